This design comes from an exercise in tuning for small area and a short achievable clock period on the open sky130 flow, not from production work. RTL that was checked went through simulation tests only; none was proved equivalent to the original. The runs stand in the order in which they began. Some may have run side by side, so a run need not build on the results above it, and the first need not be the original design. The series may have gaps, and a smaller design here may also do less where the tests do not look. No functional check of the RTL was part of runs 1 to 3, 15, 18, 20, 24, 36, 37 and 41. Power is estimated from default activity; no workload was simulated.

[flow/design.v]
`timescale 1ns / 1ps
module full_adder(
	A,B,cin,
	sum,cout);
	input A,B,cin;
	output sum, cout;
	assign sum = A ^ B ^ cin;
	assign cout = (A&B) | (B&cin)|(A&cin);
endmodule
module half_adder(
	A,B,sum,cout);
	input A,B;
	output sum, cout;
	assign sum = A^B;
	assign cout = A&B;
endmodule
`timescale 1ns / 1ps
module RCA #(parameter bw = 4)(A, B, Cin, Sum, Cout);
	input [bw:1] A;
	input [bw:1] B;
	input Cin;
	output [bw:1] Sum;
	output Cout;
	wire [bw:0] G;
	wire [bw:0] P;
	wire [bw:0] GG;
	assign G[0] = Cin;
	assign P[0] = 0;
	assign G[bw:1] = A & B;
	assign P[bw:1] = A ^ B;
	assign GG[0] = G[0];
	G_Cell U0(G[0], G[1], P[1], GG[1]);
	genvar i;
	generate
		for(i=1; i<=bw; i=i+1) begin: loop_1
			if(i<bw)
				G_Cell U1(GG[i], G[i+1], P[i+1], GG[i+1]);
			assign Sum[i] = P[i] ^ GG[i-1];
		end
	endgenerate
	assign Cout = GG[bw];
endmodule
module G_Cell(G0, G1, P1, GG);
	input G0;
	input G1;
	input P1;
	output GG;
	assign GG = G1 | (P1 & G0);
endmodule
module Adder3(
	a, b, c, d, add,
	lsb, msb
	);
	input a,b,c,d;
	input [1:0] add;
	output lsb;
	output [1:0] msb;
	wire [2:0] pSum [1:0];
	wire [2:0] out;
	wire carry;
	wire [1:0] st0;
	wire [3:0] st1;
	wire [1:0] st2;
	wire [2:0] sum;
	half_adder u0(c,d,st0[0],st1[0]);
	full_adder u1(a,b,add[0],st0[1],st1[1]);
	half_adder u2(st0[0], st0[1], sum[0],st1[2]);
	half_adder u3(st1[0],add[1],st1[3],st2[0]);
	full_adder u4(st1[3],st1[2],st1[1],sum[1],st2[1]);
	or(sum[2],st2[0],st2[1]);
	assign lsb = sum[0];
	assign msb = sum[2:1];
endmodule
module Adder2(
	a, b, c, add,
	lsb, msb
	);
	input a,b,c, add;
	output lsb;
	output [1:0] msb;
	wire [2:0] sum;
	wire [1:0] temp;
	wire [3:0] carry;
	half_adder u0(a,b,temp[0],carry[0]);
	half_adder u1(c, add, temp[1], carry[1]);
	half_adder u2(temp[0], temp[1], sum[0], carry[2]);
	full_adder u3(carry[0], carry[1], carry[2], sum[1], sum[2]);
	assign lsb = sum[0];
	assign msb[1:0] = sum[2:1];
endmodule
module Adder4(
	a, b, c, add,
	lsb, msb
	);
	input a,b,c;
	input [1:0] add;
	output lsb;
	output [1:0] msb;
	wire [2:0] sum;
	wire [2:0] temp;
	wire [1:0] carry;
	full_adder u0(a,b,c,temp[0],temp[1]);
	full_adder u1(temp[0],add[0],1'b0,sum[0],carry[0]);
	full_adder u2(temp[1],add[1],carry[0],sum[1],sum[2]);
	assign lsb = sum[0];
	assign msb = sum[2:1];
endmodule
module Adder5(
	a, b, add,
	lsb, msb
	);
	input a,b;
	input [1:0] add;
	output lsb;
	output [1:0] msb;
	wire [2:0] sum;
	wire [2:0] temp;
	wire [1:0] carry;
	full_adder u0(a,b,add[0],sum[0],carry[0]);
	full_adder u1(add[1],carry[0],1'b0,sum[1],sum[2]);
	assign lsb = sum[0];
	assign msb[1:0] = sum[2:1];
endmodule
module biasAdder(
	A,B,
	out, shift,
	cout
	);
	input [4:0] A,B;
	input shift;
	output [4:0] out;
	output cout;
	wire [4:0]temp;
	wire o1,o2;
	assign cout = o1 | o2;
	wire [4:0] temp_s, temp_ns;
	wire to1, to2;
	RCA #(.bw(5)) badder1(.A(A),.B(B),.Cin(1'b1),.Sum(temp),.Cout(o1));
	RCA #(.bw(5)) badder2(.A(temp),.B(5'b10000),.Cin(1'b1),.Sum(temp_s),.Cout(to1));
	RCA #(.bw(5)) badder3(.A(temp),.B(5'b10000),.Cin(1'b0),.Sum(temp_ns),.Cout(to2));
	assign o2 = shift ? to1 : to2;
	assign out = shift ? temp_s : temp_ns;
endmodule
module vedic_4bit(
	a,b,
	out);
	input [3:0] a,b;
	output [7:0] out;
	wire [7:0] pSum;
	wire [1:0] add[7:0];
	assign pSum[0] = a[0]&b[0];
	half_adder adder1(a[0]&b[1],a[1]&b[0],pSum[1],add[1][0]);
	Adder2 adder2(a[0]&b[2], a[1]&b[1], a[2]&b[0], add[1][0], pSum[2], add[2]);
	Adder3 adder3(a[0]&b[3], a[1]&b[2], a[2]&b[1], a[3]&b[0], add[2], pSum[3], add[3]);
	Adder4 adder4(a[3]&b[1], a[2]&b[2], a[1]&b[3], add[3], pSum[4], add[4]);
	Adder5 adder5(a[3]&b[2], a[2]&b[3], add[4], pSum[5], add[5]);
	assign pSum[6] = add[5][0] ^ a[3]&b[3];
	assign pSum[7] = add[5][1] | (add[5][0]&a[3]&b[3]);
	assign out = pSum;
endmodule
module karastuba_6bit(
	a, b,
	out);
	input [5:0] a,b;
	output [11:0] out;
	wire [3:0] a1, ar;
	wire [3:0] b1, br;
	wire [7:0] xy, r, mid, mid2, mid3;
	wire [3:0] xr1, xr2;
	wire [3:0] tsum[1:0];
	assign a1 = {1'b0,a[5:3]};
	assign ar = {1'b0,a[2:0]};
	assign b1 = {1'b0,b[5:3]};
	assign br = {1'b0,b[2:0]};
	vedic_4bit u0(a1, b1, xy);
	vedic_4bit u1(ar, br, r);
	RCA #(.bw(4)) rca1(.A(a1), .B(ar), .Cin(1'b0), .Sum(tsum[0]),.Cout());
	RCA #(.bw(4)) rca2(.A(b1), .B(br), .Cin(1'b0), .Sum(tsum[1]),.Cout());
	vedic_4bit u2(tsum[0], tsum[1], mid);
	wire [7:0] temp;
	RCA #(.bw(8)) add_mid(.A(xy), .B(r), .Cin(1'b0), .Sum(temp), .Cout());
	RCA #(.bw(8)) sub_mid(.A(~temp), .B(mid), .Cin(1'b1), .Sum(mid3), .Cout());
	wire [11:0] t1, t2, t3;
	wire [11:3] psum;
	assign t1 = {xy, r};
	wire [11:3] tx = {xy[5:0],r[5:3]};
	wire [11:3] ty = {3'b0, mid3};
	RCA #(.bw(9)) add1(.A(tx), .B(ty), .Cin(1'b0), .Sum(psum), .Cout());
	assign out = {psum,r[2:0]};
endmodule
module karastuba_12bit(
	a,b,
	out
	);
	input [11:0] a,b;
	output [23:0] out;
	wire [5:0] a1, ar;
	wire [5:0] b1, br;
	wire [11:0] xy, r, x1,x2;
	wire [11:0] mid;
	wire [11:0] mid2, mid3;
	wire [12:0] tsum;
	assign a1 = a[11:6];
	assign ar = a[5:0];
	assign b1 = b[11:6];
	assign br = b[5:0];
	karastuba_6bit km0(a1, b1, xy);
	karastuba_6bit km1(ar, br, r);
	karastuba_6bit km2(a1, br, x1);
	karastuba_6bit km3(ar, b1, x2);
	RCA #(.bw(12)) rca1(x1, x2, 1'b0, tsum[11:0],tsum[12]);
	wire [23:0] t1, t2, t3;
	assign t1 = {xy, r};
	assign t2 = {6'b0, tsum, 6'b0};
	wire [23:6] tx = {xy,r[11:6]};
	wire [23:6] ty = {6'b0, tsum};
	wire [23:6] psum;
	RCA #(.bw(18)) add1(.A(tx), .B(ty), .Cin(1'b0), .Sum(psum), .Cout());
	assign out = {psum,r[5:0]};
endmodule
module karastuba_11bit(
	a,b,
	out
	);
	input [10:0] a,b;
	output [21:0] out;
	wire [5:0] a1, ar;
	wire [5:0] b1, br;
	wire [11:0] xy, r, x1,x2;
	wire [11:0] mid;
	wire [11:0] mid2, mid3;
	wire [11:0] tsum;
	assign a1 = {1'b0,a[10:6]};
	assign ar = a[5:0];
	assign b1 = {1'b0,b[10:6]};
	assign br = b[5:0];
	karastuba_6bit km0(a1, b1, xy);
	karastuba_6bit km1(ar, br, r);
	karastuba_6bit km2(a1, br, x1);
	karastuba_6bit km3(ar, b1, x2);
	RCA #(.bw(11)) rca1(x1[10:0], x2[10:0], 1'b0, tsum[10:0],tsum[11]);
	wire [23:0] t1, t2, t3;
	wire [21:6] tx = {xy,r[11:6]};
	wire [21:6] ty = {4'b0, tsum};
	wire [21:6] psum;
	RCA #(.bw(16)) add1(.A(tx), .B(ty), .Cin(1'b0), .Sum(psum), .Cout());
	assign out = {psum,r[5:0]};
endmodule
module karastuba_11bit_test(
	a,b,
	out_t, CLK, RESETn
	);
	input [10:0] a,b;
	output reg [21:0] out_t;
	wire [21:0] out;
	input CLK, RESETn;
	karastuba_11bit k11(a,b,out);
	always@(posedge CLK, negedge RESETn) begin
		if(!RESETn) begin
			out_t <= 0;
		end else begin
			out_t <= out;
		end
	end	
endmodule
module karastuba_12bit_test(
	a,b,
	out_t, CLK, RESETn
	);
	input [11:0] a,b;
	output reg [23:0] out_t;
	wire [23:0] out;
	input CLK, RESETn;
	wire [5:0] a1, ar;
	wire [5:0] b1, br;
	wire [11:0] xy, r, x1,x2;
	wire [11:0] mid;
	wire [11:0] mid2, mid3;
	wire [12:0] tsum;
	assign a1 = a[11:6];
	assign ar = a[5:0];
	assign b1 = b[11:6];
	assign br = b[5:0];
	karastuba_6bit km0(a1, b1, xy);
	karastuba_6bit km1(ar, br, r);
	karastuba_6bit km2(a1, br, x1);
	karastuba_6bit km3(ar, b1, x2);
	RCA #(.bw(12)) rca1(x1, x2, 1'b0, tsum[11:0],tsum[12]);
	wire [23:0] t1, t2, t3;
	assign t1 = {xy, r};
	assign t2 = {6'b0, tsum, 6'b0};
	wire [23:6] tx = {xy,r[11:6]};
	wire [23:6] ty = {6'b0, tsum};
	wire [23:6] psum;
	RCA #(.bw(18)) add1(.A(tx), .B(ty), .Cin(1'b0), .Sum(psum), .Cout());
	assign out = {psum,r[5:0]};
	always@(posedge CLK, negedge RESETn) begin
		if(!RESETn) begin
			out_t <= 0;
		end else begin
			out_t <= out;
		end
	end
endmodule
module menMult(
	a,b,
	out
	);
	input [9:0] a,b;
	output [21:0] out;
	karastuba_11bit menti({1'b1,a},{1'b1,b},out);
endmodule
module rounder(
	multi,
	out, cout
	);
	input [23:2] multi;
	output [9:0]out;
	output cout;
	wire msb = multi[23];
	wire [11:0] rnd = multi[23:12];
	wire r = msb ? multi[12] : multi[11];
	wire sticky = multi[10] | multi[9] | multi[8] | multi[7] | multi[6] | multi[5] | multi[4] | multi[3] | multi[2];  
	wire s = msb ? sticky | multi[11] : sticky;
	wire g = msb ? multi[13] : multi[12];
	wire rndup = r ? (s ? 1'b1 : r & g) : 1'b0;
	wire [11:0] rnd_p;
	RCA #(.bw(12)) rnd_add(.A(rnd), .B(12'b0), .Cin(rndup), .Sum(rnd_p), .Cout());
	assign cout = rnd_p[11];
	assign out = cout ? rnd_p[10:1] : rnd_p[9:0];
endmodule
module encoder_a(
	A,B,
	out
);
	input [14:0] A, B;
	output [2:0] out;
	wire [4:0] bA = A[14:10];
	wire [4:0] bB = B[14:10];
	wire [9:0] sA = A[9:0];
	wire [9:0] sB = B[9:0];
	wire nzsA, nzsB;
	assign nzsA = (A[0] | A[1] | A[2] | A[3] | A[4] | A[5] | A[6] | A[7] | A[8] | A[9]);
	assign nzsB = (B[0] | B[1] | B[2] | B[3] | B[4] | B[5] | B[6] | B[7] | B[8] | B[9]);
	wire zA = ~(bA[0] | bA[1] | bA[2] | bA[3] | bA[4]);
	wire zB = ~(bB[0] | bB[1] | bB[2] | bB[3] | bB[4]);
	wire zzA = zA & ~(nzsA);
	wire zzB = zB & ~(nzsB);
	wire iA = bA[0] & bA[1] & bA[2] & bA[3] & bA[4];
	wire iB = bB[0] & bB[1] & bB[2] & bB[3] & bB[4];
	wire z = zzA | zzB;
	wire i = iA | iB;
	wire nanA = iA & nzsA;
	wire nanB = iB & nzsB;
	wire nan = nanA | nanB;
	assign out = {nan,z,i};
endmodule
module encoder_b(
	sig, bmp, product
);
	input [2:0] sig;
	input [14:0] bmp;
	output [14:0] product;
	wire [14:0] nanOut = {5'b11111,10'b1};
	assign product = sig[2] ? nanOut : (sig[1] ? (sig[0] ? nanOut : 15'b0) : sig[0] ? 15'h7c00 : bmp);
endmodule
module fp16multiplier_pipe(
		A,B,	CLK,	RESETn,
		out
    );
	 input [15:0] A,B;
	 input CLK, RESETn;
	 output reg [15:0] out;
	 wire [14:0] bmp;
	 wire [15:0] product;
	 wire [21:0] multi;
	 wire cout;
	 reg [5:0] p_A, p_B;
	 reg [21:0] p_multi;
	 reg [2:0] p_sig_en;
	 menMult U0(A[9:0], B[9:0], multi);
	 wire sign = (p_A[5]^p_B[5]);
	 buf(product[15],sign);
	 wire [2:0] sig_en;  
	 encoder_a U1(A[14:0], B[14:0], sig_en);
	 biasAdder U2(.A(p_A[4:0]),.B(p_B[4:0]), .out(bmp[14:10]), .shift(cout), .cout());
	 rounder U3(p_multi, bmp[9:0], cout);
	 encoder_b U4(p_sig_en, bmp, product[14:0]);
	 always@(posedge CLK, negedge RESETn) begin
		if(!RESETn) begin
			out <= 0;
		end else begin
			out <= product;
			p_multi <= multi;
			p_A <= A[15:10];
			p_B <= B[15:10];
			p_sig_en <= sig_en;
		end
	 end
endmodule
module fp16multiplier(
		A,B,	CLK,	RESETn,
		out
    );
	 input [15:0] A,B;
	 input CLK, RESETn;
	 output reg [15:0] out;
	 wire [14:0] bmp;
	 wire [15:0] product;
	 wire [21:0] multi;
	 wire cout;
	 menMult U0(A[9:0], B[9:0], multi);
	 wire sign = (A[15]^B[15]);
	 buf(product[15],sign);
	 wire [2:0] sig_en;  
	 encoder_a U1(A[14:0], B[14:0], sig_en);
	 biasAdder U2(.A(A[14:10]),.B(B[14:10]), .out(bmp[14:10]), .shift(cout), .cout());
	 rounder U3(multi, bmp[9:0], cout);
	 encoder_b U4(sig_en, bmp, product[14:0]);
	 always@(posedge CLK, negedge RESETn) begin
		if(!RESETn) begin
			out <= 0;
		end else begin
			out <= product;
		end
	 end
endmodule
`timescale 1ns / 1ps
module fpadder(A, B, CLK, RESETn, sum);
   input [15:0] A, B;
   input CLK, RESETn;
   output reg [15:0] sum;
   wire [15:0] en_sum;
	wire [15:0] Sum;
   wire [4:0] exptempA, exptempB;
   wire [10:0] mtstempA;
	wire [21:0] mtstempB;
   wire S;
   wire [22:0] R_temp;
   wire [11:0] mts;
   wire [4:0] exp;
   encoder_add en(A,B,Sum,en_sum);
   compshift cs0(A[14:10], B[14:10], {1'b1, A[9:0]}, {1'b1, B[9:0]}, exptempA, exptempB, mtstempA, mtstempB, S);
   mantissa mts0(A[15], B[15], mtstempA, mtstempB, R_temp);
   normalization nor0(A[15], B[15], S, exptempA, exp, R_temp, Sum);
   always@(posedge CLK, negedge RESETn) begin
      if(!RESETn) begin
         sum <= 0;
      end
      else begin
         sum <= en_sum;
      end
   end
endmodule
module compshift(expA, expB, mtsA, mtsB, expA_R, expB_R, mtsA_R, mtsB_R, S);
	input [4:0] expA, expB;
	input [10:0] mtsA, mtsB;
	output wire [4:0] expA_R, expB_R;
	output wire [10:0] mtsA_R;
	output wire [21:0] mtsB_R;
	output wire S;
	wire [4:0] expA_T, expB_T, Difference, Difference1, Difference2;
	wire [5:0] ex;
	RCA #(.bw(6)) rc0(.A({1'b0, expA}), .B(~{1'b0, expB}), .Cin(1'b1), .Sum(ex), .Cout());
	wire ez = ~(ex[5]|ex[4]|ex[3]|ex[2]|ex[1]|ex[0]);  
   RCA #(.bw(5)) rc1(.A(expA), .B(~expB), .Cin(1'b1), .Sum(Difference1), .Cout());
	RCA #(.bw(5)) rc2(.A(expB), .B(~expA), .Cin(1'b1), .Sum(Difference2), .Cout());
	RCA #(.bw(5)) rc3(.A(expA), .B(5'b1), .Cin(1'b0), .Sum(expA_T), .Cout());
	RCA #(.bw(5)) rc4(.A(expB), .B(5'b1), .Cin(1'b0), .Sum(expB_T), .Cout());
	assign Difference = ~ex[5] ? Difference1 : Difference2;
	assign expA_R = ez ? expA_T : ~ex[5] ? expA_T : expB_T;
	assign expB_R = ez ? expB_T : ~ex[5] ? expA_T : expB_T;
	assign mtsA_R = ez ? mtsA : ~ex[5] ? mtsA : mtsB;
	assign mtsB_R = ez ? {mtsB,11'b0} : ~ex[5] ? {mtsB,11'b0} >> Difference : {mtsA,11'b0} >> Difference;
	assign S = ez ? 1'b1 : ~ex[5] ? 1'b1 : 1'b0;
endmodule
module mantissa(sA, sB, mtsA_R, mtsB_R, R_mts);
   input wire sA, sB;
   input wire [10:0] mtsA_R;
	input wire [21:0] mtsB_R;
   output wire [22:0] R_mts;
	wire [22:0] T1_mts, T2_mts;
	wire co1, co2;
	RCA #(.bw(23)) rc5(.A({1'b0, mtsA_R, 11'b0}), .B(~{1'b0, mtsB_R}), .Cin(1'b1), .Sum(T1_mts), .Cout());
	RCA #(.bw(23)) rc6(.A({1'b0, mtsA_R, 11'b0}), .B({1'b0, mtsB_R}), .Cin(1'b0), .Sum(T2_mts), .Cout());
   assign R_mts = sA ^ sB ? T1_mts : T2_mts;
endmodule
module normalization(sA, sB, S, expA_R, exp, R_mts, Sum);
	input sA, sB;
	input wire S;
	input wire [22:0] R_mts;
	input wire[4:0] expA_R;
	output wire [15:0] Sum;
	output wire [4:0] exp;
	wire temp, g, r, rndup;
	wire [22:0] mts_temp;
	wire [11:0] mts_rnd;
	wire [22:0] mts;
	wire s;
	assign temp = sA ^ sB;
	assign s = S ? (sA ^ (R_mts[22] & temp)) : (sB ^ (R_mts[22] & temp));
	wire [22:0] neg_R_mts;
	RCA #(.bw(23)) rc7(.A(~R_mts), .B(23'b0), .Cin(1'b1), .Sum(neg_R_mts), .Cout());
	assign mts_temp = (R_mts[22] & temp) ? neg_R_mts : R_mts;
	assign exp = expA_R;
	assign mts = mts_temp;
	wire [22:0] mmts [11:0];
	wire [4:0] ee [11:0];
	assign mmts[0] = mts;
	assign ee[0] = exp;
	genvar i;
	generate
		for(i = 0; i < 11; i=i+1) begin :loop_1
			assign mmts[i+1] = mmts[i] << ~mmts[i][22];
			RCA #(.bw(5)) rc7(.A(ee[i]), .B(~{4'b0, ~mmts[i][22]}), .Cin(1'b1), .Sum(ee[i+1]), .Cout());
		end
	endgenerate
	wire [22:0] mm;
	assign mm = mmts[11];
	assign g = mm[12];
	assign r = mm[11];
	assign st = mm[10] | mm[9] | mm[8] | mm[7] | mm[6] | mm[5] | mm[4] | mm[3] | mm[2] | mm[1] | mm[0];
	assign rndup = (r & st) | (g & r);
	wire flag;
	RCA #(.bw(12)) rc8(.A(mm[22:11]), .B({11'b0, rndup}), .Cin(1'b0), .Sum(mts_rnd), .Cout(flag));
	wire [4:0] eru;
	RCA #(.bw(5)) rc9(.A(ee[11]), .B(5'b0), .Cin(1'b1), .Sum(eru), .Cout());
	wire [4:0] eout = mts_rnd[11] ? ee[11] : flag ? eru : 4'b0;
	wire sout = mts_rnd[11] ? s : flag ? s : 1'b0;
	assign Sum = {sout, eout, mts_rnd[10:1]};
endmodule
module CSA #(parameter bw = 4)(A, B, Cin, Sum, Cout);
	input [bw-1:0] A, B, Cin;
	output [bw:0] Sum;
	output Cout;
	wire [bw-1:0] S0;
	wire [bw-1:0] C0;
	genvar i;
	generate
		for(i=0; i<bw; i=i+1) begin : loop_1
			full_adder fa0(.A(A[i]), .B(B[i]), .cin(Cin[i]), .sum(S0[i]), .cout(C0[i]));
		end
	endgenerate
	assign Sum[0] = S0[0];
	RCA #(.bw(4)) r0(.A({C0[bw-1:1], 1'b0}), .B({1'b0,S0[bw-1:1]}), .Cin(C0[0]), .Sum(Sum[bw:1]), .Cout(Cout));
endmodule 
module encoder_add(
	A,B, product,
	out
);
	input [15:0] A, B;
	input [15:0] product;
	output [15:0] out;
	wire [4:0] bA = A[14:10];
	wire [4:0] bB = B[14:10];
	wire [9:0] sA = A[9:0];
	wire [9:0] sB = B[9:0];
	wire nzsA, nzsB;
	assign nzsA = (A[0] | A[1] | A[2] | A[3] | A[4] | A[5] | A[6] | A[7] | A[8] | A[9]);
	assign nzsB = (B[0] | B[1] | B[2] | B[3] | B[4] | B[5] | B[6] | B[7] | B[8] | B[9]);
	wire zA = ~(bA[0] | bA[1] | bA[2] | bA[3] | bA[4]);
	wire zB = ~(bB[0] | bB[1] | bB[2] | bB[3] | bB[4]);
	wire zzA = zA & ~(nzsA);
	wire zzB = zB & ~(nzsB);
	wire iA = bA[0] & bA[1] & bA[2] & bA[3] & bA[4];
	wire iB = bB[0] & bB[1] & bB[2] & bB[3] & bB[4];
	wire z = zzA | zzB;
	wire i = iA | iB;
	wire nanA = iA & nzsA;
	wire nanB = iB & nzsB;
	wire nan = nanA | nanB;
	wire [15:0] nanOut = {6'b011111,10'b1};
	wire [14:0] inf = 15'h7c00;
	wire sign = A[15]^B[15];
	assign out = nan ? nanOut : (zA ? B : (zB ? A : (iA ? (sign ? nanOut : {A[15],inf}) : (iB ? (sign ? nanOut : {A[15],inf}) : product))));
endmodule
`timescale 1ns / 1ps
module fp16MAC(
	a, b, acc, CLK, RESETn
    );
	 input [15:0] a, b;
	 input CLK, RESETn;
	 output reg [15:0] acc;
	 reg [15:0] input_a, input_b;
	 wire [15:0] result_m;
	 wire [15:0] result_a;
	 wire [15:0] pAcc;
	 assign pAcc = result_a;
	 fp16multiplier m1(input_a,input_b,CLK,RESETn, result_m);
	 fpadder a1(pAcc,result_m, CLK, RESETn, result_a);
	 always@(posedge CLK, negedge RESETn) begin
		if(!RESETn) begin
			acc <= 0;
			input_a <= 0;
			input_b <= 0;
		end else begin
			acc <= result_a;
			input_a <= a;
			input_b <= b;
	end
	end
endmodule
[flow/run.sh]
#!/bin/bash
# synth_recipe.tcl (not shown) runs the flow's synth.tcl, then flattens the netlist and writes it again
# the make line also repeats each setting of config.mk as NAME=value (left out here)
make -C /OpenROAD-flow-scripts/flow DESIGN_CONFIG=/design/flow/config.mk WORK_HOME=/design/flow/orfs CLKGATE_MAP_FILE= SYNTH_SCRIPT=/design/flow/synth_recipe.tcl finish
[flow/config.mk]
export PLATFORM = sky130hd
export DESIGN_NAME = fp16MAC
export DESIGN_NICKNAME = fp16MAC
export VERILOG_FILES = /design/flow/design.v
export SDC_FILE = /design/flow/constraint.sdc
export NUM_CORES = 4
export LEC_CHECK = 0
export CAP_MARGIN = 20
export CORE_MARGIN = 2
export CORE_UTILIZATION = 40
export SLEW_MARGIN = 20
[flow/constraint.sdc]
create_clock -name core_clock -period 15.5 [get_ports {CLK}]
set_input_delay 3.1000 -clock core_clock [delete_from_list [all_inputs] [get_ports {CLK}]]
set_output_delay 3.1000 -clock core_clock [all_outputs]
set_load 0.01 [all_outputs]
==> impl_metrics.py, run 1 <==
metrics = {
    "synth": {
        "ys_types": 97,
        "ys_seq_elements": 80,
        "syn-num-nets": 2149,
        "yosys_warnings": 8,
        "yosysSeqAreaShare_pct": 12.9,
        "synthCells": 1721,
        "synth_area_um2": 15500,
        "synth_edf_count": 0,
        "avgSynthCellArea_um2": 8.98,
        "yosys_most_used_dff": "dfrtp_1",
        "async_flop_share_pct": 100,
    },
    "sta": {
        "slew_violations": 0,
        "skew_ps": 9.29,
        "slew_headroom_pct": 30.0,
        "min_period_over_period_pct": 95.5,
        "setup_viol_count_final": 0,
        "hold_violations": 0,
        "period_needed_ps": 14800,
        "max_freq_mhz": 67.6,
        "tns_ps": 0,
        "worst_slew_pin_slew_ps": 1040,
        "fin_ws_ps": 698,
        "hold_ws_ps": 443,
    },
    "outcome": {
        "status": "no timing/DRC/antenna violations",
    },
    "clock_network": {
        "clockRootBuffer": "clkbuf_16",
        "clk_pin_slew_ps": 70,
        "clkLatencyLatePin_ps": 350,
        "cts_tree": "built",
        "htreeDepth": 3,
        "cts_buffers": 9,
        "cts.sinks": 80,
        "cts_max_path_buffers": 2,
    },
    "route": {
        "via_per_inst": 5.67,
        "dr.pass1.iters": 6,
        "wl_per_cell_um": 20.5,
        "wirelength_um": 47600,
        "via_count": 13200,
        "drtAntennaViolNets": 0,
        "drt_drc_violations_left": 0,
        "drt-initial-drc-count": 883,
    },
    "setup_path": {
        "arrival_ps": 15000,
        "critPathRequiredTime_ps": 15700,
        "cpPeakStageDelay_ps": 570,
        "crit_type": "flop to flop",
        "path_buf_inv": 9,
        "critical-path-slowest-cell": "fa_1",
        "ff2ff_setup_slack_ps": 700,
        "cp-start-kind": "flop",
        "crit_path_max_fanout": 17,
        "path_common_cell": "ha_1",
        "cp_top_family": "adder cells",
        "cp-end-kind": "flop",
    },
    "layout": {
        "area_growth_syn_to_layout_pct": 12.3,
        "fin_nets": 2223,
        "final_util_pct": 45.3,
        "layout-drive-gt1-share_pct": 10.6,
        "diodes": 0,
    },
    "die": {
        "rows": 72,
        "die_y_um": 201,
        "io_pins": 50,
        "core_area_um2": 38400,
        "start_util_pct": 40.3,
        "fp.dieArea_um2": 40200,
        "die_w_um": 201,
    },
    "job": {
        "max_cap_viol_count": 0,
    },
    "placement": {
        "pre_cts_ws_ps": 34.3,
        "dp_hpwl_um": 39700,
        "io_buffers": 49,
        "gp_congestion": 0.980,
    },
    "global_routing": {
        "grt_max_degree": 54,
        "gr-total-overflow": 0,
        "grt_pass1_wl_um": 75700,
        "gr-usage-all-layers_pct": 23.9,
        "antenna_found_initial": 0,
        "grt_pass1_vias": 13800,
    },
    "min_path": {
        "hold_class": "flop to flop",
    },
}
[final cells by class]
class / instances / area [µm²]
Multi-Input combinational cell: 1343 / 12400
Fill cell: 3771 / 21000
Tap cell: 518 / 648
Clock buffer: 10 / 239
Inverter: 241 / 936
Sequential cell: 80 / 2000
Timing Repair Buffer: 120 / 1030
Clock inverter: 6 / 75.1
[path summary, 6_finish.rpt]
check / depth (start not counted) / endpoint / startpoint
worst min-delay path: 1 / m1.out[15] / input_a[15]
worst max-delay path: 58 / m1.out[13] / input_b[0]
max in group asynchronous: 2 / acc[6] / RESETn
min in group asynchronous: 1 / input_a[8] / RESETn
worst min register to register: 1 / m1.out[15] / input_a[15]
worst max register to register: 58 / m1.out[13] / input_b[0]
[Yosys cell counts (all sizes together) (15+ instances only)]
| master | instances | share of area (%) |
|---|---|---|
| buf | 27 | 0.99 |
| fa | 159 | 21 |
| ha | 235 | 19 |
| or2 | 17 | 0.69 |
| a31oi | 19 | 0.77 |
| o22ai | 27 | 1.1 |
| a21oi | 72 | 2.4 |
| nand2 | 107 | 2.8 |
| nand3 | 43 | 1.4 |
| nor2 | 90 | 2.2 |
| clkbuf | 30 | 0.73 |
| inv | 238 | 5.9 |
| nor3 | 22 | 0.74 |
| o211ai | 20 | 1.0 |
| o31ai | 15 | 0.76 |
| and2 | 71 | 2.9 |
| mux2 | 19 | 1.4 |
| o21ai | 75 | 2.5 |
| nand2b | 30 | 1.2 |
| dfrtp | 80 | 13 |
| xnor2 | 32 | 1.8 |
| mux2i | 60 | 3.9 |
| nor2b | 27 | 1.1 |
[logic make-up (layout without fill, tap and decap cells)]
logic type	count (synthesis)	in the layout	synth area share [%]
multiplexers	79	79	5.27
AO/OA/AOI/OAI	364	364	16.2
buffers and inverters	298	377	7.72
adder cells (fa/ha/maj)	394	394	39.6
flip-flops	80	80	12.9
XOR/XNOR	42	42	2.38
AND/OR/NAND/NOR	464	464	15.9
[placed cells by master (no fill, tap or decap), types with 8 or more instances in the layout]
| master | n |
|---|---|
| nor3_1 | 20 |
| mux2_2 | 18 |
| xnor2_1 | 29 |
| o21a_1 | 8 |
| nand3b_1 | 8 |
| dfrtp_1 | 80 |
| nand2b_1 | 29 |
| o21ai_0 | 71 |
| clkbuf_16 | 9 |
| and2_1 | 71 |
| fa_1 | 155 |
| inv_1 | 232 |
| a21oi_1 | 67 |
| or2_2 | 15 |
| ha_1 | 234 |
| o221ai_1 | 8 |
| nand2_1 | 102 |
| o2111ai_1 | 8 |
| buf_4 | 71 |
| nor4_1 | 12 |
| o22a_1 | 9 |
| o22ai_1 | 22 |
| clkdlybuf4s50_1 | 48 |
| nor2_1 | 88 |
| nor2b_1 | 27 |
| a22oi_1 | 13 |
| mux2i_1 | 59 |
| a31oi_1 | 18 |
| xor2_1 | 10 |
| a311oi_1 | 11 |
| o211ai_1 | 18 |
| o31ai_1 | 14 |
| nand3_1 | 43 |
[registers in the layout, indices dropped and copies added, names as in the netlist]
register and count:
input_a 16, m1.out 16, a1.sum 16, acc 16
input_b 16
[per-layer routing]
layer / global-route usage, % / share of wire (%) / vias to the layer above
li1: - / - / 6134
met1: 28.5 / 40 / 6461
met3: 2.55 / 4.5 / 122
met2: 43.0 / 51 / 434
met4: 11.5 / 4.9 / 0
met5: 0 / 0 / -
[worst reg2reg max path: cells and delay by family, from the launching register on]
family                   cells  cell delay (ps)
AO/OA/AOI/OAI                2              160
flip-flops                   1              470
multiplexers                 1              240
XOR/XNOR                     6             1090
adder cells (fa/ha/maj)     37            11230
buffers and inverters        9              780
AND/OR/NAND/NOR              3              680
[per-stage QoR]
stage / instance area (µm²) / cells
3_5_place_dp: 16800 / 2294
3_3_place_gp: 16800 / 2294
5_1_grt: 17400 / 2318
4_1_cts: 17200 / 2310
6_report: 17400 / 2318
2_1_floorplan: 15500 / 1721
[repair_timing]
| action | in CTS | in global routing |
|---|---|---|
| hold buffers | 0 | 0 |
| endpoints found under the setup margin | 0 | 21 |
| gates resized for setup | 0 | 37 |
| setup buffers | 0 | 8 |
Power of run 1 is left out: the tool's default activity adds up to more than one toggle a clock period on the data nets, which glitch-free logic cannot reach.
==> run 2, diff against run 1 <==
==> flow/design.v (replaced) <==
module fm_mul_pre(a, b, s, e, c);
	input  [15:0] a, b;
	output        s;
	output [4:0]  e;
	output [1:0]  c;
	wire za  = ~|a[14:0];
	wire zb  = ~|b[14:0];
	wire ia  = &a[14:10];
	wire ib  = &b[14:10];
	wire nan = (ia & |a[9:0]) | (ib & |b[9:0]);
	wire z   = za | zb;
	wire i   = ia | ib;
	assign s = a[15] ^ b[15];
	assign e = a[14:10] + b[14:10] + 5'd17;
	assign c = (nan | (z & i)) ? 2'd3 : z ? 2'd0 : i ? 2'd2 : 2'd1;
endmodule
module fm_mul_core(s, e, c, ma, mb, p);
	input         s;
	input  [4:0]  e;
	input  [1:0]  c;
	input  [9:0]  ma, mb;
	output [15:0] p;
	wire [21:0] m = {1'b1, ma} * {1'b1, mb};
	wire hi = m[21];
	wire r  = hi ? m[10] : m[9];
	wire g  = hi ? m[11] : m[10];
	wire st = (|m[8:0]) | (hi & m[9]);
	wire up = r & (g | st);
	wire [10:0] k  = hi ? m[21:11] : m[20:10];
	wire [11:0] kp = {1'b0, k} + up;
	wire        cy = hi | kp[11];
	wire [9:0]  f  = kp[11] ? kp[10:1] : kp[9:0];
	wire [4:0]  ex = e + cy;
	reg [14:0] mag;
	always @(*) begin
		case (c)
			2'd0: mag = 15'h0000;
			2'd1: mag = {ex, f};
			2'd2: mag = 15'h7c00;
			default: mag = 15'h7c01;
		endcase
	end
	assign p = {s, mag};
endmodule
module fm_add(A, B, Y);
	input  [15:0] A, B;
	output [15:0] Y;
	wire       sA = A[15], sB = B[15];
	wire [4:0] eA = A[14:10], eB = B[14:10];
	wire [9:0] mA = A[9:0],   mB = B[9:0];
	wire zA  = ~|eA;
	wire zB  = ~|eB;
	wire iA  = &eA;
	wire iB  = &eB;
	wire nan = (iA & |mA) | (iB & |mB);
	wire sub = sA ^ sB;
	wire [5:0]  dab  = {1'b0, eA} - {1'b0, eB};
	wire [4:0]  dba  = eB - eA;
	wire        ge   = ~dab[5];
	wire [4:0]  d    = ge ? dab[4:0] : dba;
	wire [4:0]  emax = ge ? eA : eB;
	wire [10:0] Mbig = ge ? {1'b1, mA} : {1'b1, mB};
	wire [10:0] Msm  = ge ? {1'b1, mB} : {1'b1, mA};
	wire        sbig = ge ? sA : sB;
	wire [21:0] yal = {Msm, 11'b0} >> d;
	wire        st8 = |yal[8:0];
	wire        st9 = st8 | yal[9];
	wire        st10 = st9 | yal[10];
	wire [11:0] H = {1'b0, Mbig} + ({12{sub}} ^ {1'b0, yal[21:11]}) + {11'b0, sub & ~st10};
	wire        R10 = yal[10] ^ (sub & st9);
	wire        R9  = yal[9]  ^ (sub & st8);
	reg  [10:0] fk;
	reg         fr, fg, fs;
	reg  [4:0]  fe;
	always @(*) begin
		if (H[11]) begin
			fk = H[11:1]; fr = H[0]; fg = H[1]; fs = st10; fe = emax + 5'd1;
		end else if (H[10]) begin
			fk = H[10:0]; fr = R10;  fg = H[0]; fs = st9;  fe = emax;
		end else begin
			fk = {H[9:0], R10}; fr = R9; fg = R10; fs = st8; fe = emax - 5'd1;
		end
	end
	wire        fup = fr & (fg | fs);
	wire [11:0] fkp = {1'b0, fk} + fup;
	wire [4:0]  fe2 = fe + fkp[11];
	wire [14:0] far_mag = {fe2, fkp[9:0]};
	wire        d0 = (eA == eB);
	wire        d1 = (d == 5'd1);
	wire [11:0] dA = {1'b0, mA} - {1'b0, mB};    
	wire        negA = dA[11];
	wire [10:0] dAbs = negA ? (~dA[10:0] + 11'd1) : dA[10:0];
	wire [11:0] T1 = {Mbig, 1'b0} - {1'b0, Msm};
	wire [11:0] T  = d0 ? {dAbs, 1'b0} : T1;
	wire        sn = d0 ? (sA ^ negA) : sbig;
	reg [3:0] lz;
	always @(*) begin
		casez (T[10:0])
			11'b1??????????: lz = 4'd0;
			11'b01?????????: lz = 4'd1;
			11'b001????????: lz = 4'd2;
			11'b0001???????: lz = 4'd3;
			11'b00001??????: lz = 4'd4;
			11'b000001?????: lz = 4'd5;
			11'b0000001????: lz = 4'd6;
			11'b00000001???: lz = 4'd7;
			11'b000000001??: lz = 4'd8;
			default:         lz = 4'd9;
		endcase
	end
	wire [10:0] V   = T[10:0] << lz;
	wire [4:0]  en  = emax - 5'd1 - {1'b0, lz};
	wire        nv  = V[10];
	wire [15:0] near_res = nv ? {sn, en, V[9:0]} : {6'b0, V[9:0]};
	wire        near_sel = sub & (d0 | (d1 & ~T[11]));
	wire [15:0] normal = near_sel ? near_res : {sbig, far_mag};
	assign Y = nan ? 16'h7c01 :
	           zA  ? B :
	           zB  ? A :
	           (iA | iB) ? (sub ? 16'h7c01 : {sA, 15'h7c00}) :
	           normal;
endmodule
module fp16MAC(a, b, acc, CLK, RESETn);
	input [15:0] a, b;
	input CLK, RESETn;
	output reg [15:0] acc;
	wire        pre_s;
	wire [4:0]  pre_e;
	wire [1:0]  pre_c;
	fm_mul_pre u_pre(.a(a), .b(b), .s(pre_s), .e(pre_e), .c(pre_c));
	reg        in_s;
	reg [4:0]  in_e;
	reg [1:0]  in_c;
	reg [9:0]  in_ma, in_mb;
	wire [15:0] prod_w;
	fm_mul_core u_mul(.s(in_s), .e(in_e), .c(in_c), .ma(in_ma), .mb(in_mb), .p(prod_w));
	reg [15:0] prod;
	reg [15:0] sum;
	wire [15:0] sum_w;
	fm_add u_add(.A(sum), .B(prod), .Y(sum_w));
	always @(posedge CLK, negedge RESETn) begin
		if (!RESETn) begin
			in_s  <= 1'b0;
			in_e  <= 5'd0;
			in_c  <= 2'd0;
			in_ma <= 10'd0;
			in_mb <= 10'd0;
			prod  <= 16'd0;
			sum   <= 16'd0;
			acc   <= 16'd0;
		end else begin
			in_s  <= pre_s;
			in_e  <= pre_e;
			in_c  <= pre_c;
			in_ma <= a[9:0];
			in_mb <= b[9:0];
			prod  <= prod_w;
			sum   <= sum_w;
			acc   <= sum;
		end
	end
endmodule
==> run 2 against run 1 <==
Net effect:
- clock skew hardly changed
- critical endpoint is now sum[14]
- critical path depth is 27 lower
- register-to-register slack better by 6200 ps
- non-clock buffer count down 58
- sequential cell count shrank 4
- first-iteration DRC count up 7.1%
- sequential share of layout area grew 1.3 points
- synthesized area down 11%
- maximum frequency increased by 73%
- die area is 11% lower
- cell count down 6.8%
- count of clock-buffer cells in the layout up 1
==> impl_metrics.py, run 2 <==
metrics = {
    "die": {
        "io_pins": 50,
        "die_w_um": 189,
        "start_util_pct": 40.8,
        "fp.dieArea_um2": 35800,
        "die_y_um": 189,
        "rows": 67,
        "core_area_um2": 33700,
    },
    "layout": {
        "diodes": 0,
        "largestRegisters": "acc: 16 flops, prod: 16 flops, sum: 16 flops",
        "most-common-layout-cells": "nand2_1 (171), inv_1 (161), ha_1 (112)",
        "area_growth_syn_to_layout_pct": 8.09,
        "layout-drive-gt1-share_pct": 5.55,
        "fin_nets": 1940,
        "layout_commonest_cell": "nand2_1",
    },
    "clock_network": {
        "cts_tree": "built",
        "cts_max_path_buffers": 2,
        "cts_buffers": 9,
        "clk_pin_slew_ps": 70,
        "clockRootBuffer": "clkbuf_16",
        "post_cts_buffers": 0,
        "ctsResizeCount": 0,
        "clkLatencyLatePin_ps": 350,
        "htreeDepth": 3,
        "holdBufCountCts": 0,
        "cts.sinks": 76,
    },
    "placement": {
        "dp_hpwl_um": 31800,
        "gp_congestion": 0.962,
        "pre_cts_ws_ps": 7100,
        "io_buffers": 49,
    },
    "synth": {
        "synth_area_leader_cell": "dfrtp_1",
        "synth_edf_count": 0,
        "async_flop_share_pct": 100,
        "avgSynthCellArea_um2": 7.96,
        "synth_top_family_by_area": "adder cells",
        "ys_seq_elements": 76,
        "synth_compound_gate_area_share_pct": 22.1,
        "synth_simple_gate_area_share_pct": 22.3,
        "yosys_most_used_dff": "dfrtp_1",
        "ys_types": 102,
        "synthCells": 1725,
        "yosys.cell_count.top_type": "nand2_1",
        "yosys-top-cells-count": "nand2_1 (172), inv_1 (161), ha_1 (112)",
        "synth_xor_area_share_pct": 6.36,
        "synthMuxAreaShare_pct": 5.16,
        "synthTopCellsByArea": "dfrtp_1 (14%), fa_1 (13%), ha_1 (10%)",
        "yosys_warnings": 3,
        "syn-num-nets": 1958,
        "synth_top_area_share_pct": 13.8,
        "synthAdderAreaFrac_pct": 23.2,
        "synth_area_um2": 13700,
        "yosysSeqAreaShare_pct": 13.8,
    },
    "sta": {
        "fin_ws_ps": 6940,
        "rsz0062_at_grt": "false",
        "min_period_over_period_pct": 55.2,
        "setup_viol_count_final": 0,
        "slew_violations": 0,
        "skew_ps": 8.96,
        "max_freq_mhz": 117,
        "hold_violations": 0,
        "slew_headroom_pct": 31.3,
        "tns_ps": 0,
        "period_needed_ps": 8560,
        "worst_slew_pin_slew_ps": 1020,
        "hold_ws_ps": 353,
    },
    "setup_path": {
        "arrival_ps": 8790,
        "crit_path_max_fanout": 23,
        "crit_type": "flop to flop",
        "cpPeakStageDelay_ps": 1080,
        "critPathRequiredTime_ps": 15730,
        "cp-start-kind": "flop",
        "critical-path-slowest-cell": "fa_1",
        "cp-end-kind": "flop",
    },
    "global_routing": {
        "gr-total-overflow": 0,
        "antenna_found_initial": 0,
        "grt_pass1_vias": 12600,
        "gr-usage-all-layers_pct": 22.5,
        "grt_max_degree": 77,
        "grt_pass1_wl_um": 65500,
    },
    "outcome": {
        "status": "no timing/DRC/antenna violations",
    },
    "route": {
        "wirelength_um": 39900,
        "drtAntennaViolNets": 0,
        "drt_drc_violations_left": 0,
        "via_count": 12600,
        "drt-initial-drc-count": 946,
        "via_per_inst": 5.84,
        "wl_per_cell_um": 18.5,
        "dr.pass1.iters": 7,
    },
    "min_path": {
        "hold_class": "flop to flop",
    },
    "job": {
        "max_cap_viol_count": 0,
    },
}
-- run 2: cell types whose count changed after synthesis, moves of 19 or more --
cell      change
nor2_1       +20
clkbuf_1     +43
fa_1         -72
a21oi_1      +19
nand2_1      +70
inv_1        -72
ha_1        -123
a21o_1       +20
nor3_1       +20
xor2_1       +27
xnor2_1      +27
-- run 2: metrics by stage --
| step | utilization (%) | cell area [µm²] | instances |
|---|---|---|---|
| CTS | 44.0 | 14800 | 2159 |
| detailed placement | 43.0 | 14500 | 2143 |
| global route | 44.1 | 14800 | 2160 |
| floorplan | - | 13700 | 1725 |
| finish | 44.1 | 14800 | 2160 |
| global placement | 43.0 | 14500 | 2143 |
-- run 2: area by class of cell --
class	instances	area [µm²]
clock inverters	5	65.1
clock buffers	11	253
inverters	161	604
flip-flops and latches	76	1900
well taps	448	561
multi-input cells	1397	10900
repair buffers	62	606
fillers	3400	18900
-- run 2: path summary, 6_finish.rpt --
check	from	to	slack, ps	depth (start not counted)
worst max register to register	sum[10]	sum[14]	6940	31
worst min register to register	in_s	prod[15]	350	0
max in group asynchronous	RESETn	acc[2]	12270	2
worst min-delay path	in_s	prod[15]	350	0
min in group asynchronous	RESETn	in_ma[6]	2630	1
worst max-delay path	sum[10]	sum[14]	6940	31
-- run 2: logic make-up (layout without fill, tap and decap cells) --
logic type                 count (synthesis)  after routing
and+or+nand+nor                          597            597
AOI/OAI and AO/OA                        437            437
buffers and inverters                    252            239
adders and majority gates                203            203
xor gates and xnor gates                  98             98
DFF                                       76             76
muxes                                     62             62
-- run 2: critical path, delay by kind of cell (launching register included) --
family	cells	cell delay, ps
flip-flops	1	450
AND/OR/NAND/NOR	6	980
buffers and inverters	3	210
AO/OA/AOI/OAI	12	3190
XOR/XNOR	3	1090
adder cells (fa/ha/maj)	6	2310
multiplexers	1	180
-- run 2: metal layers --
metal	vias to the layer above	global-route usage (%)	routed length [µm]	share of wire (%)
met5	-	0	0	0
met4	0	10.2	1950	4.9
met3	102	3.10	2020	5.1
met2	392	38.8	19100	48
met1	6045	28.0	16900	42
li1	6071	-	-	-
Power of run 2 is left out for the same reason.
==> run 3, diff against run 2 <==
--- a/flow/design.v
+++ b/flow/design.v
@@ -14,19 +14,27 @@
 	assign e = a[14:10] + b[14:10] + 5'd17;
 	assign c = (nan | (z & i)) ? 2'd3 : z ? 2'd0 : i ? 2'd2 : 2'd1;
 endmodule
-module fm_mul_core(s, e, c, ma, mb, p);
+module fm_mul_prod(ma, mb, m, st);
+	input  [9:0]  ma, mb;
+	output [12:0] m;
+	output        st;
+	wire [21:0] p = {1'b1, ma} * {1'b1, mb};
+	assign m  = p[21:9];
+	assign st = |p[8:0];
+endmodule
+module fm_mul_round(s, e, c, m, st, p);
 	input         s;
 	input  [4:0]  e;
 	input  [1:0]  c;
-	input  [9:0]  ma, mb;
+	input  [12:0] m;      
+	input         st;     
 	output [15:0] p;
-	wire [21:0] m = {1'b1, ma} * {1'b1, mb};
-	wire hi = m[21];
-	wire r  = hi ? m[10] : m[9];
-	wire g  = hi ? m[11] : m[10];
-	wire st = (|m[8:0]) | (hi & m[9]);
-	wire up = r & (g | st);
-	wire [10:0] k  = hi ? m[21:11] : m[20:10];
+	wire hi = m[12];
+	wire r  = hi ? m[1] : m[0];
+	wire g  = hi ? m[2] : m[1];
+	wire sk = st | (hi & m[0]);
+	wire up = r & (g | sk);
+	wire [10:0] k  = hi ? m[12:2] : m[11:1];
 	wire [11:0] kp = {1'b0, k} + up;
 	wire        cy = hi | kp[11];
 	wire [9:0]  f  = kp[11] ? kp[10:1] : kp[9:0];
@@ -129,34 +137,45 @@
 	wire [1:0]  pre_c;
 	fm_mul_pre u_pre(.a(a), .b(b), .s(pre_s), .e(pre_e), .c(pre_c));
 	reg        in_s;
+	reg [1:0]  in_c;
 	reg [4:0]  in_e;
-	reg [1:0]  in_c;
 	reg [9:0]  in_ma, in_mb;
+	wire [12:0] mul_m;
+	wire        mul_st;
+	fm_mul_prod u_prod(.ma(in_ma), .mb(in_mb), .m(mul_m), .st(mul_st));
+	reg        md_s;
+	reg [1:0]  md_c;
+	reg [4:0]  md_e;
+	reg [12:0] md_m;
+	reg        md_st;
 	wire [15:0] prod_w;
-	fm_mul_core u_mul(.s(in_s), .e(in_e), .c(in_c), .ma(in_ma), .mb(in_mb), .p(prod_w));
+	fm_mul_round u_rnd(.s(md_s), .e(md_e), .c(md_c), .m(md_m), .st(md_st), .p(prod_w));
 	reg [15:0] prod;
-	reg [15:0] sum;
 	wire [15:0] sum_w;
-	fm_add u_add(.A(sum), .B(prod), .Y(sum_w));
+	fm_add u_add(.A(acc), .B(prod), .Y(sum_w));
 	always @(posedge CLK, negedge RESETn) begin
 		if (!RESETn) begin
-			in_s  <= 1'b0;
-			in_e  <= 5'd0;
-			in_c  <= 2'd0;
-			in_ma <= 10'd0;
-			in_mb <= 10'd0;
-			prod  <= 16'd0;
-			sum   <= 16'd0;
-			acc   <= 16'd0;
+			in_s <= 1'b0;
+			in_c <= 2'd0;
+			md_s <= 1'b0;
+			md_c <= 2'd0;
+			prod <= 16'd0;
+			acc  <= 16'd0;
 		end else begin
-			in_s  <= pre_s;
-			in_e  <= pre_e;
-			in_c  <= pre_c;
-			in_ma <= a[9:0];
-			in_mb <= b[9:0];
-			prod  <= prod_w;
-			sum   <= sum_w;
-			acc   <= sum;
+			in_s <= pre_s;
+			in_c <= pre_c;
+			md_s <= in_s;
+			md_c <= in_c;
+			prod <= prod_w;
+			acc  <= sum_w;
 		end
 	end
+	always @(posedge CLK) begin
+		in_e  <= pre_e;
+		in_ma <= a[9:0];
+		in_mb <= b[9:0];
+		md_e  <= in_e;
+		md_m  <= mul_m;
+		md_st <= mul_st;
+	end
 endmodule
==> run 3 against run 2 <==
Net effect:
- cell count decreased by 5.4%
- maximum frequency decreased by 0.61%
- sequential cell count increased by 6
- still clean
- critical path depth decreased by 1
- worst setup slack got worse by 53 ps
- critical path type unchanged
- count of clock-buffer cells in the layout decreased by 2
- register-to-register slack got worse by 50 ps
- die area decreased by 4.5%
- global-route usage increased by 0.091 points
- final area decreased by 4.7%
==> impl_metrics.py, run 3 <==
metrics = {
    "layout": {
        "fill_cells": 3264,
        "fin_nets": 1829,
        "diodes": 0,
        "layout-drive-gt1-share_pct": 5.68,
        "layout_commonest_cell": "nand2_1",
        "area_growth_syn_to_layout_pct": 7.94,
        "largestRegisters": "acc: 16 flops, prod: 16 flops, md_m: 13 flops",
        "most-common-layout-cells": "nand2_1 (143), inv_1 (142), ha_1 (112)",
    },
    "synth": {
        "avgSynthCellArea_um2": 8.15,
        "yosys_most_used_dff": "dfxtp_1",
        "synth_area_um2": 13100,
        "synthTopCellsByArea": "fa_1 (13%), ha_1 (11%), dfrtp_1 (7.3%)",
        "async_flop_share_pct": 46.3,
        "syn-num-nets": 1841,
        "synthCells": 1608,
        "yosys.cell_count.top_type": "nand2_1",
        "yosysSeqAreaShare_pct": 14.0,
        "synth_top_area_share_pct": 13.3,
        "yosys-top-cells-count": "nand2_1 (143), inv_1 (142), ha_1 (112)",
        "ys_seq_elements": 82,
        "synth_area_leader_cell": "fa_1",
        "ys_types": 107,
        "synth_edf_count": 0,
        "yosys_warnings": 3,
    },
    "die": {
        "io_pins": 50,
        "rows": 66,
        "die_y_um": 185,
        "start_util_pct": 40.5,
        "die_w_um": 185,
        "fp.dieArea_um2": 34200,
        "core_area_um2": 32400,
    },
    "clock_network": {
        "cts_tree": "built",
        "ctsResizeCount": 0,
        "cts_buffers": 9,
        "cts_max_path_buffers": 2,
        "post_cts_buffers": 0,
        "clockRootBuffer": "clkbuf_16",
        "clk_pin_slew_ps": 70,
        "cts.sinks": 82,
        "clkLatencyLatePin_ps": 350,
        "htreeDepth": 3,
        "holdBufCountCts": 0,
    },
    "global_routing": {
        "antenna_found_initial": 0,
        "gr-usage-all-layers_pct": 22.6,
        "grt_pass1_vias": 11800,
        "grt_pass1_wl_um": 61900,
        "grt_max_degree": 55,
        "gr-total-overflow": 0,
    },
    "setup_path": {
        "cp-start-kind": "flop",
        "arrival_ps": 8840,
        "path_common_cell": "ha_1",
        "rr_startpoint": "acc[11]",
        "crit_path_max_fanout": 54,
        "critical-path-slowest-cell": "nor2_8",
        "r2r_end": "acc[14]",
        "crit_type": "flop to flop",
        "critPathRequiredTime_ps": 15730,
        "cpPeakStageDelay_ps": 630,
        "cp-end-kind": "flop",
        "reg2regPathDepth": 30,
        "ff2ff_setup_slack_ps": 6890,
    },
    "sta": {
        "max_freq_mhz": 116,
        "setup_viol_count_final": 0,
        "worst_slew_pin_slew_ps": 1090,
        "rsz0062_at_grt": "false",
        "period_needed_ps": 8610,
        "tns_ps": 0,
        "slew_violations": 0,
        "slew_headroom_pct": 27.3,
        "skew_ps": 17.3,
        "min_period_over_period_pct": 55.5,
        "hold_violations": 0,
    },
    "placement": {
        "io_buffers": 49,
        "dp_hpwl_um": 29700,
        "gp_congestion": 0.936,
    },
    "route": {
        "via_count": 12000,
        "wl_per_cell_um": 18.4,
        "drt_drc_violations_left": 0,
        "wirelength_um": 37700,
        "drtAntennaViolNets": 0,
        "drt-initial-drc-count": 1197,
        "dr.pass1.iters": 7,
        "via_per_inst": 5.87,
    },
    "job": {
        "max_cap_viol_count": 0,
    },
    "min_path": {
        "hold_class": "flop to flop",
        "min_path_cells": 0,
        "min_from": "in_e[4]",
        "min_to": "md_e[4]",
    },
    "outcome": {
        "status": "no timing/DRC/antenna violations",
    },
}
==> run 3: changes by cell type in the layout (fill, tap and decap cells not counted), moves of 13 or more <==
cell      before  now
nand2_1      171  143
dfxtp_1        0   44
nor2_1       109   88
o31ai_1        6   21
dfrtp_1       76   38
o211ai_1      32   19
inv_1        161  142
==> run 3: how the worst max path moves through the flow <==
stage	startpoint	end	slack (ps)	cells past startpoint
final	acc[11]	acc[14]	6890	30
after global routing	acc[11]	acc[6]	6160	30
after CTS	acc[11]	acc[12]	6840	30
after detailed placement	acc[11]	acc[12]	6850	30
after global placement	acc[11]	acc[14]	7130	31
after floorplan	acc[11]	acc[14]	8430	30
==> run 3: cells by family after synthesis <==
family	Yosys count	share of synthesized area [%]
flip-flops	82	14.0
AO/OA/AOI/OAI	422	22.9
multiplexers	55	4.76
AND/OR/NAND/NOR	524	20.7
adder cells (fa/ha/maj)	202	24.2
buffers and inverters	225	6.90
XOR/XNOR	98	6.55
==> run 3: cell type report <==
class,instances,area (µm²),area share [%]
inverters,143,537,3.80
well taps,442,553,3.91
multi-input cells,1301,10400,73.4
clock buffers,9,225,1.59
clock inverters,7,58.8,0.416
flip-flops and latches,82,1830,13.0
repair buffers,59,561,3.96
==> run 3: per-layer routing <==
metal	global-route usage (%)	wire, µm	vias up
met5	0	0	-
met4	8.86	1290	0
met3	3.11	2630	77
met2	35.6	16700	456
met1	31.4	17000	5758
li1	-	-	5703
==> run 3: critical path, delay by kind of cell (launching register included) <==
family                   cells  cell delay (ps)
AO/OA/AOI/OAI               10             2950
adder cells (fa/ha/maj)      5             1380
flip-flops                   1              520
XOR/XNOR                     2              330
AND/OR/NAND/NOR             10             2420
multiplexers                 1              630
buffers and inverters        2              210
==> run 3: per-stage QoR <==
step / std cells / area, µm² / hold slack (ps) / util, % / worst slack (ps)
floorplan: 1608 / 13100 / 310 / - / 8430
global placement: 2027 / 13900 / 312 / 42.8 / 7130
detailed placement: 2027 / 13900 / 312 / 42.8 / 6850
CTS: 2043 / 14100 / 328 / 43.7 / 6840
global route: 2043 / 14100 / 331 / 43.7 / 6160
finish: 2043 / 14100 / 327 / 43.7 / 6890
Power of run 3 is left out for the same reason.
==> run 4, diff against run 3 <==
--- a/flow/design.v
+++ b/flow/design.v
@@ -18,7 +18,289 @@
 	input  [9:0]  ma, mb;
 	output [12:0] m;
 	output        st;
-	wire [21:0] p = {1'b1, ma} * {1'b1, mb};
+	wire pp_0_0 = ma[0] & mb[0];
+	wire pp_0_1 = ma[0] & mb[1];
+	wire pp_0_2 = ma[0] & mb[2];
+	wire pp_0_3 = ma[0] & mb[3];
+	wire pp_0_4 = ma[0] & mb[4];
+	wire pp_0_5 = ma[0] & mb[5];
+	wire pp_0_6 = ma[0] & mb[6];
+	wire pp_0_7 = ma[0] & mb[7];
+	wire pp_0_8 = ma[0] & mb[8];
+	wire pp_0_9 = ma[0] & mb[9];
+	wire pp_1_0 = ma[1] & mb[0];
+	wire pp_1_1 = ma[1] & mb[1];
+	wire pp_1_2 = ma[1] & mb[2];
+	wire pp_1_3 = ma[1] & mb[3];
+	wire pp_1_4 = ma[1] & mb[4];
+	wire pp_1_5 = ma[1] & mb[5];
+	wire pp_1_6 = ma[1] & mb[6];
+	wire pp_1_7 = ma[1] & mb[7];
+	wire pp_1_8 = ma[1] & mb[8];
+	wire pp_1_9 = ma[1] & mb[9];
+	wire pp_2_0 = ma[2] & mb[0];
+	wire pp_2_1 = ma[2] & mb[1];
+	wire pp_2_2 = ma[2] & mb[2];
+	wire pp_2_3 = ma[2] & mb[3];
+	wire pp_2_4 = ma[2] & mb[4];
+	wire pp_2_5 = ma[2] & mb[5];
+	wire pp_2_6 = ma[2] & mb[6];
+	wire pp_2_7 = ma[2] & mb[7];
+	wire pp_2_8 = ma[2] & mb[8];
+	wire pp_2_9 = ma[2] & mb[9];
+	wire pp_3_0 = ma[3] & mb[0];
+	wire pp_3_1 = ma[3] & mb[1];
+	wire pp_3_2 = ma[3] & mb[2];
+	wire pp_3_3 = ma[3] & mb[3];
+	wire pp_3_4 = ma[3] & mb[4];
+	wire pp_3_5 = ma[3] & mb[5];
+	wire pp_3_6 = ma[3] & mb[6];
+	wire pp_3_7 = ma[3] & mb[7];
+	wire pp_3_8 = ma[3] & mb[8];
+	wire pp_3_9 = ma[3] & mb[9];
+	wire pp_4_0 = ma[4] & mb[0];
+	wire pp_4_1 = ma[4] & mb[1];
+	wire pp_4_2 = ma[4] & mb[2];
+	wire pp_4_3 = ma[4] & mb[3];
+	wire pp_4_4 = ma[4] & mb[4];
+	wire pp_4_5 = ma[4] & mb[5];
+	wire pp_4_6 = ma[4] & mb[6];
+	wire pp_4_7 = ma[4] & mb[7];
+	wire pp_4_8 = ma[4] & mb[8];
+	wire pp_4_9 = ma[4] & mb[9];
+	wire pp_5_0 = ma[5] & mb[0];
+	wire pp_5_1 = ma[5] & mb[1];
+	wire pp_5_2 = ma[5] & mb[2];
+	wire pp_5_3 = ma[5] & mb[3];
+	wire pp_5_4 = ma[5] & mb[4];
+	wire pp_5_5 = ma[5] & mb[5];
+	wire pp_5_6 = ma[5] & mb[6];
+	wire pp_5_7 = ma[5] & mb[7];
+	wire pp_5_8 = ma[5] & mb[8];
+	wire pp_5_9 = ma[5] & mb[9];
+	wire pp_6_0 = ma[6] & mb[0];
+	wire pp_6_1 = ma[6] & mb[1];
+	wire pp_6_2 = ma[6] & mb[2];
+	wire pp_6_3 = ma[6] & mb[3];
+	wire pp_6_4 = ma[6] & mb[4];
+	wire pp_6_5 = ma[6] & mb[5];
+	wire pp_6_6 = ma[6] & mb[6];
+	wire pp_6_7 = ma[6] & mb[7];
+	wire pp_6_8 = ma[6] & mb[8];
+	wire pp_6_9 = ma[6] & mb[9];
+	wire pp_7_0 = ma[7] & mb[0];
+	wire pp_7_1 = ma[7] & mb[1];
+	wire pp_7_2 = ma[7] & mb[2];
+	wire pp_7_3 = ma[7] & mb[3];
+	wire pp_7_4 = ma[7] & mb[4];
+	wire pp_7_5 = ma[7] & mb[5];
+	wire pp_7_6 = ma[7] & mb[6];
+	wire pp_7_7 = ma[7] & mb[7];
+	wire pp_7_8 = ma[7] & mb[8];
+	wire pp_7_9 = ma[7] & mb[9];
+	wire pp_8_0 = ma[8] & mb[0];
+	wire pp_8_1 = ma[8] & mb[1];
+	wire pp_8_2 = ma[8] & mb[2];
+	wire pp_8_3 = ma[8] & mb[3];
+	wire pp_8_4 = ma[8] & mb[4];
+	wire pp_8_5 = ma[8] & mb[5];
+	wire pp_8_6 = ma[8] & mb[6];
+	wire pp_8_7 = ma[8] & mb[7];
+	wire pp_8_8 = ma[8] & mb[8];
+	wire pp_8_9 = ma[8] & mb[9];
+	wire pp_9_0 = ma[9] & mb[0];
+	wire pp_9_1 = ma[9] & mb[1];
+	wire pp_9_2 = ma[9] & mb[2];
+	wire pp_9_3 = ma[9] & mb[3];
+	wire pp_9_4 = ma[9] & mb[4];
+	wire pp_9_5 = ma[9] & mb[5];
+	wire pp_9_6 = ma[9] & mb[6];
+	wire pp_9_7 = ma[9] & mb[7];
+	wire pp_9_8 = ma[9] & mb[8];
+	wire pp_9_9 = ma[9] & mb[9];
+	wire hs0 = pp_0_9 ^ pp_1_8;
+	wire hc0 = pp_0_9 & pp_1_8;
+	wire fs1 = ma[0] ^ pp_1_9 ^ pp_2_8;
+	wire fc1 = (ma[0] & pp_1_9) | (ma[0] & pp_2_8) | (pp_1_9 & pp_2_8);
+	wire hs2 = pp_3_7 ^ pp_4_6;
+	wire hc2 = pp_3_7 & pp_4_6;
+	wire fs3 = ma[1] ^ pp_2_9 ^ pp_3_8;
+	wire fc3 = (ma[1] & pp_2_9) | (ma[1] & pp_3_8) | (pp_2_9 & pp_3_8);
+	wire hs4 = pp_4_7 ^ pp_5_6;
+	wire hc4 = pp_4_7 & pp_5_6;
+	wire fs5 = ma[2] ^ pp_3_9 ^ pp_4_8;
+	wire fc5 = (ma[2] & pp_3_9) | (ma[2] & pp_4_8) | (pp_3_9 & pp_4_8);
+	wire hs6 = pp_0_6 ^ pp_1_5;
+	wire hc6 = pp_0_6 & pp_1_5;
+	wire fs7 = pp_0_7 ^ pp_1_6 ^ pp_2_5;
+	wire fc7 = (pp_0_7 & pp_1_6) | (pp_0_7 & pp_2_5) | (pp_1_6 & pp_2_5);
+	wire hs8 = pp_3_4 ^ pp_4_3;
+	wire hc8 = pp_3_4 & pp_4_3;
+	wire fs9 = pp_0_8 ^ pp_1_7 ^ pp_2_6;
+	wire fc9 = (pp_0_8 & pp_1_7) | (pp_0_8 & pp_2_6) | (pp_1_7 & pp_2_6);
+	wire fs10 = pp_3_5 ^ pp_4_4 ^ pp_5_3;
+	wire fc10 = (pp_3_5 & pp_4_4) | (pp_3_5 & pp_5_3) | (pp_4_4 & pp_5_3);
+	wire hs11 = pp_6_2 ^ pp_7_1;
+	wire hc11 = pp_6_2 & pp_7_1;
+	wire fs12 = hs0 ^ pp_2_7 ^ pp_3_6;
+	wire fc12 = (hs0 & pp_2_7) | (hs0 & pp_3_6) | (pp_2_7 & pp_3_6);
+	wire fs13 = pp_4_5 ^ pp_5_4 ^ pp_6_3;
+	wire fc13 = (pp_4_5 & pp_5_4) | (pp_4_5 & pp_6_3) | (pp_5_4 & pp_6_3);
+	wire fs14 = pp_7_2 ^ pp_8_1 ^ pp_9_0;
+	wire fc14 = (pp_7_2 & pp_8_1) | (pp_7_2 & pp_9_0) | (pp_8_1 & pp_9_0);
+	wire fs15 = hc0 ^ fs1 ^ hs2;
+	wire fc15 = (hc0 & fs1) | (hc0 & hs2) | (fs1 & hs2);
+	wire fs16 = pp_5_5 ^ pp_6_4 ^ pp_7_3;
+	wire fc16 = (pp_5_5 & pp_6_4) | (pp_5_5 & pp_7_3) | (pp_6_4 & pp_7_3);
+	wire fs17 = pp_8_2 ^ pp_9_1 ^ mb[0];
+	wire fc17 = (pp_8_2 & pp_9_1) | (pp_8_2 & mb[0]) | (pp_9_1 & mb[0]);
+	wire fs18 = fc1 ^ hc2 ^ fs3;
+	wire fc18 = (fc1 & hc2) | (fc1 & fs3) | (hc2 & fs3);
+	wire fs19 = hs4 ^ pp_6_5 ^ pp_7_4;
+	wire fc19 = (hs4 & pp_6_5) | (hs4 & pp_7_4) | (pp_6_5 & pp_7_4);
+	wire fs20 = pp_8_3 ^ pp_9_2 ^ mb[1];
+	wire fc20 = (pp_8_3 & pp_9_2) | (pp_8_3 & mb[1]) | (pp_9_2 & mb[1]);
+	wire fs21 = fc3 ^ hc4 ^ fs5;
+	wire fc21 = (fc3 & hc4) | (fc3 & fs5) | (hc4 & fs5);
+	wire fs22 = pp_5_7 ^ pp_6_6 ^ pp_7_5;
+	wire fc22 = (pp_5_7 & pp_6_6) | (pp_5_7 & pp_7_5) | (pp_6_6 & pp_7_5);
+	wire fs23 = pp_8_4 ^ pp_9_3 ^ mb[2];
+	wire fc23 = (pp_8_4 & pp_9_3) | (pp_8_4 & mb[2]) | (pp_9_3 & mb[2]);
+	wire fs24 = fc5 ^ ma[3] ^ pp_4_9;
+	wire fc24 = (fc5 & ma[3]) | (fc5 & pp_4_9) | (ma[3] & pp_4_9);
+	wire fs25 = pp_5_8 ^ pp_6_7 ^ pp_7_6;
+	wire fc25 = (pp_5_8 & pp_6_7) | (pp_5_8 & pp_7_6) | (pp_6_7 & pp_7_6);
+	wire fs26 = pp_8_5 ^ pp_9_4 ^ mb[3];
+	wire fc26 = (pp_8_5 & pp_9_4) | (pp_8_5 & mb[3]) | (pp_9_4 & mb[3]);
+	wire fs27 = ma[4] ^ pp_5_9 ^ pp_6_8;
+	wire fc27 = (ma[4] & pp_5_9) | (ma[4] & pp_6_8) | (pp_5_9 & pp_6_8);
+	wire fs28 = pp_7_7 ^ pp_8_6 ^ pp_9_5;
+	wire fc28 = (pp_7_7 & pp_8_6) | (pp_7_7 & pp_9_5) | (pp_8_6 & pp_9_5);
+	wire fs29 = ma[5] ^ pp_6_9 ^ pp_7_8;
+	wire fc29 = (ma[5] & pp_6_9) | (ma[5] & pp_7_8) | (pp_6_9 & pp_7_8);
+	wire hs30 = pp_0_4 ^ pp_1_3;
+	wire hc30 = pp_0_4 & pp_1_3;
+	wire fs31 = pp_0_5 ^ pp_1_4 ^ pp_2_3;
+	wire fc31 = (pp_0_5 & pp_1_4) | (pp_0_5 & pp_2_3) | (pp_1_4 & pp_2_3);
+	wire hs32 = pp_3_2 ^ pp_4_1;
+	wire hc32 = pp_3_2 & pp_4_1;
+	wire fs33 = hs6 ^ pp_2_4 ^ pp_3_3;
+	wire fc33 = (hs6 & pp_2_4) | (hs6 & pp_3_3) | (pp_2_4 & pp_3_3);
+	wire fs34 = pp_4_2 ^ pp_5_1 ^ pp_6_0;
+	wire fc34 = (pp_4_2 & pp_5_1) | (pp_4_2 & pp_6_0) | (pp_5_1 & pp_6_0);
+	wire fs35 = hc6 ^ fs7 ^ hs8;
+	wire fc35 = (hc6 & fs7) | (hc6 & hs8) | (fs7 & hs8);
+	wire fs36 = pp_5_2 ^ pp_6_1 ^ pp_7_0;
+	wire fc36 = (pp_5_2 & pp_6_1) | (pp_5_2 & pp_7_0) | (pp_6_1 & pp_7_0);
+	wire fs37 = fc7 ^ hc8 ^ fs9;
+	wire fc37 = (fc7 & hc8) | (fc7 & fs9) | (hc8 & fs9);
+	wire fs38 = fs10 ^ hs11 ^ pp_8_0;
+	wire fc38 = (fs10 & hs11) | (fs10 & pp_8_0) | (hs11 & pp_8_0);
+	wire fs39 = fc9 ^ fc10 ^ hc11;
+	wire fc39 = (fc9 & fc10) | (fc9 & hc11) | (fc10 & hc11);
+	wire fs40 = fs12 ^ fs13 ^ fs14;
+	wire fc40 = (fs12 & fs13) | (fs12 & fs14) | (fs13 & fs14);
+	wire fs41 = fc12 ^ fc13 ^ fc14;
+	wire fc41 = (fc12 & fc13) | (fc12 & fc14) | (fc13 & fc14);
+	wire fs42 = fs15 ^ fs16 ^ fs17;
+	wire fc42 = (fs15 & fs16) | (fs15 & fs17) | (fs16 & fs17);
+	wire fs43 = fc15 ^ fc16 ^ fc17;
+	wire fc43 = (fc15 & fc16) | (fc15 & fc17) | (fc16 & fc17);
+	wire fs44 = fs18 ^ fs19 ^ fs20;
+	wire fc44 = (fs18 & fs19) | (fs18 & fs20) | (fs19 & fs20);
+	wire fs45 = fc18 ^ fc19 ^ fc20;
+	wire fc45 = (fc18 & fc19) | (fc18 & fc20) | (fc19 & fc20);
+	wire fs46 = fs21 ^ fs22 ^ fs23;
+	wire fc46 = (fs21 & fs22) | (fs21 & fs23) | (fs22 & fs23);
+	wire fs47 = fc21 ^ fc22 ^ fc23;
+	wire fc47 = (fc21 & fc22) | (fc21 & fc23) | (fc22 & fc23);
+	wire fs48 = fs24 ^ fs25 ^ fs26;
+	wire fc48 = (fs24 & fs25) | (fs24 & fs26) | (fs25 & fs26);
+	wire fs49 = fc24 ^ fc25 ^ fc26;
+	wire fc49 = (fc24 & fc25) | (fc24 & fc26) | (fc25 & fc26);
+	wire fs50 = fs27 ^ fs28 ^ mb[4];
+	wire fc50 = (fs27 & fs28) | (fs27 & mb[4]) | (fs28 & mb[4]);
+	wire fs51 = fc27 ^ fc28 ^ fs29;
+	wire fc51 = (fc27 & fc28) | (fc27 & fs29) | (fc28 & fs29);
+	wire fs52 = pp_8_7 ^ pp_9_6 ^ mb[5];
+	wire fc52 = (pp_8_7 & pp_9_6) | (pp_8_7 & mb[5]) | (pp_9_6 & mb[5]);
+	wire fs53 = fc29 ^ ma[6] ^ pp_7_9;
+	wire fc53 = (fc29 & ma[6]) | (fc29 & pp_7_9) | (ma[6] & pp_7_9);
+	wire fs54 = pp_8_8 ^ pp_9_7 ^ mb[6];
+	wire fc54 = (pp_8_8 & pp_9_7) | (pp_8_8 & mb[6]) | (pp_9_7 & mb[6]);
+	wire fs55 = ma[7] ^ pp_8_9 ^ pp_9_8;
+	wire fc55 = (ma[7] & pp_8_9) | (ma[7] & pp_9_8) | (pp_8_9 & pp_9_8);
+	wire hs56 = pp_0_3 ^ pp_1_2;
+	wire hc56 = pp_0_3 & pp_1_2;
+	wire fs57 = hs30 ^ pp_2_2 ^ pp_3_1;
+	wire fc57 = (hs30 & pp_2_2) | (hs30 & pp_3_1) | (pp_2_2 & pp_3_1);
+	wire fs58 = hc30 ^ fs31 ^ hs32;
+	wire fc58 = (hc30 & fs31) | (hc30 & hs32) | (fs31 & hs32);
+	wire fs59 = fc31 ^ hc32 ^ fs33;
+	wire fc59 = (fc31 & hc32) | (fc31 & fs33) | (hc32 & fs33);
+	wire fs60 = fc33 ^ fc34 ^ fs35;
+	wire fc60 = (fc33 & fc34) | (fc33 & fs35) | (fc34 & fs35);
+	wire fs61 = fc35 ^ fc36 ^ fs37;
+	wire fc61 = (fc35 & fc36) | (fc35 & fs37) | (fc36 & fs37);
+	wire fs62 = fc37 ^ fc38 ^ fs39;
+	wire fc62 = (fc37 & fc38) | (fc37 & fs39) | (fc38 & fs39);
+	wire fs63 = fc39 ^ fc40 ^ fs41;
+	wire fc63 = (fc39 & fc40) | (fc39 & fs41) | (fc40 & fs41);
+	wire fs64 = fc41 ^ fc42 ^ fs43;
+	wire fc64 = (fc41 & fc42) | (fc41 & fs43) | (fc42 & fs43);
+	wire fs65 = fc43 ^ fc44 ^ fs45;
+	wire fc65 = (fc43 & fc44) | (fc43 & fs45) | (fc44 & fs45);
+	wire fs66 = fc45 ^ fc46 ^ fs47;
+	wire fc66 = (fc45 & fc46) | (fc45 & fs47) | (fc46 & fs47);
+	wire fs67 = fc47 ^ fc48 ^ fs49;
+	wire fc67 = (fc47 & fc48) | (fc47 & fs49) | (fc48 & fs49);
+	wire fs68 = fc49 ^ fc50 ^ fs51;
+	wire fc68 = (fc49 & fc50) | (fc49 & fs51) | (fc50 & fs51);
+	wire fs69 = fc51 ^ fc52 ^ fs53;
+	wire fc69 = (fc51 & fc52) | (fc51 & fs53) | (fc52 & fs53);
+	wire fs70 = fc53 ^ fc54 ^ fs55;
+	wire fc70 = (fc53 & fc54) | (fc53 & fs55) | (fc54 & fs55);
+	wire fs71 = fc55 ^ ma[8] ^ pp_9_9;
+	wire fc71 = (fc55 & ma[8]) | (fc55 & pp_9_9) | (ma[8] & pp_9_9);
+	wire hs72 = pp_0_2 ^ pp_1_1;
+	wire hc72 = pp_0_2 & pp_1_1;
+	wire fs73 = hs56 ^ pp_2_1 ^ pp_3_0;
+	wire fc73 = (hs56 & pp_2_1) | (hs56 & pp_3_0) | (pp_2_1 & pp_3_0);
+	wire fs74 = hc56 ^ fs57 ^ pp_4_0;
+	wire fc74 = (hc56 & fs57) | (hc56 & pp_4_0) | (fs57 & pp_4_0);
+	wire fs75 = fc57 ^ fs58 ^ pp_5_0;
+	wire fc75 = (fc57 & fs58) | (fc57 & pp_5_0) | (fs58 & pp_5_0);
+	wire fs76 = fc58 ^ fs59 ^ fs34;
+	wire fc76 = (fc58 & fs59) | (fc58 & fs34) | (fs59 & fs34);
+	wire fs77 = fc59 ^ fs60 ^ fs36;
+	wire fc77 = (fc59 & fs60) | (fc59 & fs36) | (fs60 & fs36);
+	wire fs78 = fc60 ^ fs61 ^ fs38;
+	wire fc78 = (fc60 & fs61) | (fc60 & fs38) | (fs61 & fs38);
+	wire fs79 = fc61 ^ fs62 ^ fs40;
+	wire fc79 = (fc61 & fs62) | (fc61 & fs40) | (fs62 & fs40);
+	wire fs80 = fc62 ^ fs63 ^ fs42;
+	wire fc80 = (fc62 & fs63) | (fc62 & fs42) | (fs63 & fs42);
+	wire fs81 = fc63 ^ fs64 ^ fs44;
+	wire fc81 = (fc63 & fs64) | (fc63 & fs44) | (fs64 & fs44);
+	wire fs82 = fc64 ^ fs65 ^ fs46;
+	wire fc82 = (fc64 & fs65) | (fc64 & fs46) | (fs65 & fs46);
+	wire fs83 = fc65 ^ fs66 ^ fs48;
+	wire fc83 = (fc65 & fs66) | (fc65 & fs48) | (fs66 & fs48);
+	wire fs84 = fc66 ^ fs67 ^ fs50;
+	wire fc84 = (fc66 & fs67) | (fc66 & fs50) | (fs67 & fs50);
+	wire fs85 = fc67 ^ fs68 ^ fs52;
+	wire fc85 = (fc67 & fs68) | (fc67 & fs52) | (fs68 & fs52);
+	wire fs86 = fc68 ^ fs69 ^ fs54;
+	wire fc86 = (fc68 & fs69) | (fc68 & fs54) | (fs69 & fs54);
+	wire fs87 = fc69 ^ fs70 ^ mb[7];
+	wire fc87 = (fc69 & fs70) | (fc69 & mb[7]) | (fs70 & mb[7]);
+	wire fs88 = fc70 ^ fs71 ^ mb[8];
+	wire fc88 = (fc70 & fs71) | (fc70 & mb[8]) | (fs71 & mb[8]);
+	wire fs89 = fc71 ^ ma[9] ^ mb[9];
+	wire fc89 = (fc71 & ma[9]) | (fc71 & mb[9]) | (ma[9] & mb[9]);
+	wire [21:0] ra = {1'b0, fc89, fc88, fc87, fc86, fc85, fc84, fc83, fc82, fc81, fc80, fc79, fc78, fc77, fc76, fc75, fc74, fc73, hc72, hs72, pp_0_1, pp_0_0};
+	wire [21:0] rb = {1'b0, 1'b1, fs89, fs88, fs87, fs86, fs85, fs84, fs83, fs82, fs81, fs80, fs79, fs78, fs77, fs76, fs75, fs74, fs73, pp_2_0, pp_1_0, 1'b0};
+	wire [21:0] p = ra + rb;
 	assign m  = p[21:9];
 	assign st = |p[8:0];
 endmodule
--- a/flow/config.mk
+++ b/flow/config.mk
@@ -5,7 +5,8 @@
 export SDC_FILE = /design/flow/constraint.sdc
 export NUM_CORES = 4
 export LEC_CHECK = 0
+export ABC_AREA = 1
 export CAP_MARGIN = 20
 export CORE_MARGIN = 2
-export CORE_UTILIZATION = 40
+export CORE_UTILIZATION = 55
 export SLEW_MARGIN = 20
==> run 4 against run 3 <==
Net effect:
- highest routed layer unchanged
- non-clock buffer count shrank 6
- utilization is 17 points higher
- first-iteration DRC count down 37%
- final area fell by 9.2%
- routed wire length is 10% lower
- sequential share of layout area grew 1.3 points
- synthesized cell count up 11%
- maximum frequency increased by 7.7%
- register-to-register slack better by 620 ps
- synthesized area down 8.9%
- count of clock-buffer cells in the layout is the same
- clock skew down 11 ps
==> impl_metrics.py, run 4 <==
metrics = {
    "route": {
        "via_per_inst": 5.48,
        "drt-initial-drc-count": 758,
        "via_count": 11400,
        "dr.pass1.iters": 5,
        "wirelength_um": 33900,
        "drt_drc_violations_left": 0,
        "wl_per_cell_um": 16.4,
        "drtAntennaViolNets": 0,
    },
    "sta": {
        "max_freq_mhz": 125,
        "period_needed_ps": 7990,
        "min_period_over_period_pct": 51.6,
        "tns_ps": 0,
        "worst_slew_pin_slew_ps": 929,
        "rsz0062_at_grt": "false",
        "setup_viol_count_final": 0,
        "slew_headroom_pct": 37.9,
        "slew_violations": 0,
        "hold_violations": 0,
        "skew_ps": 6.02,
    },
    "setup_path": {
        "critPathRequiredTime_ps": 15720,
        "cpPeakStageDelay_ps": 600,
        "path_common_cell": "nand2_1",
        "crit_path_max_fanout": 55,
        "crit_type": "flop to flop",
        "arrival_ps": 8210,
        "cp-end-kind": "flop",
        "critical-path-slowest-cell": "nand3_4",
        "cp-start-kind": "flop",
    },
    "die": {
        "die_y_um": 151,
        "io_pins": 50,
        "die_w_um": 151,
        "fp.dieArea_um2": 22900,
        "rows": 53,
        "start_util_pct": 56.4,
        "core_area_um2": 21200,
    },
    "clock_network": {
        "clockRootBuffer": "clkbuf_16",
        "clkLatencyLatePin_ps": 340,
        "holdBufCountCts": 0,
        "post_cts_buffers": 0,
        "cts_tree": "built",
        "cts.sinks": 82,
        "ctsResizeCount": 0,
        "clk_pin_slew_ps": 70,
        "cts_max_path_buffers": 2,
        "cts_buffers": 9,
        "htreeDepth": 3,
    },
    "placement": {
        "placed_cell_area_um2": 12500,
        "dp_hpwl_um": 28000,
        "gp_congestion": 0.968,
        "io_buffers": 49,
    },
    "layout": {
        "most-common-layout-cells": "nand2_1 (472), inv_1 (321), nand3_1 (134)",
        "layout-drive-gt1-share_pct": 7.00,
        "fin_nets": 1998,
        "diodes": 0,
        "fill_cells": 2050,
        "largestRegisters": "acc: 16 flops, prod: 16 flops, md_m: 13 flops",
        "finalInstanceArea_um2": 12800,
        "area_growth_syn_to_layout_pct": 7.67,
        "layout_commonest_cell": "nand2_1",
    },
    "global_routing": {
        "gr-usage-met2_pct": 53.5,
        "grt_max_degree": 56,
        "grtUsageMet3_pct": 4.19,
        "antenna_found_initial": 0,
        "grt-busiest-layer": "met2",
        "grt_pass1_vias": 10800,
        "grtUsageMet1_pct": 37.7,
        "gr-total-overflow": 0,
        "gr-usage-all-layers_pct": 30.4,
        "grt_pass1_wl_um": 54300,
    },
    "synth": {
        "ys_seq_elements": 82,
        "synthCells": 1779,
        "ys_types": 63,
        "yosys_most_used_dff": "dfxtp_1",
        "async_flop_share_pct": 46.3,
        "yosys_warnings": 3,
        "synth_top_area_share_pct": 14.9,
        "synth_edf_count": 0,
        "synthTopCellsByArea": "nand2_1 (15%), fa_1 (15%), inv_1 (10%)",
        "syn-num-nets": 1983,
        "yosys.cell_count.top_type": "nand2_1",
        "yosys-top-cells-count": "nand2_1 (472), inv_1 (321), nand3_1 (134)",
        "avgSynthCellArea_um2": 6.71,
        "yosysSeqAreaShare_pct": 15.4,
        "synth_area_leader_cell": "nand2_1",
        "synth_area_um2": 11900,
    },
    "min_path": {
        "hold_class": "flop to flop",
    },
    "outcome": {
        "status": "no timing/DRC/antenna violations",
    },
    "job": {
        "max_cap_viol_count": 0,
    },
}
==> run 4: worst max-delay path: cells and delay by family, from the launching register on <==
family,cells,cell delay (ps)
compound gates,7,1890
buf+inv,6,590
fa+ha+maj,5,1400
simple gates,29,3560
flops,1,410
==> run 4: cell families after synthesis <==
logic type,synth area share (%)
mux,0.168
fa+ha+maj,23.4
xor+xnor,4.99
simple gates,32.1
flops,15.4
buf+inv,13.0
compound gates,11.0
==> run 4: worst paths after layout <==
check                               from  endpoint  slack [ps]  cells after the start
max in group asynchronous         RESETn   prod[1]       12070                      1
worst max-delay path            prod[14]   acc[14]        7510                     47
worst min register to register   in_e[1]   md_e[1]         330                      0
min in group asynchronous         RESETn  prod[15]        2870                      1
worst min-delay path             in_e[1]   md_e[1]         330                      0
worst max register to register  prod[14]   acc[14]        7510                     47
==> run 4: area by class of cell <==
type | count | area [µm²] | share of cell area [%]
inverter | 347 | 1310 | 10.2
clock inverter | 7 | 72.6 | 0.565
clock buffer | 9 | 225 | 1.75
timing repair buffer | 53 | 515 | 4.01
tap | 275 | 344 | 2.68
multi-input combinational | 1301 | 8550 | 66.5
sequential | 82 | 1830 | 14.3
==> run 4: metrics by stage <==
stage | worst slack, ps | hold WS (ps) | utilization (%) | std cells
after CTS | 7650 | 327 | 60.7 | 2074
final | 7510 | 327 | 60.7 | 2074
after global routing | 6610 | 331 | 60.7 | 2074
after global placement | 7820 | 310 | 59.3 | 2058
after detailed placement | 7670 | 313 | 59.3 | 2058
after floorplan | 9110 | 310 | - | 1779
==> run 4: metal layers <==
layer / up-vias / wire [µm]
met5: - / 0
li1: 5632 / -
met4: 0 / 1170
met1: 5283 / 13900
met3: 65 / 2030
met2: 383 / 16900
Power of run 4 is left out for the same reason.
==> run 5, diff against run 4 <==
--- a/flow/design.v
+++ b/flow/design.v
@@ -1,3 +1,49 @@
+module fm_sk #(parameter N = 8) (a, b, cin, sum, cout);
+	input  [N-1:0] a, b;
+	input          cin;
+	output [N-1:0] sum;
+	output         cout;
+	localparam L = (N >= 16) ? 5 : (N >= 8) ? 4 : (N >= 4) ? 3 : (N >= 2) ? 2 : 1;
+	wire [N:0] g0 = {a & b, cin};
+	wire [N:0] p0 = {a ^ b, 1'b0};
+	wire [N:0] g [0:L];
+	wire [N:0] p [0:L];
+	assign g[0] = g0;
+	assign p[0] = p0;
+	genvar l, i;
+	generate
+		for (l = 0; l < L; l = l + 1) begin : lv
+			for (i = 0; i <= N; i = i + 1) begin : bt
+				if (((i >> l) & 1) == 1) begin : comb
+					localparam integer J = ((i >> l) << l) - 1;
+					assign g[l+1][i] = g[l][i] | (p[l][i] & g[l][J]);
+					assign p[l+1][i] = p[l][i] & p[l][J];
+				end else begin : pass
+					assign g[l+1][i] = g[l][i];
+					assign p[l+1][i] = p[l][i];
+				end
+			end
+		end
+	endgenerate
+	assign sum  = p0[N:1] ^ g[L][N-1:0];
+	assign cout = g[L][N];
+endmodule
+module fm_inc #(parameter N = 8) (a, inc, sum, cout);
+	input  [N-1:0] a;
+	input          inc;
+	output [N-1:0] sum;
+	output         cout;
+	wire [N:0] c;
+	assign c[0] = inc;
+	genvar i;
+	generate
+		for (i = 1; i <= N; i = i + 1) begin : bt
+			assign c[i] = inc & (&a[i-1:0]);
+		end
+	endgenerate
+	assign sum  = a ^ c[N-1:0];
+	assign cout = c[N];
+endmodule
 module fm_mul_pre(a, b, s, e, c);
 	input  [15:0] a, b;
 	output        s;
@@ -344,45 +390,53 @@
 	wire iB  = &eB;
 	wire nan = (iA & |mA) | (iB & |mB);
 	wire sub = sA ^ sB;
-	wire [5:0]  dab  = {1'b0, eA} - {1'b0, eB};
-	wire [4:0]  dba  = eB - eA;
-	wire        ge   = ~dab[5];
-	wire [4:0]  d    = ge ? dab[4:0] : dba;
-	wire [4:0]  emax = ge ? eA : eB;
-	wire [10:0] Mbig = ge ? {1'b1, mA} : {1'b1, mB};
-	wire [10:0] Msm  = ge ? {1'b1, mB} : {1'b1, mA};
-	wire        sbig = ge ? sA : sB;
+	wire [4:0] dab, dba;
+	wire       cab, cba;
+	fm_sk #(5) u_dab(.a(eA), .b(~eB), .cin(1'b1), .sum(dab), .cout(cab));    
+	fm_sk #(5) u_dba(.a(eB), .b(~eA), .cin(1'b1), .sum(dba), .cout(cba));    
+	wire [9:0] mdum;
+	wire       cm;
+	fm_sk #(10) u_mc(.a(mA), .b(~mB), .cin(1'b1), .sum(mdum), .cout(cm));    
+	wire       d0   = cab & cba;
+	wire       ge   = cab;                       
+	wire       gm   = cab & (~cba | cm);         
+	wire [4:0] d    = ge ? dab : dba;
+	wire [4:0] emax = ge ? eA : eB;
+	wire [10:0] Mbig = gm ? {1'b1, mA} : {1'b1, mB};
+	wire [10:0] Msm  = gm ? {1'b1, mB} : {1'b1, mA};
+	wire        sbig = gm ? sA : sB;
 	wire [21:0] yal = {Msm, 11'b0} >> d;
 	wire        st8 = |yal[8:0];
 	wire        st9 = st8 | yal[9];
 	wire        st10 = st9 | yal[10];
-	wire [11:0] H = {1'b0, Mbig} + ({12{sub}} ^ {1'b0, yal[21:11]}) + {11'b0, sub & ~st10};
+	wire [11:0] H;
+	wire        Hc;
+	fm_sk #(12) u_h(.a({1'b0, Mbig}), .b({12{sub}} ^ {1'b0, yal[21:11]}), .cin(sub & ~st10), .sum(H), .cout(Hc));
 	wire        R10 = yal[10] ^ (sub & st9);
 	wire        R9  = yal[9]  ^ (sub & st8);
-	reg  [10:0] fk;
-	reg         fr, fg, fs;
-	reg  [4:0]  fe;
-	always @(*) begin
-		if (H[11]) begin
-			fk = H[11:1]; fr = H[0]; fg = H[1]; fs = st10; fe = emax + 5'd1;
-		end else if (H[10]) begin
-			fk = H[10:0]; fr = R10;  fg = H[0]; fs = st9;  fe = emax;
-		end else begin
-			fk = {H[9:0], R10}; fr = R9; fg = R10; fs = st8; fe = emax - 5'd1;
-		end
-	end
+	wire        n0 = H[11];
+	wire        n1 = ~H[11] & H[10];
+	wire        n2 = ~H[11] & ~H[10];
+	wire [10:0] fk = ({11{n0}} & H[11:1]) | ({11{n1}} & H[10:0]) | ({11{n2}} & {H[9:0], R10});
+	wire        fr = (n0 & H[0]) | (n1 & R10) | (n2 & R9);
+	wire        fg = (n0 & H[1]) | (n1 & H[0]) | (n2 & R10);
+	wire        fs = (n0 & st10) | (n1 & st9) | (n2 & st8);
 	wire        fup = fr & (fg | fs);
-	wire [11:0] fkp = {1'b0, fk} + fup;
-	wire [4:0]  fe2 = fe + fkp[11];
-	wire [14:0] far_mag = {fe2, fkp[9:0]};
-	wire        d0 = (eA == eB);
-	wire        d1 = (d == 5'd1);
-	wire [11:0] dA = {1'b0, mA} - {1'b0, mB};    
-	wire        negA = dA[11];
-	wire [10:0] dAbs = negA ? (~dA[10:0] + 11'd1) : dA[10:0];
-	wire [11:0] T1 = {Mbig, 1'b0} - {1'b0, Msm};
-	wire [11:0] T  = d0 ? {dAbs, 1'b0} : T1;
-	wire        sn = d0 ? (sA ^ negA) : sbig;
+	wire [10:0] fkp;
+	wire        fov;
+	fm_inc #(11) u_fi(.a(fk), .inc(fup), .sum(fkp), .cout(fov));
+	wire [4:0]  emp1, emp2, emm1;
+	wire        dc0, dc1, dc2;
+	fm_inc #(5) u_e1(.a(emax), .inc(1'b1), .sum(emp1), .cout(dc0));
+	fm_inc #(5) u_e2(.a(emp1), .inc(1'b1), .sum(emp2), .cout(dc1));
+	fm_sk  #(5) u_e3(.a(emax), .b(5'b11111), .cin(1'b0), .sum(emm1), .cout(dc2));
+	wire [4:0]  fe = n0 ? (fov ? emp2 : emp1) :
+	                 n1 ? (fov ? emp1 : emax) :
+	                      (fov ? emax : emm1);
+	wire [14:0] far_mag = {fe, fkp[9:0]};
+	wire [11:0] T;
+	wire        Tc;
+	fm_sk #(12) u_t(.a({Mbig, 1'b0}), .b(~(d0 ? {Msm, 1'b0} : {1'b0, Msm})), .cin(1'b1), .sum(T), .cout(Tc));
 	reg [3:0] lz;
 	always @(*) begin
 		casez (T[10:0])
@@ -398,11 +452,13 @@
 			default:         lz = 4'd9;
 		endcase
 	end
-	wire [10:0] V   = T[10:0] << lz;
-	wire [4:0]  en  = emax - 5'd1 - {1'b0, lz};
-	wire        nv  = V[10];
-	wire [15:0] near_res = nv ? {sn, en, V[9:0]} : {6'b0, V[9:0]};
-	wire        near_sel = sub & (d0 | (d1 & ~T[11]));
+	wire [10:0] V  = T[10:0] << lz;
+	wire [4:0]  en;
+	wire        enc;
+	fm_sk #(5) u_en(.a(emax), .b(~{1'b0, lz}), .cin(1'b0), .sum(en), .cout(enc));    
+	wire        nv = V[10];
+	wire [15:0] near_res = nv ? {sbig, en, V[9:0]} : {6'b0, V[9:0]};
+	wire        near_sel = sub & (d0 | ((d == 5'd1) & ~T[11]));
 	wire [15:0] normal = near_sel ? near_res : {sbig, far_mag};
 	assign Y = nan ? 16'h7c01 :
 	           zA  ? B :
==> run 5 against run 4 <==
Net effect:
- still clean on timing, DRC and antenna
- global-route usage shrank 2.0 points
- clock skew grew 7.4 ps
- non-clock buffer count shrank 3
- via count shrank 13%
- first-iteration DRC count shrank 19%
- synthesized area shrank 8.2%
- utilization shrank 0.13 points
- critical endpoint is now acc[10]
- highest routed layer unchanged
==> impl_metrics.py, run 5 <==
metrics = {
    "clock_network": {
        "cts_tree": "built",
        "cts_max_path_buffers": 2,
        "ctsResizeCount": 0,
        "clkLatencyLatePin_ps": 360,
        "cts.sinks": 82,
        "holdBufCountCts": 0,
        "post_cts_buffers": 0,
        "clk_pin_slew_ps": 70,
        "clockRootBuffer": "clkbuf_16",
        "cts_buffers": 9,
        "htreeDepth": 3,
    },
    "setup_path": {
        "crit_path_max_fanout": 27,
        "critical-path-slowest-cell": "dfrtp_1",
        "cpPeakStageDelay_ps": 490,
        "crit_type": "flop to flop",
        "cp-end-kind": "flop",
        "critPathRequiredTime_ps": 15700,
        "path_common_cell": "nand2_1",
        "cp-start-kind": "flop",
        "arrival_ps": 7770,
    },
    "layout": {
        "fin_nets": 1788,
        "largestRegisters": "acc: 16 flops, prod: 16 flops, md_m: 13 flops",
        "multi_input_area_um2": 7670,
        "most-common-layout-cells": "nand2_1 (381), inv_1 (308), nand3_1 (146)",
        "layout_commonest_cell": "nand2_1",
        "seqCellArea_um2": 1830,
        "layout-drive-gt1-share_pct": 3.87,
        "area_growth_syn_to_layout_pct": 8.06,
        "diodes": 0,
        "fill_cells": 1905,
    },
    "route": {
        "wl_per_cell_um": 15.8,
        "via_per_inst": 5.35,
        "via_count": 9858,
        "drt_drc_violations_left": 0,
        "wirelength_um": 29100,
        "dr.pass1.iters": 5,
        "drtAntennaViolNets": 0,
        "drt-initial-drc-count": 614,
    },
    "placement": {
        "io_buffers": 49,
        "dp_hpwl_um": 24200,
        "gp_congestion": 1.02,
    },
    "sta": {
        "slew_violations": 0,
        "hold_violations": 0,
        "setup_viol_count_final": 0,
        "rsz0062_at_grt": "false",
        "slew_headroom_pct": 33.3,
        "max_freq_mhz": 132,
        "skew_ps": 13.5,
        "worst_slew_pin_slew_ps": 993,
        "period_needed_ps": 7570,
        "tns_ps": 0,
        "min_period_over_period_pct": 48.9,
    },
    "die": {
        "fp.dieArea_um2": 21000,
        "io_pins": 50,
        "core_area_um2": 19500,
        "die_w_um": 145,
        "start_util_pct": 56.1,
        "rows": 51,
        "die_y_um": 145,
    },
    "synth": {
        "yosysSeqAreaShare_pct": 16.7,
        "ys_types": 60,
        "yosys_warnings": 6,
        "synth_area_leader_cell": "fa_1",
        "syn-num-nets": 1775,
        "synth_area_um2": 10900,
        "synthCells": 1560,
        "yosys-top-cells-count": "nand2_1 (381), inv_1 (308), nand3_1 (146)",
        "ys_seq_elements": 82,
        "synthTopCellsByArea": "fa_1 (17%), nand2_1 (13%), inv_1 (11%)",
        "async_flop_share_pct": 46.3,
        "avgSynthCellArea_um2": 7.02,
        "synth_edf_count": 0,
        "yosys.cell_count.top_type": "nand2_1",
        "yosys_most_used_dff": "dfxtp_1",
        "synth_top_area_share_pct": 17.4,
    },
    "outcome": {
        "status": "no timing/DRC/antenna violations",
    },
    "global_routing": {
        "grtUsageMet3_pct": 2.83,
        "antenna_found_initial": 0,
        "gr-usage-all-layers_pct": 28.3,
        "grt-busiest-layer": "met2",
        "grt_pass1_vias": 9646,
        "grt_pass1_wl_um": 48000,
        "grt_max_degree": 39,
        "gr-total-overflow": 0,
        "gr-usage-met2_pct": 51.4,
        "grtUsageMet1_pct": 34.0,
    },
    "job": {
        "max_cap_viol_count": 0,
    },
    "min_path": {
        "hold_class": "flop to flop",
    },
}
==> run 5: changes by cell type after synthesis, moves of 12 or more <==
cell / change
nand3_1: +12
nand2_1: -91
inv_1: -13
o21ai_0: +17
o21ai_1: -13
nor2_1: -14
nand4_1: -21
inv_2: -14
nand2_2: -24
a21oi_1: -24
==> run 5: critical path: cells and delay by family, from the launching register on <==
| family | cells | cell delay (ps) |
|---|---|---|
| AND/OR/NAND/NOR | 29 | 4180 |
| AO/OA/AOI/OAI | 8 | 1540 |
| buffers and inverters | 2 | 310 |
| adder cells (fa/ha/maj) | 2 | 820 |
| flip-flops | 1 | 490 |
==> run 5: stage by stage <==
step | util (%) | cell area, µm² | hold slack [ps] | setup slack, ps | cells
after floorplan | - | 10900 | 310 | 9620 | 1560
after global placement | 59.0 | 11500 | 313 | 8190 | 1827
after detailed placement | 59.0 | 11500 | 313 | 8120 | 1827
after CTS | 60.6 | 11800 | 324 | 8090 | 1843
after global routing | 60.6 | 11800 | 326 | 7150 | 1843
final | 60.6 | 11800 | 325 | 7930 | 1843
==> run 5: layout make-up <==
type | instances | area share [%]
Clock buffer | 9 | 1.90
Clock inverter | 7 | 0.645
Inverter | 318 | 10.1
Multi-Input combinational cell | 1112 | 64.9
Sequential cell | 82 | 15.5
Tap cell | 265 | 2.80
Timing Repair Buffer | 50 | 4.17
==> run 5: metal layers <==
metal  up-vias  wire [µm]
met4         0       1200
li1       4921          -
met2       288      14900
met3        71       1170
met1      4578      11800
met5         -          0
==> run 5: final timing paths <==
check                      startpoint  endpoint  slack, ps  cells after the start
min in group asynchronous      RESETn   acc[11]       2850                      1
min                           in_e[1]   md_e[1]        330                      0
max                           acc[14]   acc[10]       7930                     41
max in group asynchronous      RESETn   prod[2]      12100                      1
max reg2reg                   acc[14]   acc[10]       7930                     41
min reg2reg                   in_e[1]   md_e[1]        330                      0
==> run 5: kinds of logic (layout without fill, tap and decap cells) <==
family          after synthesis  in the layout  share of synthesized area (%)
simple gates                655            655                           25.8
buf+inv                     366            384                           13.2
flops                        82             82                           16.7
fa+ha+maj                   181            181                           27.2
xor+xnor                     66             66                           5.42
mux                           3              3                          0.320
compound gates              207            207                           11.3
Power of run 5 is left out for the same reason.
==> run 6, diff against run 5 <==
==> flow/flow/run.sh (new file) <==
#!/bin/bash
# Own flow: the standard layout (standard.sh, unchanged scripts and
# settings), except that synthesis may not use the full/half adder cells.
# Yosys's extract_fa otherwise turns the arithmetic into chains of slow
# fa/ha cells with inverters around them; without them ABC maps the same
# logic into ordinary gates.  Registers, floorplan, power grid, placement,
# clock tree and routing are the standard flow's.
set -euo pipefail
export DONT_USE_CELLS="sky130_fd_sc_hd__fa_1 sky130_fd_sc_hd__fa_2 sky130_fd_sc_hd__fa_4 sky130_fd_sc_hd__ha_1 sky130_fd_sc_hd__ha_2 sky130_fd_sc_hd__ha_4"
bash standard.sh > standard.log 2>&1
==> flow/standard.sh (new file) <==
#!/bin/bash
# synth_recipe.tcl (not shown) runs the flow's synth.tcl, then flattens the netlist and writes it again
# the make line also repeats each setting of config.mk as NAME=value (left out here)
make -C /OpenROAD-flow-scripts/flow DESIGN_CONFIG=/design/flow/config.mk WORK_HOME=/design/flow/orfs CLKGATE_MAP_FILE= SYNTH_SCRIPT=/design/flow/synth_recipe.tcl "${@:-finish}"
removed: flow/run.sh
==> run 6 against run 5 <==
Net effect:
- non-clock buffer count did not move
- highest routed layer unchanged
- worst setup slack is the same
- clock skew stayed put
- still clean
==> impl_metrics.py, run 6 <==
metrics = {
    "synth": {
        "synth_area_leader_cell": "fa_1",
        "synth_area_um2": 10900,
        "ys_types": 60,
        "avgSynthCellArea_um2": 7.02,
        "yosys-top-cells-count": "nand2_1 (381), inv_1 (308), nand3_1 (146)",
        "yosysSeqAreaShare_pct": 16.7,
        "async_flop_share_pct": 46.3,
        "yosys_most_used_dff": "dfxtp_1",
        "ys_seq_elements": 82,
        "synthTopCellsByArea": "fa_1 (17%), nand2_1 (13%), inv_1 (11%)",
        "synth_top_area_share_pct": 17.4,
        "yosys.cell_count.top_type": "nand2_1",
        "syn-num-nets": 1775,
        "synthCells": 1560,
        "synth_edf_count": 0,
        "yosys_warnings": 6,
    },
    "die": {
        "start_util_pct": 56.1,
        "io_pins": 50,
        "die_y_um": 145,
        "rows": 51,
        "die_w_um": 145,
        "core_area_um2": 19500,
        "fp.dieArea_um2": 21000,
    },
    "global_routing": {
        "grt_max_degree": 39,
        "grt_pass1_vias": 9646,
        "gr-total-overflow": 0,
        "gr-usage-all-layers_pct": 28.3,
        "grt_pass1_wl_um": 48000,
        "antenna_found_initial": 0,
    },
    "sta": {
        "slew_violations": 0,
        "min_period_over_period_pct": 48.9,
        "rsz0062_at_grt": "false",
        "setup_viol_count_final": 0,
        "hold_violations": 0,
        "max_freq_mhz": 132,
        "worst_slew_pin_slew_ps": 993,
        "fin_ws_ps": 7930,
        "slew_headroom_pct": 33.3,
        "period_needed_ps": 7570,
        "tns_ps": 0,
        "skew_ps": 13.5,
    },
    "route": {
        "drt-initial-drc-count": 614,
        "via_per_inst": 5.35,
        "drt_drc_violations_left": 0,
        "wirelength_um": 29100,
        "wl_per_cell_um": 15.8,
        "via_count": 9858,
        "drtAntennaViolNets": 0,
        "dr.pass1.iters": 5,
    },
    "layout": {
        "diodes": 0,
        "layout-drive-gt1-share_pct": 3.87,
        "fin_nets": 1788,
        "layout_commonest_cell": "nand2_1",
        "final_util_pct": 60.6,
        "largestRegisters": "acc: 16 flops, prod: 16 flops, md_m: 13 flops",
        "area_growth_syn_to_layout_pct": 8.06,
        "final_cell_count_no_fill": 1843,
        "most-common-layout-cells": "nand2_1 (381), inv_1 (308), nand3_1 (146)",
    },
    "min_path": {
        "hold_class": "flop to flop",
    },
    "placement": {
        "dp_hpwl_um": 24200,
        "dp_cells": 1827,
        "pre_cts_ws_ps": 8120,
        "io_buffers": 49,
        "gp_congestion": 1.02,
    },
    "clock_network": {
        "clk_pin_slew_ps": 70,
        "cts_buffers": 9,
        "post_cts_buffers": 0,
        "ctsResizeCount": 0,
        "cts.sinks": 82,
        "cts_tree": "built",
        "clkLatencyLatePin_ps": 360,
        "holdBufCountCts": 0,
        "clockRootBuffer": "clkbuf_16",
        "htreeDepth": 3,
        "cts_max_path_buffers": 2,
    },
    "setup_path": {
        "cp-end-kind": "flop",
        "crit_type": "flop to flop",
        "cp-start-kind": "flop",
        "critPathRequiredTime_ps": 15700,
        "critical-path-slowest-cell": "dfrtp_1",
        "ff2ff_setup_slack_ps": 7930,
        "arrival_ps": 7770,
        "cpPeakStageDelay_ps": 490,
        "crit_path_max_fanout": 27,
        "path_common_cell": "nand2_1",
    },
    "job": {
        "max_cap_viol_count": 0,
    },
    "outcome": {
        "status": "no timing/DRC/antenna violations",
    },
}
## run 6: cell counts after synthesis
Identical to the previous run, type by type.
## run 6: cells by family after synthesis
kind of cell | synth area share (%)
AOI/OAI and AO/OA | 11.3
xor gates and xnor gates | 5.42
adders and majority gates | 27.2
buffers and inverters | 13.2
DFF | 16.7
muxes | 0.320
and+or+nand+nor | 25.8
## run 6: worst max-delay path, delay by kind of cell (launching register included)
family / cells / cell delay, ps
AO/OA/AOI/OAI: 8 / 1540
adder cells (fa/ha/maj): 2 / 820
buffers and inverters: 2 / 310
flip-flops: 1 / 490
AND/OR/NAND/NOR: 29 / 4180
## run 6: final cells by class
cell class,instances,area [µm²]
flip-flops and latches,82,1830
inverters,318,1200
multi-input cells,1112,7670
clock inverters,7,76.3
well taps,265,332
clock buffers,9,225
fillers,1905,7700
repair buffers,50,493
## run 6: worst paths after layout
check	cells past startpoint	end	start
max reg2reg	41	acc[10]	acc[14]
min	0	md_e[1]	in_e[1]
max	41	acc[10]	acc[14]
max in group asynchronous	1	prod[2]	RESETn
min in group asynchronous	1	acc[11]	RESETn
min reg2reg	0	md_e[1]	in_e[1]
## run 6: layer usage
| layer | track usage [%] | vias up | wire (µm) |
|---|---|---|---|
| met2 | 51.4 | 288 | 14900 |
| met3 | 2.83 | 71 | 1170 |
| met5 | 0 | - | 0 |
| li1 | - | 4921 | - |
| met4 | 12.8 | 0 | 1200 |
| met1 | 34.0 | 4578 | 11800 |
## run 6: metrics by stage
stage	instance area (µm²)	hold slack, ps
finish	11800	325
global route	11800	326
CTS	11800	324
detailed placement	11500	313
global placement	11500	313
floorplan	10900	310
Power of run 6 is left out for the same reason.
==> run 7, diff against run 6 <==
==> flow/flow/run.sh (replaced) <==
#!/bin/bash
# Own flow: the standard layout (standard.sh: the same ORFS scripts and
# settings), except that the full/half adder cells are on the don't-use list.
# Yosys's extract_fa otherwise turns the arithmetic into chains of slow
# fa/ha cells with inverters around them; without them ABC maps the same
# logic into ordinary gates.  Registers, floorplan, power grid, placement,
# clock tree and routing are the standard flow's.
set -euo pipefail
cp config.mk own_config.mk
cat >> own_config.mk <<'EOC'
export DONT_USE_CELLS += sky130_fd_sc_hd__fa_1 sky130_fd_sc_hd__fa_2 sky130_fd_sc_hd__fa_4 sky130_fd_sc_hd__ha_1 sky130_fd_sc_hd__ha_2 sky130_fd_sc_hd__ha_4
EOC
sed -E "s#DESIGN_CONFIG=[^ ]+#DESIGN_CONFIG=$PWD/own_config.mk#" standard.sh > own_standard.sh
grep -q "DESIGN_CONFIG=$PWD/own_config.mk" own_standard.sh
bash own_standard.sh > standard.log 2>&1
==> run 7 against run 6 <==
Net effect:
- synthesized area is 5.2% higher
- first-iteration DRC count is 38% higher
- synthesized cell count is 32% higher
- maximum frequency is 26% higher
- non-clock buffer count stayed put
- utilization is 0.17 points lower
- sequential cell count stayed put
- critical path depth is 1 lower
- final area is 4.3% higher
- global-route usage is 0.70 points higher
- largest cell class unchanged
==> impl_metrics.py, run 7 <==
metrics = {
    "synth": {
        "yosys_warnings": 6,
        "ys_types": 65,
        "yosys-top-cells-count": "nand2_1 (669), inv_1 (286), nor2_1 (202)",
        "synth_top_area_share_pct": 21.8,
        "yosys_most_used_dff": "dfxtp_1",
        "synthCells": 2063,
        "async_flop_share_pct": 46.3,
        "yosysSeqAreaShare_pct": 15.9,
        "avgSynthCellArea_um2": 5.59,
        "yosys.cell_count.top_type": "nand2_1",
        "synthTopCellsByArea": "nand2_1 (22%), inv_1 (9.3%), dfrtp_1 (8.3%)",
        "ys_seq_elements": 82,
        "synth_edf_count": 0,
        "synth_area_leader_cell": "nand2_1",
        "synth_area_um2": 11500,
        "syn-num-nets": 2097,
    },
    "route": {
        "wirelength_um": 31700,
        "drtAntennaViolNets": 0,
        "dr.pass1.iters": 5,
        "drt-initial-drc-count": 845,
        "via_count": 12500,
        "via_per_inst": 5.32,
        "wl_per_cell_um": 13.5,
        "drt_drc_violations_left": 0,
    },
    "sta": {
        "rsz0062_at_grt": "false",
        "period_needed_ps": 6000,
        "slew_violations": 0,
        "setup_viol_count_final": 0,
        "min_period_over_period_pct": 38.7,
        "tns_ps": 0,
        "max_freq_mhz": 167,
        "skew_ps": 5.70,
        "hold_violations": 0,
        "worst_slew_pin_slew_ps": 870,
        "slew_headroom_pct": 42.0,
    },
    "placement": {
        "dp_hpwl_um": 26400,
        "gp_congestion": 1.01,
        "io_buffers": 49,
    },
    "layout": {
        "area_growth_syn_to_layout_pct": 7.11,
        "largestRegisters": "acc: 16 flops, prod: 16 flops, md_m: 13 flops",
        "diodes": 0,
        "most-common-layout-cells": "nand2_1 (669), inv_1 (286), nor2_1 (202)",
        "layout-drive-gt1-share_pct": 8.03,
        "fin_nets": 2109,
        "layout_commonest_cell": "nand2_1",
    },
    "setup_path": {
        "crit_path_max_fanout": 32,
        "path_common_cell": "nand2_1",
        "cp-end-kind": "flop",
        "crit_type": "flop to flop",
        "critPathRequiredTime_ps": 15720,
        "cp-start-kind": "flop",
        "arrival_ps": 6230,
        "cpPeakStageDelay_ps": 500,
        "critical-path-slowest-cell": "dfrtp_1",
    },
    "global_routing": {
        "grt_max_degree": 39,
        "grt_pass1_wl_um": 52300,
        "gr-usage-all-layers_pct": 29.1,
        "antenna_found_initial": 0,
        "grt_pass1_vias": 11300,
        "gr-total-overflow": 0,
    },
    "die": {
        "start_util_pct": 56.4,
        "die_w_um": 149,
        "die_y_um": 149,
        "fp.dieArea_um2": 22100,
        "io_pins": 50,
        "core_area_um2": 20400,
        "rows": 52,
    },
    "clock_network": {
        "post_cts_buffers": 0,
        "ctsResizeCount": 0,
        "cts_buffers": 9,
        "cts_tree": "built",
        "clk_pin_slew_ps": 60,
        "clkLatencyLatePin_ps": 340,
        "holdBufCountCts": 0,
        "htreeDepth": 3,
        "cts_max_path_buffers": 2,
        "cts.sinks": 82,
        "clockRootBuffer": "clkbuf_16",
    },
    "outcome": {
        "status": "no timing/DRC/antenna violations",
    },
    "min_path": {
        "hold_class": "flop to flop",
    },
    "job": {
        "max_cap_viol_count": 0,
    },
}
[run 7: cell types whose count changed after synthesis, moves of 20 or more]
cell | before | now
fa_1 | 95 | 0
inv_2 | 6 | 26
xor2_1 | 44 | 97
nand3_2 | 1 | 22
nand2_1 | 381 | 669
o21ai_1 | 16 | 37
o21ai_0 | 73 | 109
a21oi_1 | 57 | 90
nor2_1 | 72 | 202
ha_1 | 86 | 0
nand2_2 | 6 | 34
inv_1 | 308 | 286
[run 7: final cells by class]
class / count / area, µm²
clock buffer: 9 / 225
clock inverter: 7 / 50.0
fill: 2080 / 8090
inverter: 316 / 1190
multi-input combinational: 1616 / 8220
sequential: 82 / 1830
tap: 270 / 338
timing repair buffer: 50 / 493
[run 7: cells by family after synthesis]
family	share of synthesized area (%)
buf+inv	12.8
flops	15.9
xor+xnor	10.3
compound gates	14.4
mux	0.695
simple gates	45.9
[run 7: worst paths after layout]
check	from	endpoint	slack, ps	cells after the start
worst max-delay path	acc[7]	acc[13]	9500	40
min in group asynchronous	RESETn	acc[11]	2870	1
worst min-delay path	in_e[2]	md_e[2]	330	0
max in group asynchronous	RESETn	prod[8]	12080	1
worst min register to register	in_e[2]	md_e[2]	330	0
worst max register to register	acc[7]	acc[13]	9500	40
[run 7: metrics by stage]
stage               instance area, µm²  worst slack [ps]  hold WS (ps)  std cells  util [%]
floorplan                        11500             11180           310       2063         -
global placement                 12100              9650           313       2334      59.1
detailed placement               12100              9660           313       2334      59.1
CTS                              12300              9610           327       2350      60.4
global route                     12300              8860           339       2350      60.4
finish                           12300              9500           327       2350      60.4
[run 7: critical path: cells and delay by family (launching register included)]
| kind | cells | cell delay, ps |
|---|---|---|
| AOI/OAI and AO/OA | 7 | 990 |
| and+or+nand+nor | 31 | 4150 |
| buffers and inverters | 2 | 240 |
| DFF | 1 | 500 |
[run 7: per-layer routing]
layer	vias to the layer above	routed length, µm	track usage [%]
met4	0	1570	14.4
li1	6544	-	-
met5	-	0	0
met1	5446	13700	34.9
met3	95	1440	2.87
met2	415	15100	51.8
Power of run 7 is left out for the same reason.
==> run 8, diff against run 7 <==
--- a/flow/flow/run.sh
+++ b/flow/flow/run.sh
@@ -9,6 +9,7 @@
 cp config.mk own_config.mk
 cat >> own_config.mk <<'EOC'
 export DONT_USE_CELLS += sky130_fd_sc_hd__fa_1 sky130_fd_sc_hd__fa_2 sky130_fd_sc_hd__fa_4 sky130_fd_sc_hd__ha_1 sky130_fd_sc_hd__ha_2 sky130_fd_sc_hd__ha_4
+export SETUP_SLACK_MARGIN = 10.5
 EOC
 sed -E "s#DESIGN_CONFIG=[^ ]+#DESIGN_CONFIG=$PWD/own_config.mk#" standard.sh > own_standard.sh
 grep -q "DESIGN_CONFIG=$PWD/own_config.mk" own_standard.sh
==> run 8 against run 7 <==
Net effect:
- register-to-register slack improved by 710 ps
- via count increased by 8.7%
- synthesized area unchanged
- final area increased by 17%
- non-clock buffer count increased by 121
- sequential share of layout area decreased by 1.9 points
- critical path depth decreased by 2
- critical endpoint is now acc[14]
==> impl_metrics.py, run 8 <==
metrics = {
    "outcome": {
        "status": "no timing/DRC/antenna violations",
    },
    "synth": {
        "yosys_warnings": 6,
        "synth_edf_count": 0,
        "yosys_most_used_dff": "dfxtp_1",
        "syn-num-nets": 2097,
        "yosysSeqAreaShare_pct": 15.9,
        "synthTopCellsByArea": "nand2_1 (22%), inv_1 (9.3%), dfrtp_1 (8.3%)",
        "async_flop_share_pct": 46.3,
        "yosys.cell_count.top_type": "nand2_1",
        "ys_types": 65,
        "ys_seq_elements": 82,
        "synth_area_um2": 11500,
        "synth_top_area_share_pct": 21.8,
        "yosys-top-cells-count": "nand2_1 (669), inv_1 (286), nor2_1 (202)",
        "synth_area_leader_cell": "nand2_1",
        "avgSynthCellArea_um2": 5.59,
        "synthCells": 2063,
    },
    "min_path": {
        "hold_class": "flop to flop",
        "min_to": "md_e[2]",
        "min_from": "in_e[2]",
        "min_path_cells": 0,
    },
    "sta": {
        "min_period_over_period_pct": 34.2,
        "skew_ps": 6.78,
        "setup_viol_count_final": 0,
        "period_needed_ps": 5290,
        "hold_violations": 0,
        "tns_ps": 0,
        "slew_violations": 0,
        "slew_headroom_pct": 41.8,
        "rsz0062_at_grt": "true",
        "max_freq_mhz": 189,
        "worst_slew_pin_slew_ps": 874,
    },
    "global_routing": {
        "grt_pass1_wl_um": 54600,
        "antenna_found_initial": 0,
        "gr-total-overflow": 0,
        "grt_pass1_vias": 11800,
        "gr-usage-all-layers_pct": 30.3,
        "grt_max_degree": 39,
    },
    "die": {
        "start_util_pct": 56.4,
        "core_area_um2": 20400,
        "io_pins": 50,
        "die_y_um": 149,
        "die_w_um": 149,
        "rows": 52,
        "fp.dieArea_um2": 22100,
    },
    "placement": {
        "io_buffers": 49,
        "dp_hpwl_um": 26400,
        "gp_congestion": 1.01,
    },
    "layout": {
        "fin_nets": 2239,
        "fill_cells": 1763,
        "largestRegisters": "acc: 16 flops, prod: 16 flops, md_m: 13 flops",
        "layout_commonest_cell": "nand2_1",
        "area_growth_syn_to_layout_pct": 25.6,
        "most-common-layout-cells": "nand2_1 (617), inv_1 (275), nor2_1 (188)",
        "layout-drive-gt1-share_pct": 21.8,
        "diodes": 0,
    },
    "setup_path": {
        "rr_startpoint": "prod[11]",
        "crit_path_max_fanout": 10,
        "r2r_end": "acc[14]",
        "cp-end-kind": "flop",
        "arrival_ps": 5570,
        "cp-start-kind": "flop",
        "ff2ff_setup_slack_ps": 10210,
        "critPathRequiredTime_ps": 15770,
        "reg2regPathDepth": 38,
        "cpPeakStageDelay_ps": 450,
        "critical-path-slowest-cell": "xor2_1",
        "path_common_cell": "nand2_1",
        "crit_type": "flop to flop",
    },
    "route": {
        "wl_per_cell_um": 14.8,
        "via_per_inst": 5.48,
        "wirelength_um": 36700,
        "drt-initial-drc-count": 1146,
        "via_count": 13600,
        "drtAntennaViolNets": 0,
        "dr.pass1.iters": 7,
        "drt_drc_violations_left": 0,
    },
    "clock_network": {
        "cts_buffers": 9,
        "cts.sinks": 82,
        "htreeDepth": 3,
        "clockRootBuffer": "clkbuf_16",
        "clkLatencyLatePin_ps": 340,
        "holdBufCountCts": 0,
        "clk_pin_slew_ps": 60,
        "cts_tree": "built",
        "cts_max_path_buffers": 2,
    },
    "job": {
        "max_cap_viol_count": 0,
    },
}
## run 8: cell type report
cell class              instances  area (µm²)  area share (%)
clock inverters                 7        50.0           0.346
well taps                     270         338            2.33
repair buffers                171        1500            10.4
multi-input cells            1625        9260            64.0
clock buffers                   9         225            1.56
flip-flops and latches         82        1870            12.9
inverters                     316        1220            8.41
## run 8: how the worst max path moves through the flow
| stage | start | depth (start not counted) | end |
|---|---|---|---|
| 4_1_cts | acc[11] | 36 | acc[11] |
| 3_3_place_gp | acc[7] | 40 | acc[13] |
| 5_1_grt | prod[11] | 38 | acc[11] |
| 3_5_place_dp | acc[7] | 40 | acc[13] |
| 6_report | prod[11] | 38 | acc[14] |
| 2_1_floorplan | acc[11] | 41 | acc[14] |
## run 8: layer usage
layer / GRT usage (%) / routed length, µm / up-vias
li1: - / - / 6825
met5: 0 / 0 / -
met2: 54.1 / 17700 / 614
met3: 3.33 / 2370 / 157
met4: 16.3 / 2050 / 0
met1: 35.6 / 14500 / 5996
## run 8: stage by stage
stage / setup slack (ps) / hold WS, ps / cells / cell area (µm²) / utilization (%)
final: 10210 / 327 / 2480 / 14500 / 70.8
after global routing: 9980 / 339 / 2480 / 14500 / 70.8
after global placement: 9650 / 313 / 2334 / 12100 / 59.1
after CTS: 10490 / 327 / 2394 / 13000 / 63.4
after floorplan: 11180 / 310 / 2063 / 11500 / -
after detailed placement: 9660 / 313 / 2334 / 12100 / 59.1
## run 8: critical path: cells and delay by family, from the launching register on
family | cells | cell delay [ps]
AO/OA/AOI/OAI | 4 | 730
buffers and inverters | 6 | 780
flip-flops | 1 | 440
XOR/XNOR | 2 | 660
AND/OR/NAND/NOR | 26 | 2600
## run 8: kinds of logic after synthesis
group           share of synthesized area [%]
buf+inv                                  12.8
xor+xnor                                 10.3
simple gates                             45.9
flops                                    15.9
compound gates                           14.4
mux                                     0.695
## run 8: what timing repair did
item	in CTS	in global routing
pin swaps	30	73
resized for setup	66	216
setup buffers	38	83
endpoints found under the setup margin	16	21
gates cloned	6	3
hold endpoints to repair	0	0
Power of run 8 is left out for the same reason.
==> run 9, diff against run 8 <==
--- a/flow/flow/run.sh
+++ b/flow/flow/run.sh
@@ -9,7 +9,7 @@
 cp config.mk own_config.mk
 cat >> own_config.mk <<'EOC'
 export DONT_USE_CELLS += sky130_fd_sc_hd__fa_1 sky130_fd_sc_hd__fa_2 sky130_fd_sc_hd__fa_4 sky130_fd_sc_hd__ha_1 sky130_fd_sc_hd__ha_2 sky130_fd_sc_hd__ha_4
-export SETUP_SLACK_MARGIN = 10.5
+export SETUP_SLACK_MARGIN = 11.5
 EOC
 sed -E "s#DESIGN_CONFIG=[^ ]+#DESIGN_CONFIG=$PWD/own_config.mk#" standard.sh > own_standard.sh
 grep -q "DESIGN_CONFIG=$PWD/own_config.mk" own_standard.sh
==> run 9 against run 8 <==
Net effect:
- count of clock-buffer cells in the layout unchanged
- routed wire length grew 17%
- final area is 9.7% higher
- critical path type unchanged
- highest routed layer unchanged
==> impl_metrics.py, run 9 <==
metrics = {
    "setup_path": {
        "cp_top_family": "simple AND/OR/NAND/NOR gates",
        "crit_type": "flop to flop",
        "arrival_ps": 5700,
        "cpPeakStageDelay_ps": 430,
        "critPathRequiredTime_ps": 15790,
        "path_common_cell": "nand2_1",
        "cp-end-kind": "flop",
        "cp-start-kind": "flop",
        "path_buf_inv": 5,
        "critical-path-slowest-cell": "dfrtp_2",
        "crit_path_max_fanout": 8,
        "cp.depth": 39,
        "rr_startpoint": "acc[14]",
        "r2r_end": "acc[9]",
        "ff2ff_setup_slack_ps": 10090,
        "reg2regPathDepth": 39,
    },
    "clock_network": {
        "cts_tree": "built",
        "holdBufCountCts": 0,
        "cts.sinks": 82,
        "cts_buffers": 9,
        "clkLatencyLatePin_ps": 350,
        "clockRootBuffer": "clkbuf_16",
        "htreeDepth": 3,
        "clk_pin_slew_ps": 70,
        "cts_max_path_buffers": 2,
    },
    "synth": {
        "synth_area_leader_cell": "nand2_1",
        "async_flop_share_pct": 46.3,
        "ys_types": 65,
        "yosys_warnings": 6,
        "yosysSeqAreaShare_pct": 15.9,
        "ys_seq_elements": 82,
        "synthCells": 2063,
        "yosys_most_used_dff": "dfxtp_1",
        "avgSynthCellArea_um2": 5.59,
        "synth_area_um2": 11500,
        "yosys.cell_count.top_type": "nand2_1",
        "synth_edf_count": 0,
        "synthTopCellsByArea": "nand2_1 (22%), inv_1 (9.3%), dfrtp_1 (8.3%)",
        "yosys-top-cells-count": "nand2_1 (669), inv_1 (286), nor2_1 (202)",
        "syn-num-nets": 2097,
        "synth_top_area_share_pct": 21.8,
    },
    "sta": {
        "setup_viol_count_final": 0,
        "hold_ws_ps": 325,
        "period_needed_ps": 5410,
        "slew_headroom_pct": 42.0,
        "worst_slew_pin_slew_ps": 870,
        "max_freq_mhz": 185,
        "hold_violations": 0,
        "min_period_over_period_pct": 34.9,
        "skew_ps": 7.79,
        "tns_ps": 0,
        "slew_violations": 0,
        "rsz0062_at_grt": "true",
    },
    "placement": {
        "dp_hpwl_um": 26700,
        "io_buffers": 49,
        "gp_congestion": 1.03,
    },
    "route": {
        "drt-initial-drc-count": 1268,
        "drtAntennaViolNets": 0,
        "top_layer": "met4",
        "drt_drc_violations_left": 0,
        "via_per_inst": 5.74,
        "wirelength_um": 42900,
        "routed-wl-met2_um": 20500,
        "dr.pass1.iters": 8,
        "via_count": 14800,
        "met1_length_um": 15900,
        "wl_per_cell_um": 16.6,
        "wl_met3_um": 3490,
    },
    "global_routing": {
        "grt_max_degree": 39,
        "grt_pass1_vias": 13000,
        "antenna_found_initial": 0,
        "gr-usage-all-layers_pct": 33.9,
        "grt_pass1_wl_um": 61400,
        "gr-total-overflow": 0,
    },
    "min_path": {
        "min_from": "in_e[4]",
        "min_path_cells": 0,
        "hold_class": "flop to flop",
        "min_to": "md_e[4]",
    },
    "layout": {
        "most-common-layout-cells": "nand2_1 (577), inv_1 (272), buf_4 (168)",
        "layout-drive-gt1-share_pct": 32.2,
        "fill_cells": 1517,
        "layout_commonest_cell": "nand2_1",
        "fin_nets": 2334,
        "area_growth_syn_to_layout_pct": 37.7,
        "largestRegisters": "acc: 16 flops, prod: 16 flops, md_m: 13 flops",
        "diodes": 0,
    },
    "die": {
        "fp.dieArea_um2": 22100,
        "core_area_um2": 20400,
        "die_w_um": 149,
        "start_util_pct": 56.4,
        "die_y_um": 149,
        "io_pins": 50,
        "rows": 52,
    },
    "outcome": {
        "status": "no timing/DRC/antenna violations",
    },
    "job": {
        "max_cap_viol_count": 0,
    },
}
[run 9: cell counts after synthesis]
Identical to the previous run, type by type.
[run 9: area by class of cell]
type                       count  area, µm²  share of cell area (%)
clock buffer                   9        225                    1.42
clock inverter                 7       82.6                   0.520
inverter                     316       1220                    7.71
multi-input combinational   1624       9780                    61.6
sequential                    82       1910                    12.0
tap                          270        338                    2.13
timing repair buffer         266       2300                    14.5
timing repair inverter         1       16.3                   0.102
[run 9: what timing repair did]
action,4_1_cts,5_1_grt
endpoints found under the setup margin,44,42
pin swaps,116,134
gates cloned,9,0
hold endpoints to repair,0,0
gates resized for setup,382,215
setup buffers,146,70
[run 9: metrics by stage]
stage	instances	worst slack, ps	utilization (%)	instance area [µm²]
after global routing	2575	9750	77.7	15900
after global placement	2334	9580	59.7	12200
after floorplan	2063	11250	-	11700
after detailed placement	2334	9530	59.7	12200
after CTS	2505	10640	71.5	14600
final	2575	10090	77.7	15900
[run 9: cell families (layout without fill, tap and decap cells)]
family	Yosys count	count (layout)	synth area share, %
compound gates	296	296	14.4
xor+xnor	131	131	10.3
buf+inv	365	599	12.8
flops	82	82	15.9
mux	8	8	0.695
simple gates	1181	1189	45.9
[run 9: how the worst max path moves through the flow]
stage	start	to	slack (ps)
floorplan	acc[11]	acc[14]	11250
global placement	prod[13]	acc[13]	9580
detailed placement	prod[14]	acc[13]	9530
CTS	prod[11]	acc[13]	10640
global route	acc[14]	acc[9]	9750
finish	acc[14]	acc[9]	10090
[run 9: routing by layer]
layer / vias up / global-route usage, %
met2: 832 / 60.8
li1: 7002 / -
met5: - / 0
met1: 6688 / 39.1
met3: 266 / 4.34
met4: 0 / 19.0
Power of run 9 is left out for the same reason.
==> run 10, diff against run 9 <==
==> flow/flow/run.sh (replaced) <==
#!/bin/bash
# Own flow: the standard layout (standard.sh, unchanged ORFS scripts and
# settings) with its own synthesis script, flow/own_synth.tcl (see there).
# Floorplan, power grid, placement, clock tree and routing are the standard
# flow's.  Each make step writes its full log under orfs/logs/; the make
# output itself goes to standard.log here.
set -euo pipefail
sed -E "s#SYNTH_SCRIPT=[^ ]+#SYNTH_SCRIPT=$PWD/flow/own_synth.tcl#" standard.sh > own_standard.sh
grep -q "SYNTH_SCRIPT=$PWD/flow/own_synth.tcl" own_standard.sh
bash own_standard.sh > standard.log 2>&1
==> flow/flow/abc_area.script (new file) <==
strash
dch
amap
topo
stime -c
buffer -c
upsize -c
dnsize -c
==> flow/flow/abc_fast.script (new file) <==
strash
dch
map -B 0.9
topo
stime -c
buffer -c
upsize -c
dnsize -c
==> flow/flow/own_synth.tcl (new file) <==
set own_dir [file dirname [file normalize [info script]]]
proc synth {args} {
  if {[lsearch -exact $args "fine:"] >= 0} {
    yosys synth -nofsm -noshare -noabc {*}$args
  } else {
    yosys synth -nofsm -noshare {*}$args
  }
}
proc extract_fa {args} { yosys extract_fa {*}$args fm_mul_prod }
proc keep_hierarchy {args} {
  foreach m {fm_add fm_mul_prod fm_mul_round} { yosys setattr -mod -set keep_hierarchy 1 $m }
}
proc abc {args} {
  global own_dir
  set i [expr {[lsearch -exact $args -script] + 1}]
  yosys abc {*}[lreplace $args $i $i $own_dir/abc_fast.script] fm_add
  yosys abc {*}[lreplace $args $i $i $own_dir/abc_area.script] fm_mul_prod fm_mul_round fp16MAC
}
source $::env(SCRIPTS_DIR)/synth.tcl
# left out here: clear keep_hierarchy, flatten, clean up, hide names made inside functions, write 1_2_yosys.v
--- a/flow/config.mk
+++ b/flow/config.mk
@@ -10,3 +10,4 @@
 export CORE_MARGIN = 2
 export CORE_UTILIZATION = 55
 export SLEW_MARGIN = 20
+export SYNTH_HIERARCHICAL = 1
==> run 10 against run 9 <==
Net effect:
- still clean
- count of clock-buffer cells in the layout stayed put
- non-clock buffer count decreased by 216
- register-to-register slack got worse by 450 ps
- critical path type unchanged
- largest cell class unchanged
==> impl_metrics.py, run 10 <==
metrics = {
    "outcome": {
        "status": "no timing/DRC/antenna violations",
    },
    "die": {
        "die_y_um": 144,
        "fp.dieArea_um2": 20700,
        "start_util_pct": 55.7,
        "die_w_um": 144,
        "io_pins": 50,
        "rows": 51,
        "core_area_um2": 19300,
    },
    "setup_path": {
        "crit_type": "flop to flop",
        "critPathRequiredTime_ps": 15730,
        "path_common_cell": "nand2_1",
        "cp-start-kind": "flop",
        "critical-path-slowest-cell": "inv_1",
        "cpPeakStageDelay_ps": 510,
        "crit_path_max_fanout": 24,
        "cp-end-kind": "flop",
        "arrival_ps": 6100,
    },
    "placement": {
        "gp_congestion": 1.01,
        "io_buffers": 49,
        "pre_cts_ws_ps": 9710,
        "dp_hpwl_um": 23900,
    },
    "global_routing": {
        "grt_pass1_wl_um": 47700,
        "grt_pass1_vias": 9882,
        "grt_max_degree": 39,
        "antenna_found_initial": 0,
        "gr-usage-all-layers_pct": 29.1,
        "gr-total-overflow": 0,
    },
    "layout": {
        "layout-drive-gt1-share_pct": 9.40,
        "most-common-layout-cells": "nand2_1 (323), nor2_1 (235), inv_1 (143)",
        "area_growth_syn_to_layout_pct": 7.44,
        "diodes": 0,
        "final_util_pct": 59.8,
        "fill_cells": 1929,
        "layout_commonest_cell": "nand2_1",
        "largestRegisters": "acc: 16 flops, prod: 16 flops, md_m: 13 flops",
        "fin_nets": 1735,
    },
    "clock_network": {
        "ctsResizeCount": 0,
        "cts_tree": "built",
        "cts.sinks": 82,
        "cts_buffers": 9,
        "clkLatencyLatePin_ps": 340,
        "post_cts_buffers": 0,
        "cts_max_path_buffers": 2,
        "clockRootBuffer": "clkbuf_16",
        "htreeDepth": 3,
        "clk_pin_slew_ps": 70,
        "holdBufCountCts": 0,
    },
    "synth": {
        "avgSynthCellArea_um2": 6.82,
        "yosys-top-cells-count": "nand2_1 (323), nor2_1 (236), inv_1 (143)",
        "yosys_most_used_dff": "dfxtp_1",
        "ys_types": 80,
        "synth_edf_count": 0,
        "synth_area_um2": 10800,
        "yosys_warnings": 12,
        "synthTopCellsByArea": "fa_1 (15%), nand2_1 (11%), dfrtp_1 (8.8%)",
        "syn-num-nets": 1721,
        "synthCells": 1577,
        "synth_area_leader_cell": "fa_1",
        "async_flop_share_pct": 46.3,
        "yosys.cell_count.top_type": "nand2_1",
        "ys_seq_elements": 82,
        "yosysSeqAreaShare_pct": 17.0,
        "synth_top_area_share_pct": 15.1,
    },
    "sta": {
        "min_period_over_period_pct": 37.8,
        "setup_viol_count_final": 0,
        "max_freq_mhz": 171,
        "tns_ps": 0,
        "worst_slew_pin_slew_ps": 837,
        "rsz0062_at_grt": "false",
        "period_needed_ps": 5860,
        "fin_ws_ps": 9640,
        "slew_headroom_pct": 43.6,
        "slew_violations": 0,
        "skew_ps": 12.1,
        "hold_violations": 0,
    },
    "job": {
        "max_cap_viol_count": 0,
    },
    "route": {
        "via_count": 10400,
        "dr.pass1.iters": 7,
        "via_per_inst": 5.57,
        "wl_per_cell_um": 15.7,
        "drt-initial-drc-count": 552,
        "drtAntennaViolNets": 0,
        "drt_drc_violations_left": 0,
        "wirelength_um": 29100,
    },
    "min_path": {
        "hold_class": "flop to flop",
    },
}
[run 10: kinds of logic (layout without fill, tap and decap cells)]
| family | Yosys count | after routing | synth area share, % |
|---|---|---|---|
| flip-flops | 82 | 82 | 17.0 |
| AND/OR/NAND/NOR | 834 | 834 | 35.8 |
| XOR/XNOR | 43 | 43 | 3.64 |
| adder cells (fa/ha/maj) | 110 | 110 | 18.4 |
| buffers and inverters | 245 | 264 | 9.85 |
| AO/OA/AOI/OAI | 263 | 263 | 15.2 |
[run 10: stage by stage]
stage          instances  instance area (µm²)  hold slack, ps
6_report            1861                11600             320
5_1_grt             1861                11600             322
4_1_cts             1861                11600             319
2_1_floorplan       1577                10800             310
3_3_place_gp        1845                11300             312
3_5_place_dp        1845                11300             316
[run 10: routing by layer]
metal	global-route usage [%]	wire length (µm)
met5	0	0
met4	12.2	1120
met3	3.13	1080
met2	53.9	15000
met1	34.1	12000
[run 10: final timing paths]
kind / end / start / cells past startpoint / slack [ps]
worst max register to register: acc[11] / acc[14] / 38 / 9640
max in group asynchronous: prod[1] / RESETn / 1 / 12120
worst max-delay path: acc[11] / acc[14] / 38 / 9640
worst min-delay path: md_e[3] / in_e[3] / 0 / 320
worst min register to register: md_e[3] / in_e[3] / 0 / 320
min in group asynchronous: acc[14] / RESETn / 1 / 2850
[run 10: cell type report]
cell class              count  area, µm²  share of cell area [%]
flip-flops and latches     82       1830                    15.8
repair buffers             50        493                    4.26
well taps                 265        332                    2.87
clock inverters             7       63.8                   0.552
clock buffers               9        225                    1.95
multi-input cells        1250       7870                    68.1
inverters                 198        744                    6.44
[run 10: per-module statistics from Yosys (local to each module, per instance)]
module,flip-flops and latches,times used,cells,cell area (µm²)
fp16MAC,82,1,139,2110
fm_add,0,1,994,4990
fm_mul_prod,0,1,365,3200
fm_mul_round,0,1,79,465
[run 10: worst max-delay path, delay by kind of cell, from the launching register on]
family / cells / cell delay [ps]
AOI/OAI and AO/OA: 2 / 560
buffers and inverters: 3 / 710
DFF: 1 / 460
and+or+nand+nor: 33 / 3980
Power of run 10 is left out for the same reason.
==> run 11, diff against run 10 <==
--- a/flow/config.mk
+++ b/flow/config.mk
@@ -8,6 +8,6 @@
 export ABC_AREA = 1
 export CAP_MARGIN = 20
 export CORE_MARGIN = 2
-export CORE_UTILIZATION = 55
+export CORE_UTILIZATION = 70
 export SLEW_MARGIN = 20
 export SYNTH_HIERARCHICAL = 1
==> run 11 against run 10 <==
Net effect:
- synthesized cell count unchanged
- via count up 7.1%
- sequential cell count unchanged
- critical path type unchanged
- clock skew about the same
==> impl_metrics.py, run 11 <==
metrics = {
    "outcome": {
        "status": "no timing/DRC/antenna violations",
    },
    "synth": {
        "synth_top_area_share_pct": 15.1,
        "synthCells": 1577,
        "synth_top_family_by_area": "simple AND/OR/NAND/NOR gates",
        "synthTopCellsByArea": "fa_1 (15%), nand2_1 (11%), dfrtp_1 (8.8%)",
        "synth_area_leader_cell": "fa_1",
        "yosys.cell_count.top_type": "nand2_1",
        "yosys_warnings": 12,
        "synth_xor_area_share_pct": 3.64,
        "synth_compound_gate_area_share_pct": 15.2,
        "async_flop_share_pct": 46.3,
        "synth_area_um2": 10800,
        "yosys_most_used_dff": "dfxtp_1",
        "yosys-top-cells-count": "nand2_1 (323), nor2_1 (236), inv_1 (143)",
        "synthMuxAreaShare_pct": 0,
        "yosysSeqAreaShare_pct": 17.0,
        "avgSynthCellArea_um2": 6.82,
        "synth_simple_gate_area_share_pct": 35.8,
        "ys_types": 80,
        "ys_seq_elements": 82,
        "synth_edf_count": 0,
        "synthAdderAreaFrac_pct": 18.4,
        "syn-num-nets": 1721,
    },
    "clock_network": {
        "cts.sinks": 82,
        "clk_pin_slew_ps": 70,
        "clockRootBuffer": "clkbuf_16",
        "cts_buffers": 9,
        "cts_tree": "built",
        "holdBufCountCts": 0,
        "ctsResizeCount": 0,
        "clkLatencyLatePin_ps": 340,
        "htreeDepth": 3,
        "post_cts_buffers": 0,
        "cts_max_path_buffers": 2,
    },
    "placement": {
        "gp_congestion": 0.983,
        "io_buffers": 49,
        "placed_cell_area_um2": 11200,
        "dp_hpwl_um": 24200,
    },
    "layout": {
        "layout-drive-gt1-share_pct": 9.34,
        "multi_input_area_um2": 7870,
        "finalInstanceArea_um2": 11500,
        "largestRegisters": "acc: 16 flops, prod: 16 flops, md_m: 13 flops",
        "area_growth_syn_to_layout_pct": 6.96,
        "seqCellArea_um2": 1830,
        "final_util_pct": 76.3,
        "fin_nets": 1735,
        "fill_cells": 1136,
        "most-common-layout-cells": "nand2_1 (323), nor2_1 (236), inv_1 (143)",
        "layout_commonest_cell": "nand2_1",
        "diodes": 0,
    },
    "route": {
        "drtAntennaViolNets": 0,
        "wl_per_cell_um": 18.1,
        "drt_drc_violations_left": 0,
        "drt-initial-drc-count": 1001,
        "wl_met3_um": 2360,
        "wirelength_um": 32300,
        "via_per_inst": 6.23,
        "routed-wl-met2_um": 15900,
        "top_layer": "met4",
        "met1_length_um": 11700,
        "via_count": 11100,
        "dr.pass1.iters": 6,
    },
    "setup_path": {
        "critPathRequiredTime_ps": 15710,
        "cpPeakStageDelay_ps": 450,
        "path_common_cell": "nand2_1",
        "arrival_ps": 6090,
        "critical-path-slowest-cell": "dfrtp_1",
        "crit_path_max_fanout": 24,
        "cp-end-kind": "flop",
        "cp-start-kind": "flop",
        "crit_type": "flop to flop",
        "reg2regPathDepth": 32,
    },
    "global_routing": {
        "grt_max_degree": 39,
        "grt_pass1_wl_um": 51700,
        "grt_pass1_vias": 10700,
        "antenna_found_initial": 0,
        "gr-usage-all-layers_pct": 40.2,
        "gr-total-overflow": 0,
    },
    "sta": {
        "hold_violations": 0,
        "rsz0062_at_grt": "false",
        "min_period_over_period_pct": 37.9,
        "setup_viol_count_final": 0,
        "hold_ws_ps": 321,
        "max_freq_mhz": 170,
        "skew_ps": 12.2,
        "tns_ps": 0,
        "slew_violations": 0,
        "period_needed_ps": 5880,
        "worst_slew_pin_slew_ps": 1100,
        "slew_headroom_pct": 26.2,
    },
    "min_path": {
        "hold_class": "flop to flop",
        "min_path_cells": 0,
    },
    "die": {
        "die_y_um": 128,
        "fp.dieArea_um2": 16400,
        "core_area_um2": 15100,
        "start_util_pct": 71.3,
        "rows": 45,
        "io_pins": 50,
        "die_w_um": 128,
    },
    "job": {
        "max_cap_viol_count": 0,
    },
}
run 11: cell count changes in the layout (fill, tap and decap cells not counted):
| cell | before | now |
|---|---|---|
| nor2_2 | 11 | 10 |
| clkinvlp_4 | 1 | 0 |
| clkinv_2 | 2 | 1 |
| nor2_1 | 235 | 236 |
| bufinv_16 | 0 | 2 |
run 11: final timing paths:
kind	slack (ps)	start	end
max in group asynchronous	12090	RESETn	acc[3]
min reg2reg	320	in_e[0]	md_e[0]
max reg2reg	9620	acc[14]	acc[10]
max	9620	acc[14]	acc[10]
min in group asynchronous	2860	RESETn	acc[13]
min	320	in_e[0]	md_e[0]
run 11: per-stage QoR:
stage          setup WS (ps)  cells
3_5_place_dp            9770   1768
5_1_grt                 9120   1784
2_1_floorplan          10970   1577
4_1_cts                 9760   1784
3_3_place_gp            9830   1768
6_report                9620   1784
run 11: final cells by class:
class | instances | area share [%]
Timing Repair Buffer | 50 | 4.28
Tap cell | 188 | 2.04
Clock buffer | 9 | 1.96
Clock inverter | 7 | 0.967
Inverter | 198 | 6.47
Sequential cell | 82 | 15.9
Multi-Input combinational cell | 1250 | 68.4
run 11: critical path: cells and delay by family (launching register included):
| family | cells | cell delay [ps] |
|---|---|---|
| AND/OR/NAND/NOR | 24 | 3710 |
| AO/OA/AOI/OAI | 4 | 790 |
| buffers and inverters | 3 | 590 |
| flip-flops | 1 | 450 |
| XOR/XNOR | 1 | 180 |
run 11: logic make-up after synthesis:
group | after synthesis
buffers and inverters | 245
flip-flops | 82
XOR/XNOR | 43
AND/OR/NAND/NOR | 834
adder cells (fa/ha/maj) | 110
AO/OA/AOI/OAI | 263
run 11: modules after synthesis (local to each module, per instance):
module	cells	area, µm²	times used	flip-flops and latches
fm_add	994	4990	1	0
fm_mul_prod	365	3200	1	0
fp16MAC	139	2110	1	82
fm_mul_round	79	465	1	0
run 11: layer usage:
layer,vias up,track usage [%]
li1,5173,-
met1,5108,45.3
met2,648,71.3
met3,177,5.76
met4,0,25.9
met5,-,0
Power of run 11 is left out for the same reason.
==> run 12, diff against run 11 <==
--- a/flow/config.mk
+++ b/flow/config.mk
@@ -6,8 +6,8 @@
 export NUM_CORES = 4
 export LEC_CHECK = 0
 export ABC_AREA = 1
-export CAP_MARGIN = 20
+export CAP_MARGIN = 80
 export CORE_MARGIN = 2
-export CORE_UTILIZATION = 70
-export SLEW_MARGIN = 20
+export CORE_UTILIZATION = 55
+export SLEW_MARGIN = 80
 export SYNTH_HIERARCHICAL = 1
==> run 12 against run 11 <==
Net effect:
- synthesized cell count stayed put
- sequential share of layout area is 0.95 points lower
- critical endpoint is now acc[11]
- final area is 7.3% higher
- register-to-register slack better by 260 ps
- worst setup slack better by 260 ps
- cell count is 5.8% higher
- first-iteration DRC count is 50% lower
- synthesized area stayed put
- clock skew is 0.61 ps lower
- still clean on timing, DRC and antenna
- sequential cell count stayed put
- worst hold slack better by 6.1 ps
- via count is 5.6% lower
==> impl_metrics.py, run 12 <==
metrics = {
    "outcome": {
        "status": "no timing/DRC/antenna violations",
    },
    "synth": {
        "synth_area_um2": 10800,
        "ys_types": 80,
        "yosys_most_used_dff": "dfxtp_1",
        "avgSynthCellArea_um2": 6.82,
        "synth_top_area_share_pct": 15.1,
        "synth_area_leader_cell": "fa_1",
        "yosys_warnings": 12,
        "yosys.cell_count.top_type": "nand2_1",
        "synthCells": 1577,
        "ys_seq_elements": 82,
        "synth_edf_count": 0,
        "async_flop_share_pct": 46.3,
        "yosys-top-cells-count": "nand2_1 (323), nor2_1 (236), inv_1 (143)",
        "synthTopCellsByArea": "fa_1 (15%), nand2_1 (11%), dfrtp_1 (8.8%)",
        "syn-num-nets": 1721,
        "yosysSeqAreaShare_pct": 17.0,
    },
    "global_routing": {
        "grt_pass1_wl_um": 48900,
        "grtUsageMet3_pct": 3.47,
        "grt_max_degree": 33,
        "antenna_found_initial": 0,
        "grt-busiest-layer": "met2",
        "gr-usage-all-layers_pct": 29.7,
        "grt_pass1_vias": 10200,
        "gr-usage-met2_pct": 54.9,
        "gr-total-overflow": 0,
        "grtUsageMet1_pct": 34.1,
    },
    "sta": {
        "tns_ps": 0,
        "period_needed_ps": 5610,
        "setup_viol_count_final": 0,
        "min_period_over_period_pct": 36.2,
        "hold_violations": 0,
        "skew_ps": 11.6,
        "worst_slew_pin_slew_ps": 302,
        "fin_ws_ps": 9890,
        "rsz0062_at_grt": "false",
        "slew_violations": 0,
        "slew_headroom_pct": 79.8,
        "max_freq_mhz": 178,
    },
    "route": {
        "via_count": 10500,
        "drt_drc_violations_left": 0,
        "drtAntennaViolNets": 0,
        "wl_per_cell_um": 15.8,
        "drt-initial-drc-count": 497,
        "via_per_inst": 5.55,
        "dr.pass1.iters": 5,
        "wirelength_um": 29900,
    },
    "placement": {
        "gp_congestion": 1.01,
        "placed_cell_area_um2": 11900,
        "pre_cts_ws_ps": 9980,
        "io_buffers": 49,
        "dp_cells": 1867,
        "dp_hpwl_um": 24500,
    },
    "setup_path": {
        "cp_top_family": "simple AND/OR/NAND/NOR gates",
        "path_buf_inv": 7,
        "cp-end-kind": "flop",
        "path_common_cell": "nand2_1",
        "cpPeakStageDelay_ps": 440,
        "critPathRequiredTime_ps": 15730,
        "critical-path-slowest-cell": "dfrtp_1",
        "crit_path_max_fanout": 24,
        "arrival_ps": 5840,
        "crit_type": "flop to flop",
        "cp-start-kind": "flop",
    },
    "layout": {
        "area_growth_syn_to_layout_pct": 14.8,
        "diodes": 0,
        "fin_nets": 1762,
        "layout-drive-gt1-share_pct": 16.1,
        "layout_commonest_cell": "nand2_1",
        "fill_cells": 1814,
        "most-common-layout-cells": "nand2_1 (320), nor2_1 (223), inv_1 (138)",
        "final_cell_count_no_fill": 1888,
        "largestRegisters": "acc: 16 flops, prod: 16 flops, md_m: 13 flops",
        "finalInstanceArea_um2": 12400,
    },
    "clock_network": {
        "clk_pin_slew_ps": 70,
        "post_cts_buffers": 0,
        "holdBufCountCts": 0,
        "ctsResizeCount": 0,
        "cts_tree": "built",
        "cts_buffers": 9,
        "clockRootBuffer": "clkbuf_16",
        "cts_max_path_buffers": 2,
        "htreeDepth": 3,
        "clkLatencyLatePin_ps": 340,
        "cts.sinks": 82,
    },
    "die": {
        "start_util_pct": 55.7,
        "die_y_um": 144,
        "core_area_um2": 19300,
        "fp.dieArea_um2": 20700,
        "die_w_um": 144,
        "io_pins": 50,
        "rows": 51,
    },
    "min_path": {
        "hold_class": "flop to flop",
    },
    "job": {
        "max_cap_viol_count": 0,
    },
}
[run 12: layer usage]
layer	routed length [µm]	share of wire, %	vias to the layer above
met4	1270	4.2	0
li1	-	-	5222
met5	0	0	-
met2	15400	52	274
met1	12100	40	4902
met3	1090	3.7	84
[run 12: worst paths after layout]
| path | from | endpoint | slack [ps] | cells after the start |
|---|---|---|---|---|
| setup / recovery | prod[13] | acc[11] | 9890 | 42 |
| hold / removal | in_e[0] | md_e[0] | 330 | 0 |
| setup reg to reg | prod[13] | acc[11] | 9890 | 42 |
| hold reg to reg | in_e[0] | md_e[0] | 330 | 0 |
| max in group asynchronous | RESETn | in_c[1] | 12590 | 2 |
| min in group asynchronous | RESETn | acc[15] | 2570 | 1 |
[run 12: cells by family (layout without fill, tap and decap cells)]
family	Yosys count	in the layout	synth area share, %
simple gates	834	834	35.8
buf+inv	245	291	9.85
xor+xnor	43	43	3.64
compound gates	263	263	15.2
flops	82	82	17.0
fa+ha+maj	110	110	18.4
[run 12: final cells by class]
cell class	instances	area, µm²	area share, %
multi-input combinational	1250	8400	68.0
timing repair buffer	77	669	5.42
clock inverter	5	85.1	0.689
tap	265	332	2.68
inverter	198	778	6.30
sequential	82	1850	15.0
clock buffer	11	243	1.97
[run 12: Yosys stat by module (local to each module, per instance)]
module,cells,flops+latches
fm_add,994,0
fm_mul_prod,365,0
fp16MAC,139,82
fm_mul_round,79,0
[run 12: per-stage QoR]
step | hold WS (ps) | util, %
after floorplan | 310 | -
after global placement | 312 | 58.3
after detailed placement | 316 | 61.4
after CTS | 329 | 63.1
after global routing | 334 | 63.9
final | 327 | 63.9
Power of run 12 is left out for the same reason.
==> run 13, diff against run 12 <==
--- a/flow/flow/run.sh
+++ b/flow/flow/run.sh
@@ -5,6 +5,6 @@
 # flow's.  Each make step writes its full log under orfs/logs/; the make
 # output itself goes to standard.log here.
 set -euo pipefail
-sed -E "s#SYNTH_SCRIPT=[^ ]+#SYNTH_SCRIPT=$PWD/flow/own_synth.tcl#" standard.sh > own_standard.sh
+sed -E "s#SYNTH_SCRIPT=[^ ]+#SYNTH_SCRIPT=$PWD/flow/own_synth.tcl SETUP_SLACK_MARGIN=10.1#" standard.sh > own_standard.sh
 grep -q "SYNTH_SCRIPT=$PWD/flow/own_synth.tcl" own_standard.sh
 bash own_standard.sh > standard.log 2>&1
--- a/flow/config.mk
+++ b/flow/config.mk
@@ -6,8 +6,8 @@
 export NUM_CORES = 4
 export LEC_CHECK = 0
 export ABC_AREA = 1
-export CAP_MARGIN = 80
+export CAP_MARGIN = 20
 export CORE_MARGIN = 2
 export CORE_UTILIZATION = 55
-export SLEW_MARGIN = 80
+export SLEW_MARGIN = 20
 export SYNTH_HIERARCHICAL = 1
==> run 13 against run 12 <==
Net effect:
- still clean on timing, DRC and antenna
- sequential share of layout area increased by 0.072 points
- first-iteration DRC count increased by 26%
- global-route usage decreased by 0.49 points
- clock skew increased by 0.53 ps
- sequential cell count unchanged
- worst setup slack improved by 500 ps
- synthesized area unchanged
- non-clock buffer count increased by 3
- worst hold slack got worse by 7.4 ps
- critical path depth decreased by 1
- highest routed layer unchanged
==> impl_metrics.py, run 13 <==
metrics = {
    "die": {
        "io_pins": 50,
        "die_w_um": 144,
        "start_util_pct": 55.7,
        "die_y_um": 144,
        "fp.dieArea_um2": 20700,
        "core_area_um2": 19300,
        "rows": 51,
    },
    "setup_path": {
        "crit_type": "flop to flop",
        "critical-path-slowest-cell": "dfrtp_2",
        "reg2regPathDepth": 41,
        "path_common_cell": "nand2_1",
        "cp-start-kind": "flop",
        "arrival_ps": 5340,
        "cpPeakStageDelay_ps": 460,
        "critPathRequiredTime_ps": 15730,
        "crit_path_max_fanout": 7,
        "cp-end-kind": "flop",
    },
    "route": {
        "drt_drc_violations_left": 0,
        "drtAntennaViolNets": 0,
        "wirelength_um": 30500,
        "drt-initial-drc-count": 626,
        "wl_per_cell_um": 16.1,
        "via_count": 10700,
        "via_per_inst": 5.66,
        "dr.pass1.iters": 5,
    },
    "sta": {
        "skew_ps": 12.1,
        "worst_slew_pin_slew_ps": 867,
        "min_period_over_period_pct": 33.0,
        "tns_ps": 0,
        "hold_violations": 0,
        "rsz0062_at_grt": "true",
        "period_needed_ps": 5120,
        "slew_headroom_pct": 41.8,
        "hold_ws_ps": 320,
        "fin_ws_ps": 10380,
        "slew_violations": 0,
        "max_freq_mhz": 195,
        "setup_viol_count_final": 0,
    },
    "synth": {
        "synth_area_um2": 10800,
        "synth_edf_count": 0,
        "yosys-top-cells-count": "nand2_1 (323), nor2_1 (236), inv_1 (143)",
        "yosysSeqAreaShare_pct": 17.0,
        "synth_area_leader_cell": "fa_1",
        "yosys_warnings": 12,
        "async_flop_share_pct": 46.3,
        "avgSynthCellArea_um2": 6.82,
        "yosys_most_used_dff": "dfxtp_1",
        "synthCells": 1577,
        "ys_seq_elements": 82,
        "synth_top_area_share_pct": 15.1,
        "yosys.cell_count.top_type": "nand2_1",
        "syn-num-nets": 1721,
        "synthTopCellsByArea": "fa_1 (15%), nand2_1 (11%), dfrtp_1 (8.8%)",
        "ys_types": 80,
    },
    "global_routing": {
        "gr-total-overflow": 0,
        "grt_max_degree": 39,
        "gr-usage-all-layers_pct": 29.2,
        "grt_pass1_wl_um": 47800,
        "antenna_found_initial": 0,
        "grt_pass1_vias": 9916,
    },
    "placement": {
        "io_buffers": 49,
        "pre_cts_ws_ps": 9710,
        "gp_congestion": 1.01,
        "dp_hpwl_um": 23900,
        "dp_cells": 1845,
    },
    "layout": {
        "final_cell_count_no_fill": 1898,
        "largestRegisters": "acc: 16 flops, prod: 16 flops, md_m: 13 flops",
        "fin_nets": 1772,
        "most-common-layout-cells": "nand2_1 (309), nor2_1 (226), inv_1 (139)",
        "layout-drive-gt1-share_pct": 16.2,
        "area_growth_syn_to_layout_pct": 14.8,
        "layout_commonest_cell": "nand2_1",
        "diodes": 0,
    },
    "clock_network": {
        "htreeDepth": 3,
        "clockRootBuffer": "clkbuf_16",
        "cts_max_path_buffers": 2,
        "cts.sinks": 82,
        "cts_buffers": 9,
        "clkLatencyLatePin_ps": 340,
        "clk_pin_slew_ps": 70,
        "cts_tree": "built",
    },
    "outcome": {
        "status": "no timing/DRC/antenna violations",
    },
    "job": {
        "max_cap_viol_count": 0,
    },
    "min_path": {
        "hold_class": "flop to flop",
        "min_path_cells": 0,
    },
}
run 13: changes by cell type in the layout (fill, tap and decap cells not counted), moves of 8 or more:
cell / previous run / this run
buf_1: 9 / 0
buf_2: 9 / 1
buf_4: 3 / 28
clkinv_1: 7 / 26
clkinv_2: 18 / 1
dfrtp_1: 26 / 17
dfrtp_2: 12 / 21
nand2_1: 320 / 309
nand2_4: 9 / 18
nand3_1: 126 / 109
nand3_2: 11 / 24
o21ai_0: 53 / 74
o21ai_1: 31 / 21
run 13: layer usage:
layer | vias up | part of all wire (%) | global-route usage (%)
met2 | 365 | 51 | 54.0
li1 | 5256 | - | -
met3 | 98 | 4.8 | 3.27
met1 | 5016 | 39 | 34.1
met4 | 0 | 4.7 | 12.4
met5 | - | 0 | 0
run 13: cell families after synthesis:
kind of cell	Yosys count	synth area share, %
AOI/OAI and AO/OA	263	15.2
and+or+nand+nor	834	35.8
adders and majority gates	110	18.4
DFF	82	17.0
buffers and inverters	245	9.85
xor gates and xnor gates	43	3.64
run 13: timing repair:
| item | in CTS | in global routing |
|---|---|---|
| hold buffers | 0 | 0 |
| cloned | 1 | 6 |
| setup endpoints to repair | 14 | 16 |
| pin swaps | 0 | 19 |
| gates resized for setup | 12 | 115 |
| setup buffers | 2 | 28 |
run 13: final cells by class:
type / count / area [µm²]
fill: 1848 / 6980
clock buffer: 9 / 225
clock inverter: 7 / 63.8
tap: 265 / 332
timing repair inverter: 1 / 7.51
multi-input combinational: 1256 / 8360
timing repair buffer: 80 / 747
inverter: 198 / 767
sequential: 82 / 1860
run 13: metrics by stage:
| step | instance area, µm² | utilization, % |
|---|---|---|
| final | 12400 | 63.9 |
| after global routing | 12400 | 63.9 |
| after CTS | 11600 | 60.2 |
| after detailed placement | 11300 | 58.3 |
| after global placement | 11300 | 58.3 |
| after floorplan | 10800 | - |
run 13: final timing paths:
path / startpoint / slack, ps / to
setup / recovery: acc[11] / 10380 / acc[11]
hold / removal: in_e[3] / 320 / md_e[3]
setup reg to reg: acc[11] / 10380 / acc[11]
hold reg to reg: in_e[3] / 320 / md_e[3]
max in group asynchronous: RESETn / 12070 / acc[2]
min in group asynchronous: RESETn / 2850 / acc[15]
run 13: critical path: cells and delay by family (launching register included):
kind,cells,cell delay (ps)
DFF,1,460
and+or+nand+nor,34,3400
buffers and inverters,4,370
AOI/OAI and AO/OA,1,150
xor gates and xnor gates,2,590
run 13: Yosys stat by module, one instance, submodules excluded:
module	times used	area (µm²)
fm_add	1	4990
fm_mul_round	1	465
fp16MAC	1	2110
fm_mul_prod	1	3200
Power of run 13 is left out for the same reason.
==> run 14, diff against run 13 <==
--- a/flow/flow/run.sh
+++ b/flow/flow/run.sh
@@ -5,6 +5,6 @@
 # flow's.  Each make step writes its full log under orfs/logs/; the make
 # output itself goes to standard.log here.
 set -euo pipefail
-sed -E "s#SYNTH_SCRIPT=[^ ]+#SYNTH_SCRIPT=$PWD/flow/own_synth.tcl SETUP_SLACK_MARGIN=10.1#" standard.sh > own_standard.sh
+sed -E "s#SYNTH_SCRIPT=[^ ]+#SYNTH_SCRIPT=$PWD/flow/own_synth.tcl SETUP_SLACK_MARGIN=10.4#" standard.sh > own_standard.sh
 grep -q "SYNTH_SCRIPT=$PWD/flow/own_synth.tcl" own_standard.sh
 bash own_standard.sh > standard.log 2>&1
==> run 14 against run 13 <==
Net effect:
- routed wire length grew 11%
- worst setup slack lost 43 ps
- still clean
- non-clock buffer count grew 77
- utilization grew 7.8 points
- synthesized area is the same
- cell count grew 4.3%
==> impl_metrics.py, run 14 <==
metrics = {
    "route": {
        "via_count": 11400,
        "drtAntennaViolNets": 0,
        "met1_length_um": 13000,
        "routed-wl-met2_um": 17300,
        "wl_per_cell_um": 17.1,
        "top_layer": "met4",
        "wirelength_um": 33900,
        "via_per_inst": 5.77,
        "wl_met3_um": 1900,
        "drt-initial-drc-count": 780,
        "drt_drc_violations_left": 0,
        "dr.pass1.iters": 5,
    },
    "outcome": {
        "status": "no timing/DRC/antenna violations",
    },
    "synth": {
        "synth_edf_count": 0,
        "async_flop_share_pct": 46.3,
        "yosys_warnings": 12,
        "synth_top_area_share_pct": 15.1,
        "synthTopCellsByArea": "fa_1 (15%), nand2_1 (11%), dfrtp_1 (8.8%)",
        "synthCells": 1577,
        "synth_area_leader_cell": "fa_1",
        "ys_seq_elements": 82,
        "yosys.cell_count.top_type": "nand2_1",
        "ys_types": 80,
        "yosys-top-cells-count": "nand2_1 (323), nor2_1 (236), inv_1 (143)",
        "avgSynthCellArea_um2": 6.82,
        "syn-num-nets": 1721,
        "yosysSeqAreaShare_pct": 17.0,
        "synth_area_um2": 10800,
        "yosys_most_used_dff": "dfxtp_1",
    },
    "sta": {
        "min_period_over_period_pct": 33.3,
        "worst_slew_pin_slew_ps": 893,
        "tns_ps": 0,
        "max_freq_mhz": 194,
        "skew_ps": 11.7,
        "rsz0062_at_grt": "true",
        "slew_violations": 0,
        "setup_viol_count_final": 0,
        "slew_headroom_pct": 39.9,
        "hold_violations": 0,
        "period_needed_ps": 5160,
    },
    "setup_path": {
        "cp-endpoint": "acc[13]",
        "reg2regPathDepth": 39,
        "rr_startpoint": "prod[7]",
        "critPathRequiredTime_ps": 15780,
        "r2r_end": "acc[13]",
        "crit_path_max_fanout": 6,
        "crit_type": "flop to flop",
        "critical-path-slowest-cell": "dfrtp_2",
        "cpPeakStageDelay_ps": 450,
        "crit_path_start": "prod[7]",
        "cp-end-kind": "flop",
        "arrival_ps": 5440,
        "path_common_cell": "nand2_1",
        "ff2ff_setup_slack_ps": 10340,
        "cp-start-kind": "flop",
    },
    "layout": {
        "most-common-layout-cells": "nand2_1 (266), nor2_1 (213), inv_1 (128)",
        "layout_commonest_cell": "nand2_1",
        "fill_cells": 1602,
        "final_cell_count_no_fill": 1980,
        "layout-drive-gt1-share_pct": 28.0,
        "fin_nets": 1854,
        "diodes": 0,
        "largestRegisters": "acc: 16 flops, prod: 16 flops, md_m: 13 flops",
        "area_growth_syn_to_layout_pct": 28.8,
    },
    "min_path": {
        "hold_class": "flop to flop",
        "min_path_cells": 0,
    },
    "die": {
        "fp.dieArea_um2": 20700,
        "die_y_um": 144,
        "rows": 51,
        "io_pins": 50,
        "start_util_pct": 55.7,
        "die_w_um": 144,
        "core_area_um2": 19300,
    },
    "clock_network": {
        "cts.sinks": 82,
        "htreeDepth": 3,
        "clk_pin_slew_ps": 70,
        "holdBufCountCts": 0,
        "clockRootBuffer": "clkbuf_16",
        "cts_tree": "built",
        "clkLatencyLatePin_ps": 340,
        "cts_buffers": 9,
        "cts_max_path_buffers": 2,
    },
    "job": {
        "max_cap_viol_count": 0,
    },
    "global_routing": {
        "grt_pass1_wl_um": 48700,
        "gr-total-overflow": 0,
        "gr-usage-all-layers_pct": 29.7,
        "grt_max_degree": 39,
        "grt_pass1_vias": 9993,
        "antenna_found_initial": 0,
    },
    "placement": {
        "io_buffers": 49,
        "gp_congestion": 1.01,
        "dp_cells": 1845,
        "dp_hpwl_um": 23900,
    },
}
==> run 14: critical path, delay by kind of cell, from the launching register on <==
family / cells / cell delay (ps)
DFF: 1 / 450
and+or+nand+nor: 32 / 3510
AOI/OAI and AO/OA: 1 / 240
xor gates and xnor gates: 2 / 380
buffers and inverters: 4 / 480
==> run 14: modules after synthesis (local to each module, per instance) <==
module / cell area [µm²] / flops+latches
fm_add: 4990 / 0
fm_mul_prod: 3200 / 0
fm_mul_round: 465 / 0
fp16MAC: 2110 / 82
==> run 14: final cells by class <==
class / count / area [µm²] / area share, %
timing repair inverter: 2 / 16.3 / 0.117
clock buffer: 9 / 225 / 1.63
tap: 265 / 332 / 2.39
clock inverter: 7 / 63.8 / 0.460
sequential: 82 / 1860 / 13.5
inverter: 198 / 803 / 5.80
timing repair buffer: 157 / 1410 / 10.1
multi-input combinational: 1260 / 9150 / 66.0
==> run 14: cells by family (layout without fill, tap and decap cells) <==
family / count (synthesis) / after routing / share of synthesized area (%)
adders and majority gates: 110 / 110 / 18.4
AOI/OAI and AO/OA: 263 / 263 / 15.2
and+or+nand+nor: 834 / 844 / 35.8
DFF: 82 / 82 / 17.0
xor gates and xnor gates: 43 / 43 / 3.64
buffers and inverters: 245 / 373 / 9.85
==> run 14: layer usage <==
metal  global-route usage, %  up-vias
li1                        -     5440
met1                    35.0     5415
met2                    53.7      436
met3                    3.67      132
met4                    14.1        0
met5                       0        -
==> run 14: metrics by stage <==
| stage | cell area, µm² | hold slack (ps) | setup WS, ps | util, % |
|---|---|---|---|---|
| floorplan | 10800 | 310 | 10970 | - |
| finish | 13900 | 320 | 10340 | 71.7 |
| CTS | 11700 | 319 | 10410 | 60.8 |
| global placement | 11300 | 312 | 9740 | 58.3 |
| global route | 13900 | 322 | 9960 | 71.7 |
| detailed placement | 11300 | 316 | 9710 | 58.3 |
==> run 14: worst min-delay path by stage <==
stage | slack, ps | from | end
final | 320 | in_e[3] | md_e[3]
after floorplan | 310 | in_e[0] | md_e[0]
after CTS | 320 | in_e[0] | md_e[0]
after global placement | 310 | in_e[3] | md_e[3]
after global routing | 320 | in_e[3] | md_e[3]
after detailed placement | 320 | in_e[0] | md_e[0]
==> run 14: repair_timing <==
| item | 4_1_cts | 5_1_grt |
|---|---|---|
| buffers inserted | 3 | 104 |
| pin swaps | 6 | 83 |
| endpoints found under the setup margin | 16 | 19 |
| cloned | 4 | 8 |
| gates resized for setup | 31 | 294 |
Power of run 14 is left out for the same reason.
==> run 15, diff against run 14 <==
--- a/flow/design.v
+++ b/flow/design.v
@@ -44,6 +44,32 @@
 	assign sum  = a ^ c[N-1:0];
 	assign cout = c[N];
 endmodule
+module fm_cpd #(parameter N = 8) (a, b, s0, s1);
+	input  [N-1:0] a, b;
+	output [N:0]   s0, s1;
+	localparam L = (N >= 16) ? 5 : (N >= 8) ? 4 : (N >= 4) ? 3 : (N >= 2) ? 2 : 1;
+	wire [N-1:0] g [0:L];
+	wire [N-1:0] p [0:L];
+	assign g[0] = a & b;
+	assign p[0] = a ^ b;
+	genvar l, i;
+	generate
+		for (l = 0; l < L; l = l + 1) begin : lv
+			for (i = 0; i < N; i = i + 1) begin : bt
+				if (((i >> l) & 1) == 1) begin : comb
+					localparam integer J = ((i >> l) << l) - 1;
+					assign g[l+1][i] = g[l][i] | (p[l][i] & g[l][J]);
+					assign p[l+1][i] = p[l][i] & p[l][J];
+				end else begin : pass
+					assign g[l+1][i] = g[l][i];
+					assign p[l+1][i] = p[l][i];
+				end
+			end
+		end
+	endgenerate
+	assign s0 = {g[L][N-1], p[0][N-1:1] ^ g[L][N-2:0], p[0][0]};
+	assign s1 = {g[L][N-1] | p[L][N-1], p[0][N-1:1] ^ (g[L][N-2:0] | p[L][N-2:0]), ~p[0][0]};
+endmodule
 module fm_mul_pre(a, b, s, e, c);
 	input  [15:0] a, b;
 	output        s;
@@ -57,7 +83,7 @@
 	wire z   = za | zb;
 	wire i   = ia | ib;
 	assign s = a[15] ^ b[15];
-	assign e = a[14:10] + b[14:10] + 5'd17;
+	assign e = a[14:10] + b[14:10];
 	assign c = (nan | (z & i)) ? 2'd3 : z ? 2'd0 : i ? 2'd2 : 2'd1;
 endmodule
 module fm_mul_prod(ma, mb, m, st);
@@ -346,7 +372,9 @@
 	wire fc89 = (fc71 & ma[9]) | (fc71 & mb[9]) | (ma[9] & mb[9]);
 	wire [21:0] ra = {1'b0, fc89, fc88, fc87, fc86, fc85, fc84, fc83, fc82, fc81, fc80, fc79, fc78, fc77, fc76, fc75, fc74, fc73, hc72, hs72, pp_0_1, pp_0_0};
 	wire [21:0] rb = {1'b0, 1'b1, fs89, fs88, fs87, fs86, fs85, fs84, fs83, fs82, fs81, fs80, fs79, fs78, fs77, fs76, fs75, fs74, fs73, pp_2_0, pp_1_0, 1'b0};
-	wire [21:0] p = ra + rb;
+	wire [21:0] p;
+	wire        pc;
+	fm_sk #(22) u_cpa(.a(ra), .b(rb), .cin(1'b0), .sum(p), .cout(pc));
 	assign m  = p[21:9];
 	assign st = |p[8:0];
 endmodule
@@ -366,7 +394,7 @@
 	wire [11:0] kp = {1'b0, k} + up;
 	wire        cy = hi | kp[11];
 	wire [9:0]  f  = kp[11] ? kp[10:1] : kp[9:0];
-	wire [4:0]  ex = e + cy;
+	wire [4:0]  ex = e + {3'b100, cy, ~cy};         
 	reg [14:0] mag;
 	always @(*) begin
 		case (c)
@@ -409,34 +437,40 @@
 	wire        st8 = |yal[8:0];
 	wire        st9 = st8 | yal[9];
 	wire        st10 = st9 | yal[10];
-	wire [11:0] H;
-	wire        Hc;
-	fm_sk #(12) u_h(.a({1'b0, Mbig}), .b({12{sub}} ^ {1'b0, yal[21:11]}), .cin(sub & ~st10), .sum(H), .cout(Hc));
+	wire [11:0] X   = {1'b0, Mbig};
+	wire [11:0] Yx  = {12{sub}} ^ {1'b0, yal[21:11]};
+	wire        cin = sub & ~st10;
+	wire [11:0] S   = X ^ Yx;
+	wire [11:0] C   = X & Yx;
+	wire [11:0] Z0, Z1;                          
+	fm_cpd #(11) u_h(.a(S[11:1]), .b(C[10:0]), .s0(Z0), .s1(Z1));
+	wire        h0  = S[0] ^ cin;                
+	wire [10:0] Hs  = (S[0] & cin) ? Z1[10:0] : Z0[10:0];    
 	wire        R10 = yal[10] ^ (sub & st9);
 	wire        R9  = yal[9]  ^ (sub & st8);
-	wire        n0 = H[11];
-	wire        n1 = ~H[11] & H[10];
-	wire        n2 = ~H[11] & ~H[10];
-	wire [10:0] fk = ({11{n0}} & H[11:1]) | ({11{n1}} & H[10:0]) | ({11{n2}} & {H[9:0], R10});
-	wire        fr = (n0 & H[0]) | (n1 & R10) | (n2 & R9);
-	wire        fg = (n0 & H[1]) | (n1 & H[0]) | (n2 & R10);
-	wire        fs = (n0 & st10) | (n1 & st9) | (n2 & st8);
-	wire        fup = fr & (fg | fs);
-	wire [10:0] fkp;
-	wire        fov;
-	fm_inc #(11) u_fi(.a(fk), .inc(fup), .sum(fkp), .cout(fov));
+	wire        n0 = Hs[10];
+	wire        n1 = ~Hs[10] & Hs[9];
+	wire        up0 = h0  & (Hs[0] | st10);
+	wire        up1 = R10 & (h0 | st9);
+	wire        up2 = R9  & (R10 | st8);
+	wire [9:0]  fm0 = up0 ? Z1[9:0] : Z0[9:0];
+	wire [9:0]  fm1 = ~up1 ? {Hs[8:0], h0} : h0 ? {Z1[8:0], 1'b0} : {Hs[8:0], 1'b1};
+	wire [9:0]  fm2 = ~up2 ? {Hs[7:0], h0, R10} : ~R10 ? {Hs[7:0], h0, 1'b1} :
+	                  h0 ? {Z1[7:0], 2'b00} : {Hs[7:0], 2'b10};
+	wire        fo0 = up0 & Z1[11];
+	wire        fo1 = up1 & h0 & Z1[10];
+	wire        fo2 = up2 & R10 & h0 & Z1[9];
 	wire [4:0]  emp1, emp2, emm1;
 	wire        dc0, dc1, dc2;
 	fm_inc #(5) u_e1(.a(emax), .inc(1'b1), .sum(emp1), .cout(dc0));
 	fm_inc #(5) u_e2(.a(emp1), .inc(1'b1), .sum(emp2), .cout(dc1));
 	fm_sk  #(5) u_e3(.a(emax), .b(5'b11111), .cin(1'b0), .sum(emm1), .cout(dc2));
-	wire [4:0]  fe = n0 ? (fov ? emp2 : emp1) :
-	                 n1 ? (fov ? emp1 : emax) :
-	                      (fov ? emax : emm1);
-	wire [14:0] far_mag = {fe, fkp[9:0]};
-	wire [11:0] T;
-	wire        Tc;
-	fm_sk #(12) u_t(.a({Mbig, 1'b0}), .b(~(d0 ? {Msm, 1'b0} : {1'b0, Msm})), .cin(1'b1), .sum(T), .cout(Tc));
+	wire [4:0]  fe = n0 ? (fo0 ? emp2 : emp1) :
+	                 n1 ? (fo1 ? emp1 : emax) :
+	                      (fo2 ? emax : emm1);
+	wire [9:0]  fm = n0 ? fm0 : n1 ? fm1 : fm2;
+	wire [14:0] far_mag = {fe, fm};
+	wire [11:0] T = {Hs[9:0], h0, R10};
 	reg [3:0] lz;
 	always @(*) begin
 		casez (T[10:0])
--- a/flow/flow/run.sh
+++ b/flow/flow/run.sh
@@ -5,6 +5,6 @@
 # flow's.  Each make step writes its full log under orfs/logs/; the make
 # output itself goes to standard.log here.
 set -euo pipefail
-sed -E "s#SYNTH_SCRIPT=[^ ]+#SYNTH_SCRIPT=$PWD/flow/own_synth.tcl SETUP_SLACK_MARGIN=10.4#" standard.sh > own_standard.sh
+sed -E "s#SYNTH_SCRIPT=[^ ]+#SYNTH_SCRIPT=$PWD/flow/own_synth.tcl SETUP_SLACK_MARGIN=9.8#" standard.sh > own_standard.sh
 grep -q "SYNTH_SCRIPT=$PWD/flow/own_synth.tcl" own_standard.sh
 bash own_standard.sh > standard.log 2>&1
==> run 15 against run 14 <==
Net effect:
- still clean
- worst hold slack gained 6.3 ps
- final area shrank 13%
- worst setup slack lost 130 ps
- cell count shrank 4.5%
- synthesized area grew 0.40%
- register-to-register slack lost 130 ps
- clock skew grew 2.5 ps
- die area grew 0.38%
- count of clock-buffer cells in the layout is the same
- critical endpoint is now acc[9]
==> impl_metrics.py, run 15 <==
metrics = {
    "sta": {
        "tns_ps": 0,
        "worst_slew_pin_slew_ps": 984,
        "period_needed_ps": 5280,
        "slew_violations": 0,
        "slew_headroom_pct": 33.7,
        "rsz0062_at_grt": "false",
        "min_period_over_period_pct": 34.1,
        "hold_violations": 0,
        "skew_ps": 14.2,
        "max_freq_mhz": 189,
        "setup_viol_count_final": 0,
    },
    "synth": {
        "syn-num-nets": 1720,
        "yosysSeqAreaShare_pct": 17.0,
        "yosys.cell_count.top_type": "nand2_1",
        "ys_seq_elements": 82,
        "synthTopCellsByArea": "fa_1 (16%), nand2_1 (13%), dfrtp_1 (8.8%)",
        "synth_edf_count": 0,
        "async_flop_share_pct": 46.3,
        "synth_top_area_share_pct": 15.6,
        "ys_types": 71,
        "synthCells": 1574,
        "yosys_warnings": 13,
        "avgSynthCellArea_um2": 6.86,
        "yosys-top-cells-count": "nand2_1 (376), nor2_1 (184), nand3_1 (169)",
        "synth_area_leader_cell": "fa_1",
        "yosys_most_used_dff": "dfxtp_1",
        "synth_area_um2": 10800,
    },
    "job": {
        "max_cap_viol_count": 0,
    },
    "setup_path": {
        "ff2ff_setup_slack_ps": 10220,
        "path_common_cell": "nand2_1",
        "arrival_ps": 5510,
        "cpPeakStageDelay_ps": 550,
        "crit_type": "flop to flop",
        "cp-start-kind": "flop",
        "cp-end-kind": "flop",
        "critPathRequiredTime_ps": 15720,
        "critical-path-slowest-cell": "dfrtp_1",
        "crit_path_max_fanout": 15,
    },
    "layout": {
        "multi_input_area_um2": 8210,
        "layout-drive-gt1-share_pct": 13.5,
        "seqCellArea_um2": 1830,
        "diodes": 0,
        "fill_cells": 1911,
        "fin_nets": 1767,
        "largestRegisters": "acc: 16 flops, prod: 16 flops, md_m: 13 flops",
        "most-common-layout-cells": "nand2_1 (368), nor2_1 (182), nand3_1 (166)",
        "area_growth_syn_to_layout_pct": 11.3,
        "layout_commonest_cell": "nand2_1",
    },
    "die": {
        "die_w_um": 144,
        "start_util_pct": 55.7,
        "io_pins": 50,
        "die_y_um": 144,
        "fp.dieArea_um2": 20800,
        "rows": 51,
        "core_area_um2": 19400,
    },
    "clock_network": {
        "clk_pin_slew_ps": 70,
        "cts_buffers": 9,
        "holdBufCountCts": 0,
        "cts_tree": "built",
        "cts_max_path_buffers": 2,
        "htreeDepth": 3,
        "cts.sinks": 82,
        "clockRootBuffer": "clkbuf_16",
        "clkLatencyLatePin_ps": 340,
    },
    "route": {
        "dr.pass1.iters": 8,
        "wirelength_um": 31300,
        "via_per_inst": 5.74,
        "drt-initial-drc-count": 752,
        "drt_drc_violations_left": 0,
        "drtAntennaViolNets": 0,
        "wl_per_cell_um": 16.5,
        "via_count": 10900,
    },
    "global_routing": {
        "antenna_found_initial": 0,
        "gr-total-overflow": 0,
        "grt_max_degree": 39,
        "grt_pass1_vias": 10000,
        "gr-usage-all-layers_pct": 30.3,
        "grt_pass1_wl_um": 49900,
    },
    "min_path": {
        "hold_class": "flop to flop",
    },
    "placement": {
        "gp_congestion": 1.02,
        "dp_hpwl_um": 25200,
        "io_buffers": 49,
    },
    "outcome": {
        "status": "no timing/DRC/antenna violations",
    },
}
## run 15: final timing paths
kind	startpoint	to	cells after the start
setup / recovery	acc[14]	acc[9]	35
hold / removal	in_e[2]	md_e[2]	0
setup reg to reg	acc[14]	acc[9]	35
hold reg to reg	in_e[2]	md_e[2]	0
max in group asynchronous	RESETn	acc[6]	1
min in group asynchronous	RESETn	prod[9]	1
## run 15: critical path, delay by kind of cell (launching register included)
kind,cells,cell delay (ps)
AOI/OAI and AO/OA,5,580
xor gates and xnor gates,1,310
buffers and inverters,4,660
DFF,1,550
and+or+nand+nor,25,3040
## run 15: metrics by stage
step / util [%] / setup slack, ps / instances / hold slack (ps) / instance area (µm²)
detailed placement: 58.4 / 9310 / 1845 / 314 / 11300
finish: 62.0 / 10220 / 1891 / 326 / 12000
global route: 62.0 / 9790 / 1891 / 330 / 12000
CTS: 60.2 / 9840 / 1865 / 328 / 11700
global placement: 58.4 / 9300 / 1845 / 311 / 11300
floorplan: - / 10700 / 1574 / 310 / 10800
## run 15: layer usage
| metal | track usage, % | vias to the layer above | routed length, µm |
|---|---|---|---|
| met3 | 3.11 | 79 | 1400 |
| met1 | 38.6 | 5114 | 13300 |
| met4 | 10.6 | 0 | 1010 |
| met2 | 53.7 | 351 | 15500 |
| li1 | - | 5317 | - |
| met5 | 0 | - | 0 |
## run 15: cells by family after synthesis
group / Yosys count / share of synthesized area [%]
xor+xnor: 21 / 1.84
simple gates: 881 / 38.4
flops: 82 / 17.0
buf+inv: 209 / 8.56
compound gates: 269 / 15.4
fa+ha+maj: 112 / 18.8
## run 15: timing repair
item                                    in CTS  in global routing
endpoints found under the hold margin        0                  0
endpoints found under the setup margin      16                 16
pin swaps                                    2                 12
cloned                                       1                  1
resized for setup                            3                 31
setup buffers                                3                 25
## run 15: area by class of cell
type,count,area share (%)
well taps,265,2.76
clock inverters,7,0.635
multi-input cells,1285,68.3
clock buffers,9,1.87
repair buffers,79,6.02
flip-flops and latches,82,15.2
inverters,164,5.18
## run 15: Yosys stat by module (local to each module, per instance)
module | flops+latches | copies in the design
fm_mul_round | 0 | 1
fm_mul_prod | 0 | 1
fp16MAC | 82 | 1
fm_add | 0 | 1
Power of run 15 is left out for the same reason.
==> run 16, diff against run 15 <==
==> flow/design.v: back to that of run 5 <==
==> flow/flow/abc_fast.script (replaced) <==
strash
dch
amap
topo
stime -c
buffer -c
upsize -c
dnsize -c
==> run 16 against run 15 <==
Net effect:
- worst setup slack got worse by 2300 ps
- sequential share of layout area rose by 0.43 points
- die area fell by 13%
- synthesized area fell by 13%
- critical path type unchanged
- still clean
- cell count fell by 16%
- global-route usage rose by 2.1 points
- count of clock-buffer cells in the layout rose by 3
- critical path depth rose by 16
- synthesized cell count fell by 21%
- first-iteration DRC count rose by 23%
- final area fell by 2.1%
==> impl_metrics.py, run 16 <==
metrics = {
    "sta": {
        "slew_violations": 0,
        "max_freq_mhz": 133,
        "setup_viol_count_final": 0,
        "hold_violations": 0,
        "rsz0062_at_grt": "true",
        "slew_headroom_pct": 28.4,
        "skew_ps": 10.2,
        "min_period_over_period_pct": 48.7,
        "tns_ps": 0,
        "worst_slew_pin_slew_ps": 1070,
        "period_needed_ps": 7540,
    },
    "synth": {
        "syn-num-nets": 1394,
        "yosys_most_used_dff": "dfxtp_1",
        "ys_seq_elements": 82,
        "synth_edf_count": 0,
        "async_flop_share_pct": 46.3,
        "synthTopCellsByArea": "fa_1 (17%), nor2_1 (11%), dfrtp_1 (10%)",
        "synth_top_area_share_pct": 17.2,
        "yosys_warnings": 12,
        "synth_area_um2": 9410,
        "ys_types": 81,
        "yosys.cell_count.top_type": "nor2_1",
        "synth_area_leader_cell": "fa_1",
        "synthCells": 1250,
        "avgSynthCellArea_um2": 7.53,
        "yosys-top-cells-count": "nor2_1 (272), nand2_1 (98), a21oi_1 (84)",
        "yosysSeqAreaShare_pct": 19.5,
    },
    "route": {
        "via_count": 9930,
        "via_per_inst": 6.22,
        "drt_drc_violations_left": 0,
        "wirelength_um": 29000,
        "dr.pass1.iters": 5,
        "drt-initial-drc-count": 926,
        "wl_per_cell_um": 18.1,
        "drtAntennaViolNets": 0,
    },
    "global_routing": {
        "grt_max_degree": 39,
        "gr-total-overflow": 0,
        "grt_pass1_vias": 9441,
        "grt_pass1_wl_um": 47100,
        "antenna_found_initial": 0,
        "gr-usage-all-layers_pct": 32.4,
    },
    "die": {
        "core_area_um2": 16600,
        "start_util_pct": 56.5,
        "rows": 47,
        "die_y_um": 135,
        "die_w_um": 135,
        "io_pins": 50,
        "fp.dieArea_um2": 18200,
    },
    "clock_network": {
        "htreeDepth": 3,
        "clkLatencyLatePin_ps": 340,
        "clk_pin_slew_ps": 70,
        "clockRootBuffer": "clkbuf_16",
        "cts_tree": "built",
        "cts_max_path_buffers": 2,
        "cts_buffers": 9,
        "cts.sinks": 82,
    },
    "layout": {
        "finalInstanceArea_um2": 11800,
        "diodes": 0,
        "area_growth_syn_to_layout_pct": 25.2,
        "seqCellArea_um2": 1850,
        "multi_input_area_um2": 7510,
        "fin_nets": 1516,
        "most-common-layout-cells": "nor2_1 (252), buf_4 (96), nand2_1 (94)",
        "fill_cells": 1325,
        "final_util_pct": 70.8,
        "layout-drive-gt1-share_pct": 22.1,
        "largestRegisters": "acc: 16 flops, prod: 16 flops, md_m: 13 flops",
        "layout_commonest_cell": "nor2_1",
    },
    "setup_path": {
        "arrival_ps": 7780,
        "critical-path-slowest-cell": "dfrtp_2",
        "cp_top_family": "compound AO/OA/AOI/OAI gates",
        "cpPeakStageDelay_ps": 460,
        "critPathRequiredTime_ps": 15740,
        "crit_type": "flop to flop",
        "cp-start-kind": "flop",
        "crit_path_max_fanout": 8,
        "cp-end-kind": "flop",
        "path_buf_inv": 10,
    },
    "placement": {
        "gp_congestion": 0.950,
        "placed_cell_area_um2": 10100,
        "io_buffers": 49,
        "dp_hpwl_um": 20900,
    },
    "outcome": {
        "status": "no timing/DRC/antenna violations",
    },
    "job": {
        "max_cap_viol_count": 0,
    },
    "min_path": {
        "hold_class": "flop to flop",
    },
}
-- run 16: cell types whose count changed after synthesis, sizes merged, moves of 12 or more --
cell	change
nand3	-173
o22a	+32
o221ai	+13
o211ai	-16
nand2	-317
o21ai	-14
nand4	-16
o21a	+12
nor2	+74
a31oi	+14
a21oi	+15
o22ai	+59
inv	-45
-- run 16: cell families after synthesis --
logic type | count (synthesis) | synth area share (%)
adder cells (fa/ha/maj) | 110 | 21.1
flip-flops | 82 | 19.5
buffers and inverters | 167 | 7.57
XOR/XNOR | 3 | 0.279
AND/OR/NAND/NOR | 474 | 22.4
AO/OA/AOI/OAI | 414 | 29.2
-- run 16: layer usage --
layer / global-route usage, % / routed length [µm] / up-vias
met5: 0 / 0 / -
met2: 49.4 / 12900 / 479
met1: 46.3 / 12700 / 4704
met4: 10.0 / 790 / 0
li1: - / - / 4676
met3: 7.06 / 2630 / 71
-- run 16: through the flow --
step                hold WS (ps)  instances  setup slack, ps
floorplan                    310       1250             8640
global placement             311       1474             6410
detailed placement           315       1474             6210
CTS                          329       1570             8340
global route                 333       1597             7630
finish                       326       1597             7960
-- run 16: cell type report --
cell class / instances / share of cell area (%)
Timing Repair inverter: 1 / 0.0638
Multi-Input combinational cell: 1002 / 63.8
Sequential cell: 82 / 15.7
Clock inverter: 4 / 0.298
Clock buffer: 12 / 2.18
Tap cell: 220 / 2.34
Timing Repair Buffer: 156 / 11.4
Inverter: 120 / 4.21
-- run 16: Yosys stat by module (local to each module, per instance) --
module / copies in the design / area, µm² / cells
fm_mul_round: 1 / 465 / 79
fm_mul_prod: 1 / 3200 / 365
fp16MAC: 1 / 2110 / 139
fm_add: 1 / 3640 / 667
-- run 16: timing repair --
action / in CTS / in global routing
hold buffers: 0 / 0
cloned: 2 / 0
resized for setup: 86 / 68
buffers inserted: 78 / 27
pin swaps: 27 / 27
setup endpoints to repair: 16 / 16
-- run 16: path summary, 6_finish.rpt --
check	endpoint	from	depth (start not counted)	slack, ps
worst min-delay path	md_e[1]	in_e[1]	0	330
min in group asynchronous	acc[13]	RESETn	1	2840
worst max register to register	acc[12]	acc[11]	51	7960
worst max-delay path	acc[12]	acc[11]	51	7960
worst min register to register	md_e[1]	in_e[1]	0	330
max in group asynchronous	prod[4]	RESETn	1	12070
-- run 16: worst register-to-register path: cells and delay by family (launching register included) --
family	cells	cell delay, ps
AOI/OAI and AO/OA	17	3000
and+or+nand+nor	24	2890
buffers and inverters	10	1090
DFF	1	460
Power of run 16 is left out for the same reason.
==> run 17, diff against run 16 <==
==> flow/flow/abc_fast.script (replaced) <==
strash
dch
map -B 0.9
topo
stime -c
buffer -c
upsize -c
dnsize -c
==> run 17 against run 16 <==
Net effect:
- still clean on timing, DRC and antenna
- synthesized area is 14% higher
- routed wire length is 1.6% higher
- worst setup slack better by 2300 ps
- global-route usage is 3.3 points lower
- critical path depth is 11 lower
- first-iteration DRC count is 36% lower
- die area is 14% higher
- non-clock buffer count is 102 lower
- critical path type unchanged
- critical endpoint is now acc[11]
==> impl_metrics.py, run 17 <==
metrics = {
    "sta": {
        "hold_violations": 0,
        "slew_headroom_pct": 41.5,
        "skew_ps": 12.5,
        "min_period_over_period_pct": 33.6,
        "period_needed_ps": 5210,
        "worst_slew_pin_slew_ps": 868,
        "tns_ps": 0,
        "fin_ws_ps": 10290,
        "slew_violations": 0,
        "max_freq_mhz": 192,
        "rsz0062_at_grt": "false",
        "setup_viol_count_final": 0,
    },
    "synth": {
        "synth_area_leader_cell": "fa_1",
        "ys_types": 80,
        "yosys.cell_count.top_type": "nand2_1",
        "synth_area_um2": 10800,
        "yosysSeqAreaShare_pct": 17.0,
        "yosys_warnings": 12,
        "synthTopCellsByArea": "fa_1 (15%), nand2_1 (11%), dfrtp_1 (8.8%)",
        "avgSynthCellArea_um2": 6.82,
        "ys_seq_elements": 82,
        "synth_edf_count": 0,
        "syn-num-nets": 1721,
        "async_flop_share_pct": 46.3,
        "yosys-top-cells-count": "nand2_1 (323), nor2_1 (236), inv_1 (143)",
        "synthCells": 1577,
        "yosys_most_used_dff": "dfxtp_1",
        "synth_top_area_share_pct": 15.1,
    },
    "die": {
        "start_util_pct": 55.7,
        "rows": 51,
        "die_w_um": 144,
        "core_area_um2": 19300,
        "io_pins": 50,
        "die_y_um": 144,
        "fp.dieArea_um2": 20700,
    },
    "clock_network": {
        "clk_pin_slew_ps": 70,
        "htreeDepth": 3,
        "holdBufCountCts": 0,
        "cts_tree": "built",
        "clkLatencyLatePin_ps": 340,
        "clockRootBuffer": "clkbuf_16",
        "cts_max_path_buffers": 2,
        "cts.sinks": 82,
        "cts_buffers": 9,
    },
    "setup_path": {
        "ff2ff_setup_slack_ps": 10290,
        "crit_type": "flop to flop",
        "crit_path_max_fanout": 25,
        "path_common_cell": "nand2_1",
        "critical-path-slowest-cell": "dfrtp_1",
        "cp-end-kind": "flop",
        "arrival_ps": 5440,
        "cp-start-kind": "flop",
        "critPathRequiredTime_ps": 15730,
        "cpPeakStageDelay_ps": 440,
    },
    "route": {
        "dr.pass1.iters": 7,
        "wirelength_um": 29400,
        "drtAntennaViolNets": 0,
        "wl_per_cell_um": 15.8,
        "via_per_inst": 5.57,
        "drt-initial-drc-count": 592,
        "via_count": 10400,
        "drt_drc_violations_left": 0,
    },
    "job": {
        "max_cap_viol_count": 0,
    },
    "global_routing": {
        "grt_pass1_wl_um": 47700,
        "gr-usage-all-layers_pct": 29.2,
        "gr-total-overflow": 0,
        "grt_max_degree": 39,
        "antenna_found_initial": 0,
        "grt_pass1_vias": 9896,
    },
    "layout": {
        "layout-drive-gt1-share_pct": 10.3,
        "most-common-layout-cells": "nand2_1 (320), nor2_1 (235), inv_1 (142)",
        "final_cell_count_no_fill": 1867,
        "layout_commonest_cell": "nand2_1",
        "largestRegisters": "acc: 16 flops, prod: 16 flops, md_m: 13 flops",
        "finalInstanceArea_um2": 11700,
        "area_growth_syn_to_layout_pct": 8.79,
        "diodes": 0,
        "fin_nets": 1741,
    },
    "placement": {
        "gp_congestion": 1.01,
        "placed_cell_area_um2": 11300,
        "pre_cts_ws_ps": 9710,
        "io_buffers": 49,
        "dp_cells": 1845,
        "dp_hpwl_um": 23900,
    },
    "min_path": {
        "hold_class": "flop to flop",
    },
    "outcome": {
        "status": "no timing/DRC/antenna violations",
    },
}
## run 17: metrics by stage
step | hold WS (ps) | utilization (%)
4_1_cts | 319 | 59.9
2_1_floorplan | 310 | -
6_report | 320 | 60.6
3_3_place_gp | 312 | 58.3
3_5_place_dp | 316 | 58.3
5_1_grt | 322 | 60.6
## run 17: worst paths after layout
kind | cells after the start | endpoint | startpoint
setup / recovery | 40 | acc[11] | acc[11]
hold / removal | 0 | md_e[3] | in_e[3]
setup reg to reg | 40 | acc[11] | acc[11]
hold reg to reg | 0 | md_e[3] | in_e[3]
max in group asynchronous | 1 | acc[13] | RESETn
min in group asynchronous | 1 | acc[15] | RESETn
## run 17: kinds of logic after synthesis
family,after synthesis,synth area share (%)
buffers and inverters,245,9.85
XOR/XNOR,43,3.64
flip-flops,82,17.0
AO/OA/AOI/OAI,263,15.2
adder cells (fa/ha/maj),110,18.4
AND/OR/NAND/NOR,834,35.8
## run 17: area by class of cell
| type | instances | area, µm² |
|---|---|---|
| clock buffers | 9 | 225 |
| clock inverters | 7 | 63.8 |
| fillers | 1913 | 7630 |
| inverters | 198 | 759 |
| multi-input cells | 1251 | 7960 |
| flip-flops and latches | 82 | 1830 |
| well taps | 265 | 332 |
| repair buffers | 54 | 523 |
| repair inverters | 1 | 7.51 |
## run 17: timing repair
item / 4_1_cts / 5_1_grt
endpoints found under the setup margin: 6 / 16
buffers inserted: 0 / 4
resized for setup: 5 / 19
pin swaps: 0 / 2
cloned: 0 / 2
## run 17: Yosys stat by module, one instance, submodules excluded
module	cells inside	flip-flops and latches
fm_mul_round	79	0
fp16MAC	139	82
fm_mul_prod	365	0
fm_add	994	0
## run 17: layer usage
metal	wire, µm	GRT usage, %	vias to the layer above	part of all wire, %
met1	12000	34.0	4835	41
met4	1170	12.3	0	4.0
met3	1260	3.23	68	4.3
met2	15000	54.1	308	51
met5	0	0	-	0
li1	-	-	5182	-
## run 17: worst max-delay path: cells and delay by family (launching register included)
| family | cells | cell delay [ps] |
|---|---|---|
| AND/OR/NAND/NOR | 31 | 3270 |
| buffers and inverters | 5 | 580 |
| XOR/XNOR | 2 | 550 |
| flip-flops | 1 | 440 |
| AO/OA/AOI/OAI | 2 | 240 |
Power of run 17 is left out for the same reason.
==> run 18, diff against run 17 <==
--- a/flow/design.v
+++ b/flow/design.v
@@ -44,6 +44,32 @@
 	assign sum  = a ^ c[N-1:0];
 	assign cout = c[N];
 endmodule
+module fm_cpd #(parameter N = 8) (a, b, s0, s1);
+	input  [N-1:0] a, b;
+	output [N:0]   s0, s1;
+	localparam L = (N >= 16) ? 5 : (N >= 8) ? 4 : (N >= 4) ? 3 : (N >= 2) ? 2 : 1;
+	wire [N-1:0] g [0:L];
+	wire [N-1:0] p [0:L];
+	assign g[0] = a & b;
+	assign p[0] = a ^ b;
+	genvar l, i;
+	generate
+		for (l = 0; l < L; l = l + 1) begin : lv
+			for (i = 0; i < N; i = i + 1) begin : bt
+				if (((i >> l) & 1) == 1) begin : comb
+					localparam integer J = ((i >> l) << l) - 1;
+					assign g[l+1][i] = g[l][i] | (p[l][i] & g[l][J]);
+					assign p[l+1][i] = p[l][i] & p[l][J];
+				end else begin : pass
+					assign g[l+1][i] = g[l][i];
+					assign p[l+1][i] = p[l][i];
+				end
+			end
+		end
+	endgenerate
+	assign s0 = {g[L][N-1], p[0][N-1:1] ^ g[L][N-2:0], p[0][0]};
+	assign s1 = {g[L][N-1] | p[L][N-1], p[0][N-1:1] ^ (g[L][N-2:0] | p[L][N-2:0]), ~p[0][0]};
+endmodule
 module fm_mul_pre(a, b, s, e, c);
 	input  [15:0] a, b;
 	output        s;
@@ -57,7 +83,7 @@
 	wire z   = za | zb;
 	wire i   = ia | ib;
 	assign s = a[15] ^ b[15];
-	assign e = a[14:10] + b[14:10] + 5'd17;
+	assign e = a[14:10] + b[14:10];
 	assign c = (nan | (z & i)) ? 2'd3 : z ? 2'd0 : i ? 2'd2 : 2'd1;
 endmodule
 module fm_mul_prod(ma, mb, m, st);
@@ -366,7 +392,7 @@
 	wire [11:0] kp = {1'b0, k} + up;
 	wire        cy = hi | kp[11];
 	wire [9:0]  f  = kp[11] ? kp[10:1] : kp[9:0];
-	wire [4:0]  ex = e + cy;
+	wire [4:0]  ex = e + {3'b100, cy, ~cy};         
 	reg [14:0] mag;
 	always @(*) begin
 		case (c)
@@ -409,34 +435,40 @@
 	wire        st8 = |yal[8:0];
 	wire        st9 = st8 | yal[9];
 	wire        st10 = st9 | yal[10];
-	wire [11:0] H;
-	wire        Hc;
-	fm_sk #(12) u_h(.a({1'b0, Mbig}), .b({12{sub}} ^ {1'b0, yal[21:11]}), .cin(sub & ~st10), .sum(H), .cout(Hc));
+	wire [11:0] X   = {1'b0, Mbig};
+	wire [11:0] Yx  = {12{sub}} ^ {1'b0, yal[21:11]};
+	wire        cin = sub & ~st10;
+	wire [11:0] S   = X ^ Yx;
+	wire [11:0] C   = X & Yx;
+	wire [11:0] Z0, Z1;                          
+	fm_cpd #(11) u_h(.a(S[11:1]), .b(C[10:0]), .s0(Z0), .s1(Z1));
+	wire        h0  = S[0] ^ cin;                
+	wire [10:0] Hs  = (S[0] & cin) ? Z1[10:0] : Z0[10:0];    
 	wire        R10 = yal[10] ^ (sub & st9);
 	wire        R9  = yal[9]  ^ (sub & st8);
-	wire        n0 = H[11];
-	wire        n1 = ~H[11] & H[10];
-	wire        n2 = ~H[11] & ~H[10];
-	wire [10:0] fk = ({11{n0}} & H[11:1]) | ({11{n1}} & H[10:0]) | ({11{n2}} & {H[9:0], R10});
-	wire        fr = (n0 & H[0]) | (n1 & R10) | (n2 & R9);
-	wire        fg = (n0 & H[1]) | (n1 & H[0]) | (n2 & R10);
-	wire        fs = (n0 & st10) | (n1 & st9) | (n2 & st8);
-	wire        fup = fr & (fg | fs);
-	wire [10:0] fkp;
-	wire        fov;
-	fm_inc #(11) u_fi(.a(fk), .inc(fup), .sum(fkp), .cout(fov));
+	wire        n0 = Hs[10];
+	wire        n1 = ~Hs[10] & Hs[9];
+	wire        up0 = h0  & (Hs[0] | st10);
+	wire        up1 = R10 & (h0 | st9);
+	wire        up2 = R9  & (R10 | st8);
+	wire [9:0]  fm0 = up0 ? Z1[9:0] : Z0[9:0];
+	wire [9:0]  fm1 = ~up1 ? {Hs[8:0], h0} : h0 ? {Z1[8:0], 1'b0} : {Hs[8:0], 1'b1};
+	wire [9:0]  fm2 = ~up2 ? {Hs[7:0], h0, R10} : ~R10 ? {Hs[7:0], h0, 1'b1} :
+	                  h0 ? {Z1[7:0], 2'b00} : {Hs[7:0], 2'b10};
+	wire        fo0 = up0 & Z1[11];
+	wire        fo1 = up1 & h0 & Z1[10];
+	wire        fo2 = up2 & R10 & h0 & Z1[9];
 	wire [4:0]  emp1, emp2, emm1;
 	wire        dc0, dc1, dc2;
 	fm_inc #(5) u_e1(.a(emax), .inc(1'b1), .sum(emp1), .cout(dc0));
 	fm_inc #(5) u_e2(.a(emp1), .inc(1'b1), .sum(emp2), .cout(dc1));
 	fm_sk  #(5) u_e3(.a(emax), .b(5'b11111), .cin(1'b0), .sum(emm1), .cout(dc2));
-	wire [4:0]  fe = n0 ? (fov ? emp2 : emp1) :
-	                 n1 ? (fov ? emp1 : emax) :
-	                      (fov ? emax : emm1);
-	wire [14:0] far_mag = {fe, fkp[9:0]};
-	wire [11:0] T;
-	wire        Tc;
-	fm_sk #(12) u_t(.a({Mbig, 1'b0}), .b(~(d0 ? {Msm, 1'b0} : {1'b0, Msm})), .cin(1'b1), .sum(T), .cout(Tc));
+	wire [4:0]  fe = n0 ? (fo0 ? emp2 : emp1) :
+	                 n1 ? (fo1 ? emp1 : emax) :
+	                      (fo2 ? emax : emm1);
+	wire [9:0]  fm = n0 ? fm0 : n1 ? fm1 : fm2;
+	wire [14:0] far_mag = {fe, fm};
+	wire [11:0] T = {Hs[9:0], h0, R10};
 	reg [3:0] lz;
 	always @(*) begin
 		casez (T[10:0])
==> run 18 against run 17 <==
Net effect:
- die area grew 0.95%
- worst setup slack lost 190 ps
- count of clock-buffer cells in the layout grew 2
- critical path depth shrank 14
- sequential cell count is the same
- clock skew shrank 2.5 ps
- final area grew 1.8%
- still clean
- first-iteration DRC count grew 66%
- non-clock buffer count grew 10
==> impl_metrics.py, run 18 <==
metrics = {
    "outcome": {
        "status": "no timing/DRC/antenna violations",
    },
    "placement": {
        "gp_congestion": 0.988,
        "dp_hpwl_um": 27200,
        "placed_cell_area_um2": 11400,
        "io_buffers": 49,
    },
    "sta": {
        "period_needed_ps": 5400,
        "slew_violations": 0,
        "hold_violations": 0,
        "min_period_over_period_pct": 34.8,
        "setup_viol_count_final": 0,
        "max_freq_mhz": 185,
        "worst_slew_pin_slew_ps": 895,
        "tns_ps": 0,
        "slew_headroom_pct": 40.3,
        "skew_ps": 9.92,
        "rsz0062_at_grt": "true",
    },
    "global_routing": {
        "gr-total-overflow": 0,
        "antenna_found_initial": 0,
        "grt_max_degree": 39,
        "grt_pass1_vias": 10500,
        "gr-usage-all-layers_pct": 33.3,
        "grt_pass1_wl_um": 54200,
    },
    "synth": {
        "yosysSeqAreaShare_pct": 16.9,
        "yosys.cell_count.top_type": "nand2_1",
        "yosys_most_used_dff": "dfxtp_1",
        "synth_edf_count": 0,
        "yosys_warnings": 12,
        "synthTopCellsByArea": "fa_1 (15%), nand2_1 (14%), dfrtp_1 (8.8%)",
        "avgSynthCellArea_um2": 6.78,
        "synthCells": 1603,
        "synth_top_area_share_pct": 14.9,
        "async_flop_share_pct": 46.3,
        "ys_seq_elements": 82,
        "yosys-top-cells-count": "nand2_1 (393), nor2_1 (198), nand3_1 (176)",
        "syn-num-nets": 1747,
        "ys_types": 76,
        "synth_area_um2": 10900,
        "synth_area_leader_cell": "fa_1",
    },
    "setup_path": {
        "cp-end-kind": "flop",
        "crit_path_max_fanout": 26,
        "critPathRequiredTime_ps": 15760,
        "cpPeakStageDelay_ps": 440,
        "path_common_cell": "nand2_1",
        "ff2ff_setup_slack_ps": 10100,
        "path_buf_inv": 7,
        "cp-start-kind": "flop",
        "crit_type": "flop to flop",
        "cp.depth": 26,
        "arrival_ps": 5660,
        "cp_top_family": "simple AND/OR/NAND/NOR gates",
        "critical-path-slowest-cell": "dfrtp_1",
        "reg2regPathDepth": 26,
    },
    "route": {
        "drt_drc_violations_left": 0,
        "wl_per_cell_um": 17.9,
        "dr.pass1.iters": 7,
        "via_per_inst": 5.98,
        "drtAntennaViolNets": 0,
        "drt-initial-drc-count": 980,
        "via_count": 11400,
        "wirelength_um": 34000,
    },
    "clock_network": {
        "htreeDepth": 3,
        "clk_pin_slew_ps": 70,
        "clockRootBuffer": "clkbuf_16",
        "cts_tree": "built",
        "clkLatencyLatePin_ps": 340,
        "cts_buffers": 9,
        "cts_max_path_buffers": 2,
        "holdBufCountCts": 0,
        "cts.sinks": 82,
    },
    "job": {
        "max_cap_viol_count": 0,
    },
    "layout": {
        "area_growth_syn_to_layout_pct": 9.70,
        "diodes": 0,
        "largestRegisters": "acc: 16 flops, prod: 16 flops, md_m: 13 flops",
        "layout-drive-gt1-share_pct": 11.4,
        "finalInstanceArea_um2": 11900,
        "most-common-layout-cells": "nand2_1 (389), nor2_1 (194), nand3_1 (175)",
        "layout_commonest_cell": "nand2_1",
        "fin_nets": 1775,
    },
    "die": {
        "die_w_um": 145,
        "rows": 51,
        "start_util_pct": 56.0,
        "io_pins": 50,
        "die_y_um": 145,
        "core_area_um2": 19400,
        "fp.dieArea_um2": 20900,
    },
    "min_path": {
        "min_path_cells": 0,
        "hold_class": "flop to flop",
    },
}
[run 18: changes by cell type in the layout (fill, tap and decap cells not counted), sizes merged, moves of 7 or more]
cell	before	now
clkinv	30	23
inv	173	132
nand2	365	433
o21ai	100	112
nor2	250	213
nand3	138	192
o211ai	9	17
buf	6	16
xor2	35	12
or2	16	6
[run 18: cells by family (layout without fill, tap and decap cells)]
kind of cell / count (synthesis) / count (layout) / share of synthesized area [%]
fa+ha+maj: 110 / 110 / 18.3
compound gates: 288 / 288 / 16.4
simple gates: 903 / 905 / 38.8
buf+inv: 202 / 233 / 8.19
flops: 82 / 82 / 16.9
xor+xnor: 18 / 18 / 1.52
[run 18: metrics by stage]
stage	std cells	hold slack [ps]	util, %	setup slack (ps)
4_1_cts	1887	328	60.3	9810
2_1_floorplan	1603	310	-	11040
6_report	1901	326	61.4	10100
3_5_place_dp	1871	313	58.7	9820
3_3_place_gp	1871	311	58.7	9870
5_1_grt	1901	335	61.4	9680
[run 18: layer usage]
layer  vias up  wire length, µm  track usage, %  share of wire [%]
met3       141             2050            3.34                6.0
met4         0             2020            18.0                5.9
met5         -                0               0                  0
li1       5419                -               -                  -
met2       511            16800            58.0                 49
met1      5292            13200            40.6                 39
[run 18: layout make-up]
type	instances	area [µm²]
fillers	1922	7480
repair buffers	64	611
flip-flops and latches	82	1840
clock buffers	11	264
multi-input cells	1321	8250
well taps	265	332
clock inverters	5	42.5
inverters	153	591
[run 18: worst paths after layout]
| check | to | start |
|---|---|---|
| hold reg to reg | md_e[3] | in_e[3] |
| hold / removal | md_e[3] | in_e[3] |
| setup / recovery | acc[1] | acc[13] |
| min in group asynchronous | md_s | RESETn |
| setup reg to reg | acc[1] | acc[13] |
| max in group asynchronous | acc[8] | RESETn |
[run 18: timing repair]
action                                  CTS  global route
gates cloned                              0             2
endpoints found under the setup margin    6            16
buffers inserted                          0            12
pin swaps                                 0             6
gates resized for setup                   1            29
[run 18: per-module statistics from Yosys (local to each module, per instance)]
| module | cell area (µm²) | times used | cells inside |
|---|---|---|---|
| fm_add | 5020 | 1 | 1029 |
| fm_mul_prod | 3230 | 1 | 364 |
| fm_mul_round | 499 | 1 | 72 |
| fp16MAC | 2110 | 1 | 138 |
Power of run 18 is left out for the same reason.
==> run 19, diff against run 18 <==
--- a/flow/design.v
+++ b/flow/design.v
@@ -44,32 +44,6 @@
 	assign sum  = a ^ c[N-1:0];
 	assign cout = c[N];
 endmodule
-module fm_cpd #(parameter N = 8) (a, b, s0, s1);
-	input  [N-1:0] a, b;
-	output [N:0]   s0, s1;
-	localparam L = (N >= 16) ? 5 : (N >= 8) ? 4 : (N >= 4) ? 3 : (N >= 2) ? 2 : 1;
-	wire [N-1:0] g [0:L];
-	wire [N-1:0] p [0:L];
-	assign g[0] = a & b;
-	assign p[0] = a ^ b;
-	genvar l, i;
-	generate
-		for (l = 0; l < L; l = l + 1) begin : lv
-			for (i = 0; i < N; i = i + 1) begin : bt
-				if (((i >> l) & 1) == 1) begin : comb
-					localparam integer J = ((i >> l) << l) - 1;
-					assign g[l+1][i] = g[l][i] | (p[l][i] & g[l][J]);
-					assign p[l+1][i] = p[l][i] & p[l][J];
-				end else begin : pass
-					assign g[l+1][i] = g[l][i];
-					assign p[l+1][i] = p[l][i];
-				end
-			end
-		end
-	endgenerate
-	assign s0 = {g[L][N-1], p[0][N-1:1] ^ g[L][N-2:0], p[0][0]};
-	assign s1 = {g[L][N-1] | p[L][N-1], p[0][N-1:1] ^ (g[L][N-2:0] | p[L][N-2:0]), ~p[0][0]};
-endmodule
 module fm_mul_pre(a, b, s, e, c);
 	input  [15:0] a, b;
 	output        s;
@@ -435,40 +409,32 @@
 	wire        st8 = |yal[8:0];
 	wire        st9 = st8 | yal[9];
 	wire        st10 = st9 | yal[10];
-	wire [11:0] X   = {1'b0, Mbig};
-	wire [11:0] Yx  = {12{sub}} ^ {1'b0, yal[21:11]};
-	wire        cin = sub & ~st10;
-	wire [11:0] S   = X ^ Yx;
-	wire [11:0] C   = X & Yx;
-	wire [11:0] Z0, Z1;                          
-	fm_cpd #(11) u_h(.a(S[11:1]), .b(C[10:0]), .s0(Z0), .s1(Z1));
-	wire        h0  = S[0] ^ cin;                
-	wire [10:0] Hs  = (S[0] & cin) ? Z1[10:0] : Z0[10:0];    
+	wire [11:0] H;
+	wire        Hc;
+	fm_sk #(12) u_h(.a({1'b0, Mbig}), .b({12{sub}} ^ {1'b0, yal[21:11]}), .cin(sub & ~st10), .sum(H), .cout(Hc));
 	wire        R10 = yal[10] ^ (sub & st9);
 	wire        R9  = yal[9]  ^ (sub & st8);
-	wire        n0 = Hs[10];
-	wire        n1 = ~Hs[10] & Hs[9];
-	wire        up0 = h0  & (Hs[0] | st10);
-	wire        up1 = R10 & (h0 | st9);
-	wire        up2 = R9  & (R10 | st8);
-	wire [9:0]  fm0 = up0 ? Z1[9:0] : Z0[9:0];
-	wire [9:0]  fm1 = ~up1 ? {Hs[8:0], h0} : h0 ? {Z1[8:0], 1'b0} : {Hs[8:0], 1'b1};
-	wire [9:0]  fm2 = ~up2 ? {Hs[7:0], h0, R10} : ~R10 ? {Hs[7:0], h0, 1'b1} :
-	                  h0 ? {Z1[7:0], 2'b00} : {Hs[7:0], 2'b10};
-	wire        fo0 = up0 & Z1[11];
-	wire        fo1 = up1 & h0 & Z1[10];
-	wire        fo2 = up2 & R10 & h0 & Z1[9];
+	wire        n0 = H[11];
+	wire        n1 = ~H[11] & H[10];
+	wire        n2 = ~H[11] & ~H[10];
+	wire [10:0] fk = ({11{n0}} & H[11:1]) | ({11{n1}} & H[10:0]) | ({11{n2}} & {H[9:0], R10});
+	wire        fr = (n0 & H[0]) | (n1 & R10) | (n2 & R9);
+	wire        fg = (n0 & H[1]) | (n1 & H[0]) | (n2 & R10);
+	wire        fs = (n0 & st10) | (n1 & st9) | (n2 & st8);
+	wire        fup = fr & (fg | fs);
+	wire [10:0] fkp;
+	wire        fov;
+	fm_inc #(11) u_fi(.a(fk), .inc(fup), .sum(fkp), .cout(fov));
 	wire [4:0]  emp1, emp2, emm1;
 	wire        dc0, dc1, dc2;
 	fm_inc #(5) u_e1(.a(emax), .inc(1'b1), .sum(emp1), .cout(dc0));
 	fm_inc #(5) u_e2(.a(emp1), .inc(1'b1), .sum(emp2), .cout(dc1));
 	fm_sk  #(5) u_e3(.a(emax), .b(5'b11111), .cin(1'b0), .sum(emm1), .cout(dc2));
-	wire [4:0]  fe = n0 ? (fo0 ? emp2 : emp1) :
-	                 n1 ? (fo1 ? emp1 : emax) :
-	                      (fo2 ? emax : emm1);
-	wire [9:0]  fm = n0 ? fm0 : n1 ? fm1 : fm2;
-	wire [14:0] far_mag = {fe, fm};
-	wire [11:0] T = {Hs[9:0], h0, R10};
+	wire [4:0]  fe = n0 ? (fov ? emp2 : emp1) :
+	                 n1 ? (fov ? emp1 : emax) :
+	                      (fov ? emax : emm1);
+	wire [14:0] far_mag = {fe, fkp[9:0]};
+	wire [11:0] T = {H[10:0], R10};
 	reg [3:0] lz;
 	always @(*) begin
 		casez (T[10:0])
==> run 19 against run 18 <==
Net effect:
- count of clock-buffer cells in the layout shrank 2
- critical path depth grew 13
- via count shrank 10%
- synthesized area shrank 3.3%
- utilization shrank 0.25 points
- routed wire length shrank 14%
- worst hold slack gained 2.0 ps
- synthesized cell count shrank 5.1%
- cell count shrank 6.5%
- critical path type unchanged
==> impl_metrics.py, run 19 <==
metrics = {
    "outcome": {
        "status": "no timing/DRC/antenna violations",
    },
    "placement": {
        "gp_congestion": 0.980,
        "pre_cts_ws_ps": 9470,
        "io_buffers": 49,
        "dp_hpwl_um": 23600,
    },
    "synth": {
        "synth_area_um2": 10500,
        "syn-num-nets": 1666,
        "yosys_warnings": 12,
        "synthTopCellsByArea": "fa_1 (15%), nand2_1 (12%), dfrtp_1 (9.0%)",
        "synth_edf_count": 0,
        "synth_top_area_share_pct": 15.4,
        "synthCells": 1522,
        "yosys_most_used_dff": "dfxtp_1",
        "synth_area_leader_cell": "fa_1",
        "avgSynthCellArea_um2": 6.91,
        "async_flop_share_pct": 46.3,
        "ys_types": 80,
        "ys_seq_elements": 82,
        "yosys-top-cells-count": "nand2_1 (332), nor2_1 (217), nand3_1 (147)",
        "yosysSeqAreaShare_pct": 17.4,
        "yosys.cell_count.top_type": "nand2_1",
    },
    "clock_network": {
        "cts_max_path_buffers": 2,
        "clockRootBuffer": "clkbuf_16",
        "cts.sinks": 82,
        "clkLatencyLatePin_ps": 340,
        "clk_pin_slew_ps": 70,
        "cts_tree": "built",
        "cts_buffers": 9,
        "holdBufCountCts": 0,
        "htreeDepth": 3,
    },
    "sta": {
        "setup_viol_count_final": 0,
        "hold_violations": 0,
        "max_freq_mhz": 189,
        "min_period_over_period_pct": 34.1,
        "rsz0062_at_grt": "true",
        "skew_ps": 6.40,
        "worst_slew_pin_slew_ps": 856,
        "slew_headroom_pct": 43.0,
        "period_needed_ps": 5280,
        "tns_ps": 0,
        "fin_ws_ps": 10220,
        "hold_ws_ps": 328,
        "slew_violations": 0,
    },
    "die": {
        "io_pins": 50,
        "rows": 50,
        "fp.dieArea_um2": 20200,
        "core_area_um2": 18700,
        "die_w_um": 142,
        "start_util_pct": 56.2,
        "die_y_um": 142,
    },
    "setup_path": {
        "crit_path_max_fanout": 17,
        "path_buf_inv": 4,
        "cpPeakStageDelay_ps": 450,
        "cp_top_family": "simple AND/OR/NAND/NOR gates",
        "arrival_ps": 5540,
        "cp-start-kind": "flop",
        "cp-end-kind": "flop",
        "path_common_cell": "nand2_1",
        "critPathRequiredTime_ps": 15760,
        "critical-path-slowest-cell": "dfrtp_2",
        "crit_type": "flop to flop",
    },
    "layout": {
        "fin_nets": 1682,
        "largestRegisters": "acc: 16 flops, prod: 16 flops, md_m: 13 flops",
        "layout_commonest_cell": "nand2_1",
        "fill_cells": 1772,
        "diodes": 0,
        "most-common-layout-cells": "nand2_1 (328), nor2_1 (215), nand3_1 (146)",
        "area_growth_syn_to_layout_pct": 8.92,
        "layout-drive-gt1-share_pct": 12.4,
    },
    "route": {
        "drtAntennaViolNets": 0,
        "via_per_inst": 5.73,
        "via_count": 10200,
        "drt-initial-drc-count": 548,
        "wirelength_um": 29200,
        "dr.pass1.iters": 5,
        "wl_per_cell_um": 16.4,
        "drt_drc_violations_left": 0,
    },
    "global_routing": {
        "grtUsageMet1_pct": 34.0,
        "grt_pass1_vias": 9813,
        "gr-usage-met2_pct": 53.1,
        "grt-busiest-layer": "met2",
        "antenna_found_initial": 0,
        "gr-total-overflow": 0,
        "grt_max_degree": 39,
        "gr-usage-all-layers_pct": 28.9,
        "grtUsageMet3_pct": 2.89,
        "grt_pass1_wl_um": 46900,
    },
    "job": {
        "max_cap_viol_count": 0,
    },
    "min_path": {
        "hold_class": "flop to flop",
    },
}
## run 19: changes by cell type after synthesis, moves of 6 or more
cell      delta
nor2_1      +19
xor2_1       +9
o211ai_1    -13
a21oi_1     -10
o21ai_1     +17
nand3_1     -29
o21ai_0     -32
inv_2        +8
nand2_1     -61
nor2_2       +6
## run 19: timing repair
| item | 4_1_cts | 5_1_grt |
|---|---|---|
| cloned | 0 | 2 |
| gates resized for setup | 4 | 32 |
| pin swaps | 0 | 4 |
| buffers inserted | 0 | 1 |
| endpoints found under the setup margin | 16 | 16 |
## run 19: kinds of logic (layout without fill, tap and decap cells)
| kind of cell | Yosys count | count (layout) | synth area share (%) |
|---|---|---|---|
| AND/OR/NAND/NOR | 843 | 845 | 37.7 |
| flip-flops | 82 | 82 | 17.4 |
| buffers and inverters | 213 | 232 | 9.01 |
| adder cells (fa/ha/maj) | 110 | 110 | 18.9 |
| AO/OA/AOI/OAI | 249 | 249 | 14.8 |
| XOR/XNOR | 25 | 25 | 2.15 |
## run 19: per-layer routing
layer	part of all wire [%]	wire, µm
met5	0	0
met4	3.9	1150
met3	4.1	1200
met1	41	11900
met2	51	14900
## run 19: path summary, 6_finish.rpt
kind | startpoint | slack [ps] | cells past startpoint | endpoint
min in group asynchronous | RESETn | 2860 | 1 | md_s
worst min register to register | in_e[1] | 330 | 0 | md_e[1]
worst max register to register | acc[11] | 10220 | 39 | acc[7]
worst min-delay path | in_e[1] | 330 | 0 | md_e[1]
worst max-delay path | acc[11] | 10220 | 39 | acc[7]
max in group asynchronous | RESETn | 12050 | 1 | acc[11]
## run 19: layout make-up
type                       count  area (µm²)  area share (%)
inverter                     165         646            5.64
sequential                    82        1840            16.0
clock buffer                   9         225            1.97
multi-input combinational   1229        7870            68.8
tap                          234         293            2.56
timing repair buffer          51         500            4.37
clock inverter                 7        72.6           0.634
## run 19: per-stage QoR
stage | util (%) | cell area, µm² | cells
detailed placement | 58.6 | 11000 | 1758
global placement | 58.6 | 11000 | 1758
finish | 61.2 | 11400 | 1777
floorplan | - | 10500 | 1522
CTS | 60.3 | 11300 | 1774
global route | 61.2 | 11400 | 1777
## run 19: per-module statistics from Yosys, one instance, submodules excluded
module,flip-flops and latches,copies in the design,cell area [µm²]
fm_add,0,1,4740
fm_mul_prod,0,1,3200
fm_mul_round,0,1,455
fp16MAC,82,1,2120
Power of run 19 is left out for the same reason.
==> run 20, diff against run 19 <==
==> flow/design.v (replaced) <==
module fm_sk #(parameter N = 8) (a, b, cin, sum, cout);
	input  [N-1:0] a, b;
	input          cin;
	output [N-1:0] sum;
	output         cout;
	localparam L = (N >= 16) ? 5 : (N >= 8) ? 4 : (N >= 4) ? 3 : (N >= 2) ? 2 : 1;
	wire [N:0] g0 = {a & b, cin};
	wire [N:0] p0 = {a ^ b, 1'b0};
	wire [N:0] g [0:L];
	wire [N:0] p [0:L];
	assign g[0] = g0;
	assign p[0] = p0;
	genvar l, i;
	generate
		for (l = 0; l < L; l = l + 1) begin : lv
			for (i = 0; i <= N; i = i + 1) begin : bt
				if (((i >> l) & 1) == 1) begin : comb
					localparam integer J = ((i >> l) << l) - 1;
					assign g[l+1][i] = g[l][i] | (p[l][i] & g[l][J]);
					assign p[l+1][i] = p[l][i] & p[l][J];
				end else begin : pass
					assign g[l+1][i] = g[l][i];
					assign p[l+1][i] = p[l][i];
				end
			end
		end
	endgenerate
	assign sum  = p0[N:1] ^ g[L][N-1:0];
	assign cout = g[L][N];
endmodule
module fm_inc #(parameter N = 8) (a, inc, sum, cout);
	input  [N-1:0] a;
	input          inc;
	output [N-1:0] sum;
	output         cout;
	wire [N:0] c;
	assign c[0] = inc;
	genvar i;
	generate
		for (i = 1; i <= N; i = i + 1) begin : bt
			assign c[i] = inc & (&a[i-1:0]);
		end
	endgenerate
	assign sum  = a ^ c[N-1:0];
	assign cout = c[N];
endmodule
module fm_mul_pre(a, b, s, e, c);
	input  [15:0] a, b;
	output        s;
	output [4:0]  e;
	output [1:0]  c;
	wire za  = ~|a[14:0];
	wire zb  = ~|b[14:0];
	wire ia  = &a[14:10];
	wire ib  = &b[14:10];
	wire nan = (ia & |a[9:0]) | (ib & |b[9:0]);
	wire z   = za | zb;
	wire i   = ia | ib;
	assign s = a[15] ^ b[15];
	assign e = a[14:10] + b[14:10];
	assign c = (nan | (z & i)) ? 2'd3 : z ? 2'd0 : i ? 2'd2 : 2'd1;
endmodule
module fm_booth_enc(mb, bn, b1, b2);
	input  [9:0] mb;
	output [4:0] bn, b1, b2;
	wire   [10:0] y = {mb, 1'b0};    
	genvar i;
	generate
		for (i = 0; i < 5; i = i + 1) begin : dg
			wire h = y[2*i+2], m = y[2*i+1], l = y[2*i];
			assign bn[i] = h & ~(m & l);
			assign b1[i] = m ^ l;
			assign b2[i] = (h & ~m & ~l) | (~h & m & l);
		end
	endgenerate
endmodule
module fm_mul_prod(ma, bn, b1, b2, mb9, m, st);
	input  [9:0]  ma;
	input  [4:0]  bn, b1, b2;
	input         mb9;
	output [12:0] m;
	output        st;
	wire pp_0_0 = ((b1[0] & ma[0])) ^ bn[0];
	wire pp_0_1 = ((b1[0] & ma[1]) | (b2[0] & ma[0])) ^ bn[0];
	wire pp_0_2 = ((b1[0] & ma[2]) | (b2[0] & ma[1])) ^ bn[0];
	wire pp_0_3 = ((b1[0] & ma[3]) | (b2[0] & ma[2])) ^ bn[0];
	wire pp_0_4 = ((b1[0] & ma[4]) | (b2[0] & ma[3])) ^ bn[0];
	wire pp_0_5 = ((b1[0] & ma[5]) | (b2[0] & ma[4])) ^ bn[0];
	wire pp_0_6 = ((b1[0] & ma[6]) | (b2[0] & ma[5])) ^ bn[0];
	wire pp_0_7 = ((b1[0] & ma[7]) | (b2[0] & ma[6])) ^ bn[0];
	wire pp_0_8 = ((b1[0] & ma[8]) | (b2[0] & ma[7])) ^ bn[0];
	wire pp_0_9 = ((b1[0] & ma[9]) | (b2[0] & ma[8])) ^ bn[0];
	wire pp_0_10 = (b1[0] | (b2[0] & ma[9])) ^ bn[0];
	wire pp_0_11 = (b2[0]) ^ bn[0];
	wire bs0 = ~bn[0];
	wire pp_1_0 = ((b1[1] & ma[0])) ^ bn[1];
	wire pp_1_1 = ((b1[1] & ma[1]) | (b2[1] & ma[0])) ^ bn[1];
	wire pp_1_2 = ((b1[1] & ma[2]) | (b2[1] & ma[1])) ^ bn[1];
	wire pp_1_3 = ((b1[1] & ma[3]) | (b2[1] & ma[2])) ^ bn[1];
	wire pp_1_4 = ((b1[1] & ma[4]) | (b2[1] & ma[3])) ^ bn[1];
	wire pp_1_5 = ((b1[1] & ma[5]) | (b2[1] & ma[4])) ^ bn[1];
	wire pp_1_6 = ((b1[1] & ma[6]) | (b2[1] & ma[5])) ^ bn[1];
	wire pp_1_7 = ((b1[1] & ma[7]) | (b2[1] & ma[6])) ^ bn[1];
	wire pp_1_8 = ((b1[1] & ma[8]) | (b2[1] & ma[7])) ^ bn[1];
	wire pp_1_9 = ((b1[1] & ma[9]) | (b2[1] & ma[8])) ^ bn[1];
	wire pp_1_10 = (b1[1] | (b2[1] & ma[9])) ^ bn[1];
	wire pp_1_11 = (b2[1]) ^ bn[1];
	wire bs1 = ~bn[1];
	wire pp_2_0 = ((b1[2] & ma[0])) ^ bn[2];
	wire pp_2_1 = ((b1[2] & ma[1]) | (b2[2] & ma[0])) ^ bn[2];
	wire pp_2_2 = ((b1[2] & ma[2]) | (b2[2] & ma[1])) ^ bn[2];
	wire pp_2_3 = ((b1[2] & ma[3]) | (b2[2] & ma[2])) ^ bn[2];
	wire pp_2_4 = ((b1[2] & ma[4]) | (b2[2] & ma[3])) ^ bn[2];
	wire pp_2_5 = ((b1[2] & ma[5]) | (b2[2] & ma[4])) ^ bn[2];
	wire pp_2_6 = ((b1[2] & ma[6]) | (b2[2] & ma[5])) ^ bn[2];
	wire pp_2_7 = ((b1[2] & ma[7]) | (b2[2] & ma[6])) ^ bn[2];
	wire pp_2_8 = ((b1[2] & ma[8]) | (b2[2] & ma[7])) ^ bn[2];
	wire pp_2_9 = ((b1[2] & ma[9]) | (b2[2] & ma[8])) ^ bn[2];
	wire pp_2_10 = (b1[2] | (b2[2] & ma[9])) ^ bn[2];
	wire pp_2_11 = (b2[2]) ^ bn[2];
	wire bs2 = ~bn[2];
	wire pp_3_0 = ((b1[3] & ma[0])) ^ bn[3];
	wire pp_3_1 = ((b1[3] & ma[1]) | (b2[3] & ma[0])) ^ bn[3];
	wire pp_3_2 = ((b1[3] & ma[2]) | (b2[3] & ma[1])) ^ bn[3];
	wire pp_3_3 = ((b1[3] & ma[3]) | (b2[3] & ma[2])) ^ bn[3];
	wire pp_3_4 = ((b1[3] & ma[4]) | (b2[3] & ma[3])) ^ bn[3];
	wire pp_3_5 = ((b1[3] & ma[5]) | (b2[3] & ma[4])) ^ bn[3];
	wire pp_3_6 = ((b1[3] & ma[6]) | (b2[3] & ma[5])) ^ bn[3];
	wire pp_3_7 = ((b1[3] & ma[7]) | (b2[3] & ma[6])) ^ bn[3];
	wire pp_3_8 = ((b1[3] & ma[8]) | (b2[3] & ma[7])) ^ bn[3];
	wire pp_3_9 = ((b1[3] & ma[9]) | (b2[3] & ma[8])) ^ bn[3];
	wire pp_3_10 = (b1[3] | (b2[3] & ma[9])) ^ bn[3];
	wire pp_3_11 = (b2[3]) ^ bn[3];
	wire bs3 = ~bn[3];
	wire pp_4_0 = ((b1[4] & ma[0])) ^ bn[4];
	wire pp_4_1 = ((b1[4] & ma[1]) | (b2[4] & ma[0])) ^ bn[4];
	wire pp_4_2 = ((b1[4] & ma[2]) | (b2[4] & ma[1])) ^ bn[4];
	wire pp_4_3 = ((b1[4] & ma[3]) | (b2[4] & ma[2])) ^ bn[4];
	wire pp_4_4 = ((b1[4] & ma[4]) | (b2[4] & ma[3])) ^ bn[4];
	wire pp_4_5 = ((b1[4] & ma[5]) | (b2[4] & ma[4])) ^ bn[4];
	wire pp_4_6 = ((b1[4] & ma[6]) | (b2[4] & ma[5])) ^ bn[4];
	wire pp_4_7 = ((b1[4] & ma[7]) | (b2[4] & ma[6])) ^ bn[4];
	wire pp_4_8 = ((b1[4] & ma[8]) | (b2[4] & ma[7])) ^ bn[4];
	wire pp_4_9 = ((b1[4] & ma[9]) | (b2[4] & ma[8])) ^ bn[4];
	wire pp_4_10 = (b1[4] | (b2[4] & ma[9])) ^ bn[4];
	wire pp_4_11 = (b2[4]) ^ bn[4];
	wire bs4 = ~bn[4];
	wire pp_5_0 = (~mb9 & ma[0]);
	wire pp_5_1 = (~mb9 & ma[1]) | (mb9 & ma[0]);
	wire pp_5_2 = (~mb9 & ma[2]) | (mb9 & ma[1]);
	wire pp_5_3 = (~mb9 & ma[3]) | (mb9 & ma[2]);
	wire pp_5_4 = (~mb9 & ma[4]) | (mb9 & ma[3]);
	wire pp_5_5 = (~mb9 & ma[5]) | (mb9 & ma[4]);
	wire pp_5_6 = (~mb9 & ma[6]) | (mb9 & ma[5]);
	wire pp_5_7 = (~mb9 & ma[7]) | (mb9 & ma[6]);
	wire pp_5_8 = (~mb9 & ma[8]) | (mb9 & ma[7]);
	wire pp_5_9 = (~mb9 & ma[9]) | (mb9 & ma[8]);
	wire pp_5_10 = ~mb9 | (mb9 & ma[9]);
	wire pp_5_11 = mb9;
	wire hs0 = bs0 ^ pp_1_10;
	wire hc0 = bs0 & pp_1_10;
	wire hs1 = pp_1_11 ^ pp_2_9;
	wire hc1 = pp_1_11 & pp_2_9;
	wire hs2 = pp_0_6 ^ pp_1_4;
	wire hc2 = pp_0_6 & pp_1_4;
	wire hs3 = pp_0_7 ^ pp_1_5;
	wire hc3 = pp_0_7 & pp_1_5;
	wire fs4 = pp_0_8 ^ pp_1_6 ^ pp_2_4;
	wire fc4 = (pp_0_8 & pp_1_6) | (pp_0_8 & pp_2_4) | (pp_1_6 & pp_2_4);
	wire hs5 = pp_3_2 ^ pp_4_0;
	wire hc5 = pp_3_2 & pp_4_0;
	wire fs6 = pp_0_9 ^ pp_1_7 ^ pp_2_5;
	wire fc6 = (pp_0_9 & pp_1_7) | (pp_0_9 & pp_2_5) | (pp_1_7 & pp_2_5);
	wire hs7 = pp_3_3 ^ pp_4_1;
	wire hc7 = pp_3_3 & pp_4_1;
	wire fs8 = pp_0_10 ^ pp_1_8 ^ pp_2_6;
	wire fc8 = (pp_0_10 & pp_1_8) | (pp_0_10 & pp_2_6) | (pp_1_8 & pp_2_6);
	wire fs9 = pp_3_4 ^ pp_4_2 ^ pp_5_0;
	wire fc9 = (pp_3_4 & pp_4_2) | (pp_3_4 & pp_5_0) | (pp_4_2 & pp_5_0);
	wire fs10 = pp_0_11 ^ pp_1_9 ^ pp_2_7;
	wire fc10 = (pp_0_11 & pp_1_9) | (pp_0_11 & pp_2_7) | (pp_1_9 & pp_2_7);
	wire fs11 = pp_3_5 ^ pp_4_3 ^ pp_5_1;
	wire fc11 = (pp_3_5 & pp_4_3) | (pp_3_5 & pp_5_1) | (pp_4_3 & pp_5_1);
	wire fs12 = hs0 ^ pp_2_8 ^ pp_3_6;
	wire fc12 = (hs0 & pp_2_8) | (hs0 & pp_3_6) | (pp_2_8 & pp_3_6);
	wire fs13 = pp_4_4 ^ pp_5_2 ^ 1'b1;
	wire fc13 = (pp_4_4 & pp_5_2) | (pp_4_4 & 1'b1) | (pp_5_2 & 1'b1);
	wire fs14 = hc0 ^ hs1 ^ pp_3_7;
	wire fc14 = (hc0 & hs1) | (hc0 & pp_3_7) | (hs1 & pp_3_7);
	wire fs15 = pp_4_5 ^ pp_5_3 ^ 1'b1;
	wire fc15 = (pp_4_5 & pp_5_3) | (pp_4_5 & 1'b1) | (pp_5_3 & 1'b1);
	wire fs16 = hc1 ^ bs1 ^ pp_2_10;
	wire fc16 = (hc1 & bs1) | (hc1 & pp_2_10) | (bs1 & pp_2_10);
	wire fs17 = pp_3_8 ^ pp_4_6 ^ pp_5_4;
	wire fc17 = (pp_3_8 & pp_4_6) | (pp_3_8 & pp_5_4) | (pp_4_6 & pp_5_4);
	wire fs18 = pp_2_11 ^ pp_3_9 ^ pp_4_7;
	wire fc18 = (pp_2_11 & pp_3_9) | (pp_2_11 & pp_4_7) | (pp_3_9 & pp_4_7);
	wire hs19 = pp_5_5 ^ 1'b1;
	wire hc19 = pp_5_5 & 1'b1;
	wire fs20 = bs2 ^ pp_3_10 ^ pp_4_8;
	wire fc20 = (bs2 & pp_3_10) | (bs2 & pp_4_8) | (pp_3_10 & pp_4_8);
	wire hs21 = pp_3_11 ^ pp_4_9;
	wire hc21 = pp_3_11 & pp_4_9;
	wire hs22 = pp_0_4 ^ pp_1_2;
	wire hc22 = pp_0_4 & pp_1_2;
	wire hs23 = pp_0_5 ^ pp_1_3;
	wire hc23 = pp_0_5 & pp_1_3;
	wire fs24 = hs2 ^ pp_2_2 ^ pp_3_0;
	wire fc24 = (hs2 & pp_2_2) | (hs2 & pp_3_0) | (pp_2_2 & pp_3_0);
	wire fs25 = hc2 ^ hs3 ^ pp_2_3;
	wire fc25 = (hc2 & hs3) | (hc2 & pp_2_3) | (hs3 & pp_2_3);
	wire fs26 = hc3 ^ fs4 ^ hs5;
	wire fc26 = (hc3 & fs4) | (hc3 & hs5) | (fs4 & hs5);
	wire fs27 = fc4 ^ hc5 ^ fs6;
	wire fc27 = (fc4 & hc5) | (fc4 & fs6) | (hc5 & fs6);
	wire fs28 = fc6 ^ hc7 ^ fs8;
	wire fc28 = (fc6 & hc7) | (fc6 & fs8) | (hc7 & fs8);
	wire fs29 = fc8 ^ fc9 ^ fs10;
	wire fc29 = (fc8 & fc9) | (fc8 & fs10) | (fc9 & fs10);
	wire fs30 = fc10 ^ fc11 ^ fs12;
	wire fc30 = (fc10 & fc11) | (fc10 & fs12) | (fc11 & fs12);
	wire fs31 = fc12 ^ fc13 ^ fs14;
	wire fc31 = (fc12 & fc13) | (fc12 & fs14) | (fc13 & fs14);
	wire fs32 = fc14 ^ fc15 ^ fs16;
	wire fc32 = (fc14 & fc15) | (fc14 & fs16) | (fc15 & fs16);
	wire fs33 = fc16 ^ fc17 ^ fs18;
	wire fc33 = (fc16 & fc17) | (fc16 & fs18) | (fc17 & fs18);
	wire fs34 = fc18 ^ hc19 ^ fs20;
	wire fc34 = (fc18 & hc19) | (fc18 & fs20) | (hc19 & fs20);
	wire fs35 = fc20 ^ hs21 ^ pp_5_7;
	wire fc35 = (fc20 & hs21) | (fc20 & pp_5_7) | (hs21 & pp_5_7);
	wire fs36 = hc21 ^ bs3 ^ pp_4_10;
	wire fc36 = (hc21 & bs3) | (hc21 & pp_4_10) | (bs3 & pp_4_10);
	wire hs37 = pp_4_11 ^ pp_5_9;
	wire hc37 = pp_4_11 & pp_5_9;
	wire hs38 = pp_0_2 ^ pp_1_0;
	wire hc38 = pp_0_2 & pp_1_0;
	wire hs39 = pp_0_3 ^ pp_1_1;
	wire hc39 = pp_0_3 & pp_1_1;
	wire fs40 = hs22 ^ pp_2_0 ^ bn[2];
	wire fc40 = (hs22 & pp_2_0) | (hs22 & bn[2]) | (pp_2_0 & bn[2]);
	wire fs41 = hc22 ^ hs23 ^ pp_2_1;
	wire fc41 = (hc22 & hs23) | (hc22 & pp_2_1) | (hs23 & pp_2_1);
	wire fs42 = hc23 ^ fs24 ^ bn[3];
	wire fc42 = (hc23 & fs24) | (hc23 & bn[3]) | (fs24 & bn[3]);
	wire fs43 = fc24 ^ fs25 ^ pp_3_1;
	wire fc43 = (fc24 & fs25) | (fc24 & pp_3_1) | (fs25 & pp_3_1);
	wire fs44 = fc25 ^ fs26 ^ bn[4];
	wire fc44 = (fc25 & fs26) | (fc25 & bn[4]) | (fs26 & bn[4]);
	wire fs45 = fc26 ^ fs27 ^ hs7;
	wire fc45 = (fc26 & fs27) | (fc26 & hs7) | (fs27 & hs7);
	wire fs46 = fc27 ^ fs28 ^ fs9;
	wire fc46 = (fc27 & fs28) | (fc27 & fs9) | (fs28 & fs9);
	wire fs47 = fc28 ^ fs29 ^ fs11;
	wire fc47 = (fc28 & fs29) | (fc28 & fs11) | (fs29 & fs11);
	wire fs48 = fc29 ^ fs30 ^ fs13;
	wire fc48 = (fc29 & fs30) | (fc29 & fs13) | (fs30 & fs13);
	wire fs49 = fc30 ^ fs31 ^ fs15;
	wire fc49 = (fc30 & fs31) | (fc30 & fs15) | (fs31 & fs15);
	wire fs50 = fc31 ^ fs32 ^ fs17;
	wire fc50 = (fc31 & fs32) | (fc31 & fs17) | (fs32 & fs17);
	wire fs51 = fc32 ^ fs33 ^ hs19;
	wire fc51 = (fc32 & fs33) | (fc32 & hs19) | (fs33 & hs19);
	wire fs52 = fc33 ^ fs34 ^ pp_5_6;
	wire fc52 = (fc33 & fs34) | (fc33 & pp_5_6) | (fs34 & pp_5_6);
	wire fs53 = fc34 ^ fs35 ^ 1'b1;
	wire fc53 = (fc34 & fs35) | (fc34 & 1'b1) | (fs35 & 1'b1);
	wire fs54 = fc35 ^ fs36 ^ pp_5_8;
	wire fc54 = (fc35 & fs36) | (fc35 & pp_5_8) | (fs36 & pp_5_8);
	wire fs55 = fc36 ^ hs37 ^ 1'b1;
	wire fc55 = (fc36 & hs37) | (fc36 & 1'b1) | (hs37 & 1'b1);
	wire fs56 = hc37 ^ bs4 ^ pp_5_10;
	wire fc56 = (hc37 & bs4) | (hc37 & pp_5_10) | (bs4 & pp_5_10);
	wire hs57 = pp_5_11 ^ 1'b1;
	wire hc57 = pp_5_11 & 1'b1;
	wire [21:0] ra = {fc56, fc55, fc54, fc53, fc52, fc51, fc50, fc49, fc48, fc47, fc46, fc45, fc44, fc43, fc42, fc41, fc40, hc39, hc38, hs38, pp_0_1, pp_0_0};
	wire [21:0] rb = {hs57, fs56, fs55, fs54, fs53, fs52, fs51, fs50, fs49, fs48, fs47, fs46, fs45, fs44, fs43, fs42, fs41, fs40, hs39, bn[1], 1'b0, bn[0]};
	wire [21:0] p = ra + rb;
	assign m  = p[21:9];
	assign st = |p[8:0];
endmodule
module fm_mul_round(s, e, c, m, st, p);
	input         s;
	input  [4:0]  e;
	input  [1:0]  c;
	input  [12:0] m;      
	input         st;     
	output [15:0] p;
	wire hi = m[12];
	wire r  = hi ? m[1] : m[0];
	wire g  = hi ? m[2] : m[1];
	wire sk = st | (hi & m[0]);
	wire up = r & (g | sk);
	wire [10:0] k  = hi ? m[12:2] : m[11:1];
	wire [11:0] kp = {1'b0, k} + up;
	wire        cy = hi | kp[11];
	wire [9:0]  f  = kp[11] ? kp[10:1] : kp[9:0];
	wire [4:0]  ex = e + {3'b100, cy, ~cy};         
	reg [14:0] mag;
	always @(*) begin
		case (c)
			2'd0: mag = 15'h0000;
			2'd1: mag = {ex, f};
			2'd2: mag = 15'h7c00;
			default: mag = 15'h7c01;
		endcase
	end
	assign p = {s, mag};
endmodule
module fm_add(A, B, Y);
	input  [15:0] A, B;
	output [15:0] Y;
	wire       sA = A[15], sB = B[15];
	wire [4:0] eA = A[14:10], eB = B[14:10];
	wire [9:0] mA = A[9:0],   mB = B[9:0];
	wire zA  = ~|eA;
	wire zB  = ~|eB;
	wire iA  = &eA;
	wire iB  = &eB;
	wire nan = (iA & |mA) | (iB & |mB);
	wire sub = sA ^ sB;
	wire [4:0] dab, dba;
	wire       cab, cba;
	fm_sk #(5) u_dab(.a(eA), .b(~eB), .cin(1'b1), .sum(dab), .cout(cab));    
	fm_sk #(5) u_dba(.a(eB), .b(~eA), .cin(1'b1), .sum(dba), .cout(cba));    
	wire [9:0] mdum;
	wire       cm;
	fm_sk #(10) u_mc(.a(mA), .b(~mB), .cin(1'b1), .sum(mdum), .cout(cm));    
	wire       d0   = cab & cba;
	wire       ge   = cab;                       
	wire       gm   = cab & (~cba | cm);         
	wire [4:0] d    = ge ? dab : dba;
	wire [4:0] emax = ge ? eA : eB;
	wire [10:0] Mbig = gm ? {1'b1, mA} : {1'b1, mB};
	wire [10:0] Msm  = gm ? {1'b1, mB} : {1'b1, mA};
	wire        sbig = gm ? sA : sB;
	wire [21:0] yal = {Msm, 11'b0} >> d;
	wire        st8 = |yal[8:0];
	wire        st9 = st8 | yal[9];
	wire        st10 = st9 | yal[10];
	wire [11:0] H;
	wire        Hc;
	fm_sk #(12) u_h(.a({1'b0, Mbig}), .b({12{sub}} ^ {1'b0, yal[21:11]}), .cin(sub & ~st10), .sum(H), .cout(Hc));
	wire        R10 = yal[10] ^ (sub & st9);
	wire        R9  = yal[9]  ^ (sub & st8);
	wire        n0 = H[11];
	wire        n1 = ~H[11] & H[10];
	wire        n2 = ~H[11] & ~H[10];
	wire [10:0] fk = ({11{n0}} & H[11:1]) | ({11{n1}} & H[10:0]) | ({11{n2}} & {H[9:0], R10});
	wire        fr = (n0 & H[0]) | (n1 & R10) | (n2 & R9);
	wire        fg = (n0 & H[1]) | (n1 & H[0]) | (n2 & R10);
	wire        fs = (n0 & st10) | (n1 & st9) | (n2 & st8);
	wire        fup = fr & (fg | fs);
	wire [10:0] fkp;
	wire        fov;
	fm_inc #(11) u_fi(.a(fk), .inc(fup), .sum(fkp), .cout(fov));
	wire [4:0]  emp1, emp2, emm1;
	wire        dc0, dc1, dc2;
	fm_inc #(5) u_e1(.a(emax), .inc(1'b1), .sum(emp1), .cout(dc0));
	fm_inc #(5) u_e2(.a(emp1), .inc(1'b1), .sum(emp2), .cout(dc1));
	fm_sk  #(5) u_e3(.a(emax), .b(5'b11111), .cin(1'b0), .sum(emm1), .cout(dc2));
	wire [4:0]  fe = n0 ? (fov ? emp2 : emp1) :
	                 n1 ? (fov ? emp1 : emax) :
	                      (fov ? emax : emm1);
	wire [14:0] far_mag = {fe, fkp[9:0]};
	wire [11:0] T = {H[10:0], R10};
	reg [3:0] lz;
	always @(*) begin
		casez (T[10:0])
			11'b1??????????: lz = 4'd0;
			11'b01?????????: lz = 4'd1;
			11'b001????????: lz = 4'd2;
			11'b0001???????: lz = 4'd3;
			11'b00001??????: lz = 4'd4;
			11'b000001?????: lz = 4'd5;
			11'b0000001????: lz = 4'd6;
			11'b00000001???: lz = 4'd7;
			11'b000000001??: lz = 4'd8;
			default:         lz = 4'd9;
		endcase
	end
	wire [10:0] V  = T[10:0] << lz;
	wire [4:0]  en;
	wire        enc;
	fm_sk #(5) u_en(.a(emax), .b(~{1'b0, lz}), .cin(1'b0), .sum(en), .cout(enc));    
	wire        nv = V[10];
	wire [15:0] near_res = nv ? {sbig, en, V[9:0]} : {6'b0, V[9:0]};
	wire        near_sel = sub & (d0 | ((d == 5'd1) & ~T[11]));
	wire [15:0] normal = near_sel ? near_res : {sbig, far_mag};
	assign Y = nan ? 16'h7c01 :
	           zA  ? B :
	           zB  ? A :
	           (iA | iB) ? (sub ? 16'h7c01 : {sA, 15'h7c00}) :
	           normal;
endmodule
module fp16MAC(a, b, acc, CLK, RESETn);
	input [15:0] a, b;
	input CLK, RESETn;
	output reg [15:0] acc;
	wire        pre_s;
	wire [4:0]  pre_e;
	wire [1:0]  pre_c;
	fm_mul_pre u_pre(.a(a), .b(b), .s(pre_s), .e(pre_e), .c(pre_c));
	reg        in_s;
	reg [1:0]  in_c;
	reg [4:0]  in_e;
	reg [9:0]  in_ma;
	reg [4:0]  in_bn, in_b1, in_b2;    
	reg        in_mb9;                 
	wire [4:0] pre_bn, pre_b1, pre_b2;
	fm_booth_enc u_benc(.mb(b[9:0]), .bn(pre_bn), .b1(pre_b1), .b2(pre_b2));
	wire [12:0] mul_m;
	wire        mul_st;
	fm_mul_prod u_prod(.ma(in_ma), .bn(in_bn), .b1(in_b1), .b2(in_b2), .mb9(in_mb9), .m(mul_m), .st(mul_st));
	reg        md_s;
	reg [1:0]  md_c;
	reg [4:0]  md_e;
	reg [12:0] md_m;
	reg        md_st;
	wire [15:0] prod_w;
	fm_mul_round u_rnd(.s(md_s), .e(md_e), .c(md_c), .m(md_m), .st(md_st), .p(prod_w));
	reg [15:0] prod;
	wire [15:0] sum_w;
	fm_add u_add(.A(acc), .B(prod), .Y(sum_w));
	always @(posedge CLK, negedge RESETn) begin
		if (!RESETn) begin
			in_s <= 1'b0;
			in_c <= 2'd0;
			md_s <= 1'b0;
			md_c <= 2'd0;
			prod <= 16'd0;
			acc  <= 16'd0;
		end else begin
			in_s <= pre_s;
			in_c <= pre_c;
			md_s <= in_s;
			md_c <= in_c;
			prod <= prod_w;
			acc  <= sum_w;
		end
	end
	always @(posedge CLK) begin
		in_e  <= pre_e;
		in_ma <= a[9:0];
		in_bn  <= pre_bn;
		in_b1  <= pre_b1;
		in_b2  <= pre_b2;
		in_mb9 <= b[9];
		md_e  <= in_e;
		md_m  <= mul_m;
		md_st <= mul_st;
	end
endmodule
==> run 20 against run 19 <==
Net effect:
- still clean on timing, DRC and antenna
- routed wire length is 6.3% higher
- cell count increased by 5.1%
- sequential cell count grew 6
- worst hold slack improved by 0.91 ps
- clock skew is 7.1 ps higher
- worst setup slack worse by 35 ps
- maximum frequency shrank 0.66%
- first-iteration DRC count is 57% higher
- synthesized area increased by 0.18%
- non-clock buffer count increased by 21
- via count increased by 8.6%
- global-route usage rose by 1.3 points
==> impl_metrics.py, run 20 <==
metrics = {
    "sta": {
        "hold_violations": 0,
        "worst_slew_pin_slew_ps": 933,
        "slew_violations": 0,
        "min_period_over_period_pct": 34.3,
        "slew_headroom_pct": 37.6,
        "skew_ps": 13.5,
        "period_needed_ps": 5310,
        "rsz0062_at_grt": "false",
        "max_freq_mhz": 188,
        "setup_viol_count_final": 0,
        "tns_ps": 0,
    },
    "min_path": {
        "hold_class": "flop to flop",
    },
    "clock_network": {
        "cts_buffers": 9,
        "cts_max_path_buffers": 2,
        "cts_tree": "built",
        "clkLatencyLatePin_ps": 350,
        "cts.sinks": 88,
        "clockRootBuffer": "clkbuf_16",
        "htreeDepth": 3,
        "clk_pin_slew_ps": 60,
        "holdBufCountCts": 0,
    },
    "layout": {
        "largestRegisters": "acc: 16 flops, prod: 16 flops, md_m: 13 flops",
        "layout_commonest_cell": "nand2_1",
        "most-common-layout-cells": "nand2_1 (320), nor2_1 (166), inv_1 (149), nand3_1 (149), a21oi_1 (129)",
        "diodes": 0,
        "fin_nets": 1742,
        "area_growth_syn_to_layout_pct": 10.7,
        "layout-drive-gt1-share_pct": 12.0,
    },
    "route": {
        "via_per_inst": 5.92,
        "via_count": 11100,
        "drt-initial-drc-count": 861,
        "wl_per_cell_um": 16.6,
        "drt_drc_violations_left": 0,
        "drtAntennaViolNets": 0,
        "wl_met3_um": 1660,
        "met1_length_um": 12300,
        "dr.pass1.iters": 7,
        "top_layer": "met4",
        "wirelength_um": 31000,
        "routed-wl-met2_um": 15400,
    },
    "setup_path": {
        "cp-end-kind": "flop",
        "crit_path_max_fanout": 13,
        "cpPeakStageDelay_ps": 450,
        "critical-path-slowest-cell": "dfrtp_1",
        "cp-start-kind": "flop",
        "path_common_cell": "nand2_1",
        "crit_type": "flop to flop",
        "critPathRequiredTime_ps": 15730,
        "arrival_ps": 5550,
    },
    "synth": {
        "yosysSeqAreaShare_pct": 18.5,
        "yosys-top-cells-count": "nand2_1 (327), nor2_1 (170), nand3_1 (152)",
        "synth_area_leader_cell": "nand2_1",
        "yosys_warnings": 12,
        "synthTopCellsByArea": "nand2_1 (12%), dfxtp_1 (9.5%), dfrtp_1 (9.0%)",
        "syn-num-nets": 1723,
        "synth_top_area_share_pct": 11.7,
        "synthCells": 1610,
        "synth_edf_count": 0,
        "ys_types": 78,
        "yosys.cell_count.top_type": "nand2_1",
        "ys_seq_elements": 88,
        "synth_area_um2": 10500,
        "async_flop_share_pct": 43.2,
        "yosys_most_used_dff": "dfxtp_1",
        "avgSynthCellArea_um2": 6.54,
    },
    "die": {
        "core_area_um2": 18800,
        "fp.dieArea_um2": 20300,
        "die_y_um": 142,
        "die_w_um": 142,
        "start_util_pct": 56.1,
        "io_pins": 50,
        "rows": 50,
    },
    "global_routing": {
        "grt_max_degree": 39,
        "antenna_found_initial": 0,
        "gr-usage-all-layers_pct": 30.2,
        "grt_pass1_vias": 10100,
        "grt_pass1_wl_um": 49000,
        "gr-total-overflow": 0,
    },
    "placement": {
        "io_buffers": 49,
        "dp_hpwl_um": 23900,
        "gp_congestion": 0.946,
    },
    "outcome": {
        "status": "no timing/DRC/antenna violations",
    },
    "job": {
        "max_cap_viol_count": 0,
    },
}
[run 20: cell count changes after synthesis, sizes merged, moves of 6 or more]
cell,previous run,this run
clkbuf,11,36
dfxtp,44,50
nor3,12,19
ha,29,39
o22ai,12,71
inv,141,186
clkinv,24,9
fa,81,40
a21oi,78,136
o21ai,98,113
nand2,378,356
nor2,239,189
[run 20: stage by stage]
| step | setup slack (ps) | cells | cell area (µm²) | util [%] | hold WS [ps] |
|---|---|---|---|---|---|
| final | 10190 | 1868 | 11700 | 62.1 | 329 |
| after global routing | 9730 | 1868 | 11700 | 62.1 | 334 |
| after CTS | 9820 | 1844 | 11300 | 60.0 | 330 |
| after detailed placement | 9820 | 1828 | 11000 | 58.4 | 315 |
| after global placement | 9800 | 1828 | 11000 | 58.4 | 312 |
| after floorplan | 11120 | 1610 | 10500 | - | 310 |
[run 20: kinds of logic (layout without fill, tap and decap cells)]
kind of cell / after synthesis / in the layout / synth area share (%)
AO/OA/AOI/OAI: 374 / 374 / 21.8
XOR/XNOR: 30 / 30 / 2.82
adder cells (fa/ha/maj): 79 / 79 / 12.2
buffers and inverters: 263 / 283 / 10.5
flip-flops: 88 / 88 / 18.5
AND/OR/NAND/NOR: 776 / 780 / 34.1
[run 20: final cells by class]
type | instances | area [µm²]
fillers | 1769 | 7110
repair buffers | 72 | 658
clock buffers | 10 | 229
well taps | 234 | 293
multi-input cells | 1263 | 7700
clock inverters | 6 | 72.6
flip-flops and latches | 88 | 1950
inverters | 195 | 742
[run 20: critical path: cells and delay by family (launching register included)]
kind | cells | cell delay [ps]
simple gates | 26 | 2740
buf+inv | 9 | 1050
xor+xnor | 1 | 200
compound gates | 4 | 710
flops | 1 | 450
[run 20: layer usage]
layer	global-route usage, %	up-vias
li1	-	5473
met1	35.0	5030
met2	54.8	449
met3	3.77	105
met4	15.0	0
met5	0	-
[run 20: what timing repair did]
action | CTS | global route
setup endpoints to repair | 1 | 16
resized for setup | 1 | 44
cloned | 0 | 4
pin swaps | 0 | 13
buffers inserted | 0 | 20
[run 20: per-module statistics from Yosys, one instance, submodules excluded]
module        cells inside  cell area [µm²]  copies in the design  flops+latches
fp16MAC                172             2350                     1             88
fm_mul_round            74              425                     1              0
fm_add                 901             4490                     1              0
fm_mul_prod            463             3260                     1              0
[run 20: worst paths after layout]
| check | start | endpoint | slack (ps) | cells past startpoint |
|---|---|---|---|---|
| min reg2reg | in_e[4] | md_e[4] | 330 | 0 |
| max reg2reg | acc[12] | acc[11] | 10190 | 40 |
| min in group asynchronous | RESETn | acc[13] | 2850 | 1 |
| max in group asynchronous | RESETn | acc[11] | 12060 | 1 |
| min | in_e[4] | md_e[4] | 330 | 0 |
| max | acc[12] | acc[11] | 10190 | 40 |
Power of run 20 is left out for the same reason.
==> run 21, diff against run 20 <==
==> flow/design.v: back to that of run 19 <==
--- a/flow/flow/run.sh
+++ b/flow/flow/run.sh
@@ -5,6 +5,6 @@
 # flow's.  Each make step writes its full log under orfs/logs/; the make
 # output itself goes to standard.log here.
 set -euo pipefail
-sed -E "s#SYNTH_SCRIPT=[^ ]+#SYNTH_SCRIPT=$PWD/flow/own_synth.tcl SETUP_SLACK_MARGIN=9.8#" standard.sh > own_standard.sh
+sed -E "s#SYNTH_SCRIPT=[^ ]+#SYNTH_SCRIPT=$PWD/flow/own_synth.tcl SETUP_SLACK_MARGIN=9.8 RECOVER_POWER=100#" standard.sh > own_standard.sh
 grep -q "SYNTH_SCRIPT=$PWD/flow/own_synth.tcl" own_standard.sh
 bash own_standard.sh > standard.log 2>&1
==> run 21 against run 20 <==
Net effect:
- now fails the layout checks on capacitance limit, slew limit
- first-iteration DRC count fell by 34%
- clock skew shrank 7.9 ps
- utilization shrank 1.7 points
- cell count down 4.9%
- critical path type unchanged
==> impl_metrics.py, run 21 <==
metrics = {
    "setup_path": {
        "arrival_ps": 7100,
        "critPathRequiredTime_ps": 15770,
        "rr_startpoint": "acc[13]",
        "cp_top_family": "simple AND/OR/NAND/NOR gates",
        "crit_path_max_fanout": 16,
        "cpPeakStageDelay_ps": 660,
        "cp-start-kind": "flop",
        "crit_type": "flop to flop",
        "path_common_cell": "nand2_1",
        "cp-end-kind": "flop",
        "critical-path-slowest-cell": "a21oi_1",
        "path_buf_inv": 4,
        "crit_path_start": "acc[13]",
    },
    "route": {
        "drt_drc_violations_left": 0,
        "wl_per_cell_um": 16.4,
        "via_count": 10200,
        "drt-initial-drc-count": 566,
        "via_per_inst": 5.73,
        "wirelength_um": 29200,
        "dr.pass1.iters": 5,
        "drtAntennaViolNets": 0,
    },
    "placement": {
        "gp_congestion": 0.980,
        "io_buffers": 49,
        "dp_hpwl_um": 23600,
    },
    "layout": {
        "area_growth_syn_to_layout_pct": 7.57,
        "layout-drive-gt1-share_pct": 10.5,
        "multi_input_area_um2": 7740,
        "fin_nets": 1682,
        "fill_cells": 1804,
        "diodes": 0,
        "seqCellArea_um2": 1830,
        "largestRegisters": "acc: 16 flops, prod: 16 flops, md_m: 13 flops",
        "layout_commonest_cell": "nand2_1",
        "most-common-layout-cells": "nand2_1 (337), nor2_1 (219), nand3_1 (146)",
    },
    "global_routing": {
        "grt_max_degree": 39,
        "gr-usage-all-layers_pct": 28.9,
        "grt_pass1_vias": 9813,
        "grt_pass1_wl_um": 46900,
        "gr-total-overflow": 0,
        "antenna_found_initial": 0,
    },
    "synth": {
        "syn-num-nets": 1666,
        "ys_types": 80,
        "yosys_warnings": 12,
        "yosysSeqAreaShare_pct": 17.4,
        "synth_edf_count": 0,
        "synthTopCellsByArea": "fa_1 (15%), nand2_1 (12%), dfrtp_1 (9.0%)",
        "yosys.cell_count.top_type": "nand2_1",
        "yosys-top-cells-count": "nand2_1 (332), nor2_1 (217), nand3_1 (147)",
        "async_flop_share_pct": 46.3,
        "avgSynthCellArea_um2": 6.91,
        "synth_area_leader_cell": "fa_1",
        "ys_seq_elements": 82,
        "synthCells": 1522,
        "synth_area_um2": 10500,
        "synth_top_area_share_pct": 15.4,
        "yosys_most_used_dff": "dfxtp_1",
    },
    "clock_network": {
        "cts_tree": "built",
        "clk_pin_slew_ps": 70,
        "cts_buffers": 9,
        "htreeDepth": 3,
        "clockRootBuffer": "clkbuf_16",
        "holdBufCountCts": 0,
        "cts.sinks": 82,
        "clkLatencyLatePin_ps": 350,
        "cts_max_path_buffers": 2,
    },
    "die": {
        "io_pins": 50,
        "rows": 50,
        "start_util_pct": 56.2,
        "fp.dieArea_um2": 20200,
        "core_area_um2": 18700,
        "die_y_um": 142,
        "die_w_um": 142,
    },
    "sta": {
        "slew_headroom_pct": -34.0,
        "rsz0062_at_grt": "true",
        "hold_violations": 0,
        "slew_violations": 39,
        "setup_viol_count_final": 0,
        "period_needed_ps": 6830,
        "min_period_over_period_pct": 44.1,
        "skew_ps": 5.63,
        "hold_ws_ps": 327,
        "worst_slew_pin_slew_ps": 2010,
        "tns_ps": 0,
        "max_freq_mhz": 146,
    },
    "min_path": {
        "min_from": "in_e[1]",
        "hold_class": "flop to flop",
    },
    "job": {
        "max_cap_viol_count": 1,
    },
    "outcome": {
        "status": "complete, but fails checks",
        "failed_checks": "capacitance limit, slew limit",
    },
}
==> run 21: cells by family after synthesis <==
kind of cell | synth area share [%]
AOI/OAI and AO/OA | 14.8
adders and majority gates | 18.9
and+or+nand+nor | 37.7
DFF | 17.4
xor gates and xnor gates | 2.15
buffers and inverters | 9.01
==> run 21: worst paths after layout <==
check                      endpoint  slack [ps]  depth (start not counted)
setup / recovery             acc[8]        8670                         35
hold / removal              md_e[1]         330                          0
setup reg to reg             acc[8]        8670                         35
hold reg to reg             md_e[1]         330                          0
max in group asynchronous   acc[12]       10870                          1
min in group asynchronous   acc[13]        3310                          1
==> run 21: repair_timing <==
item	in CTS	in global routing
gates cloned	0	2
endpoints found under the setup margin	16	16
buffers inserted	0	1
gates resized for setup	4	32
pin swaps	0	4
==> run 21: layout make-up <==
cell class	instances	share of cell area [%]
multi-input cells	1229	68.4
flip-flops and latches	82	16.2
inverters	165	5.71
repair buffers	51	4.42
well taps	234	2.59
clock buffers	9	1.99
clock inverters	7	0.642
==> run 21: stage by stage <==
step,worst slack (ps),instance area (µm²),std cells,utilization [%]
after floorplan,10970,10500,1522,-
after global placement,9640,11000,1758,58.6
after detailed placement,9470,11000,1758,58.6
after CTS,9810,11300,1774,60.3
after global routing,7770,11300,1777,60.4
final,8670,11300,1777,60.4
==> run 21: worst register-to-register path: cells and delay by family, from the launching register on <==
family          cells  cell delay [ps]
flops               1              470
buf+inv             4              850
simple gates       25             3730
compound gates      5             1530
xor+xnor            1              190
==> run 21: layer usage <==
layer  wire length, µm  part of all wire (%)  global-route usage, %  vias to the layer above
met5                 0                     0                      0                        -
met3              1140                   3.9                   2.89                       82
met2             14900                    51                   53.1                      297
li1                  -                     -                      -                     5033
met1             12000                    41                   34.0                     4769
met4              1150                   3.9                   13.1                        0
==> run 21: Yosys stat by module (local to each module, per instance) <==
module        cells  cell area [µm²]
fm_add          947             4740
fm_mul_prod     365             3200
fm_mul_round     73              455
fp16MAC         137             2120
Power of run 21 is left out for the same reason.
==> run 22, diff against run 21 <==
--- a/flow/flow/run.sh
+++ b/flow/flow/run.sh
@@ -5,6 +5,6 @@
 # flow's.  Each make step writes its full log under orfs/logs/; the make
 # output itself goes to standard.log here.
 set -euo pipefail
-sed -E "s#SYNTH_SCRIPT=[^ ]+#SYNTH_SCRIPT=$PWD/flow/own_synth.tcl SETUP_SLACK_MARGIN=9.8 RECOVER_POWER=100#" standard.sh > own_standard.sh
+sed -E "s#SYNTH_SCRIPT=[^ ]+#SYNTH_SCRIPT=$PWD/flow/own_synth.tcl SETUP_SLACK_MARGIN=9.8#" standard.sh > own_standard.sh
 grep -q "SYNTH_SCRIPT=$PWD/flow/own_synth.tcl" own_standard.sh
 bash own_standard.sh > standard.log 2>&1
==> flow/flow/abc_fast.script (replaced) <==
strash
balance
rewrite
refactor
balance
rewrite -z
refactor -z
balance
rewrite -z
refactor -z
balance
dch
map -B 0.9
topo
stime -c
buffer -c
upsize -c
dnsize -c
==> run 22 against run 21 <==
Net effect:
- now clean on timing, DRC and antenna
- critical endpoint is now acc[3]
- critical path type unchanged
- synthesized area decreased by 4.2%
- first-iteration DRC count increased by 39%
- global-route usage increased by 1.0 points
- highest routed layer unchanged
- synthesized cell count decreased by 4.3%
- non-clock buffer count increased by 15
- register-to-register slack improved by 1600 ps
- routed wire length increased by 0.43%
- count of clock-buffer cells in the layout increased by 2
- worst hold slack improved by 2.5 ps
- final area decreased by 1.1%
- worst setup slack improved by 1600 ps
==> impl_metrics.py, run 22 <==
metrics = {
    "layout": {
        "fill_cells": 1739,
        "layout_commonest_cell": "nand2_1",
        "largestRegisters": "acc: 16 flops, prod: 16 flops, md_m: 13 flops",
        "diodes": 0,
        "final_cell_count_no_fill": 1723,
        "area_growth_syn_to_layout_pct": 11.0,
        "layout-drive-gt1-share_pct": 11.4,
        "most-common-layout-cells": "nand2_1 (347), nor2_1 (193), nand3_1 (128)",
        "fin_nets": 1633,
    },
    "synth": {
        "synth_top_area_share_pct": 16.1,
        "yosys_warnings": 12,
        "yosysSeqAreaShare_pct": 18.2,
        "synth_top_family_by_area": "simple AND/OR/NAND/NOR gates",
        "async_flop_share_pct": 46.3,
        "synth_xor_area_share_pct": 1.74,
        "avgSynthCellArea_um2": 6.91,
        "ys_seq_elements": 82,
        "synthAdderAreaFrac_pct": 19.7,
        "synth_compound_gate_area_share_pct": 15.3,
        "syn-num-nets": 1601,
        "synthTopCellsByArea": "fa_1 (16%), nand2_1 (13%), dfrtp_1 (9.4%)",
        "synth_simple_gate_area_share_pct": 36.2,
        "yosys.cell_count.top_type": "nand2_1",
        "yosys_most_used_dff": "dfxtp_1",
        "synth_area_um2": 10100,
        "synth_area_leader_cell": "fa_1",
        "ys_types": 74,
        "yosys-top-cells-count": "nand2_1 (357), nor2_1 (193), nand3_1 (131)",
        "synth_edf_count": 0,
        "synthCells": 1457,
        "synthMuxAreaShare_pct": 0,
    },
    "sta": {
        "worst_slew_pin_slew_ps": 925,
        "max_freq_mhz": 190,
        "period_needed_ps": 5280,
        "hold_violations": 0,
        "slew_headroom_pct": 38.3,
        "rsz0062_at_grt": "true",
        "skew_ps": 9.34,
        "tns_ps": 0,
        "min_period_over_period_pct": 34.0,
        "setup_viol_count_final": 0,
        "slew_violations": 0,
    },
    "die": {
        "rows": 49,
        "die_y_um": 139,
        "die_w_um": 139,
        "fp.dieArea_um2": 19400,
        "start_util_pct": 56.1,
        "core_area_um2": 18000,
        "io_pins": 50,
    },
    "global_routing": {
        "gr-usage-met2_pct": 53.5,
        "grtUsageMet3_pct": 4.03,
        "gr-total-overflow": 0,
        "grt-busiest-layer": "met2",
        "grtUsageMet1_pct": 35.7,
        "grt_pass1_wl_um": 47100,
        "grt_pass1_vias": 9518,
        "antenna_found_initial": 0,
        "gr-usage-all-layers_pct": 29.9,
        "grt_max_degree": 39,
    },
    "placement": {
        "dp_hpwl_um": 23700,
        "io_buffers": 49,
        "gp_congestion": 0.976,
        "dp_cells": 1688,
    },
    "setup_path": {
        "crit_path_start": "prod[11]",
        "path_common_cell": "nand2_1",
        "r2r_end": "acc[3]",
        "critical-path-slowest-cell": "dfrtp_2",
        "ff2ff_setup_slack_ps": 10220,
        "cp-start-kind": "flop",
        "crit_type": "flop to flop",
        "crit_path_max_fanout": 25,
        "rr_startpoint": "prod[11]",
        "reg2regPathDepth": 39,
        "cp-end-kind": "flop",
        "cp-endpoint": "acc[3]",
        "arrival_ps": 5530,
        "cpPeakStageDelay_ps": 450,
        "critPathRequiredTime_ps": 15750,
    },
    "clock_network": {
        "cts_max_path_buffers": 2,
        "htreeDepth": 3,
        "cts_tree": "built",
        "clk_pin_slew_ps": 60,
        "clockRootBuffer": "clkbuf_16",
        "cts_buffers": 9,
        "cts.sinks": 82,
        "clkLatencyLatePin_ps": 340,
    },
    "outcome": {
        "status": "no timing/DRC/antenna violations",
    },
    "route": {
        "drtAntennaViolNets": 0,
        "drt_drc_violations_left": 0,
        "wirelength_um": 29300,
        "wl_per_cell_um": 17.0,
        "via_per_inst": 5.75,
        "dr.pass1.iters": 8,
        "drt-initial-drc-count": 788,
        "via_count": 9910,
    },
    "job": {
        "max_cap_viol_count": 0,
    },
    "min_path": {
        "hold_class": "flop to flop",
    },
}
-- run 22: changes by cell type in the layout (fill, tap and decap cells not counted), moves of 8 or more --
cell | before | now
buf_4 | 2 | 17
clkdlybuf4s50_1 | 12 | 48
dlygate4sd3_1 | 36 | 0
inv_2 | 28 | 18
nand2_1 | 337 | 347
nand3_1 | 146 | 128
nand4_1 | 24 | 16
nor2_1 | 219 | 193
-- run 22: worst min-delay path by stage --
stage,start,endpoint,slack (ps),cells after the start
floorplan,in_e[0],md_e[0],310,0
global placement,in_e[1],md_e[1],310,0
detailed placement,in_e[1],md_e[1],310,0
CTS,in_e[1],md_e[1],330,0
global route,in_e[2],md_e[2],340,0
finish,in_e[1],md_e[1],330,0
-- run 22: cell families after synthesis --
family | after synthesis
compound gates | 250
xor+xnor | 17
fa+ha+maj | 110
buf+inv | 195
flops | 82
simple gates | 803
-- run 22: metal layers --
layer  routed length (µm)  up-vias  part of all wire, %
li1                     -     4870                    -
met5                    0        -                    0
met3                 1540       92                  5.2
met4                 1270        0                  4.3
met2                14800      365                   50
met1                11700     4583                   40
-- run 22: final cells by class --
type / instances / area, µm² / share of cell area, %
Clock buffer: 11 / 275 / 2.46
Timing Repair Buffer: 66 / 613 / 5.48
Inverter: 147 / 569 / 5.09
Sequential cell: 82 / 1840 / 16.5
Clock inverter: 5 / 72.6 / 0.649
Tap cell: 229 / 287 / 2.56
Multi-Input combinational cell: 1183 / 7520 / 67.3
-- run 22: through the flow --
stage               setup WS, ps  util, %  hold WS, ps  area [µm²]
floorplan                  10970        -          310       10100
global placement            9560     58.5          313       10500
detailed placement          9500     58.5          314       10500
CTS                         9710     60.5          330       10900
global route                9740     62.2          339       11200
finish                     10220     62.2          329       11200
-- run 22: per-module statistics from Yosys, one instance, submodules excluded --
module	area, µm²	times used	cells inside
fm_add	4300	1	882
fm_mul_prod	3200	1	365
fp16MAC	2120	1	137
fm_mul_round	455	1	73
-- run 22: worst max-delay path, delay by kind of cell, from the launching register on --
kind | cells | cell delay (ps)
flops | 1 | 450
simple gates | 29 | 2950
xor+xnor | 1 | 340
compound gates | 6 | 1060
buf+inv | 3 | 390
-- run 22: timing repair --
item,4_1_cts,5_1_grt
gates resized for setup,3,46
gates cloned,0,3
setup buffers,0,16
hold buffers,0,0
endpoints found under the setup margin,14,16
pin swaps,0,7
endpoints found under the hold margin,0,0
Power of run 22 is not shown: the default activity estimate is doubtful for this run.
==> run 23, diff against run 22 <==
--- a/flow/flow/run.sh
+++ b/flow/flow/run.sh
@@ -5,6 +5,6 @@
 # flow's.  Each make step writes its full log under orfs/logs/; the make
 # output itself goes to standard.log here.
 set -euo pipefail
-sed -E "s#SYNTH_SCRIPT=[^ ]+#SYNTH_SCRIPT=$PWD/flow/own_synth.tcl SETUP_SLACK_MARGIN=9.8#" standard.sh > own_standard.sh
+sed -E "s#SYNTH_SCRIPT=[^ ]+#SYNTH_SCRIPT=$PWD/flow/own_synth.tcl SETUP_SLACK_MARGIN=10.0#" standard.sh > own_standard.sh
 grep -q "SYNTH_SCRIPT=$PWD/flow/own_synth.tcl" own_standard.sh
 bash own_standard.sh > standard.log 2>&1
==> run 23 against run 22 <==
Net effect:
- worst setup slack better by 180 ps
- critical path depth up 3
- sequential share of layout area shrank 0.46 points
- synthesized area did not move
- non-clock buffer count rose by 19
- final area grew 3.2%
- critical path type unchanged
==> impl_metrics.py, run 23 <==
metrics = {
    "setup_path": {
        "cpPeakStageDelay_ps": 450,
        "cp-start-kind": "flop",
        "path_common_cell": "nand2_1",
        "critPathRequiredTime_ps": 15710,
        "critical-path-slowest-cell": "dfrtp_2",
        "arrival_ps": 5310,
        "crit_path_max_fanout": 12,
        "reg2regPathDepth": 42,
        "crit_type": "flop to flop",
        "cp-end-kind": "flop",
    },
    "layout": {
        "layout_commonest_cell": "nand2_1",
        "final_cell_count_no_fill": 1746,
        "finalInstanceArea_um2": 11500,
        "largestRegisters": "acc: 16 flops, prod: 16 flops, md_m: 13 flops",
        "layout-drive-gt1-share_pct": 14.6,
        "diodes": 0,
        "fin_nets": 1656,
        "most-common-layout-cells": "nand2_1 (339), nor2_1 (192), nand3_1 (120)",
        "area_growth_syn_to_layout_pct": 14.5,
        "fill_cells": 1670,
    },
    "die": {
        "io_pins": 50,
        "die_y_um": 139,
        "core_area_um2": 18000,
        "fp.dieArea_um2": 19400,
        "start_util_pct": 56.1,
        "rows": 49,
        "die_w_um": 139,
    },
    "route": {
        "wl_met3_um": 1760,
        "drt_drc_violations_left": 0,
        "routed-wl-met2_um": 15200,
        "dr.pass1.iters": 6,
        "drt-initial-drc-count": 858,
        "wirelength_um": 30300,
        "top_layer": "met4",
        "drtAntennaViolNets": 0,
        "via_per_inst": 5.82,
        "wl_per_cell_um": 17.4,
        "met1_length_um": 12000,
        "via_count": 10200,
    },
    "sta": {
        "worst_slew_pin_slew_ps": 919,
        "setup_viol_count_final": 0,
        "hold_violations": 0,
        "skew_ps": 9.23,
        "slew_headroom_pct": 38.7,
        "fin_ws_ps": 10400,
        "tns_ps": 0,
        "rsz0062_at_grt": "true",
        "max_freq_mhz": 196,
        "slew_violations": 0,
        "period_needed_ps": 5100,
        "min_period_over_period_pct": 32.9,
    },
    "global_routing": {
        "grt_max_degree": 39,
        "antenna_found_initial": 0,
        "grt_pass1_wl_um": 47400,
        "gr-total-overflow": 0,
        "gr-usage-all-layers_pct": 30.1,
        "grt_pass1_vias": 9566,
    },
    "placement": {
        "gp_congestion": 0.976,
        "placed_cell_area_um2": 10500,
        "io_buffers": 49,
        "dp_hpwl_um": 23700,
        "pre_cts_ws_ps": 9500,
        "dp_cells": 1688,
    },
    "synth": {
        "ys_seq_elements": 82,
        "synth_area_um2": 10100,
        "synth_area_leader_cell": "fa_1",
        "synth_xor_area_share_pct": 1.74,
        "yosysSeqAreaShare_pct": 18.2,
        "yosys-top-cells-count": "nand2_1 (357), nor2_1 (193), nand3_1 (131)",
        "synthMuxAreaShare_pct": 0,
        "synthAdderAreaFrac_pct": 19.7,
        "syn-num-nets": 1601,
        "synth_top_family_by_area": "simple AND/OR/NAND/NOR gates",
        "synth_compound_gate_area_share_pct": 15.3,
        "synth_top_area_share_pct": 16.1,
        "avgSynthCellArea_um2": 6.91,
        "synth_simple_gate_area_share_pct": 36.2,
        "yosys_warnings": 12,
        "synth_edf_count": 0,
        "synthCells": 1457,
        "async_flop_share_pct": 46.3,
        "yosys.cell_count.top_type": "nand2_1",
        "synthTopCellsByArea": "fa_1 (16%), nand2_1 (13%), dfrtp_1 (9.4%)",
        "yosys_most_used_dff": "dfxtp_1",
        "ys_types": 74,
    },
    "job": {
        "max_cap_viol_count": 0,
    },
    "clock_network": {
        "cts_max_path_buffers": 2,
        "clkLatencyLatePin_ps": 340,
        "cts.sinks": 82,
        "cts_tree": "built",
        "clockRootBuffer": "clkbuf_16",
        "cts_buffers": 9,
        "htreeDepth": 3,
        "holdBufCountCts": 0,
        "clk_pin_slew_ps": 60,
    },
    "outcome": {
        "status": "no timing/DRC/antenna violations",
    },
    "min_path": {
        "hold_class": "flop to flop",
        "min_path_cells": 0,
    },
}
-- run 23: cell types whose count changed in the layout (fill, tap and decap cells not counted), moves of 5 or more --
cell / delta
buf_4: +16
nand2_1: -8
nand3_1: -8
nand3_2: +8
nand2_2: +5
nand2_4: +5
-- run 23: layer usage --
layer  track usage (%)  up-vias
li1                  -     4917
met1              35.9     4736
met2              54.2      412
met3              4.06      100
met4              13.6        0
met5                 0        -
-- run 23: Yosys stat by module, one instance, submodules excluded --
module | times used | cell area, µm² | cells inside | flops+latches
fm_mul_prod | 1 | 3200 | 365 | 0
fp16MAC | 1 | 2120 | 137 | 82
fm_add | 1 | 4300 | 882 | 0
fm_mul_round | 1 | 455 | 73 | 0
-- run 23: repair_timing --
item                       4_1_cts  5_1_grt
setup endpoints to repair       16       16
pin swaps                        1       18
resized for setup                8       81
gates cloned                     1        6
buffers inserted                 4       31
-- run 23: worst max-delay path: cells and delay by family, from the launching register on --
kind	cells	cell delay, ps
compound gates	2	170
xor+xnor	2	460
buf+inv	3	330
flops	1	450
simple gates	35	3560
-- run 23: layout make-up --
| cell class | count | area [µm²] | area share (%) |
|---|---|---|---|
| clock buffer | 11 | 275 | 2.39 |
| clock inverter | 5 | 72.6 | 0.629 |
| inverter | 147 | 568 | 4.92 |
| multi-input combinational | 1187 | 7700 | 66.8 |
| sequential | 82 | 1840 | 16.0 |
| tap | 229 | 287 | 2.48 |
| timing repair buffer | 85 | 785 | 6.80 |
-- run 23: per-stage QoR --
| step | hold WS (ps) | utilization, % |
|---|---|---|
| after detailed placement | 314 | 58.5 |
| after CTS | 330 | 60.8 |
| after global routing | 339 | 64.2 |
| after global placement | 313 | 58.5 |
| after floorplan | 310 | - |
| final | 329 | 64.2 |
-- run 23: worst paths after layout --
check	endpoint	slack, ps	startpoint
max	acc[5]	10400	prod[11]
min	md_e[1]	330	in_e[1]
max reg2reg	acc[5]	10400	prod[11]
min reg2reg	md_e[1]	330	in_e[1]
max in group asynchronous	prod[11]	11970	RESETn
min in group asynchronous	prod[1]	2880	RESETn
-- run 23: kinds of logic (layout without fill, tap and decap cells) --
group / Yosys count / count (layout)
simple gates: 803 / 810
compound gates: 250 / 250
buf+inv: 195 / 248
fa+ha+maj: 110 / 110
flops: 82 / 82
xor+xnor: 17 / 17
Power of run 23 is not shown: the default activity estimate is doubtful for this run.
==> run 24, diff against run 23 <==
--- a/flow/design.v
+++ b/flow/design.v
@@ -399,11 +399,12 @@
 	fm_sk #(10) u_mc(.a(mA), .b(~mB), .cin(1'b1), .sum(mdum), .cout(cm));    
 	wire       d0   = cab & cba;
 	wire       ge   = cab;                       
-	wire       gm   = cab & (~cba | cm);         
+	wire       zz   = zA | zB;
+	wire       gm   = cab & (~cba | cm) & ~zA;   
 	wire [4:0] d    = ge ? dab : dba;
 	wire [4:0] emax = ge ? eA : eB;
 	wire [10:0] Mbig = gm ? {1'b1, mA} : {1'b1, mB};
-	wire [10:0] Msm  = gm ? {1'b1, mB} : {1'b1, mA};
+	wire [10:0] Msm  = zz ? 11'd0 : gm ? {1'b1, mB} : {1'b1, mA};
 	wire        sbig = gm ? sA : sB;
 	wire [21:0] yal = {Msm, 11'b0} >> d;
 	wire        st8 = |yal[8:0];
@@ -456,12 +457,10 @@
 	fm_sk #(5) u_en(.a(emax), .b(~{1'b0, lz}), .cin(1'b0), .sum(en), .cout(enc));    
 	wire        nv = V[10];
 	wire [15:0] near_res = nv ? {sbig, en, V[9:0]} : {6'b0, V[9:0]};
-	wire        near_sel = sub & (d0 | ((d == 5'd1) & ~T[11]));
+	wire        near_sel = sub & ~zz & (d0 | ((d == 5'd1) & ~T[11]));
 	wire [15:0] normal = near_sel ? near_res : {sbig, far_mag};
 	assign Y = nan ? 16'h7c01 :
-	           zA  ? B :
-	           zB  ? A :
-	           (iA | iB) ? (sub ? 16'h7c01 : {sA, 15'h7c00}) :
+	           ((iA | iB) & ~zz) ? (sub ? 16'h7c01 : {sA, 15'h7c00}) :
 	           normal;
 endmodule
 module fp16MAC(a, b, acc, CLK, RESETn);
--- a/flow/flow/run.sh
+++ b/flow/flow/run.sh
@@ -5,6 +5,6 @@
 # flow's.  Each make step writes its full log under orfs/logs/; the make
 # output itself goes to standard.log here.
 set -euo pipefail
-sed -E "s#SYNTH_SCRIPT=[^ ]+#SYNTH_SCRIPT=$PWD/flow/own_synth.tcl SETUP_SLACK_MARGIN=10.0#" standard.sh > own_standard.sh
+sed -E "s#SYNTH_SCRIPT=[^ ]+#SYNTH_SCRIPT=$PWD/flow/own_synth.tcl SETUP_SLACK_MARGIN=9.8#" standard.sh > own_standard.sh
 grep -q "SYNTH_SCRIPT=$PWD/flow/own_synth.tcl" own_standard.sh
 bash own_standard.sh > standard.log 2>&1
==> run 24 against run 23 <==
Net effect:
- utilization shrank 1.6 points
- sequential share of layout area grew 0.32 points
- synthesized cell count shrank 2.1%
- global-route usage shrank 1.9 points
- die area grew 0.24%
- critical endpoint is now acc[10]
- highest routed layer unchanged
==> impl_metrics.py, run 24 <==
metrics = {
    "synth": {
        "ys_types": 78,
        "synth_edf_count": 0,
        "avgSynthCellArea_um2": 7.07,
        "synth_top_area_share_pct": 16.1,
        "yosys_warnings": 12,
        "yosys-top-cells-count": "nand2_1 (335), nor2_1 (191), nand3_1 (132)",
        "ys_seq_elements": 82,
        "synthCells": 1427,
        "synth_area_leader_cell": "fa_1",
        "synthTopCellsByArea": "fa_1 (16%), nand2_1 (12%), dfrtp_1 (9.4%)",
        "async_flop_share_pct": 46.3,
        "yosysSeqAreaShare_pct": 18.1,
        "syn-num-nets": 1571,
        "yosys.cell_count.top_type": "nand2_1",
        "synth_area_um2": 10100,
        "yosys_most_used_dff": "dfxtp_1",
    },
    "route": {
        "drt-initial-drc-count": 703,
        "drtAntennaViolNets": 0,
        "via_count": 9668,
        "wl_per_cell_um": 16.4,
        "drt_drc_violations_left": 0,
        "via_per_inst": 5.68,
        "dr.pass1.iters": 5,
        "wirelength_um": 28000,
    },
    "sta": {
        "slew_headroom_pct": 37.8,
        "worst_slew_pin_slew_ps": 927,
        "setup_viol_count_final": 0,
        "min_period_over_period_pct": 34.8,
        "skew_ps": 12.1,
        "tns_ps": 0,
        "hold_violations": 0,
        "hold_ws_ps": 328,
        "period_needed_ps": 5390,
        "slew_violations": 0,
        "rsz0062_at_grt": "true",
        "max_freq_mhz": 186,
    },
    "global_routing": {
        "gr-usage-met2_pct": 51.0,
        "grtUsageMet3_pct": 2.82,
        "grt_pass1_vias": 9007,
        "grt-busiest-layer": "met2",
        "gr-usage-all-layers_pct": 28.2,
        "grtUsageMet1_pct": 35.3,
        "antenna_found_initial": 0,
        "gr-total-overflow": 0,
        "grt_pass1_wl_um": 44600,
        "grt_max_degree": 39,
    },
    "layout": {
        "layout-drive-gt1-share_pct": 12.8,
        "layout_commonest_cell": "nand2_1",
        "most-common-layout-cells": "nand2_1 (325), nor2_1 (188), nand3_1 (130)",
        "area_growth_syn_to_layout_pct": 11.5,
        "final_util_pct": 62.6,
        "diodes": 0,
        "fin_nets": 1613,
        "largestRegisters": "acc: 16 flops, prod: 16 flops, md_m: 13 flops",
        "fill_cells": 1669,
    },
    "setup_path": {
        "cpPeakStageDelay_ps": 440,
        "path_common_cell": "nand2_1",
        "crit_path_max_fanout": 25,
        "cp-end-kind": "flop",
        "rr_startpoint": "acc[14]",
        "crit_path_start": "acc[14]",
        "critical-path-slowest-cell": "dfrtp_2",
        "crit_type": "flop to flop",
        "cp-start-kind": "flop",
        "critPathRequiredTime_ps": 15700,
        "arrival_ps": 5590,
    },
    "clock_network": {
        "cts_tree": "built",
        "cts_buffers": 9,
        "clockRootBuffer": "clkbuf_16",
        "cts.sinks": 82,
        "htreeDepth": 3,
        "clkLatencyLatePin_ps": 340,
        "clk_pin_slew_ps": 70,
        "cts_max_path_buffers": 2,
    },
    "placement": {
        "gp_congestion": 0.976,
        "io_buffers": 49,
        "dp_hpwl_um": 22700,
    },
    "die": {
        "core_area_um2": 18000,
        "fp.dieArea_um2": 19500,
        "die_w_um": 139,
        "io_pins": 50,
        "rows": 49,
        "die_y_um": 139,
        "start_util_pct": 56.2,
    },
    "job": {
        "max_cap_viol_count": 0,
    },
    "outcome": {
        "status": "no timing/DRC/antenna violations",
    },
    "min_path": {
        "min_from": "in_e[1]",
        "hold_class": "flop to flop",
    },
}
-- run 24: Yosys stat by module (local to each module, per instance) --
module	flops+latches	times used	cell area, µm²	cells inside
fm_add	0	1	4330	852
fm_mul_prod	0	1	3200	365
fp16MAC	82	1	2120	137
fm_mul_round	0	1	448	73
-- run 24: layout make-up --
type | count | area, µm² | area share, %
Multi-Input combinational cell | 1153 | 7570 | 67.3
Clock inverter | 6 | 72.6 | 0.645
Timing Repair Buffer | 71 | 663 | 5.89
Tap cell | 229 | 287 | 2.55
Inverter | 152 | 587 | 5.22
Sequential cell | 82 | 1840 | 16.3
Clock buffer | 10 | 239 | 2.12
-- run 24: through the flow --
| step | setup WS [ps] | instances | area [µm²] |
|---|---|---|---|
| 2_1_floorplan | 10970 | 1427 | 10100 |
| 4_1_cts | 9810 | 1681 | 10900 |
| 3_3_place_gp | 9580 | 1665 | 10600 |
| 3_5_place_dp | 9610 | 1665 | 10600 |
| 6_report | 10110 | 1703 | 11300 |
| 5_1_grt | 9740 | 1703 | 11300 |
-- run 24: timing repair --
action,4_1_cts,5_1_grt
setup endpoints to repair,8,16
cloned,0,1
hold buffers,0,0
buffers inserted,0,21
gates resized for setup,1,43
pin swaps,0,11
-- run 24: critical path: cells and delay by family (launching register included) --
kind                   cells  cell delay (ps)
AO/OA/AOI/OAI              2              350
XOR/XNOR                   1              250
buffers and inverters      4              450
flip-flops                 1              440
AND/OR/NAND/NOR           32             3770
-- run 24: layer usage --
layer / wire, µm / part of all wire (%) / up-vias
li1: - / - / 4784
met1: 11700 / 42 / 4478
met2: 14000 / 50 / 340
met3: 1250 / 4.5 / 66
met4: 1040 / 3.7 / 0
met5: 0 / 0 / -
-- run 24: cells by family (layout without fill, tap and decap cells) --
group / Yosys count / in the layout / share of synthesized area, %
AND/OR/NAND/NOR: 812 / 813 / 38.2
flip-flops: 82 / 82 / 18.1
AO/OA/AOI/OAI: 204 / 204 / 12.5
XOR/XNOR: 25 / 25 / 2.65
buffers and inverters: 193 / 239 / 8.74
adder cells (fa/ha/maj): 110 / 110 / 19.7
multiplexers: 1 / 1 / 0.0991
-- run 24: worst paths after layout --
check                                end  slack, ps  cells after the start
max in group asynchronous       prod[14]      12000                      1
worst max register to register   acc[10]      10110                     39
min in group asynchronous        acc[11]       2870                      1
worst min-delay path             md_e[1]        330                      0
worst min register to register   md_e[1]        330                      0
worst max-delay path             acc[10]      10110                     39
Power of run 24 is not shown: default switching activity piles up to over one toggle a cycle in this logic, so the estimate is an artifact.
==> run 25, diff against run 24 <==
--- a/flow/design.v
+++ b/flow/design.v
@@ -346,7 +346,9 @@
 	wire fc89 = (fc71 & ma[9]) | (fc71 & mb[9]) | (ma[9] & mb[9]);
 	wire [21:0] ra = {1'b0, fc89, fc88, fc87, fc86, fc85, fc84, fc83, fc82, fc81, fc80, fc79, fc78, fc77, fc76, fc75, fc74, fc73, hc72, hs72, pp_0_1, pp_0_0};
 	wire [21:0] rb = {1'b0, 1'b1, fs89, fs88, fs87, fs86, fs85, fs84, fs83, fs82, fs81, fs80, fs79, fs78, fs77, fs76, fs75, fs74, fs73, pp_2_0, pp_1_0, 1'b0};
-	wire [21:0] p = ra + rb;
+	wire [21:0] p;
+	wire        pc;
+	fm_sk #(22) u_cpa(.a(ra), .b(rb), .cin(1'b0), .sum(p), .cout(pc));
 	assign m  = p[21:9];
 	assign st = |p[8:0];
 endmodule
@@ -399,12 +401,11 @@
 	fm_sk #(10) u_mc(.a(mA), .b(~mB), .cin(1'b1), .sum(mdum), .cout(cm));    
 	wire       d0   = cab & cba;
 	wire       ge   = cab;                       
-	wire       zz   = zA | zB;
-	wire       gm   = cab & (~cba | cm) & ~zA;   
+	wire       gm   = cab & (~cba | cm);         
 	wire [4:0] d    = ge ? dab : dba;
 	wire [4:0] emax = ge ? eA : eB;
 	wire [10:0] Mbig = gm ? {1'b1, mA} : {1'b1, mB};
-	wire [10:0] Msm  = zz ? 11'd0 : gm ? {1'b1, mB} : {1'b1, mA};
+	wire [10:0] Msm  = gm ? {1'b1, mB} : {1'b1, mA};
 	wire        sbig = gm ? sA : sB;
 	wire [21:0] yal = {Msm, 11'b0} >> d;
 	wire        st8 = |yal[8:0];
@@ -457,10 +458,12 @@
 	fm_sk #(5) u_en(.a(emax), .b(~{1'b0, lz}), .cin(1'b0), .sum(en), .cout(enc));    
 	wire        nv = V[10];
 	wire [15:0] near_res = nv ? {sbig, en, V[9:0]} : {6'b0, V[9:0]};
-	wire        near_sel = sub & ~zz & (d0 | ((d == 5'd1) & ~T[11]));
+	wire        near_sel = sub & (d0 | ((d == 5'd1) & ~T[11]));
 	wire [15:0] normal = near_sel ? near_res : {sbig, far_mag};
 	assign Y = nan ? 16'h7c01 :
-	           ((iA | iB) & ~zz) ? (sub ? 16'h7c01 : {sA, 15'h7c00}) :
+	           zA  ? B :
+	           zB  ? A :
+	           (iA | iB) ? (sub ? 16'h7c01 : {sA, 15'h7c00}) :
 	           normal;
 endmodule
 module fp16MAC(a, b, acc, CLK, RESETn);
==> run 25 against run 24 <==
Net effect:
- still clean
- utilization down 0.44 points
- synthesized cell count hardly changed
- via count grew 0.58%
- maximum frequency up 1.1%
- cell count rose by 0.12%
- count of clock-buffer cells in the layout is 1 lower
- die area down 1.9%
- largest cell class unchanged
- highest routed layer unchanged
==> impl_metrics.py, run 25 <==
metrics = {
    "sta": {
        "fin_ws_ps": 10170,
        "min_period_over_period_pct": 34.4,
        "hold_violations": 0,
        "slew_headroom_pct": 41.6,
        "slew_violations": 0,
        "period_needed_ps": 5330,
        "setup_viol_count_final": 0,
        "worst_slew_pin_slew_ps": 876,
        "max_freq_mhz": 187,
        "skew_ps": 7.92,
        "rsz0062_at_grt": "false",
        "tns_ps": 0,
    },
    "synth": {
        "synth_area_leader_cell": "fa_1",
        "ys_seq_elements": 82,
        "synthCells": 1426,
        "synthTopCellsByArea": "fa_1 (17%), nand2_1 (13%), dfrtp_1 (9.6%)",
        "yosys-top-cells-count": "nand2_1 (352), nor2_1 (194), nand3_1 (131)",
        "yosysSeqAreaShare_pct": 18.5,
        "yosys_most_used_dff": "dfxtp_1",
        "synth_edf_count": 0,
        "async_flop_share_pct": 46.3,
        "syn-num-nets": 1572,
        "synth_top_area_share_pct": 17.0,
        "yosys_warnings": 13,
        "yosys.cell_count.top_type": "nand2_1",
        "ys_types": 72,
        "synth_area_um2": 9900,
        "avgSynthCellArea_um2": 6.94,
    },
    "clock_network": {
        "cts_max_path_buffers": 2,
        "cts_buffers": 9,
        "cts.sinks": 82,
        "clockRootBuffer": "clkbuf_16",
        "clk_pin_slew_ps": 60,
        "clkLatencyLatePin_ps": 350,
        "htreeDepth": 3,
        "cts_tree": "built",
    },
    "setup_path": {
        "arrival_ps": 5560,
        "cp-start-kind": "flop",
        "critical-path-slowest-cell": "fa_1",
        "path_common_cell": "fa_1",
        "cp_top_family": "adder cells",
        "cp.depth": 17,
        "rr_startpoint": "in_mb[8]",
        "crit_type": "flop to flop",
        "r2r_end": "md_m[7]",
        "cpPeakStageDelay_ps": 530,
        "ff2ff_setup_slack_ps": 10170,
        "crit_path_start": "in_mb[8]",
        "path_buf_inv": 2,
        "path_cells": "clkinv_1 -> nor2_1 -> fa_1 -> fa_1 -> fa_1 -> fa_1 -> fa_1 -> ha_1 -> a21oi_1 -> nor2_1 -> nor3_1 -> o32ai_2 -> a41oi_4 -> inv_1 -> fa_1 -> nor2_1 -> a21oi_1",
        "crit_path_max_fanout": 10,
        "cp-end-kind": "flop",
        "cp-endpoint": "md_m[7]",
        "critPathRequiredTime_ps": 15730,
        "reg2regPathDepth": 17,
    },
    "route": {
        "via_per_inst": 5.70,
        "drt-initial-drc-count": 648,
        "drt_drc_violations_left": 0,
        "dr.pass1.iters": 5,
        "via_count": 9724,
        "wirelength_um": 28100,
        "drtAntennaViolNets": 0,
        "wl_per_cell_um": 16.5,
    },
    "layout": {
        "layout_commonest_cell": "nand2_1",
        "largestRegisters": "acc: 16 flops, prod: 16 flops, md_m: 13 flops",
        "area_growth_syn_to_layout_pct": 12.1,
        "most-common-layout-cells": "nand2_1 (344), nor2_1 (193), nand3_1 (127)",
        "layout-drive-gt1-share_pct": 12.1,
        "diodes": 0,
        "final_util_pct": 62.2,
        "fin_nets": 1617,
        "fill_cells": 1722,
    },
    "die": {
        "fp.dieArea_um2": 19100,
        "die_w_um": 138,
        "start_util_pct": 55.5,
        "rows": 49,
        "die_y_um": 138,
        "io_pins": 50,
        "core_area_um2": 17800,
    },
    "global_routing": {
        "gr-usage-all-layers_pct": 28.9,
        "antenna_found_initial": 0,
        "gr-total-overflow": 0,
        "grt_pass1_wl_um": 44900,
        "grt_max_degree": 39,
        "grt_pass1_vias": 9166,
    },
    "power_and_ir_drop": {
        "clockPowerShare_pct": 12.7,
        "power_density_nw_per_um2": 155,
        "power.switching_uw": 905,
        "p_comb_share_pct": 69.3,
        "seqPwrFrac_pct": 18.0,
        "ir_drop_mv": 0.112,
        "internal_power_uw": 818,
        "p_sw_share_pct": 52.5,
        "cellLeakagePower_uw": 0.00532,
    },
    "min_path": {
        "min_path_cells": 0,
        "hold_class": "flop to flop",
    },
    "placement": {
        "gp_congestion": 0.978,
        "io_buffers": 49,
        "pre_cts_ws_ps": 9450,
        "dp_hpwl_um": 22300,
    },
    "job": {
        "max_cap_viol_count": 0,
    },
    "outcome": {
        "status": "no timing/DRC/antenna violations",
    },
}
run 25: cell types whose count changed in the layout (fill, tap and decap cells not counted), moves of 5 or more:
cell,previous run,this run
o21a_1,9,2
a31oi_1,10,5
nand2_2,32,25
o211ai_1,3,10
nor2_1,188,193
a21oi_1,52,64
nand3_2,21,15
nor2_4,6,11
nand2_1,325,344
nand4_1,29,13
o21ai_1,22,27
run 25: how the worst min path moves through the flow:
stage                       start  slack (ps)      end
final                     in_e[4]         330  md_e[4]
after CTS                 in_e[1]         330  md_e[1]
after floorplan           in_e[0]         310  md_e[0]
after global routing      in_e[3]         330  md_e[3]
after global placement    in_e[0]         310  md_e[0]
after detailed placement  in_e[3]         310  md_e[3]
run 25: final cells by class:
type                       count  area, µm²  share of cell area [%]
timing repair buffer          74        698                    6.29
sequential                    82       1830                    16.5
clock inverter                 7       82.6                   0.744
tap                          229        287                    2.58
clock buffer                   9        225                    2.03
multi-input combinational   1148       7370                    66.4
inverter                     156        602                    5.42
run 25: cells by family (layout without fill, tap and decap cells):
family	after synthesis	in the layout	share of synthesized area, %
and+or+nand+nor	795	800	36.1
AOI/OAI and AO/OA	218	218	13.8
buffers and inverters	201	246	9.19
adders and majority gates	112	112	20.5
DFF	82	82	18.5
xor gates and xnor gates	18	18	1.86
run 25: through the flow:
stage               hold WS, ps  power (µW)  cell area [µm²]  std cells
global route                332        1900            11100       1705
global placement            313        1420            10400       1659
finish                      326        1720            11100       1705
floorplan                   310        1290             9900       1426
detailed placement          312        1440            10400       1659
CTS                         326        1660            10700       1676
run 25: power groups by stage:
stage | clock, µW | sequential [µW] | combinational (µW)
2_1_floorplan | 0 | 292 | 1000
6_report | 219 | 310 | 1190
3_5_place_dp | 0 | 312 | 1120
5_1_grt | 232 | 315 | 1350
3_3_place_gp | 0 | 313 | 1110
4_1_cts | 224 | 308 | 1130
run 25: what timing repair did:
action | 4_1_cts | 5_1_grt
hold endpoints to repair | 0 | 0
endpoints found under the setup margin | 15 | 17
gates cloned | 1 | 4
setup buffers | 0 | 25
pin swaps | 1 | 9
hold buffers | 0 | 0
gates resized for setup | 4 | 42
run 25: layer usage:
metal	track usage (%)	vias to the layer above	wire (µm)	part of all wire, %
li1	-	4743	-	-
met1	34.5	4576	11200	40
met2	52.9	331	14400	51
met3	3.46	74	1360	4.8
met4	11.9	0	1140	4.1
met5	0	-	0	0
run 25: modules after synthesis (local to each module, per instance):
module | area, µm² | flip-flops and latches
fm_add | 4300 | 0
fm_mul_prod | 3040 | 0
fm_mul_round | 445 | 0
fp16MAC | 2110 | 82
==> run 26, diff against run 25 <==
==> flow/flow/run.sh (replaced) <==
#!/bin/bash
# Own flow: the standard layout (standard.sh, unchanged ORFS scripts)
# with three changes:
#  - its own synthesis script, flow/own_synth.tcl (see there);
#  - repair_timing aims for 9.8 ns of setup slack (SETUP_SLACK_MARGIN),
#    i.e. it sizes the critical paths for about a 5.7 ns clock, while the
#    design is still laid out and signed off at the design's period;
#  - the ports are buffered with buf_1 cells instead of the larger delay
#    buffers buffer_ports picks by default (every port is still buffered).
# Floorplan, power grid, placement, clock tree and routing are otherwise the
# standard flow's.  Each make step writes its full log under orfs/logs/; the
# make output itself goes to standard.log here.
set -euo pipefail
cp config.mk own_config.mk
echo 'export BUFFER_PORTS_ARGS = -buffer_cell sky130_fd_sc_hd__buf_1' >> own_config.mk
sed -E -e "s#SYNTH_SCRIPT=[^ ]+#SYNTH_SCRIPT=$PWD/flow/own_synth.tcl SETUP_SLACK_MARGIN=9.8#" \
       -e "s#DESIGN_CONFIG=[^ ]+#DESIGN_CONFIG=$PWD/own_config.mk#" standard.sh > own_standard.sh
grep -q "SYNTH_SCRIPT=$PWD/flow/own_synth.tcl" own_standard.sh
grep -q "DESIGN_CONFIG=$PWD/own_config.mk" own_standard.sh
bash own_standard.sh > standard.log 2>&1
==> run 26 against run 25 <==
Net effect:
- critical path depth stayed put
- synthesized cell count is the same
- synthesized area is the same
- register-to-register slack lost 30 ps
- final area shrank 4.0%
- via count decreased by 2.2%
- total power decreased by 2.8%
- die area did not move
- combinational power about the same
- non-clock buffer count is 12 lower
- worst setup slack got worse by 29 ps
- sequential share of layout area grew 0.77 points
- largest power group unchanged
==> impl_metrics.py, run 26 <==
metrics = {
    "clock_network": {
        "clkLatencyLatePin_ps": 340,
        "clk_pin_slew_ps": 60,
        "htreeDepth": 3,
        "cts_buffers": 9,
        "cts_tree": "built",
        "cts.sinks": 82,
        "holdBufCountCts": 0,
        "cts_max_path_buffers": 2,
        "clockRootBuffer": "clkbuf_16",
    },
    "sta": {
        "tns_ps": 0,
        "slew_headroom_pct": 33.9,
        "min_period_over_period_pct": 34.6,
        "period_needed_ps": 5360,
        "hold_ws_ps": 327,
        "hold_violations": 0,
        "max_freq_mhz": 186,
        "fin_ws_ps": 10140,
        "worst_slew_pin_slew_ps": 992,
        "skew_ps": 12.0,
        "setup_viol_count_final": 0,
        "rsz0062_at_grt": "true",
        "slew_violations": 0,
    },
    "layout": {
        "fin_nets": 1606,
        "most-common-layout-cells": "nand2_1 (347), nor2_1 (194), nand3_1 (126)",
        "final_util_pct": 59.7,
        "layout-drive-gt1-share_pct": 11.5,
        "layout_commonest_cell": "nand2_1",
        "largestRegisters": "acc: 16 flops, prod: 16 flops, md_m: 13 flops",
        "diodes": 0,
        "fill_cells": 1740,
        "area_growth_syn_to_layout_pct": 7.62,
    },
    "power_and_ir_drop": {
        "cellLeakagePower_uw": 0.00511,
        "ir_drop_mv": 0.107,
        "finalPower_uw": 1670,
        "power_density_nw_per_um2": 157,
    },
    "route": {
        "via_count": 9511,
        "wl_per_cell_um": 16.4,
        "wl_met3_um": 1390,
        "drt_drc_violations_left": 0,
        "top_layer": "met4",
        "routed-wl-met2_um": 13700,
        "drtAntennaViolNets": 0,
        "wirelength_um": 27800,
        "dr.pass1.iters": 5,
        "met1_length_um": 11400,
        "via_per_inst": 5.61,
        "drt-initial-drc-count": 632,
    },
    "setup_path": {
        "arrival_ps": 5580,
        "crit_type": "flop to flop",
        "cp-end-kind": "flop",
        "rr_startpoint": "in_mb[8]",
        "cp-endpoint": "md_m[7]",
        "r2r_end": "md_m[7]",
        "cp-start-kind": "flop",
        "crit_path_max_fanout": 10,
        "ff2ff_setup_slack_ps": 10140,
        "reg2regPathDepth": 17,
        "crit_path_start": "in_mb[8]",
        "critPathRequiredTime_ps": 15720,
    },
    "die": {
        "die_w_um": 138,
        "die_y_um": 138,
        "rows": 49,
        "core_area_um2": 17800,
        "start_util_pct": 55.5,
        "fp.dieArea_um2": 19100,
        "io_pins": 50,
    },
    "global_routing": {
        "grt_max_degree": 39,
        "antenna_found_initial": 0,
        "gr-usage-all-layers_pct": 28.5,
        "grt_pass1_vias": 9059,
        "gr-total-overflow": 0,
        "grt_pass1_wl_um": 44500,
    },
    "synth": {
        "synthTopCellsByArea": "fa_1 (17%), nand2_1 (13%), dfrtp_1 (9.6%)",
        "syn-num-nets": 1572,
        "yosysSeqAreaShare_pct": 18.5,
        "ys_types": 72,
        "synthCells": 1426,
        "avgSynthCellArea_um2": 6.94,
        "yosys-top-cells-count": "nand2_1 (352), nor2_1 (194), nand3_1 (131)",
        "synth_area_leader_cell": "fa_1",
        "async_flop_share_pct": 46.3,
        "yosys.cell_count.top_type": "nand2_1",
        "yosys_most_used_dff": "dfxtp_1",
        "synth_area_um2": 9900,
        "synth_edf_count": 0,
        "yosys_warnings": 13,
        "ys_seq_elements": 82,
        "synth_top_area_share_pct": 17.0,
    },
    "outcome": {
        "status": "no timing/DRC/antenna violations",
    },
    "placement": {
        "gp_congestion": 0.958,
        "dp_hpwl_um": 22000,
        "io_buffers": 49,
        "pre_cts_ws_ps": 9560,
    },
    "min_path": {
        "hold_class": "flop to flop",
    },
    "job": {
        "max_cap_viol_count": 0,
    },
}
## run 26: cell counts after synthesis
No cell type changed its count.
## run 26: stage by stage
stage                     area [µm²]  instances
after floorplan                 9900       1426
after global placement         10100       1659
after detailed placement       10100       1659
after CTS                      10300       1675
after global routing           10700       1694
final                          10700       1694
## run 26: critical path, cell delays in order (launching register included)
cell and delay (ps):
dfxtp_1 370, clkinv_1 320, nor2_1 280, fa_1 460, fa_1 500, fa_1 470
fa_1 540, fa_1 420, ha_1 330, a21oi_1 180, nor2_1 90, nor3_1 190
o32ai_2 130, a41oi_4 280, inv_1 100, fa_1 450, nor2_1 100, a21oi_1 40
## run 26: cell families (layout without fill, tap and decap cells)
| logic type | count (synthesis) | in the layout | synth area share, % |
|---|---|---|---|
| xor gates and xnor gates | 18 | 18 | 1.86 |
| DFF | 82 | 82 | 18.5 |
| adders and majority gates | 112 | 112 | 20.5 |
| and+or+nand+nor | 795 | 801 | 36.1 |
| AOI/OAI and AO/OA | 218 | 218 | 13.8 |
| buffers and inverters | 201 | 234 | 9.19 |
## run 26: cell type report
type	instances	area [µm²]	area share [%]
inverters	156	596	5.59
clock buffers	9	225	2.11
flip-flops and latches	82	1840	17.3
well taps	229	287	2.69
repair buffers	62	283	2.65
clock inverters	7	61.3	0.575
multi-input cells	1149	7360	69.1
## run 26: Yosys stat by module, one instance, submodules excluded
module	flip-flops and latches	cells	copies in the design	area [µm²]
fm_add	0	882	1	4300
fm_mul_prod	0	327	1	3040
fp16MAC	82	138	1	2110
fm_mul_round	0	79	1	445
## run 26: what timing repair did
item / in CTS / in global routing
cloned: 0 / 6
buffers inserted: 0 / 13
pin swaps: 0 / 7
setup endpoints to repair: 14 / 16
resized for setup: 3 / 41
## run 26: how the worst min path moves through the flow
stage	start	end	slack, ps	depth (start not counted)
after floorplan	in_e[0]	md_e[0]	310	0
after global placement	in_e[2]	md_e[2]	310	0
after detailed placement	in_e[4]	md_e[4]	310	0
after CTS	in_e[4]	md_e[4]	330	0
after global routing	in_e[0]	md_e[0]	340	0
final	in_e[4]	md_e[4]	330	0
## run 26: metal layers
metal	vias up	track usage, %
met3	83	2.84
li1	4723	-
met5	-	0
met4	0	13.4
met1	4365	35.6
met2	340	49.6
## run 26: where the power goes
| part | total (µW) | internal, µW | switching [µW] |
|---|---|---|---|
| Combinational | 1160 | 410 | 750 |
| Clock | 204 | 112 | 91.9 |
| Sequential | 311 | 262 | 49.0 |
| Total | 1670 | 784 | 891 |
==> run 27, diff against run 26 <==
--- a/flow/config.mk
+++ b/flow/config.mk
@@ -9,5 +9,6 @@
 export CAP_MARGIN = 20
 export CORE_MARGIN = 2
 export CORE_UTILIZATION = 55
+export CTS_BUF_LIST = sky130_fd_sc_hd__clkbuf_8
 export SLEW_MARGIN = 20
 export SYNTH_HIERARCHICAL = 1
==> run 27 against run 26 <==
Net effect:
- sequential share of layout area rose by 0.12 points
- utilization fell by 0.44 points
- register-to-register slack barely moved
- die area did not move
- combinational power barely moved
- synthesized area did not move
- total power fell by 3.2%
- still clean
- worst hold slack improved by 5.5 ps
- critical path type unchanged
- via count rose by 0.47%
- highest routed layer unchanged
- worst setup slack improved by 4.2 ps
- sequential power barely moved
- maximum frequency barely moved
==> impl_metrics.py, run 27 <==
metrics = {
    "outcome": {
        "status": "no timing/DRC/antenna violations",
    },
    "layout": {
        "area_growth_syn_to_layout_pct": 6.82,
        "fill_cells": 1759,
        "most-common-layout-cells": "nand2_1 (345), nor2_1 (194), nand3_1 (127)",
        "largestRegisters": "acc: 16 flops, prod: 16 flops, md_m: 13 flops",
        "final_cell_count_no_fill": 1698,
        "layout_commonest_cell": "nand2_1",
        "diodes": 0,
        "layout-drive-gt1-share_pct": 11.8,
        "fin_nets": 1610,
    },
    "setup_path": {
        "cp-end-kind": "flop",
        "crit_path_start": "in_mb[9]",
        "cp_top_family": "adder cells",
        "path_common_cell": "fa_1",
        "path_buf_inv": 2,
        "critPathRequiredTime_ps": 15750,
        "ff2ff_setup_slack_ps": 10140,
        "critical-path-slowest-cell": "fa_1",
        "crit_path_max_fanout": 10,
        "rr_startpoint": "in_mb[9]",
        "cp-start-kind": "flop",
        "crit_type": "flop to flop",
        "path_cells": "clkinv_1 -> nor2_1 -> fa_1 -> fa_1 -> fa_1 -> fa_1 -> fa_1 -> ha_1 -> a21oi_1 -> nor2_1 -> nor3_1 -> o32ai_2 -> a41oi_4 -> inv_1 -> fa_1 -> nor2_1 -> a21oi_1",
        "cpPeakStageDelay_ps": 540,
        "arrival_ps": 5610,
    },
    "sta": {
        "skew_ps": 19.4,
        "slew_headroom_pct": 33.3,
        "period_needed_ps": 5360,
        "rsz0062_at_grt": "false",
        "worst_slew_pin_slew_ps": 1000,
        "max_freq_mhz": 187,
        "min_period_over_period_pct": 34.6,
        "setup_viol_count_final": 0,
        "slew_violations": 0,
        "hold_violations": 0,
        "tns_ps": 0,
    },
    "route": {
        "dr.pass1.iters": 7,
        "wl_per_cell_um": 16.3,
        "drt_drc_violations_left": 0,
        "routed-wl-met2_um": 13700,
        "drtAntennaViolNets": 0,
        "via_per_inst": 5.63,
        "met1_length_um": 11500,
        "drt-initial-drc-count": 617,
        "wl_met3_um": 1270,
        "top_layer": "met4",
        "wirelength_um": 27700,
        "via_count": 9556,
    },
    "synth": {
        "ys_seq_elements": 82,
        "synth_top_area_share_pct": 17.0,
        "yosys.cell_count.top_type": "nand2_1",
        "synth_area_um2": 9900,
        "synth_area_leader_cell": "fa_1",
        "yosys_warnings": 13,
        "ys_types": 72,
        "synth_compound_gate_area_share_pct": 13.8,
        "async_flop_share_pct": 46.3,
        "synth_simple_gate_area_share_pct": 36.1,
        "syn-num-nets": 1572,
        "yosys_most_used_dff": "dfxtp_1",
        "avgSynthCellArea_um2": 6.94,
        "yosys-top-cells-count": "nand2_1 (352), nor2_1 (194), nand3_1 (131)",
        "synthMuxAreaShare_pct": 0,
        "synthAdderAreaFrac_pct": 20.5,
        "synthCells": 1426,
        "synth_xor_area_share_pct": 1.86,
        "synth_top_family_by_area": "simple AND/OR/NAND/NOR gates",
        "yosysSeqAreaShare_pct": 18.5,
        "synthTopCellsByArea": "fa_1 (17%), nand2_1 (13%), dfrtp_1 (9.6%)",
        "synth_edf_count": 0,
    },
    "power_and_ir_drop": {
        "ir_drop_mv": 0.101,
        "cellLeakagePower_uw": 0.00508,
        "power_density_nw_per_um2": 153,
    },
    "placement": {
        "io_buffers": 49,
        "dp_hpwl_um": 22000,
        "dp_cells": 1659,
        "gp_congestion": 0.958,
    },
    "die": {
        "io_pins": 50,
        "core_area_um2": 17800,
        "rows": 49,
        "fp.dieArea_um2": 19100,
        "die_y_um": 138,
        "start_util_pct": 55.5,
        "die_w_um": 138,
    },
    "min_path": {
        "min_from": "in_e[0]",
        "hold_class": "flop to flop",
    },
    "global_routing": {
        "grt_pass1_vias": 9068,
        "grt_max_degree": 39,
        "gr-usage-all-layers_pct": 28.4,
        "grt_pass1_wl_um": 44600,
        "antenna_found_initial": 0,
        "gr-total-overflow": 0,
    },
    "clock_network": {
        "clockRootBuffer": "clkbuf_8",
        "cts.sinks": 82,
        "cts_buffers": 9,
        "htreeDepth": 3,
        "holdBufCountCts": 0,
        "cts_tree": "built",
        "cts_max_path_buffers": 2,
        "clk_pin_slew_ps": 90,
        "clkLatencyLatePin_ps": 360,
    },
    "job": {
        "max_cap_viol_count": 0,
    },
}
==> run 27: cell counts after synthesis <==
Identical to the previous run, type by type.
==> run 27: cell families after synthesis <==
kind of cell | Yosys count
AO/OA/AOI/OAI | 218
XOR/XNOR | 18
adder cells (fa/ha/maj) | 112
buffers and inverters | 201
flip-flops | 82
AND/OR/NAND/NOR | 795
==> run 27: power breakdown <==
part	internal (µW)	switching, µW
clock	61.6	86.9
combinational	413	750
sequential	262	48.8
==> run 27: final timing paths <==
check                      cells past startpoint       to
max reg2reg                                   17  md_m[7]
max in group asynchronous                      1  prod[4]
min                                            0  md_e[0]
min reg2reg                                    0  md_e[0]
max                                           17  md_m[7]
min in group asynchronous                      1  acc[13]
==> run 27: per-layer routing <==
metal / track usage, % / up-vias
met2: 50.1 / 349
li1: - / 4738
met5: 0 / -
met4: 11.9 / 0
met3: 2.87 / 80
met1: 35.8 / 4389
==> run 27: per-stage QoR <==
stage	hold WS [ps]	utilization, %	total power (µW)	worst slack [ps]	area [µm²]
4_1_cts	335	57.4	1570	9870	10200
3_5_place_dp	313	56.3	1420	9560	10100
2_1_floorplan	310	-	1290	10540	9900
6_report	333	59.3	1620	10140	10600
3_3_place_gp	314	56.3	1420	9530	10100
5_1_grt	340	59.3	1780	9780	10600
==> run 27: per-module statistics from Yosys, one instance, submodules excluded <==
module	cell area (µm²)	flops+latches	times used
fm_add	4300	0	1
fm_mul_prod	3040	0	1
fm_mul_round	445	0	1
fp16MAC	2110	82	1
==> run 27: cell type report <==
cell class                 count  area, µm²  share of cell area (%)
multi-input combinational   1147       7340                    69.4
tap                          229        287                    2.71
clock buffer                   9        124                    1.17
sequential                    82       1840                    17.4
clock inverter                 7       61.3                   0.580
inverter                     156        598                    5.65
timing repair buffer          68        328                    3.10
==> run 27: repair_timing <==
item	4_1_cts	5_1_grt
setup buffers	0	19
setup endpoints to repair	14	16
cloned	0	4
gates resized for setup	3	42
pin swaps	0	6
==> run 28, diff against run 27 <==
--- a/flow/config.mk
+++ b/flow/config.mk
@@ -8,7 +8,7 @@
 export ABC_AREA = 1
 export CAP_MARGIN = 20
 export CORE_MARGIN = 2
-export CORE_UTILIZATION = 55
+export CORE_UTILIZATION = 70
 export CTS_BUF_LIST = sky130_fd_sc_hd__clkbuf_8
 export SLEW_MARGIN = 20
 export SYNTH_HIERARCHICAL = 1
==> run 28 against run 27 <==
Net effect:
- clock power up 14%
- synthesized cell count unchanged
- utilization up 16 points
- sequential power down 1%
- via count up 5.4%
- routed wire length up 5.3%
- count of clock-buffer cells in the layout unchanged
- non-clock buffer count down 6
- sequential share of layout area up 0.18 points
- first-iteration DRC count up 55%
- critical path type unchanged
- highest routed layer unchanged
==> impl_metrics.py, run 28 <==
metrics = {
    "outcome": {
        "status": "no timing/DRC/antenna violations",
    },
    "placement": {
        "io_buffers": 49,
        "gp_congestion": 1.04,
        "dp_hpwl_um": 22800,
        "dp_cells": 1611,
    },
    "power_and_ir_drop": {
        "power_density_nw_per_um2": 161,
        "finalPower_uw": 1680,
        "ir_drop_mv": 0.109,
        "cellLeakagePower_uw": 0.00505,
    },
    "route": {
        "drt_drc_violations_left": 0,
        "via_per_inst": 6.14,
        "drt-initial-drc-count": 959,
        "dr.pass1.iters": 9,
        "wirelength_um": 29100,
        "drtAntennaViolNets": 0,
        "wl_per_cell_um": 17.8,
        "via_count": 10100,
    },
    "die": {
        "io_pins": 50,
        "rows": 43,
        "core_area_um2": 13800,
        "die_w_um": 123,
        "start_util_pct": 71.6,
        "die_y_um": 123,
        "fp.dieArea_um2": 15100,
    },
    "synth": {
        "ys_types": 72,
        "synthTopCellsByArea": "fa_1 (17%), nand2_1 (13%), dfrtp_1 (9.6%)",
        "synth_area_um2": 9900,
        "synthCells": 1426,
        "yosys-top-cells-count": "nand2_1 (352), nor2_1 (194), nand3_1 (131)",
        "yosys_warnings": 13,
        "async_flop_share_pct": 46.3,
        "synth_edf_count": 0,
        "yosys.cell_count.top_type": "nand2_1",
        "synth_top_area_share_pct": 17.0,
        "synth_area_leader_cell": "fa_1",
        "ys_seq_elements": 82,
        "yosysSeqAreaShare_pct": 18.5,
        "avgSynthCellArea_um2": 6.94,
        "yosys_most_used_dff": "dfxtp_1",
        "syn-num-nets": 1572,
    },
    "layout": {
        "layout_commonest_cell": "nand2_1",
        "final_cell_count_no_fill": 1641,
        "seqCellArea_um2": 1840,
        "fin_nets": 1602,
        "largestRegisters": "acc: 16 flops, prod: 16 flops, md_m: 13 flops",
        "fill_cells": 1107,
        "most-common-layout-cells": "nand2_1 (346), nor2_1 (194), nand3_1 (131)",
        "area_growth_syn_to_layout_pct": 5.57,
        "diodes": 0,
        "multi_input_area_um2": 7300,
        "layout-drive-gt1-share_pct": 10.9,
    },
    "sta": {
        "tns_ps": 0,
        "worst_slew_pin_slew_ps": 937,
        "rsz0062_at_grt": "false",
        "setup_viol_count_final": 0,
        "min_period_over_period_pct": 35.2,
        "slew_violations": 0,
        "period_needed_ps": 5450,
        "hold_violations": 0,
        "max_freq_mhz": 183,
        "hold_ws_ps": 335,
        "slew_headroom_pct": 36.9,
        "skew_ps": 17.7,
    },
    "clock_network": {
        "holdBufCountCts": 0,
        "cts.sinks": 82,
        "cts_tree": "built",
        "clk_pin_slew_ps": 90,
        "clkLatencyLatePin_ps": 390,
        "cts_buffers": 9,
        "clockRootBuffer": "clkbuf_8",
        "cts_max_path_buffers": 2,
        "htreeDepth": 3,
    },
    "global_routing": {
        "gr-usage-all-layers_pct": 38.9,
        "grt_pass1_vias": 9556,
        "grt_max_degree": 39,
        "antenna_found_initial": 0,
        "gr-total-overflow": 0,
        "grt_pass1_wl_um": 45400,
    },
    "setup_path": {
        "arrival_ps": 5720,
        "crit_path_start": "in_ma[4]",
        "critPathRequiredTime_ps": 15770,
        "crit_type": "flop to flop",
        "reg2regPathDepth": 17,
        "rr_startpoint": "in_ma[4]",
        "cp-end-kind": "flop",
        "r2r_end": "md_m[7]",
        "cp-start-kind": "flop",
        "crit_path_max_fanout": 10,
        "ff2ff_setup_slack_ps": 10050,
    },
    "min_path": {
        "min_path_cells": 0,
        "min_from": "in_e[0]",
        "min_to": "md_e[0]",
        "hold_class": "flop to flop",
    },
    "job": {
        "max_cap_viol_count": 0,
    },
}
==> run 28: modules after synthesis (local to each module, per instance) <==
module        copies in the design  flip-flops and latches  cell area, µm²
fm_add                           1                       0            4300
fm_mul_prod                      1                       0            3040
fp16MAC                          1                      82            2110
fm_mul_round                     1                       0             445
==> run 28: worst max-delay path, stage by stage, from the launching register on <==
cell and delay, ps:
dfxtp_1 450, clkinv_1 340, nor2_1 220, fa_1 480
fa_1 490, fa_1 640, fa_1 450, fa_1 460
ha_1 310, inv_1 90, nor2_1 70, nor3_1 200
o32ai_2 130, a41oi_4 290, inv_1 110, fa_1 460
nor2_1 110, a21oi_1 40
==> run 28: worst max-delay path by stage <==
stage | endpoint | cells after the start
floorplan | md_m[7] | 18
finish | md_m[7] | 17
detailed placement | acc[11] | 43
CTS | acc[11] | 39
global placement | acc[11] | 43
global route | acc[6] | 43
==> run 28: area by class of cell <==
| class | instances | share of cell area (%) |
|---|---|---|
| inverters | 156 | 5.76 |
| well taps | 180 | 2.15 |
| multi-input cells | 1145 | 69.8 |
| flip-flops and latches | 82 | 17.6 |
| repair buffers | 62 | 2.70 |
| clock buffers | 9 | 1.18 |
| clock inverters | 7 | 0.778 |
==> run 28: cell families (layout without fill, tap and decap cells) <==
logic type	after synthesis	after routing	synth area share, %
simple gates	795	797	36.1
buf+inv	201	234	9.19
fa+ha+maj	112	112	20.5
flops	82	82	18.5
compound gates	218	218	13.8
xor+xnor	18	18	1.86
==> run 28: report_power, final <==
part / total (µW) / internal (µW) / switching (µW) / leakage [µW]
clock: 169 / 77.3 / 91.4 / 0.000107
combinational: 1200 / 415 / 787 / 0.00413
sequential: 307 / 261 / 46.0 / 0.000814
total: 1680 / 754 / 925 / 0.00505
==> run 28: metal layers <==
layer | up-vias | routed length, µm | share of wire, % | track usage [%]
li1 | 4725 | - | - | -
met1 | 4616 | 10500 | 36 | 43.9
met2 | 570 | 14300 | 49 | 67.6
met3 | 162 | 2470 | 8.5 | 7.10
met4 | 0 | 1830 | 6.3 | 24.5
met5 | - | 0 | 0 | 0
==> run 28: metrics by stage <==
step	setup WS [ps]	utilization (%)	cell area, µm²
floorplan	10540	-	9900
global placement	9480	72.3	10000
detailed placement	9430	72.3	10000
CTS	9860	73.9	10200
global route	9720	75.6	10500
finish	10050	75.6	10500
==> run 28: repair_timing <==
| action | in CTS | in global routing |
|---|---|---|
| setup endpoints to repair | 16 | 17 |
| pin swaps | 0 | 5 |
| buffers inserted | 0 | 12 |
| resized for setup | 5 | 32 |
| cloned | 0 | 2 |
| endpoints found under the hold margin | 0 | 0 |
==> run 29, diff against run 28 <==
--- a/flow/flow/run.sh
+++ b/flow/flow/run.sh
@@ -13,7 +13,7 @@
 set -euo pipefail
 cp config.mk own_config.mk
 echo 'export BUFFER_PORTS_ARGS = -buffer_cell sky130_fd_sc_hd__buf_1' >> own_config.mk
-sed -E -e "s#SYNTH_SCRIPT=[^ ]+#SYNTH_SCRIPT=$PWD/flow/own_synth.tcl SETUP_SLACK_MARGIN=9.8#" \
+sed -E -e "s#SYNTH_SCRIPT=[^ ]+#SYNTH_SCRIPT=$PWD/flow/own_synth.tcl SETUP_SLACK_MARGIN=10.0#" \
        -e "s#DESIGN_CONFIG=[^ ]+#DESIGN_CONFIG=$PWD/own_config.mk#" standard.sh > own_standard.sh
 grep -q "SYNTH_SCRIPT=$PWD/flow/own_synth.tcl" own_standard.sh
 grep -q "DESIGN_CONFIG=$PWD/own_config.mk" own_standard.sh
--- a/flow/config.mk
+++ b/flow/config.mk
@@ -8,7 +8,7 @@
 export ABC_AREA = 1
 export CAP_MARGIN = 20
 export CORE_MARGIN = 2
-export CORE_UTILIZATION = 70
+export CORE_UTILIZATION = 55
 export CTS_BUF_LIST = sky130_fd_sc_hd__clkbuf_8
 export SLEW_MARGIN = 20
 export SYNTH_HIERARCHICAL = 1
==> run 29 against run 28 <==
Net effect:
- combinational power about the same
- first-iteration DRC count shrank 30%
- sequential power barely moved
- count of clock-buffer cells in the layout unchanged
- utilization down 15 points
- total power decreased by 1.2%
- sequential share of layout area decreased by 0.66 points
- non-clock buffer count grew 24
- cell count grew 4.9%
- worst setup slack improved by 200 ps
- final area increased by 4.2%
- die area increased by 26%
- largest cell class unchanged
- largest power group unchanged
- highest routed layer unchanged
==> impl_metrics.py, run 29 <==
metrics = {
    "min_path": {
        "hold_class": "flop to flop",
    },
    "setup_path": {
        "arrival_ps": 5500,
        "path_cells": "clkinvlp_4 -> nor2_1 -> fa_1 -> fa_1 -> fa_1 -> fa_1 -> fa_1 -> ha_1 -> a21oi_1 -> nor2_1 -> nor3_1 -> o32ai_2 -> a41oi_4 -> inv_1 -> fa_1 -> nor2_1 -> a21oi_1",
        "crit_path_max_fanout": 9,
        "cp-end-kind": "flop",
        "path_buf_inv": 2,
        "critical-path-slowest-cell": "fa_1",
        "cp_top_family": "adder cells",
        "crit_type": "flop to flop",
        "cp-start-kind": "flop",
        "cpPeakStageDelay_ps": 540,
        "path_common_cell": "fa_1",
        "critPathRequiredTime_ps": 15750,
    },
    "die": {
        "io_pins": 50,
        "die_w_um": 138,
        "rows": 49,
        "core_area_um2": 17800,
        "die_y_um": 138,
        "fp.dieArea_um2": 19100,
        "start_util_pct": 55.5,
    },
    "global_routing": {
        "grt_pass1_wl_um": 44800,
        "grt_pass1_vias": 9118,
        "gr-usage-all-layers_pct": 28.5,
        "grt_max_degree": 39,
        "antenna_found_initial": 0,
        "gr-total-overflow": 0,
    },
    "placement": {
        "pre_cts_ws_ps": 9560,
        "gp_congestion": 0.958,
        "io_buffers": 49,
        "placed_cell_area_um2": 10100,
        "dp_hpwl_um": 22000,
        "dp_cells": 1659,
    },
    "route": {
        "met1_length_um": 11600,
        "wirelength_um": 28400,
        "wl_per_cell_um": 16.5,
        "drt-initial-drc-count": 676,
        "dr.pass1.iters": 5,
        "via_per_inst": 5.62,
        "wl_met3_um": 1400,
        "drt_drc_violations_left": 0,
        "via_count": 9676,
        "top_layer": "met4",
        "routed-wl-met2_um": 14100,
        "drtAntennaViolNets": 0,
    },
    "layout": {
        "most-common-layout-cells": "nand2_1 (335), nor2_1 (191), nand3_1 (122)",
        "diodes": 0,
        "layout_commonest_cell": "nand2_1",
        "area_growth_syn_to_layout_pct": 9.99,
        "layout-drive-gt1-share_pct": 15.2,
        "finalInstanceArea_um2": 10900,
        "fill_cells": 1709,
        "largestRegisters": "acc: 16 flops, prod: 16 flops, md_m: 13 flops",
        "final_cell_count_no_fill": 1721,
        "fin_nets": 1633,
    },
    "synth": {
        "yosys.cell_count.top_type": "nand2_1",
        "syn-num-nets": 1572,
        "synthCells": 1426,
        "synth_top_area_share_pct": 17.0,
        "yosys-top-cells-count": "nand2_1 (352), nor2_1 (194), nand3_1 (131)",
        "yosys_most_used_dff": "dfxtp_1",
        "synthTopCellsByArea": "fa_1 (17%), nand2_1 (13%), dfrtp_1 (9.6%)",
        "ys_seq_elements": 82,
        "synth_edf_count": 0,
        "yosysSeqAreaShare_pct": 18.5,
        "ys_types": 72,
        "avgSynthCellArea_um2": 6.94,
        "yosys_warnings": 13,
        "synth_area_leader_cell": "fa_1",
        "async_flop_share_pct": 46.3,
        "synth_area_um2": 9900,
    },
    "clock_network": {
        "cts_tree": "built",
        "clk_pin_slew_ps": 90,
        "clockRootBuffer": "clkbuf_8",
        "htreeDepth": 3,
        "cts_buffers": 9,
        "clkLatencyLatePin_ps": 360,
        "cts_max_path_buffers": 2,
        "cts.sinks": 82,
    },
    "sta": {
        "rsz0062_at_grt": "false",
        "skew_ps": 17.5,
        "slew_headroom_pct": 34.9,
        "fin_ws_ps": 10240,
        "period_needed_ps": 5260,
        "hold_ws_ps": 334,
        "hold_violations": 0,
        "tns_ps": 0,
        "max_freq_mhz": 190,
        "slew_violations": 0,
        "worst_slew_pin_slew_ps": 966,
        "setup_viol_count_final": 0,
        "min_period_over_period_pct": 33.9,
    },
    "job": {
        "max_cap_viol_count": 0,
    },
    "power_and_ir_drop": {
        "power_density_nw_per_um2": 152,
        "cellLeakagePower_uw": 0.00519,
        "ir_drop_mv": 0.101,
    },
    "outcome": {
        "status": "no timing/DRC/antenna violations",
    },
}
## run 29: cell families after synthesis
group,after synthesis,share of synthesized area [%]
AO/OA/AOI/OAI,218,13.8
XOR/XNOR,18,1.86
adder cells (fa/ha/maj),112,20.5
buffers and inverters,201,9.19
flip-flops,82,18.5
AND/OR/NAND/NOR,795,36.1
## run 29: per-stage QoR
| stage | power, µW | util (%) |
|---|---|---|
| 5_1_grt | 1820 | 61.0 |
| 6_report | 1660 | 61.0 |
| 4_1_cts | 1580 | 57.7 |
| 3_5_place_dp | 1420 | 56.3 |
| 3_3_place_gp | 1420 | 56.3 |
| 2_1_floorplan | 1290 | - |
## run 29: report_power, final
group | leakage [µW] | total (µW) | internal, µW | switching (µW)
Combinational | 0.00429 | 1200 | 430 | 770
Clock | 0.0000940 | 148 | 61.6 | 86.7
Sequential | 0.000808 | 309 | 262 | 47.8
Total | 0.00519 | 1660 | 753 | 904
## run 29: final timing paths
| kind | start | slack [ps] | to | cells after the start |
|---|---|---|---|---|
| max | in_mb[8] | 10240 | md_m[7] | 17 |
| min | in_e[0] | 330 | md_e[0] | 0 |
| max reg2reg | in_mb[8] | 10240 | md_m[7] | 17 |
| min reg2reg | in_e[0] | 330 | md_e[0] | 0 |
| max in group asynchronous | RESETn | 11990 | prod[4] | 1 |
| min in group asynchronous | RESETn | 2850 | acc[13] | 1 |
## run 29: final cells by class
| type | count | area [µm²] | area share, % |
|---|---|---|---|
| flip-flops and latches | 82 | 1840 | 16.9 |
| clock inverters | 7 | 61.3 | 0.563 |
| multi-input cells | 1152 | 7490 | 68.7 |
| well taps | 229 | 287 | 2.63 |
| inverters | 156 | 626 | 5.74 |
| repair buffers | 86 | 463 | 4.25 |
| clock buffers | 9 | 124 | 1.14 |
## run 29: per-module statistics from Yosys, one instance, submodules excluded
module	times used	area, µm²
fm_add	1	4300
fm_mul_prod	1	3040
fm_mul_round	1	445
fp16MAC	1	2110
## run 29: what timing repair did
item	4_1_cts	5_1_grt
cloned	1	8
setup endpoints to repair	16	17
gates resized for setup	7	77
pin swaps	1	19
buffers inserted	2	35
hold buffers	0	0
## run 29: layer usage
layer / GRT usage [%] / up-vias
li1: - / 4786
met1: 35.9 / 4437
met2: 50.4 / 360
met3: 2.84 / 93
met4: 11.8 / 0
met5: 0 / -
==> run 30, diff against run 29 <==
--- a/flow/flow/run.sh
+++ b/flow/flow/run.sh
@@ -13,7 +13,7 @@
 set -euo pipefail
 cp config.mk own_config.mk
 echo 'export BUFFER_PORTS_ARGS = -buffer_cell sky130_fd_sc_hd__buf_1' >> own_config.mk
-sed -E -e "s#SYNTH_SCRIPT=[^ ]+#SYNTH_SCRIPT=$PWD/flow/own_synth.tcl SETUP_SLACK_MARGIN=10.0#" \
+sed -E -e "s#SYNTH_SCRIPT=[^ ]+#SYNTH_SCRIPT=$PWD/flow/own_synth.tcl SETUP_SLACK_MARGIN=9.8#" \
        -e "s#DESIGN_CONFIG=[^ ]+#DESIGN_CONFIG=$PWD/own_config.mk#" standard.sh > own_standard.sh
 grep -q "SYNTH_SCRIPT=$PWD/flow/own_synth.tcl" own_standard.sh
 grep -q "DESIGN_CONFIG=$PWD/own_config.mk" own_standard.sh
==> run 30 against run 29 <==
Net effect:
- total power shrank 2.1%
- still clean on timing, DRC and antenna
- register-to-register slack lost 100 ps
- sequential cell count is the same
- non-clock buffer count shrank 18
- die area is the same
- via count shrank 1.2%
- cell count shrank 1.3%
- largest cell class unchanged
- maximum frequency shrank 1.9%
- utilization shrank 1.8 points
==> impl_metrics.py, run 30 <==
metrics = {
    "min_path": {
        "min_from": "in_e[0]",
        "hold_class": "flop to flop",
    },
    "die": {
        "rows": 49,
        "start_util_pct": 55.5,
        "die_y_um": 138,
        "fp.dieArea_um2": 19100,
        "core_area_um2": 17800,
        "io_pins": 50,
        "die_w_um": 138,
    },
    "global_routing": {
        "grt_max_degree": 39,
        "gr-total-overflow": 0,
        "antenna_found_initial": 0,
        "gr-usage-all-layers_pct": 28.4,
        "grt_pass1_vias": 9068,
        "grt_pass1_wl_um": 44600,
    },
    "layout": {
        "fin_nets": 1610,
        "diodes": 0,
        "layout-drive-gt1-share_pct": 11.8,
        "most-common-layout-cells": "nand2_1 (345), nor2_1 (194), nand3_1 (127)",
        "area_growth_syn_to_layout_pct": 6.82,
        "layout_commonest_cell": "nand2_1",
        "fill_cells": 1759,
        "seqCellArea_um2": 1840,
        "largestRegisters": "acc: 16 flops, prod: 16 flops, md_m: 13 flops",
        "multi_input_area_um2": 7340,
    },
    "synth": {
        "synth_edf_count": 0,
        "async_flop_share_pct": 46.3,
        "synthCells": 1426,
        "yosysSeqAreaShare_pct": 18.5,
        "ys_types": 72,
        "synth_top_area_share_pct": 17.0,
        "yosys.cell_count.top_type": "nand2_1",
        "yosys-top-cells-count": "nand2_1 (352), nor2_1 (194), nand3_1 (131)",
        "yosys_warnings": 13,
        "ys_seq_elements": 82,
        "yosys_most_used_dff": "dfxtp_1",
        "avgSynthCellArea_um2": 6.94,
        "syn-num-nets": 1572,
        "synthTopCellsByArea": "fa_1 (17%), nand2_1 (13%), dfrtp_1 (9.6%)",
        "synth_area_leader_cell": "fa_1",
        "synth_area_um2": 9900,
    },
    "power_and_ir_drop": {
        "power_density_nw_per_um2": 153,
        "ir_drop_mv": 0.101,
        "cellLeakagePower_uw": 0.00508,
    },
    "job": {
        "max_cap_viol_count": 0,
    },
    "sta": {
        "min_period_over_period_pct": 34.6,
        "hold_ws_ps": 333,
        "worst_slew_pin_slew_ps": 1000,
        "tns_ps": 0,
        "rsz0062_at_grt": "false",
        "slew_violations": 0,
        "setup_viol_count_final": 0,
        "period_needed_ps": 5360,
        "max_freq_mhz": 187,
        "skew_ps": 19.4,
        "slew_headroom_pct": 33.3,
        "hold_violations": 0,
    },
    "setup_path": {
        "path_common_cell": "fa_1",
        "cp_top_family": "adder cells",
        "path_buf_inv": 2,
        "arrival_ps": 5610,
        "path_cells": "clkinv_1 -> nor2_1 -> fa_1 -> fa_1 -> fa_1 -> fa_1 -> fa_1 -> ha_1 -> a21oi_1 -> nor2_1 -> nor3_1 -> o32ai_2 -> a41oi_4 -> inv_1 -> fa_1 -> nor2_1 -> a21oi_1",
        "cpPeakStageDelay_ps": 540,
        "crit_path_start": "in_mb[9]",
        "cp-end-kind": "flop",
        "rr_startpoint": "in_mb[9]",
        "crit_type": "flop to flop",
        "critical-path-slowest-cell": "fa_1",
        "cp-start-kind": "flop",
        "critPathRequiredTime_ps": 15750,
        "crit_path_max_fanout": 10,
    },
    "route": {
        "drtAntennaViolNets": 0,
        "dr.pass1.iters": 7,
        "via_per_inst": 5.63,
        "drt-initial-drc-count": 617,
        "wirelength_um": 27700,
        "wl_per_cell_um": 16.3,
        "drt_drc_violations_left": 0,
        "via_count": 9556,
    },
    "clock_network": {
        "htreeDepth": 3,
        "cts_tree": "built",
        "clockRootBuffer": "clkbuf_8",
        "cts_buffers": 9,
        "clkLatencyLatePin_ps": 360,
        "holdBufCountCts": 0,
        "clk_pin_slew_ps": 90,
        "cts.sinks": 82,
        "cts_max_path_buffers": 2,
    },
    "outcome": {
        "status": "no timing/DRC/antenna violations",
    },
    "placement": {
        "io_buffers": 49,
        "dp_hpwl_um": 22000,
        "gp_congestion": 0.958,
    },
}
## run 30: changes by cell type in the layout (fill, tap and decap cells not counted), moves of 4 or more
cell,delta
buf_4,-18
nand2_1,+10
nand2_2,-7
nand2_4,-7
clkinvlp_4,-6
nand3_2,-6
clkinv_1,+5
nand3_1,+5
inv_1,+4
## run 30: logic make-up after synthesis
| group | count (synthesis) | share of synthesized area (%) |
|---|---|---|
| buffers and inverters | 201 | 9.19 |
| adder cells (fa/ha/maj) | 112 | 20.5 |
| flip-flops | 82 | 18.5 |
| AND/OR/NAND/NOR | 795 | 36.1 |
| XOR/XNOR | 18 | 1.86 |
| AO/OA/AOI/OAI | 218 | 13.8 |
## run 30: per-layer routing
layer	share of wire, %	track usage (%)
met5	0	0
met4	4.1	11.9
met3	4.6	2.87
met2	50	50.1
met1	42	35.8
## run 30: modules after synthesis (local to each module, per instance)
module / cells inside / times used / flops+latches
fm_add: 882 / 1 / 0
fm_mul_prod: 327 / 1 / 0
fp16MAC: 138 / 1 / 82
fm_mul_round: 79 / 1 / 0
## run 30: cell type report
cell class	count	area share, %
well taps	229	2.71
clock buffers	9	1.17
inverters	156	5.65
clock inverters	7	0.580
flip-flops and latches	82	17.4
multi-input cells	1147	69.4
repair buffers	68	3.10
## run 30: path summary, 6_finish.rpt
| check | to | slack, ps | cells past startpoint |
|---|---|---|---|
| max reg2reg | md_m[7] | 10140 | 17 |
| max | md_m[7] | 10140 | 17 |
| max in group asynchronous | prod[4] | 12010 | 1 |
| min in group asynchronous | acc[13] | 2840 | 1 |
| min reg2reg | md_e[0] | 330 | 0 |
| min | md_e[0] | 330 | 0 |
## run 30: what timing repair did
item / 4_1_cts / 5_1_grt
setup buffers: 0 / 19
endpoints found under the setup margin: 14 / 16
gates cloned: 0 / 4
gates resized for setup: 3 / 42
pin swaps: 0 / 6
## run 30: power by group
group | total, µW | internal (µW) | leakage [µW] | switching [µW]
Clock | 148 | 61.6 | 0.0000940 | 86.9
Sequential | 311 | 262 | 0.000809 | 48.8
Combinational | 1160 | 413 | 0.00418 | 750
Total | 1620 | 736 | 0.00508 | 886
## run 30: metrics by stage
step	worst slack (ps)	total power [µW]	util, %	std cells	area (µm²)
6_report	10140	1620	59.3	1698	10600
5_1_grt	9780	1780	59.3	1698	10600
4_1_cts	9870	1570	57.4	1675	10200
3_5_place_dp	9560	1420	56.3	1659	10100
3_3_place_gp	9530	1420	56.3	1659	10100
2_1_floorplan	10540	1290	-	1426	9900
==> run 31, diff against run 30 <==
--- a/flow/config.mk
+++ b/flow/config.mk
@@ -10,5 +10,6 @@
 export CORE_MARGIN = 2
 export CORE_UTILIZATION = 55
 export CTS_BUF_LIST = sky130_fd_sc_hd__clkbuf_8
+export GPL_TIMING_DRIVEN = 1
 export SLEW_MARGIN = 20
 export SYNTH_HIERARCHICAL = 1
==> run 31 against run 30 <==
Net effect:
- still clean
- sequential cell count unchanged
- sequential power hardly changed
- non-clock buffer count unchanged
- die area unchanged
- clock power about the same
- critical endpoint unchanged
- largest cell class unchanged
==> impl_metrics.py, run 31 <==
metrics = {
    "outcome": {
        "status": "no timing/DRC/antenna violations",
    },
    "layout": {
        "fin_nets": 1610,
        "diodes": 0,
        "multi_input_area_um2": 7340,
        "largestRegisters": "acc: 16 flops, prod: 16 flops, md_m: 13 flops",
        "final_util_pct": 59.3,
        "most-common-layout-cells": "nand2_1 (345), nor2_1 (194), nand3_1 (127)",
        "seqCellArea_um2": 1840,
        "fill_cells": 1759,
        "layout-drive-gt1-share_pct": 11.8,
        "final_cell_count_no_fill": 1698,
        "layout_commonest_cell": "nand2_1",
        "area_growth_syn_to_layout_pct": 6.82,
    },
    "synth": {
        "ys_seq_elements": 82,
        "yosys_warnings": 13,
        "synth_top_area_share_pct": 17.0,
        "yosys-top-cells-count": "nand2_1 (352), nor2_1 (194), nand3_1 (131)",
        "synth_area_leader_cell": "fa_1",
        "avgSynthCellArea_um2": 6.94,
        "yosysSeqAreaShare_pct": 18.5,
        "yosys.cell_count.top_type": "nand2_1",
        "syn-num-nets": 1572,
        "synthCells": 1426,
        "synthTopCellsByArea": "fa_1 (17%), nand2_1 (13%), dfrtp_1 (9.6%)",
        "yosys_most_used_dff": "dfxtp_1",
        "ys_types": 72,
        "synth_edf_count": 0,
        "async_flop_share_pct": 46.3,
        "synth_area_um2": 9900,
    },
    "route": {
        "drtAntennaViolNets": 0,
        "via_count": 9556,
        "wirelength_um": 27700,
        "drt-initial-drc-count": 617,
        "dr.pass1.iters": 7,
        "wl_per_cell_um": 16.3,
        "drt_drc_violations_left": 0,
        "via_per_inst": 5.63,
    },
    "setup_path": {
        "cpPeakStageDelay_ps": 540,
        "reg2regPathDepth": 17,
        "critical-path-slowest-cell": "fa_1",
        "cp-start-kind": "flop",
        "cp-end-kind": "flop",
        "critPathRequiredTime_ps": 15750,
        "arrival_ps": 5610,
        "crit_path_max_fanout": 10,
        "path_common_cell": "fa_1",
        "path_cells": "clkinv_1 -> nor2_1 -> fa_1 -> fa_1 -> fa_1 -> fa_1 -> fa_1 -> ha_1 -> a21oi_1 -> nor2_1 -> nor3_1 -> o32ai_2 -> a41oi_4 -> inv_1 -> fa_1 -> nor2_1 -> a21oi_1",
        "crit_type": "flop to flop",
    },
    "placement": {
        "io_buffers": 49,
        "dp_hpwl_um": 22000,
        "dp_cells": 1659,
        "gp_congestion": 0.958,
    },
    "global_routing": {
        "grt_max_degree": 39,
        "antenna_found_initial": 0,
        "grt_pass1_wl_um": 44600,
        "gr-usage-all-layers_pct": 28.4,
        "gr-total-overflow": 0,
        "grt_pass1_vias": 9068,
    },
    "clock_network": {
        "cts.sinks": 82,
        "cts_tree": "built",
        "clk_pin_slew_ps": 90,
        "clockRootBuffer": "clkbuf_8",
        "cts_max_path_buffers": 2,
        "clkLatencyLatePin_ps": 360,
        "cts_buffers": 9,
        "htreeDepth": 3,
    },
    "sta": {
        "rsz0062_at_grt": "false",
        "min_period_over_period_pct": 34.6,
        "slew_headroom_pct": 33.3,
        "max_freq_mhz": 187,
        "hold_violations": 0,
        "skew_ps": 19.4,
        "setup_viol_count_final": 0,
        "slew_violations": 0,
        "tns_ps": 0,
        "period_needed_ps": 5360,
        "worst_slew_pin_slew_ps": 1000,
    },
    "job": {
        "max_cap_viol_count": 0,
    },
    "die": {
        "core_area_um2": 17800,
        "start_util_pct": 55.5,
        "die_w_um": 138,
        "io_pins": 50,
        "die_y_um": 138,
        "fp.dieArea_um2": 19100,
        "rows": 49,
    },
    "power_and_ir_drop": {
        "cellLeakagePower_uw": 0.00508,
        "power_density_nw_per_um2": 153,
        "ir_drop_mv": 0.101,
    },
    "min_path": {
        "min_path_cells": 0,
        "hold_class": "flop to flop",
    },
}
## run 31: cell counts after synthesis
Identical to the previous run, type by type.
## run 31: cell families after synthesis
family                   share of synthesized area (%)
AO/OA/AOI/OAI                                     13.8
XOR/XNOR                                          1.86
adder cells (fa/ha/maj)                           20.5
buffers and inverters                             9.19
flip-flops                                        18.5
AND/OR/NAND/NOR                                   36.1
## run 31: layout make-up
class / instances / area share, %
clock inverters: 7 / 0.580
inverters: 156 / 5.65
flip-flops and latches: 82 / 17.4
well taps: 229 / 2.71
repair buffers: 68 / 3.10
clock buffers: 9 / 1.17
multi-input cells: 1147 / 69.4
## run 31: worst paths after layout
check                         start       to  slack (ps)
max                        in_mb[9]  md_m[7]       10140
min                         in_e[0]  md_e[0]         330
max reg2reg                in_mb[9]  md_m[7]       10140
min reg2reg                 in_e[0]  md_e[0]         330
max in group asynchronous    RESETn  prod[4]       12010
min in group asynchronous    RESETn  acc[13]        2840
## run 31: worst max-delay path, delay by kind of cell (launching register included)
| family | cells | cell delay, ps |
|---|---|---|
| flops | 1 | 360 |
| fa+ha+maj | 7 | 3170 |
| compound gates | 4 | 630 |
| buf+inv | 2 | 430 |
| simple gates | 4 | 670 |
## run 31: per-stage QoR
stage / power [µW] / hold slack [ps] / worst slack [ps] / instance area, µm²
finish: 1620 / 333 / 10140 / 10600
CTS: 1570 / 335 / 9870 / 10200
global placement: 1420 / 314 / 9530 / 10100
floorplan: 1290 / 310 / 10540 / 9900
detailed placement: 1420 / 313 / 9560 / 10100
global route: 1780 / 340 / 9780 / 10600
## run 31: what timing repair did
action	in CTS	in global routing
buffers inserted	0	19
hold buffers	0	0
pin swaps	0	6
endpoints found under the setup margin	14	16
cloned	0	4
gates resized for setup	3	42
## run 31: Yosys stat by module, one instance, submodules excluded
module        flip-flops and latches  times used
fm_add                             0           1
fm_mul_prod                        0           1
fm_mul_round                       0           1
fp16MAC                           82           1
## run 31: metal layers
layer,GRT usage [%],routed length [µm],up-vias,part of all wire [%]
li1,-,-,4738,-
met3,2.87,1270,80,4.6
met2,50.1,13700,349,50
met1,35.8,11500,4389,42
met4,11.9,1130,0,4.1
met5,0,0,-,0
## run 31: power by group
group | total, µW | switching, µW | leakage [µW] | internal [µW]
clock network | 148 | 86.9 | 0.0000940 | 61.6
registers | 311 | 48.8 | 0.000809 | 262
logic | 1160 | 750 | 0.00418 | 413
total | 1620 | 886 | 0.00508 | 736
==> run 32, diff against run 31 <==
--- a/flow/flow/run.sh
+++ b/flow/flow/run.sh
@@ -13,7 +13,7 @@
 set -euo pipefail
 cp config.mk own_config.mk
 echo 'export BUFFER_PORTS_ARGS = -buffer_cell sky130_fd_sc_hd__buf_1' >> own_config.mk
-sed -E -e "s#SYNTH_SCRIPT=[^ ]+#SYNTH_SCRIPT=$PWD/flow/own_synth.tcl SETUP_SLACK_MARGIN=9.8#" \
+sed -E -e "s#SYNTH_SCRIPT=[^ ]+#SYNTH_SCRIPT=$PWD/flow/own_synth.tcl SETUP_SLACK_MARGIN=9.8 ABC_LOAD_IN_FF=10#" \
        -e "s#DESIGN_CONFIG=[^ ]+#DESIGN_CONFIG=$PWD/own_config.mk#" standard.sh > own_standard.sh
 grep -q "SYNTH_SCRIPT=$PWD/flow/own_synth.tcl" own_standard.sh
 grep -q "DESIGN_CONFIG=$PWD/own_config.mk" own_standard.sh
--- a/flow/config.mk
+++ b/flow/config.mk
@@ -10,6 +10,5 @@
 export CORE_MARGIN = 2
 export CORE_UTILIZATION = 55
 export CTS_BUF_LIST = sky130_fd_sc_hd__clkbuf_8
-export GPL_TIMING_DRIVEN = 1
 export SLEW_MARGIN = 20
 export SYNTH_HIERARCHICAL = 1
==> run 32 against run 31 <==
Net effect:
- still clean
- sequential power hardly changed
- sequential share of layout area rose by 0.063 points
- sequential cell count unchanged
- critical path depth did not move
- clock power grew 5%
- die area is 0.24% higher
- combinational power about the same
- synthesized area up 0.24%
- cell count down 0.59%
- total power increased by 1.2%
==> impl_metrics.py, run 32 <==
metrics = {
    "setup_path": {
        "crit_path_max_fanout": 10,
        "arrival_ps": 5560,
        "critPathRequiredTime_ps": 15760,
        "path_cells": "clkinv_1 -> nor2_1 -> fa_1 -> fa_1 -> fa_1 -> fa_1 -> fa_1 -> ha_1 -> a21oi_1 -> nor2_1 -> nor3_1 -> o32ai_2 -> a41oi_4 -> inv_1 -> fa_1 -> nor2_1 -> a21oi_1",
        "crit_type": "flop to flop",
        "critical-path-slowest-cell": "fa_1",
        "cp-end-kind": "flop",
        "path_common_cell": "fa_1",
        "cpPeakStageDelay_ps": 540,
        "cp-start-kind": "flop",
        "crit_path_start": "in_mb[8]",
        "rr_startpoint": "in_mb[8]",
    },
    "route": {
        "wirelength_um": 27900,
        "drt-initial-drc-count": 749,
        "drt_drc_violations_left": 0,
        "via_per_inst": 5.60,
        "wl_per_cell_um": 16.6,
        "drtAntennaViolNets": 0,
        "dr.pass1.iters": 5,
        "via_count": 9450,
    },
    "placement": {
        "gp_congestion": 0.947,
        "dp_hpwl_um": 22300,
        "io_buffers": 49,
    },
    "synth": {
        "synth_area_um2": 9930,
        "synth_edf_count": 0,
        "synth_area_leader_cell": "fa_1",
        "syn-num-nets": 1573,
        "yosys.cell_count.top_type": "nand2_1",
        "avgSynthCellArea_um2": 6.96,
        "synthTopCellsByArea": "fa_1 (17%), nand2_1 (13%), dfrtp_1 (9.6%)",
        "async_flop_share_pct": 46.3,
        "yosys-top-cells-count": "nand2_1 (350), nor2_1 (196), nand3_1 (134)",
        "ys_types": 72,
        "synthCells": 1427,
        "yosys_most_used_dff": "dfxtp_1",
        "yosys_warnings": 13,
        "synth_top_area_share_pct": 16.9,
        "ys_seq_elements": 82,
        "yosysSeqAreaShare_pct": 18.5,
    },
    "power_and_ir_drop": {
        "power_density_nw_per_um2": 156,
        "cellLeakagePower_uw": 0.00503,
        "ir_drop_mv": 0.0875,
    },
    "layout": {
        "most-common-layout-cells": "nand2_1 (339), nor2_1 (195), nand3_1 (131)",
        "fin_nets": 1600,
        "layout-drive-gt1-share_pct": 12.4,
        "fill_cells": 1742,
        "layout_commonest_cell": "nand2_1",
        "diodes": 0,
        "area_growth_syn_to_layout_pct": 6.33,
        "largestRegisters": "acc: 16 flops, prod: 16 flops, md_m: 13 flops",
    },
    "sta": {
        "slew_headroom_pct": 36.3,
        "min_period_over_period_pct": 34.2,
        "tns_ps": 0,
        "period_needed_ps": 5300,
        "slew_violations": 0,
        "setup_viol_count_final": 0,
        "skew_ps": 9.32,
        "hold_ws_ps": 334,
        "rsz0062_at_grt": "false",
        "max_freq_mhz": 189,
        "hold_violations": 0,
        "worst_slew_pin_slew_ps": 955,
    },
    "job": {
        "max_cap_viol_count": 0,
    },
    "clock_network": {
        "cts.sinks": 82,
        "cts_max_path_buffers": 2,
        "clkLatencyLatePin_ps": 370,
        "htreeDepth": 3,
        "clk_pin_slew_ps": 90,
        "cts_buffers": 9,
        "holdBufCountCts": 0,
        "clockRootBuffer": "clkbuf_8",
        "cts_tree": "built",
    },
    "global_routing": {
        "gr-usage-all-layers_pct": 29.2,
        "grt_pass1_vias": 8995,
        "gr-total-overflow": 0,
        "grt_pass1_wl_um": 45500,
        "grt_max_degree": 39,
        "antenna_found_initial": 0,
    },
    "die": {
        "die_w_um": 138,
        "io_pins": 50,
        "core_area_um2": 17800,
        "rows": 49,
        "die_y_um": 138,
        "start_util_pct": 55.6,
        "fp.dieArea_um2": 19100,
    },
    "min_path": {
        "hold_class": "flop to flop",
        "min_from": "in_e[4]",
    },
    "outcome": {
        "status": "no timing/DRC/antenna violations",
    },
}
[run 32: repair_timing]
item | in CTS | in global routing
gates resized for setup | 3 | 47
pin swaps | 0 | 6
cloned | 0 | 3
endpoints found under the setup margin | 11 | 16
endpoints found under the hold margin | 0 | 0
setup buffers | 0 | 9
[run 32: per-module statistics from Yosys, one instance, submodules excluded]
module	cell area [µm²]	copies in the design
fm_mul_round	445	1
fm_mul_prod	3060	1
fp16MAC	2120	1
fm_add	4300	1
[run 32: path summary, 6_finish.rpt]
check / cells after the start / endpoint / slack, ps
setup / recovery: 17 / md_m[7] / 10200
hold / removal: 0 / md_e[4] / 330
setup reg to reg: 17 / md_m[7] / 10200
hold reg to reg: 0 / md_e[4] / 330
max in group asynchronous: 1 / acc[11] / 11980
min in group asynchronous: 1 / acc[14] / 2870
[run 32: per-layer routing]
layer	track usage, %	vias to the layer above	wire length (µm)
met3	3.26	65	1190
met5	0	-	0
li1	-	4717	-
met4	9.40	0	903
met1	36.7	4405	11800
met2	52.6	263	14000
[run 32: stage by stage]
step                      area (µm²)  setup slack [ps]  total power, µW  utilization [%]  cells
final                          10600             10200             1640             59.2   1688
after global routing           10600              9780             1810             59.2   1688
after floorplan                 9930             10540             1300                -   1427
after global placement         10100              9600             1430             56.5   1660
after detailed placement       10100              9580             1440             56.5   1660
after CTS                      10300              9880             1600             57.6   1676
[run 32: power breakdown]
part	switching (µW)	total, µW	internal (µW)
logic	765	1180	413
registers	47.6	309	261
clock network	92.5	155	62.9
[run 32: layout make-up]
cell class / instances / area [µm²] / share of cell area (%)
Sequential cell: 82 / 1840 / 17.5
Timing Repair Buffer: 59 / 260 / 2.47
Tap cell: 229 / 287 / 2.71
Inverter: 156 / 597 / 5.65
Multi-Input combinational cell: 1146 / 7370 / 69.8
Clock inverter: 7 / 72.6 / 0.688
Clock buffer: 9 / 124 / 1.17
[run 32: cell families after synthesis]
kind of cell	share of synthesized area, %
AND/OR/NAND/NOR	36.0
AO/OA/AOI/OAI	14.0
buffers and inverters	9.21
adder cells (fa/ha/maj)	20.5
flip-flops	18.5
XOR/XNOR	1.85
[run 32: critical path, delay by kind of cell, from the launching register on]
kind | cells | cell delay [ps]
fa+ha+maj | 7 | 3140
compound gates | 4 | 620
simple gates | 4 | 610
buf+inv | 2 | 440
flops | 1 | 370
==> run 33, diff against run 32 <==
--- a/flow/flow/run.sh
+++ b/flow/flow/run.sh
@@ -13,7 +13,7 @@
 set -euo pipefail
 cp config.mk own_config.mk
 echo 'export BUFFER_PORTS_ARGS = -buffer_cell sky130_fd_sc_hd__buf_1' >> own_config.mk
-sed -E -e "s#SYNTH_SCRIPT=[^ ]+#SYNTH_SCRIPT=$PWD/flow/own_synth.tcl SETUP_SLACK_MARGIN=9.8 ABC_LOAD_IN_FF=10#" \
+sed -E -e "s#SYNTH_SCRIPT=[^ ]+#SYNTH_SCRIPT=$PWD/flow/own_synth.tcl SETUP_SLACK_MARGIN=9.8 ABC_LOAD_IN_FF=2#" \
        -e "s#DESIGN_CONFIG=[^ ]+#DESIGN_CONFIG=$PWD/own_config.mk#" standard.sh > own_standard.sh
 grep -q "SYNTH_SCRIPT=$PWD/flow/own_synth.tcl" own_standard.sh
 grep -q "DESIGN_CONFIG=$PWD/own_config.mk" own_standard.sh
==> run 33 against run 32 <==
Net effect:
- sequential share of layout area shrank 0.37 points
- worst setup slack lost 41 ps
- final area grew 2.2%
- via count grew 4.8%
- combinational power is essentially flat
- global-route usage grew 0.76 points
- synthesized cell count is essentially flat
- maximum frequency shrank 0.77%
- die area shrank 0.54%
- total power grew 1.4%
- count of clock-buffer cells in the layout is the same
- synthesized area shrank 0.55%
- largest power group unchanged
==> impl_metrics.py, run 33 <==
metrics = {
    "outcome": {
        "status": "no timing/DRC/antenna violations",
    },
    "clock_network": {
        "clk_pin_slew_ps": 100,
        "cts_buffers": 9,
        "clkLatencyLatePin_ps": 370,
        "clockRootBuffer": "clkbuf_8",
        "htreeDepth": 3,
        "cts.sinks": 82,
        "cts_tree": "built",
        "cts_max_path_buffers": 2,
    },
    "setup_path": {
        "reg2regPathDepth": 17,
        "critPathRequiredTime_ps": 15770,
        "r2r_end": "md_m[7]",
        "arrival_ps": 5610,
        "crit_path_max_fanout": 10,
        "cp-end-kind": "flop",
        "cp-start-kind": "flop",
        "ff2ff_setup_slack_ps": 10160,
        "crit_type": "flop to flop",
        "rr_startpoint": "in_ma[2]",
    },
    "synth": {
        "yosys-top-cells-count": "nand2_1 (350), nor2_1 (197), nand3_1 (129)",
        "yosys_warnings": 13,
        "synthCells": 1426,
        "ys_types": 71,
        "synth_area_um2": 9870,
        "syn-num-nets": 1572,
        "synth_top_area_share_pct": 17.0,
        "synth_area_leader_cell": "fa_1",
        "avgSynthCellArea_um2": 6.92,
        "yosysSeqAreaShare_pct": 18.6,
        "yosys_most_used_dff": "dfxtp_1",
        "synth_edf_count": 0,
        "async_flop_share_pct": 46.3,
        "yosys.cell_count.top_type": "nand2_1",
        "synthTopCellsByArea": "fa_1 (17%), nand2_1 (13%), dfrtp_1 (9.6%)",
        "ys_seq_elements": 82,
    },
    "route": {
        "dr.pass1.iters": 7,
        "wl_per_cell_um": 16.9,
        "wirelength_um": 28900,
        "drt-initial-drc-count": 694,
        "via_count": 9902,
        "drtAntennaViolNets": 0,
        "drt_drc_violations_left": 0,
        "via_per_inst": 5.78,
    },
    "layout": {
        "layout-drive-gt1-share_pct": 13.4,
        "final_util_pct": 62.0,
        "area_growth_syn_to_layout_pct": 9.32,
        "diodes": 0,
        "most-common-layout-cells": "nand2_1 (341), nor2_1 (197), nand3_1 (124)",
        "fin_nets": 1630,
        "layout_commonest_cell": "nand2_1",
        "largestRegisters": "acc: 16 flops, prod: 16 flops, md_m: 13 flops",
    },
    "min_path": {
        "min_path_cells": 0,
        "min_to": "md_e[2]",
        "hold_class": "flop to flop",
        "min_from": "in_e[2]",
    },
    "die": {
        "core_area_um2": 17400,
        "io_pins": 50,
        "die_w_um": 138,
        "die_y_um": 138,
        "fp.dieArea_um2": 19000,
        "start_util_pct": 56.7,
        "rows": 48,
    },
    "global_routing": {
        "gr-usage-all-layers_pct": 29.9,
        "gr-total-overflow": 0,
        "grt_pass1_wl_um": 44500,
        "grt_max_degree": 39,
        "antenna_found_initial": 0,
        "grt_pass1_vias": 8808,
    },
    "sta": {
        "hold_violations": 0,
        "worst_slew_pin_slew_ps": 1020,
        "tns_ps": 0,
        "rsz0062_at_grt": "false",
        "slew_headroom_pct": 31.8,
        "max_freq_mhz": 187,
        "skew_ps": 8.57,
        "setup_viol_count_final": 0,
        "period_needed_ps": 5340,
        "min_period_over_period_pct": 34.5,
        "slew_violations": 0,
    },
    "placement": {
        "io_buffers": 49,
        "gp_congestion": 0.933,
        "dp_hpwl_um": 22300,
    },
    "power_and_ir_drop": {
        "power_density_nw_per_um2": 154,
        "finalPower_uw": 1660,
        "cellLeakagePower_uw": 0.00519,
        "ir_drop_mv": 0.120,
    },
    "job": {
        "max_cap_viol_count": 0,
    },
}
[run 33: kinds of logic (layout without fill, tap and decap cells)]
| group | Yosys count | after routing | share of synthesized area, % |
|---|---|---|---|
| buffers and inverters | 201 | 259 | 9.06 |
| xor gates and xnor gates | 18 | 18 | 1.86 |
| and+or+nand+nor | 795 | 800 | 36.2 |
| adders and majority gates | 112 | 112 | 20.6 |
| AOI/OAI and AO/OA | 218 | 218 | 13.8 |
| DFF | 82 | 82 | 18.6 |
[run 33: worst max-delay path by stage]
stage             start       to  slack, ps
6_report       in_ma[2]  md_m[7]      10160
5_1_grt         acc[11]   acc[6]       9740
4_1_cts         acc[11]  acc[14]       9820
3_5_place_dp     acc[4]  acc[13]       9400
3_3_place_gp     acc[1]  acc[13]       9460
2_1_floorplan  in_ma[2]  md_m[7]      10550
[run 33: metrics by stage]
step / worst slack (ps) / area, µm² / instances / hold slack [ps]
detailed placement: 9400 / 10000 / 1656 / 312
global placement: 9460 / 10000 / 1656 / 312
floorplan: 10550 / 9870 / 1426 / 310
global route: 9740 / 10800 / 1714 / 343
CTS: 9820 / 10300 / 1672 / 335
finish: 10160 / 10800 / 1714 / 335
[run 33: repair_timing]
item,in CTS,in global routing
endpoints found under the setup margin,16,16
gates resized for setup,6,55
pin swaps,0,15
cloned,0,5
buffers inserted,0,37
hold buffers,0,0
[run 33: final cells by class]
cell class | count | area, µm²
Clock buffer | 9 | 124
Fill cell | 1670 | 6630
Clock inverter | 7 | 81.3
Tap cell | 225 | 282
Sequential cell | 82 | 1850
Multi-Input combinational cell | 1148 | 7380
Inverter | 156 | 598
Timing Repair Buffer | 87 | 483
[run 33: report_power, final]
| part | internal (µW) | switching, µW | leakage (µW) | total, µW |
|---|---|---|---|---|
| clock network | 64.6 | 96.5 | 0.000104 | 161 |
| registers | 261 | 45.2 | 0.000806 | 307 |
| logic | 423 | 773 | 0.00428 | 1200 |
| total | 749 | 915 | 0.00519 | 1660 |
[run 33: Yosys stat by module (local to each module, per instance)]
module | area (µm²) | flip-flops and latches
fm_mul_prod | 3040 | 0
fm_mul_round | 449 | 0
fm_add | 4270 | 0
fp16MAC | 2110 | 82
[run 33: critical path: stages (launching register included)]
cell and delay (ps):
dfxtp_1 390, clkinv_1 320, nor2_1 240, fa_1 460, fa_1 490, fa_1 460
fa_1 540, fa_1 420, ha_1 330, a21oi_1 170, nor2_1 90, nor3_1 200
o32ai_2 140, a41oi_4 290, inv_1 110, fa_1 450, nor2_1 100, a21oi_1 40
[run 33: metal layers]
layer	share of wire [%]	routed length (µm)	vias to the layer above	global-route usage [%]
met5	0	0	-	0
met3	6.5	1880	77	4.71
li1	-	-	4769	-
met2	49	14100	419	52.5
met1	41	11800	4637	37.4
met4	3.7	1070	0	10.5
==> run 34, diff against run 33 <==
--- a/flow/flow/run.sh
+++ b/flow/flow/run.sh
@@ -13,7 +13,7 @@
 set -euo pipefail
 cp config.mk own_config.mk
 echo 'export BUFFER_PORTS_ARGS = -buffer_cell sky130_fd_sc_hd__buf_1' >> own_config.mk
-sed -E -e "s#SYNTH_SCRIPT=[^ ]+#SYNTH_SCRIPT=$PWD/flow/own_synth.tcl SETUP_SLACK_MARGIN=9.8 ABC_LOAD_IN_FF=2#" \
+sed -E -e "s#SYNTH_SCRIPT=[^ ]+#SYNTH_SCRIPT=$PWD/flow/own_synth.tcl SETUP_SLACK_MARGIN=9.8 ABC_LOAD_IN_FF=15#" \
        -e "s#DESIGN_CONFIG=[^ ]+#DESIGN_CONFIG=$PWD/own_config.mk#" standard.sh > own_standard.sh
 grep -q "SYNTH_SCRIPT=$PWD/flow/own_synth.tcl" own_standard.sh
 grep -q "DESIGN_CONFIG=$PWD/own_config.mk" own_standard.sh
==> run 34 against run 33 <==
Net effect:
- clock skew is essentially flat
- utilization shrank 2.5 points
- sequential power grew 2%
- non-clock buffer count shrank 22
- clock power shrank 9%
- final area shrank 1.3%
- routed wire length shrank 2.8%
- synthesized cell count grew 0.14%
- worst setup slack gained 28 ps
- critical endpoint unchanged
==> impl_metrics.py, run 34 <==
metrics = {
    "outcome": {
        "status": "no timing/DRC/antenna violations",
    },
    "clock_network": {
        "clkLatencyLatePin_ps": 360,
        "clockRootBuffer": "clkbuf_8",
        "clk_pin_slew_ps": 90,
        "htreeDepth": 3,
        "cts.sinks": 82,
        "holdBufCountCts": 0,
        "cts_max_path_buffers": 2,
        "cts_buffers": 9,
        "cts_tree": "built",
    },
    "layout": {
        "layout_commonest_cell": "nand2_1",
        "final_util_pct": 59.5,
        "fin_nets": 1610,
        "layout-drive-gt1-share_pct": 13.0,
        "seqCellArea_um2": 1830,
        "multi_input_area_um2": 7440,
        "most-common-layout-cells": "nand2_1 (339), nor2_1 (199), nand3_1 (131)",
        "largestRegisters": "acc: 16 flops, prod: 16 flops, md_m: 13 flops",
        "finalInstanceArea_um2": 10600,
        "fill_cells": 1766,
        "diodes": 0,
        "area_growth_syn_to_layout_pct": 6.75,
    },
    "setup_path": {
        "critPathRequiredTime_ps": 15750,
        "crit_type": "flop to flop",
        "ff2ff_setup_slack_ps": 10190,
        "rr_startpoint": "in_ma[2]",
        "reg2regPathDepth": 17,
        "crit_path_max_fanout": 10,
        "arrival_ps": 5560,
        "cp-start-kind": "flop",
        "r2r_end": "md_m[7]",
        "cp-end-kind": "flop",
    },
    "synth": {
        "synth_top_area_share_pct": 16.9,
        "synth_area_um2": 9970,
        "yosys_most_used_dff": "dfxtp_1",
        "avgSynthCellArea_um2": 6.98,
        "synth_edf_count": 0,
        "synthCells": 1428,
        "syn-num-nets": 1574,
        "ys_seq_elements": 82,
        "yosysSeqAreaShare_pct": 18.4,
        "synthTopCellsByArea": "fa_1 (17%), nand2_1 (13%), dfrtp_1 (9.5%)",
        "synth_area_leader_cell": "fa_1",
        "yosys.cell_count.top_type": "nand2_1",
        "ys_types": 73,
        "yosys_warnings": 13,
        "async_flop_share_pct": 46.3,
        "yosys-top-cells-count": "nand2_1 (348), nor2_1 (199), nand3_1 (133)",
    },
    "min_path": {
        "hold_class": "flop to flop",
        "min_from": "in_e[3]",
        "min_to": "md_e[3]",
        "min_path_cells": 0,
    },
    "job": {
        "max_cap_viol_count": 0,
    },
    "power_and_ir_drop": {
        "ir_drop_mv": 0.0873,
        "power_density_nw_per_um2": 154,
        "cellLeakagePower_uw": 0.00512,
    },
    "die": {
        "die_y_um": 139,
        "die_w_um": 139,
        "io_pins": 50,
        "rows": 49,
        "core_area_um2": 17900,
        "start_util_pct": 55.7,
        "fp.dieArea_um2": 19200,
    },
    "route": {
        "wl_per_cell_um": 16.5,
        "via_per_inst": 5.70,
        "dr.pass1.iters": 5,
        "wirelength_um": 28100,
        "drtAntennaViolNets": 0,
        "via_count": 9682,
        "drt-initial-drc-count": 694,
        "drt_drc_violations_left": 0,
    },
    "sta": {
        "max_freq_mhz": 188,
        "setup_viol_count_final": 0,
        "worst_slew_pin_slew_ps": 945,
        "min_period_over_period_pct": 34.3,
        "rsz0062_at_grt": "true",
        "slew_violations": 0,
        "tns_ps": 0,
        "period_needed_ps": 5310,
        "fin_ws_ps": 10190,
        "skew_ps": 8.45,
        "slew_headroom_pct": 37.0,
        "hold_violations": 0,
    },
    "placement": {
        "gp_congestion": 0.953,
        "io_buffers": 49,
        "dp_hpwl_um": 22600,
        "placed_cell_area_um2": 10100,
        "pre_cts_ws_ps": 9390,
    },
    "global_routing": {
        "grt-busiest-layer": "met2",
        "antenna_found_initial": 0,
        "grtUsageMet3_pct": 2.90,
        "gr-usage-met2_pct": 50.8,
        "grtUsageMet1_pct": 36.5,
        "gr-total-overflow": 0,
        "grt_max_degree": 39,
        "gr-usage-all-layers_pct": 28.9,
        "grt_pass1_vias": 9286,
        "grt_pass1_wl_um": 45500,
    },
}
[run 34: cell count changes after synthesis, moves of 4 or more]
cell,delta
a21oi_1,-8
a21oi_2,+8
inv_1,-7
inv_2,+6
o21ai_2,+5
nand3_1,+4
nand3_2,-4
o21ai_1,-4
[run 34: through the flow]
| stage | instances | hold slack [ps] | power [µW] |
|---|---|---|---|
| after detailed placement | 1662 | 312 | 1440 |
| final | 1698 | 323 | 1630 |
| after global placement | 1662 | 313 | 1430 |
| after floorplan | 1428 | 310 | 1300 |
| after global routing | 1698 | 331 | 1810 |
| after CTS | 1682 | 324 | 1590 |
[run 34: cell type report]
class                      instances  share of cell area [%]
clock inverter                     5                   0.341
timing repair buffer              65                    2.87
inverter                         156                    5.59
clock buffer                      11                    1.42
multi-input combinational       1150                    69.9
tap                              229                    2.69
sequential                        82                    17.2
[run 34: cell families after synthesis]
kind of cell    Yosys count  synth area share [%]
compound gates          218                  14.3
xor+xnor                 18                  1.84
fa+ha+maj               112                  20.4
buf+inv                 203                  9.18
flops                    82                  18.4
simple gates            795                  35.9
[run 34: repair_timing]
item / 4_1_cts / 5_1_grt
buffers inserted: 3 / 10
cloned: 1 / 6
setup endpoints to repair: 13 / 16
pin swaps: 1 / 9
gates resized for setup: 6 / 37
[run 34: power by group]
group / internal (µW) / switching (µW) / leakage, µW / total [µW]
Clock: 67.6 / 79.6 / 0.0000997 / 147
Sequential: 261 / 52.2 / 0.000818 / 313
Combinational: 416 / 758 / 0.00420 / 1170
Total: 744 / 890 / 0.00512 / 1630
[run 34: worst max-delay path: stages, from the launching register on]
cell and delay, ps:
dfxtp_1 360, clkinv_1 300, nor2_1 250, fa_1 460, fa_1 480, fa_1 460, fa_1 540, fa_1 410
ha_1 340, a21oi_1 190, nor2_1 110, nor3_1 180, o32ai_2 120, a41oi_4 290, inv_1 110, fa_1 460
nor2_1 100, a21oi_1 40
[run 34: metal layers]
metal / vias to the layer above / routed length, µm
met5: - / 0
met4: 0 / 1200
met3: 77 / 1370
met2: 346 / 13900
met1: 4514 / 11600
li1: 4745 / -
[run 34: how the worst max path moves through the flow]
stage,endpoint,cells past startpoint,from
floorplan,md_m[7],18,in_ma[2]
global placement,acc[11],38,acc[14]
detailed placement,acc[11],37,acc[12]
CTS,acc[11],45,acc[10]
global route,acc[11],41,acc[12]
finish,md_m[7],17,in_ma[2]
[run 34: Yosys stat by module, one instance, submodules excluded]
module        copies in the design  flip-flops and latches  cell area [µm²]
fp16MAC                          1                      82             2170
fm_mul_round                     1                       0              448
fm_add                           1                       0             4290
fm_mul_prod                      1                       0             3070
==> run 35, diff against run 34 <==
--- a/flow/flow/run.sh
+++ b/flow/flow/run.sh
@@ -13,7 +13,7 @@
 set -euo pipefail
 cp config.mk own_config.mk
 echo 'export BUFFER_PORTS_ARGS = -buffer_cell sky130_fd_sc_hd__buf_1' >> own_config.mk
-sed -E -e "s#SYNTH_SCRIPT=[^ ]+#SYNTH_SCRIPT=$PWD/flow/own_synth.tcl SETUP_SLACK_MARGIN=9.8 ABC_LOAD_IN_FF=15#" \
+sed -E -e "s#SYNTH_SCRIPT=[^ ]+#SYNTH_SCRIPT=$PWD/flow/own_synth.tcl SETUP_SLACK_MARGIN=9.8 ABC_LOAD_IN_FF=20#" \
        -e "s#DESIGN_CONFIG=[^ ]+#DESIGN_CONFIG=$PWD/own_config.mk#" standard.sh > own_standard.sh
 grep -q "SYNTH_SCRIPT=$PWD/flow/own_synth.tcl" own_standard.sh
 grep -q "DESIGN_CONFIG=$PWD/own_config.mk" own_standard.sh
==> run 35 against run 34 <==
Net effect:
- still clean
- final area is 1.9% higher
- maximum frequency is 0.63% lower
- synthesized cell count stayed put
- critical path type unchanged
- critical endpoint unchanged
- largest cell class unchanged
- largest power group unchanged
==> impl_metrics.py, run 35 <==
metrics = {
    "layout": {
        "layout-drive-gt1-share_pct": 13.8,
        "diodes": 0,
        "finalInstanceArea_um2": 10800,
        "layout_commonest_cell": "nand2_1",
        "most-common-layout-cells": "nand2_1 (332), nor2_1 (193), nand3_1 (129)",
        "fin_nets": 1606,
        "largestRegisters": "acc: 16 flops, prod: 16 flops, md_m: 13 flops",
        "final_util_pct": 60.4,
        "area_growth_syn_to_layout_pct": 7.38,
    },
    "power_and_ir_drop": {
        "p_comb_share_pct": 70.5,
        "power.switching_uw": 921,
        "finalPower_uw": 1740,
        "power_density_nw_per_um2": 160,
        "cellLeakagePower_uw": 0.00517,
        "clockPowerShare_pct": 11.8,
        "internal_power_uw": 815,
        "seqPwrFrac_pct": 17.7,
        "p_sw_share_pct": 53.1,
        "ir_drop_mv": 0.0856,
    },
    "setup_path": {
        "r2r_end": "md_m[7]",
        "path_buf_inv": 2,
        "crit_path_max_fanout": 10,
        "path_common_cell": "fa_1",
        "critical-path-slowest-cell": "fa_1",
        "cp-start-kind": "flop",
        "ff2ff_setup_slack_ps": 10150,
        "cpPeakStageDelay_ps": 580,
        "cp_top_family": "adder cells",
        "rr_startpoint": "in_mb[8]",
        "critPathRequiredTime_ps": 15760,
        "cp-end-kind": "flop",
        "reg2regPathDepth": 17,
        "arrival_ps": 5610,
        "crit_type": "flop to flop",
        "path_cells": "clkinv_1 -> nor2_1 -> fa_1 -> fa_1 -> fa_1 -> fa_1 -> fa_1 -> ha_1 -> a21oi_1 -> nor2_1 -> nor3_1 -> o32ai_1 -> a41oi_4 -> inv_1 -> fa_1 -> nor2_1 -> a21oi_1",
    },
    "die": {
        "start_util_pct": 56.2,
        "core_area_um2": 18000,
        "die_w_um": 140,
        "io_pins": 50,
        "fp.dieArea_um2": 19500,
        "die_y_um": 140,
        "rows": 49,
    },
    "synth": {
        "ys_types": 72,
        "synthTopCellsByArea": "fa_1 (17%), nand2_1 (13%), dfrtp_1 (9.4%)",
        "synth_area_leader_cell": "fa_1",
        "synthCells": 1428,
        "syn-num-nets": 1574,
        "yosys_most_used_dff": "dfxtp_1",
        "synth_top_area_share_pct": 16.6,
        "async_flop_share_pct": 46.3,
        "yosys_warnings": 13,
        "yosys-top-cells-count": "nand2_1 (342), nor2_1 (194), nand3_1 (131)",
        "avgSynthCellArea_um2": 7.07,
        "ys_seq_elements": 82,
        "synth_area_um2": 10100,
        "synth_edf_count": 0,
        "yosys.cell_count.top_type": "nand2_1",
        "yosysSeqAreaShare_pct": 18.1,
    },
    "placement": {
        "gp_congestion": 0.988,
        "dp_hpwl_um": 22800,
        "placed_cell_area_um2": 10300,
        "pre_cts_ws_ps": 9380,
        "io_buffers": 49,
    },
    "sta": {
        "slew_violations": 0,
        "fin_ws_ps": 10150,
        "setup_viol_count_final": 0,
        "skew_ps": 17.4,
        "rsz0062_at_grt": "true",
        "slew_headroom_pct": 37.4,
        "min_period_over_period_pct": 34.5,
        "hold_violations": 0,
        "worst_slew_pin_slew_ps": 940,
        "tns_ps": 0,
        "max_freq_mhz": 187,
        "period_needed_ps": 5350,
    },
    "route": {
        "drtAntennaViolNets": 0,
        "wirelength_um": 28300,
        "via_count": 9557,
        "via_per_inst": 5.64,
        "dr.pass1.iters": 5,
        "wl_per_cell_um": 16.7,
        "drt-initial-drc-count": 609,
        "drt_drc_violations_left": 0,
    },
    "global_routing": {
        "gr-usage-all-layers_pct": 29.2,
        "antenna_found_initial": 0,
        "grt_pass1_wl_um": 45500,
        "grt_pass1_vias": 9158,
        "gr-total-overflow": 0,
        "grt_max_degree": 39,
    },
    "outcome": {
        "status": "no timing/DRC/antenna violations",
    },
    "min_path": {
        "min_from": "in_e[2]",
        "hold_class": "flop to flop",
        "min_path_cells": 0,
        "min_to": "md_e[2]",
    },
    "clock_network": {
        "cts_max_path_buffers": 2,
        "cts_tree": "built",
        "clk_pin_slew_ps": 80,
        "cts_buffers": 9,
        "htreeDepth": 3,
        "cts.sinks": 82,
        "clockRootBuffer": "clkbuf_8",
        "clkLatencyLatePin_ps": 370,
    },
    "job": {
        "max_cap_viol_count": 0,
    },
}
-- run 35: changes by cell type in the layout (fill, tap and decap cells not counted), sizes merged --
cell and delta:
clkinvlp -1, nand3 -1, nand2 -2, clkinv -3, bufinv +4, inv +2, clkbuf -3
-- run 35: power by group through the flow --
| stage | clock [µW] | sequential, µW | combinational (µW) |
|---|---|---|---|
| 2_1_floorplan | 0 | 292 | 1050 |
| 3_3_place_gp | 0 | 311 | 1160 |
| 3_5_place_dp | 0 | 310 | 1170 |
| 4_1_cts | 210 | 306 | 1180 |
| 5_1_grt | 218 | 312 | 1370 |
| 6_report | 205 | 306 | 1220 |
-- run 35: per-layer routing --
layer / routed length [µm] / GRT usage, %
met1: 11400 / 33.8
met4: 1110 / 12.2
met3: 1330 / 4.54
met5: 0 / 0
met2: 14500 / 53.6
-- run 35: logic make-up after synthesis --
kind of cell             synth area share, %
AO/OA/AOI/OAI                           14.6
buffers and inverters                   9.12
flip-flops                              18.1
AND/OR/NAND/NOR                         36.3
adder cells (fa/ha/maj)                 20.1
XOR/XNOR                                1.82
-- run 35: repair_timing --
action,in CTS,in global routing
setup buffers,0,13
cloned,0,4
gates resized for setup,5,39
hold buffers,0,0
pin swaps,0,10
endpoints found under the setup margin,16,16
-- run 35: worst max path at each step --
stage / from / endpoint / slack (ps) / cells past startpoint
6_report: in_mb[8] / md_m[7] / 10150 / 17
5_1_grt: acc[10] / acc[13] / 9750 / 47
4_1_cts: prod[11] / acc[0] / 9880 / 40
3_5_place_dp: acc[4] / acc[13] / 9380 / 45
3_3_place_gp: acc[4] / acc[13] / 9420 / 44
2_1_floorplan: in_ma[2] / md_m[7] / 10500 / 18
-- run 35: Yosys stat by module, one instance, submodules excluded --
module / times used / cells inside
fp16MAC: 1 / 139
fm_mul_prod: 1 / 327
fm_add: 1 / 882
fm_mul_round: 1 / 80
-- run 35: final cells by class --
cell class / instances / area [µm²]
Clock buffer: 9 / 124
Clock inverter: 7 / 140
Fill cell: 1814 / 7120
Inverter: 156 / 593
Multi-Input combinational cell: 1147 / 7560
Sequential cell: 82 / 1840
Tap cell: 229 / 287
Timing Repair Buffer: 64 / 310
-- run 35: metrics by stage --
step / instances / hold WS, ps
after floorplan: 1428 / 310
after global placement: 1661 / 313
after detailed placement: 1661 / 315
after CTS: 1677 / 333
after global routing: 1694 / 339
final: 1694 / 331
==> run 36, diff against run 35 <==
--- a/flow/design.v
+++ b/flow/design.v
@@ -458,7 +458,7 @@
 	fm_sk #(5) u_en(.a(emax), .b(~{1'b0, lz}), .cin(1'b0), .sum(en), .cout(enc));    
 	wire        nv = V[10];
 	wire [15:0] near_res = nv ? {sbig, en, V[9:0]} : {6'b0, V[9:0]};
-	wire        near_sel = sub & (d0 | ((d == 5'd1) & ~T[11]));
+	wire near_sel = 1'b0;  
 	wire [15:0] normal = near_sel ? near_res : {sbig, far_mag};
 	assign Y = nan ? 16'h7c01 :
 	           zA  ? B :
--- a/flow/flow/run.sh
+++ b/flow/flow/run.sh
@@ -13,7 +13,7 @@
 set -euo pipefail
 cp config.mk own_config.mk
 echo 'export BUFFER_PORTS_ARGS = -buffer_cell sky130_fd_sc_hd__buf_1' >> own_config.mk
-sed -E -e "s#SYNTH_SCRIPT=[^ ]+#SYNTH_SCRIPT=$PWD/flow/own_synth.tcl SETUP_SLACK_MARGIN=9.8 ABC_LOAD_IN_FF=20#" \
+sed -E -e "s#SYNTH_SCRIPT=[^ ]+#SYNTH_SCRIPT=$PWD/flow/own_synth.tcl SETUP_SLACK_MARGIN=9.8 ABC_LOAD_IN_FF=10#" \
        -e "s#DESIGN_CONFIG=[^ ]+#DESIGN_CONFIG=$PWD/own_config.mk#" standard.sh > own_standard.sh
 grep -q "SYNTH_SCRIPT=$PWD/flow/own_synth.tcl" own_standard.sh
 grep -q "DESIGN_CONFIG=$PWD/own_config.mk" own_standard.sh
==> run 36 against run 35 <==
Net effect:
- first-iteration DRC count up 2.5%
- via count shrank 12%
- routed wire length fell by 18%
- synthesized cell count decreased by 10%
- worst hold slack improved by 1.8 ps
- final area fell by 10%
- sequential cell count did not move
- synthesized area decreased by 6.8%
- critical endpoint unchanged
- largest cell class unchanged
==> impl_metrics.py, run 36 <==
metrics = {
    "outcome": {
        "status": "no timing/DRC/antenna violations",
    },
    "route": {
        "drtAntennaViolNets": 0,
        "wirelength_um": 23200,
        "drt-initial-drc-count": 624,
        "top_layer": "met4",
        "routed-wl-met2_um": 10200,
        "drt_drc_violations_left": 0,
        "wl_met3_um": 1350,
        "wl_per_cell_um": 15.2,
        "via_per_inst": 5.51,
        "via_count": 8411,
        "met1_length_um": 11400,
        "dr.pass1.iters": 5,
    },
    "die": {
        "start_util_pct": 56.6,
        "die_y_um": 135,
        "rows": 47,
        "core_area_um2": 16600,
        "io_pins": 50,
        "die_w_um": 135,
        "fp.dieArea_um2": 18200,
    },
    "setup_path": {
        "crit_path_start": "in_ma[2]",
        "crit_type": "flop to flop",
        "path_common_cell": "fa_1",
        "cp-start-kind": "flop",
        "critPathRequiredTime_ps": 15750,
        "cpPeakStageDelay_ps": 530,
        "path_buf_inv": 2,
        "path_cells": "clkinv_1 -> nor2_1 -> fa_1 -> fa_1 -> fa_1 -> fa_1 -> fa_1 -> ha_1 -> a21oi_1 -> nor2_1 -> nor3_1 -> o32ai_2 -> a41oi_4 -> inv_1 -> fa_1 -> nor2_1 -> a21oi_1",
        "ff2ff_setup_slack_ps": 10240,
        "crit_path_max_fanout": 10,
        "critical-path-slowest-cell": "fa_1",
        "cp_top_family": "adder cells",
        "cp-end-kind": "flop",
        "arrival_ps": 5500,
        "rr_startpoint": "in_ma[2]",
    },
    "clock_network": {
        "htreeDepth": 3,
        "holdBufCountCts": 0,
        "cts_max_path_buffers": 2,
        "clockRootBuffer": "clkbuf_8",
        "clk_pin_slew_ps": 90,
        "clkLatencyLatePin_ps": 360,
        "cts.sinks": 82,
        "cts_buffers": 9,
        "cts_tree": "built",
    },
    "sta": {
        "setup_viol_count_final": 0,
        "hold_violations": 0,
        "worst_slew_pin_slew_ps": 967,
        "min_period_over_period_pct": 33.9,
        "tns_ps": 0,
        "period_needed_ps": 5260,
        "rsz0062_at_grt": "false",
        "skew_ps": 12.1,
        "max_freq_mhz": 190,
        "slew_violations": 0,
        "slew_headroom_pct": 35.3,
    },
    "placement": {
        "dp_cells": 1510,
        "placed_cell_area_um2": 9540,
        "dp_hpwl_um": 19100,
        "gp_congestion": 0.938,
        "io_buffers": 49,
    },
    "synth": {
        "yosys.cell_count.top_type": "nand2_1",
        "synthTopCellsByArea": "fa_1 (18%), nand2_1 (11%), dfrtp_1 (10%)",
        "yosysSeqAreaShare_pct": 19.5,
        "ys_types": 75,
        "async_flop_share_pct": 46.3,
        "synth_top_area_share_pct": 17.9,
        "synth_area_leader_cell": "fa_1",
        "yosys_most_used_dff": "dfxtp_1",
        "ys_seq_elements": 82,
        "yosys-top-cells-count": "nand2_1 (274), nor2_1 (177), nand3_1 (132)",
        "synth_edf_count": 0,
        "syn-num-nets": 1426,
        "yosys_warnings": 13,
        "synthCells": 1280,
        "synth_area_um2": 9420,
        "avgSynthCellArea_um2": 7.36,
    },
    "global_routing": {
        "grt_max_degree": 39,
        "gr-total-overflow": 0,
        "grt_pass1_wl_um": 39700,
        "gr-usage-all-layers_pct": 27.2,
        "antenna_found_initial": 0,
        "grt_pass1_vias": 8130,
    },
    "job": {
        "max_cap_viol_count": 0,
    },
    "layout": {
        "layout-drive-gt1-share_pct": 10.5,
        "seqCellArea_um2": 1830,
        "area_growth_syn_to_layout_pct": 3.68,
        "multi_input_area_um2": 6700,
        "final_cell_count_no_fill": 1526,
        "largestRegisters": "acc: 16 flops, prod: 16 flops, md_m: 13 flops",
        "most-common-layout-cells": "nand2_1 (273), nor2_1 (177), nand3_1 (132)",
        "layout_commonest_cell": "nand2_1",
        "final_util_pct": 58.7,
        "fin_nets": 1447,
        "fill_cells": 1616,
        "diodes": 0,
        "finalInstanceArea_um2": 9760,
    },
    "min_path": {
        "min_from": "in_e[3]",
        "hold_class": "flop to flop",
    },
}
==> run 36: kinds of logic after synthesis <==
group / count (synthesis) / share of synthesized area, %
and+or+nand+nor: 702 / 34.4
DFF: 82 / 19.5
xor gates and xnor gates: 20 / 2.26
buffers and inverters: 185 / 9.48
AOI/OAI and AO/OA: 179 / 12.8
adders and majority gates: 112 / 21.6
==> run 36: per-layer routing <==
| metal | up-vias | track usage [%] |
|---|---|---|
| li1 | 4205 | - |
| met1 | 3930 | 41.4 |
| met2 | 253 | 41.3 |
| met3 | 23 | 3.42 |
| met4 | 0 | 6.43 |
| met5 | - | 0 |
==> run 36: modules after synthesis (local to each module, per instance) <==
| module | flops+latches | area (µm²) | cells | copies in the design |
|---|---|---|---|---|
| fm_add | 0 | 3760 | 740 | 1 |
| fp16MAC | 82 | 2120 | 139 | 1 |
| fm_mul_prod | 0 | 3060 | 327 | 1 |
| fm_mul_round | 0 | 479 | 74 | 1 |
==> run 36: path summary, 6_finish.rpt <==
path                       cells after the start       to
setup / recovery                              17  md_m[7]
hold / removal                                 0  md_e[3]
setup reg to reg                              17  md_m[7]
hold reg to reg                                0  md_e[3]
max in group asynchronous                      1  prod[1]
min in group asynchronous                      1     in_s
==> run 36: repair_timing <==
item,CTS,global route
setup endpoints to repair,0,4
gates resized for setup,0,2
setup buffers,0,0
==> run 36: area by class of cell <==
cell class	count	area share (%)
flip-flops and latches	82	18.8
repair buffers	50	1.97
well taps	220	2.82
multi-input cells	1013	68.7
clock inverters	7	0.846
clock buffers	9	1.27
inverters	145	5.67
==> run 36: worst register-to-register path: stages (launching register included) <==
cell	delay, ps
dfxtp_1	400
clkinv_1	310
nor2_1	240
fa_1	460
fa_1	470
fa_1	460
fa_1	530
fa_1	410
ha_1	330
a21oi_1	190
nor2_1	100
nor3_1	180
o32ai_2	120
a41oi_4	270
inv_1	100
fa_1	440
nor2_1	90
a21oi_1	40
==> run 36: stage by stage <==
| stage | hold slack (ps) | worst slack, ps |
|---|---|---|
| 2_1_floorplan | 310 | 10540 |
| 3_5_place_dp | 314 | 10230 |
| 6_report | 332 | 10240 |
| 3_3_place_gp | 311 | 10320 |
| 4_1_cts | 336 | 10210 |
| 5_1_grt | 349 | 9810 |
Power of run 36 is not shown: default switching activity piles up to over one toggle a cycle in this logic, so the estimate is an artifact.
--- run 37: outline of the changes from run 36 ---
flow/design.v: 519 -> 455 lines; modules unchanged: 4
  fm_booth_enc: new, 14 lines
  fm_mul_prod: edited, 292 -> 207 lines, shown in part
  fm_add: edited, 86 -> 86 lines
  fp16MAC: edited, 51 -> 58 lines, not shown
==> module fm_booth_enc as of run 37 <==
module fm_booth_enc(mb, bn, b1, b2);
	input  [9:0] mb;
	output [4:0] bn, b1, b2;
	wire   [10:0] y = {mb, 1'b0};    
	genvar i;
	generate
		for (i = 0; i < 5; i = i + 1) begin : dg
			wire h = y[2*i+2], m = y[2*i+1], l = y[2*i];
			assign bn[i] = h & ~(m & l);
			assign b1[i] = m ^ l;
			assign b2[i] = (h & ~m & ~l) | (~h & m & l);
		end
	endgenerate
endmodule
==> module fm_mul_prod, changes in run 37, first 59 of 489 lines <==
@@ -1,289 +1,204 @@
-module fm_mul_prod(ma, mb, m, st);
-	input  [9:0]  ma, mb;
+module fm_mul_prod(ma, bn, b1, b2, mb9, m, st);
+	input  [9:0]  ma;
+	input  [4:0]  bn, b1, b2;
+	input         mb9;
 	output [12:0] m;
 	output        st;
-	wire pp_0_0 = ma[0] & mb[0];
-	wire pp_0_1 = ma[0] & mb[1];
-	wire pp_0_2 = ma[0] & mb[2];
-	wire pp_0_3 = ma[0] & mb[3];
-	wire pp_0_4 = ma[0] & mb[4];
-	wire pp_0_5 = ma[0] & mb[5];
-	wire pp_0_6 = ma[0] & mb[6];
-	wire pp_0_7 = ma[0] & mb[7];
-	wire pp_0_8 = ma[0] & mb[8];
-	wire pp_0_9 = ma[0] & mb[9];
-	wire pp_1_0 = ma[1] & mb[0];
-	wire pp_1_1 = ma[1] & mb[1];
-	wire pp_1_2 = ma[1] & mb[2];
-	wire pp_1_3 = ma[1] & mb[3];
-	wire pp_1_4 = ma[1] & mb[4];
-	wire pp_1_5 = ma[1] & mb[5];
-	wire pp_1_6 = ma[1] & mb[6];
-	wire pp_1_7 = ma[1] & mb[7];
-	wire pp_1_8 = ma[1] & mb[8];
-	wire pp_1_9 = ma[1] & mb[9];
-	wire pp_2_0 = ma[2] & mb[0];
-	wire pp_2_1 = ma[2] & mb[1];
-	wire pp_2_2 = ma[2] & mb[2];
-	wire pp_2_3 = ma[2] & mb[3];
-	wire pp_2_4 = ma[2] & mb[4];
-	wire pp_2_5 = ma[2] & mb[5];
-	wire pp_2_6 = ma[2] & mb[6];
-	wire pp_2_7 = ma[2] & mb[7];
-	wire pp_2_8 = ma[2] & mb[8];
-	wire pp_2_9 = ma[2] & mb[9];
-	wire pp_3_0 = ma[3] & mb[0];
-	wire pp_3_1 = ma[3] & mb[1];
-	wire pp_3_2 = ma[3] & mb[2];
-	wire pp_3_3 = ma[3] & mb[3];
-	wire pp_3_4 = ma[3] & mb[4];
-	wire pp_3_5 = ma[3] & mb[5];
-	wire pp_3_6 = ma[3] & mb[6];
-	wire pp_3_7 = ma[3] & mb[7];
-	wire pp_3_8 = ma[3] & mb[8];
-	wire pp_3_9 = ma[3] & mb[9];
-	wire pp_4_0 = ma[4] & mb[0];
-	wire pp_4_1 = ma[4] & mb[1];
-	wire pp_4_2 = ma[4] & mb[2];
-	wire pp_4_3 = ma[4] & mb[3];
-	wire pp_4_4 = ma[4] & mb[4];
-	wire pp_4_5 = ma[4] & mb[5];
-	wire pp_4_6 = ma[4] & mb[6];
-	wire pp_4_7 = ma[4] & mb[7];
-	wire pp_4_8 = ma[4] & mb[8];
-	wire pp_4_9 = ma[4] & mb[9];
==> module fm_add, changes in run 37 <==
@@ -76,7 +76,7 @@
 	fm_sk #(5) u_en(.a(emax), .b(~{1'b0, lz}), .cin(1'b0), .sum(en), .cout(enc));    
 	wire        nv = V[10];
 	wire [15:0] near_res = nv ? {sbig, en, V[9:0]} : {6'b0, V[9:0]};
-	wire near_sel = 1'b0;  
+	wire        near_sel = sub & (d0 | ((d == 5'd1) & ~T[11]));
 	wire [15:0] normal = near_sel ? near_res : {sbig, far_mag};
 	assign Y = nan ? 16'h7c01 :
 	           zA  ? B :
==> run 37 against run 36 <==
Net effect:
- synthesized area grew 9.2%
- via count grew 22%
- cell count grew 19%
- utilization shrank 0.12 points
- global-route usage grew 1.7 points
- non-clock buffer count grew 14
- register-to-register slack gained 40 ps
- clock skew grew 0.97 ps
- sequential cell count grew 6
- die area grew 8.9%
- critical path type unchanged
==> impl_metrics.py, run 37 <==
metrics = {
    "setup_path": {
        "crit_path_max_fanout": 16,
        "arrival_ps": 5480,
        "cp-end-kind": "flop",
        "crit_type": "flop to flop",
        "cp-start-kind": "flop",
        "cpPeakStageDelay_ps": 530,
        "critPathRequiredTime_ps": 15760,
        "path_common_cell": "nand2_1",
        "critical-path-slowest-cell": "dfrtp_1",
    },
    "layout": {
        "fin_nets": 1690,
        "final_util_pct": 58.5,
        "layout_commonest_cell": "nand2_1",
        "layout-drive-gt1-share_pct": 10.6,
        "most-common-layout-cells": "nand2_1 (359), nor2_1 (164), inv_1 (151)",
        "area_growth_syn_to_layout_pct": 5.41,
        "largestRegisters": "acc: 16 flops, prod: 16 flops, md_m: 13 flops",
        "final_cell_count_no_fill": 1813,
        "diodes": 0,
    },
    "synth": {
        "ys_seq_elements": 88,
        "yosys_warnings": 13,
        "yosys-top-cells-count": "nand2_1 (364), nor2_1 (165), inv_1 (151)",
        "syn-num-nets": 1683,
        "synth_edf_count": 0,
        "avgSynthCellArea_um2": 6.56,
        "async_flop_share_pct": 43.2,
        "synth_area_um2": 10300,
        "ys_types": 74,
        "synth_area_leader_cell": "nand2_1",
        "yosysSeqAreaShare_pct": 19.0,
        "synthCells": 1567,
        "yosys_most_used_dff": "dfxtp_1",
        "yosys.cell_count.top_type": "nand2_1",
        "synth_top_area_share_pct": 13.3,
        "synthTopCellsByArea": "nand2_1 (13%), dfxtp_1 (9.7%), dfrtp_1 (9.2%)",
    },
    "route": {
        "drtAntennaViolNets": 0,
        "dr.pass1.iters": 6,
        "wl_per_cell_um": 15.9,
        "wirelength_um": 28900,
        "via_count": 10300,
        "drt-initial-drc-count": 660,
        "drt_drc_violations_left": 0,
        "via_per_inst": 5.67,
    },
    "clock_network": {
        "cts_tree": "built",
        "clkLatencyLatePin_ps": 360,
        "clk_pin_slew_ps": 100,
        "cts_max_path_buffers": 2,
        "clockRootBuffer": "clkbuf_8",
        "cts_buffers": 9,
        "cts.sinks": 88,
        "htreeDepth": 3,
    },
    "placement": {
        "dp_cells": 1782,
        "dp_hpwl_um": 22700,
        "io_buffers": 49,
        "gp_congestion": 0.973,
    },
    "power_and_ir_drop": {
        "power_density_nw_per_um2": 165,
        "finalPower_uw": 1790,
        "cellLeakagePower_uw": 0.00517,
        "ir_drop_mv": 0.0775,
    },
    "sta": {
        "worst_slew_pin_slew_ps": 936,
        "period_needed_ps": 5220,
        "min_period_over_period_pct": 33.7,
        "hold_violations": 0,
        "hold_ws_ps": 324,
        "tns_ps": 0,
        "skew_ps": 13.1,
        "max_freq_mhz": 192,
        "slew_violations": 0,
        "slew_headroom_pct": 37.5,
        "setup_viol_count_final": 0,
        "rsz0062_at_grt": "false",
    },
    "die": {
        "die_w_um": 141,
        "die_y_um": 141,
        "io_pins": 50,
        "fp.dieArea_um2": 19800,
        "rows": 50,
        "start_util_pct": 55.5,
        "core_area_um2": 18500,
    },
    "outcome": {
        "status": "no timing/DRC/antenna violations",
    },
    "job": {
        "max_cap_viol_count": 0,
    },
    "global_routing": {
        "grt_max_degree": 39,
        "grt_pass1_wl_um": 46300,
        "antenna_found_initial": 0,
        "gr-total-overflow": 0,
        "gr-usage-all-layers_pct": 28.9,
        "grt_pass1_vias": 9395,
    },
    "min_path": {
        "hold_class": "flop to flop",
    },
}
[run 37: modules after synthesis, one instance, submodules excluded]
module | copies in the design | cell area, µm² | cells | flip-flops and latches
fm_add | 1 | 4300 | 882 | 0
fm_mul_round | 1 | 457 | 76 | 0
fm_mul_prod | 1 | 3180 | 437 | 0
fp16MAC | 1 | 2350 | 172 | 88
[run 37: critical path: cells and delay by family (launching register included)]
kind                   cells  cell delay (ps)
AO/OA/AOI/OAI              1              130
XOR/XNOR                   1              140
buffers and inverters      3              440
flip-flops                 1              530
AND/OR/NAND/NOR           41             3880
[run 37: worst paths after layout]
path	from	to	slack, ps	cells after the start
min reg2reg	in_e[0]	md_e[0]	320	0
max reg2reg	acc[1]	acc[13]	10280	46
max	acc[1]	acc[13]	10280	46
min in group asynchronous	RESETn	acc[11]	2840	1
max in group asynchronous	RESETn	prod[10]	12070	1
min	in_e[0]	md_e[0]	320	0
[run 37: logic make-up (layout without fill, tap and decap cells)]
group | count (synthesis) | in the layout | synth area share (%)
xor gates and xnor gates | 19 | 19 | 1.87
and+or+nand+nor | 784 | 787 | 34.9
DFF | 88 | 88 | 19.0
buffers and inverters | 256 | 265 | 10.9
AOI/OAI and AO/OA | 338 | 338 | 20.2
adders and majority gates | 82 | 82 | 13.1
[run 37: what timing repair did]
item,CTS,global route
cloned,0,3
gates resized for setup,2,33
hold buffers,0,0
pin swaps,0,8
setup endpoints to repair,9,16
buffers inserted,0,12
[run 37: area by class of cell]
class | instances | area [µm²]
multi-input combinational | 1226 | 7380
tap | 234 | 293
timing repair buffer | 64 | 310
clock buffer | 9 | 124
fill | 1811 | 7680
sequential | 88 | 1960
inverter | 185 | 699
clock inverter | 7 | 78.8
[run 37: routing by layer]
metal	part of all wire (%)	vias up	wire length (µm)	global-route usage (%)
met3	4.8	96	1380	3.67
met2	49	358	14300	51.6
met1	41	4576	11900	34.7
li1	-	5246	-	-
met4	4.7	0	1350	13.0
met5	0	-	0	0
[run 37: metrics by stage]
stage / setup slack (ps) / instance area, µm²
finish: 10280 / 10800
global route: 9810 / 10800
CTS: 9840 / 10600
detailed placement: 9690 / 10400
global placement: 9750 / 10400
floorplan: 11020 / 10300
[run 37: where the power goes]
group / switching (µW) / total, µW / internal, µW
clock network: 88.0 / 165 / 76.6
logic: 832 / 1300 / 463
registers: 51.5 / 331 / 279
total: 972 / 1790 / 819
==> run 38, diff against run 37 <==
==> flow/design.v: back to that of run 25 <==
--- a/flow/flow/run.sh
+++ b/flow/flow/run.sh
@@ -13,7 +13,7 @@
 set -euo pipefail
 cp config.mk own_config.mk
 echo 'export BUFFER_PORTS_ARGS = -buffer_cell sky130_fd_sc_hd__buf_1' >> own_config.mk
-sed -E -e "s#SYNTH_SCRIPT=[^ ]+#SYNTH_SCRIPT=$PWD/flow/own_synth.tcl SETUP_SLACK_MARGIN=9.8 ABC_LOAD_IN_FF=10#" \
+sed -E -e "s#SYNTH_SCRIPT=[^ ]+#SYNTH_SCRIPT=$PWD/flow/own_synth.tcl SETUP_SLACK_MARGIN=9.6 ABC_LOAD_IN_FF=10#" \
        -e "s#DESIGN_CONFIG=[^ ]+#DESIGN_CONFIG=$PWD/own_config.mk#" standard.sh > own_standard.sh
 grep -q "SYNTH_SCRIPT=$PWD/flow/own_synth.tcl" own_standard.sh
 grep -q "DESIGN_CONFIG=$PWD/own_config.mk" own_standard.sh
==> run 38 against run 37 <==
Net effect:
- still clean on timing, DRC and antenna
- maximum frequency fell by 1.6%
- sequential cell count fell by 6
- first-iteration DRC count rose by 1.5%
- synthesized area fell by 3.5%
- synthesized cell count fell by 8.9%
- global-route usage rose by 0.32 points
- via count fell by 7.8%
- register-to-register slack got worse by 90 ps
==> impl_metrics.py, run 38 <==
metrics = {
    "die": {
        "core_area_um2": 17800,
        "die_y_um": 138,
        "io_pins": 50,
        "die_w_um": 138,
        "start_util_pct": 55.6,
        "fp.dieArea_um2": 19100,
        "rows": 49,
    },
    "synth": {
        "ys_types": 72,
        "yosys.cell_count.top_type": "nand2_1",
        "yosys-top-cells-count": "nand2_1 (350), nor2_1 (196), nand3_1 (134)",
        "synthTopCellsByArea": "fa_1 (17%), nand2_1 (13%), dfrtp_1 (9.6%)",
        "synth_area_um2": 9930,
        "async_flop_share_pct": 46.3,
        "synth_edf_count": 0,
        "yosys_warnings": 13,
        "yosys_most_used_dff": "dfxtp_1",
        "synth_top_area_share_pct": 16.9,
        "ys_seq_elements": 82,
        "synth_area_leader_cell": "fa_1",
        "yosysSeqAreaShare_pct": 18.5,
        "syn-num-nets": 1573,
        "avgSynthCellArea_um2": 6.96,
        "synthCells": 1427,
    },
    "setup_path": {
        "critical-path-slowest-cell": "dfrtp_1",
        "path_common_cell": "nand2_1",
        "cpPeakStageDelay_ps": 420,
        "rr_startpoint": "acc[13]",
        "arrival_ps": 5560,
        "critPathRequiredTime_ps": 15760,
        "r2r_end": "acc[14]",
        "reg2regPathDepth": 41,
        "cp-start-kind": "flop",
        "ff2ff_setup_slack_ps": 10190,
        "cp-end-kind": "flop",
        "crit_path_max_fanout": 31,
        "crit_path_start": "acc[13]",
        "crit_type": "flop to flop",
    },
    "min_path": {
        "min_path_cells": 0,
        "min_from": "in_e[4]",
        "hold_class": "flop to flop",
        "min_to": "md_e[4]",
    },
    "power_and_ir_drop": {
        "cellLeakagePower_uw": 0.00501,
        "clockPowerShare_pct": 9.6,
        "power.switching_uw": 895,
        "seqPwrFrac_pct": 19.0,
        "p_comb_share_pct": 71.4,
        "p_sw_share_pct": 55.1,
        "ir_drop_mv": 0.0886,
        "power_density_nw_per_um2": 156,
        "internal_power_uw": 729,
        "finalPower_uw": 1620,
    },
    "sta": {
        "skew_ps": 10.3,
        "rsz0062_at_grt": "false",
        "worst_slew_pin_slew_ps": 969,
        "slew_violations": 0,
        "period_needed_ps": 5310,
        "slew_headroom_pct": 35.4,
        "setup_viol_count_final": 0,
        "min_period_over_period_pct": 34.2,
        "hold_ws_ps": 334,
        "tns_ps": 0,
        "hold_violations": 0,
        "max_freq_mhz": 188,
    },
    "layout": {
        "fin_nets": 1594,
        "finalInstanceArea_um2": 10400,
        "layout_commonest_cell": "nand2_1",
        "most-common-layout-cells": "nand2_1 (345), nor2_1 (195), nand3_1 (134)",
        "final_util_pct": 58.4,
        "area_growth_syn_to_layout_pct": 4.99,
        "largestRegisters": "acc: 16 flops, prod: 16 flops, md_m: 13 flops",
        "diodes": 0,
        "layout-drive-gt1-share_pct": 10.5,
        "fill_cells": 1740,
    },
    "route": {
        "wirelength_um": 27700,
        "drt_drc_violations_left": 0,
        "wl_per_cell_um": 16.4,
        "drt-initial-drc-count": 670,
        "via_per_inst": 5.63,
        "via_count": 9470,
        "drtAntennaViolNets": 0,
        "dr.pass1.iters": 5,
    },
    "global_routing": {
        "gr-total-overflow": 0,
        "gr-usage-all-layers_pct": 29.2,
        "grt_pass1_vias": 8987,
        "grt_pass1_wl_um": 45500,
        "grt_max_degree": 39,
        "antenna_found_initial": 0,
    },
    "placement": {
        "placed_cell_area_um2": 10100,
        "gp_congestion": 0.947,
        "dp_hpwl_um": 22300,
        "io_buffers": 49,
    },
    "clock_network": {
        "cts_buffers": 9,
        "clockRootBuffer": "clkbuf_8",
        "holdBufCountCts": 0,
        "cts_max_path_buffers": 2,
        "cts.sinks": 82,
        "clkLatencyLatePin_ps": 370,
        "htreeDepth": 3,
        "clk_pin_slew_ps": 90,
        "cts_tree": "built",
    },
    "outcome": {
        "status": "no timing/DRC/antenna violations",
    },
    "job": {
        "max_cap_viol_count": 0,
    },
}
==> run 38: layout make-up <==
| type | count | area [µm²] | area share [%] |
|---|---|---|---|
| clock buffers | 9 | 124 | 1.19 |
| inverters | 156 | 593 | 5.69 |
| clock inverters | 7 | 72.6 | 0.696 |
| repair buffers | 56 | 238 | 2.28 |
| well taps | 229 | 287 | 2.75 |
| flip-flops and latches | 82 | 1830 | 17.6 |
| multi-input cells | 1143 | 7280 | 69.8 |
==> run 38: modules after synthesis (local to each module, per instance) <==
module / cell area, µm² / times used
fm_add: 4300 / 1
fm_mul_prod: 3060 / 1
fp16MAC: 2120 / 1
fm_mul_round: 445 / 1
==> run 38: power groups by stage <==
stage,combinational (µW),clock (µW),sequential [µW]
2_1_floorplan,1010,0,292
3_3_place_gp,1120,0,311
3_5_place_dp,1130,0,312
4_1_cts,1140,159,307
5_1_grt,1310,167,314
6_report,1160,155,308
==> run 38: how the worst max path moves through the flow <==
stage / slack [ps] / to / depth (start not counted)
2_1_floorplan: 10540 / md_m[7] / 18
3_3_place_gp: 9600 / acc[13] / 45
3_5_place_dp: 9580 / acc[13] / 42
4_1_cts: 9640 / acc[14] / 43
5_1_grt: 9610 / acc[14] / 44
6_report: 10190 / acc[14] / 41
==> run 38: kinds of logic after synthesis <==
family	count (synthesis)	synth area share [%]
AOI/OAI and AO/OA	218	14.0
xor gates and xnor gates	18	1.85
adders and majority gates	112	20.5
buffers and inverters	202	9.21
DFF	82	18.5
and+or+nand+nor	795	36.0
==> run 38: per-layer routing <==
metal  share of wire [%]  global-route usage [%]  up-vias
met5                   0                       0        -
met4                 3.4                    9.34        0
met3                 4.8                    3.19       59
met2                  50                    52.6      323
met1                  42                    36.7     4397
li1                    -                       -     4691
==> run 38: what timing repair did <==
item                       in CTS  in global routing
setup endpoints to repair       2                 16
buffers inserted                0                  6
gates resized for setup         1                 20
pin swaps                       0                  1
==> run 38: worst max-delay path, delay by kind of cell (launching register included) <==
family                 cells  cell delay, ps
flip-flops                 1             420
buffers and inverters      5             580
AND/OR/NAND/NOR           31            3290
AO/OA/AOI/OAI              5             860
==> run 38: per-stage QoR <==
| step | setup WS, ps | instances |
|---|---|---|
| global placement | 9600 | 1660 |
| global route | 9610 | 1682 |
| floorplan | 10540 | 1427 |
| detailed placement | 9580 | 1660 |
| finish | 10190 | 1682 |
| CTS | 9640 | 1676 |
==> run 39, diff against run 38 <==
--- a/flow/flow/run.sh
+++ b/flow/flow/run.sh
@@ -13,7 +13,7 @@
 set -euo pipefail
 cp config.mk own_config.mk
 echo 'export BUFFER_PORTS_ARGS = -buffer_cell sky130_fd_sc_hd__buf_1' >> own_config.mk
-sed -E -e "s#SYNTH_SCRIPT=[^ ]+#SYNTH_SCRIPT=$PWD/flow/own_synth.tcl SETUP_SLACK_MARGIN=9.6 ABC_LOAD_IN_FF=10#" \
+sed -E -e "s#SYNTH_SCRIPT=[^ ]+#SYNTH_SCRIPT=$PWD/flow/own_synth.tcl SETUP_SLACK_MARGIN=9.9 ABC_LOAD_IN_FF=10#" \
        -e "s#DESIGN_CONFIG=[^ ]+#DESIGN_CONFIG=$PWD/own_config.mk#" standard.sh > own_standard.sh
 grep -q "SYNTH_SCRIPT=$PWD/flow/own_synth.tcl" own_standard.sh
 grep -q "DESIGN_CONFIG=$PWD/own_config.mk" own_standard.sh
==> run 39 against run 38 <==
Net effect:
- still clean
- critical path depth down 23
- sequential cell count unchanged
- cell count is 1.6% higher
- final area rose by 3.8%
- synthesized cell count did not move
- clock skew down 1.3 ps
- combinational power increased by 4%
- total power grew 3.0%
==> impl_metrics.py, run 39 <==
metrics = {
    "outcome": {
        "status": "no timing/DRC/antenna violations",
    },
    "sta": {
        "slew_headroom_pct": 36.2,
        "min_period_over_period_pct": 33.8,
        "hold_ws_ps": 334,
        "max_freq_mhz": 191,
        "skew_ps": 8.98,
        "period_needed_ps": 5230,
        "tns_ps": 0,
        "worst_slew_pin_slew_ps": 957,
        "hold_violations": 0,
        "rsz0062_at_grt": "false",
        "slew_violations": 0,
        "setup_viol_count_final": 0,
    },
    "power_and_ir_drop": {
        "p_sw_share_pct": 54.9,
        "clockPowerShare_pct": 9.3,
        "power_density_nw_per_um2": 155,
        "power.switching_uw": 920,
        "internal_power_uw": 754,
        "cellLeakagePower_uw": 0.00515,
        "seqPwrFrac_pct": 18.5,
        "ir_drop_mv": 0.0878,
        "p_comb_share_pct": 72.2,
    },
    "synth": {
        "synthTopCellsByArea": "fa_1 (17%), nand2_1 (13%), dfrtp_1 (9.6%)",
        "yosys.cell_count.top_type": "nand2_1",
        "synth_top_area_share_pct": 16.9,
        "yosys-top-cells-count": "nand2_1 (350), nor2_1 (196), nand3_1 (134)",
        "yosysSeqAreaShare_pct": 18.5,
        "synth_area_um2": 9930,
        "ys_seq_elements": 82,
        "yosys_warnings": 13,
        "ys_types": 72,
        "syn-num-nets": 1573,
        "synth_area_leader_cell": "fa_1",
        "yosys_most_used_dff": "dfxtp_1",
        "async_flop_share_pct": 46.3,
        "synth_edf_count": 0,
        "avgSynthCellArea_um2": 6.96,
        "synthCells": 1427,
    },
    "layout": {
        "fill_cells": 1694,
        "most-common-layout-cells": "nand2_1 (336), nor2_1 (195), nand3_1 (125)",
        "largestRegisters": "acc: 16 flops, prod: 16 flops, md_m: 13 flops",
        "area_growth_syn_to_layout_pct": 9.03,
        "fin_nets": 1621,
        "layout-drive-gt1-share_pct": 14.9,
        "layout_commonest_cell": "nand2_1",
        "diodes": 0,
    },
    "route": {
        "met1_length_um": 11600,
        "top_layer": "met4",
        "wl_met3_um": 1490,
        "via_per_inst": 5.68,
        "drt-initial-drc-count": 837,
        "drt_drc_violations_left": 0,
        "drtAntennaViolNets": 0,
        "routed-wl-met2_um": 14200,
        "dr.pass1.iters": 6,
        "wirelength_um": 28500,
        "wl_per_cell_um": 16.7,
        "via_count": 9707,
    },
    "die": {
        "start_util_pct": 55.6,
        "fp.dieArea_um2": 19100,
        "die_w_um": 138,
        "die_y_um": 138,
        "rows": 49,
        "core_area_um2": 17800,
        "io_pins": 50,
    },
    "setup_path": {
        "reg2regPathDepth": 18,
        "cp-start-kind": "flop",
        "crit_path_max_fanout": 8,
        "r2r_end": "md_m[7]",
        "crit_type": "flop to flop",
        "ff2ff_setup_slack_ps": 10270,
        "rr_startpoint": "in_mb[9]",
        "critPathRequiredTime_ps": 15760,
        "arrival_ps": 5490,
        "cp-end-kind": "flop",
    },
    "clock_network": {
        "clockRootBuffer": "clkbuf_8",
        "htreeDepth": 3,
        "clkLatencyLatePin_ps": 370,
        "cts.sinks": 82,
        "cts_max_path_buffers": 2,
        "cts_buffers": 9,
        "clk_pin_slew_ps": 90,
        "cts_tree": "built",
        "holdBufCountCts": 0,
    },
    "min_path": {
        "min_from": "in_e[4]",
        "min_path_cells": 0,
        "hold_class": "flop to flop",
        "min_to": "md_e[4]",
    },
    "placement": {
        "io_buffers": 49,
        "dp_hpwl_um": 22300,
        "gp_congestion": 0.947,
    },
    "global_routing": {
        "gr-total-overflow": 0,
        "gr-usage-all-layers_pct": 29.2,
        "grt_max_degree": 39,
        "grt_pass1_wl_um": 45500,
        "antenna_found_initial": 0,
        "grt_pass1_vias": 9012,
    },
    "job": {
        "max_cap_viol_count": 0,
    },
}
[run 39: cell count changes in the layout (fill, tap and decap cells not counted), sizes merged]
cell	previous run	this run
buf	55	75
clkinv	28	25
clkinvlp	1	5
inv	134	133
nand2	379	385
nand3	143	144
[run 39: logic make-up after synthesis]
logic type | Yosys count | share of synthesized area [%]
compound gates | 218 | 14.0
xor+xnor | 18 | 1.85
fa+ha+maj | 112 | 20.5
buf+inv | 202 | 9.21
flops | 82 | 18.5
simple gates | 795 | 36.0
[run 39: what timing repair did]
| item | 4_1_cts | 5_1_grt |
|---|---|---|
| endpoints found under the setup margin | 16 | 17 |
| resized for setup | 5 | 69 |
| pin swaps | 0 | 16 |
| buffers inserted | 3 | 23 |
| gates cloned | 0 | 7 |
[run 39: through the flow]
step	util, %	total power, µW	instance area, µm²	setup slack (ps)	instances
after floorplan	-	1300	9930	10540	1427
after global placement	56.5	1430	10100	9600	1660
after detailed placement	56.5	1440	10100	9580	1660
after CTS	57.8	1610	10300	10000	1679
after global routing	60.7	1840	10800	9840	1709
final	60.7	1670	10800	10270	1709
[run 39: worst max path at each step]
| stage | startpoint | end | slack, ps |
|---|---|---|---|
| global route | acc[14] | acc[13] | 9840 |
| finish | in_mb[9] | md_m[7] | 10270 |
| global placement | acc[6] | acc[13] | 9600 |
| CTS | acc[10] | acc[13] | 10000 |
| detailed placement | acc[2] | acc[13] | 9580 |
| floorplan | in_ma[2] | md_m[7] | 10540 |
[run 39: area by class of cell]
cell class                      count  area (µm²)  area share, %
Multi-Input combinational cell   1150        7480           69.1
Sequential cell                    82        1850           17.1
Inverter                          156         608           5.62
Timing Repair Buffer               76         404           3.73
Tap cell                          229         287           2.65
Clock buffer                        9         124           1.14
Clock inverter                      7        72.6          0.671
[run 39: Yosys stat by module, one instance, submodules excluded]
module / cells / times used
fm_add: 882 / 1
fm_mul_round: 79 / 1
fp16MAC: 139 / 1
fm_mul_prod: 327 / 1
[run 39: worst max-delay path: stages (launching register included)]
cell	delay [ps]
dfxtp_1	410
clkinvlp_4	230
buf_4	190
nor2_1	120
fa_1	460
fa_1	510
fa_1	460
fa_1	540
fa_1	420
ha_1	310
inv_1	100
nor2_1	80
nor3_1	180
o32ai_2	120
a41oi_4	280
inv_1	110
fa_1	450
nor2_1	100
a21oi_1	40
[run 39: power groups by stage]
stage	registers (µW)	clock network (µW)	logic (µW)
finish	310	155	1210
global route	315	167	1360
CTS	307	159	1140
detailed placement	312	0	1130
global placement	311	0	1120
floorplan	292	0	1010
[run 39: layer usage]
| metal | up-vias | global-route usage, % |
|---|---|---|
| met1 | 4516 | 36.7 |
| met3 | 87 | 3.43 |
| met2 | 347 | 52.2 |
| met5 | - | 0 |
| li1 | 4757 | - |
| met4 | 0 | 9.99 |
==> run 40, diff against run 39 <==
==> flow/flow/run.sh (replaced) <==
#!/bin/bash
set -euo pipefail
cp config.mk own_config.mk
echo 'export BUFFER_PORTS_ARGS = -buffer_cell sky130_fd_sc_hd__buf_1' >> own_config.mk
sed -E -e "s#SYNTH_SCRIPT=[^ ]+#SYNTH_SCRIPT=$PWD/flow/own_synth.tcl SETUP_SLACK_MARGIN=9.8 ABC_LOAD_IN_FF=10#" \
       -e "s#DESIGN_CONFIG=[^ ]+#DESIGN_CONFIG=$PWD/own_config.mk#" standard.sh > own_standard.sh
grep -q "SYNTH_SCRIPT=$PWD/flow/own_synth.tcl" own_standard.sh
grep -q "DESIGN_CONFIG=$PWD/own_config.mk" own_standard.sh
bash own_standard.sh > standard.log 2>&1
==> run 40 against run 39 <==
Net effect:
- still clean on timing, DRC and antenna
- non-clock buffer count down 17
- worst setup slack got worse by 68 ps
- count of clock-buffer cells in the layout unchanged
- first-iteration DRC count fell by 11%
- sequential power about the same
- cell count fell by 1.2%
- critical path depth decreased by 1
- total power down 1.9%
- combinational power is essentially flat
- sequential share of layout area rose by 0.40 points
- synthesized area did not move
- largest cell class unchanged
==> impl_metrics.py, run 40 <==
metrics = {
    "outcome": {
        "status": "no timing/DRC/antenna violations",
    },
    "setup_path": {
        "cp-end-kind": "flop",
        "critPathRequiredTime_ps": 15760,
        "cp.depth": 17,
        "path_cells": "clkinv_1 -> nor2_1 -> fa_1 -> fa_1 -> fa_1 -> fa_1 -> fa_1 -> ha_1 -> a21oi_1 -> nor2_1 -> nor3_1 -> o32ai_2 -> a41oi_4 -> inv_1 -> fa_1 -> nor2_1 -> a21oi_1",
        "crit_path_max_fanout": 10,
        "path_buf_inv": 2,
        "cpPeakStageDelay_ps": 540,
        "arrival_ps": 5560,
        "critical-path-slowest-cell": "fa_1",
        "reg2regPathDepth": 17,
        "cp_top_family": "adder cells",
        "cp-start-kind": "flop",
        "crit_type": "flop to flop",
        "path_common_cell": "fa_1",
    },
    "route": {
        "via_per_inst": 5.60,
        "drt-initial-drc-count": 749,
        "dr.pass1.iters": 5,
        "drt_drc_violations_left": 0,
        "wirelength_um": 27900,
        "via_count": 9450,
        "drtAntennaViolNets": 0,
        "wl_per_cell_um": 16.6,
    },
    "global_routing": {
        "gr-total-overflow": 0,
        "grt_pass1_wl_um": 45500,
        "antenna_found_initial": 0,
        "grt_pass1_vias": 8995,
        "gr-usage-all-layers_pct": 29.2,
        "grt_max_degree": 39,
    },
    "sta": {
        "rsz0062_at_grt": "false",
        "slew_headroom_pct": 36.3,
        "max_freq_mhz": 189,
        "worst_slew_pin_slew_ps": 955,
        "slew_violations": 0,
        "period_needed_ps": 5300,
        "skew_ps": 9.32,
        "hold_violations": 0,
        "tns_ps": 0,
        "min_period_over_period_pct": 34.2,
        "setup_viol_count_final": 0,
    },
    "clock_network": {
        "clkLatencyLatePin_ps": 370,
        "cts_tree": "built",
        "cts_buffers": 9,
        "clockRootBuffer": "clkbuf_8",
        "clk_pin_slew_ps": 90,
        "cts_max_path_buffers": 2,
        "cts.sinks": 82,
        "htreeDepth": 3,
    },
    "die": {
        "die_w_um": 138,
        "io_pins": 50,
        "start_util_pct": 55.6,
        "core_area_um2": 17800,
        "rows": 49,
        "die_y_um": 138,
        "fp.dieArea_um2": 19100,
    },
    "synth": {
        "ys_seq_elements": 82,
        "syn-num-nets": 1573,
        "yosys.cell_count.top_type": "nand2_1",
        "synthCells": 1427,
        "synth_area_leader_cell": "fa_1",
        "synth_area_um2": 9930,
        "ys_types": 72,
        "synth_edf_count": 0,
        "yosys_warnings": 13,
        "synth_top_area_share_pct": 16.9,
        "async_flop_share_pct": 46.3,
        "yosysSeqAreaShare_pct": 18.5,
        "avgSynthCellArea_um2": 6.96,
        "synthTopCellsByArea": "fa_1 (17%), nand2_1 (13%), dfrtp_1 (9.6%)",
        "yosys-top-cells-count": "nand2_1 (350), nor2_1 (196), nand3_1 (134)",
        "yosys_most_used_dff": "dfxtp_1",
    },
    "power_and_ir_drop": {
        "ir_drop_mv": 0.0875,
        "cellLeakagePower_uw": 0.00503,
        "finalPower_uw": 1640,
        "power_density_nw_per_um2": 156,
    },
    "min_path": {
        "hold_class": "flop to flop",
        "min_path_cells": 0,
    },
    "layout": {
        "diodes": 0,
        "most-common-layout-cells": "nand2_1 (339), nor2_1 (195), nand3_1 (131)",
        "fin_nets": 1600,
        "fill_cells": 1742,
        "layout_commonest_cell": "nand2_1",
        "largestRegisters": "acc: 16 flops, prod: 16 flops, md_m: 13 flops",
        "area_growth_syn_to_layout_pct": 6.33,
        "layout-drive-gt1-share_pct": 12.4,
    },
    "placement": {
        "dp_hpwl_um": 22300,
        "gp_congestion": 0.947,
        "io_buffers": 49,
    },
    "job": {
        "max_cap_viol_count": 0,
    },
}
[run 40: cell counts after synthesis]
Identical to the previous run, type by type.
[run 40: metal layers]
metal | vias to the layer above | track usage (%) | part of all wire, %
li1 | 4717 | - | -
met4 | 0 | 9.40 | 3.2
met5 | - | 0 | 0
met2 | 263 | 52.6 | 50
met3 | 65 | 3.26 | 4.2
met1 | 4405 | 36.7 | 42
[run 40: power breakdown]
group / internal (µW) / switching [µW]
clock: 62.9 / 92.5
combinational: 413 / 765
sequential: 261 / 47.6
[run 40: layout make-up]
| type | count | area (µm²) | share of cell area (%) |
|---|---|---|---|
| clock buffer | 9 | 124 | 1.17 |
| clock inverter | 7 | 72.6 | 0.688 |
| inverter | 156 | 597 | 5.65 |
| multi-input combinational | 1146 | 7370 | 69.8 |
| sequential | 82 | 1840 | 17.5 |
| tap | 229 | 287 | 2.71 |
| timing repair buffer | 59 | 260 | 2.47 |
[run 40: what timing repair did]
action / CTS / global route
endpoints found under the setup margin: 11 / 16
hold buffers: 0 / 0
setup buffers: 0 / 9
resized for setup: 3 / 47
gates cloned: 0 / 3
pin swaps: 0 / 6
[run 40: Yosys stat by module, one instance, submodules excluded]
module        cells  area (µm²)  flip-flops and latches  copies in the design
fm_mul_round     79         445                       0                     1
fm_mul_prod     327        3060                       0                     1
fm_add          882        4300                       0                     1
fp16MAC         139        2120                      82                     1
[run 40: logic make-up after synthesis]
| logic type | Yosys count | synth area share, % |
|---|---|---|
| AOI/OAI and AO/OA | 218 | 14.0 |
| xor gates and xnor gates | 18 | 1.85 |
| adders and majority gates | 112 | 20.5 |
| buffers and inverters | 202 | 9.21 |
| DFF | 82 | 18.5 |
| and+or+nand+nor | 795 | 36.0 |
[run 40: final timing paths]
| check | from | to | slack, ps |
|---|---|---|---|
| min in group asynchronous | RESETn | acc[14] | 2870 |
| max in group asynchronous | RESETn | acc[11] | 11980 |
| worst min register to register | in_e[4] | md_e[4] | 330 |
| worst min-delay path | in_e[4] | md_e[4] | 330 |
| worst max register to register | in_mb[8] | md_m[7] | 10200 |
| worst max-delay path | in_mb[8] | md_m[7] | 10200 |
[run 40: metrics by stage]
stage / instance area (µm²) / setup slack [ps] / hold slack, ps / cells / utilization (%)
2_1_floorplan: 9930 / 10540 / 310 / 1427 / -
3_3_place_gp: 10100 / 9600 / 312 / 1660 / 56.5
3_5_place_dp: 10100 / 9580 / 313 / 1660 / 56.5
4_1_cts: 10300 / 9880 / 336 / 1676 / 57.6
5_1_grt: 10600 / 9780 / 342 / 1688 / 59.2
6_report: 10600 / 10200 / 334 / 1688 / 59.2
==> run 41, diff against run 40 <==
--- a/flow/design.v
+++ b/flow/design.v
@@ -401,11 +401,12 @@
 	fm_sk #(10) u_mc(.a(mA), .b(~mB), .cin(1'b1), .sum(mdum), .cout(cm));    
 	wire       d0   = cab & cba;
 	wire       ge   = cab;                       
-	wire       gm   = cab & (~cba | cm);         
+	wire       zz   = zA | zB;
+	wire       gm   = cab & (~cba | cm) & ~zA;   
 	wire [4:0] d    = ge ? dab : dba;
 	wire [4:0] emax = ge ? eA : eB;
 	wire [10:0] Mbig = gm ? {1'b1, mA} : {1'b1, mB};
-	wire [10:0] Msm  = gm ? {1'b1, mB} : {1'b1, mA};
+	wire [10:0] Msm  = zz ? 11'd0 : gm ? {1'b1, mB} : {1'b1, mA};
 	wire        sbig = gm ? sA : sB;
 	wire [21:0] yal = {Msm, 11'b0} >> d;
 	wire        st8 = |yal[8:0];
@@ -458,12 +459,10 @@
 	fm_sk #(5) u_en(.a(emax), .b(~{1'b0, lz}), .cin(1'b0), .sum(en), .cout(enc));    
 	wire        nv = V[10];
 	wire [15:0] near_res = nv ? {sbig, en, V[9:0]} : {6'b0, V[9:0]};
-	wire        near_sel = sub & (d0 | ((d == 5'd1) & ~T[11]));
+	wire        near_sel = sub & ~zz & (d0 | ((d == 5'd1) & ~T[11]));
 	wire [15:0] normal = near_sel ? near_res : {sbig, far_mag};
 	assign Y = nan ? 16'h7c01 :
-	           zA  ? B :
-	           zB  ? A :
-	           (iA | iB) ? (sub ? 16'h7c01 : {sA, 15'h7c00}) :
+	           ((iA | iB) & ~zz) ? (sub ? 16'h7c01 : {sA, 15'h7c00}) :
 	           normal;
 endmodule
 module fp16MAC(a, b, acc, CLK, RESETn);
==> run 41 against run 40 <==
Net effect:
- still clean
- synthesized cell count decreased by 2.1%
- worst hold slack better by 3.1 ps
- first-iteration DRC count up 1.1%
- count of clock-buffer cells in the layout stayed put
- register-to-register slack about the same
- utilization increased by 1.6 points
- highest routed layer unchanged
- routed wire length is 3.8% higher
- synthesized area down 1.1%
- maximum frequency grew 0.22%
- critical path depth increased by 21
- critical endpoint is now acc[10]
- non-clock buffer count increased by 2
==> impl_metrics.py, run 41 <==
metrics = {
    "clock_network": {
        "holdBufCountCts": 0,
        "cts_tree": "built",
        "clkLatencyLatePin_ps": 400,
        "clockRootBuffer": "clkbuf_8",
        "cts.sinks": 82,
        "clk_pin_slew_ps": 110,
        "cts_buffers": 9,
        "htreeDepth": 3,
        "cts_max_path_buffers": 2,
    },
    "layout": {
        "multi_input_area_um2": 7310,
        "seqCellArea_um2": 1840,
        "fin_nets": 1579,
        "finalInstanceArea_um2": 10600,
        "diodes": 0,
        "area_growth_syn_to_layout_pct": 7.45,
        "fill_cells": 1706,
        "layout-drive-gt1-share_pct": 12.6,
        "most-common-layout-cells": "nand2_1 (330), nor2_1 (188), nand3_1 (138)",
        "largestRegisters": "acc: 16 flops, prod: 16 flops, md_m: 13 flops",
        "layout_commonest_cell": "nand2_1",
    },
    "outcome": {
        "status": "no timing/DRC/antenna violations",
    },
    "synth": {
        "ys_types": 69,
        "yosysSeqAreaShare_pct": 18.7,
        "synth_top_area_share_pct": 17.1,
        "yosys_most_used_dff": "dfxtp_1",
        "yosys.cell_count.top_type": "nand2_1",
        "synth_area_leader_cell": "fa_1",
        "synthTopCellsByArea": "fa_1 (17%), nand2_1 (13%), dfrtp_1 (9.7%)",
        "avgSynthCellArea_um2": 7.03,
        "synthCells": 1397,
        "yosys-top-cells-count": "nand2_1 (339), nor2_1 (193), nand3_1 (139)",
        "synth_edf_count": 0,
        "yosys_warnings": 13,
        "synth_area_um2": 9820,
        "syn-num-nets": 1543,
        "ys_seq_elements": 82,
        "async_flop_share_pct": 46.3,
    },
    "sta": {
        "max_freq_mhz": 189,
        "hold_ws_ps": 337,
        "skew_ps": 18.1,
        "min_period_over_period_pct": 34.1,
        "slew_violations": 0,
        "tns_ps": 0,
        "hold_violations": 0,
        "worst_slew_pin_slew_ps": 1050,
        "rsz0062_at_grt": "true",
        "slew_headroom_pct": 29.7,
        "period_needed_ps": 5290,
        "setup_viol_count_final": 0,
    },
    "setup_path": {
        "cp-start-kind": "flop",
        "path_buf_inv": 3,
        "arrival_ps": 5580,
        "critical-path-slowest-cell": "dfrtp_2",
        "cpPeakStageDelay_ps": 470,
        "cp_top_family": "simple AND/OR/NAND/NOR gates",
        "crit_path_max_fanout": 7,
        "path_common_cell": "nand2_1",
        "crit_type": "flop to flop",
        "critPathRequiredTime_ps": 15790,
        "cp-end-kind": "flop",
    },
    "job": {
        "max_cap_viol_count": 0,
    },
    "route": {
        "via_count": 9493,
        "wl_per_cell_um": 17.4,
        "via_per_inst": 5.71,
        "wirelength_um": 29000,
        "drt-initial-drc-count": 757,
        "drtAntennaViolNets": 0,
        "drt_drc_violations_left": 0,
        "dr.pass1.iters": 7,
    },
    "global_routing": {
        "grt_pass1_vias": 8834,
        "grt_pass1_wl_um": 45500,
        "antenna_found_initial": 0,
        "gr-usage-all-layers_pct": 31.8,
        "gr-total-overflow": 0,
        "grt_max_degree": 39,
    },
    "placement": {
        "io_buffers": 49,
        "placed_cell_area_um2": 10000,
        "dp_hpwl_um": 23200,
        "gp_congestion": 0.981,
    },
    "die": {
        "fp.dieArea_um2": 18900,
        "rows": 48,
        "die_w_um": 138,
        "die_y_um": 138,
        "io_pins": 50,
        "start_util_pct": 56.6,
        "core_area_um2": 17400,
    },
    "min_path": {
        "hold_class": "flop to flop",
    },
}
==> run 41: cell types whose count changed after synthesis, moves of 6 or more <==
cell      change
o21ai_1       -6
a21oi_1      -14
o21ai_0       -6
nand3_2       +6
nand4_1      +13
o211ai_1      -8
nand2_1      -11
==> run 41: Yosys stat by module, one instance, submodules excluded <==
module        flops+latches  times used
fm_add                    0           1
fm_mul_prod               0           1
fm_mul_round              0           1
fp16MAC                  82           1
==> run 41: logic make-up (layout without fill, tap and decap cells) <==
| group | after synthesis | after routing | share of synthesized area [%] |
|---|---|---|---|
| DFF | 82 | 82 | 18.7 |
| and+or+nand+nor | 804 | 807 | 37.5 |
| xor gates and xnor gates | 26 | 26 | 2.89 |
| adders and majority gates | 112 | 112 | 20.7 |
| buffers and inverters | 199 | 237 | 9.01 |
| AOI/OAI and AO/OA | 173 | 173 | 11.2 |
| muxes | 1 | 1 | 0.102 |
==> run 41: per-layer routing <==
| metal | up-vias | share of wire, % | track usage (%) |
|---|---|---|---|
| li1 | 4619 | - | - |
| met1 | 4399 | 41 | 38.4 |
| met2 | 393 | 46 | 52.4 |
| met3 | 82 | 7.6 | 6.92 |
| met4 | 0 | 5.7 | 18.0 |
| met5 | - | 0 | 0 |
==> run 41: area by class of cell <==
class | instances | share of cell area (%)
inverters | 160 | 5.82
repair buffers | 61 | 2.85
flip-flops and latches | 82 | 17.4
clock inverters | 7 | 0.818
well taps | 225 | 2.67
multi-input cells | 1119 | 69.2
clock buffers | 9 | 1.17
==> run 41: worst reg2reg max path: cells and delay by family (launching register included) <==
family	cells	cell delay, ps
and+or+nand+nor	31	3580
buffers and inverters	3	330
DFF	1	470
AOI/OAI and AO/OA	4	810
==> run 41: path summary, 6_finish.rpt <==
check / startpoint / to / slack (ps) / cells past startpoint
max in group asynchronous: RESETn / prod[11] / 12080 / 1
setup reg to reg: prod[13] / acc[10] / 10210 / 38
min in group asynchronous: RESETn / prod[15] / 2810 / 1
hold / removal: in_e[1] / md_e[1] / 340 / 0
setup / recovery: prod[13] / acc[10] / 10210 / 38
hold reg to reg: in_e[1] / md_e[1] / 340 / 0
==> run 41: what timing repair did <==
item | 4_1_cts | 5_1_grt
setup buffers | 1 | 10
setup endpoints to repair | 16 | 16
endpoints found under the hold margin | 0 | 0
pin swaps | 1 | 8
resized for setup | 6 | 38
cloned | 0 | 3
==> run 41: stage by stage <==
stage / setup slack, ps / utilization, % / instances
2_1_floorplan: 10540 / - / 1397
3_3_place_gp: 9380 / 57.7 / 1633
3_5_place_dp: 9260 / 57.7 / 1633
4_1_cts: 9870 / 59.1 / 1650
5_1_grt: 9770 / 60.8 / 1663
6_report: 10210 / 60.8 / 1663
Power of run 41 is not shown: default switching activity piles up to over one toggle a cycle in this logic, so the estimate is an artifact.
==> run 42, diff against run 41 <==
--- a/flow/design.v
+++ b/flow/design.v
@@ -401,12 +401,11 @@
 	fm_sk #(10) u_mc(.a(mA), .b(~mB), .cin(1'b1), .sum(mdum), .cout(cm));    
 	wire       d0   = cab & cba;
 	wire       ge   = cab;                       
-	wire       zz   = zA | zB;
-	wire       gm   = cab & (~cba | cm) & ~zA;   
+	wire       gm   = cab & (~cba | cm);         
 	wire [4:0] d    = ge ? dab : dba;
 	wire [4:0] emax = ge ? eA : eB;
 	wire [10:0] Mbig = gm ? {1'b1, mA} : {1'b1, mB};
-	wire [10:0] Msm  = zz ? 11'd0 : gm ? {1'b1, mB} : {1'b1, mA};
+	wire [10:0] Msm  = gm ? {1'b1, mB} : {1'b1, mA};
 	wire        sbig = gm ? sA : sB;
 	wire [21:0] yal = {Msm, 11'b0} >> d;
 	wire        st8 = |yal[8:0];
@@ -459,10 +458,12 @@
 	fm_sk #(5) u_en(.a(emax), .b(~{1'b0, lz}), .cin(1'b0), .sum(en), .cout(enc));    
 	wire        nv = V[10];
 	wire [15:0] near_res = nv ? {sbig, en, V[9:0]} : {6'b0, V[9:0]};
-	wire        near_sel = sub & ~zz & (d0 | ((d == 5'd1) & ~T[11]));
+	wire        near_sel = sub & (d0 | ((d == 5'd1) & ~T[11]));
 	wire [15:0] normal = near_sel ? near_res : {sbig, far_mag};
 	assign Y = nan ? 16'h7c01 :
-	           ((iA | iB) & ~zz) ? (sub ? 16'h7c01 : {sA, 15'h7c00}) :
+	           zA  ? B :
+	           zB  ? A :
+	           (iA | iB) ? (sub ? 16'h7c01 : {sA, 15'h7c00}) :
 	           normal;
 endmodule
 module fp16MAC(a, b, acc, CLK, RESETn);
--- a/flow/config.mk
+++ b/flow/config.mk
@@ -12,3 +12,4 @@
 export CTS_BUF_LIST = sky130_fd_sc_hd__clkbuf_8
 export SLEW_MARGIN = 20
 export SYNTH_HIERARCHICAL = 1
+export TNS_END_PERCENT = 20
==> run 42 against run 41 <==
Net effect:
- still clean
- sequential share of layout area barely moved
- count of clock-buffer cells in the layout did not move
- maximum frequency fell by 0.22%
- sequential cell count did not move
- first-iteration DRC count fell by 1.1%
- critical path depth fell by 21
- synthesized cell count rose by 2.1%
- global-route usage fell by 2.6 points
- routed wire length fell by 3.7%
- utilization fell by 1.6 points
- critical path type unchanged
==> impl_metrics.py, run 42 <==
metrics = {
    "sta": {
        "worst_slew_pin_slew_ps": 955,
        "hold_violations": 0,
        "min_period_over_period_pct": 34.2,
        "max_freq_mhz": 189,
        "period_needed_ps": 5300,
        "rsz0062_at_grt": "false",
        "tns_ps": 0,
        "skew_ps": 9.32,
        "setup_viol_count_final": 0,
        "slew_violations": 0,
        "slew_headroom_pct": 36.3,
    },
    "global_routing": {
        "grt_pass1_wl_um": 45500,
        "gr-total-overflow": 0,
        "antenna_found_initial": 0,
        "grt_max_degree": 39,
        "gr-usage-all-layers_pct": 29.2,
        "grt_pass1_vias": 8995,
    },
    "clock_network": {
        "cts_buffers": 9,
        "cts_tree": "built",
        "clockRootBuffer": "clkbuf_8",
        "htreeDepth": 3,
        "holdBufCountCts": 0,
        "clk_pin_slew_ps": 90,
        "clkLatencyLatePin_ps": 370,
        "cts_max_path_buffers": 2,
        "cts.sinks": 82,
    },
    "setup_path": {
        "crit_path_max_fanout": 10,
        "cp-end-kind": "flop",
        "arrival_ps": 5560,
        "reg2regPathDepth": 17,
        "r2r_end": "md_m[7]",
        "crit_type": "flop to flop",
        "critPathRequiredTime_ps": 15760,
        "cp-start-kind": "flop",
        "ff2ff_setup_slack_ps": 10200,
        "rr_startpoint": "in_mb[8]",
    },
    "power_and_ir_drop": {
        "power.switching_uw": 905,
        "power_density_nw_per_um2": 156,
        "seqPwrFrac_pct": 18.8,
        "internal_power_uw": 737,
        "cellLeakagePower_uw": 0.00503,
        "finalPower_uw": 1640,
        "p_comb_share_pct": 71.7,
        "clockPowerShare_pct": 9.5,
        "ir_drop_mv": 0.0875,
        "p_sw_share_pct": 55.1,
    },
    "synth": {
        "syn-num-nets": 1573,
        "yosysSeqAreaShare_pct": 18.5,
        "synth_xor_area_share_pct": 1.85,
        "synth_top_area_share_pct": 16.9,
        "synth_top_family_by_area": "simple AND/OR/NAND/NOR gates",
        "yosys_most_used_dff": "dfxtp_1",
        "synth_area_leader_cell": "fa_1",
        "ys_seq_elements": 82,
        "synth_compound_gate_area_share_pct": 14.0,
        "synthTopCellsByArea": "fa_1 (17%), nand2_1 (13%), dfrtp_1 (9.6%)",
        "synth_area_um2": 9930,
        "yosys_warnings": 13,
        "yosys.cell_count.top_type": "nand2_1",
        "synthMuxAreaShare_pct": 0,
        "ys_types": 72,
        "yosys-top-cells-count": "nand2_1 (350), nor2_1 (196), nand3_1 (134)",
        "synth_simple_gate_area_share_pct": 36.0,
        "avgSynthCellArea_um2": 6.96,
        "async_flop_share_pct": 46.3,
        "synth_edf_count": 0,
        "synthAdderAreaFrac_pct": 20.5,
        "synthCells": 1427,
    },
    "layout": {
        "multi_input_area_um2": 7370,
        "layout_commonest_cell": "nand2_1",
        "most-common-layout-cells": "nand2_1 (339), nor2_1 (195), nand3_1 (131)",
        "layout-drive-gt1-share_pct": 12.4,
        "area_growth_syn_to_layout_pct": 6.33,
        "seqCellArea_um2": 1840,
        "fin_nets": 1600,
        "largestRegisters": "acc: 16 flops, prod: 16 flops, md_m: 13 flops",
        "diodes": 0,
        "fill_cells": 1742,
    },
    "placement": {
        "io_buffers": 49,
        "dp_hpwl_um": 22300,
        "gp_congestion": 0.947,
    },
    "die": {
        "die_w_um": 138,
        "rows": 49,
        "io_pins": 50,
        "fp.dieArea_um2": 19100,
        "start_util_pct": 55.6,
        "die_y_um": 138,
        "core_area_um2": 17800,
    },
    "route": {
        "routed-wl-met2_um": 14000,
        "drt-initial-drc-count": 749,
        "top_layer": "met4",
        "drt_drc_violations_left": 0,
        "via_per_inst": 5.60,
        "via_count": 9450,
        "dr.pass1.iters": 5,
        "wl_met3_um": 1190,
        "wirelength_um": 27900,
        "drtAntennaViolNets": 0,
        "wl_per_cell_um": 16.6,
        "met1_length_um": 11800,
    },
    "job": {
        "max_cap_viol_count": 0,
    },
    "outcome": {
        "status": "no timing/DRC/antenna violations",
    },
    "min_path": {
        "min_path_cells": 0,
        "hold_class": "flop to flop",
        "min_from": "in_e[4]",
        "min_to": "md_e[4]",
    },
}
[run 42: cell count changes after synthesis, sizes merged, moves of 5 or more]
cell,change
o21ai,+13
buf,+6
o211ai,+8
a21oi,+20
nand3,-11
nand4,-13
xnor2,-5
nand2,+11
nor2,+6
[run 42: per-module statistics from Yosys, one instance, submodules excluded]
module,copies in the design,cells inside,cell area (µm²),flip-flops and latches
fp16MAC,1,139,2120,82
fm_mul_round,1,79,445,0
fm_mul_prod,1,327,3060,0
fm_add,1,882,4300,0
[run 42: logic make-up after synthesis]
logic type | after synthesis
AOI/OAI and AO/OA | 218
adders and majority gates | 112
buffers and inverters | 202
and+or+nand+nor | 795
xor gates and xnor gates | 18
DFF | 82
[run 42: worst max path at each step]
stage / startpoint / end / cells past startpoint
floorplan: in_ma[2] / md_m[7] / 18
global placement: acc[6] / acc[13] / 45
detailed placement: acc[2] / acc[13] / 42
CTS: acc[2] / acc[13] / 42
global route: acc[4] / acc[14] / 45
finish: in_mb[8] / md_m[7] / 17
[run 42: final cells by class]
| class | count | share of cell area [%] |
|---|---|---|
| multi-input cells | 1146 | 69.8 |
| flip-flops and latches | 82 | 17.5 |
| clock buffers | 9 | 1.17 |
| repair buffers | 59 | 2.47 |
| inverters | 156 | 5.65 |
| well taps | 229 | 2.71 |
| clock inverters | 7 | 0.688 |
[run 42: timing repair]
action | in CTS | in global routing
resized for setup | 3 | 47
endpoints found under the setup margin | 11 | 16
buffers inserted | 0 | 9
pin swaps | 0 | 6
cloned | 0 | 3
[run 42: metrics by stage]
| step | utilization [%] | cells | instance area [µm²] | hold slack (ps) | setup slack (ps) |
|---|---|---|---|---|---|
| 2_1_floorplan | - | 1427 | 9930 | 310 | 10540 |
| 3_3_place_gp | 56.5 | 1660 | 10100 | 312 | 9600 |
| 3_5_place_dp | 56.5 | 1660 | 10100 | 313 | 9580 |
| 4_1_cts | 57.6 | 1676 | 10300 | 336 | 9880 |
| 5_1_grt | 59.2 | 1688 | 10600 | 342 | 9780 |
| 6_report | 59.2 | 1688 | 10600 | 334 | 10200 |
[run 42: critical path: stages, from the launching register on]
cell      delay, ps
dfxtp_1         370
clkinv_1        330
nor2_1          240
fa_1            450
fa_1            500
fa_1            460
fa_1            540
fa_1            410
ha_1            330
a21oi_1         180
nor2_1           90
nor3_1          180
o32ai_2         120
a41oi_4         280
inv_1           110
fa_1            450
nor2_1          100
a21oi_1          40
[run 42: metal layers]
layer  vias to the layer above  GRT usage, %
met5                         -             0
met3                        65          3.26
met4                         0          9.40
met2                       263          52.6
met1                      4405          36.7
li1                       4717             -
[run 42: power groups by stage]
stage	combinational (µW)	sequential [µW]	clock, µW
final	1180	309	155
after global routing	1330	314	167
after CTS	1140	307	159
after detailed placement	1130	312	0
after global placement	1120	311	0
after floorplan	1010	292	0
==> run 43, diff against run 42 <==
--- a/flow/config.mk
+++ b/flow/config.mk
@@ -12,4 +12,4 @@
 export CTS_BUF_LIST = sky130_fd_sc_hd__clkbuf_8
 export SLEW_MARGIN = 20
 export SYNTH_HIERARCHICAL = 1
-export TNS_END_PERCENT = 20
+export TNS_END_PERCENT = 50
==> run 43 against run 42 <==
Net effect:
- maximum frequency is the same
- clock power is essentially flat
- non-clock buffer count is the same
- routed wire length is the same
- critical path type unchanged
- largest cell class unchanged
- largest power group unchanged
==> impl_metrics.py, run 43 <==
metrics = {
    "synth": {
        "yosysSeqAreaShare_pct": 18.5,
        "synth_top_area_share_pct": 16.9,
        "synthCells": 1427,
        "synth_edf_count": 0,
        "yosys_warnings": 13,
        "yosys-top-cells-count": "nand2_1 (350), nor2_1 (196), nand3_1 (134)",
        "synth_area_leader_cell": "fa_1",
        "syn-num-nets": 1573,
        "ys_seq_elements": 82,
        "synthTopCellsByArea": "fa_1 (17%), nand2_1 (13%), dfrtp_1 (9.6%)",
        "async_flop_share_pct": 46.3,
        "synth_area_um2": 9930,
        "yosys_most_used_dff": "dfxtp_1",
        "avgSynthCellArea_um2": 6.96,
        "yosys.cell_count.top_type": "nand2_1",
        "ys_types": 72,
    },
    "global_routing": {
        "gr-total-overflow": 0,
        "grt_pass1_wl_um": 45500,
        "grt_pass1_vias": 8995,
        "gr-usage-all-layers_pct": 29.2,
        "grtUsageMet1_pct": 36.7,
        "grt-busiest-layer": "met2",
        "antenna_found_initial": 0,
        "grtUsageMet3_pct": 3.26,
        "grt_max_degree": 39,
        "gr-usage-met2_pct": 52.6,
    },
    "setup_path": {
        "cp-start-kind": "flop",
        "critical-path-slowest-cell": "fa_1",
        "path_common_cell": "fa_1",
        "path_cells": "clkinv_1 -> nor2_1 -> fa_1 -> fa_1 -> fa_1 -> fa_1 -> fa_1 -> ha_1 -> a21oi_1 -> nor2_1 -> nor3_1 -> o32ai_2 -> a41oi_4 -> inv_1 -> fa_1 -> nor2_1 -> a21oi_1",
        "arrival_ps": 5560,
        "cpPeakStageDelay_ps": 540,
        "crit_type": "flop to flop",
        "ff2ff_setup_slack_ps": 10200,
        "r2r_end": "md_m[7]",
        "cp-end-kind": "flop",
        "critPathRequiredTime_ps": 15760,
        "rr_startpoint": "in_mb[8]",
        "crit_path_max_fanout": 10,
        "crit_path_start": "in_mb[8]",
        "reg2regPathDepth": 17,
        "path_buf_inv": 2,
        "cp_top_family": "adder cells",
    },
    "sta": {
        "hold_violations": 0,
        "rsz0062_at_grt": "false",
        "period_needed_ps": 5300,
        "tns_ps": 0,
        "max_freq_mhz": 189,
        "min_period_over_period_pct": 34.2,
        "worst_slew_pin_slew_ps": 955,
        "slew_headroom_pct": 36.3,
        "slew_violations": 0,
        "skew_ps": 9.32,
        "setup_viol_count_final": 0,
    },
    "layout": {
        "most-common-layout-cells": "nand2_1 (339), nor2_1 (195), nand3_1 (131)",
        "fin_nets": 1600,
        "layout_commonest_cell": "nand2_1",
        "finalInstanceArea_um2": 10600,
        "diodes": 0,
        "layout-drive-gt1-share_pct": 12.4,
        "largestRegisters": "acc: 16 flops, prod: 16 flops, md_m: 13 flops",
        "area_growth_syn_to_layout_pct": 6.33,
    },
    "clock_network": {
        "clk_pin_slew_ps": 90,
        "clkLatencyLatePin_ps": 370,
        "cts_tree": "built",
        "cts_buffers": 9,
        "clockRootBuffer": "clkbuf_8",
        "htreeDepth": 3,
        "cts.sinks": 82,
        "cts_max_path_buffers": 2,
    },
    "die": {
        "die_w_um": 138,
        "io_pins": 50,
        "core_area_um2": 17800,
        "start_util_pct": 55.6,
        "fp.dieArea_um2": 19100,
        "die_y_um": 138,
        "rows": 49,
    },
    "power_and_ir_drop": {
        "cellLeakagePower_uw": 0.00503,
        "power_density_nw_per_um2": 156,
        "ir_drop_mv": 0.0875,
    },
    "route": {
        "drt-initial-drc-count": 749,
        "via_count": 9450,
        "drt_drc_violations_left": 0,
        "drtAntennaViolNets": 0,
        "via_per_inst": 5.60,
        "wirelength_um": 27900,
        "wl_per_cell_um": 16.6,
        "dr.pass1.iters": 5,
    },
    "min_path": {
        "min_from": "in_e[4]",
        "min_path_cells": 0,
        "hold_class": "flop to flop",
        "min_to": "md_e[4]",
    },
    "placement": {
        "gp_congestion": 0.947,
        "placed_cell_area_um2": 10100,
        "io_buffers": 49,
        "dp_hpwl_um": 22300,
    },
    "outcome": {
        "status": "no timing/DRC/antenna violations",
    },
    "job": {
        "max_cap_viol_count": 0,
    },
}
[run 43: layout make-up]
| cell class | instances | area, µm² |
|---|---|---|
| sequential | 82 | 1840 |
| inverter | 156 | 597 |
| clock inverter | 7 | 72.6 |
| timing repair buffer | 59 | 260 |
| tap | 229 | 287 |
| fill | 1742 | 7290 |
| clock buffer | 9 | 124 |
| multi-input combinational | 1146 | 7370 |
[run 43: how the worst max path moves through the flow]
stage | end | slack [ps] | cells past startpoint
final | md_m[7] | 10200 | 17
after global routing | acc[14] | 9780 | 45
after CTS | acc[13] | 9880 | 42
after detailed placement | acc[13] | 9580 | 42
after global placement | acc[13] | 9600 | 45
after floorplan | md_m[7] | 10540 | 18
[run 43: kinds of logic after synthesis]
kind of cell	Yosys count	share of synthesized area (%)
compound gates	218	14.0
simple gates	795	36.0
buf+inv	202	9.21
fa+ha+maj	112	20.5
flops	82	18.5
xor+xnor	18	1.85
[run 43: power breakdown]
part           total, µW  switching (µW)  internal, µW
logic               1180             765           413
registers            309            47.6           261
clock network        155            92.5          62.9
total               1640             905           737
[run 43: per-layer routing]
metal  vias up  routed length [µm]
met5         -                   0
li1       4717                   -
met1      4405               11800
met4         0                 903
met3        65                1190
met2       263               14000
[run 43: repair_timing]
action	in CTS	in global routing
cloned	0	3
gates resized for setup	3	47
hold buffers	0	0
pin swaps	0	6
endpoints found under the setup margin	11	16
buffers inserted	0	9
[run 43: per-module statistics from Yosys, one instance, submodules excluded]
module,flip-flops and latches,cells
fm_add,0,882
fm_mul_prod,0,327
fp16MAC,82,139
fm_mul_round,0,79
[run 43: per-stage QoR]
| stage | hold slack, ps | instances | total power [µW] | utilization (%) | setup WS [ps] |
|---|---|---|---|---|---|
| 6_report | 334 | 1688 | 1640 | 59.2 | 10200 |
| 5_1_grt | 342 | 1688 | 1810 | 59.2 | 9780 |
| 4_1_cts | 336 | 1676 | 1600 | 57.6 | 9880 |
| 3_5_place_dp | 313 | 1660 | 1440 | 56.5 | 9580 |
| 3_3_place_gp | 312 | 1660 | 1430 | 56.5 | 9600 |
| 2_1_floorplan | 310 | 1427 | 1300 | - | 10540 |
[run 43: worst register-to-register path: stages, from the launching register on]
cell and delay [ps]:
dfxtp_1 370, clkinv_1 330, nor2_1 240, fa_1 450, fa_1 500, fa_1 470
fa_1 540, fa_1 410, ha_1 330, a21oi_1 180, nor2_1 90, nor3_1 180
o32ai_2 120, a41oi_4 280, inv_1 110, fa_1 450, nor2_1 100, a21oi_1 40

[port drivers added, routing unchanged]
The flow's constraints put no driver on any port. The routed layouts listed below were extracted and timed again, unchanged, in two steps. Step 1 assumes that a clkbuf_16 drives the clock port and a buf_2 every other input. Step 2, shift: input delay + t, output delay - t, t = (earliest + latest rising clock arrival at the registers) / 2. This alone moves slack from input paths to output paths. a / b / c = ideal / step 1 / step 2; a / b = the first two.
run	shift t [ns]	setup WS [ns]	hold slack, ns	worst setup path at the end	cell pins on the clock port's net
run 1	0.384	0.698 / 0.698 / 0.698	0.443 / 0.443 / 0.443	register to register	1
run 2	0.395	6.945 / 6.945 / 6.945	0.353 / 0.353 / 0.353	register to register	1
run 3	0.382	6.892 / 6.892 / 6.892	0.327 / 0.327 / 0.327	register to register	1
run 4	0.379	7.508 / 7.508 / 7.508	0.327 / 0.327 / 0.327	register to register	1
run 5	0.398	7.928 / 7.928 / 7.928	0.325 / 0.325 / 0.325	register to register	1
run 6	0.398	7.928 / 7.928 / 7.928	0.325 / 0.325 / 0.325	register to register	1
run 7	0.381	9.499 / 9.499 / 9.499	0.327 / 0.327 / 0.327	register to register	1
run 8	0.381	10.205 / 10.205 / 10.205	0.327 / 0.327 / 0.327	register to register	1
run 9	0.386	10.087 / 10.087 / 10.087	0.325 / 0.325 / 0.325	register to register	1
run 10	0.379	9.635 / 9.635 / 9.635	0.320 / 0.320 / 0.320	register to register	1
run 11	0.380	9.623 / 9.623 / 9.623	0.321 / 0.321 / 0.321	register to register	1
run 12	0.378	9.886 / 9.886 / 9.886	0.327 / 0.327 / 0.327	register to register	1
run 13	0.379	10.384 / 10.384 / 10.384	0.320 / 0.320 / 0.320	register to register	1
run 14	0.379	10.342 / 10.342 / 10.342	0.320 / 0.320 / 0.320	register to register	1
run 15	0.370	10.216 / 10.216 / 10.216	0.326 / 0.326 / 0.326	register to register	1
run 16	0.377	7.957 / 7.957 / 7.957	0.326 / 0.326 / 0.326	register to register	1
run 17	0.380	10.290 / 10.290 / 10.290	0.320 / 0.320 / 0.320	register to register	1
run 18	0.374	10.101 / 10.101 / 10.101	0.326 / 0.326 / 0.326	register to register	1
run 19	0.380	10.222 / 10.222 / 10.222	0.328 / 0.328 / 0.328	register to register	1
run 20	0.391	10.187 / 10.187 / 10.187	0.329 / 0.329 / 0.329	register to register	1
run 21	0.382	8.666 / 8.666 / 8.666	0.327 / 0.327 / 0.327	register to register	1
run 22	0.381	10.224 / 10.224 / 10.224	0.329 / 0.329 / 0.329	register to register	1
run 23	0.379	10.402 / 10.402 / 10.402	0.329 / 0.329 / 0.329	register to register	1
run 24	0.371	10.109 / 10.109 / 10.109	0.328 / 0.328 / 0.328	register to register	1
run 25	0.386	10.167 / 10.167 / 10.167	0.326 / 0.326 / 0.326	register to register	1
run 26	0.374	10.137 / 10.137 / 10.137	0.327 / 0.327 / 0.327	register to register	1
run 27	0.391	10.141 / 10.141 / 10.141	0.333 / 0.333 / 0.333	register to register	1
run 28	0.411	10.048 / 10.048 / 10.048	0.335 / 0.335 / 0.335	register to register	1
run 29	0.389	10.244 / 10.244 / 10.244	0.334 / 0.334 / 0.334	register to register	1
run 30	0.391	10.141 / 10.141 / 10.141	0.333 / 0.333 / 0.333	register to register	1
run 31	0.391	10.141 / 10.141 / 10.141	0.333 / 0.333 / 0.333	register to register	1
run 32	0.400	10.199 / 10.199 / 10.199	0.334 / 0.334 / 0.334	register to register	1
run 33	0.405	10.158 / 10.158 / 10.158	0.335 / 0.335 / 0.335	register to register	1
run 34	0.387	10.186 / 10.186 / 10.186	0.323 / 0.323 / 0.323	register to register	1
run 35	0.404	10.152 / 10.152 / 10.152	0.331 / 0.331 / 0.331	register to register	1
run 36	0.388	10.242 / 10.242 / 10.242	0.332 / 0.332 / 0.332	register to register	1
run 37	0.390	10.279 / 10.279 / 10.279	0.324 / 0.324 / 0.324	register to register	1
run 38	0.401	10.194 / 10.194 / 10.194	0.334 / 0.334 / 0.334	register to register	1
run 39	0.399	10.267 / 10.267 / 10.267	0.334 / 0.334 / 0.334	register to register	1
run 40	0.400	10.199 / 10.199 / 10.199	0.334 / 0.334 / 0.334	register to register	1
run 41	0.429	10.211 / 10.211 / 10.211	0.337 / 0.337 / 0.337	register to register	1
run 42	0.400	10.199 / 10.199 / 10.199	0.334 / 0.334 / 0.334	register to register	1
run 43	0.400	10.199 / 10.199 / 10.199	0.334 / 0.334 / 0.334	register to register	1
